Context: an optimization exercise on an open-source flow, tuned for small area, a short achievable clock period and few clock cycles per item. The choices shown serve that exercise and are no tape-out recipe.
RTL that was checked went through simulation tests only; none was proved equivalent to the original.
Order is by start time. A run may have started before the one above it ended, and the first run may already hold edits.
The series may have gaps, and a smaller design here may also do less where the tests do not look.
The RTL of runs 3 to 8, 13, 15, 16, 19, 21, 22, 26, 29, 30, 33 to 37 and 40 to 44 was laid out without a check of its function.

--- run.sh ---
#!/bin/bash
# synth_recipe.tcl (not shown) runs the flow's synth.tcl, then flattens the netlist and writes it again
# the make line also repeats each setting of config.mk as NAME=value (left out here)
make -C /OpenROAD-flow-scripts/flow DESIGN_CONFIG=/design/flow/config.mk WORK_HOME=/design/flow/orfs CLKGATE_MAP_FILE= SYNTH_SCRIPT=/design/flow/synth_recipe.tcl finish
--- design.v ---
`timescale 1ns/1ns
module divide
   (
	input         clock,		 
	input         reset,		 
	input         start,		 
	input         stop,			 
	input  [31:0] dividend,		 
	input  [31:0] divisor,		 
	output [31:0] quotient,		 
	output [31:0] rest			 
);
reg [31:0] rest_r, quotient_r, rdivisor;
reg [63:0] rdiv;
wire [63:0] muxes_output;
wire [32:0] prest;
assign rest = rest_r;
assign quotient = quotient_r;
always @(posedge clock)
begin
  if ( reset )   
  begin
    rest_r     <= 32'd0;
	quotient_r <= 32'd0;
	rdivisor   <= 32'd0;
	rdiv       <= 64'd0;
  end
  else
  begin
    if ( stop )
    begin
      rest_r     <= rdiv[63:32];
	  quotient_r <= rdiv[31:0];
    end
	if ( start )
	begin
	  rdivisor <= divisor;
	end
	rdiv <= muxes_output;
  end
end
assign prest = rdiv[63:31] - { 1'b0, divisor };
assign muxes_output[30:0] = start ? dividend[30:0] :
                                    { rdiv[29:0], ~prest[32] };
reg [32:0] left_mux_output_r;
always @*
begin
  if ( start )
    left_mux_output_r = { 32'd0, dividend[31] };
  else
  begin
    if ( prest[32] )
	  left_mux_output_r = rdiv[62:30];
	else
	  left_mux_output_r = { prest[31:0], rdiv[30] };
  end
end
assign muxes_output[63:31] = left_mux_output_r;
endmodule
module datapath #(
    parameter RAM_SIZE = 10,
    parameter N = 5,
    parameter NBITS = 32
)(
    input clock,
    input reset,
    output reg [RAM_SIZE-1:0] Addr,
    output [NBITS-1:0] Wdata,
    input [NBITS-1:0] Rdata,
    input [RAM_SIZE-1:0] Ndata,
    input Wdata_control,
    input LoadX_reg,             
    input LoadY_reg,             
    input [2:0] control_Addr,
    input stop_div,
    input start_div,
    output stopvd
);
parameter   resetAddr = 3'd0,
            inc_Addr = 3'd1,
            inc2_Addr = 3'd2,
            dec_Addr = 3'd3,
            hold_Addr = 3'd4;
reg [NBITS-1:0] regX;   
reg [NBITS-1:0] regY;   
wire [NBITS-1:0] rest_w;
wire [NBITS-1:0] quotient_w;
divide u_divide(
    .clock(clock),
    .reset(reset),
    .start(start_div),
    .stop(stop_div),
    .dividend(regX),
    .divisor(regY),
    .quotient(quotient_w),
    .rest(rest_w)
);
assign stopvd = (Addr == (Ndata << 1)) ? 1'b1 : 1'b0;
assign Wdata = Wdata_control ? quotient_w : rest_w;
always @(posedge clock) begin
    case (control_Addr)
        resetAddr:
            Addr <= 'h0;
        inc_Addr:
            Addr <= Addr + 1;
        inc2_Addr:
            Addr <= Addr + 2;
        dec_Addr:
            Addr <= Addr - 1;
        hold_Addr:
            Addr <= Addr;
        default:
            Addr <= Addr;
    endcase
end
always @(posedge clock) begin
    if(reset) begin
        regX <= 0;
        regY <= 0;
    end else begin
        if(LoadX_reg) regX <= Rdata;
        if(LoadY_reg) regY <= Rdata;
    end
end
endmodule
module fsm #(
    parameter RAM_SIZE = 10,
    parameter N = 5,
    parameter NBITS = 32
)(
    input clock,
    input reset,
    output reg Wdata_control,    
    output reg LoadX_reg,        
    output reg LoadY_reg,        
    output reg [2:0] control_Addr,
    output reg stop_div,
    output reg start_div,
    output reg Wenable,
    output reg busyvd,
    input startvd,   
    input stopvd     
);
reg [2:0] state, next_state;
reg [RAM_SIZE-1:0] clock_count;           
parameter   IDLE = 3'd0,
            READ_MEM = 3'd1,              
            DIVISION = 3'd2,              
            WRITE_MEM = 3'd3,             
            STOP = 3'd4;
always @(posedge clock) begin
  if(reset) begin
    state <= IDLE;
    clock_count <= 'd0;
  end else begin
    state <= next_state;
    if(state != IDLE && state != STOP)
      clock_count <= clock_count + 1;
    else
      clock_count <= 'd0;
  end
end
always @(*) begin
  next_state = state;                
  start_div = 0;                     
  stop_div = 0;                      
  Wenable = 0;                       
  busyvd = 1;                        
  LoadX_reg = 0;                     
  LoadY_reg = 0;                     
  Wdata_control = 0;                 
  control_Addr = 3'd4;
  case(state)
    IDLE: begin
      busyvd = 0;
      control_Addr = 'd0;
      if (startvd) begin
        next_state = READ_MEM;       
      end
    end
     READ_MEM: begin                  
      busyvd = 1;                    
      if(clock_count == 0) begin
        LoadX_reg = 1;               
        control_Addr = 3'd1;         
      end
      else if (clock_count == 2)
        LoadY_reg = 1;               
      else if (clock_count == 3) begin
        start_div = 1;               
        next_state = DIVISION;       
      end
    end
    DIVISION: begin                  
      if(clock_count == NBITS + 4)
        stop_div = 1;                
      if(clock_count == NBITS + 5) begin
        Wenable = 1;                 
        control_Addr = 3'd3;         
        next_state = WRITE_MEM;      
      end
    end
    WRITE_MEM: begin                 
        Wenable = 1;                 
        Wdata_control = 1;           
        control_Addr = 3'd2;         
        next_state = STOP;           
    end
    STOP: begin
      if(stopvd) begin
        busyvd = 0;                  
        control_Addr = 3'd0;         
        next_state = IDLE;           
      end else begin
        next_state = READ_MEM;       
      end
    end
  endcase
end
endmodule
module vector_divider #(
    parameter RAM_SIZE = 10,        
    parameter N = 5,
    parameter NBITS = 32            
)(
    input clock,
    input reset,
    output [RAM_SIZE-1:0] Addr,     
    output [NBITS-1:0] Wdata,       
    input [NBITS-1:0] Rdata,        
    input [RAM_SIZE-1:0] Ndata,     
    output Wenable,                 
    input startvd,                  
    output busyvd                   
);
wire LoadX_w;
wire LoadY_w;
wire [2:0] control_Addr_w;
wire stop_div_w;
wire start_div_w;
wire Wdata_control_w;
wire stopvd_w;
fsm #(
    .RAM_SIZE(RAM_SIZE),
    .N(N),
    .NBITS(NBITS)
)   u_fsm(
    .clock(clock),
    .reset(reset),
    .Wdata_control(Wdata_control_w),
    .LoadX_reg(LoadX_w),
    .LoadY_reg(LoadY_w),
    .control_Addr(control_Addr_w),
    .stop_div(stop_div_w),
    .start_div(start_div_w),
    .Wenable(Wenable),
    .busyvd(busyvd),
    .startvd(startvd),
    .stopvd(stopvd_w)
);
datapath #(
    .RAM_SIZE(RAM_SIZE),
    .N(N),
    .NBITS(NBITS)
)   u_datapath(
    .clock(clock),
    .reset(reset),
    .Addr(Addr),
    .Wdata(Wdata),
    .Rdata(Rdata),
    .Ndata(Ndata),
    .Wdata_control(Wdata_control_w),
    .LoadX_reg(LoadX_w),
    .LoadY_reg(LoadY_w),
    .control_Addr(control_Addr_w),
    .stop_div(stop_div_w),
    .start_div(start_div_w),
    .stopvd(stopvd_w)
);
endmodule
--- config.mk ---
export PLATFORM = sky130hd
export DESIGN_NAME = vector_divider
export DESIGN_NICKNAME = vector_divider
export VERILOG_FILES = /design/flow/design.v
export SDC_FILE = /design/flow/constraint.sdc
export NUM_CORES = 4
export LEC_CHECK = 0
export CAP_MARGIN = 20
export CORE_MARGIN = 2
export CORE_UTILIZATION = 40
export SLEW_MARGIN = 20
--- constraint.sdc ---
create_clock -name core_clock -period 4.5 [get_ports {clock}]
set_input_delay 0.9000 -clock core_clock [delete_from_list [all_inputs] [get_ports {clock}]]
set_output_delay 0.9000 -clock core_clock [all_outputs]
set_load 0.01 [all_outputs]
==> results by group, run 1 <==
Critical path
  – Critical R2R Launch: u_datapath.u_divide.rdiv[31]
  – CP Cell Sequence: inv_1, ha_1, fa_1, nand2b_1, a21oi_1, o21ai_2, a2111oi_4, nor4b_2, o21bai_2, a311o_2, mux2i_1, nor2_1
  – Crit path launch: u_datapath.u_divide.rdiv[31]
  – CP arrival: 4.14 ns
  – CP max stage delay: 0.93 ns
  – Critical path capture point type: flip-flop
  – CP Data Required Time: 4.87 ns
  – WS Path Type: flip-flop to flip-flop
  – CP Launch Type: flip-flop
  – Crit Path Max Fanout: 36
  – Slowest CP cell: a311o_2

STA
  – Final hold violation count: 0
  – Worst-margin pin slew: 1.08 ns
  – Final period util: 83.7%
  – Max-slew headroom: 28.3%
  – Fmax: 265 MHz
  – RSZ-0062 raised after global routing: no
  – # setup viols final: 0
  – Fin Setup TNS: 0 ns
  – Skew final: 0.0159 ns
  – Max-slew violations: 0
  – Tmin final: 3.77 ns

Synth
  – Syn Inst Count: 1,279
  – Area contributors post-synth: dfxtp_1 40%, nand2_1 13%, a21oi_1 9.8%
  – Area share of xor/xnor cells in the synthesized design: 5.10%
  – Top-count cell post-synth: nand2_1
  – Mux share of post-synthesis cell area: 6.42%
  – Sequential area share after synthesis: 42.8%
  – Synthesized cell area: 10,300 um2
  – Synth top area share: 39.9%
  – Largest family of logic cells by synthesized area: simple AND/OR/NAND/NOR gates
  – Biggest area consumer among synthesized cells: dfxtp_1
  – Synth Area in Adders: 5.86%
  – Top cells by count, synth: 359 x nand2_1, 205 x dfxtp_1, 201 x a21oi_1
  – Ys Warns: 3
  – Seq cells post-synth: 215
  – Complex-gate fraction of the synthesized area: 15.2%
  – Synth Flop Type: dfxtp_1
  – Async S/R FF share, synth: 0%
  – Simple-gate share of the synthesized area: 19.9%
  – Number of synthesized flops with an enable pin: 10
  – Syn avg cell area: 8.05 um2
  – Yosys cell types: 53

Layout
  – Area Growth Syn to Fin: 18.7%
  – Cell area after layout: 12,200 um2
  – # nets final: 1,427
  – Fraction of layout cells with a size suffix above 1: 7.25%
  – Ant. Diodes: 0
  – Fill cell count: 2,499

Clock network
  – Inserted Clock Buffers: 24
  – TritonCTS clock tree: built
  – CTS root buffer: clkbuf_16
  – TritonCTS Sinks: 215
  – Hold_buf cts: 0
  – Postcts setup bufs: 0
  – Clock Tree Buf Depth: 3
  – Post-CTS sizing: 0
  – H-tree depth: 1
  – Clock slew at the register clock pins of the worst setup and hold paths: 0.06 ns
  – Worst-Skew Late Latency: 0.52 ns

Outcome
  – Status: complete, no violations

Detailed routing
  – Final ANT Viol Nets: 0
  – Vias per Instance: 5.04
  – Routed wire per std cell: 14.4 um
  – Initial DRC count: 408
  – First-pass DRT Iterations: 4
  – Via count: 8,479
  – Residual DRC: 0
  – Final wirelength: 24,200 um

Die
  – Num ports: 89
  – Initial Util: 40.8%
  – Die width: 164 um
  – DIE AREA: 27,000 um2
  – Die Y: 164 um
  – Placeable Area: 25,300 um2
  – Cell row count: 58

Global routing
  – All-Layer GR Usage: 18.3%
  – Antenna violations before repair: 0
  – Largest net degree at the start of global routing: 64
  – Grt total ovfl: 0
  – Global-route wire length before repair: 40,600 um
  – Vias in the first global route: 8,230

Placed design
  – Post-DP Area: 11,400 um2
  – I/O Buffers: 87
  – Final HPWL DP: 16,200 um
  – GP Congestion: 0.818

Hold path
  – Worst hold path type: flip-flop to flip-flop
  – Hold Crit Start: u_datapath.u_divide.quotient_r[4]

Run
  – Max cap viols: 0
cell type report:
class	instances	area (um2)	area share, %
flip-flops and latches	215	4400	36.0
repair buffers	99	958	7.84
multi-input cells	944	5410	44.3
clock inverters	7	90.1	0.737
clock buffers	35	754	6.17
well taps	330	413	3.38
inverters	51	191	1.57
worst paths after layout:
check                                 endpoint  slack, ns  cells past startpoint
max               u_datapath.u_divide.rdiv[43]       0.73                     12
max reg2reg       u_datapath.u_divide.rdiv[43]       0.73                     12
min reg2reg  u_datapath.u_divide.quotient_r[4]       0.45                      2
min          u_datapath.u_divide.quotient_r[4]       0.45                      2
cell usage in the layout, fill, tap and decap left out, types with 9 or more instances in the layout:
master           synthesis  layout
a31oi_1                  9       9
nand2_1                359     359
buf_4                    0      13
mux2_2                  32      32
o21bai_1                10      10
inv_1                   51      51
clkdlybuf4s50_1          0      86
a21o_1                  12      12
nand3_1                 16      15
xor2_1                  28      28
o21ai_0                 17      17
clkbuf_16                0      26
dfxtp_1                205     205
a21oi_1                201     201
mux2i_1                 30      30
ha_1                    45      45
nor2b_1                  9       9
xnor2_1                 32      32
edfxtp_1                10      10
nor2_1                  63      63
sequential cells by signal, indices dropped and copies added (netlist names):
name / flops
u_datapath.regX: 32
u_datapath.Addr: 10
u_datapath.u_divide.rest_r: 32
u_fsm.clock_count: 10
u_datapath.regY: 32
u_datapath.u_divide.quotient_r: 32
u_fsm.state: 3
u_datapath.u_divide.rdiv: 64
worst max-delay path, delay by kind of cell, from the launching register on:
family / cells / cell delay [ns]
adder cells (fa/ha/maj): 2 / 0.61
buffers and inverters: 1 / 0.06
AO/OA/AOI/OAI: 5 / 1.94
multiplexers: 1 / 0.29
flip-flops: 1 / 0.36
AND/OR/NAND/NOR: 3 / 0.36
routing by layer:
| metal | GRT usage (%) | part of all wire [%] | up-vias |
|---|---|---|---|
| met5 | 0 | 0 | - |
| met1 | 25.2 | 49 | 3956 |
| met4 | 3.87 | 1.4 | 0 |
| li1 | - | - | 4361 |
| met3 | 2.54 | 4.0 | 24 |
| met2 | 30.8 | 46 | 138 |
kinds of logic after synthesis:
family | after synthesis
buffers and inverters | 120
xor gates and xnor gates | 60
and+or+nand+nor | 497
muxes | 62
adders and majority gates | 47
AOI/OAI and AO/OA | 278
DFF | 215
metrics by stage:
stage               instances  worst slack (ns)  hold slack, ns  utilization, %
finish                   1681             0.732           0.450            48.4
global route             1681             0.421           0.462            48.4
CTS                      1681             0.682           0.451            48.4
detailed placement       1639             0.718           0.442            45.1
global placement         1639             0.773           0.438            45.1
floorplan                1279              1.37           0.432               -
Testbench counts, summed over its fixed seeds: cycles 28,048, items 700.
Power of run 1 is not shown: the default activity estimate is doubtful for this run.
==> inputs of run 2 (changes only) <==
==> design.v (replaced) <==
module vector_divider #(
    parameter RAM_SIZE = 10,
    parameter N = 5,
    parameter NBITS = 32
)(
    input clock,
    input reset,
    output reg [RAM_SIZE-1:0] Addr,
    output [NBITS-1:0] Wdata,
    input [NBITS-1:0] Rdata,
    input [RAM_SIZE-1:0] Ndata,
    output Wenable,
    input startvd,
    output busyvd
);
localparam RX = 3;            
localparam XW = 32 + RX;      
localparam [3:0] IDLE = 4'd0,
                 C1   = 4'd1,    
                 C2   = 4'd2,    
                 D1   = 4'd3,    
                 P1   = 4'd4,    
                 P2   = 4'd5,    
                 E    = 4'd6,    
                 W1   = 4'd7,    
                 W2   = 4'd8;    
reg [3:0] state;
reg first;
reg [31:0] R, Q;
reg [XW-1:0] X;
reg [5:0] j;
wire [32:0] diff = {1'b0, R} - {1'b0, X[31:0]};
wire ge = ~diff[32] & ~|X[XW-1:32];
wire ph1 = (state == D1) | (state == P1);
wire shl = ge & ~j[5];                  
wire last = (Addr[9:1] == Ndata[8:0]);  
wire done2 = (j == 6'd0);
assign busyvd = (state != IDLE);
assign Wenable = ((state == C2) | (state == D1)) & ~first | (state == W1) | (state == W2);
assign Wdata = ((state == D1) | (state == W2)) ? Q : R;
always @(posedge clock) begin
    if (reset) begin
        state <= IDLE;
        Addr <= 10'd1;
        first <= 1'b0;
    end else begin
        case (state)
            IDLE: if (startvd) begin
                state <= C1;
                Addr <= Addr - 10'd1;
                first <= 1'b1;
            end
            C1: begin
                state <= C2;
                Addr <= Addr - 10'd1;
            end
            C2: begin
                state <= D1;
                Addr <= Addr - 10'd1;
            end
            D1: begin
                state <= shl ? P1 : E;
                Addr <= Addr + 10'd5;
                first <= 1'b0;
            end
            P1: if (!shl) state <= P2;
            P2: if (done2) begin
                state <= last ? W1 : C1;
                Addr <= last ? Addr - 10'd2 : Addr - 10'd1;
            end
            E: begin
                state <= last ? W1 : C1;
                Addr <= last ? Addr - 10'd2 : Addr - 10'd1;
            end
            W1: begin
                state <= W2;
                Addr <= Addr - 10'd1;
            end
            default: begin
                state <= IDLE;
                Addr <= 10'd1;
            end
        endcase
    end
end
always @(posedge clock) begin
    if (state == C1)
        X <= {{RX{1'b0}}, Rdata};
    else if (ph1)
        X <= shl ? {X[XW-1-RX:0], {RX{1'b0}}} : {1'b0, X[XW-1:1]};
    else if (state == P2)
        X <= {1'b0, X[XW-1:1]};
    if (state == C2)
        R <= Rdata;
    else if (state == P2 && ge)
        R <= diff[31:0];
    if (state == D1)
        Q <= 32'd0;
    else if (state == P2)
        Q <= {Q[30:0], ge};
    if (state == C1)
        j <= 6'd0;
    else if (ph1)
        j <= shl ? j + RX : j - 6'd1;
    else if (state == P2)
        j <= j - 6'd1;
end
endmodule
==> run 2 against run 1 <==
  * Clock-buffer cell count fell by 12
  * Setup slack got worse by 0.29 ns
  * Clock skew barely moved
  * Hold slack got worse by 0.00088 ns
  * First-iteration DRC count rose by 16%
  * Largest cell class unchanged
==> results by group, run 2 <==
Outcome
  – Status: complete, no violations

Layout
  – Fraction of layout cells with a size suffix above 1: 9.06%
  – # nets final: 1,154
  – Most frequent cells in the layout: 178 x nand2_1, 106 x a21oi_1, 94 x nor2_1, 87 x clkdlybuf4s50_1, 64 x edfxtp_1
  – Ant. Diodes: 0
  – Biggest regs: X: 35 flops, Q: 32 flops, R: 32 flops
  – Area Growth Syn to Fin: 20.5%
  – Final std cells w/o fill: 1,352
  – Most common cell after layout, fill and taps aside: nand2_1
  – Max reg flops: 35
  – Reg with most FFs: X

Synth
  – Seq cells post-synth: 120
  – Area contributors post-synth: edfxtp_1 23%, dfxtp_1 14%, nand2_1 8.1%
  – Synth Flop Type: edfxtp_1
  – Synthesized cell area: 8250 um2
  – Number of synthesized flops with an enable pin: 64
  – Top cells by count, synth: 179 x nand2_1, 107 x a21oi_1, 95 x nor2_1
  – Biggest area consumer among synthesized cells: edfxtp_1
  – Top-count cell post-synth: nand2_1
  – Syn avg cell area: 8.20 um2
  – Sequential area share after synthesis: 36.9%
  – Synth top area share: 23.3%
  – Ys Warns: 1
  – Syn Inst Count: 1,006
  – Async S/R FF share, synth: 0%
  – Yosys cell types: 74

Detailed routing
  – Residual DRC: 0
  – Via count: 7,470
  – Routed wire per std cell: 17.3 um
  – Final ANT Viol Nets: 0
  – Vias per Instance: 5.53
  – First-pass DRT Iterations: 5
  – Final wirelength: 23,400 um
  – Initial DRC count: 472

Critical path
  – Reg2reg path depth: 11
  – Slowest CP cell: dfxtp_1
  – CP Launch Type: flip-flop
  – CP arrival: 3.16 ns
  – R2R setup slack: 0.93 ns
  – CP Data Required Time: 3.60 ns
  – Critical path capture point type: output pin
  – CP Cell Sequence: or3b_2, a21oi_4, buf_4, nand2_1, o21ai_0, clkdlybuf4s50_1
  – Crit Path Max Fanout: 19
  – Top delay family on crit path: buffers and inverters
  – Critical R2R Capture: R[20]
  – WS Path Type: flip-flop to output pin
  – Critical R2R Launch: X[0]
  – CP max stage delay: 0.67 ns
  – Crit path buf inv count: 2

Die
  – Die width: 148 um
  – Cell row count: 52
  – Num ports: 89
  – Die Y: 148 um
  – DIE AREA: 21,800 um2
  – Initial Util: 40.8%
  – Placeable Area: 20,200 um2

Clock network
  – Postcts setup bufs: 0
  – Hold_buf cts: 0
  – CTS root buffer: clkbuf_16
  – Post-CTS sizing: 0
  – Worst-Skew Late Latency: 0.43 ns
  – Clock slew at the register clock pins of the worst setup and hold paths: 0.06 ns
  – H-tree depth: 4
  – Clock Tree Buf Depth: 2
  – TritonCTS Sinks: 120
  – Inserted Clock Buffers: 17
  – TritonCTS clock tree: built

STA
  – Max-slew headroom: 41.3%
  – Worst-margin pin slew: 0.877 ns
  – Skew final: 0.0164 ns
  – Max-slew violations: 0
  – Final period util: 90.3%
  – # setup viols final: 0
  – Post-route setup slack: 0.437 ns
  – Final hold violation count: 0
  – RSZ-0062 raised after global routing: no
  – Fin Setup TNS: 0 ns
  – Tmin final: 4.06 ns
  – Fmax: 246 MHz

Hold path
  – Hold depth: 2
  – Hold Crit Start: Q[31]
  – WHS Endpoint: Q[31]
  – Worst hold path type: flip-flop to flip-flop

Placed design
  – Final HPWL DP: 16,600 um
  – I/O Buffers: 87
  – GP Congestion: 0.871
  – Pre-CTS setup slack: 0.905 ns
  – DP Cell Count: 1,320

Global routing
  – Antenna violations before repair: 0
  – Global-route wire length before repair: 37,100 um
  – All-Layer GR Usage: 21.5%
  – Grt total ovfl: 0
  – Vias in the first global route: 7,030
  – Largest net degree at the start of global routing: 59

Run
  – Max cap viols: 0
==> run 2: changes by cell type after synthesis, moves of 17 or more <==
cell and change:
nor2_1 +32, mux2i_1 -26, a31oi_1 +30, dfxtp_1 -149, o21ai_1 +18, nand2_1 -180, xor2_1 -18, clkbuf_1 -17
edfxtp_1 +54, a21oi_1 -94
==> run 2: stage by stage <==
step | area, um2 | utilization (%) | hold slack, ns
floorplan | 8250 | - | 0.433
global placement | 9350 | 46.2 | 0.441
detailed placement | 9350 | 46.2 | 0.443
CTS | 9940 | 49.1 | 0.451
global route | 9940 | 49.1 | 0.486
finish | 9940 | 49.1 | 0.449
==> run 2: area by class of cell <==
type,count,area [um2]
clock buffer,23,489
tap,270,338
inverter,47,176
fill,1969,10300
timing repair buffer,102,996
clock inverter,9,96.3
multi-input combinational,781,4800
sequential,120,3040
==> run 2: worst register-to-register path, cell delays in order (launching register included) <==
cell,delay [ns]
edfxtp_1,0.39
ha_1,0.23
fa_1,0.44
nor2b_4,0.16
o31a_4,0.16
a41oi_4,0.18
nor4_4,0.43
o21a_1,0.31
a21o_1,0.14
nand3_1,0.09
nand2_1,0.45
buf_12,0.27
==> run 2: kinds of logic (layout without fill, tap and decap cells) <==
logic type | count (synthesis) | in the layout | share of synthesized area, %
compound gates | 293 | 293 | 22.7
mux | 35 | 35 | 4.72
buf+inv | 105 | 181 | 5.35
simple gates | 378 | 378 | 20.5
xor+xnor | 35 | 35 | 3.72
flops | 120 | 120 | 36.9
fa+ha+maj | 40 | 40 | 6.16
==> run 2: routing by layer <==
layer	GRT usage, %	vias to the layer above	part of all wire (%)
met4	7.45	0	2.2
met1	30.3	3497	48
met3	3.86	35	4.7
met5	0	-	0
met2	33.4	196	45
li1	-	3742	-
==> run 2: how the worst max path moves through the flow <==
stage | start | end | cells past startpoint
after floorplan | X[0] | R[0] | 10
after global placement | state[3] | Wdata[1] | 6
after detailed placement | state[3] | Wdata[1] | 6
after CTS | state[3] | Wdata[1] | 6
after global routing | state[3] | Wdata[1] | 6
final | state[3] | Wdata[1] | 6
Testbench counts for the RTL of run 2, summed over its fixed seeds: cycles 8,089, items 700.
Power of run 2 is not shown: the default activity estimate is doubtful for this run.
==> inputs of run 3 (changes only) <==
==> design.v (replaced) <==
module vector_divider #(
    parameter RAM_SIZE = 10,
    parameter N = 5,
    parameter NBITS = 32
)(
    input clock,
    input reset,
    output reg [RAM_SIZE-1:0] Addr,
    output [NBITS-1:0] Wdata,
    input [NBITS-1:0] Rdata,
    input [RAM_SIZE-1:0] Ndata,
    output reg Wenable,
    input startvd,
    output reg busyvd
);
localparam RX = 3;            
localparam XW = 32 + RX;      
localparam [3:0] IDLE = 4'd0,
                 C1   = 4'd1,    
                 C2   = 4'd2,    
                 D1   = 4'd3,    
                 P1   = 4'd4,    
                 P2   = 4'd5,    
                 E    = 4'd6,    
                 W1   = 4'd7,    
                 W2   = 4'd8;    
reg [3:0] state, nstate;
reg first, wsel;
reg [31:0] R, Q;
reg [XW-1:0] X;
reg [5:0] j;
wire [32:0] diff = {1'b0, R} - {1'b0, X[31:0]};
wire ge = ~diff[32] & ~|X[XW-1:32];
wire ph1 = (state == D1) | (state == P1);
wire shl = ge & ~j[5];                  
wire last = (Addr[9:1] == Ndata[8:0]);  
wire done2 = (j == 6'd0);
assign Wdata = wsel ? Q : R;
always @(*) begin
    nstate = state;
    case (state)
        IDLE: if (startvd) nstate = C1;
        C1:   nstate = C2;
        C2:   nstate = D1;
        D1:   nstate = shl ? P1 : E;
        P1:   if (!shl) nstate = P2;
        P2:   if (done2) nstate = last ? W1 : C1;
        E:    nstate = last ? W1 : C1;
        W1:   nstate = W2;
        default: nstate = IDLE;
    endcase
end
always @(posedge clock) begin
    if (reset) begin
        state <= IDLE;
        Addr <= 10'd1;
        first <= 1'b0;
        busyvd <= 1'b0;
        Wenable <= 1'b0;
        wsel <= 1'b0;
    end else begin
        state <= nstate;
        busyvd <= (nstate != IDLE);
        wsel <= (nstate == D1) | (nstate == W2);
        Wenable <= ((nstate == C2) | (nstate == D1)) & ~first | (nstate == W1) | (nstate == W2);
        case (state)
            IDLE: if (startvd) begin
                Addr <= Addr - 10'd1;
                first <= 1'b1;
            end
            C1: Addr <= Addr - 10'd1;
            C2: Addr <= Addr - 10'd1;
            D1: begin
                Addr <= Addr + 10'd5;
                first <= 1'b0;
            end
            P2: if (done2) Addr <= last ? Addr - 10'd2 : Addr - 10'd1;
            E:  Addr <= last ? Addr - 10'd2 : Addr - 10'd1;
            W1: Addr <= Addr - 10'd1;
            W2: Addr <= 10'd1;
            default: ;
        endcase
    end
end
always @(posedge clock) begin
    if (state == C1)
        X <= {{RX{1'b0}}, Rdata};
    else if (ph1)
        X <= shl ? {X[XW-1-RX:0], {RX{1'b0}}} : {1'b0, X[XW-1:1]};
    else if (state == P2)
        X <= {1'b0, X[XW-1:1]};
    if (state == C2)
        R <= Rdata;
    else if (state == P2 && ge)
        R <= diff[31:0];
    if (state == D1)
        Q <= 32'd0;
    else if (state == P2)
        Q <= {Q[30:0], ge};
    if (state == C1)
        j <= 6'd0;
    else if (ph1)
        j <= shl ? j + RX : j - 6'd1;
    else if (state == P2)
        j <= j - 6'd1;
end
endmodule
==> run 3 against run 2 <==
  * Still clean
  * Utilization shrank 0.19 points
  * Synthesized cell count shrank 3.2%
  * Critical path depth grew 6
  * Final area shrank 1.0%
  * Hold slack gained 0.0063 ns
  * Area after synthesis shrank 1.4%
  * Fmax grew 20%
  * Critical path type is now flip-flop to flip-flop
  * Largest cell class unchanged
==> results by group, run 3 <==
Outcome
  – Status: complete, no violations

Critical path
  – Crit path buf inv count: 1
  – Top delay family on crit path: simple AND/OR/NAND/NOR gates
  – WS Path Type: flip-flop to flip-flop
  – Slowest CP cell: edfxtp_1
  – CP Cell Sequence: ha_1, fa_1, nand2b_1, a21oi_1, nor3b_1, or2_2, a21oi_2, o21ai_2, nor2_4, buf_4, mux2i_1, o21ai_0
  – Critical path capture point type: flip-flop
  – CP Launch Type: flip-flop
  – Reg2reg path depth: 12
  – CP arrival: 3.55 ns
  – CP max stage delay: 0.41 ns
  – Total stage count of the critical path: 12
  – CP Data Required Time: 4.65 ns
  – Crit Path Max Fanout: 25

Clock network
  – Hold_buf cts: 0
  – Worst-Skew Late Latency: 0.43 ns
  – Postcts setup bufs: 0
  – TritonCTS Sinks: 123
  – Clock slew at the register clock pins of the worst setup and hold paths: 0.06 ns
  – CTS root buffer: clkbuf_16
  – Clock Tree Buf Depth: 2
  – TritonCTS clock tree: built
  – Inserted Clock Buffers: 17
  – H-tree depth: 4
  – Post-CTS sizing: 0

Die
  – Placeable Area: 20,100 um2
  – Num ports: 89
  – DIE AREA: 21,500 um2
  – Initial Util: 40.4%
  – Die Y: 147 um
  – Cell row count: 52
  – Die width: 147 um

STA
  – RSZ-0062 raised after global routing: no
  – Fin Setup TNS: 0 ns
  – Max-slew headroom: 34.7%
  – Final period util: 75.5%
  – # setup viols final: 0
  – Max-slew violations: 0
  – Skew final: 0.00595 ns
  – Final hold violation count: 0
  – Worst-margin pin slew: 0.955 ns
  – Fmax: 295 MHz
  – Tmin final: 3.40 ns
  – Post-route setup slack: 1.10 ns

Synth
  – Syn avg cell area: 8.35 um2
  – Syn Inst Count: 974
  – Synth top area share: 23.6%
  – Synth Flop Type: edfxtp_1
  – Complex-gate fraction of the synthesized area: 20.8%
  – Synthesized cell area: 8130 um2
  – Largest family of logic cells by synthesized area: compound AO/OA/AOI/OAI gates
  – Simple-gate share of the synthesized area: 17.8%
  – Top cells by count, synth: 175 x nand2_1, 114 x a21oi_1, 73 x nor2_1
  – Sequential area share after synthesis: 38.2%
  – Async S/R FF share, synth: 0%
  – Seq cells post-synth: 123
  – Biggest area consumer among synthesized cells: edfxtp_1
  – Top-count cell post-synth: nand2_1
  – Yosys cell types: 68
  – Mux share of post-synthesis cell area: 8.22%
  – Synth Area in Adders: 6.09%
  – Area contributors post-synth: edfxtp_1 24%, dfxtp_1 15%, nand2_1 8.1%
  – Ys Warns: 1
  – Area share of xor/xnor cells in the synthesized design: 4.20%
  – Number of synthesized flops with an enable pin: 64

Global routing
  – Vias in the first global route: 6,941
  – Global-route wire length before repair: 36,200 um
  – Grt total ovfl: 0
  – Antenna violations before repair: 0
  – All-Layer GR Usage: 21.1%
  – Largest net degree at the start of global routing: 66

Placed design
  – I/O Buffers: 87
  – Pre-CTS setup slack: 0.972 ns
  – GP Congestion: 0.859
  – Final HPWL DP: 15,400 um
  – Post-DP Area: 9230 um2

Detailed routing
  – Final wirelength: 22,100 um
  – Routed wire per std cell: 16.7 um
  – Vias per Instance: 5.42
  – Residual DRC: 0
  – Final ANT Viol Nets: 0
  – Initial DRC count: 595
  – First-pass DRT Iterations: 5
  – Via count: 7,182

Hold path
  – Hold depth: 1
  – Worst hold path type: flip-flop to flip-flop

Layout
  – Reg with most FFs: X
  – Cell area after layout: 9840 um2
  – Ant. Diodes: 0
  – Most frequent cells in the layout: 175 x nand2_1, 114 x a21oi_1, 87 x clkdlybuf4s50_1, 72 x nor2_1, 71 x o21ai_0
  – Max reg flops: 35
  – Fraction of layout cells with a size suffix above 1: 7.58%
  – Area Growth Syn to Fin: 21.0%
  – Biggest regs: X: 35 flops, Q: 32 flops, R: 32 flops
  – Most common cell after layout, fill and taps aside: nand2_1
  – # nets final: 1,126

Run
  – Max cap viols: 0
run 3: changes by cell type after synthesis, moves of 6 or more:
cell / before / now
xnor2_1: 25 / 12
nor3_1: 20 / 14
o21a_1: 10 / 4
mux2i_1: 4 / 33
o21ai_0: 31 / 71
a21oi_1: 107 / 114
buf_2: 11 / 5
nor2_1: 95 / 73
a31oi_1: 39 / 9
xor2_1: 10 / 27
o21ai_1: 19 / 4
run 3: metal layers:
metal | wire [um] | GRT usage [%] | up-vias
met2 | 10000 | 33.6 | 211
li1 | - | - | 3603
met1 | 10500 | 29.1 | 3342
met3 | 1110 | 3.38 | 26
met4 | 429 | 7.72 | 0
met5 | 0 | 0 | -
run 3: worst register-to-register path, cell delays in order, from the launching register on:
cell,delay (ns)
edfxtp_1,0.41
ha_1,0.23
fa_1,0.40
nand2b_1,0.19
a21oi_1,0.20
nor3b_1,0.10
or2_2,0.34
a21oi_2,0.21
o21ai_2,0.18
nor2_4,0.11
buf_4,0.39
mux2i_1,0.29
o21ai_0,0.09
run 3: layout make-up:
cell class                 instances  area [um2]
sequential                       123        3100
multi-input combinational        756        4660
tap                              270         338
timing repair buffer             101         976
clock inverter                    14         178
fill                            1933       10300
clock buffer                      18         429
inverter                          43         161
run 3: final timing paths:
path                            startpoint    to  slack (ns)
worst max-delay path                  X[0]  X[8]        1.10
worst min register to register        j[0]  j[0]        0.45
worst min-delay path                  j[0]  j[0]        0.45
worst max register to register        X[0]  X[8]        1.10
run 3: kinds of logic after synthesis:
family	count (synthesis)
AO/OA/AOI/OAI	284
XOR/XNOR	39
adder cells (fa/ha/maj)	39
buffers and inverters	95
flip-flops	123
multiplexers	63
AND/OR/NAND/NOR	331
run 3: stage by stage:
step,cells,hold WS [ns],utilization [%]
2_1_floorplan,974,0.429,-
3_3_place_gp,1293,0.441,45.9
3_5_place_dp,1293,0.449,45.9
4_1_cts,1325,0.456,48.9
5_1_grt,1325,0.483,48.9
6_report,1325,0.455,48.9
Power of run 3 is not shown: the default activity estimate is doubtful for this run.
==> inputs of run 4 (changes only) <==
--- a/config.mk
+++ b/config.mk
@@ -6,4 +6,5 @@
 export NUM_CORES = 4
 export LEC_CHECK = 0
+export ABC_CLOCK_PERIOD_IN_PS = 2500
 export CAP_MARGIN = 20
 export CORE_MARGIN = 2
==> run 4 against run 3 <==
  * Synthesized cell count is the same
  * Hold slack is the same
  * Sequential cell count is the same
  * Sequential share of layout area is the same
  * Critical path depth is the same
  * Cell count is the same
  * Via count is the same
  * Critical path type unchanged
  * Critical endpoint unchanged
  * Highest routed layer unchanged
==> results by group, run 4 <==
Synth
  – Synthesized cell area: 8130 um2
  – Syn avg cell area: 8.35 um2
  – Async S/R FF share, synth: 0%
  – Top cells by count, synth: 175 x nand2_1, 114 x a21oi_1, 73 x nor2_1
  – Biggest area consumer among synthesized cells: edfxtp_1
  – Ys Warns: 1
  – Synth top area share: 23.6%
  – Number of synthesized flops with an enable pin: 64
  – Yosys cell types: 68
  – Area contributors post-synth: edfxtp_1 24%, dfxtp_1 15%, nand2_1 8.1%
  – Top-count cell post-synth: nand2_1
  – Synth Flop Type: edfxtp_1
  – Sequential area share after synthesis: 38.2%
  – Syn Inst Count: 974
  – Seq cells post-synth: 123

Clock network
  – Clock slew at the register clock pins of the worst setup and hold paths: 0.06 ns
  – Worst-Skew Late Latency: 0.43 ns
  – TritonCTS clock tree: built
  – CTS root buffer: clkbuf_16
  – TritonCTS Sinks: 123
  – Post-CTS sizing: 0
  – Hold_buf cts: 0
  – H-tree depth: 4
  – Postcts setup bufs: 0
  – Clock Tree Buf Depth: 2
  – Inserted Clock Buffers: 17

Hold path
  – Hold Crit Start: j[0]
  – WHS Endpoint: j[0]
  – Hold depth: 1
  – Worst hold path type: flip-flop to flip-flop

Critical path
  – CP Launch Type: flip-flop
  – Slowest CP cell: edfxtp_1
  – CP max stage delay: 0.41 ns
  – R2R setup slack: 1.10 ns
  – CP Cell Sequence: ha_1, fa_1, nand2b_1, a21oi_1, nor3b_1, or2_2, a21oi_2, o21ai_2, nor2_4, buf_4, mux2i_1, o21ai_0
  – Critical R2R Capture: X[8]
  – Critical path capture point type: flip-flop
  – Critical R2R Launch: X[0]
  – CP Data Required Time: 4.65 ns
  – Crit path launch: X[0]
  – WS Path Type: flip-flop to flip-flop
  – Crit Path Max Fanout: 25
  – CP arrival: 3.55 ns
  – Reg2reg path depth: 12

Layout
  – # nets final: 1,126
  – Fraction of layout cells with a size suffix above 1: 7.58%
  – Fill cell count: 1,933
  – Area Growth Syn to Fin: 21.0%
  – Most frequent cells in the layout: 175 x nand2_1, 114 x a21oi_1, 87 x clkdlybuf4s50_1, 72 x nor2_1, 71 x o21ai_0
  – Most common cell after layout, fill and taps aside: nand2_1
  – Biggest regs: X: 35 flops, Q: 32 flops, R: 32 flops
  – Final std cells w/o fill: 1,325
  – Reg with most FFs: X
  – Ant. Diodes: 0
  – Max reg flops: 35

Placed design
  – Final HPWL DP: 15,400 um
  – I/O Buffers: 87
  – DP Cell Count: 1,293
  – GP Congestion: 0.859

Die
  – Die Y: 147 um
  – Die width: 147 um
  – Num ports: 89
  – Cell row count: 52
  – Placeable Area: 20,100 um2
  – DIE AREA: 21,500 um2
  – Initial Util: 40.4%

Global routing
  – Grt total ovfl: 0
  – All-Layer GR Usage: 21.1%
  – Vias in the first global route: 6,941
  – Global-route wire length before repair: 36,200 um
  – Largest net degree at the start of global routing: 66
  – Antenna violations before repair: 0

STA
  – Max-slew headroom: 34.7%
  – RSZ-0062 raised after global routing: no
  – Tmin final: 3.40 ns
  – Max-slew violations: 0
  – # setup viols final: 0
  – Final period util: 75.5%
  – Fin Setup TNS: 0 ns
  – Fmax: 295 MHz
  – Worst-margin pin slew: 0.955 ns
  – Skew final: 0.00595 ns
  – Final hold violation count: 0

Detailed routing
  – First-pass DRT Iterations: 5
  – Final wirelength: 22,100 um
  – Via count: 7,182
  – Vias per Instance: 5.42
  – Residual DRC: 0
  – Initial DRC count: 595
  – Final ANT Viol Nets: 0
  – Routed wire per std cell: 16.7 um

Run
  – Max cap viols: 0

Outcome
  – Status: complete, no violations
-- run 4: cell counts after synthesis --
Identical to the previous run, type by type.
-- run 4: kinds of logic after synthesis --
| kind of cell | count (synthesis) | share of synthesized area, % |
|---|---|---|
| compound gates | 284 | 20.8 |
| mux | 63 | 8.22 |
| flops | 123 | 38.2 |
| xor+xnor | 39 | 4.20 |
| fa+ha+maj | 39 | 6.09 |
| simple gates | 331 | 17.8 |
| buf+inv | 95 | 4.74 |
-- run 4: worst max-delay path by stage --
stage,slack [ns],depth (start not counted),to
floorplan,1.31,11,R[0]
global placement,0.97,9,Addr[8]
detailed placement,0.97,9,Addr[8]
CTS,1.06,12,X[8]
global route,0.84,12,X[8]
finish,1.10,12,X[8]
-- run 4: stage by stage --
| step | util (%) | hold WS [ns] | cell area [um2] | setup slack, ns |
|---|---|---|---|---|
| 6_report | 48.9 | 0.455 | 9840 | 1.10 |
| 5_1_grt | 48.9 | 0.483 | 9840 | 0.835 |
| 2_1_floorplan | - | 0.429 | 8130 | 1.31 |
| 3_5_place_dp | 45.9 | 0.449 | 9230 | 0.972 |
| 4_1_cts | 48.9 | 0.456 | 9840 | 1.06 |
| 3_3_place_gp | 45.9 | 0.441 | 9230 | 0.973 |
-- run 4: worst max-delay path: cells and delay by family, from the launching register on --
family	cells	cell delay, ns
AND/OR/NAND/NOR	4	0.73
AO/OA/AOI/OAI	4	0.68
adder cells (fa/ha/maj)	2	0.63
flip-flops	1	0.41
buffers and inverters	1	0.39
multiplexers	1	0.27
-- run 4: area by class of cell --
cell class	instances	area [um2]	share of cell area (%)
clock buffers	18	429	4.36
clock inverters	14	178	1.81
inverters	43	161	1.64
multi-input cells	756	4660	47.3
flip-flops and latches	123	3100	31.5
well taps	270	338	3.43
repair buffers	101	976	9.92
-- run 4: per-layer routing --
| metal | global-route usage (%) | routed length, um |
|---|---|---|
| met2 | 33.6 | 10000 |
| met3 | 3.38 | 1110 |
| met4 | 7.72 | 429 |
| met5 | 0 | 0 |
| met1 | 29.1 | 10500 |
Power of run 4 is not shown: the default activity estimate is doubtful for this run.
==> inputs of run 5 (changes only) <==
--- a/design.v
+++ b/design.v
@@ -1,2 +1,123 @@
+module cmpsub #(parameter W=32) (input [W-1:0] a, input [W-1:0] b, output [W-1:0] d, output c);
+wire [W-1:0] p = a ^ ~b;
+wire [W-1:0] g0 = a & ~b;
+wire G_0_0 = g0[0] | p[0];
+wire ng1 = g0[1] | (p[1] & G_0_0);
+wire ng2 = g0[3] | (p[3] & g0[2]);
+wire np2 = p[3] & p[2];
+wire ng3 = g0[5] | (p[5] & g0[4]);
+wire np3 = p[5] & p[4];
+wire ng4 = g0[7] | (p[7] & g0[6]);
+wire np4 = p[7] & p[6];
+wire ng5 = g0[9] | (p[9] & g0[8]);
+wire np5 = p[9] & p[8];
+wire ng6 = g0[11] | (p[11] & g0[10]);
+wire np6 = p[11] & p[10];
+wire ng7 = g0[13] | (p[13] & g0[12]);
+wire np7 = p[13] & p[12];
+wire ng8 = g0[15] | (p[15] & g0[14]);
+wire np8 = p[15] & p[14];
+wire ng9 = g0[17] | (p[17] & g0[16]);
+wire np9 = p[17] & p[16];
+wire ng10 = g0[19] | (p[19] & g0[18]);
+wire np10 = p[19] & p[18];
+wire ng11 = g0[21] | (p[21] & g0[20]);
+wire np11 = p[21] & p[20];
+wire ng12 = g0[23] | (p[23] & g0[22]);
+wire np12 = p[23] & p[22];
+wire ng13 = g0[25] | (p[25] & g0[24]);
+wire np13 = p[25] & p[24];
+wire ng14 = g0[27] | (p[27] & g0[26]);
+wire np14 = p[27] & p[26];
+wire ng15 = g0[29] | (p[29] & g0[28]);
+wire np15 = p[29] & p[28];
+wire ng16 = g0[31] | (p[31] & g0[30]);
+wire np16 = p[31] & p[30];
+wire ng17 = ng2 | (np2 & ng1);
+wire ng18 = ng4 | (np4 & ng3);
+wire np18 = np4 & np3;
+wire ng19 = ng6 | (np6 & ng5);
+wire np19 = np6 & np5;
+wire ng20 = ng8 | (np8 & ng7);
+wire np20 = np8 & np7;
+wire ng21 = ng10 | (np10 & ng9);
+wire np21 = np10 & np9;
+wire ng22 = ng12 | (np12 & ng11);
+wire np22 = np12 & np11;
+wire ng23 = ng14 | (np14 & ng13);
+wire np23 = np14 & np13;
+wire ng24 = ng16 | (np16 & ng15);
+wire np24 = np16 & np15;
+wire ng25 = ng18 | (np18 & ng17);
+wire ng26 = ng20 | (np20 & ng19);
+wire np26 = np20 & np19;
+wire ng27 = ng22 | (np22 & ng21);
+wire np27 = np22 & np21;
+wire ng28 = ng24 | (np24 & ng23);
+wire np28 = np24 & np23;
+wire ng29 = ng26 | (np26 & ng25);
+wire ng30 = ng28 | (np28 & ng27);
+wire np30 = np28 & np27;
+wire ng31 = ng30 | (np30 & ng29);
+wire ng32 = ng27 | (np27 & ng29);
+wire ng33 = ng19 | (np19 & ng25);
+wire ng34 = ng21 | (np21 & ng29);
+wire ng35 = ng23 | (np23 & ng32);
+wire ng36 = ng3 | (np3 & ng17);
+wire ng37 = ng5 | (np5 & ng25);
+wire ng38 = ng7 | (np7 & ng33);
+wire ng39 = ng9 | (np9 & ng29);
+wire ng40 = ng11 | (np11 & ng34);
+wire ng41 = ng13 | (np13 & ng32);
+wire ng42 = ng15 | (np15 & ng35);
+wire ng43 = g0[2] | (p[2] & ng1);
+wire ng44 = g0[4] | (p[4] & ng17);
+wire ng45 = g0[6] | (p[6] & ng36);
+wire ng46 = g0[8] | (p[8] & ng25);
+wire ng47 = g0[10] | (p[10] & ng37);
+wire ng48 = g0[12] | (p[12] & ng33);
+wire ng49 = g0[14] | (p[14] & ng38);
+wire ng50 = g0[16] | (p[16] & ng29);
+wire ng51 = g0[18] | (p[18] & ng39);
+wire ng52 = g0[20] | (p[20] & ng34);
+wire ng53 = g0[22] | (p[22] & ng40);
+wire ng54 = g0[24] | (p[24] & ng32);
+wire ng55 = g0[26] | (p[26] & ng41);
+wire ng56 = g0[28] | (p[28] & ng35);
+wire ng57 = g0[30] | (p[30] & ng42);
+assign d[0] = ~p[0];
+assign d[1] = p[1] ^ G_0_0;
+assign d[2] = p[2] ^ ng1;
+assign d[3] = p[3] ^ ng43;
+assign d[4] = p[4] ^ ng17;
+assign d[5] = p[5] ^ ng44;
+assign d[6] = p[6] ^ ng36;
+assign d[7] = p[7] ^ ng45;
+assign d[8] = p[8] ^ ng25;
+assign d[9] = p[9] ^ ng46;
+assign d[10] = p[10] ^ ng37;
+assign d[11] = p[11] ^ ng47;
+assign d[12] = p[12] ^ ng33;
+assign d[13] = p[13] ^ ng48;
+assign d[14] = p[14] ^ ng38;
+assign d[15] = p[15] ^ ng49;
+assign d[16] = p[16] ^ ng29;
+assign d[17] = p[17] ^ ng50;
+assign d[18] = p[18] ^ ng39;
+assign d[19] = p[19] ^ ng51;
+assign d[20] = p[20] ^ ng34;
+assign d[21] = p[21] ^ ng52;
+assign d[22] = p[22] ^ ng40;
+assign d[23] = p[23] ^ ng53;
+assign d[24] = p[24] ^ ng32;
+assign d[25] = p[25] ^ ng54;
+assign d[26] = p[26] ^ ng41;
+assign d[27] = p[27] ^ ng55;
+assign d[28] = p[28] ^ ng35;
+assign d[29] = p[29] ^ ng56;
+assign d[30] = p[30] ^ ng42;
+assign d[31] = p[31] ^ ng57;
+assign c = ng31;
+endmodule
 module vector_divider #(
     parameter RAM_SIZE = 10,
@@ -30,6 +151,8 @@
 reg [XW-1:0] X;
 reg [5:0] j;
-wire [32:0] diff = {1'b0, R} - {1'b0, X[31:0]};
-wire ge = ~diff[32] & ~|X[XW-1:32];
+wire [31:0] diff;
+wire nb;
+cmpsub #(.W(32)) u_sub (.a(R), .b(X[31:0]), .d(diff), .c(nb));
+wire ge = nb & ~|X[XW-1:32];
 wire ph1 = (state == D1) | (state == P1);
 wire shl = ge & ~j[5];                  
@@ -93,5 +216,5 @@
         R <= Rdata;
     else if (state == P2 && ge)
-        R <= diff[31:0];
+        R <= diff;
     if (state == D1)
         Q <= 32'd0;
--- a/config.mk
+++ b/config.mk
@@ -6,5 +6,4 @@
 export NUM_CORES = 4
 export LEC_CHECK = 0
-export ABC_CLOCK_PERIOD_IN_PS = 2500
 export CAP_MARGIN = 20
 export CORE_MARGIN = 2
==> run 5 against run 4 <==
  * Final area is 3.3% lower
  * Register-to-register slack worse by 0.23 ns
  * Critical path depth stayed put
  * Clock-buffer cell count is 7 higher
  * Clock skew is 0.0043 ns higher
  * Non-clock buffer count is 4 lower
  * Hold slack worse by 0.0032 ns
==> results by group, run 5 <==
STA
  – Final period util: 80.6%
  – # setup viols final: 0
  – RSZ-0062 raised after global routing: no
  – Tmin final: 3.63 ns
  – Final hold violation count: 0
  – Max-slew violations: 0
  – Skew final: 0.0102 ns
  – Max-slew headroom: 33.7%
  – Fmax: 276 MHz
  – Fin Setup TNS: 0 ns
  – Post-route setup slack: 0.871 ns
  – Worst-margin pin slew: 0.989 ns

Outcome
  – Status: complete, no violations

Placed design
  – I/O Buffers: 87
  – GP Congestion: 0.850
  – Final HPWL DP: 14,100 um
  – Pre-CTS setup slack: 0.895 ns

Detailed routing
  – Initial DRC count: 462
  – Final ANT Viol Nets: 0
  – Via count: 6,622
  – Routed wire per std cell: 16.1 um
  – Residual DRC: 0
  – Final wirelength: 20,100 um
  – Vias per Instance: 5.30
  – First-pass DRT Iterations: 5

Global routing
  – Global-route wire length before repair: 33,200 um
  – Vias in the first global route: 6,347
  – Largest net degree at the start of global routing: 62
  – All-Layer GR Usage: 20.5%
  – Grt total ovfl: 0
  – Antenna violations before repair: 0

Layout
  – Fraction of layout cells with a size suffix above 1: 9.44%
  – Ant. Diodes: 0
  – Most common cell after layout, fill and taps aside: nand2_1
  – Biggest regs: X: 35 flops, Q: 32 flops, R: 32 flops
  – # nets final: 1,070
  – Max reg flops: 35
  – Most frequent cells in the layout: 189 x nand2_1, 87 x clkdlybuf4s50_1, 77 x a21oi_1, 68 x nor2_1, 64 x edfxtp_1
  – Reg with most FFs: X
  – Area Growth Syn to Fin: 21.4%

Clock network
  – H-tree depth: 4
  – Clock Tree Buf Depth: 2
  – Post-CTS sizing: 0
  – Postcts setup bufs: 0
  – TritonCTS Sinks: 123
  – Worst-Skew Late Latency: 0.42 ns
  – CTS root buffer: clkbuf_16
  – Clock slew at the register clock pins of the worst setup and hold paths: 0.06 ns
  – TritonCTS clock tree: built
  – Hold_buf cts: 0
  – Inserted Clock Buffers: 17

Hold path
  – Hold Crit Start: Q[31]
  – WHS Endpoint: Q[31]
  – Worst hold path type: flip-flop to flip-flop
  – Hold depth: 2

Critical path
  – Reg2reg path depth: 12
  – CP arrival: 3.80 ns
  – WS Path Type: flip-flop to flip-flop
  – Crit Path Max Fanout: 3
  – Slowest CP cell: fa_1
  – CP Data Required Time: 4.67 ns
  – Top delay family on crit path: compound AO/OA/AOI/OAI gates
  – Critical R2R Launch: X[0]
  – Crit path buf inv count: 1
  – Critical path capture point type: flip-flop
  – CP max stage delay: 0.45 ns
  – CP Cell Sequence: ha_1, fa_1, nand2b_1, a21oi_1, o21ai_1, a21oi_1, a21bo_2, inv_1, o21a_1, o21ai_0, fa_1, mux2_2
  – Critical R2R Capture: R[30]
  – R2R setup slack: 0.87 ns
  – CP Launch Type: flip-flop

Synth
  – Sequential area share after synthesis: 39.6%
  – Yosys cell types: 69
  – Ys Warns: 1
  – Syn avg cell area: 8.63 um2
  – Syn Inst Count: 908
  – Synthesized cell area: 7840 um2
  – Async S/R FF share, synth: 0%
  – Synth top area share: 24.5%
  – Area contributors post-synth: edfxtp_1 25%, dfxtp_1 15%, nand2_1 9.1%
  – Biggest area consumer among synthesized cells: edfxtp_1
  – Seq cells post-synth: 123
  – Top-count cell post-synth: nand2_1
  – Number of synthesized flops with an enable pin: 64
  – Top cells by count, synth: 190 x nand2_1, 77 x a21oi_1, 69 x nor2_1
  – Synth Flop Type: edfxtp_1

Die
  – Die width: 144 um
  – Placeable Area: 19,300 um2
  – Initial Util: 40.5%
  – DIE AREA: 20,700 um2
  – Cell row count: 51
  – Die Y: 144 um
  – Num ports: 89

Run
  – Max cap viols: 0
-- run 5: cell count changes after synthesis, moves of 7 or more --
cell,before,now
mux2_2,30,38
mux2i_1,33,4
a21o_1,18,10
xor2_1,27,13
or3_1,1,8
a31oi_1,9,32
nand3_1,16,9
nand2_1,175,190
o21ai_0,71,51
fa_1,1,16
a21oi_1,114,77
-- run 5: metrics by stage --
step	instance area (um2)	util (%)	hold WS (ns)	cells
after floorplan	7840	-	0.433	908
after global placement	8930	46.2	0.439	1218
after detailed placement	8930	46.2	0.447	1218
after CTS	9510	49.2	0.455	1250
after global routing	9510	49.2	0.480	1250
final	9510	49.2	0.452	1250
-- run 5: worst max-delay path by stage --
stage               start    end  cells past startpoint
global route        X[13]  R[19]                     10
detailed placement   X[0]  R[14]                     10
finish               X[0]  R[30]                     12
global placement     X[0]  R[30]                     12
CTS                  X[0]  R[30]                     12
floorplan            X[0]   R[0]                      9
-- run 5: cell type report --
class | count | area [um2]
Multi-Input combinational cell | 683 | 4360
Timing Repair Buffer | 97 | 958
Sequential cell | 123 | 3100
Tap cell | 265 | 332
Inverter | 50 | 188
Clock buffer | 25 | 485
Fill cell | 1848 | 9820
Clock inverter | 7 | 90.1
-- run 5: cell families (layout without fill, tap and decap cells) --
group | after synthesis | after routing | share of synthesized area [%]
AO/OA/AOI/OAI | 227 | 227 | 17.8
XOR/XNOR | 28 | 28 | 3.13
adder cells (fa/ha/maj) | 53 | 53 | 10.0
buffers and inverters | 102 | 179 | 5.08
flip-flops | 123 | 123 | 39.6
multiplexers | 43 | 43 | 6.16
AND/OR/NAND/NOR | 332 | 332 | 18.2
-- run 5: layer usage --
metal,vias up,wire [um],part of all wire [%],GRT usage (%)
met4,0,144,0.72,5.68
met3,11,1020,5.1,3.47
met2,171,9130,45,31.6
met5,-,0,0,0
met1,3123,9790,49,29.6
li1,3317,-,-,-
-- run 5: worst min-delay path, stage by stage (launching register included) --
cell     delay (ns)
dfxtp_1        0.30
nand2_1        0.05
a21oi_1        0.05
Power of run 5 is not shown: the default activity estimate is doubtful for this run.
==> inputs of run 6 (changes only) <==
--- a/design.v
+++ b/design.v
@@ -135,5 +135,5 @@
     output reg busyvd
 );
-localparam RX = 3;            
+localparam RX = 4;            
 localparam XW = 32 + RX;      
 localparam [3:0] IDLE = 4'd0,
==> run 6 against run 5 <==
  * Area after synthesis decreased by 1.7%
  * Via count shrank 4.2%
  * Register-to-register slack gained 0.20 ns
  * First-iteration DRC count decreased by 18%
  * Clock skew is 0.0027 ns higher
  * Wire length down 3.0%
  * Critical path depth did not move
==> results by group, run 6 <==
Outcome
  – Status: complete, no violations

Run
  – Max cap viols: 0

STA
  – Tmin final: 3.43 ns
  – Max-slew headroom: 31.1%
  – Skew final: 0.0130 ns
  – RSZ-0062 raised after global routing: no
  – Worst hold slack: 0.468 ns
  – # setup viols final: 0
  – Fmax: 292 MHz
  – Final period util: 76.2%
  – Final hold violation count: 0
  – Worst-margin pin slew: 1.03 ns
  – Fin Setup TNS: 0 ns
  – Max-slew violations: 0
  – Post-route setup slack: 1.07 ns

Detailed routing
  – Final wirelength: 19,500 um
  – Via count: 6,346
  – Routed wire per std cell: 16.4 um
  – First-pass DRT Iterations: 5
  – Residual DRC: 0
  – Vias per Instance: 5.33
  – Final ANT Viol Nets: 0
  – Initial DRC count: 380

Critical path
  – Critical R2R Launch: X[0]
  – CP Launch Type: flip-flop
  – Critical R2R Capture: R[22]
  – CP Data Required Time: 4.67 ns
  – R2R setup slack: 1.07 ns
  – CP arrival: 3.60 ns
  – Crit Path Max Fanout: 3
  – Critical path capture point type: flip-flop
  – WS Path Type: flip-flop to flip-flop
  – Crit path capture: R[22]
  – Reg2reg path depth: 12
  – Crit path launch: X[0]

Global routing
  – M3 GR Usage: 4.19%
  – Met2 usage: 32.5%
  – Global-route wire length before repair: 31,900 um
  – All-Layer GR Usage: 20.0%
  – Grt total ovfl: 0
  – GR peak layer: met2
  – Vias in the first global route: 6,092
  – Antenna violations before repair: 0
  – Largest net degree at the start of global routing: 66
  – Grt met1 use: 27.7%

Clock network
  – Clock slew at the register clock pins of the worst setup and hold paths: 0.06 ns
  – Clock Tree Buf Depth: 2
  – Post-CTS sizing: 0
  – Inserted Clock Buffers: 17
  – Hold_buf cts: 0
  – TritonCTS clock tree: built
  – TritonCTS Sinks: 124
  – CTS root buffer: clkbuf_16
  – Worst-Skew Late Latency: 0.42 ns
  – H-tree depth: 4
  – Postcts setup bufs: 0

Die
  – Placeable Area: 18,800 um2
  – Cell row count: 50
  – Num ports: 89
  – Die width: 143 um
  – DIE AREA: 20,400 um2
  – Initial Util: 40.9%
  – Die Y: 143 um

Synth
  – Yosys cell types: 60
  – Syn avg cell area: 9.06 um2
  – Area share of xor/xnor cells in the synthesized design: 3.41%
  – Synth Flop Type: edfxtp_1
  – Syn Inst Count: 850
  – Mux share of post-synthesis cell area: 6.33%
  – Complex-gate fraction of the synthesized area: 18.9%
  – Top-count cell post-synth: nand2_1
  – Sequential area share after synthesis: 40.5%
  – Ys Warns: 1
  – Number of synthesized flops with an enable pin: 64
  – Simple-gate share of the synthesized area: 15.1%
  – Synth top area share: 24.9%
  – Async S/R FF share, synth: 0%
  – Top cells by count, synth: 147 x nand2_1, 76 x a21oi_1, 64 x edfxtp_1, 64 x o21ai_0, 60 x dfxtp_1
  – Area contributors post-synth: edfxtp_1 25%, dfxtp_1 16%, nand2_1 7.2%
  – Seq cells post-synth: 124
  – Biggest area consumer among synthesized cells: edfxtp_1
  – Synth Area in Adders: 10.5%
  – Largest family of logic cells by synthesized area: compound AO/OA/AOI/OAI gates
  – Synthesized cell area: 7700 um2

Layout
  – Ant. Diodes: 0
  – Biggest regs: X: 36 flops, Q: 32 flops, R: 32 flops
  – Max reg flops: 36
  – # nets final: 1,018
  – Reg with most FFs: X
  – Fraction of layout cells with a size suffix above 1: 9.24%
  – Area Growth Syn to Fin: 21.5%
  – Most common cell after layout, fill and taps aside: nand2_1
  – Cell area after layout: 9360 um2
  – Most frequent cells in the layout: 147 x nand2_1, 87 x clkdlybuf4s50_1, 76 x a21oi_1, 64 x edfxtp_1, 64 x o21ai_0

Hold path
  – Hold Crit Start: Q[14]
  – Worst hold path type: flip-flop to flip-flop

Placed design
  – Final HPWL DP: 13,800 um
  – Pre-CTS setup slack: 1.06 ns
  – GP Congestion: 0.852
  – Post-DP Area: 8800 um2
  – I/O Buffers: 87
[run 6: changes by cell type in the layout (fill, tap and decap cells not counted), moves of 4 or more]
cell and delta:
inv_1 +9, nor3_1 +19, nor2_1 -37, nand2_1 -42, a221o_1 +20, o311ai_0 +5, o21ai_0 +13, o21a_1 -4
a31oi_1 -26
[run 6: final cells by class]
| class | instances | area, um2 |
|---|---|---|
| sequential | 124 | 3120 |
| clock buffer | 28 | 539 |
| tap | 260 | 325 |
| inverter | 58 | 218 |
| timing repair buffer | 96 | 938 |
| clock inverter | 4 | 26.3 |
| fill | 1784 | 9470 |
| multi-input combinational | 621 | 4190 |
[run 6: worst max-delay path, stage by stage, from the launching register on]
cell,delay (ns)
edfxtp_1,0.41
ha_1,0.21
fa_1,0.41
nor2b_1,0.16
o2111a_1,0.24
o211ai_1,0.16
nand3_1,0.21
a21o_1,0.14
a21o_1,0.17
a31oi_1,0.10
nor3_1,0.26
fa_1,0.45
mux2_2,0.26
[run 6: worst min path at each step]
stage | to | cells past startpoint | slack, ns
finish | Q[15] | 2 | 0.47
floorplan | Q[31] | 2 | 0.43
global route | Q[19] | 2 | 0.48
detailed placement | Q[23] | 2 | 0.46
global placement | Q[19] | 2 | 0.45
CTS | Q[14] | 2 | 0.47
[run 6: stage by stage]
stage               utilization [%]  cells
global route                   49.7   1191
detailed placement             46.7   1159
global placement               46.7   1159
finish                         49.7   1191
floorplan                         -    850
CTS                            49.7   1191
[run 6: cells by family (layout without fill, tap and decap cells)]
| kind of cell | after synthesis | after routing |
|---|---|---|
| DFF | 124 | 124 |
| and+or+nand+nor | 263 | 263 |
| xor gates and xnor gates | 30 | 30 |
| AOI/OAI and AO/OA | 229 | 229 |
| buffers and inverters | 105 | 186 |
| adders and majority gates | 55 | 55 |
| muxes | 44 | 44 |
[run 6: per-layer routing]
layer	wire length, um	share of wire (%)
met1	9470	49
met2	8990	46
met3	855	4.4
met4	178	0.91
met5	0	0
Power of run 6 is not shown: the default activity estimate is doubtful for this run.
==> inputs of run 7 (changes only) <==
--- a/config.mk
+++ b/config.mk
@@ -8,4 +8,4 @@
 export CAP_MARGIN = 20
 export CORE_MARGIN = 2
-export CORE_UTILIZATION = 40
+export CORE_UTILIZATION = 65
 export SLEW_MARGIN = 20
==> run 7 against run 6 <==
  * Still clean on timing, DRC and antenna
  * Global-route usage is 13 points higher
  * Critical path type unchanged
  * Critical path depth stayed put
  * Largest cell class unchanged
  * Clock-buffer cell count is 10 lower
==> results by group, run 7 <==
Layout
  – Most common cell after layout, fill and taps aside: nand2_1
  – Biggest regs: X: 36 flops, Q: 32 flops, R: 32 flops
  – Ant. Diodes: 0
  – Fraction of layout cells with a size suffix above 1: 9.54%
  – Max reg flops: 36
  – # nets final: 1,020
  – Reg with most FFs: X
  – Area Growth Syn to Fin: 21.0%
  – Most frequent cells in the layout: 147 x nand2_1, 87 x clkdlybuf4s50_1, 76 x a21oi_1, 64 x edfxtp_1, 64 x o21ai_0

Detailed routing
  – Routed wire per std cell: 18.9 um
  – Via count: 6,848
  – Vias per Instance: 6.36
  – Final ANT Viol Nets: 0
  – First-pass DRT Iterations: 17
  – Initial DRC count: 720
  – Final wirelength: 20,300 um
  – Residual DRC: 0

STA
  – Fin Setup TNS: 0 ns
  – RSZ-0062 raised after global routing: no
  – Fmax: 282 MHz
  – # setup viols final: 0
  – Max-slew violations: 0
  – Final period util: 78.9%
  – Tmin final: 3.55 ns
  – Worst-margin pin slew: 1.03 ns
  – Max-slew headroom: 31.3%
  – Skew final: 0.00805 ns
  – Final hold violation count: 0

Critical path
  – Critical R2R Launch: X[0]
  – CP Launch Type: flip-flop
  – Slowest CP cell: fa_1
  – R2R setup slack: 0.95 ns
  – WS Path Type: flip-flop to flip-flop
  – Reg2reg path depth: 12
  – CP Cell Sequence: ha_1, fa_1, nor2b_1, o2111a_1, o211ai_1, nand3_1, a21o_1, a21o_1, a31oi_1, nor3_1, fa_1, mux2_2
  – Crit path launch: X[0]
  – CP arrival: 3.72 ns
  – Crit path buf inv count: 0
  – Crit Path Max Fanout: 3
  – CP Data Required Time: 4.67 ns
  – Critical path capture point type: flip-flop
  – CP max stage delay: 0.46 ns
  – Critical R2R Capture: R[22]
  – Crit path capture: R[22]
  – Total stage count of the critical path: 12
  – Top delay family on crit path: adder cells

Die
  – Num ports: 89
  – Initial Util: 66.9%
  – DIE AREA: 12,700 um2
  – Die Y: 113 um
  – Die width: 113 um
  – Cell row count: 39
  – Placeable Area: 11,500 um2

Synth
  – Async S/R FF share, synth: 0%
  – Top-count cell post-synth: nand2_1
  – Yosys cell types: 60
  – Synth Flop Type: edfxtp_1
  – Ys Warns: 1
  – Biggest area consumer among synthesized cells: edfxtp_1
  – Seq cells post-synth: 124
  – Synth top area share: 24.9%
  – Area contributors post-synth: edfxtp_1 25%, dfxtp_1 16%, nand2_1 7.2%
  – Syn avg cell area: 9.06 um2
  – Sequential area share after synthesis: 40.5%
  – Syn Inst Count: 850
  – Synthesized cell area: 7700 um2
  – Top cells by count, synth: 147 x nand2_1, 76 x a21oi_1, 64 x edfxtp_1, 64 x o21ai_0, 60 x dfxtp_1
  – Number of synthesized flops with an enable pin: 64

Placed design
  – Final HPWL DP: 14,200 um
  – GP Congestion: 0.967
  – I/O Buffers: 87

Global routing
  – Largest net degree at the start of global routing: 55
  – Global-route wire length before repair: 32,700 um
  – Antenna violations before repair: 0
  – All-Layer GR Usage: 32.6%
  – Grt total ovfl: 0
  – Vias in the first global route: 6,664

Hold path
  – Hold Crit Start: Q[4]
  – Worst hold path type: flip-flop to flip-flop

Clock network
  – Postcts setup bufs: 0
  – Clock slew at the register clock pins of the worst setup and hold paths: 0.05 ns
  – Hold_buf cts: 0
  – H-tree depth: 4
  – TritonCTS clock tree: built
  – Post-CTS sizing: 0
  – TritonCTS Sinks: 124
  – Clock Tree Buf Depth: 2
  – Worst-Skew Late Latency: 0.42 ns
  – CTS root buffer: clkbuf_16
  – Inserted Clock Buffers: 17

Run
  – Max cap viols: 0

Outcome
  – Status: complete, no violations
==> run 7: cell counts after synthesis <==
No cell type changed its count.
==> run 7: worst register-to-register path: stages, from the launching register on <==
cell and delay, ns:
edfxtp_1 0.40, ha_1 0.22, fa_1 0.41, nor2b_1 0.18
o2111a_1 0.25, o211ai_1 0.17, nand3_1 0.21, a21o_1 0.14
a21o_1 0.18, a31oi_1 0.12, nor3_1 0.30, fa_1 0.47
mux2_2 0.27
==> run 7: per-layer routing <==
layer	part of all wire, %	up-vias	GRT usage [%]
li1	-	3185	-
met1	39	3275	39.7
met2	50	333	55.7
met3	8.2	55	8.03
met4	2.6	0	13.3
met5	0	-	0
==> run 7: area by class of cell <==
type | instances | area [um2]
inverters | 58 | 218
multi-input cells | 621 | 4200
repair buffers | 98 | 953
clock inverters | 14 | 224
well taps | 143 | 179
clock buffers | 18 | 429
fillers | 736 | 2190
flip-flops and latches | 124 | 3120
==> run 7: worst min-delay path by stage <==
| stage | cells after the start | to | slack (ns) |
|---|---|---|---|
| 6_report | 2 | Q[5] | 0.47 |
| 5_1_grt | 2 | Q[31] | 0.48 |
| 4_1_cts | 2 | Q[30] | 0.47 |
| 3_5_place_dp | 2 | Q[30] | 0.46 |
| 3_3_place_gp | 2 | Q[9] | 0.45 |
| 2_1_floorplan | 2 | Q[31] | 0.43 |
==> run 7: through the flow <==
stage               hold slack, ns  instances  util (%)  area [um2]  setup WS (ns)
finish                       0.466       1076      81.0        9330          0.949
detailed placement           0.461       1044      75.3        8670           1.01
CTS                          0.468       1076      81.0        9330           1.01
global placement             0.448       1044      75.2        8670          0.989
global route                 0.480       1076      81.0        9330          0.806
floorplan                    0.433        850         -        7700           1.48
==> run 7: logic make-up (layout without fill, tap and decap cells) <==
group / Yosys count / in the layout / share of synthesized area [%]
AOI/OAI and AO/OA: 229 / 229 / 18.9
xor gates and xnor gates: 30 / 30 / 3.41
adders and majority gates: 55 / 55 / 10.5
buffers and inverters: 105 / 188 / 5.23
DFF: 124 / 124 / 40.5
muxes: 44 / 44 / 6.33
and+or+nand+nor: 263 / 263 / 15.1
Power of run 7 is not shown: the default activity estimate is doubtful for this run.
==> inputs of run 8 (changes only) <==
--- a/config.mk
+++ b/config.mk
@@ -8,4 +8,4 @@
 export CAP_MARGIN = 20
 export CORE_MARGIN = 2
-export CORE_UTILIZATION = 65
+export CORE_UTILIZATION = 80
 export SLEW_MARGIN = 20
==> run 8 against run 7 <==
  * The flow now stops in clock tree synthesis (4_1_cts)
  * Synthesized cell count did not move
  * Area after synthesis did not move
==> results by group, run 8 <==
Outcome
  – Status: stopped before the end
  – Stopping stage: clock tree synthesis (4_1_cts)
  – First error: [ERROR DPL-0033] detailed placement checks failed during check placement.

Synth
  – Synth Flop Type: edfxtp_1
  – Yosys cell types: 60
  – Number of synthesized flops with an enable pin: 64
  – Seq cells post-synth: 124
  – Biggest area consumer among synthesized cells: edfxtp_1
  – Area contributors post-synth: edfxtp_1 25%, dfxtp_1 16%, nand2_1 7.2%
  – Top-count cell post-synth: nand2_1
  – Synthesized cell area: 7700 um2
  – Synth top area share: 24.9%
  – Ys Warns: 1
  – Async S/R FF share, synth: 0%
  – Syn Inst Count: 850
  – Syn avg cell area: 9.06 um2
  – Top cells by count, synth: 147 x nand2_1, 76 x a21oi_1, 64 x edfxtp_1, 64 x o21ai_0, 60 x dfxtp_1
  – Sequential area share after synthesis: 40.5%

Placed design
  – GP Congestion: 0.961
  – Final HPWL DP: 17,100 um
  – I/O Buffers: 87

Die
  – Cell row count: 35
  – Initial Util: 83.0%
  – Die width: 102 um
  – Num ports: 89
  – Die Y: 102 um

Clock network
  – Postcts setup bufs: 0
  – Clock Tree Buf Depth: 2
  – Hold_buf cts: 0
  – CTS root buffer: clkbuf_8
  – Post-CTS sizing: 0
  – TritonCTS Sinks: 124
  – Inserted Clock Buffers: 17
  – H-tree depth: 4
[run 8: cell counts after synthesis]
No cell type changed its count.
[run 8: how the worst min path moves through the flow]
stage / start / to / depth (start not counted)
floorplan: Q[31] / Q[31] / 2
global placement: Q[29] / Q[30] / 2
detailed placement: Q[6] / Q[6] / 2
[run 8: cells by family after synthesis]
family	count (synthesis)	synth area share, %
AND/OR/NAND/NOR	263	15.1
adder cells (fa/ha/maj)	55	10.5
XOR/XNOR	30	3.41
buffers and inverters	105	5.23
multiplexers	44	6.33
AO/OA/AOI/OAI	229	18.9
flip-flops	124	40.5
[run 8: stage by stage]
step	setup slack (ns)	hold slack (ns)	util, %	instance area [um2]	cells
3_5_place_dp	0.892	0.464	93.2	8660	1031
3_3_place_gp	1.16	0.446	93.2	8650	1030
2_1_floorplan	1.48	0.433	-	7700	850
==> inputs of run 9 (changes only) <==
--- a/design.v
+++ b/design.v
@@ -208,8 +208,8 @@
 always @(posedge clock) begin
     if (state == C1)
-        X <= {{RX{1'b0}}, Rdata};
-    else if (ph1)
-        X <= shl ? {X[XW-1-RX:0], {RX{1'b0}}} : {1'b0, X[XW-1:1]};
-    else if (state == P2)
+        X <= {{RX-1{1'b0}}, Rdata, 1'b0};
+    else if (ph1 && shl)
+        X <= {X[XW-1-RX:0], {RX{1'b0}}};
+    else
         X <= {1'b0, X[XW-1:1]};
     if (state == C2)
@@ -222,8 +222,8 @@
         Q <= {Q[30:0], ge};
     if (state == C1)
-        j <= 6'd0;
-    else if (ph1)
-        j <= shl ? j + RX : j - 6'd1;
-    else if (state == P2)
+        j <= 6'd1;
+    else if (ph1 && shl)
+        j <= j + RX;
+    else
         j <= j - 6'd1;
 end
==> flow/run.sh (new file) <==
#!/bin/bash
cd "$(dirname "$0")/.."
cp standard.sh standard_sh_copy.log
export BUFFER_PORTS_ARGS="-buffer_cell sky130_fd_sc_hd__buf_1"
bash standard.sh > standard_run.log 2>&1
==> standard.sh (new file) <==
#!/bin/bash
# synth_recipe.tcl (not shown) runs the flow's synth.tcl, then flattens the netlist and writes it again
# the make line also repeats each setting of config.mk as NAME=value (left out here)
make -C /OpenROAD-flow-scripts/flow DESIGN_CONFIG=/design/flow/config.mk WORK_HOME=/design/flow/orfs CLKGATE_MAP_FILE= SYNTH_SCRIPT=/design/flow/synth_recipe.tcl "${@:-finish}"
--- a/config.mk
+++ b/config.mk
@@ -8,4 +8,4 @@
 export CAP_MARGIN = 20
 export CORE_MARGIN = 2
-export CORE_UTILIZATION = 80
+export CORE_UTILIZATION = 40
 export SLEW_MARGIN = 20
removed: run.sh
==> run 9 against run 8 <==
  * The run now finishes clean
  * Area after synthesis shrank 3.1%
  * Synthesized cell count is 0.24% lower
==> results by group, run 9 <==
Clock network
  – Inserted Clock Buffers: 17
  – Worst-Skew Late Latency: 0.42 ns
  – TritonCTS clock tree: built
  – Hold_buf cts: 0
  – Clock Tree Buf Depth: 2
  – H-tree depth: 4
  – Clock slew at the register clock pins of the worst setup and hold paths: 0.06 ns
  – TritonCTS Sinks: 124
  – Post-CTS sizing: 0
  – Postcts setup bufs: 0
  – CTS root buffer: clkbuf_16

STA
  – Max-slew violations: 0
  – Worst hold slack: 0.451 ns
  – Fmax: 284 MHz
  – Skew final: 0.00927 ns
  – Fin Setup TNS: 0 ns
  – Worst-margin pin slew: 0.934 ns
  – RSZ-0062 raised after global routing: no
  – Tmin final: 3.53 ns
  – Final hold violation count: 0
  – Post-route setup slack: 0.974 ns
  – Max-slew headroom: 37.7%
  – # setup viols final: 0
  – Final period util: 78.4%

Synth
  – Synthesized cell area: 7470 um2
  – Top-count cell post-synth: nand2_1
  – Seq cells post-synth: 124
  – Syn avg cell area: 8.81 um2
  – Async S/R FF share, synth: 0%
  – Number of synthesized flops with an enable pin: 32
  – Synth Flop Type: dfxtp_1
  – Sequential area share after synthesis: 37.5%
  – Area contributors post-synth: dfxtp_1 25%, edfxtp_1 13%, nand2_1 7.1%
  – Synth top area share: 24.7%
  – Biggest area consumer among synthesized cells: dfxtp_1
  – Ys Warns: 1
  – Top cells by count, synth: 142 x nand2_1, 99 x a21oi_1, 92 x dfxtp_1
  – Syn Inst Count: 848
  – Yosys cell types: 67

Layout
  – Reg with most FFs: X
  – Fill cell count: 1,775
  – Most common cell after layout, fill and taps aside: nand2_1
  – Ant. Diodes: 0
  – Most frequent cells in the layout: 142 x nand2_1, 99 x a21oi_1, 91 x dfxtp_1, 87 x buf_1, 55 x o21ai_0
  – Fraction of layout cells with a size suffix above 1: 10.7%
  – Util after Layout: 47.5%
  – Area Growth Syn to Fin: 15.4%
  – Biggest regs: X: 36 flops, Q: 32 flops, R: 32 flops
  – Max reg flops: 36
  – # nets final: 1,014

Critical path
  – Crit path buf inv count: 2
  – Slowest CP cell: or3_1
  – R2R setup slack: 0.97 ns
  – CP Data Required Time: 4.59 ns
  – CP arrival: 3.61 ns
  – WS Path Type: flip-flop to flip-flop
  – Crit path launch: R[0]
  – CP max stage delay: 0.41 ns
  – Crit Path Max Fanout: 22
  – Total stage count of the critical path: 12
  – CP Cell Sequence: inv_1, ha_1, fa_1, nand2b_1, a21o_1, a21oi_1, o31a_1, or2_1, a31oi_1, or3_1, nand2b_2, buf_4
  – Reg2reg path depth: 12
  – CP Launch Type: flip-flop
  – Critical R2R Launch: R[0]
  – Critical path capture point type: flip-flop
  – Top delay family on crit path: simple AND/OR/NAND/NOR gates
  – Critical R2R Capture: R[3]

Die
  – Die Y: 141 um
  – Die width: 141 um
  – Num ports: 89
  – Placeable Area: 18,100 um2
  – Initial Util: 41.2%
  – Cell row count: 49
  – DIE AREA: 19,800 um2

Detailed routing
  – Vias per Instance: 5.49
  – Residual DRC: 0
  – First-pass DRT Iterations: 5
  – Initial DRC count: 340
  – Final ANT Viol Nets: 0
  – Final wirelength: 19,100 um
  – Via count: 6,349
  – Routed wire per std cell: 16.6 um

Global routing
  – All-Layer GR Usage: 19.7%
  – Antenna violations before repair: 0
  – Grt total ovfl: 0
  – Met2 usage: 30.9%
  – GR peak layer: met2
  – M3 GR Usage: 4.31%
  – Grt met1 use: 27.5%
  – Global-route wire length before repair: 31,100 um
  – Largest net degree at the start of global routing: 39
  – Vias in the first global route: 6,085

Run
  – Max cap viols: 0

Hold path
  – Worst hold path type: flip-flop to flip-flop
  – Hold depth: 2
  – Hold Crit Start: Q[31]
  – WHS Endpoint: Q[31]

Placed design
  – GP Congestion: 0.881
  – Final HPWL DP: 13,400 um
  – I/O Buffers: 87
  – Pre-CTS setup slack: 0.979 ns

Outcome
  – Status: complete, no violations
[run 9: layout make-up]
cell class	instances	area, um2	area share (%)
inverter	53	199	2.31
timing repair buffer	98	409	4.75
multi-input combinational	620	4250	49.3
clock buffer	19	453	5.26
sequential	124	2800	32.5
clock inverter	13	214	2.48
tap	229	287	3.33
[run 9: through the flow]
stage                     area, um2  instances
after floorplan                7470        848
after global placement         7950       1124
after detailed placement       7950       1124
after CTS                      8620       1156
after global routing           8620       1156
final                          8620       1156
[run 9: worst register-to-register path, cell delays in order (launching register included)]
cell      delay, ns
edfxtp_1       0.32
inv_1          0.05
ha_1           0.20
fa_1           0.39
nand2b_1       0.18
a21o_1         0.18
a21oi_1        0.20
o31a_1         0.25
or2_1          0.21
a31oi_1        0.10
or3_1          0.41
nand2b_2       0.28
buf_4          0.39
[run 9: cells by family (layout without fill, tap and decap cells)]
group,count (synthesis),in the layout,share of synthesized area (%)
buf+inv,104,183,5.78
xor+xnor,30,30,3.52
compound gates,249,249,21.4
fa+ha+maj,55,55,10.8
simple gates,246,246,15.0
flops,124,124,37.5
mux,40,40,6.00
[run 9: layer usage]
metal  up-vias  share of wire (%)  routed length, um
met2       183                 45               8610
met3        15                5.7               1080
met5         -                  0                  0
li1       3159                  -                  -
met4         0                1.0                197
met1      2992                 48               9240
[run 9: worst max path at each step]
| stage | end | slack, ns |
|---|---|---|
| 3_5_place_dp | R[9] | 0.98 |
| 5_1_grt | R[7] | 0.79 |
| 6_report | R[3] | 0.97 |
| 4_1_cts | R[7] | 0.94 |
| 3_3_place_gp | R[2] | 0.95 |
| 2_1_floorplan | R[0] | 1.20 |
Testbench counts for the RTL of run 9, summed over its fixed seeds: cycles 7,930, items 700.
Power of run 9 is not shown: the default activity estimate is doubtful for this run.
==> inputs of run 10 (changes only) <==
--- a/config.mk
+++ b/config.mk
@@ -9,3 +9,6 @@
 export CORE_MARGIN = 2
 export CORE_UTILIZATION = 40
+export CTS_BUF_LIST = sky130_fd_sc_hd__clkbuf_4 sky130_fd_sc_hd__clkbuf_8
+export CTS_CLUSTER_DIAMETER = 100
+export CTS_CLUSTER_SIZE = 30
 export SLEW_MARGIN = 20
==> run 10 against run 9 <==
  * Still clean on timing, DRC and antenna
  * Hold slack better by 0.0020 ns
  * Via count down 0.14%
  * First-iteration DRC count up 5.3%
  * Synthesized cell count unchanged
  * Critical endpoint unchanged
==> results by group, run 10 <==
Outcome
  – Status: complete, no violations

Clock network
  – Inserted Clock Buffers: 17
  – Hold_buf cts: 0
  – Post-CTS sizing: 0
  – Clock slew at the register clock pins of the worst setup and hold paths: 0.08 ns
  – H-tree depth: 4
  – Worst-Skew Late Latency: 0.46 ns
  – TritonCTS clock tree: built
  – CTS root buffer: clkbuf_8
  – Clock Tree Buf Depth: 2
  – TritonCTS Sinks: 124
  – Postcts setup bufs: 0

Placed design
  – I/O Buffers: 87
  – Final HPWL DP: 13,400 um
  – GP Congestion: 0.881

Detailed routing
  – Via count: 6,340
  – Residual DRC: 0
  – Initial DRC count: 358
  – Vias per Instance: 5.48
  – Final ANT Viol Nets: 0
  – Routed wire per std cell: 16.5 um
  – Final wirelength: 19,100 um
  – First-pass DRT Iterations: 6

Synth
  – Syn avg cell area: 8.81 um2
  – Syn Inst Count: 848
  – Seq cells post-synth: 124
  – Synthesized cell area: 7470 um2
  – Area contributors post-synth: dfxtp_1 25%, edfxtp_1 13%, nand2_1 7.1%
  – Ys Warns: 1
  – Top-count cell post-synth: nand2_1
  – Async S/R FF share, synth: 0%
  – Yosys cell types: 67
  – Top cells by count, synth: 142 x nand2_1, 99 x a21oi_1, 92 x dfxtp_1
  – Synth Flop Type: dfxtp_1
  – Number of synthesized flops with an enable pin: 32
  – Synth top area share: 24.7%
  – Biggest area consumer among synthesized cells: dfxtp_1
  – Sequential area share after synthesis: 37.5%

STA
  – Final period util: 78.6%
  – RSZ-0062 raised after global routing: no
  – Fmax: 283 MHz
  – Fin Setup TNS: 0 ns
  – Max-slew violations: 0
  – Tmin final: 3.54 ns
  – Worst-margin pin slew: 0.922 ns
  – # setup viols final: 0
  – Skew final: 0.0149 ns
  – Final hold violation count: 0
  – Max-slew headroom: 38.5%

Critical path
  – Crit path launch: R[0]
  – Critical R2R Launch: R[0]
  – CP Data Required Time: 4.62 ns
  – Crit Path Max Fanout: 22
  – WS Path Type: flip-flop to flip-flop
  – Reg2reg path depth: 12
  – R2R setup slack: 0.96 ns
  – Critical path capture point type: flip-flop
  – CP Launch Type: flip-flop
  – Critical R2R Capture: R[3]
  – CP arrival: 3.66 ns

Layout
  – Biggest regs: X: 36 flops, Q: 32 flops, R: 32 flops
  – Fraction of layout cells with a size suffix above 1: 10.7%
  – Area Growth Syn to Fin: 12.8%
  – Sequential cell area: 2800 um2
  – Most frequent cells in the layout: 142 x nand2_1, 99 x a21oi_1, 91 x dfxtp_1, 87 x buf_1, 55 x o21ai_0
  – Reg with most FFs: X
  – Fill cell count: 1,801
  – Ant. Diodes: 0
  – Most common cell after layout, fill and taps aside: nand2_1
  – Max reg flops: 36
  – Footprint of the multi-input gates: 4250 um2
  – # nets final: 1,014

Global routing
  – Global-route wire length before repair: 31,100 um
  – Largest net degree at the start of global routing: 39
  – Vias in the first global route: 6,068
  – Grt total ovfl: 0
  – All-Layer GR Usage: 19.7%
  – Antenna violations before repair: 0

Die
  – Initial Util: 41.2%
  – Die Y: 141 um
  – Die width: 141 um
  – DIE AREA: 19,800 um2
  – Num ports: 89
  – Cell row count: 49
  – Placeable Area: 18,100 um2

Hold path
  – Hold depth: 2
  – Hold Crit Start: Q[31]
  – Worst hold path type: flip-flop to flip-flop
  – WHS Endpoint: Q[31]

Run
  – Max cap viols: 0
[run 10: cell counts after synthesis]
No cell type changed its count.
[run 10: area by class of cell]
cell class,count,share of cell area (%)
clock buffer,19,3.10
clock inverter,13,2.54
inverter,53,2.36
multi-input combinational,620,50.5
sequential,124,33.3
tap,229,3.40
timing repair buffer,98,4.86
[run 10: cell families (layout without fill, tap and decap cells)]
kind of cell | Yosys count | count (layout) | synth area share [%]
buf+inv | 104 | 183 | 5.78
fa+ha+maj | 55 | 55 | 10.8
simple gates | 246 | 246 | 15.0
compound gates | 249 | 249 | 21.4
mux | 40 | 40 | 6.00
xor+xnor | 30 | 30 | 3.52
flops | 124 | 124 | 37.5
[run 10: worst max-delay path by stage]
| stage | endpoint | slack, ns | depth (start not counted) |
|---|---|---|---|
| 3_5_place_dp | R[9] | 0.98 | 12 |
| 3_3_place_gp | R[2] | 0.95 | 12 |
| 5_1_grt | R[7] | 0.78 | 12 |
| 2_1_floorplan | R[0] | 1.20 | 11 |
| 4_1_cts | R[7] | 0.93 | 12 |
| 6_report | R[3] | 0.96 | 12 |
[run 10: layer usage]
layer	global-route usage [%]	wire length (um)	vias to the layer above
li1	-	-	3161
met1	27.5	9320	2998
met2	30.9	8560	162
met3	4.31	940	19
met4	5.63	233	0
met5	0	0	-
[run 10: stage by stage]
stage          cell area [um2]  hold WS (ns)  setup slack (ns)  cells  utilization [%]
5_1_grt                   8420         0.471             0.783   1156             46.4
3_3_place_gp              7950         0.434             0.948   1124             43.8
3_5_place_dp              7950         0.446             0.979   1124             43.8
6_report                  8420         0.453             0.961   1156             46.4
2_1_floorplan             7470         0.425              1.20    848                -
4_1_cts                   8420         0.457             0.932   1156             46.4
[run 10: worst max-delay path, cell delays in order (launching register included)]
cell and delay [ns]:
edfxtp_1 0.33, inv_1 0.05, ha_1 0.20, fa_1 0.39, nand2b_1 0.18, a21o_1 0.18, a21oi_1 0.20, o31a_1 0.25
or2_1 0.21, a31oi_1 0.10, or3_1 0.41, nand2b_2 0.28, buf_4 0.39
Power of run 10 is not shown: the default activity estimate is doubtful for this run.
==> inputs of run 11 (changes only) <==
==> run.sh (new file) <==
#!/bin/bash
# synth_recipe.tcl (not shown) runs the flow's synth.tcl, then flattens the netlist and writes it again
# the make line also repeats each setting of config.mk as NAME=value (left out here)
make -C /OpenROAD-flow-scripts/flow DESIGN_CONFIG=/design/flow/config.mk WORK_HOME=/design/flow/orfs CLKGATE_MAP_FILE= SYNTH_SCRIPT=/design/flow/synth_recipe.tcl finish
--- a/config.mk
+++ b/config.mk
@@ -9,6 +9,3 @@
 export CORE_MARGIN = 2
 export CORE_UTILIZATION = 40
-export CTS_BUF_LIST = sky130_fd_sc_hd__clkbuf_4 sky130_fd_sc_hd__clkbuf_8
-export CTS_CLUSTER_DIAMETER = 100
-export CTS_CLUSTER_SIZE = 30
 export SLEW_MARGIN = 20
removed: flow/run.sh
removed: standard.sh
==> run 11 against run 10 <==
  * Register-to-register slack better by 0.10 ns
  * Clock skew down 0.0051 ns
  * Setup slack better by 0.10 ns
  * Still clean
==> results by group, run 11 <==
Clock network
  – Inserted Clock Buffers: 17
  – Worst-Skew Late Latency: 0.42 ns
  – Postcts setup bufs: 0
  – TritonCTS clock tree: built
  – TritonCTS Sinks: 124
  – Hold_buf cts: 0
  – Post-CTS sizing: 0
  – CTS root buffer: clkbuf_16
  – Clock Tree Buf Depth: 2
  – Clock slew at the register clock pins of the worst setup and hold paths: 0.06 ns
  – H-tree depth: 4

Die
  – Die width: 141 um
  – Die Y: 141 um
  – DIE AREA: 19,800 um2
  – Num ports: 89
  – Placeable Area: 18,100 um2
  – Initial Util: 41.2%
  – Cell row count: 49

Layout
  – Area Growth Syn to Fin: 21.9%
  – Footprint of the multi-input gates: 4250 um2
  – Fill cell count: 1,737
  – Ant. Diodes: 0
  – Max reg flops: 36
  – Reg with most FFs: X
  – Sequential cell area: 2800 um2
  – Fraction of layout cells with a size suffix above 1: 10.2%
  – # nets final: 1,014
  – Biggest regs: X: 36 flops, Q: 32 flops, R: 32 flops
  – Most common cell after layout, fill and taps aside: nand2_1
  – Most frequent cells in the layout: 142 x nand2_1, 99 x a21oi_1, 91 x dfxtp_1, 87 x clkdlybuf4s50_1, 55 x o21ai_0

Synth
  – Synth top area share: 24.7%
  – Synth Flop Type: dfxtp_1
  – Number of synthesized flops with an enable pin: 32
  – Async S/R FF share, synth: 0%
  – Area contributors post-synth: dfxtp_1 25%, edfxtp_1 13%, nand2_1 7.1%
  – Top cells by count, synth: 142 x nand2_1, 99 x a21oi_1, 92 x dfxtp_1
  – Syn avg cell area: 8.81 um2
  – Seq cells post-synth: 124
  – Sequential area share after synthesis: 37.5%
  – Synthesized cell area: 7470 um2
  – Top-count cell post-synth: nand2_1
  – Ys Warns: 1
  – Syn Inst Count: 848
  – Yosys cell types: 67
  – Biggest area consumer among synthesized cells: dfxtp_1

Placed design
  – GP Congestion: 0.852
  – Final HPWL DP: 13,300 um
  – I/O Buffers: 87

Critical path
  – CP Data Required Time: 4.67 ns
  – CP arrival: 3.61 ns
  – WS Path Type: flip-flop to flip-flop
  – Crit Path Max Fanout: 3
  – Critical path capture point type: flip-flop
  – CP Launch Type: flip-flop

Global routing
  – Global-route wire length before repair: 31,400 um
  – Vias in the first global route: 6,118
  – Grt total ovfl: 0
  – Largest net degree at the start of global routing: 48
  – All-Layer GR Usage: 19.8%
  – Antenna violations before repair: 0

Hold path
  – Worst hold path type: flip-flop to flip-flop

Detailed routing
  – Via count: 6,250
  – Vias per Instance: 5.41
  – Final ANT Viol Nets: 0
  – Routed wire per std cell: 16.4 um
  – Initial DRC count: 386
  – First-pass DRT Iterations: 5
  – Residual DRC: 0
  – Final wirelength: 18,900 um

STA
  – Fmax: 291 MHz
  – RSZ-0062 raised after global routing: no
  – Max-slew headroom: 35.4%
  – Skew final: 0.00974 ns
  – Final period util: 76.4%
  – Fin Setup TNS: 0 ns
  – # setup viols final: 0
  – Final hold violation count: 0
  – Worst-margin pin slew: 0.969 ns
  – Tmin final: 3.44 ns
  – Max-slew violations: 0

Run
  – Max cap viols: 0

Outcome
  – Status: complete, no violations
run 11: area by class of cell:
class,count,area share [%]
sequential,124,30.8
inverter,53,2.19
clock inverter,6,0.880
timing repair buffer,98,10.5
multi-input combinational,620,46.7
tap,229,3.15
clock buffer,26,5.83
run 11: routing by layer:
metal | share of wire [%] | routed length [um] | vias to the layer above | GRT usage (%)
li1 | - | - | 3158 | -
met1 | 49 | 9300 | 2934 | 27.6
met2 | 45 | 8440 | 134 | 30.9
met4 | 1.5 | 279 | 0 | 6.00
met3 | 4.7 | 894 | 24 | 4.18
met5 | 0 | 0 | - | 0
run 11: path summary, 6_finish.rpt:
| kind | from | end | slack (ns) | cells after the start |
|---|---|---|---|---|
| worst max-delay path | R[0] | R[22] | 1.06 | 13 |
| worst min-delay path | Q[31] | Q[31] | 0.45 | 2 |
| worst max register to register | R[0] | R[22] | 1.06 | 13 |
| worst min register to register | Q[31] | Q[31] | 0.45 | 2 |
run 11: worst max-delay path: stages (launching register included):
cell and delay [ns]:
edfxtp_1 0.32, inv_1 0.05, ha_1 0.20, fa_1 0.39
nand2b_1 0.18, a21o_1 0.19, a21oi_1 0.20, o31a_1 0.25
or2_1 0.20, a21o_1 0.15, a41oi_1 0.15, a21oi_1 0.23
fa_1 0.44, mux2_2 0.26
run 11: through the flow:
stage | cell area [um2] | hold WS [ns] | setup WS, ns | cells | util [%]
6_report | 9100 | 0.451 | 1.06 | 1156 | 50.2
3_3_place_gp | 8490 | 0.439 | 1.07 | 1124 | 46.8
2_1_floorplan | 7470 | 0.425 | 1.20 | 848 | -
5_1_grt | 9100 | 0.473 | 0.851 | 1156 | 50.2
4_1_cts | 9100 | 0.454 | 1.05 | 1156 | 50.2
3_5_place_dp | 8490 | 0.446 | 1.07 | 1124 | 46.8
run 11: kinds of logic after synthesis:
| logic type | after synthesis | share of synthesized area [%] |
|---|---|---|
| flops | 124 | 37.5 |
| simple gates | 246 | 15.0 |
| buf+inv | 104 | 5.78 |
| compound gates | 249 | 21.4 |
| fa+ha+maj | 55 | 10.8 |
| xor+xnor | 30 | 3.52 |
| mux | 40 | 6.00 |
Power of run 11 is not shown: the default activity estimate is doubtful for this run.
==> inputs of run 12 (changes only) <==
==> flow/run.sh (new file) <==
#!/bin/bash
cd "$(dirname "$0")/.."
cp standard.sh standard_sh_copy.log
export BUFFER_PORTS_ARGS="-buffer_cell sky130_fd_sc_hd__buf_1"
bash standard.sh > standard_run.log 2>&1
==> standard.sh (new file) <==
#!/bin/bash
# synth_recipe.tcl (not shown) runs the flow's synth.tcl, then flattens the netlist and writes it again
# the make line also repeats each setting of config.mk as NAME=value (left out here)
make -C /OpenROAD-flow-scripts/flow DESIGN_CONFIG=/design/flow/config.mk WORK_HOME=/design/flow/orfs CLKGATE_MAP_FILE= SYNTH_SCRIPT=/design/flow/synth_recipe.tcl "${@:-finish}"
--- a/config.mk
+++ b/config.mk
@@ -9,3 +9,5 @@
 export CORE_MARGIN = 2
 export CORE_UTILIZATION = 40
+export CTS_BUF_LIST = sky130_fd_sc_hd__clkbuf_8
+export SETUP_SLACK_MARGIN = 1.3
 export SLEW_MARGIN = 20
removed: run.sh
==> run 12 against run 11 <==
  * Still clean on timing, DRC and antenna
  * Clock-buffer cell count decreased by 6
  * Synthesized cell count unchanged
  * Sequential share of layout area increased by 1.8 points
  * Hold slack improved by 0.0069 ns
  * Final area decreased by 5.5%
  * Utilization decreased by 2.8 points
  * Critical path depth unchanged
  * Clock skew decreased by 0.00091 ns
  * Non-clock buffer count increased by 11
==> results by group, run 12 <==
Global routing
  – Grt total ovfl: 0
  – Global-route wire length before repair: 30,800 um
  – Largest net degree at the start of global routing: 46
  – Antenna violations before repair: 0
  – All-Layer GR Usage: 19.5%
  – Vias in the first global route: 5,939

Critical path
  – CP max stage delay: 0.44 ns
  – Reg2reg path depth: 13
  – Slowest CP cell: fa_2
  – Critical path capture point type: flip-flop
  – Critical R2R Launch: R[0]
  – Crit path buf inv count: 1
  – WS Path Type: flip-flop to flip-flop
  – Critical R2R Capture: R[22]
  – R2R setup slack: 1.25 ns
  – CP Cell Sequence: inv_2, ha_4, fa_2, nand2b_4, a21o_1, a21oi_2, o31a_1, or2_4, a21o_1, a41oi_2, a21oi_2, fa_2, mux2_4
  – Top delay family on crit path: compound AO/OA/AOI/OAI gates
  – CP Data Required Time: 4.71 ns
  – Crit Path Max Fanout: 3
  – CP Launch Type: flip-flop
  – CP arrival: 3.45 ns

Synth
  – Biggest area consumer among synthesized cells: dfxtp_1
  – Sequential area share after synthesis: 37.5%
  – Synth top area share: 24.7%
  – Ys Warns: 1
  – Async S/R FF share, synth: 0%
  – Syn Inst Count: 848
  – Number of synthesized flops with an enable pin: 32
  – Area contributors post-synth: dfxtp_1 25%, edfxtp_1 13%, nand2_1 7.1%
  – Synthesized cell area: 7470 um2
  – Seq cells post-synth: 124
  – Synth Flop Type: dfxtp_1
  – Yosys cell types: 67
  – Top cells by count, synth: 142 x nand2_1, 99 x a21oi_1, 92 x dfxtp_1
  – Syn avg cell area: 8.81 um2
  – Top-count cell post-synth: nand2_1

STA
  – Fin Setup TNS: 0 ns
  – Max-slew violations: 0
  – # setup viols final: 0
  – Final period util: 72.2%
  – Skew final: 0.00883 ns
  – RSZ-0062 raised after global routing: yes
  – Fmax: 308 MHz
  – Max-slew headroom: 29.0%
  – Tmin final: 3.25 ns
  – Worst-margin pin slew: 1.06 ns
  – Final hold violation count: 0

Detailed routing
  – Vias per Instance: 5.45
  – Routed wire per std cell: 16.4 um
  – Final wirelength: 19,100 um
  – Initial DRC count: 368
  – Residual DRC: 0
  – Via count: 6,363
  – First-pass DRT Iterations: 5
  – Final ANT Viol Nets: 0

Clock network
  – TritonCTS Sinks: 124
  – H-tree depth: 4
  – Clock Tree Buf Depth: 2
  – TritonCTS clock tree: built
  – Hold_buf cts: 0
  – Worst-Skew Late Latency: 0.45 ns
  – Clock slew at the register clock pins of the worst setup and hold paths: 0.08 ns
  – CTS root buffer: clkbuf_8
  – Inserted Clock Buffers: 17

Die
  – Initial Util: 41.2%
  – Num ports: 89
  – Die Y: 141 um
  – Die width: 141 um
  – DIE AREA: 19,800 um2
  – Cell row count: 49
  – Placeable Area: 18,100 um2

Placed design
  – I/O Buffers: 87
  – GP Congestion: 0.828
  – DP Cell Count: 1,122
  – Final HPWL DP: 13,200 um

Layout
  – Most frequent cells in the layout: 142 x nand2_1, 94 x a21oi_1, 91 x dfxtp_1, 87 x buf_1
  – Final std cells w/o fill: 1,167
  – Sequential cell area: 2800 um2
  – Fill cell count: 1,786
  – Footprint of the multi-input gates: 4370 um2
  – Most common cell after layout, fill and taps aside: nand2_1
  – Ant. Diodes: 0
  – Fraction of layout cells with a size suffix above 1: 13.9%
  – Reg with most FFs: X
  – Biggest regs: X: 36 flops, Q: 32 flops, R: 32 flops
  – # nets final: 1,025
  – Max reg flops: 36
  – Area Growth Syn to Fin: 15.2%

Hold path
  – Worst hold path type: flip-flop to flip-flop
  – WHS Endpoint: Q[31]
  – Hold depth: 2
  – Hold Crit Start: Q[31]

Outcome
  – Status: complete, no violations

Run
  – Max cap viols: 0
[run 12: cell types whose count changed in the layout (fill, tap and decap cells not counted), sizes merged]
cell           change
buf               +98
bufinv             +2
clkbuf             -6
clkdlybuf4s50     -87
clkinv             +1
clkinvlp           +2
inv                +1
[run 12: worst max path at each step]
stage	start	end	slack, ns	depth (start not counted)
floorplan	R[6]	R[22]	1.40	11
global placement	R[0]	R[2]	0.98	12
detailed placement	R[0]	R[4]	0.98	12
CTS	R[0]	R[22]	1.24	13
global route	R[0]	R[22]	1.14	13
finish	R[0]	R[22]	1.25	13
[run 12: cell type report]
cell class | count | share of cell area [%]
clock buffers | 20 | 3.20
clock inverters | 12 | 1.93
inverters | 53 | 2.31
multi-input cells | 620 | 50.8
flip-flops and latches | 124 | 32.6
well taps | 229 | 3.33
repair buffers | 109 | 5.86
[run 12: cell families after synthesis]
family | Yosys count | synth area share, %
flip-flops | 124 | 37.5
AND/OR/NAND/NOR | 246 | 15.0
buffers and inverters | 104 | 5.78
multiplexers | 40 | 6.00
adder cells (fa/ha/maj) | 55 | 10.8
AO/OA/AOI/OAI | 249 | 21.4
XOR/XNOR | 30 | 3.52
[run 12: routing by layer]
metal  vias to the layer above  global-route usage, %  routed length, um
met5                         -                      0                  0
met4                         0                   6.32                319
met3                        21                   3.43                824
met2                       149                   30.5               8740
met1                      3017                   27.4               9210
li1                       3176                      -                  -
[run 12: timing repair]
item                                   CTS  global route
pin swaps                                7             9
setup buffers                            5             8
setup endpoints to repair               31            62
endpoints found under the hold margin    0             0
gates cloned                             0             0
gates resized for setup                 17            14
[run 12: stage by stage]
step,instance area [um2],hold slack (ns),utilization [%],setup slack (ns)
2_1_floorplan,7470,0.425,-,1.40
3_3_place_gp,7930,0.435,43.7,0.975
3_5_place_dp,7930,0.450,43.7,0.983
4_1_cts,8490,0.461,46.8,1.24
5_1_grt,8600,0.469,47.4,1.14
6_report,8600,0.458,47.4,1.25
[run 12: tightest hold or removal path, cell delays in order (launching register included)]
cell and delay, ns:
dfxtp_1 0.31, nand2_1 0.05, a21oi_1 0.05
Power of run 12 is not shown: the default activity estimate is doubtful for this run.
==> inputs of run 13 (changes only) <==
==> design.v (replaced) <==
module cmpsub #(parameter W=32) (input [W-1:0] a, input [W-1:0] b, output [W-1:0] d, output c);
wire [W-1:0] p = a ^ ~b;
wire [W-1:0] g0 = a & ~b;
wire G_0_0 = g0[0] | p[0];
wire ng1 = g0[31] | (p[31] & g0[30]);
wire np1 = p[31] & p[30];
wire ng2 = g0[30] | (p[30] & g0[29]);
wire np2 = p[30] & p[29];
wire ng3 = g0[29] | (p[29] & g0[28]);
wire np3 = p[29] & p[28];
wire ng4 = g0[28] | (p[28] & g0[27]);
wire np4 = p[28] & p[27];
wire ng5 = g0[27] | (p[27] & g0[26]);
wire np5 = p[27] & p[26];
wire ng6 = g0[26] | (p[26] & g0[25]);
wire np6 = p[26] & p[25];
wire ng7 = g0[25] | (p[25] & g0[24]);
wire np7 = p[25] & p[24];
wire ng8 = g0[24] | (p[24] & g0[23]);
wire np8 = p[24] & p[23];
wire ng9 = g0[23] | (p[23] & g0[22]);
wire np9 = p[23] & p[22];
wire ng10 = g0[22] | (p[22] & g0[21]);
wire np10 = p[22] & p[21];
wire ng11 = g0[21] | (p[21] & g0[20]);
wire np11 = p[21] & p[20];
wire ng12 = g0[20] | (p[20] & g0[19]);
wire np12 = p[20] & p[19];
wire ng13 = g0[19] | (p[19] & g0[18]);
wire np13 = p[19] & p[18];
wire ng14 = g0[18] | (p[18] & g0[17]);
wire np14 = p[18] & p[17];
wire ng15 = g0[17] | (p[17] & g0[16]);
wire np15 = p[17] & p[16];
wire ng16 = g0[16] | (p[16] & g0[15]);
wire np16 = p[16] & p[15];
wire ng17 = g0[15] | (p[15] & g0[14]);
wire np17 = p[15] & p[14];
wire ng18 = g0[14] | (p[14] & g0[13]);
wire np18 = p[14] & p[13];
wire ng19 = g0[13] | (p[13] & g0[12]);
wire np19 = p[13] & p[12];
wire ng20 = g0[12] | (p[12] & g0[11]);
wire np20 = p[12] & p[11];
wire ng21 = g0[11] | (p[11] & g0[10]);
wire np21 = p[11] & p[10];
wire ng22 = g0[10] | (p[10] & g0[9]);
wire np22 = p[10] & p[9];
wire ng23 = g0[9] | (p[9] & g0[8]);
wire np23 = p[9] & p[8];
wire ng24 = g0[8] | (p[8] & g0[7]);
wire np24 = p[8] & p[7];
wire ng25 = g0[7] | (p[7] & g0[6]);
wire np25 = p[7] & p[6];
wire ng26 = g0[6] | (p[6] & g0[5]);
wire np26 = p[6] & p[5];
wire ng27 = g0[5] | (p[5] & g0[4]);
wire np27 = p[5] & p[4];
wire ng28 = g0[4] | (p[4] & g0[3]);
wire np28 = p[4] & p[3];
wire ng29 = g0[3] | (p[3] & g0[2]);
wire np29 = p[3] & p[2];
wire ng30 = g0[2] | (p[2] & g0[1]);
wire np30 = p[2] & p[1];
wire ng31 = g0[1] | (p[1] & G_0_0);
wire ng32 = ng1 | (np1 & ng3);
wire np32 = np1 & np3;
wire ng33 = ng2 | (np2 & ng4);
wire np33 = np2 & np4;
wire ng34 = ng3 | (np3 & ng5);
wire np34 = np3 & np5;
wire ng35 = ng4 | (np4 & ng6);
wire np35 = np4 & np6;
wire ng36 = ng5 | (np5 & ng7);
wire np36 = np5 & np7;
wire ng37 = ng6 | (np6 & ng8);
wire np37 = np6 & np8;
wire ng38 = ng7 | (np7 & ng9);
wire np38 = np7 & np9;
wire ng39 = ng8 | (np8 & ng10);
wire np39 = np8 & np10;
wire ng40 = ng9 | (np9 & ng11);
wire np40 = np9 & np11;
wire ng41 = ng10 | (np10 & ng12);
wire np41 = np10 & np12;
wire ng42 = ng11 | (np11 & ng13);
wire np42 = np11 & np13;
wire ng43 = ng12 | (np12 & ng14);
wire np43 = np12 & np14;
wire ng44 = ng13 | (np13 & ng15);
wire np44 = np13 & np15;
wire ng45 = ng14 | (np14 & ng16);
wire np45 = np14 & np16;
wire ng46 = ng15 | (np15 & ng17);
wire np46 = np15 & np17;
wire ng47 = ng16 | (np16 & ng18);
wire np47 = np16 & np18;
wire ng48 = ng17 | (np17 & ng19);
wire np48 = np17 & np19;
wire ng49 = ng18 | (np18 & ng20);
wire np49 = np18 & np20;
wire ng50 = ng19 | (np19 & ng21);
wire np50 = np19 & np21;
wire ng51 = ng20 | (np20 & ng22);
wire np51 = np20 & np22;
wire ng52 = ng21 | (np21 & ng23);
wire np52 = np21 & np23;
wire ng53 = ng22 | (np22 & ng24);
wire np53 = np22 & np24;
wire ng54 = ng23 | (np23 & ng25);
wire np54 = np23 & np25;
wire ng55 = ng24 | (np24 & ng26);
wire np55 = np24 & np26;
wire ng56 = ng25 | (np25 & ng27);
wire np56 = np25 & np27;
wire ng57 = ng26 | (np26 & ng28);
wire np57 = np26 & np28;
wire ng58 = ng27 | (np27 & ng29);
wire np58 = np27 & np29;
wire ng59 = ng28 | (np28 & ng30);
wire np59 = np28 & np30;
wire ng60 = ng29 | (np29 & ng31);
wire ng61 = ng30 | (np30 & G_0_0);
wire ng62 = ng32 | (np32 & ng36);
wire np62 = np32 & np36;
wire ng63 = ng33 | (np33 & ng37);
wire np63 = np33 & np37;
wire ng64 = ng34 | (np34 & ng38);
wire np64 = np34 & np38;
wire ng65 = ng35 | (np35 & ng39);
wire np65 = np35 & np39;
wire ng66 = ng36 | (np36 & ng40);
wire np66 = np36 & np40;
wire ng67 = ng37 | (np37 & ng41);
wire np67 = np37 & np41;
wire ng68 = ng38 | (np38 & ng42);
wire np68 = np38 & np42;
wire ng69 = ng39 | (np39 & ng43);
wire np69 = np39 & np43;
wire ng70 = ng40 | (np40 & ng44);
wire np70 = np40 & np44;
wire ng71 = ng41 | (np41 & ng45);
wire np71 = np41 & np45;
wire ng72 = ng42 | (np42 & ng46);
wire np72 = np42 & np46;
wire ng73 = ng43 | (np43 & ng47);
wire np73 = np43 & np47;
wire ng74 = ng44 | (np44 & ng48);
wire np74 = np44 & np48;
wire ng75 = ng45 | (np45 & ng49);
wire np75 = np45 & np49;
wire ng76 = ng46 | (np46 & ng50);
wire np76 = np46 & np50;
wire ng77 = ng47 | (np47 & ng51);
wire np77 = np47 & np51;
wire ng78 = ng48 | (np48 & ng52);
wire np78 = np48 & np52;
wire ng79 = ng49 | (np49 & ng53);
wire np79 = np49 & np53;
wire ng80 = ng50 | (np50 & ng54);
wire np80 = np50 & np54;
wire ng81 = ng51 | (np51 & ng55);
wire np81 = np51 & np55;
wire ng82 = ng52 | (np52 & ng56);
wire np82 = np52 & np56;
wire ng83 = ng53 | (np53 & ng57);
wire np83 = np53 & np57;
wire ng84 = ng54 | (np54 & ng58);
wire np84 = np54 & np58;
wire ng85 = ng55 | (np55 & ng59);
wire np85 = np55 & np59;
wire ng86 = ng56 | (np56 & ng60);
wire ng87 = ng57 | (np57 & ng61);
wire ng88 = ng58 | (np58 & ng31);
wire ng89 = ng59 | (np59 & G_0_0);
wire ng90 = ng62 | (np62 & ng70);
wire np90 = np62 & np70;
wire ng91 = ng63 | (np63 & ng71);
wire np91 = np63 & np71;
wire ng92 = ng64 | (np64 & ng72);
wire np92 = np64 & np72;
wire ng93 = ng65 | (np65 & ng73);
wire np93 = np65 & np73;
wire ng94 = ng66 | (np66 & ng74);
wire np94 = np66 & np74;
wire ng95 = ng67 | (np67 & ng75);
wire np95 = np67 & np75;
wire ng96 = ng68 | (np68 & ng76);
wire np96 = np68 & np76;
wire ng97 = ng69 | (np69 & ng77);
wire np97 = np69 & np77;
wire ng98 = ng70 | (np70 & ng78);
wire np98 = np70 & np78;
wire ng99 = ng71 | (np71 & ng79);
wire np99 = np71 & np79;
wire ng100 = ng72 | (np72 & ng80);
wire np100 = np72 & np80;
wire ng101 = ng73 | (np73 & ng81);
wire np101 = np73 & np81;
wire ng102 = ng74 | (np74 & ng82);
wire np102 = np74 & np82;
wire ng103 = ng75 | (np75 & ng83);
wire np103 = np75 & np83;
wire ng104 = ng76 | (np76 & ng84);
wire np104 = np76 & np84;
wire ng105 = ng77 | (np77 & ng85);
wire np105 = np77 & np85;
wire ng106 = ng78 | (np78 & ng86);
wire ng107 = ng79 | (np79 & ng87);
wire ng108 = ng80 | (np80 & ng88);
wire ng109 = ng81 | (np81 & ng89);
wire ng110 = ng82 | (np82 & ng60);
wire ng111 = ng83 | (np83 & ng61);
wire ng112 = ng84 | (np84 & ng31);
wire ng113 = ng85 | (np85 & G_0_0);
wire ng114 = ng90 | (np90 & ng106);
wire ng115 = ng91 | (np91 & ng107);
wire ng116 = ng92 | (np92 & ng108);
wire ng117 = ng93 | (np93 & ng109);
wire ng118 = ng94 | (np94 & ng110);
wire ng119 = ng95 | (np95 & ng111);
wire ng120 = ng96 | (np96 & ng112);
wire ng121 = ng97 | (np97 & ng113);
wire ng122 = ng98 | (np98 & ng86);
wire ng123 = ng99 | (np99 & ng87);
wire ng124 = ng100 | (np100 & ng88);
wire ng125 = ng101 | (np101 & ng89);
wire ng126 = ng102 | (np102 & ng60);
wire ng127 = ng103 | (np103 & ng61);
wire ng128 = ng104 | (np104 & ng31);
wire ng129 = ng105 | (np105 & G_0_0);
assign d[0] = ~p[0];
assign d[1] = p[1] ^ G_0_0;
assign d[2] = p[2] ^ ng31;
assign d[3] = p[3] ^ ng61;
assign d[4] = p[4] ^ ng60;
assign d[5] = p[5] ^ ng89;
assign d[6] = p[6] ^ ng88;
assign d[7] = p[7] ^ ng87;
assign d[8] = p[8] ^ ng86;
assign d[9] = p[9] ^ ng113;
assign d[10] = p[10] ^ ng112;
assign d[11] = p[11] ^ ng111;
assign d[12] = p[12] ^ ng110;
assign d[13] = p[13] ^ ng109;
assign d[14] = p[14] ^ ng108;
assign d[15] = p[15] ^ ng107;
assign d[16] = p[16] ^ ng106;
assign d[17] = p[17] ^ ng129;
assign d[18] = p[18] ^ ng128;
assign d[19] = p[19] ^ ng127;
assign d[20] = p[20] ^ ng126;
assign d[21] = p[21] ^ ng125;
assign d[22] = p[22] ^ ng124;
assign d[23] = p[23] ^ ng123;
assign d[24] = p[24] ^ ng122;
assign d[25] = p[25] ^ ng121;
assign d[26] = p[26] ^ ng120;
assign d[27] = p[27] ^ ng119;
assign d[28] = p[28] ^ ng118;
assign d[29] = p[29] ^ ng117;
assign d[30] = p[30] ^ ng116;
assign d[31] = p[31] ^ ng115;
assign c = ng114;
endmodule
module vector_divider #(
    parameter RAM_SIZE = 10,
    parameter N = 5,
    parameter NBITS = 32
)(
    input clock,
    input reset,
    output reg [RAM_SIZE-1:0] Addr,
    output [NBITS-1:0] Wdata,
    input [NBITS-1:0] Rdata,
    input [RAM_SIZE-1:0] Ndata,
    output reg Wenable,
    input startvd,
    output reg busyvd
);
localparam RX = 4;            
localparam XW = 32 + RX;      
localparam [3:0] IDLE = 4'd0,
                 C1   = 4'd1,    
                 C2   = 4'd2,    
                 D1   = 4'd3,    
                 P1   = 4'd4,    
                 P2   = 4'd5,    
                 E    = 4'd6,    
                 W1   = 4'd7,    
                 W2   = 4'd8;    
reg [3:0] state, nstate;
reg first, wsel;
reg [31:0] R, Q;
reg [XW-1:0] X;
reg [5:0] j;
wire [31:0] diff;
wire nb;
cmpsub #(.W(32)) u_sub (.a(R), .b(X[31:0]), .d(diff), .c(nb));
wire ge = nb & ~|X[XW-1:32];
wire ph1 = (state == D1) | (state == P1);
wire shl = ge & ~j[5];                  
wire last = (Addr[9:1] == Ndata[8:0]);  
wire done2 = (j == 6'd0);
assign Wdata = wsel ? Q : R;
always @(*) begin
    nstate = state;
    case (state)
        IDLE: if (startvd) nstate = C1;
        C1:   nstate = C2;
        C2:   nstate = D1;
        D1:   nstate = shl ? P1 : E;
        P1:   if (!shl) nstate = P2;
        P2:   if (done2) nstate = last ? W1 : C1;
        E:    nstate = last ? W1 : C1;
        W1:   nstate = W2;
        default: nstate = IDLE;
    endcase
end
always @(posedge clock) begin
    if (reset) begin
        state <= IDLE;
        Addr <= 10'd1;
        first <= 1'b0;
        busyvd <= 1'b0;
        Wenable <= 1'b0;
        wsel <= 1'b0;
    end else begin
        state <= nstate;
        busyvd <= (nstate != IDLE);
        wsel <= (nstate == D1) | (nstate == W2);
        Wenable <= ((nstate == C2) | (nstate == D1)) & ~first | (nstate == W1) | (nstate == W2);
        case (state)
            IDLE: if (startvd) begin
                Addr <= Addr - 10'd1;
                first <= 1'b1;
            end
            C1: Addr <= Addr - 10'd1;
            C2: Addr <= Addr - 10'd1;
            D1: begin
                Addr <= Addr + 10'd5;
                first <= 1'b0;
            end
            P2: if (done2) Addr <= last ? Addr - 10'd2 : Addr - 10'd1;
            E:  Addr <= last ? Addr - 10'd2 : Addr - 10'd1;
            W1: Addr <= Addr - 10'd1;
            W2: Addr <= 10'd1;
            default: ;
        endcase
    end
end
always @(posedge clock) begin
    if (state == C1)
        X <= {{RX-1{1'b0}}, Rdata, 1'b0};
    else if (ph1 && shl)
        X <= {X[XW-1-RX:0], {RX{1'b0}}};
    else
        X <= {1'b0, X[XW-1:1]};
    if (state == C2)
        R <= Rdata;
    else if (state == P2 && ge)
        R <= diff;
    if (state == D1)
        Q <= 32'd0;
    else if (state == P2)
        Q <= {Q[30:0], ge};
    if (state == C1)
        j <= 6'd1;
    else if (ph1 && shl)
        j <= j + RX;
    else
        j <= j - 6'd1;
end
endmodule
--- a/config.mk
+++ b/config.mk
@@ -9,5 +9,6 @@
 export CORE_MARGIN = 2
 export CORE_UTILIZATION = 40
-export CTS_BUF_LIST = sky130_fd_sc_hd__clkbuf_8
-export SETUP_SLACK_MARGIN = 1.3
+export CTS_BUF_LIST = sky130_fd_sc_hd__clkbuf_4 sky130_fd_sc_hd__clkbuf_8
+export CTS_CLUSTER_DIAMETER = 100
+export CTS_CLUSTER_SIZE = 30
 export SLEW_MARGIN = 20
==> run 13 against run 12 <==
  * Still clean on timing, DRC and antenna
  * Sequential cell count stayed put
  * Register-to-register slack got worse by 0.32 ns
  * Clock skew about the same
  * Via count rose by 12%
  * Cell count is 11% higher
  * Critical endpoint is now R[30]
==> results by group, run 13 <==
Outcome
  – Status: complete, no violations

Clock network
  – CTS root buffer: clkbuf_8
  – Clock Tree Buf Depth: 2
  – H-tree depth: 4
  – Worst-Skew Late Latency: 0.46 ns
  – Post-CTS sizing: 0
  – TritonCTS clock tree: built
  – Inserted Clock Buffers: 17
  – Postcts setup bufs: 0
  – Hold_buf cts: 0
  – Clock slew at the register clock pins of the worst setup and hold paths: 0.07 ns
  – TritonCTS Sinks: 124

Detailed routing
  – Residual DRC: 0
  – Initial DRC count: 552
  – Via count: 7,142
  – Final ANT Viol Nets: 0
  – First-pass DRT Iterations: 5
  – Routed wire per std cell: 16.4 um
  – Final wirelength: 21,200 um
  – Vias per Instance: 5.53

Die
  – Die width: 144 um
  – Die Y: 144 um
  – Placeable Area: 19,300 um2
  – Initial Util: 40.5%
  – Num ports: 89
  – DIE AREA: 20,600 um2
  – Cell row count: 51

Synth
  – Async S/R FF share, synth: 0%
  – Mux share of post-synthesis cell area: 4.59%
  – Synthesized cell area: 7800 um2
  – Number of synthesized flops with an enable pin: 32
  – Synth Flop Type: dfxtp_1
  – Yosys cell types: 70
  – Top-count cell post-synth: nand2_1
  – Area contributors post-synth: dfxtp_1 24%, edfxtp_1 12%, nand2_1 6.5%
  – Simple-gate share of the synthesized area: 18.0%
  – Complex-gate fraction of the synthesized area: 25.2%
  – Area share of xor/xnor cells in the synthesized design: 3.93%
  – Syn Inst Count: 952
  – Syn avg cell area: 8.19 um2
  – Top cells by count, synth: 134 x nand2_1, 97 x a21oi_1, 92 x dfxtp_1
  – Synth Area in Adders: 6.68%
  – Biggest area consumer among synthesized cells: dfxtp_1
  – Ys Warns: 1
  – Sequential area share after synthesis: 35.9%
  – Seq cells post-synth: 124
  – Synth top area share: 23.6%
  – Largest family of logic cells by synthesized area: compound AO/OA/AOI/OAI gates

Global routing
  – Grt total ovfl: 0
  – All-Layer GR Usage: 21.1%
  – Largest net degree at the start of global routing: 43
  – Global-route wire length before repair: 34,400 um
  – Antenna violations before repair: 0
  – Vias in the first global route: 6,668

STA
  – Fin Setup TNS: 0 ns
  – Max-slew violations: 0
  – Tmin final: 3.57 ns
  – Skew final: 0.00928 ns
  – Fmax: 280 MHz
  – Max-slew headroom: 41.1%
  – RSZ-0062 raised after global routing: no
  – # setup viols final: 0
  – Final period util: 79.4%
  – Final hold violation count: 0
  – Worst-margin pin slew: 0.883 ns

Critical path
  – WS Path Type: flip-flop to flip-flop
  – Crit path launch: R[0]
  – Crit Path Max Fanout: 12
  – Critical path capture point type: flip-flop
  – CP Launch Type: flip-flop
  – CP Cell Sequence: inv_1, ha_1, fa_1, nor2b_1, o31a_1, o21ai_1, a21oi_1, o21ai_2, or3_1, nand2_1, buf_4
  – Slowest CP cell: or3_1
  – CP arrival: 3.72 ns
  – Crit path buf inv count: 2
  – Top delay family on crit path: simple AND/OR/NAND/NOR gates
  – CP Data Required Time: 4.65 ns
  – CP max stage delay: 0.45 ns
  – Critical R2R Launch: R[0]

Placed design
  – GP Congestion: 0.896
  – DP Cell Count: 1,261
  – Final HPWL DP: 15,400 um
  – I/O Buffers: 87

Layout
  – Area Growth Syn to Fin: 12.7%
  – # nets final: 1,101
  – Most frequent cells in the layout: 134 x nand2_1, 97 x a21oi_1, 91 x dfxtp_1, 87 x buf_1, 62 x nor2_1
  – Most common cell after layout, fill and taps aside: nand2_1
  – Final std cells w/o fill: 1,292
  – Biggest regs: X: 36 flops, Q: 32 flops, R: 32 flops
  – Ant. Diodes: 0
  – Reg with most FFs: X
  – Fraction of layout cells with a size suffix above 1: 8.37%
  – Max reg flops: 36

Run
  – Max cap viols: 0

Hold path
  – Worst hold path type: flip-flop to flip-flop
  – Hold Crit Start: Q[31]
## run 13: cell types whose count changed after synthesis, moves of 8 or more
cell,change
buf_2,-9
xnor2_1,+13
nand2_1,-8
mux2_2,-8
nor3_1,+32
xor2_1,-8
nor2_1,+32
clkbuf_1,+13
fa_1,-15
## run 13: tightest hold or removal path: cells and delay by family, from the launching register on
| family | cells | cell delay [ns] |
|---|---|---|
| simple gates | 1 | 0.05 |
| flops | 1 | 0.31 |
| compound gates | 1 | 0.05 |
## run 13: cells by family after synthesis
kind of cell,after synthesis
xor gates and xnor gates,35
and+or+nand+nor,310
adders and majority gates,41
buffers and inverters,113
muxes,32
AOI/OAI and AO/OA,297
DFF,124
## run 13: layer usage
| layer | vias up | part of all wire [%] | global-route usage [%] |
|---|---|---|---|
| met5 | - | 0 | 0 |
| met4 | 0 | 1.4 | 5.88 |
| met1 | 3333 | 48 | 28.8 |
| li1 | 3577 | - | - |
| met3 | 28 | 4.9 | 4.00 |
| met2 | 204 | 46 | 34.1 |
## run 13: path summary, 6_finish.rpt
| path | endpoint | slack [ns] | cells after the start |
|---|---|---|---|
| max | R[30] | 0.93 | 11 |
| min | Q[31] | 0.45 | 2 |
| max reg2reg | R[30] | 0.93 | 11 |
| min reg2reg | Q[31] | 0.45 | 2 |
## run 13: layout make-up
class / count / area, um2
clock inverters: 8 / 139
well taps: 265 / 332
clock buffers: 23 / 304
flip-flops and latches: 124 / 2800
multi-input cells: 715 / 4570
inverters: 56 / 210
fillers: 1997 / 10500
repair buffers: 101 / 432
## run 13: per-stage QoR
step / hold slack [ns] / instance area, um2 / utilization, % / setup slack, ns
after floorplan: 0.433 / 7800 / - / 1.26
after global placement: 0.441 / 8340 / 43.3 / 0.986
after detailed placement: 0.447 / 8340 / 43.3 / 0.918
after CTS: 0.455 / 8790 / 45.6 / 0.896
after global routing: 0.483 / 8790 / 45.6 / 0.696
final: 0.455 / 8790 / 45.6 / 0.928
Power of run 13 is not shown: the default activity estimate is doubtful for this run.
==> inputs of run 14 (changes only) <==
==> design.v: back to that of run 9 <==
--- a/config.mk
+++ b/config.mk
@@ -9,6 +9,5 @@
 export CORE_MARGIN = 2
 export CORE_UTILIZATION = 40
-export CTS_BUF_LIST = sky130_fd_sc_hd__clkbuf_4 sky130_fd_sc_hd__clkbuf_8
-export CTS_CLUSTER_DIAMETER = 100
-export CTS_CLUSTER_SIZE = 30
+export CTS_BUF_LIST = sky130_fd_sc_hd__clkbuf_8
+export SETUP_SLACK_MARGIN = 1.8
 export SLEW_MARGIN = 20
==> run 14 against run 13 <==
  * Fmax up 11%
  * Die area shrank 4.1%
  * Synthesized cell count down 11%
  * Area after synthesis shrank 4.2%
  * Largest cell class unchanged
  * First-iteration DRC count decreased by 24%
  * Global-route usage decreased by 0.86 points
  * Clock-buffer cell count down 5
  * Critical endpoint is now R[26]
  * Highest routed layer unchanged
==> results by group, run 14 <==
Critical path
  – CP arrival: 3.43 ns
  – Most used cell, CP: a21o_1
  – Slowest CP cell: fa_2
  – Top delay family on crit path: compound AO/OA/AOI/OAI gates
  – CP max stage delay: 0.43 ns
  – CP Cell Sequence: ha_1, o21a_1, o21ai_1, a21oi_2, o31a_1, buf_6, o21ai_4, nand2_4, a21o_1, a21o_1, fa_2, mux2_2
  – Crit Path Max Fanout: 3
  – Crit path buf inv count: 1
  – CP Data Required Time: 4.70 ns
  – WS Path Type: flip-flop to flip-flop
  – CP Launch Type: flip-flop
  – Critical path capture point type: flip-flop

Global routing
  – Global-route wire length before repair: 32,000 um
  – Vias in the first global route: 6,201
  – Antenna violations before repair: 0
  – Largest net degree at the start of global routing: 40
  – All-Layer GR Usage: 20.2%
  – Grt total ovfl: 0

Synth
  – Yosys cell types: 67
  – Top cells by count, synth: 142 x nand2_1, 99 x a21oi_1, 92 x dfxtp_1
  – Area contributors post-synth: dfxtp_1 25%, edfxtp_1 13%, nand2_1 7.1%
  – Number of synthesized flops with an enable pin: 32
  – Ys Warns: 1
  – Async S/R FF share, synth: 0%
  – Biggest area consumer among synthesized cells: dfxtp_1
  – Synth top area share: 24.7%
  – Syn avg cell area: 8.81 um2
  – Seq cells post-synth: 124
  – Synth Flop Type: dfxtp_1
  – Top-count cell post-synth: nand2_1
  – Syn Inst Count: 848
  – Sequential area share after synthesis: 37.5%
  – Synthesized cell area: 7470 um2

Layout
  – Reg with most FFs: X
  – Fill cell count: 1,779
  – Cell area after layout: 9140 um2
  – # nets final: 1,046
  – Ant. Diodes: 0
  – Fraction of layout cells with a size suffix above 1: 18.0%
  – Max reg flops: 36
  – Most frequent cells in the layout: 141 x nand2_1, 93 x a21oi_1, 88 x dfxtp_1, 87 x buf_1, 52 x inv_1
  – Area Growth Syn to Fin: 22.3%
  – Most common cell after layout, fill and taps aside: nand2_1
  – Biggest regs: X: 36 flops, Q: 32 flops, R: 32 flops

Die
  – Die width: 141 um
  – Die Y: 141 um
  – Initial Util: 41.2%
  – Placeable Area: 18,100 um2
  – Num ports: 89
  – Cell row count: 49
  – DIE AREA: 19,800 um2

STA
  – Final period util: 71.6%
  – Fmax: 310 MHz
  – Fin Setup TNS: 0 ns
  – Worst-margin pin slew: 0.840 ns
  – Tmin final: 3.22 ns
  – RSZ-0062 raised after global routing: yes
  – # setup viols final: 0
  – Worst hold slack: 0.458 ns
  – Skew final: 0.0128 ns
  – Max-slew headroom: 43.4%
  – Max-slew violations: 0
  – Final hold violation count: 0

Placed design
  – Post-DP Area: 8000 um2
  – Final HPWL DP: 13,500 um
  – GP Congestion: 0.845
  – I/O Buffers: 87

Clock network
  – Clock Tree Buf Depth: 2
  – TritonCTS Sinks: 124
  – CTS root buffer: clkbuf_8
  – Inserted Clock Buffers: 17
  – H-tree depth: 4
  – Clock slew at the register clock pins of the worst setup and hold paths: 0.08 ns
  – TritonCTS clock tree: built
  – Worst-Skew Late Latency: 0.46 ns

Detailed routing
  – Residual DRC: 0
  – Final wirelength: 19,900 um
  – First-pass DRT Iterations: 5
  – Initial DRC count: 419
  – Final ANT Viol Nets: 0
  – Vias per Instance: 5.44
  – Via count: 6,467
  – Routed wire per std cell: 16.8 um

Hold path
  – Worst hold path type: flip-flop to flip-flop

Run
  – Max cap viols: 0

Outcome
  – Status: complete, no violations
==> run 14: cell types whose count changed after synthesis, moves of 7 or more <==
| cell | delta |
|---|---|
| a211oi_1 | -7 |
| buf_2 | +9 |
| clkbuf_1 | -13 |
| fa_1 | +15 |
| mux2_2 | +8 |
| nand2_1 | +8 |
| nor2_1 | -32 |
| nor3_1 | -32 |
| xnor2_1 | -13 |
| xor2_1 | +8 |
==> run 14: logic make-up (layout without fill, tap and decap cells) <==
| logic type | Yosys count | after routing | synth area share, % |
|---|---|---|---|
| AO/OA/AOI/OAI | 249 | 249 | 21.4 |
| XOR/XNOR | 30 | 30 | 3.52 |
| adder cells (fa/ha/maj) | 55 | 55 | 10.8 |
| buffers and inverters | 104 | 214 | 5.78 |
| flip-flops | 124 | 124 | 37.5 |
| multiplexers | 40 | 40 | 6.00 |
| AND/OR/NAND/NOR | 246 | 247 | 15.0 |
==> run 14: worst paths after layout <==
kind                            start  endpoint  slack (ns)  cells after the start
worst min register to register   Q[8]      Q[9]        0.46                      2
worst min-delay path             Q[8]      Q[9]        0.46                      2
worst max register to register   R[6]     R[26]        1.28                     12
worst max-delay path             R[6]     R[26]        1.28                     12
==> run 14: final cells by class <==
type	instances	area, um2	share of cell area [%]
Timing Repair Buffer	129	837	9.16
Inverter	53	199	2.18
Multi-Input combinational cell	621	4510	49.4
Clock inverter	14	241	2.64
Sequential cell	124	2810	30.8
Tap cell	229	287	3.14
Clock buffer	18	248	2.71
==> run 14: routing by layer <==
| metal | track usage (%) | vias to the layer above | share of wire [%] |
|---|---|---|---|
| met5 | 0 | - | 0 |
| met4 | 6.26 | 0 | 1.9 |
| met3 | 4.14 | 23 | 4.7 |
| met2 | 31.4 | 154 | 46 |
| met1 | 28.5 | 3067 | 48 |
| li1 | - | 3223 | - |
==> run 14: per-stage QoR <==
| step | setup WS (ns) | instances | utilization (%) |
|---|---|---|---|
| global placement | 1.18 | 1123 | 44.1 |
| CTS | 1.36 | 1178 | 49.2 |
| finish | 1.28 | 1188 | 50.3 |
| global route | 1.19 | 1188 | 50.3 |
| detailed placement | 1.19 | 1123 | 44.1 |
| floorplan | 1.52 | 848 | - |
==> run 14: worst reg2reg max path, stage by stage (launching register included) <==
cell and delay [ns]:
edfxtp_1 0.42, ha_1 0.33, o21a_1 0.19, o21ai_1 0.16
a21oi_2 0.06, o31a_1 0.33, buf_6 0.14, o21ai_4 0.17
nand2_4 0.09, a21o_1 0.21, a21o_1 0.18, fa_2 0.43
mux2_2 0.26
==> run 14: what timing repair did <==
item                       CTS  global route
cloned                       3             1
pin swaps                   10            13
setup buffers               20             9
hold buffers                 0             0
gates resized for setup     40            30
setup endpoints to repair  115           102
Testbench counts for the RTL of run 14, summed over its fixed seeds: cycles 7,930, items 700.
Power of run 14 is not shown: the default activity estimate is doubtful for this run.
==> inputs of run 15 (changes only) <==
--- a/design.v
+++ b/design.v
@@ -127,5 +127,5 @@
     input clock,
     input reset,
-    output reg [RAM_SIZE-1:0] Addr,
+    output [RAM_SIZE-1:0] Addr,
     output [NBITS-1:0] Wdata,
     input [NBITS-1:0] Rdata,
@@ -147,5 +147,6 @@
                  W2   = 4'd8;    
 reg [3:0] state, nstate;
-reg first, wsel;
+reg first, wsel, ainc, alo;
+reg [8:0] h;
 reg [31:0] R, Q;
 reg [XW-1:0] X;
@@ -157,6 +158,8 @@
 wire ph1 = (state == D1) | (state == P1);
 wire shl = ge & ~j[5];                  
-wire last = (Addr[9:1] == Ndata[8:0]);  
+wire [8:0] h1 = h + 9'd1;
+wire last = (h1 == Ndata[8:0]);         
 wire done2 = (j == 6'd0);
+assign Addr = {ainc ? h1 : h, alo};
 assign Wdata = wsel ? Q : R;
 always @(*) begin
@@ -177,9 +180,11 @@
     if (reset) begin
         state <= IDLE;
-        Addr <= 10'd1;
+        h <= 9'h1ff;
         first <= 1'b0;
         busyvd <= 1'b0;
         Wenable <= 1'b0;
         wsel <= 1'b0;
+        ainc <= 1'b1;
+        alo <= 1'b1;
     end else begin
         state <= nstate;
@@ -187,21 +192,14 @@
         wsel <= (nstate == D1) | (nstate == W2);
         Wenable <= ((nstate == C2) | (nstate == D1)) & ~first | (nstate == W1) | (nstate == W2);
-        case (state)
-            IDLE: if (startvd) begin
-                Addr <= Addr - 10'd1;
-                first <= 1'b1;
-            end
-            C1: Addr <= Addr - 10'd1;
-            C2: Addr <= Addr - 10'd1;
-            D1: begin
-                Addr <= Addr + 10'd5;
-                first <= 1'b0;
-            end
-            P2: if (done2) Addr <= last ? Addr - 10'd2 : Addr - 10'd1;
-            E:  Addr <= last ? Addr - 10'd2 : Addr - 10'd1;
-            W1: Addr <= Addr - 10'd1;
-            W2: Addr <= 10'd1;
-            default: ;
-        endcase
+        ainc <= ~((nstate == C2) | (nstate == D1) | (nstate == W1) | (nstate == W2));
+        alo <= ~((nstate == C1) | (nstate == D1) | (nstate == W2));
+        if (state == IDLE && startvd)
+            first <= 1'b1;
+        if (state == D1) begin
+            h <= h1;
+            first <= 1'b0;
+        end
+        if (state == W2)
+            h <= 9'h1ff;
     end
 end
--- a/config.mk
+++ b/config.mk
@@ -10,4 +10,3 @@
 export CORE_UTILIZATION = 40
 export CTS_BUF_LIST = sky130_fd_sc_hd__clkbuf_8
-export SETUP_SLACK_MARGIN = 1.8
 export SLEW_MARGIN = 20
==> run 15 against run 14 <==
  * Still clean
  * Critical path depth unchanged
  * Register-to-register slack got worse by 0.43 ns
  * Setup slack worse by 0.43 ns
  * Fmax down 12%
  * Clock skew shrank 0.0018 ns
  * Sequential cell count is 1 higher
  * Global-route usage down 0.75 points
  * Hold slack got worse by 0.0051 ns
  * Wire length is 12% lower
  * Critical path type unchanged
==> results by group, run 15 <==
Synth
  – Complex-gate fraction of the synthesized area: 16.7%
  – Async S/R FF share, synth: 0%
  – Top-count cell post-synth: nand2_1
  – Largest family of logic cells by synthesized area: simple AND/OR/NAND/NOR gates
  – Sequential area share after synthesis: 39.8%
  – Syn avg cell area: 8.90 um2
  – Syn Inst Count: 797
  – Area share of xor/xnor cells in the synthesized design: 5.06%
  – Biggest area consumer among synthesized cells: dfxtp_1
  – Number of synthesized flops with an enable pin: 32
  – Ys Warns: 1
  – Seq cells post-synth: 125
  – Simple-gate share of the synthesized area: 17.7%
  – Area contributors post-synth: dfxtp_1 26%, edfxtp_1 14%, nand2_1 8.1%
  – Synth Flop Type: dfxtp_1
  – Top cells by count, synth: 153 x nand2_1, 93 x dfxtp_1, 71 x a21oi_1
  – Synth Area in Adders: 10.7%
  – Synthesized cell area: 7100 um2
  – Yosys cell types: 62
  – Mux share of post-synthesis cell area: 4.43%
  – Synth top area share: 26.2%

Detailed routing
  – Residual DRC: 0
  – Final ANT Viol Nets: 0
  – Final wirelength: 17,500 um
  – Vias per Instance: 5.26
  – Routed wire per std cell: 15.8 um
  – Initial DRC count: 402
  – First-pass DRT Iterations: 4
  – Via count: 5,807

STA
  – Max-slew headroom: 38.4%
  – Final period util: 81.1%
  – # setup viols final: 0
  – Fin Setup TNS: 0 ns
  – Skew final: 0.0110 ns
  – Final hold violation count: 0
  – Fmax: 274 MHz
  – Tmin final: 3.65 ns
  – RSZ-0062 raised after global routing: no
  – Worst-margin pin slew: 0.924 ns
  – Post-route setup slack: 0.851 ns
  – Max-slew violations: 0

Outcome
  – Status: complete, no violations

Die
  – Initial Util: 41.0%
  – Die width: 137 um
  – DIE AREA: 18,800 um2
  – Cell row count: 48
  – Die Y: 137 um
  – Placeable Area: 17,300 um2
  – Num ports: 89

Clock network
  – Clock slew at the register clock pins of the worst setup and hold paths: 0.08 ns
  – Clock Tree Buf Depth: 2
  – Inserted Clock Buffers: 17
  – H-tree depth: 4
  – TritonCTS Sinks: 125
  – CTS root buffer: clkbuf_8
  – Worst-Skew Late Latency: 0.45 ns
  – Hold_buf cts: 0
  – Post-CTS sizing: 0
  – Postcts setup bufs: 0
  – TritonCTS clock tree: built

Critical path
  – Critical path capture point type: flip-flop
  – Crit path launch: R[9]
  – CP Data Required Time: 4.70 ns
  – CP arrival: 3.85 ns
  – Crit Path Max Fanout: 4
  – Critical R2R Launch: R[9]
  – WS Path Type: flip-flop to flip-flop
  – CP Launch Type: flip-flop
  – Reg2reg path depth: 12

Hold path
  – Hold depth: 2
  – Worst hold path type: flip-flop to flip-flop
  – Hold Crit Start: j[1]

Layout
  – Most common cell after layout, fill and taps aside: nand2_1
  – Ant. Diodes: 0
  – Fraction of layout cells with a size suffix above 1: 10.2%
  – Final std cells w/o fill: 1,105
  – Area Growth Syn to Fin: 13.4%
  – Most frequent cells in the layout: 153 x nand2_1, 92 x dfxtp_1, 87 x buf_1, 70 x a21oi_1, 50 x inv_1
  – Max reg flops: 36
  – Reg with most FFs: X
  – # nets final: 963
  – Biggest regs: X: 36 flops, Q: 32 flops, R: 32 flops

Placed design
  – I/O Buffers: 87
  – DP Cell Count: 1,073
  – GP Congestion: 0.813
  – Pre-CTS setup slack: 0.917 ns
  – Final HPWL DP: 12,300 um

Global routing
  – Vias in the first global route: 5,504
  – All-Layer GR Usage: 19.5%
  – Largest net degree at the start of global routing: 71
  – Global-route wire length before repair: 28,300 um
  – Antenna violations before repair: 0
  – Grt total ovfl: 0

Run
  – Max cap viols: 0
==> run 15: metrics by stage <==
step / hold WS (ns) / cell area (um2) / util (%)
detailed placement: 0.440 / 7600 / 43.9
global route: 0.488 / 8050 / 46.5
floorplan: 0.425 / 7100 / -
finish: 0.453 / 8050 / 46.5
CTS: 0.458 / 8050 / 46.5
global placement: 0.435 / 7600 / 43.9
==> run 15: worst paths after layout <==
kind / endpoint / slack (ns)
worst max-delay path: R[31] / 0.85
worst min-delay path: j[1] / 0.45
worst max register to register: R[31] / 0.85
worst min register to register: j[1] / 0.45
==> run 15: per-layer routing <==
layer | routed length (um) | vias to the layer above | track usage (%)
met1 | 8340 | 2733 | 26.6
met4 | 232 | 0 | 6.24
li1 | - | 2929 | -
met2 | 8030 | 127 | 30.8
met3 | 902 | 18 | 4.08
met5 | 0 | - | 0
==> run 15: critical path: stages, from the launching register on <==
cell	delay, ns
edfxtp_1	0.41
ha_1	0.39
a2111oi_2	0.38
nand2_1	0.09
nor3_1	0.35
o41ai_2	0.17
nor2_1	0.23
nor2b_1	0.10
a21boi_0	0.36
o21ai_0	0.21
fa_1	0.41
xnor2_1	0.19
o21ai_0	0.09
==> run 15: area by class of cell <==
cell class                      instances  area, um2
Inverter                               50        188
Clock inverter                         13        188
Tap cell                              225        282
Clock buffer                           19        262
Multi-Input combinational cell        575       3900
Sequential cell                       125       2820
Timing Repair Buffer                   98        409
Fill cell                            1738       9250
==> run 15: cells by family (layout without fill, tap and decap cells) <==
family	Yosys count	after routing
adders and majority gates	51	51
buffers and inverters	97	180
and+or+nand+nor	278	278
AOI/OAI and AO/OA	177	177
xor gates and xnor gates	41	41
muxes	28	28
DFF	125	125
Power of run 15 is not shown: the default activity estimate is doubtful for this run.
==> inputs of run 16 (changes only) <==
--- a/config.mk
+++ b/config.mk
@@ -10,3 +10,4 @@
 export CORE_UTILIZATION = 40
 export CTS_BUF_LIST = sky130_fd_sc_hd__clkbuf_8
+export SETUP_SLACK_MARGIN = 1.3
 export SLEW_MARGIN = 20
==> run 16 against run 15 <==
  * Area after synthesis stayed put
  * Critical path depth is 1 higher
  * Wire length is 4.6% higher
  * Clock skew is 0.0011 ns lower
  * Utilization is 1.9 points higher
  * Die area stayed put
  * Register-to-register slack better by 0.51 ns
==> results by group, run 16 <==
Global routing
  – Antenna violations before repair: 0
  – Global-route wire length before repair: 28,200 um
  – Vias in the first global route: 5,504
  – All-Layer GR Usage: 19.4%
  – Grt total ovfl: 0
  – Largest net degree at the start of global routing: 71

STA
  – RSZ-0062 raised after global routing: yes
  – Final period util: 69.8%
  – Max-slew violations: 0
  – Tmin final: 3.14 ns
  – Max-slew headroom: 33.9%
  – # setup viols final: 0
  – Final hold violation count: 0
  – Fin Setup TNS: 0 ns
  – Skew final: 0.00995 ns
  – Fmax: 318 MHz
  – Worst-margin pin slew: 0.992 ns

Synth
  – Area contributors post-synth: dfxtp_1 26%, edfxtp_1 14%, nand2_1 8.1%
  – Complex-gate fraction of the synthesized area: 16.7%
  – Largest family of logic cells by synthesized area: simple AND/OR/NAND/NOR gates
  – Ys Warns: 1
  – Area share of xor/xnor cells in the synthesized design: 5.06%
  – Syn Inst Count: 797
  – Biggest area consumer among synthesized cells: dfxtp_1
  – Top cells by count, synth: 153 x nand2_1, 93 x dfxtp_1, 71 x a21oi_1
  – Sequential area share after synthesis: 39.8%
  – Synth Area in Adders: 10.7%
  – Async S/R FF share, synth: 0%
  – Top-count cell post-synth: nand2_1
  – Number of synthesized flops with an enable pin: 32
  – Synth top area share: 26.2%
  – Syn avg cell area: 8.90 um2
  – Synthesized cell area: 7100 um2
  – Synth Flop Type: dfxtp_1
  – Simple-gate share of the synthesized area: 17.7%
  – Yosys cell types: 62
  – Seq cells post-synth: 125
  – Mux share of post-synthesis cell area: 4.43%

Placed design
  – I/O Buffers: 87
  – GP Congestion: 0.844
  – Final HPWL DP: 12,300 um

Detailed routing
  – First-pass DRT Iterations: 4
  – Vias per Instance: 5.26
  – Residual DRC: 0
  – Initial DRC count: 354
  – Via count: 5,904
  – Final ANT Viol Nets: 0
  – Routed wire per std cell: 16.3 um
  – Final wirelength: 18,300 um

Layout
  – Fraction of layout cells with a size suffix above 1: 16.0%
  – Most frequent cells in the layout: 150 x nand2_1, 88 x dfxtp_1, 87 x buf_1, 67 x a21oi_1, 49 x inv_1
  – Biggest regs: X: 36 flops, Q: 32 flops, R: 32 flops
  – Reg with most FFs: X
  – Max reg flops: 36
  – Ant. Diodes: 0
  – Util after Layout: 48.4%
  – Area Growth Syn to Fin: 18.0%
  – Most common cell after layout, fill and taps aside: nand2_1
  – # nets final: 981

Clock network
  – TritonCTS clock tree: built
  – TritonCTS Sinks: 125
  – Clock slew at the register clock pins of the worst setup and hold paths: 0.08 ns
  – Hold_buf cts: 0
  – H-tree depth: 4
  – CTS root buffer: clkbuf_8
  – Worst-Skew Late Latency: 0.46 ns
  – Inserted Clock Buffers: 17
  – Clock Tree Buf Depth: 2

Run
  – Max cap viols: 0

Critical path
  – Critical R2R Capture: X[6]
  – Reg2reg path depth: 13
  – Critical R2R Launch: R[0]
  – CP arrival: 3.49 ns
  – CP Launch Type: flip-flop
  – Critical path capture point type: flip-flop
  – CP Data Required Time: 4.85 ns
  – WS Path Type: flip-flop to flip-flop
  – Crit Path Max Fanout: 30
  – R2R setup slack: 1.36 ns

Die
  – DIE AREA: 18,800 um2
  – Cell row count: 48
  – Placeable Area: 17,300 um2
  – Initial Util: 41.0%
  – Die Y: 137 um
  – Num ports: 89
  – Die width: 137 um

Outcome
  – Status: complete, no violations

Hold path
  – Hold depth: 2
  – Worst hold path type: flip-flop to flip-flop
  – WHS Endpoint: X[31]
  – Hold Crit Start: X[32]
-- run 16: changes by cell type in the layout (fill, tap and decap cells not counted), sizes merged --
cell	previous run	this run
inv	52	54
bufinv	4	0
clkinv	4	8
clkbuf	19	20
buf	98	113
-- run 16: layout make-up --
class | instances | area [um2]
timing repair buffer | 116 | 609
multi-input combinational | 575 | 4110
fill | 1654 | 8930
clock buffer | 17 | 234
inverter | 50 | 188
tap | 225 | 282
clock inverter | 15 | 116
sequential | 125 | 2830
-- run 16: cells by family after synthesis --
group	count (synthesis)
AOI/OAI and AO/OA	177
xor gates and xnor gates	41
adders and majority gates	51
buffers and inverters	97
DFF	125
muxes	28
and+or+nand+nor	278
-- run 16: critical path: stages, from the launching register on --
cell	delay [ns]
edfxtp_1	0.35
inv_2	0.06
ha_4	0.15
fa_2	0.38
nand2b_4	0.16
a21oi_4	0.17
nor3_4	0.08
buf_6	0.12
o41ai_4	0.41
o2111ai_2	0.21
a21oi_4	0.20
buf_4	0.34
nor3_1	0.09
a221o_1	0.28
-- run 16: worst max-delay path by stage --
stage                     slack, ns  startpoint  endpoint
after CTS                      1.30        R[9]     R[23]
after detailed placement       0.91        R[9]     R[31]
after floorplan                1.43        R[9]     R[23]
after global placement         0.94        R[9]     R[23]
final                          1.36        R[0]      X[6]
after global routing           1.22        R[0]     R[26]
-- run 16: per-stage QoR --
step | worst slack [ns] | std cells | hold WS, ns | area, um2
2_1_floorplan | 1.43 | 797 | 0.425 | 7100
3_3_place_gp | 0.940 | 1071 | 0.437 | 7600
3_5_place_dp | 0.913 | 1071 | 0.440 | 7600
4_1_cts | 1.30 | 1113 | 0.458 | 8160
5_1_grt | 1.22 | 1123 | 0.495 | 8370
6_report | 1.36 | 1123 | 0.455 | 8370
-- run 16: what timing repair did --
item / in CTS / in global routing
buffers inserted: 10 / 8
resized for setup: 30 / 25
gates cloned: 0 / 2
pin swaps: 11 / 17
endpoints found under the setup margin: 71 / 72
-- run 16: per-layer routing --
layer	up-vias	share of wire [%]	global-route usage (%)
li1	2975	-	-
met4	0	2.0	7.16
met3	27	4.7	4.42
met1	2767	48	27.0
met2	135	45	29.6
met5	-	0	0
Power of run 16 is not shown: the default activity estimate is doubtful for this run.
==> inputs of run 17 (changes only) <==
--- a/design.v
+++ b/design.v
@@ -131,5 +131,5 @@
     input [NBITS-1:0] Rdata,
     input [RAM_SIZE-1:0] Ndata,
-    output reg Wenable,
+    output Wenable,
     input startvd,
     output reg busyvd
@@ -137,15 +137,15 @@
 localparam RX = 4;            
 localparam XW = 32 + RX;      
-localparam [3:0] IDLE = 4'd0,
-                 C1   = 4'd1,    
-                 C2   = 4'd2,    
-                 D1   = 4'd3,    
-                 P1   = 4'd4,    
-                 P2   = 4'd5,    
-                 E    = 4'd6,    
-                 W1   = 4'd7,    
-                 W2   = 4'd8;    
+localparam [3:0] IDLE = 4'b1000,
+                 P1   = 4'b1001,    
+                 P2   = 4'b1010,    
+                 E    = 4'b1011,    
+                 C1   = 4'b0000,    
+                 C2   = 4'b1100,    
+                 W1   = 4'b1101,    
+                 D1   = 4'b0100,    
+                 W2   = 4'b0101;    
 reg [3:0] state, nstate;
-reg first, wsel, ainc, alo;
+reg first;
 reg [8:0] h;
 reg [31:0] R, Q;
@@ -161,6 +161,9 @@
 wire last = (h1 == Ndata[8:0]);         
 wire done2 = (j == 6'd0);
-assign Addr = {ainc ? h1 : h, alo};
-assign Wdata = wsel ? Q : R;
+wire alo = state[3];
+wire we = state[2];
+assign Addr = {we ? h : h1, alo};
+assign Wdata = alo ? R : Q;
+assign Wenable = we & ~first;
 always @(*) begin
     nstate = state;
@@ -174,4 +177,5 @@
         E:    nstate = last ? W1 : C1;
         W1:   nstate = W2;
+        W2:   nstate = IDLE;
         default: nstate = IDLE;
     endcase
@@ -183,15 +187,7 @@
         first <= 1'b0;
         busyvd <= 1'b0;
-        Wenable <= 1'b0;
-        wsel <= 1'b0;
-        ainc <= 1'b1;
-        alo <= 1'b1;
     end else begin
         state <= nstate;
         busyvd <= (nstate != IDLE);
-        wsel <= (nstate == D1) | (nstate == W2);
-        Wenable <= ((nstate == C2) | (nstate == D1)) & ~first | (nstate == W1) | (nstate == W2);
-        ainc <= ~((nstate == C2) | (nstate == D1) | (nstate == W1) | (nstate == W2));
-        alo <= ~((nstate == C1) | (nstate == D1) | (nstate == W2));
         if (state == IDLE && startvd)
             first <= 1'b1;
--- a/config.mk
+++ b/config.mk
@@ -10,4 +10,4 @@
 export CORE_UTILIZATION = 40
 export CTS_BUF_LIST = sky130_fd_sc_hd__clkbuf_8
-export SETUP_SLACK_MARGIN = 1.3
+export SETUP_SLACK_MARGIN = 1.0
 export SLEW_MARGIN = 20
==> run 17 against run 16 <==
  * Final area is 4.8% lower
  * Largest cell class unchanged
  * Critical path type unchanged
  * Global-route usage is 0.18 points lower
  * Non-clock buffer count is 16 lower
  * Highest routed layer unchanged
==> results by group, run 17 <==
STA
  – Worst-margin pin slew: 0.910 ns
  – Post-route setup slack: 1.22 ns
  – Max-slew headroom: 39.3%
  – Skew final: 0.0118 ns
  – # setup viols final: 0
  – Fin Setup TNS: 0 ns
  – RSZ-0062 raised after global routing: yes
  – Max-slew violations: 0
  – Final period util: 72.9%
  – Tmin final: 3.28 ns
  – Fmax: 305 MHz
  – Final hold violation count: 0

Synth
  – Synth Flop Type: dfxtp_1
  – Syn avg cell area: 8.89 um2
  – Synthesized cell area: 7030 um2
  – Yosys cell types: 61
  – Syn Inst Count: 790
  – Area contributors post-synth: dfxtp_1 25%, edfxtp_1 14%, nand2_1 8.0%
  – Ys Warns: 1
  – Top-count cell post-synth: nand2_1
  – Number of synthesized flops with an enable pin: 32
  – Async S/R FF share, synth: 0%
  – Sequential area share after synthesis: 39.0%
  – Synth top area share: 25.4%
  – Top cells by count, synth: 150 x nand2_1, 89 x dfxtp_1, 62 x a21oi_1
  – Seq cells post-synth: 121
  – Biggest area consumer among synthesized cells: dfxtp_1

Critical path
  – R2R setup slack: 1.22 ns
  – CP Launch Type: flip-flop
  – CP arrival: 3.49 ns
  – Critical R2R Capture: R[30]
  – WS Path Type: flip-flop to flip-flop
  – CP Data Required Time: 4.71 ns
  – Critical path capture point type: flip-flop
  – Crit Path Max Fanout: 4
  – Critical R2R Launch: R[0]
  – Reg2reg path depth: 14

Layout
  – Most frequent cells in the layout: 150 x nand2_1, 88 x dfxtp_1, 87 x buf_1, 62 x a21oi_1, 50 x inv_1
  – Max reg flops: 36
  – Most common cell after layout, fill and taps aside: nand2_1
  – # nets final: 955
  – Cell area after layout: 7970 um2
  – Ant. Diodes: 0
  – Reg with most FFs: X
  – Area Growth Syn to Fin: 13.5%
  – Fraction of layout cells with a size suffix above 1: 10.7%
  – Util after Layout: 46.3%
  – Biggest regs: X: 36 flops, Q: 32 flops, R: 32 flops

Clock network
  – Worst-Skew Late Latency: 0.45 ns
  – Inserted Clock Buffers: 17
  – Clock slew at the register clock pins of the worst setup and hold paths: 0.07 ns
  – CTS root buffer: clkbuf_8
  – H-tree depth: 4
  – TritonCTS Sinks: 121
  – TritonCTS clock tree: built
  – Clock Tree Buf Depth: 2
  – Postcts setup bufs: 0

Hold path
  – Hold Crit Start: X[5]
  – Hold depth: 2
  – Worst hold path type: flip-flop to flip-flop
  – WHS Endpoint: X[4]

Run
  – Max cap viols: 0

Die
  – DIE AREA: 18,600 um2
  – Die width: 137 um
  – Die Y: 137 um
  – Num ports: 89
  – Initial Util: 40.8%
  – Cell row count: 48
  – Placeable Area: 17,200 um2

Placed design
  – Post-DP Area: 7510 um2
  – Pre-CTS setup slack: 0.767 ns
  – GP Congestion: 0.815
  – I/O Buffers: 87
  – Final HPWL DP: 12,500 um

Global routing
  – Antenna violations before repair: 0
  – Largest net degree at the start of global routing: 43
  – Grt total ovfl: 0
  – Vias in the first global route: 5,498
  – All-Layer GR Usage: 19.3%
  – Global-route wire length before repair: 27,900 um

Detailed routing
  – Routed wire per std cell: 15.7 um
  – Final ANT Viol Nets: 0
  – First-pass DRT Iterations: 4
  – Vias per Instance: 5.16
  – Residual DRC: 0
  – Final wirelength: 17,200 um
  – Initial DRC count: 270
  – Via count: 5,662

Outcome
  – Status: complete, no violations
-- run 17: cell count changes in the layout (fill, tap and decap cells not counted), sizes merged, moves of 4 or more --
| cell | delta |
|---|---|
| clkinv | -5 |
| buf | -13 |
| nand3 | +4 |
| xnor2 | -7 |
| xor2 | +5 |
| mux2 | +7 |
| dfxtp | -4 |
| a21oi | -7 |
| bufinv | +4 |
| and3 | -7 |
| or3 | +7 |
-- run 17: per-stage QoR --
step                      cells  hold slack (ns)
after floorplan             790            0.422
after global routing       1097            0.470
after global placement     1065            0.428
after CTS                  1097            0.438
final                      1097            0.442
after detailed placement   1065            0.434
-- run 17: what timing repair did --
action / 4_1_cts / 5_1_grt
endpoints found under the setup margin: 5 / 7
pin swaps: 0 / 0
hold endpoints to repair: 0 / 0
hold buffers: 0 / 0
resized for setup: 3 / 4
-- run 17: cell type report --
cell class / count / area [um2]
Fill cell: 1753 / 9260
Tap cell: 225 / 282
Sequential cell: 121 / 2740
Inverter: 47 / 176
Clock buffer: 20 / 275
Timing Repair Buffer: 100 / 424
Clock inverter: 12 / 156
Multi-Input combinational cell: 572 / 3920
-- run 17: kinds of logic (layout without fill, tap and decap cells) --
family,Yosys count,after routing,share of synthesized area [%]
buffers and inverters,97,179,5.91
flip-flops,121,121,39.0
multiplexers,35,35,5.59
AND/OR/NAND/NOR,282,282,18.2
XOR/XNOR,39,39,4.86
adder cells (fa/ha/maj),51,51,10.8
AO/OA/AOI/OAI,165,165,15.6
-- run 17: worst max-delay path by stage --
stage                      from  endpoint  cells after the start
after floorplan            R[0]     R[30]                     14
after global placement     R[0]     R[30]                     14
after detailed placement   R[0]     R[30]                     14
after CTS                  R[9]     R[31]                     12
after global routing      R[19]    busyvd                      9
final                      R[0]     R[30]                     14
-- run 17: critical path, cell delays in order, from the launching register on --
cell and delay [ns]:
edfxtp_1 0.35, inv_1 0.05, ha_1 0.20, fa_1 0.38, nand2b_1 0.17, a21o_1 0.18, a31o_2 0.24, o21ai_4 0.22
nand2_1 0.12, o21ai_2 0.23, a21oi_1 0.14, o21ai_1 0.19, fa_1 0.43, nand2_1 0.06, nand2_1 0.07
-- run 17: layer usage --
layer | track usage [%] | up-vias | routed length (um) | share of wire [%]
li1 | - | 2898 | - | -
met1 | 26.5 | 2643 | 8300 | 48
met2 | 30.7 | 106 | 7970 | 46
met3 | 3.56 | 15 | 727 | 4.2
met4 | 6.31 | 0 | 203 | 1.2
met5 | 0 | - | 0 | 0
Testbench counts for the RTL of run 17, summed over its fixed seeds: cycles 7,930, items 700.
Power of run 17 is not shown: the default activity estimate is doubtful for this run.
==> inputs of run 18 (changes only) <==
--- a/config.mk
+++ b/config.mk
@@ -10,4 +10,4 @@
 export CORE_UTILIZATION = 40
 export CTS_BUF_LIST = sky130_fd_sc_hd__clkbuf_8
-export SETUP_SLACK_MARGIN = 1.0
+export SETUP_SLACK_MARGIN = 1.3
 export SLEW_MARGIN = 20
==> run 18 against run 17 <==
  * Still clean on timing, DRC and antenna
  * First-iteration DRC count is 1.9% lower
  * Clock-buffer cell count stayed put
  * Clock skew hardly changed
  * Non-clock buffer count rose by 8
  * Register-to-register slack improved by 0.16 ns
  * Die area is the same
  * Utilization grew 0.65 points
  * Area after synthesis stayed put
  * Fmax increased by 5.2%
  * Hold slack hardly changed
  * Sequential cell count is the same
  * Critical path type unchanged
==> results by group, run 18 <==
Outcome
  – Status: complete, no violations

Clock network
  – TritonCTS clock tree: built
  – CTS root buffer: clkbuf_8
  – Clock slew at the register clock pins of the worst setup and hold paths: 0.07 ns
  – Hold_buf cts: 0
  – TritonCTS Sinks: 121
  – Clock Tree Buf Depth: 2
  – Inserted Clock Buffers: 17
  – H-tree depth: 4
  – Worst-Skew Late Latency: 0.45 ns

Synth
  – Ys Warns: 1
  – Area contributors post-synth: dfxtp_1 25%, edfxtp_1 14%, nand2_1 8.0%
  – Syn avg cell area: 8.89 um2
  – Syn Inst Count: 790
  – Synth Flop Type: dfxtp_1
  – Async S/R FF share, synth: 0%
  – Top-count cell post-synth: nand2_1
  – Yosys cell types: 61
  – Top cells by count, synth: 150 x nand2_1, 89 x dfxtp_1, 62 x a21oi_1
  – Number of synthesized flops with an enable pin: 32
  – Sequential area share after synthesis: 39.0%
  – Biggest area consumer among synthesized cells: dfxtp_1
  – Seq cells post-synth: 121
  – Synth top area share: 25.4%
  – Synthesized cell area: 7030 um2

Global routing
  – Grt met1 use: 26.6%
  – Antenna violations before repair: 0
  – Met2 usage: 30.9%
  – Largest net degree at the start of global routing: 43
  – Global-route wire length before repair: 28,100 um
  – Grt total ovfl: 0
  – All-Layer GR Usage: 19.4%
  – GR peak layer: met2
  – M3 GR Usage: 3.56%
  – Vias in the first global route: 5,512

Hold path
  – Worst hold path type: flip-flop to flip-flop

STA
  – Tmin final: 3.12 ns
  – RSZ-0062 raised after global routing: yes
  – Final hold violation count: 0
  – Max-slew headroom: 39.2%
  – Final period util: 69.4%
  – # setup viols final: 0
  – Max-slew violations: 0
  – Worst-margin pin slew: 0.910 ns
  – Skew final: 0.0123 ns
  – Fmax: 320 MHz
  – Fin Setup TNS: 0 ns

Layout
  – Biggest regs: X: 36 flops, Q: 32 flops, R: 32 flops
  – # nets final: 963
  – Most common cell after layout, fill and taps aside: nand2_1
  – Fill cell count: 1,742
  – Max reg flops: 36
  – Area Growth Syn to Fin: 15.0%
  – Most frequent cells in the layout: 149 x nand2_1, 87 x dfxtp_1, 87 x buf_1, 62 x a21oi_1, 50 x inv_1
  – Fraction of layout cells with a size suffix above 1: 12.2%
  – Reg with most FFs: X
  – Ant. Diodes: 0

Critical path
  – Critical path capture point type: flip-flop
  – CP Data Required Time: 4.69 ns
  – Crit Path Max Fanout: 3
  – CP arrival: 3.31 ns
  – WS Path Type: flip-flop to flip-flop
  – CP Launch Type: flip-flop

Placed design
  – I/O Buffers: 87
  – Final HPWL DP: 12,500 um
  – GP Congestion: 0.815

Detailed routing
  – Final wirelength: 17,300 um
  – Routed wire per std cell: 15.7 um
  – First-pass DRT Iterations: 4
  – Final ANT Viol Nets: 0
  – Via count: 5,733
  – Residual DRC: 0
  – Vias per Instance: 5.19
  – Initial DRC count: 265

Die
  – Die width: 137 um
  – Initial Util: 40.8%
  – Placeable Area: 17,200 um2
  – Cell row count: 48
  – Die Y: 137 um
  – DIE AREA: 18,600 um2
  – Num ports: 89

Run
  – Max cap viols: 0
[run 18: cell counts after synthesis]
Identical to the previous run, type by type.
[run 18: per-layer routing]
layer / wire length, um / vias to the layer above
met2: 8160 / 108
met5: 0 / -
li1: - / 2913
met4: 180 / 0
met1: 8260 / 2699
met3: 706 / 13
[run 18: what timing repair did]
action	CTS	global route
gates resized for setup	9	7
pin swaps	3	4
endpoints found under the hold margin	0	0
buffers inserted	2	6
endpoints found under the setup margin	22	20
[run 18: final timing paths]
| check | slack (ns) | endpoint | startpoint | cells past startpoint |
|---|---|---|---|---|
| hold / removal | 0.44 | X[4] | X[5] | 2 |
| setup reg to reg | 1.38 | R[22] | R[0] | 14 |
| hold reg to reg | 0.44 | X[4] | X[5] | 2 |
| setup / recovery | 1.38 | R[22] | R[0] | 14 |
[run 18: final cells by class]
class | count | area, um2 | share of cell area (%)
Timing Repair Buffer | 108 | 484 | 5.99
Sequential cell | 121 | 2750 | 34.0
Tap cell | 225 | 282 | 3.48
Inverter | 47 | 176 | 2.18
Multi-Input combinational cell | 572 | 3970 | 49.0
Clock inverter | 12 | 156 | 1.93
Clock buffer | 20 | 275 | 3.41
[run 18: cell families after synthesis]
family                   Yosys count  synth area share, %
AO/OA/AOI/OAI                    165                 15.6
multiplexers                      35                 5.59
AND/OR/NAND/NOR                  282                 18.2
adder cells (fa/ha/maj)           51                 10.8
flip-flops                       121                 39.0
XOR/XNOR                          39                 4.86
buffers and inverters             97                 5.91
[run 18: stage by stage]
step | instance area, um2 | utilization (%) | worst slack [ns] | hold WS, ns | instances
2_1_floorplan | 7030 | - | 1.31 | 0.422 | 790
3_3_place_gp | 7510 | 43.6 | 0.809 | 0.428 | 1065
3_5_place_dp | 7510 | 43.6 | 0.767 | 0.434 | 1065
4_1_cts | 8000 | 46.4 | 1.29 | 0.438 | 1099
5_1_grt | 8080 | 46.9 | 1.22 | 0.470 | 1105
6_report | 8080 | 46.9 | 1.38 | 0.442 | 1105
[run 18: critical path: stages (launching register included)]
cell	delay, ns
edfxtp_1	0.36
inv_1	0.05
ha_2	0.18
fa_2	0.34
nand2b_4	0.15
a21o_1	0.18
a31o_4	0.24
o21ai_4	0.17
a31o_2	0.17
a21o_1	0.15
nand2_1	0.08
a31oi_1	0.22
fa_1	0.44
nand2_1	0.07
nand2_1	0.08
Power of run 18 is not shown: the default activity estimate is doubtful for this run.
==> inputs of run 19 (changes only) <==
--- a/design.v
+++ b/design.v
@@ -1,6 +1,7 @@
 module cmpsub #(parameter W=32) (input [W-1:0] a, input [W-1:0] b, output [W-1:0] d, output c);
-wire [W-1:0] p = a ^ ~b;
+wire [W-1:0] x = a ^ ~b;
 wire [W-1:0] g0 = a & ~b;
-wire G_0_0 = g0[0] | p[0];
+wire [W-1:0] p = x;
+wire G_0_0 = a[0] | ~b[0];
 wire ng1 = g0[1] | (p[1] & G_0_0);
 wire ng2 = g0[3] | (p[3] & g0[2]);
@@ -71,51 +72,81 @@
 wire ng41 = ng13 | (np13 & ng32);
 wire ng42 = ng15 | (np15 & ng35);
-wire ng43 = g0[2] | (p[2] & ng1);
-wire ng44 = g0[4] | (p[4] & ng17);
-wire ng45 = g0[6] | (p[6] & ng36);
-wire ng46 = g0[8] | (p[8] & ng25);
-wire ng47 = g0[10] | (p[10] & ng37);
-wire ng48 = g0[12] | (p[12] & ng33);
-wire ng49 = g0[14] | (p[14] & ng38);
-wire ng50 = g0[16] | (p[16] & ng29);
-wire ng51 = g0[18] | (p[18] & ng39);
-wire ng52 = g0[20] | (p[20] & ng34);
-wire ng53 = g0[22] | (p[22] & ng40);
-wire ng54 = g0[24] | (p[24] & ng32);
-wire ng55 = g0[26] | (p[26] & ng41);
-wire ng56 = g0[28] | (p[28] & ng35);
-wire ng57 = g0[30] | (p[30] & ng42);
-assign d[0] = ~p[0];
-assign d[1] = p[1] ^ G_0_0;
-assign d[2] = p[2] ^ ng1;
-assign d[3] = p[3] ^ ng43;
-assign d[4] = p[4] ^ ng17;
-assign d[5] = p[5] ^ ng44;
-assign d[6] = p[6] ^ ng36;
-assign d[7] = p[7] ^ ng45;
-assign d[8] = p[8] ^ ng25;
-assign d[9] = p[9] ^ ng46;
-assign d[10] = p[10] ^ ng37;
-assign d[11] = p[11] ^ ng47;
-assign d[12] = p[12] ^ ng33;
-assign d[13] = p[13] ^ ng48;
-assign d[14] = p[14] ^ ng38;
-assign d[15] = p[15] ^ ng49;
-assign d[16] = p[16] ^ ng29;
-assign d[17] = p[17] ^ ng50;
-assign d[18] = p[18] ^ ng39;
-assign d[19] = p[19] ^ ng51;
-assign d[20] = p[20] ^ ng34;
-assign d[21] = p[21] ^ ng52;
-assign d[22] = p[22] ^ ng40;
-assign d[23] = p[23] ^ ng53;
-assign d[24] = p[24] ^ ng32;
-assign d[25] = p[25] ^ ng54;
-assign d[26] = p[26] ^ ng41;
-assign d[27] = p[27] ^ ng55;
-assign d[28] = p[28] ^ ng35;
-assign d[29] = p[29] ^ ng56;
-assign d[30] = p[30] ^ ng42;
-assign d[31] = p[31] ^ ng57;
+wire ng43 = g0[2] | (p[2] & g0[1]);
+wire np43 = p[2] & p[1];
+wire ng44 = ng43 | (np43 & G_0_0);
+wire ng45 = g0[4] | (p[4] & g0[3]);
+wire np45 = p[4] & p[3];
+wire ng46 = ng45 | (np45 & ng44);
+wire ng47 = g0[6] | (p[6] & g0[5]);
+wire np47 = p[6] & p[5];
+wire ng48 = ng47 | (np47 & ng46);
+wire ng49 = g0[8] | (p[8] & g0[7]);
+wire np49 = p[8] & p[7];
+wire ng50 = ng49 | (np49 & ng48);
+wire ng51 = g0[10] | (p[10] & g0[9]);
+wire np51 = p[10] & p[9];
+wire ng52 = ng51 | (np51 & ng50);
+wire ng53 = g0[12] | (p[12] & g0[11]);
+wire np53 = p[12] & p[11];
+wire ng54 = ng53 | (np53 & ng52);
+wire ng55 = g0[14] | (p[14] & g0[13]);
+wire np55 = p[14] & p[13];
+wire ng56 = ng55 | (np55 & ng54);
+wire ng57 = g0[16] | (p[16] & g0[15]);
+wire np57 = p[16] & p[15];
+wire ng58 = ng57 | (np57 & ng56);
+wire ng59 = g0[18] | (p[18] & g0[17]);
+wire np59 = p[18] & p[17];
+wire ng60 = ng59 | (np59 & ng58);
+wire ng61 = g0[20] | (p[20] & g0[19]);
+wire np61 = p[20] & p[19];
+wire ng62 = ng61 | (np61 & ng60);
+wire ng63 = g0[22] | (p[22] & g0[21]);
+wire np63 = p[22] & p[21];
+wire ng64 = ng63 | (np63 & ng62);
+wire ng65 = g0[24] | (p[24] & g0[23]);
+wire np65 = p[24] & p[23];
+wire ng66 = ng65 | (np65 & ng64);
+wire ng67 = g0[26] | (p[26] & g0[25]);
+wire np67 = p[26] & p[25];
+wire ng68 = ng67 | (np67 & ng66);
+wire ng69 = g0[28] | (p[28] & g0[27]);
+wire np69 = p[28] & p[27];
+wire ng70 = ng69 | (np69 & ng68);
+wire ng71 = g0[30] | (p[30] & g0[29]);
+wire np71 = p[30] & p[29];
+wire ng72 = ng71 | (np71 & ng70);
+assign d[0] = ~x[0];
+assign d[1] = x[1] ^ G_0_0;
+assign d[2] = x[2] ^ ng1;
+assign d[3] = x[3] ^ ng44;
+assign d[4] = x[4] ^ ng17;
+assign d[5] = x[5] ^ ng46;
+assign d[6] = x[6] ^ ng36;
+assign d[7] = x[7] ^ ng48;
+assign d[8] = x[8] ^ ng25;
+assign d[9] = x[9] ^ ng50;
+assign d[10] = x[10] ^ ng37;
+assign d[11] = x[11] ^ ng52;
+assign d[12] = x[12] ^ ng33;
+assign d[13] = x[13] ^ ng54;
+assign d[14] = x[14] ^ ng38;
+assign d[15] = x[15] ^ ng56;
+assign d[16] = x[16] ^ ng29;
+assign d[17] = x[17] ^ ng58;
+assign d[18] = x[18] ^ ng39;
+assign d[19] = x[19] ^ ng60;
+assign d[20] = x[20] ^ ng34;
+assign d[21] = x[21] ^ ng62;
+assign d[22] = x[22] ^ ng40;
+assign d[23] = x[23] ^ ng64;
+assign d[24] = x[24] ^ ng32;
+assign d[25] = x[25] ^ ng66;
+assign d[26] = x[26] ^ ng41;
+assign d[27] = x[27] ^ ng68;
+assign d[28] = x[28] ^ ng35;
+assign d[29] = x[29] ^ ng70;
+assign d[30] = x[30] ^ ng42;
+assign d[31] = x[31] ^ ng72;
 assign c = ng31;
 endmodule
==> flow/run.sh (replaced) <==
#!/bin/bash
cd "$(dirname "$0")/.."
export BUFFER_PORTS_ARGS="-buffer_cell sky130_fd_sc_hd__buf_1"
export CTS_ARGS="-sink_clustering_enable -repair_clock_nets -buf_list sky130_fd_sc_hd__clkbuf_8 -dont_use_dummy_load"
bash standard.sh > standard_run.log 2>&1
==> run 19 against run 18 <==
  * First-iteration DRC count increased by 63%
  * Sequential share of layout area decreased by 0.070 points
  * Area after synthesis increased by 1.1%
  * Critical endpoint is now X[31]
==> results by group, run 19 <==
Outcome
  – Status: complete, no violations

Die
  – Initial Util: 40.9%
  – DIE AREA: 18,800 um2
  – Cell row count: 48
  – Die width: 137 um
  – Die Y: 137 um
  – Num ports: 89
  – Placeable Area: 17,400 um2

Synth
  – Syn Inst Count: 827
  – Async S/R FF share, synth: 0%
  – Synth Flop Type: dfxtp_1
  – Area share of xor/xnor cells in the synthesized design: 6.29%
  – Yosys cell types: 58
  – Number of synthesized flops with an enable pin: 32
  – Top cells by count, synth: 118 x nand2_1, 89 x dfxtp_1, 79 x a21oi_1
  – Area contributors post-synth: dfxtp_1 25%, edfxtp_1 14%, ha_1 6.3%
  – Complex-gate fraction of the synthesized area: 21.8%
  – Mux share of post-synthesis cell area: 5.51%
  – Seq cells post-synth: 121
  – Ys Warns: 1
  – Largest family of logic cells by synthesized area: compound AO/OA/AOI/OAI gates
  – Synth Area in Adders: 6.62%
  – Simple-gate share of the synthesized area: 16.0%
  – Syn avg cell area: 8.59 um2
  – Top-count cell post-synth: nand2_1
  – Synth top area share: 25.1%
  – Sequential area share after synthesis: 38.6%
  – Synthesized cell area: 7100 um2
  – Biggest area consumer among synthesized cells: dfxtp_1

Layout
  – Reg with most FFs: X
  – Final std cells w/o fill: 1,125
  – Max reg flops: 36
  – Area Growth Syn to Fin: 14.3%
  – Biggest regs: X: 36 flops, Q: 32 flops, R: 32 flops
  – Most common cell after layout, fill and taps aside: nand2_1
  – Most frequent cells in the layout: 116 x nand2_1, 86 x buf_1, 85 x dfxtp_1, 78 x a21oi_1, 46 x inv_1
  – Fraction of layout cells with a size suffix above 1: 11.4%
  – Ant. Diodes: 0
  – # nets final: 984

Critical path
  – WS Path Type: flip-flop to flip-flop
  – Crit path capture: X[31]
  – Critical R2R Capture: X[31]
  – Critical R2R Launch: R[5]
  – CP arrival: 3.42 ns
  – Crit path launch: R[5]
  – CP Data Required Time: 4.82 ns
  – Reg2reg path depth: 11
  – CP max stage delay: 0.44 ns
  – Slowest CP cell: a211oi_4
  – CP Cell Sequence: ha_2, and3_1, a221oi_4, o21a_4, nor4_4, o211a_1, o21ai_4, a211oi_4, buf_12, nor2_2, a21o_1
  – R2R setup slack: 1.40 ns
  – Crit Path Max Fanout: 19
  – Critical path capture point type: flip-flop
  – CP Launch Type: flip-flop

Placed design
  – Final HPWL DP: 12,700 um
  – GP Congestion: 0.798
  – DP Cell Count: 1,099
  – I/O Buffers: 87

Detailed routing
  – Residual DRC: 0
  – Final ANT Viol Nets: 0
  – Routed wire per std cell: 16.3 um
  – Vias per Instance: 5.37
  – First-pass DRT Iterations: 5
  – Initial DRC count: 432
  – Final wirelength: 18,300 um
  – Via count: 6,045

Clock network
  – CTS root buffer: clkbuf_8
  – TritonCTS Sinks: 121
  – Inserted Clock Buffers: 17
  – H-tree depth: 4
  – Clock Tree Buf Depth: 2
  – Worst-Skew Late Latency: 0.46 ns
  – TritonCTS clock tree: built
  – Clock slew at the register clock pins of the worst setup and hold paths: 0.09 ns

Global routing
  – Vias in the first global route: 5,749
  – All-Layer GR Usage: 19.7%
  – Global-route wire length before repair: 29,000 um
  – Grt total ovfl: 0
  – Largest net degree at the start of global routing: 71
  – Antenna violations before repair: 0

STA
  – Final period util: 68.9%
  – RSZ-0062 raised after global routing: yes
  – Skew final: 0.0369 ns
  – Fin Setup TNS: 0 ns
  – Max-slew headroom: 37.2%
  – # setup viols final: 0
  – Final hold violation count: 0
  – Worst-margin pin slew: 0.940 ns
  – Fmax: 323 MHz
  – Max-slew violations: 0
  – Tmin final: 3.10 ns

Hold path
  – Worst hold path type: flip-flop to flip-flop

Run
  – Max cap viols: 0
## run 19: cell families after synthesis
kind of cell	count (synthesis)
XOR/XNOR	51
adder cells (fa/ha/maj)	37
AO/OA/AOI/OAI	241
flip-flops	121
multiplexers	35
AND/OR/NAND/NOR	249
buffers and inverters	93
## run 19: worst min path at each step
stage	cells after the start	to	from	slack, ns
after CTS	1	X[32]	X[33]	0.46
after global placement	1	X[32]	X[33]	0.44
after floorplan	1	X[31]	X[32]	0.43
after global routing	2	Q[4]	Q[3]	0.47
after detailed placement	1	X[32]	X[33]	0.44
final	2	Q[14]	Q[13]	0.46
## run 19: metal layers
layer  vias up  part of all wire, %  GRT usage, %
li1       3076                    -             -
met1      2820                   49          27.5
met2       130                   45          31.0
met3        19                  3.9          3.79
met4         0                  1.5          5.73
met5         -                    0             0
## run 19: through the flow
stage               hold slack, ns  cell area, um2  utilization (%)  setup slack, ns
finish                       0.458            8120             46.8             1.40
detailed placement           0.444            7580             43.7            0.830
global route                 0.471            8120             46.8             1.25
floorplan                    0.426            7110                -             1.43
CTS                          0.457            7900             45.5             1.28
global placement             0.445            7580             43.7            0.862
## run 19: cell type report
class | instances | area, um2
multi-input cells | 615 | 4210
well taps | 225 | 282
fillers | 1721 | 9230
clock buffers | 17 | 234
inverters | 46 | 173
repair buffers | 101 | 475
flip-flops and latches | 121 | 2750
## run 19: what timing repair did
item,CTS,global route
pin swaps,2,5
cloned,1,2
hold buffers,0,0
setup endpoints to repair,69,78
buffers inserted,2,4
gates resized for setup,11,32
## run 19: worst max-delay path, delay by kind of cell, from the launching register on
kind	cells	cell delay (ns)
compound gates	6	1.30
fa+ha+maj	1	0.41
buf+inv	1	0.23
flops	1	0.42
simple gates	3	0.59
Power of run 19 is not shown: the default activity estimate is doubtful for this run.
==> inputs of run 20 (changes only) <==
==> design.v: back to that of run 17 <==
==> run 20 against run 19 <==
  * Register-to-register slack barely moved
  * Synthesized cell count fell by 4.5%
  * Cell count fell by 3.2%
  * Area after synthesis fell by 1.1%
  * Die area fell by 1.1%
  * Setup slack got worse by 0.0016 ns
  * Hold slack got worse by 0.029 ns
  * Fmax barely moved
  * Critical path depth rose by 2
  * Clock-buffer cell count did not move
  * Via count fell by 5.6%
  * Non-clock buffer count rose by 6
  * Critical path type unchanged
==> results by group, run 20 <==
Detailed routing
  – First-pass DRT Iterations: 5
  – Via count: 5,708
  – Routed wire per std cell: 15.8 um
  – Final ANT Viol Nets: 0
  – Final wirelength: 17,200 um
  – Initial DRC count: 261
  – Residual DRC: 0
  – Vias per Instance: 5.24

Clock network
  – CTS root buffer: clkbuf_8
  – Clock Tree Buf Depth: 2
  – TritonCTS Sinks: 121
  – Clock slew at the register clock pins of the worst setup and hold paths: 0.07 ns
  – Worst-Skew Late Latency: 0.45 ns
  – H-tree depth: 4
  – TritonCTS clock tree: built
  – Inserted Clock Buffers: 17
  – Hold_buf cts: 0

Placed design
  – I/O Buffers: 87
  – GP Congestion: 0.815
  – Final HPWL DP: 12,500 um

Global routing
  – Global-route wire length before repair: 27,800 um
  – Vias in the first global route: 5,456
  – Grt total ovfl: 0
  – Antenna violations before repair: 0
  – Largest net degree at the start of global routing: 43
  – All-Layer GR Usage: 19.2%

Synth
  – Ys Warns: 1
  – Synth Flop Type: dfxtp_1
  – Largest family of logic cells by synthesized area: simple AND/OR/NAND/NOR gates
  – Syn avg cell area: 8.89 um2
  – Top-count cell post-synth: nand2_1
  – Complex-gate fraction of the synthesized area: 15.6%
  – Yosys cell types: 61
  – Synth top area share: 25.4%
  – Sequential area share after synthesis: 39.0%
  – Biggest area consumer among synthesized cells: dfxtp_1
  – Area contributors post-synth: dfxtp_1 25%, edfxtp_1 14%, nand2_1 8.0%
  – Top cells by count, synth: 150 x nand2_1, 89 x dfxtp_1, 62 x a21oi_1
  – Seq cells post-synth: 121
  – Synthesized cell area: 7030 um2
  – Syn Inst Count: 790
  – Mux share of post-synthesis cell area: 5.59%
  – Async S/R FF share, synth: 0%
  – Simple-gate share of the synthesized area: 18.2%
  – Area share of xor/xnor cells in the synthesized design: 4.86%
  – Number of synthesized flops with an enable pin: 32
  – Synth Area in Adders: 10.8%

Die
  – Cell row count: 48
  – Initial Util: 40.8%
  – DIE AREA: 18,600 um2
  – Num ports: 89
  – Die Y: 137 um
  – Die width: 137 um
  – Placeable Area: 17,200 um2

Run
  – Max cap viols: 0

Layout
  – # nets final: 962
  – Fraction of layout cells with a size suffix above 1: 11.6%
  – Most common cell after layout, fill and taps aside: nand2_1
  – Most frequent cells in the layout: 149 x nand2_1, 87 x dfxtp_1, 87 x buf_1, 61 x a21oi_1, 46 x inv_1
  – Biggest regs: X: 36 flops, Q: 32 flops, R: 32 flops
  – Ant. Diodes: 0
  – Reg with most FFs: X
  – Area Growth Syn to Fin: 12.4%
  – Fill cell count: 1,760
  – Max reg flops: 36

Critical path
  – Crit Path Max Fanout: 3
  – R2R setup slack: 1.40 ns
  – CP Launch Type: flip-flop
  – CP Data Required Time: 4.66 ns
  – CP arrival: 3.26 ns
  – Critical path capture point type: flip-flop
  – WS Path Type: flip-flop to flip-flop

STA
  – Final hold violation count: 0
  – Final period util: 68.9%
  – # setup viols final: 0
  – Max-slew headroom: 40.3%
  – Fin Setup TNS: 0 ns
  – Worst-margin pin slew: 0.895 ns
  – Max-slew violations: 0
  – Skew final: 0.0250 ns
  – Tmin final: 3.10 ns
  – Fmax: 323 MHz
  – RSZ-0062 raised after global routing: yes

Outcome
  – Status: complete, no violations

Hold path
  – Worst hold path type: flip-flop to flip-flop
## run 20: cell types whose count changed in the layout (fill, tap and decap cells not counted), sizes merged, moves of 10 or more
cell	before	now
a22oi	27	2
nor3	11	41
fa	1	16
a21o	20	10
o21ai	42	32
a221o	1	27
nor2	46	34
nand2	120	150
o31ai	33	6
a21oi	79	65
## run 20: worst paths after layout
kind,depth (start not counted),startpoint,to
worst min-delay path,2,X[6],X[5]
worst max register to register,13,R[0],R[20]
worst min register to register,2,X[6],X[5]
worst max-delay path,13,R[0],R[20]
## run 20: critical path, stage by stage (launching register included)
cell	delay [ns]
edfxtp_1	0.35
inv_1	0.05
ha_2	0.18
fa_2	0.34
nand2b_4	0.15
a21o_1	0.18
a31o_4	0.24
o21ai_4	0.16
a31o_2	0.16
a21o_1	0.16
nand2_2	0.07
and2_4	0.16
fa_2	0.56
a21oi_1	0.06
## run 20: logic make-up after synthesis
| kind of cell | count (synthesis) |
|---|---|
| AOI/OAI and AO/OA | 165 |
| xor gates and xnor gates | 39 |
| adders and majority gates | 51 |
| buffers and inverters | 97 |
| DFF | 121 |
| muxes | 35 |
| and+or+nand+nor | 282 |
## run 20: what timing repair did
action / 4_1_cts / 5_1_grt
gates resized for setup: 11 / 10
endpoints found under the setup margin: 20 / 18
setup buffers: 2 / 5
pin swaps: 3 / 8
## run 20: final cells by class
cell class	count	area (um2)	share of cell area [%]
Clock buffer	17	234	2.96
Inverter	47	176	2.23
Multi-Input combinational cell	572	3980	50.4
Sequential cell	121	2750	34.8
Tap cell	225	282	3.56
Timing Repair Buffer	107	477	6.04
## run 20: layer usage
layer	share of wire, %	wire [um]	global-route usage (%)
met1	48	8270	26.4
met2	47	8020	30.6
met3	4.3	742	3.67
met4	1.1	191	6.13
met5	0	0	0
## run 20: metrics by stage
stage | hold slack, ns | utilization [%] | setup WS, ns | cells | area [um2]
after floorplan | 0.422 | - | 1.31 | 790 | 7030
after global placement | 0.428 | 43.6 | 0.809 | 1065 | 7510
after detailed placement | 0.434 | 43.6 | 0.767 | 1065 | 7510
after CTS | 0.432 | 45.3 | 1.34 | 1084 | 7820
after global routing | 0.469 | 45.8 | 1.27 | 1089 | 7900
final | 0.429 | 45.8 | 1.40 | 1089 | 7900
Testbench counts for the RTL of run 20, summed over its fixed seeds: cycles 7,930, items 700.
Power of run 20 is not shown: the default activity estimate is doubtful for this run.
==> inputs of run 21 (changes only) <==
--- a/design.v
+++ b/design.v
@@ -158,10 +158,10 @@
 wire ph1 = (state == D1) | (state == P1);
 wire shl = ge & ~j[5];                  
-wire [8:0] h1 = h + 9'd1;
-wire last = (h1 == Ndata[8:0]);         
+wire [8:0] hd = h - 9'd1;
+wire last = (h == 9'd0);                
 wire done2 = (j == 6'd0);
 wire alo = state[3];
 wire we = state[2];
-assign Addr = {we ? h : h1, alo};
+assign Addr = {we ? h : hd, alo};
 assign Wdata = alo ? R : Q;
 assign Wenable = we & ~first;
@@ -169,5 +169,5 @@
     nstate = state;
     case (state)
-        IDLE: if (startvd) nstate = C1;
+        IDLE: if (startvd) nstate = E;
         C1:   nstate = C2;
         C2:   nstate = D1;
@@ -184,5 +184,4 @@
     if (reset) begin
         state <= IDLE;
-        h <= 9'h1ff;
         first <= 1'b0;
         busyvd <= 1'b0;
@@ -190,12 +189,12 @@
         state <= nstate;
         busyvd <= (nstate != IDLE);
-        if (state == IDLE && startvd)
+        if (state == IDLE) begin
+            h <= Ndata[8:0];
             first <= 1'b1;
+        end
         if (state == D1) begin
-            h <= h1;
+            h <= hd;
             first <= 1'b0;
         end
-        if (state == W2)
-            h <= 9'h1ff;
     end
 end
==> run 21 against run 20 <==
  * Clock skew decreased by 0.013 ns
  * Still clean
  * Sequential share of layout area increased by 0.96 points
  * Setup slack got worse by 0.074 ns
  * Critical path depth fell by 7
  * Via count fell by 3.3%
==> results by group, run 21 <==
Clock network
  – TritonCTS clock tree: built
  – Inserted Clock Buffers: 17
  – TritonCTS Sinks: 121
  – Clock slew at the register clock pins of the worst setup and hold paths: 0.07 ns
  – Clock Tree Buf Depth: 2
  – CTS root buffer: clkbuf_8
  – Hold_buf cts: 0
  – Worst-Skew Late Latency: 0.44 ns
  – H-tree depth: 4

Global routing
  – Antenna violations before repair: 1
  – Vias in the first global route: 5,288
  – Grt total ovfl: 0
  – All-Layer GR Usage: 18.9%
  – Largest net degree at the start of global routing: 70
  – Global-route wire length before repair: 27,100 um

STA
  – # setup viols final: 0
  – Max-slew headroom: 32.4%
  – RSZ-0062 raised after global routing: yes
  – Fmax: 315 MHz
  – Final hold violation count: 0
  – Final period util: 70.5%
  – Post-route setup slack: 1.33 ns
  – Fin Setup TNS: 0 ns
  – Worst hold slack: 0.452 ns
  – Tmin final: 3.17 ns
  – Worst-margin pin slew: 1.01 ns
  – Max-slew violations: 0
  – Skew final: 0.0122 ns

Synth
  – Synthesized cell area: 6930 um2
  – Synth Flop Type: dfxtp_1
  – Area contributors post-synth: dfxtp_1 23%, edfxtp_1 18%, nand2_1 7.5%
  – Top cells by count, synth: 139 x nand2_1, 80 x dfxtp_1, 60 x a21oi_1
  – Seq cells post-synth: 121
  – Ys Warns: 1
  – Yosys cell types: 53
  – Async S/R FF share, synth: 0%
  – Top-count cell post-synth: nand2_1
  – Number of synthesized flops with an enable pin: 41
  – Sequential area share after synthesis: 40.9%
  – Synth top area share: 23.1%
  – Syn Inst Count: 747
  – Biggest area consumer among synthesized cells: dfxtp_1
  – Syn avg cell area: 9.27 um2

Layout
  – Area Growth Syn to Fin: 14.6%
  – Ant. Diodes: 0
  – Reg with most FFs: X
  – Most common cell after layout, fill and taps aside: nand2_1
  – Fill cell count: 1,699
  – Max reg flops: 36
  – # nets final: 933
  – Biggest regs: X: 36 flops, Q: 32 flops, R: 32 flops
  – Most frequent cells in the layout: 136 x nand2_1, 84 x buf_1, 79 x dfxtp_1, 58 x a21oi_1, 49 x inv_1
  – Fraction of layout cells with a size suffix above 1: 14.0%
  – Final std cells w/o fill: 1,060

Detailed routing
  – Initial DRC count: 299
  – Final ANT Viol Nets: 0
  – Via count: 5,519
  – Final wirelength: 16,900 um
  – First-pass DRT Iterations: 4
  – Residual DRC: 0
  – Vias per Instance: 5.21
  – Routed wire per std cell: 15.9 um

Placed design
  – I/O Buffers: 87
  – Pre-CTS setup slack: 0.916 ns
  – DP Cell Count: 1,025
  – Final HPWL DP: 11,400 um
  – GP Congestion: 0.827

Die
  – DIE AREA: 18,400 um2
  – Num ports: 89
  – Cell row count: 48
  – Die width: 136 um
  – Initial Util: 40.5%
  – Placeable Area: 17,100 um2
  – Die Y: 136 um

Critical path
  – Slowest CP cell: edfxtp_1
  – CP Launch Type: flip-flop
  – CP arrival: 2.27 ns
  – Reg2reg path depth: 13
  – Most used cell, CP: or3_4
  – Critical path capture point type: output pin
  – CP Cell Sequence: buf_4, or3_4, or3_4, nor4_4, xor2_1, buf_2
  – Crit Path Max Fanout: 4
  – CP Data Required Time: 3.60 ns
  – WS Path Type: flip-flop to output pin
  – CP max stage delay: 0.41 ns

Run
  – Max cap viols: 0

Hold path
  – Worst hold path type: flip-flop to flip-flop
  – Hold depth: 2

Outcome
  – Status: complete, no violations
-- run 21: changes by cell type in the layout (fill, tap and decap cells not counted), sizes merged, moves of 5 or more --
cell    before  now
dfxtp       89   80
edfxtp      32   41
nand2      150  141
nand3       12    4
nor3        41   35
and3         6    1
buf        107  112
nor2        34   29
xnor2       23   18
-- run 21: worst max-delay path, delay by kind of cell (launching register included) --
| kind | cells | cell delay [ns] |
|---|---|---|
| and+or+nand+nor | 3 | 0.94 |
| DFF | 1 | 0.41 |
| buffers and inverters | 2 | 0.32 |
| xor gates and xnor gates | 1 | 0.17 |
-- run 21: worst paths after layout --
kind	slack, ns	start	end
setup reg to reg	1.37	R[0]	R[30]
hold reg to reg	0.45	Q[6]	Q[7]
hold / removal	0.45	Q[6]	Q[7]
setup / recovery	1.33	h[0]	Addr[8]
-- run 21: area by class of cell --
class	count	area [um2]	area share [%]
clock buffers	17	234	2.95
well taps	225	282	3.55
inverters	51	191	2.41
multi-input cells	533	3830	48.2
repair buffers	113	567	7.14
flip-flops and latches	121	2830	35.7
-- run 21: cells by family (layout without fill, tap and decap cells) --
kind of cell / Yosys count / after routing / synth area share [%]
xor+xnor: 34 / 34 / 4.30
simple gates: 244 / 246 / 15.6
mux: 33 / 33 / 5.35
buf+inv: 95 / 181 / 6.07
flops: 121 / 121 / 40.9
fa+ha+maj: 51 / 51 / 10.9
compound gates: 169 / 169 / 16.9
-- run 21: metal layers --
layer / wire [um] / global-route usage [%] / vias up
li1: - / - / 2783
met1: 8060 / 26.1 / 2596
met2: 7690 / 29.5 / 115
met3: 878 / 4.71 / 23
met4: 233 / 5.27 / 2
met5: 13 / 0 / -
-- run 21: timing repair --
action | in CTS | in global routing
pin swaps | 3 | 10
gates resized for setup | 17 | 20
endpoints found under the setup margin | 59 | 72
buffers inserted | 8 | 8
endpoints found under the hold margin | 0 | 0
cloned | 2 | 0
-- run 21: per-stage QoR --
stage          area [um2]  util (%)
2_1_floorplan        6930         -
3_3_place_gp         7400      43.2
3_5_place_dp         7400      43.2
4_1_cts              7830      45.8
5_1_grt              7940      46.4
6_report             7940      46.4
Power of run 21 is not shown: the default activity estimate is doubtful for this run.
==> inputs of run 22 (changes only) <==
==> flow/run.sh (replaced) <==
#!/bin/bash
cd "$(dirname "$0")/.."
export BUFFER_PORTS_ARGS="-buffer_cell sky130_fd_sc_hd__buf_1"
export CTS_ARGS="-sink_clustering_enable -repair_clock_nets -root_buf sky130_fd_sc_hd__clkbuf_8 -buf_list sky130_fd_sc_hd__clkbuf_4 -dont_use_dummy_load"
bash standard.sh > standard_run.log 2>&1
==> run 22 against run 21 <==
  * Critical path depth did not move
  * Hold slack lost 0.0058 ns
  * Clock skew up 0.013 ns
  * Die area is the same
  * Setup slack improved by 0.013 ns
  * Cell count is essentially flat
  * Sequential cell count unchanged
  * Sequential share of layout area increased by 0.42 points
  * Still clean
  * Non-clock buffer count increased by 1
  * First-iteration DRC count up 15%
  * Critical path type unchanged
  * Clock-buffer cell count stayed put
==> results by group, run 22 <==
Clock network
  – TritonCTS clock tree: built
  – H-tree depth: 4
  – CTS root buffer: clkbuf_8
  – TritonCTS Sinks: 121
  – Clock Tree Buf Depth: 2
  – Worst-Skew Late Latency: 0.42 ns
  – Clock slew at the register clock pins of the worst setup and hold paths: 0.10 ns
  – Inserted Clock Buffers: 17
  – Hold_buf cts: 0

Placed design
  – GP Congestion: 0.827
  – I/O Buffers: 87
  – Final HPWL DP: 11,400 um

Synth
  – Number of synthesized flops with an enable pin: 41
  – Async S/R FF share, synth: 0%
  – Synth top area share: 23.1%
  – Sequential area share after synthesis: 40.9%
  – Synth Flop Type: dfxtp_1
  – Mux share of post-synthesis cell area: 5.35%
  – Top-count cell post-synth: nand2_1
  – Biggest area consumer among synthesized cells: dfxtp_1
  – Syn avg cell area: 9.27 um2
  – Complex-gate fraction of the synthesized area: 16.9%
  – Ys Warns: 1
  – Synthesized cell area: 6930 um2
  – Seq cells post-synth: 121
  – Syn Inst Count: 747
  – Yosys cell types: 53
  – Synth Area in Adders: 10.9%
  – Largest family of logic cells by synthesized area: compound AO/OA/AOI/OAI gates
  – Simple-gate share of the synthesized area: 15.6%
  – Area contributors post-synth: dfxtp_1 23%, edfxtp_1 18%, nand2_1 7.5%
  – Area share of xor/xnor cells in the synthesized design: 4.30%
  – Top cells by count, synth: 139 x nand2_1, 80 x dfxtp_1, 60 x a21oi_1

STA
  – Final period util: 70.2%
  – Skew final: 0.0253 ns
  – Max-slew violations: 0
  – RSZ-0062 raised after global routing: yes
  – # setup viols final: 0
  – Final hold violation count: 0
  – Fmax: 316 MHz
  – Max-slew headroom: 31.0%
  – Worst-margin pin slew: 1.03 ns
  – Tmin final: 3.16 ns
  – Fin Setup TNS: 0 ns

Hold path
  – Worst hold path type: flip-flop to flip-flop
  – Hold depth: 2

Detailed routing
  – Initial DRC count: 344
  – Routed wire per std cell: 15.7 um
  – Via count: 5,508
  – Final ANT Viol Nets: 0
  – Final wirelength: 16,600 um
  – First-pass DRT Iterations: 5
  – Residual DRC: 0
  – Vias per Instance: 5.19

Layout
  – Most frequent cells in the layout: 136 x nand2_1, 84 x buf_1, 79 x dfxtp_1, 58 x a21oi_1, 49 x inv_1
  – Reg with most FFs: X
  – # nets final: 934
  – Max reg flops: 36
  – Ant. Diodes: 0
  – Most common cell after layout, fill and taps aside: nand2_1
  – Fill cell count: 1,713
  – Biggest regs: X: 36 flops, Q: 32 flops, R: 32 flops
  – Fraction of layout cells with a size suffix above 1: 14.1%
  – Area Growth Syn to Fin: 13.2%

Global routing
  – Global-route wire length before repair: 27,000 um
  – Largest net degree at the start of global routing: 70
  – Grt total ovfl: 0
  – Antenna violations before repair: 1
  – All-Layer GR Usage: 18.8%
  – Vias in the first global route: 5,261

Die
  – Initial Util: 40.5%
  – Num ports: 89
  – DIE AREA: 18,400 um2
  – Die Y: 136 um
  – Die width: 136 um
  – Placeable Area: 17,100 um2
  – Cell row count: 48

Run
  – Max cap viols: 0

Critical path
  – CP Launch Type: flip-flop
  – Reg2reg path depth: 13
  – CP arrival: 2.26 ns
  – WS Path Type: flip-flop to output pin
  – CP Data Required Time: 3.60 ns
  – Crit Path Max Fanout: 4
  – Critical path capture point type: output pin

Outcome
  – Status: complete, no violations
run 22: cell count changes in the layout (fill, tap and decap cells not counted), sizes merged:
| cell | change |
|---|---|
| buf | +1 |
run 22: routing by layer:
metal,track usage [%],routed length (um),share of wire (%)
met5,0,13,0.078
met4,5.56,216,1.3
met3,4.94,930,5.6
met2,28.8,7540,45
met1,26.0,7940,48
run 22: worst paths after layout:
check,slack (ns),startpoint,to
min reg2reg,0.45,Q[6],Q[7]
max,1.34,h[0],Addr[8]
max reg2reg,1.39,R[0],R[30]
min,0.45,Q[6],Q[7]
run 22: what timing repair did:
action / 4_1_cts / 5_1_grt
resized for setup: 17 / 20
buffers inserted: 8 / 9
pin swaps: 3 / 10
cloned: 2 / 0
endpoints found under the setup margin: 58 / 72
run 22: cell type report:
cell class,count,area (um2),area share [%]
multi-input combinational,533,3830,48.8
sequential,121,2830,36.1
timing repair buffer,114,574,7.32
tap,225,282,3.59
inverter,51,191,2.44
clock buffer,17,134,1.71
run 22: metrics by stage:
stage                     area [um2]  hold slack [ns]  cells  utilization (%)  worst slack [ns]
after global placement          7400            0.438   1025             43.2             0.991
final                           7840            0.447   1061             45.8              1.34
after detailed placement        7400            0.448   1025             43.2             0.916
after global routing            7840            0.483   1061             45.8              1.21
after floorplan                 6930            0.426    747                -              1.55
after CTS                       7730            0.448   1052             45.2              1.29
run 22: cell families after synthesis:
logic type / count (synthesis)
simple gates: 244
compound gates: 169
xor+xnor: 34
flops: 121
mux: 33
buf+inv: 95
fa+ha+maj: 51
run 22: worst max-delay path: stages (launching register included):
cell and delay, ns:
edfxtp_1 0.42, buf_4 0.16, or3_4 0.40, or3_4 0.38, nor4_4 0.17, xor2_1 0.17
buf_2 0.15
Power of run 22 is not shown: the default activity estimate is doubtful for this run.
==> inputs of run 23 (changes only) <==
--- a/design.v
+++ b/design.v
@@ -158,10 +158,10 @@
 wire ph1 = (state == D1) | (state == P1);
 wire shl = ge & ~j[5];                  
-wire [8:0] hd = h - 9'd1;
-wire last = (h == 9'd0);                
+wire [8:0] h1 = h + 9'd1;
+wire last = (h1 == Ndata[8:0]);         
 wire done2 = (j == 6'd0);
 wire alo = state[3];
 wire we = state[2];
-assign Addr = {we ? h : hd, alo};
+assign Addr = {we ? h : h1, alo};
 assign Wdata = alo ? R : Q;
 assign Wenable = we & ~first;
@@ -169,5 +169,5 @@
     nstate = state;
     case (state)
-        IDLE: if (startvd) nstate = E;
+        IDLE: if (startvd) nstate = C1;
         C1:   nstate = C2;
         C2:   nstate = D1;
@@ -184,4 +184,5 @@
     if (reset) begin
         state <= IDLE;
+        h <= 9'h1ff;
         first <= 1'b0;
         busyvd <= 1'b0;
@@ -189,12 +190,12 @@
         state <= nstate;
         busyvd <= (nstate != IDLE);
-        if (state == IDLE) begin
-            h <= Ndata[8:0];
+        if (state == IDLE && startvd)
             first <= 1'b1;
-        end
         if (state == D1) begin
-            h <= hd;
+            h <= h1;
             first <= 1'b0;
         end
+        if (state == W2)
+            h <= 9'h1ff;
     end
 end
==> flow/run.sh (replaced) <==
#!/bin/bash
cd "$(dirname "$0")/.."
export BUFFER_PORTS_ARGS="-buffer_cell sky130_fd_sc_hd__buf_1"
export CTS_ARGS="-sink_clustering_enable -repair_clock_nets -buf_list sky130_fd_sc_hd__clkbuf_8 -dont_use_dummy_load"
bash standard.sh > standard_run.log 2>&1
--- a/config.mk
+++ b/config.mk
@@ -9,5 +9,4 @@
 export CORE_MARGIN = 2
 export CORE_UTILIZATION = 40
-export CTS_BUF_LIST = sky130_fd_sc_hd__clkbuf_8
-export SETUP_SLACK_MARGIN = 1.3
+export SETUP_SLACK_MARGIN = 1.5
 export SLEW_MARGIN = 20
==> run 23 against run 22 <==
  * Utilization increased by 0.78 points
  * Wire length increased by 3.4%
  * Global-route usage increased by 0.38 points
  * Sequential share of layout area decreased by 1.9 points
==> results by group, run 23 <==
Critical path
  – Crit path buf inv count: 1
  – CP arrival: 3.24 ns
  – Total stage count of the critical path: 14
  – CP Cell Sequence: inv_1, ha_2, fa_2, nand2b_4, a21o_1, a31o_4, o21ai_4, a31o_2, a21o_1, nand2_2, a31oi_2, fa_1, nand2_1, nand2_1
  – CP max stage delay: 0.43 ns
  – CP Launch Type: flip-flop
  – Critical R2R Launch: R[0]
  – WS Path Type: flip-flop to flip-flop
  – Slowest CP cell: fa_1
  – CP Data Required Time: 4.68 ns
  – Crit path launch: R[0]
  – R2R setup slack: 1.43 ns
  – Reg2reg path depth: 14
  – Critical R2R Capture: R[22]
  – Critical path capture point type: flip-flop
  – Top delay family on crit path: compound AO/OA/AOI/OAI gates
  – Crit Path Max Fanout: 3
  – Crit path capture: R[22]

Die
  – Placeable Area: 17,200 um2
  – Num ports: 89
  – Die Y: 137 um
  – DIE AREA: 18,600 um2
  – Die width: 137 um
  – Cell row count: 48
  – Initial Util: 40.8%

Global routing
  – Antenna violations before repair: 1
  – Global-route wire length before repair: 27,800 um
  – Largest net degree at the start of global routing: 43
  – All-Layer GR Usage: 19.2%
  – Vias in the first global route: 5,462
  – Grt total ovfl: 0

Synth
  – Synth top area share: 25.4%
  – Biggest area consumer among synthesized cells: dfxtp_1
  – Seq cells post-synth: 121
  – Ys Warns: 1
  – Area contributors post-synth: dfxtp_1 25%, edfxtp_1 14%, nand2_1 8.0%
  – Number of synthesized flops with an enable pin: 32
  – Top-count cell post-synth: nand2_1
  – Synth Flop Type: dfxtp_1
  – Syn avg cell area: 8.89 um2
  – Syn Inst Count: 790
  – Synthesized cell area: 7030 um2
  – Top cells by count, synth: 150 x nand2_1, 89 x dfxtp_1, 62 x a21oi_1
  – Async S/R FF share, synth: 0%
  – Sequential area share after synthesis: 39.0%
  – Yosys cell types: 61

Detailed routing
  – Via count: 5,793
  – Routed wire per std cell: 15.7 um
  – First-pass DRT Iterations: 4
  – Vias per Instance: 5.29
  – Final ANT Viol Nets: 0
  – Initial DRC count: 297
  – Final wirelength: 17,200 um
  – Residual DRC: 0

Layout
  – Reg with most FFs: X
  – Ant. Diodes: 0
  – Most frequent cells in the layout: 147 x nand2_1, 87 x dfxtp_1, 87 x buf_1, 59 x a21oi_1, 44 x inv_1
  – # nets final: 969
  – Biggest regs: X: 36 flops, Q: 32 flops, R: 32 flops
  – Fill cell count: 1,709
  – Most common cell after layout, fill and taps aside: nand2_1
  – Area Growth Syn to Fin: 14.3%
  – Max reg flops: 36
  – Fraction of layout cells with a size suffix above 1: 13.7%

STA
  – Final period util: 68.1%
  – Fmax: 326 MHz
  – # setup viols final: 0
  – Max-slew headroom: 36.1%
  – Worst-margin pin slew: 0.959 ns
  – Skew final: 0.0196 ns
  – Tmin final: 3.07 ns
  – Final hold violation count: 0
  – RSZ-0062 raised after global routing: yes
  – Post-route setup slack: 1.43 ns
  – Max-slew violations: 0
  – Fin Setup TNS: 0 ns

Hold path
  – Hold depth: 2
  – Worst hold path type: flip-flop to flip-flop

Clock network
  – Inserted Clock Buffers: 17
  – Worst-Skew Late Latency: 0.44 ns
  – TritonCTS Sinks: 121
  – CTS root buffer: clkbuf_8
  – Clock slew at the register clock pins of the worst setup and hold paths: 0.07 ns
  – TritonCTS clock tree: built
  – H-tree depth: 4
  – Clock Tree Buf Depth: 2

Placed design
  – I/O Buffers: 87
  – GP Congestion: 0.820
  – Pre-CTS setup slack: 1.11 ns
  – Final HPWL DP: 12,200 um

Run
  – Max cap viols: 0

Outcome
  – Status: complete, no violations
## run 23: changes by cell type after synthesis, moves of 6 or more
cell / change
dfxtp_1: +9
edfxtp_1: -9
nand2_1: +11
nand3_1: +7
o21ai_0: -6
## run 23: area by class of cell
| cell class | count | area, um2 | area share [%] |
|---|---|---|---|
| Tap cell | 225 | 282 | 3.51 |
| Multi-Input combinational cell | 572 | 4050 | 50.4 |
| Timing Repair Buffer | 114 | 546 | 6.79 |
| Inverter | 47 | 176 | 2.20 |
| Sequential cell | 121 | 2750 | 34.2 |
| Clock buffer | 17 | 234 | 2.91 |
## run 23: worst min path at each step
stage,from,endpoint,slack [ns]
6_report,X[6],X[5],0.44
5_1_grt,X[6],X[5],0.48
4_1_cts,X[6],X[5],0.44
3_5_place_dp,X[6],X[5],0.43
3_3_place_gp,X[5],X[4],0.43
2_1_floorplan,X[5],X[4],0.42
## run 23: worst register-to-register path: stages, from the launching register on
cell	delay [ns]
edfxtp_1	0.34
inv_1	0.05
ha_2	0.18
fa_2	0.34
nand2b_4	0.15
a21o_1	0.18
a31o_4	0.24
o21ai_4	0.17
a31o_2	0.17
a21o_1	0.15
nand2_2	0.07
a31oi_2	0.22
fa_1	0.43
nand2_1	0.07
nand2_1	0.06
## run 23: metal layers
metal  track usage [%]  part of all wire (%)
met5                 0                 0.093
met4              6.31                   1.4
met3              4.30                   4.8
met2              30.1                    46
met1              26.2                    48
## run 23: logic make-up (layout without fill, tap and decap cells)
kind of cell	Yosys count	count (layout)	synth area share [%]
simple gates	282	282	18.2
compound gates	165	165	15.6
flops	121	121	39.0
buf+inv	97	178	5.91
fa+ha+maj	51	51	10.8
xor+xnor	39	39	4.86
mux	35	35	5.59
## run 23: through the flow
stage | area, um2 | cells | util [%] | hold WS (ns)
finish | 8030 | 1096 | 46.6 | 0.442
global route | 8030 | 1096 | 46.6 | 0.475
CTS | 7910 | 1087 | 45.9 | 0.443
detailed placement | 7530 | 1063 | 43.7 | 0.435
global placement | 7530 | 1063 | 43.7 | 0.430
floorplan | 7040 | 790 | - | 0.422
## run 23: repair_timing
| item | 4_1_cts | 5_1_grt |
|---|---|---|
| hold buffers | 0 | 0 |
| buffers inserted | 7 | 9 |
| pin swaps | 6 | 3 |
| resized for setup | 19 | 12 |
| setup endpoints to repair | 75 | 43 |
Testbench counts for the RTL of run 23, summed over its fixed seeds: cycles 7,930, items 700.
Power of run 23 is not shown: the default activity estimate is doubtful for this run.
==> inputs of run 24 (changes only) <==
--- a/config.mk
+++ b/config.mk
@@ -6,7 +6,7 @@
 export NUM_CORES = 4
 export LEC_CHECK = 0
-export CAP_MARGIN = 20
+export CAP_MARGIN = 0
 export CORE_MARGIN = 2
 export CORE_UTILIZATION = 40
-export SETUP_SLACK_MARGIN = 1.5
-export SLEW_MARGIN = 20
+export SETUP_SLACK_MARGIN = 1.3
+export SLEW_MARGIN = 0
==> run 24 against run 23 <==
  * Hold slack worse by 0.0097 ns
  * Still clean on timing, DRC and antenna
  * Critical path depth is 1 lower
  * Wire length hardly changed
  * Via count decreased by 2.0%
  * First-iteration DRC count shrank 10%
  * Sequential share of layout area is 0.58 points higher
  * Clock skew grew 0.0048 ns
  * Area after synthesis unchanged
  * Die area did not move
  * Setup slack lost 0.036 ns
  * Final area fell by 1.7%
  * Critical path type unchanged
==> results by group, run 24 <==
Synth
  – Sequential area share after synthesis: 39.0%
  – Top-count cell post-synth: nand2_1
  – Synth top area share: 25.4%
  – Ys Warns: 1
  – Simple-gate share of the synthesized area: 18.2%
  – Number of synthesized flops with an enable pin: 32
  – Async S/R FF share, synth: 0%
  – Seq cells post-synth: 121
  – Syn Inst Count: 790
  – Area contributors post-synth: dfxtp_1 25%, edfxtp_1 14%, nand2_1 8.0%
  – Biggest area consumer among synthesized cells: dfxtp_1
  – Area share of xor/xnor cells in the synthesized design: 4.86%
  – Syn avg cell area: 8.89 um2
  – Yosys cell types: 61
  – Synth Flop Type: dfxtp_1
  – Largest family of logic cells by synthesized area: simple AND/OR/NAND/NOR gates
  – Synth Area in Adders: 10.8%
  – Top cells by count, synth: 150 x nand2_1, 89 x dfxtp_1, 62 x a21oi_1
  – Complex-gate fraction of the synthesized area: 15.6%
  – Synthesized cell area: 7030 um2
  – Mux share of post-synthesis cell area: 5.59%

Clock network
  – Inserted Clock Buffers: 17
  – Worst-Skew Late Latency: 0.44 ns
  – TritonCTS Sinks: 121
  – TritonCTS clock tree: built
  – Clock Tree Buf Depth: 2
  – H-tree depth: 4
  – Hold_buf cts: 0
  – Clock slew at the register clock pins of the worst setup and hold paths: 0.06 ns
  – CTS root buffer: clkbuf_8

Layout
  – Max reg flops: 36
  – Fraction of layout cells with a size suffix above 1: 11.6%
  – Cell area after layout: 7890 um2
  – Reg with most FFs: X
  – # nets final: 962
  – Most common cell after layout, fill and taps aside: nand2_1
  – Most frequent cells in the layout: 149 x nand2_1, 87 x dfxtp_1, 87 x buf_1, 61 x a21oi_1, 46 x inv_1
  – Fill cell count: 1,759
  – Ant. Diodes: 0
  – Biggest regs: X: 36 flops, Q: 32 flops, R: 32 flops
  – Area Growth Syn to Fin: 12.3%

Placed design
  – Final HPWL DP: 12,500 um
  – I/O Buffers: 87
  – Post-DP Area: 7510 um2
  – GP Congestion: 0.815

Critical path
  – Critical R2R Launch: R[0]
  – CP Data Required Time: 4.66 ns
  – CP Launch Type: flip-flop
  – Critical path capture point type: flip-flop
  – Reg2reg path depth: 13
  – Crit Path Max Fanout: 3
  – WS Path Type: flip-flop to flip-flop
  – CP arrival: 3.26 ns
  – Crit path launch: R[0]

STA
  – Tmin final: 3.10 ns
  – Fmax: 322 MHz
  – # setup viols final: 0
  – Final period util: 68.9%
  – RSZ-0062 raised after global routing: yes
  – Max-slew violations: 0
  – Max-slew headroom: 22.7%
  – Final hold violation count: 0
  – Worst-margin pin slew: 1.15 ns
  – Skew final: 0.0243 ns
  – Fin Setup TNS: 0 ns

Die
  – DIE AREA: 18,600 um2
  – Initial Util: 40.8%
  – Die width: 137 um
  – Num ports: 89
  – Placeable Area: 17,200 um2
  – Cell row count: 48
  – Die Y: 137 um

Hold path
  – Hold depth: 2
  – Worst hold path type: flip-flop to flip-flop
  – Hold Crit Start: X[6]

Detailed routing
  – Routed wire per std cell: 15.8 um
  – Final wirelength: 17,200 um
  – Residual DRC: 0
  – Via count: 5,676
  – First-pass DRT Iterations: 4
  – Final ANT Viol Nets: 0
  – Initial DRC count: 266
  – Vias per Instance: 5.21

Outcome
  – Status: complete, no violations

Global routing
  – Global-route wire length before repair: 27,800 um
  – Vias in the first global route: 5,456
  – Grt total ovfl: 0
  – All-Layer GR Usage: 19.2%
  – Largest net degree at the start of global routing: 43
  – Antenna violations before repair: 0

Run
  – Max cap viols: 0
-- run 24: layout make-up --
type	instances	area (um2)	area share [%]
clock buffers	17	234	2.96
inverters	47	176	2.24
multi-input cells	572	3980	50.4
flip-flops and latches	121	2750	34.8
well taps	225	282	3.57
repair buffers	107	477	6.04
-- run 24: repair_timing --
| item | in CTS | in global routing |
|---|---|---|
| endpoints found under the setup margin | 20 | 18 |
| cloned | 0 | 0 |
| setup buffers | 2 | 5 |
| gates resized for setup | 11 | 10 |
| pin swaps | 3 | 8 |
-- run 24: path summary, 6_finish.rpt --
| path | to | slack (ns) |
|---|---|---|
| setup / recovery | R[20] | 1.40 |
| hold / removal | X[5] | 0.43 |
| setup reg to reg | R[20] | 1.40 |
| hold reg to reg | X[5] | 0.43 |
-- run 24: metal layers --
layer / track usage [%] / share of wire (%)
met1: 26.4 / 48
met2: 30.6 / 47
met3: 3.67 / 4.3
met4: 6.13 / 0.92
met5: 0 / 0
-- run 24: per-stage QoR --
stage,instances,hold slack (ns),util [%],setup WS (ns)
final,1089,0.432,45.8,1.40
after global routing,1089,0.469,45.8,1.27
after CTS,1084,0.432,45.3,1.34
after detailed placement,1065,0.434,43.6,0.767
after global placement,1065,0.428,43.6,0.809
after floorplan,790,0.422,-,1.31
-- run 24: logic make-up after synthesis --
| family | count (synthesis) |
|---|---|
| AND/OR/NAND/NOR | 282 |
| AO/OA/AOI/OAI | 165 |
| flip-flops | 121 |
| buffers and inverters | 97 |
| adder cells (fa/ha/maj) | 51 |
| XOR/XNOR | 39 |
| multiplexers | 35 |
-- run 24: critical path, cell delays in order (launching register included) --
cell and delay [ns]:
edfxtp_1 0.35, inv_1 0.05, ha_2 0.18, fa_2 0.34, nand2b_4 0.15, a21o_1 0.18, a31o_4 0.24, o21ai_4 0.16
a31o_2 0.16, a21o_1 0.16, nand2_2 0.07, and2_4 0.16, fa_2 0.56, a21oi_1 0.06
Power of run 24 is not shown: the default activity estimate is doubtful for this run.
==> inputs of run 25 (changes only) <==
==> flow/run.sh (replaced) <==
#!/bin/bash
cd "$(dirname "$0")/.."
export BUFFER_PORTS_ARGS="-buffer_cell sky130_fd_sc_hd__buf_1"
export CTS_ARGS="-sink_clustering_enable -repair_clock_nets -root_buf sky130_fd_sc_hd__clkbuf_8 -buf_list sky130_fd_sc_hd__clkbuf_4 -dont_use_dummy_load"
bash standard.sh > standard_run.log 2>&1
--- a/config.mk
+++ b/config.mk
@@ -6,7 +6,8 @@
 export NUM_CORES = 4
 export LEC_CHECK = 0
-export CAP_MARGIN = 0
+export CAP_MARGIN = 20
 export CORE_MARGIN = 2
 export CORE_UTILIZATION = 40
+export CTS_BUF_LIST = sky130_fd_sc_hd__clkbuf_8
 export SETUP_SLACK_MARGIN = 1.3
-export SLEW_MARGIN = 0
+export SLEW_MARGIN = 20
==> run 25 against run 24 <==
  * Final area fell by 1.1%
  * Utilization fell by 0.52 points
  * Setup slack got worse by 0.059 ns
  * Critical path type unchanged
  * Critical path depth did not move
  * Still clean on timing, DRC and antenna
  * Area after synthesis did not move
  * Highest routed layer unchanged
  * First-iteration DRC count fell by 4.5%
  * Fmax fell by 1.9%
  * Via count fell by 0.74%
  * Register-to-register slack got worse by 0.06 ns
  * Non-clock buffer count did not move
==> results by group, run 25 <==
Synth
  – Area contributors post-synth: dfxtp_1 25%, edfxtp_1 14%, nand2_1 8.0%
  – Number of synthesized flops with an enable pin: 32
  – Synth Flop Type: dfxtp_1
  – Synthesized cell area: 7030 um2
  – Ys Warns: 1
  – Top cells by count, synth: 150 x nand2_1, 89 x dfxtp_1, 62 x a21oi_1
  – Biggest area consumer among synthesized cells: dfxtp_1
  – Sequential area share after synthesis: 39.0%
  – Syn Inst Count: 790
  – Async S/R FF share, synth: 0%
  – Synth top area share: 25.4%
  – Syn avg cell area: 8.89 um2
  – Top-count cell post-synth: nand2_1
  – Yosys cell types: 61
  – Seq cells post-synth: 121

STA
  – Post-route setup slack: 1.34 ns
  – Worst-margin pin slew: 0.907 ns
  – Fmax: 316 MHz
  – Tmin final: 3.16 ns
  – Fin Setup TNS: 0 ns
  – Final hold violation count: 0
  – RSZ-0062 raised after global routing: yes
  – Max-slew violations: 0
  – Skew final: 0.0388 ns
  – # setup viols final: 0
  – Max-slew headroom: 39.5%
  – Final period util: 70.2%

Detailed routing
  – Routed wire per std cell: 15.7 um
  – Initial DRC count: 254
  – Final ANT Viol Nets: 0
  – Final wirelength: 17,100 um
  – Vias per Instance: 5.17
  – Residual DRC: 0
  – First-pass DRT Iterations: 4
  – Via count: 5,634

Run
  – Max cap viols: 0

Die
  – Die width: 137 um
  – Cell row count: 48
  – DIE AREA: 18,600 um2
  – Placeable Area: 17,200 um2
  – Num ports: 89
  – Die Y: 137 um
  – Initial Util: 40.8%

Placed design
  – Final HPWL DP: 12,500 um
  – GP Congestion: 0.815
  – I/O Buffers: 87
  – Pre-CTS setup slack: 0.767 ns

Layout
  – Most frequent cells in the layout: 148 x nand2_1, 87 x dfxtp_1, 87 x buf_1, 60 x a21oi_1, 46 x inv_1
  – Most common cell after layout, fill and taps aside: nand2_1
  – Fraction of layout cells with a size suffix above 1: 11.6%
  – # nets final: 962
  – Ant. Diodes: 0
  – Reg with most FFs: X
  – Biggest regs: X: 36 flops, Q: 32 flops, R: 32 flops
  – Area Growth Syn to Fin: 11.0%
  – Max reg flops: 36

Critical path
  – WS Path Type: flip-flop to flip-flop
  – Slowest CP cell: fa_2
  – Critical R2R Launch: R[0]
  – Crit Path Max Fanout: 3
  – Top delay family on crit path: adder cells
  – CP Cell Sequence: inv_1, ha_2, fa_2, nand2b_4, a21o_1, a31o_4, o21ai_4, a31o_2, a21o_1, nand2_2, and2_4, fa_2, a21oi_1
  – Crit path buf inv count: 1
  – Crit path launch: R[0]
  – CP Launch Type: flip-flop
  – R2R setup slack: 1.34 ns
  – CP max stage delay: 0.52 ns
  – Critical path capture point type: flip-flop
  – CP arrival: 3.30 ns
  – CP Data Required Time: 4.64 ns

Global routing
  – M3 GR Usage: 3.81%
  – Grt total ovfl: 0
  – Antenna violations before repair: 0
  – GR peak layer: met2
  – Met2 usage: 30.4%
  – Largest net degree at the start of global routing: 43
  – All-Layer GR Usage: 19.2%
  – Global-route wire length before repair: 27,700 um
  – Grt met1 use: 26.4%
  – Vias in the first global route: 5,439

Clock network
  – TritonCTS Sinks: 121
  – TritonCTS clock tree: built
  – CTS root buffer: clkbuf_8
  – Hold_buf cts: 0
  – Clock slew at the register clock pins of the worst setup and hold paths: 0.10 ns
  – H-tree depth: 4
  – Inserted Clock Buffers: 17
  – Worst-Skew Late Latency: 0.43 ns
  – Clock Tree Buf Depth: 2

Outcome
  – Status: complete, no violations

Hold path
  – Worst hold path type: flip-flop to flip-flop
  – Hold Crit Start: X[6]
[run 25: timing repair]
action / CTS / global route
pin swaps: 2 / 8
gates resized for setup: 11 / 11
buffers inserted: 2 / 5
setup endpoints to repair: 20 / 16
[run 25: kinds of logic after synthesis]
group	synth area share [%]
AOI/OAI and AO/OA	15.6
muxes	5.59
adders and majority gates	10.8
DFF	39.0
buffers and inverters	5.91
xor gates and xnor gates	4.86
and+or+nand+nor	18.2
[run 25: worst paths after layout]
path	endpoint	depth (start not counted)
hold / removal	X[5]	2
setup / recovery	R[20]	13
setup reg to reg	R[20]	13
hold reg to reg	X[5]	2
[run 25: layout make-up]
class	instances	area (um2)
clock buffers	17	134
fillers	1773	9430
inverters	47	176
multi-input cells	572	3990
flip-flops and latches	121	2750
well taps	225	282
repair buffers	107	477
[run 25: stage by stage]
stage          cell area (um2)  std cells  util (%)  hold WS [ns]
2_1_floorplan             7030        790         -         0.422
3_3_place_gp              7510       1065      43.6         0.428
3_5_place_dp              7510       1065      43.6         0.434
4_1_cts                   7710       1084      44.8         0.425
5_1_grt                   7800       1089      45.3         0.462
6_report                  7800       1089      45.3         0.428
[run 25: tightest hold or removal path, delay by kind of cell, from the launching register on]
kind	cells	cell delay [ns]
flip-flops	1	0.32
AND/OR/NAND/NOR	2	0.09
[run 25: routing by layer]
metal / vias up / wire length, um
met5: - / 0
met3: 12 / 768
met1: 2607 / 8190
met4: 0 / 184
met2: 105 / 7980
li1: 2910 / -
Power of run 25 is not shown: the default activity estimate is doubtful for this run.
==> inputs of run 26 (changes only) <==
--- a/design.v
+++ b/design.v
@@ -161,4 +161,7 @@
 wire last = (h1 == Ndata[8:0]);         
 wire done2 = (j == 6'd0);
+wire xld = (state == C1);
+wire xsl = ~xld & ph1 & shl;
+wire xsr = ~xld & ~(ph1 & shl);
 wire alo = state[3];
 wire we = state[2];
@@ -201,10 +204,7 @@
 end
 always @(posedge clock) begin
-    if (state == C1)
-        X <= {{RX-1{1'b0}}, Rdata, 1'b0};
-    else if (ph1 && shl)
-        X <= {X[XW-1-RX:0], {RX{1'b0}}};
-    else
-        X <= {1'b0, X[XW-1:1]};
+    X <= ({XW{xld}} & {{RX-1{1'b0}}, Rdata, 1'b0})
+       | ({XW{xsl}} & {X[XW-1-RX:0], {RX{1'b0}}})
+       | ({XW{xsr}} & {1'b0, X[XW-1:1]});
     if (state == C2)
         R <= Rdata;
==> run 26 against run 25 <==
  * Clock-buffer cell count did not move
  * Largest cell class unchanged
  * Wire length fell by 4.6%
  * Hold slack improved by 0.026 ns
  * Die area fell by 0.66%
  * Sequential cell count did not move
  * Critical path depth fell by 1
  * Still clean on timing, DRC and antenna
  * Clock skew fell by 0.0064 ns
  * Register-to-register slack got worse by 0.04 ns
  * Sequential share of layout area rose by 0.085 points
  * Utilization barely moved
==> results by group, run 26 <==
Clock network
  – H-tree depth: 4
  – Inserted Clock Buffers: 17
  – CTS root buffer: clkbuf_8
  – Hold_buf cts: 0
  – Worst-Skew Late Latency: 0.43 ns
  – Clock Tree Buf Depth: 2
  – TritonCTS clock tree: built
  – Clock slew at the register clock pins of the worst setup and hold paths: 0.11 ns
  – TritonCTS Sinks: 121

Detailed routing
  – Residual DRC: 0
  – First-pass DRT Iterations: 5
  – Routed wire per std cell: 15.4 um
  – Final ANT Viol Nets: 0
  – Final wirelength: 16,300 um
  – Vias per Instance: 5.29
  – Via count: 5,616
  – Initial DRC count: 312

Placed design
  – Final HPWL DP: 11,800 um
  – I/O Buffers: 87
  – GP Congestion: 0.802

Synth
  – Number of synthesized flops with an enable pin: 32
  – Top cells by count, synth: 113 x nand2_1, 89 x dfxtp_1, 53 x a21oi_1
  – Synth Flop Type: dfxtp_1
  – Syn Inst Count: 763
  – Ys Warns: 1
  – Area contributors post-synth: dfxtp_1 26%, edfxtp_1 14%, mux2_2 7.1%
  – Top-count cell post-synth: nand2_1
  – Sequential area share after synthesis: 39.3%
  – Synth top area share: 25.5%
  – Yosys cell types: 57
  – Synthesized cell area: 6980 um2
  – Biggest area consumer among synthesized cells: dfxtp_1
  – Async S/R FF share, synth: 0%
  – Seq cells post-synth: 121
  – Syn avg cell area: 9.15 um2

Critical path
  – WS Path Type: flip-flop to flip-flop
  – CP Data Required Time: 4.67 ns
  – Crit Path Max Fanout: 4
  – Reg2reg path depth: 12
  – Critical R2R Capture: R[26]
  – R2R setup slack: 1.30 ns
  – Critical path capture point type: flip-flop
  – CP Launch Type: flip-flop
  – CP arrival: 3.37 ns
  – Critical R2R Launch: R[0]

Global routing
  – Antenna violations before repair: 0
  – Vias in the first global route: 5,304
  – Global-route wire length before repair: 26,700 um
  – Grt total ovfl: 0
  – Largest net degree at the start of global routing: 68
  – All-Layer GR Usage: 18.5%

Hold path
  – Worst hold path type: flip-flop to flip-flop
  – WHS Endpoint: Q[3]
  – Hold depth: 2
  – Hold Crit Start: Q[2]

Layout
  – Most common cell after layout, fill and taps aside: nand2_1
  – Reg with most FFs: X
  – Ant. Diodes: 0
  – Area Growth Syn to Fin: 11.5%
  – Most frequent cells in the layout: 112 x nand2_1, 87 x dfxtp_1, 87 x buf_1, 51 x inv_1, 51 x a21oi_1
  – Biggest regs: X: 36 flops, Q: 32 flops, R: 32 flops
  – # nets final: 935
  – Max reg flops: 36
  – Fraction of layout cells with a size suffix above 1: 12.3%

STA
  – Max-slew headroom: 42.4%
  – Final period util: 71.1%
  – Max-slew violations: 0
  – Worst-margin pin slew: 0.863 ns
  – Fin Setup TNS: 0 ns
  – Fmax: 312 MHz
  – Final hold violation count: 0
  – Skew final: 0.0324 ns
  – # setup viols final: 0
  – Tmin final: 3.20 ns
  – RSZ-0062 raised after global routing: yes

Die
  – Cell row count: 48
  – Num ports: 89
  – Die width: 136 um
  – Placeable Area: 17,200 um2
  – DIE AREA: 18,500 um2
  – Die Y: 136 um
  – Initial Util: 40.6%

Run
  – Max cap viols: 0

Outcome
  – Status: complete, no violations
==> run 26: changes by cell type after synthesis, sizes merged, moves of 13 or more <==
cell | before | now
o31ai | 6 | 30
nor3 | 41 | 10
nor2 | 34 | 21
a221o | 27 | 0
nand2 | 150 | 113
a22oi | 2 | 27
==> run 26: cell families after synthesis <==
family | share of synthesized area, %
and+or+nand+nor | 14.2
AOI/OAI and AO/OA | 17.5
DFF | 39.3
buffers and inverters | 5.97
adders and majority gates | 10.9
muxes | 7.39
xor gates and xnor gates | 4.77
==> run 26: per-layer routing <==
| layer | part of all wire (%) | vias up | track usage, % | wire length [um] |
|---|---|---|---|---|
| li1 | - | 2825 | - | - |
| met1 | 48 | 2666 | 25.2 | 7870 |
| met2 | 46 | 104 | 29.4 | 7580 |
| met3 | 3.8 | 21 | 3.32 | 624 |
| met4 | 1.6 | 0 | 6.54 | 269 |
| met5 | 0 | - | 0 | 0 |
==> run 26: worst max-delay path by stage <==
stage	from	end	slack, ns	cells after the start
final	R[0]	R[26]	1.30	12
after global routing	R[0]	R[26]	1.17	12
after CTS	R[0]	R[26]	1.29	12
after detailed placement	R[0]	R[26]	1.01	12
after global placement	R[2]	R[26]	1.04	10
after floorplan	R[2]	R[26]	1.40	10
==> run 26: area by class of cell <==
class                           instances  area (um2)
Clock buffer                           17         134
Fill cell                            1759        9390
Inverter                               51         191
Multi-Input combinational cell        543        3960
Sequential cell                       121        2750
Tap cell                              225         282
Timing Repair Buffer                  105         469
==> run 26: what timing repair did <==
item	4_1_cts	5_1_grt
hold endpoints to repair	0	0
cloned	0	0
setup endpoints to repair	8	77
resized for setup	7	22
pin swaps	2	8
setup buffers	2	6
==> run 26: critical path, stage by stage, from the launching register on <==
cell       delay, ns
edfxtp_1        0.39
inv_1           0.07
ha_2            0.20
fa_2            0.25
nor2b_4         0.06
o2111ai_4       0.24
a31oi_4         0.13
or3_4           0.42
a31oi_4         0.20
o21bai_1        0.12
a21bo_1         0.19
fa_2            0.40
mux2_4          0.27
==> run 26: through the flow <==
stage	worst slack, ns	instance area [um2]	utilization (%)	hold slack (ns)	std cells
after global routing	1.17	7780	45.3	0.487	1062
after floorplan	1.40	6980	-	0.426	763
final	1.30	7780	45.3	0.454	1062
after global placement	1.04	7450	43.4	0.435	1037
after CTS	1.29	7640	44.5	0.463	1056
after detailed placement	1.01	7450	43.4	0.446	1037
Power of run 26 is not shown: the default activity estimate is doubtful for this run.
==> inputs of run 27 (changes only) <==
--- a/design.v
+++ b/design.v
@@ -161,7 +161,4 @@
 wire last = (h1 == Ndata[8:0]);         
 wire done2 = (j == 6'd0);
-wire xld = (state == C1);
-wire xsl = ~xld & ph1 & shl;
-wire xsr = ~xld & ~(ph1 & shl);
 wire alo = state[3];
 wire we = state[2];
@@ -204,7 +201,10 @@
 end
 always @(posedge clock) begin
-    X <= ({XW{xld}} & {{RX-1{1'b0}}, Rdata, 1'b0})
-       | ({XW{xsl}} & {X[XW-1-RX:0], {RX{1'b0}}})
-       | ({XW{xsr}} & {1'b0, X[XW-1:1]});
+    if (state == C1)
+        X <= {{RX-1{1'b0}}, Rdata, 1'b0};
+    else if (ph1 && shl)
+        X <= {X[XW-1-RX:0], {RX{1'b0}}};
+    else
+        X <= {1'b0, X[XW-1:1]};
     if (state == C2)
         R <= Rdata;
==> flow/run.sh (replaced) <==
#!/bin/bash
cd "$(dirname "$0")/.."
export BUFFER_PORTS_ARGS="-buffer_cell sky130_fd_sc_hd__buf_1"
export CTS_ARGS="-sink_clustering_enable -repair_clock_nets -buf_list sky130_fd_sc_hd__clkbuf_8 -dont_use_dummy_load"
bash standard.sh > standard_run.log 2>&1
--- a/config.mk
+++ b/config.mk
@@ -9,5 +9,5 @@
 export CORE_MARGIN = 2
 export CORE_UTILIZATION = 40
-export CTS_BUF_LIST = sky130_fd_sc_hd__clkbuf_8
+export PLACE_DENSITY = 0.8
 export SETUP_SLACK_MARGIN = 1.3
 export SLEW_MARGIN = 20
==> run 27 against run 26 <==
  * Still clean
  * Utilization rose by 0.47 points
  * Synthesized cell count rose by 3.5%
  * Via count rose by 4.4%
  * Clock skew fell by 0.0055 ns
  * Cell count rose by 2.3%
  * Clock-buffer cell count did not move
  * Hold slack got worse by 0.0027 ns
  * Non-clock buffer count fell by 1
==> results by group, run 27 <==
Synth
  – Synth Flop Type: dfxtp_1
  – Biggest area consumer among synthesized cells: dfxtp_1
  – Sequential area share after synthesis: 39.0%
  – Yosys cell types: 61
  – Async S/R FF share, synth: 0%
  – Seq cells post-synth: 121
  – Syn Inst Count: 790
  – Synthesized cell area: 7030 um2
  – Top-count cell post-synth: nand2_1
  – Ys Warns: 1
  – Top cells by count, synth: 150 x nand2_1, 89 x dfxtp_1, 62 x a21oi_1
  – Synth top area share: 25.4%
  – Number of synthesized flops with an enable pin: 32
  – Syn avg cell area: 8.89 um2
  – Area contributors post-synth: dfxtp_1 25%, edfxtp_1 14%, nand2_1 8.0%

Die
  – Placeable Area: 17,200 um2
  – Initial Util: 40.8%
  – Cell row count: 48
  – Die width: 137 um
  – DIE AREA: 18,600 um2
  – Num ports: 89
  – Die Y: 137 um

Detailed routing
  – First-pass DRT Iterations: 5
  – Residual DRC: 0
  – Via count: 5,865
  – Vias per Instance: 5.40
  – Initial DRC count: 437
  – Final wirelength: 17,100 um
  – Routed wire per std cell: 15.8 um
  – Final ANT Viol Nets: 0

Placed design
  – GP Congestion: 0.847
  – I/O Buffers: 87
  – Final HPWL DP: 12,200 um

Layout
  – Area Growth Syn to Fin: 12.3%
  – Fill cell count: 1,667
  – Footprint of the multi-input gates: 4000 um2
  – Reg with most FFs: X
  – Biggest regs: X: 36 flops, Q: 32 flops, R: 32 flops
  – Most frequent cells in the layout: 149 x nand2_1, 88 x dfxtp_1, 87 x buf_1, 61 x a21oi_1, 46 x inv_1
  – Fraction of layout cells with a size suffix above 1: 11.3%
  – # nets final: 959
  – Max reg flops: 36
  – Ant. Diodes: 0
  – Most common cell after layout, fill and taps aside: nand2_1
  – Sequential cell area: 2750 um2

Global routing
  – Vias in the first global route: 5,657
  – Grt total ovfl: 0
  – Antenna violations before repair: 0
  – All-Layer GR Usage: 19.2%
  – Largest net degree at the start of global routing: 46
  – Global-route wire length before repair: 28,100 um

Critical path
  – Crit Path Max Fanout: 3
  – Slowest CP cell: fa_2
  – CP max stage delay: 0.36 ns
  – WS Path Type: flip-flop to flip-flop
  – Top delay family on crit path: compound AO/OA/AOI/OAI gates
  – CP Launch Type: flip-flop
  – CP Data Required Time: 4.68 ns
  – Critical path capture point type: flip-flop
  – CP arrival: 3.29 ns
  – CP Cell Sequence: inv_1, ha_2, fa_2, nand2b_4, a21o_1, a31o_4, o21ai_4, a31o_2, a21o_1, nand2_2, and2_1, fa_2, xor2_1, a21oi_1
  – Crit path buf inv count: 1

Clock network
  – Worst-Skew Late Latency: 0.44 ns
  – CTS root buffer: clkbuf_8
  – TritonCTS clock tree: built
  – Clock slew at the register clock pins of the worst setup and hold paths: 0.07 ns
  – Inserted Clock Buffers: 17
  – Clock Tree Buf Depth: 2
  – TritonCTS Sinks: 121
  – Hold_buf cts: 0
  – H-tree depth: 4

Outcome
  – Status: complete, no violations

STA
  – Final period util: 69.1%
  – Worst-margin pin slew: 1.04 ns
  – Fmax: 321 MHz
  – Skew final: 0.0269 ns
  – Tmin final: 3.11 ns
  – RSZ-0062 raised after global routing: yes
  – Max-slew violations: 0
  – Fin Setup TNS: 0 ns
  – Final hold violation count: 0
  – # setup viols final: 0
  – Max-slew headroom: 30.8%

Hold path
  – Worst hold path type: flip-flop to flip-flop

Run
  – Max cap viols: 0
-- run 27: cell count changes in the layout (fill, tap and decap cells not counted), moves of 24 or more --
cell	delta
a221o_1	+27
a22oi_1	-25
nand2_1	+37
nor3_1	+29
o31ai_1	-24
-- run 27: metal layers --
| metal | track usage [%] | vias to the layer above | share of wire (%) |
|---|---|---|---|
| met5 | 0 | - | 0 |
| met4 | 5.32 | 0 | 1.0 |
| met3 | 4.59 | 19 | 6.3 |
| met2 | 30.2 | 178 | 47 |
| met1 | 26.3 | 2767 | 46 |
| li1 | - | 2901 | - |
-- run 27: final timing paths --
path | startpoint | endpoint | slack (ns) | cells after the start
worst max-delay path | R[0] | R[21] | 1.39 | 14
worst min-delay path | Q[24] | Q[25] | 0.45 | 2
worst max register to register | R[0] | R[21] | 1.39 | 14
worst min register to register | Q[24] | Q[25] | 0.45 | 2
-- run 27: kinds of logic after synthesis --
family	share of synthesized area, %
buf+inv	5.91
mux	5.59
compound gates	15.6
xor+xnor	4.86
fa+ha+maj	10.8
simple gates	18.2
flops	39.0
-- run 27: cell type report --
type,count,share of cell area [%]
Tap cell,225,3.57
Sequential cell,121,34.8
Timing Repair Buffer,104,5.75
Inverter,47,2.24
Multi-Input combinational cell,572,50.7
Clock buffer,17,2.96
-- run 27: worst min-delay path, delay by kind of cell (launching register included) --
| family | cells | cell delay (ns) |
|---|---|---|
| AO/OA/AOI/OAI | 1 | 0.05 |
| flip-flops | 1 | 0.32 |
| AND/OR/NAND/NOR | 1 | 0.06 |
-- run 27: per-stage QoR --
stage                     worst slack [ns]  hold slack, ns  util [%]  cells  area [um2]
after floorplan                       1.31           0.422         -    790        7030
after global placement               0.901           0.428      43.5   1063        7500
after detailed placement             0.875           0.450      43.5   1063        7500
after CTS                             1.30           0.457      45.2   1081        7790
after global routing                  1.20           0.471      45.8   1086        7890
final                                 1.39           0.451      45.8   1086        7890
-- run 27: repair_timing --
item	4_1_cts	5_1_grt
cloned	0	0
setup buffers	1	5
gates resized for setup	11	11
setup endpoints to repair	30	29
pin swaps	3	5
Testbench counts for the RTL of run 27, summed over its fixed seeds: cycles 7,930, items 700.
Power of run 27 is not shown: the default activity estimate is doubtful for this run.
==> inputs of run 28 (changes only) <==
--- a/config.mk
+++ b/config.mk
@@ -8,6 +8,5 @@
 export CAP_MARGIN = 20
 export CORE_MARGIN = 2
-export CORE_UTILIZATION = 40
-export PLACE_DENSITY = 0.8
+export CORE_UTILIZATION = 50
 export SETUP_SLACK_MARGIN = 1.3
 export SLEW_MARGIN = 20
==> run 28 against run 27 <==
  * Largest cell class unchanged
  * Via count barely moved
  * Final area about the same
  * Critical path depth is the same
  * Clock-buffer cell count did not move
  * Fmax is 0.10% lower
  * Utilization grew 11 points
  * Area after synthesis unchanged
  * Global-route usage rose by 4.5 points
==> results by group, run 28 <==
Layout
  – # nets final: 963
  – Max reg flops: 36
  – Most common cell after layout, fill and taps aside: nand2_1
  – Area Growth Syn to Fin: 12.2%
  – Most frequent cells in the layout: 148 x nand2_1, 88 x dfxtp_1, 87 x buf_1, 61 x a21oi_1, 46 x inv_1
  – Ant. Diodes: 0
  – Reg with most FFs: X
  – Fill cell count: 1,318
  – Biggest regs: X: 36 flops, Q: 32 flops, R: 32 flops
  – Fraction of layout cells with a size suffix above 1: 11.8%

Die
  – DIE AREA: 15,000 um2
  – Die Y: 123 um
  – Initial Util: 50.8%
  – Placeable Area: 13,800 um2
  – Num ports: 89
  – Cell row count: 43
  – Die width: 123 um

STA
  – Fmax: 321 MHz
  – Final period util: 69.2%
  – Worst-margin pin slew: 1.12 ns
  – Tmin final: 3.11 ns
  – RSZ-0062 raised after global routing: yes
  – Post-route setup slack: 1.39 ns
  – Final hold violation count: 0
  – Max-slew violations: 0
  – # setup viols final: 0
  – Skew final: 0.00995 ns
  – Max-slew headroom: 25.4%
  – Fin Setup TNS: 0 ns

Clock network
  – H-tree depth: 4
  – TritonCTS clock tree: built
  – Inserted Clock Buffers: 17
  – Clock Tree Buf Depth: 2
  – CTS root buffer: clkbuf_8
  – Worst-Skew Late Latency: 0.44 ns
  – TritonCTS Sinks: 121
  – Clock slew at the register clock pins of the worst setup and hold paths: 0.06 ns

Placed design
  – I/O Buffers: 87
  – Final HPWL DP: 12,200 um
  – Pre-CTS setup slack: 0.783 ns
  – GP Congestion: 0.843

Global routing
  – Vias in the first global route: 5,676
  – Global-route wire length before repair: 27,700 um
  – All-Layer GR Usage: 23.7%
  – Antenna violations before repair: 0
  – Largest net degree at the start of global routing: 46
  – Grt total ovfl: 0

Critical path
  – CP Data Required Time: 4.69 ns
  – CP Launch Type: flip-flop
  – CP arrival: 3.31 ns
  – WS Path Type: flip-flop to flip-flop
  – Crit Path Max Fanout: 3
  – Critical path capture point type: flip-flop

Synth
  – Yosys cell types: 61
  – Synth Flop Type: dfxtp_1
  – Synth top area share: 25.4%
  – Area contributors post-synth: dfxtp_1 25%, edfxtp_1 14%, nand2_1 8.0%
  – Seq cells post-synth: 121
  – Async S/R FF share, synth: 0%
  – Sequential area share after synthesis: 39.0%
  – Synthesized cell area: 7030 um2
  – Number of synthesized flops with an enable pin: 32
  – Syn Inst Count: 790
  – Top-count cell post-synth: nand2_1
  – Top cells by count, synth: 150 x nand2_1, 89 x dfxtp_1, 62 x a21oi_1
  – Biggest area consumer among synthesized cells: dfxtp_1
  – Ys Warns: 1
  – Syn avg cell area: 8.89 um2

Detailed routing
  – First-pass DRT Iterations: 5
  – Via count: 5,860
  – Vias per Instance: 5.61
  – Initial DRC count: 288
  – Final wirelength: 17,100 um
  – Residual DRC: 0
  – Final ANT Viol Nets: 0
  – Routed wire per std cell: 16.4 um

Hold path
  – Worst hold path type: flip-flop to flip-flop

Outcome
  – Status: complete, no violations

Run
  – Max cap viols: 0
run 28: cell counts after synthesis:
Identical to the previous run, type by type.
run 28: through the flow:
step           util (%)  instances  cell area (um2)  hold slack [ns]
2_1_floorplan         -        790             7030            0.422
3_3_place_gp       53.9       1018             7450            0.437
3_5_place_dp       53.9       1018             7450            0.445
4_1_cts            56.1       1038             7760            0.451
5_1_grt            57.0       1045             7890            0.476
6_report           57.0       1045             7890            0.450
run 28: worst paths after layout:
| check | start | endpoint | slack, ns | cells past startpoint |
|---|---|---|---|---|
| worst max-delay path | R[0] | R[22] | 1.39 | 14 |
| worst min-delay path | X[5] | X[4] | 0.45 | 2 |
| worst max register to register | R[0] | R[22] | 1.39 | 14 |
| worst min register to register | X[5] | X[4] | 0.45 | 2 |
run 28: what timing repair did:
action                     in CTS  in global routing
setup buffers                   3                  7
setup endpoints to repair      74                 49
pin swaps                       2                  4
gates resized for setup        11                 13
hold buffers                    0                  0
run 28: metal layers:
metal / up-vias / wire [um] / GRT usage, %
met5: - / 0 / 0
li1: 2906 / - / -
met4: 0 / 323 / 9.12
met1: 2772 / 7980 / 31.0
met3: 33 / 744 / 4.93
met2: 149 / 8070 / 38.6
run 28: cell families (layout without fill, tap and decap cells):
group | after synthesis | after routing | synth area share (%)
simple gates | 282 | 282 | 18.2
fa+ha+maj | 51 | 51 | 10.8
xor+xnor | 39 | 39 | 4.86
flops | 121 | 121 | 39.0
mux | 35 | 35 | 5.59
buf+inv | 97 | 172 | 5.91
compound gates | 165 | 165 | 15.6
run 28: area by class of cell:
class / instances / area [um2] / area share [%]
timing repair buffer: 108 / 497 / 6.30
clock buffer: 17 / 234 / 2.97
multi-input combinational: 572 / 4010 / 50.8
tap: 180 / 225 / 2.86
sequential: 121 / 2750 / 34.8
inverter: 47 / 176 / 2.24
run 28: critical path, stage by stage, from the launching register on:
cell and delay [ns]:
edfxtp_1 0.35, inv_1 0.05, ha_1 0.20, fa_2 0.35
nand2b_4 0.15, a21o_1 0.18, a31o_4 0.25, o21ai_4 0.18
a31o_2 0.17, a21o_1 0.15, nand2_2 0.07, a31oi_1 0.22
fa_1 0.44, nand2_1 0.07, nand2_1 0.05
Power of run 28 is not shown: the default activity estimate is doubtful for this run.
==> inputs of run 29 (changes only) <==
--- a/design.v
+++ b/design.v
@@ -158,10 +158,13 @@
 wire ph1 = (state == D1) | (state == P1);
 wire shl = ge & ~j[5];                  
-wire [8:0] h1 = h + 9'd1;
-wire last = (h1 == Ndata[8:0]);         
+wire [8:0] hd = h - 9'd1;
+wire last = (h == 9'd0);                
 wire done2 = (j == 6'd0);
+wire xld = (state == C1);
+wire xsl = ~xld & ph1 & shl;
+wire xsr = ~xld & ~(ph1 & shl);
 wire alo = state[3];
 wire we = state[2];
-assign Addr = {we ? h : h1, alo};
+assign Addr = {we ? h : hd, alo};
 assign Wdata = alo ? R : Q;
 assign Wenable = we & ~first;
@@ -169,5 +172,5 @@
     nstate = state;
     case (state)
-        IDLE: if (startvd) nstate = C1;
+        IDLE: if (startvd) nstate = E;
         C1:   nstate = C2;
         C2:   nstate = D1;
@@ -184,5 +187,4 @@
     if (reset) begin
         state <= IDLE;
-        h <= 9'h1ff;
         first <= 1'b0;
         busyvd <= 1'b0;
@@ -190,21 +192,18 @@
         state <= nstate;
         busyvd <= (nstate != IDLE);
-        if (state == IDLE && startvd)
+        if (state == IDLE) begin
+            h <= Ndata[8:0];
             first <= 1'b1;
+        end
         if (state == D1) begin
-            h <= h1;
+            h <= hd;
             first <= 1'b0;
         end
-        if (state == W2)
-            h <= 9'h1ff;
     end
 end
 always @(posedge clock) begin
-    if (state == C1)
-        X <= {{RX-1{1'b0}}, Rdata, 1'b0};
-    else if (ph1 && shl)
-        X <= {X[XW-1-RX:0], {RX{1'b0}}};
-    else
-        X <= {1'b0, X[XW-1:1]};
+    X <= ({XW{xld}} & {{RX-1{1'b0}}, Rdata, 1'b0})
+       | ({XW{xsl}} & {X[XW-1-RX:0], {RX{1'b0}}})
+       | ({XW{xsr}} & {1'b0, X[XW-1:1]});
     if (state == C2)
         R <= Rdata;
--- a/config.mk
+++ b/config.mk
@@ -8,5 +8,6 @@
 export CAP_MARGIN = 20
 export CORE_MARGIN = 2
-export CORE_UTILIZATION = 50
+export CORE_UTILIZATION = 40
+export CTS_BUF_LIST = sky130_fd_sc_hd__clkbuf_8
 export SETUP_SLACK_MARGIN = 1.3
 export SLEW_MARGIN = 20
==> run 29 against run 28 <==
  * Area after synthesis is 2.0% lower
  * Global-route usage is 4.9 points lower
  * Still clean
  * Synthesized cell count is 7.6% lower
==> results by group, run 29 <==
Synth
  – Ys Warns: 1
  – Sequential area share after synthesis: 41.1%
  – Synth Flop Type: dfxtp_1
  – Top-count cell post-synth: nand2_1
  – Syn Inst Count: 730
  – Syn avg cell area: 9.44 um2
  – Top cells by count, synth: 112 x nand2_1, 80 x dfxtp_1, 55 x inv_1
  – Area contributors post-synth: dfxtp_1 23%, edfxtp_1 18%, mux2_2 7.0%
  – Seq cells post-synth: 121
  – Biggest area consumer among synthesized cells: dfxtp_1
  – Number of synthesized flops with an enable pin: 41
  – Synth top area share: 23.2%
  – Async S/R FF share, synth: 0%
  – Yosys cell types: 51
  – Synthesized cell area: 6890 um2

STA
  – Tmin final: 3.21 ns
  – Fin Setup TNS: 0 ns
  – Worst hold slack: 0.456 ns
  – RSZ-0062 raised after global routing: yes
  – Max-slew headroom: 38.1%
  – Skew final: 0.0197 ns
  – Final hold violation count: 0
  – Final period util: 71.3%
  – Max-slew violations: 0
  – Worst-margin pin slew: 0.927 ns
  – Fmax: 312 MHz
  – Post-route setup slack: 1.29 ns
  – # setup viols final: 0

Clock network
  – Clock slew at the register clock pins of the worst setup and hold paths: 0.07 ns
  – Worst-Skew Late Latency: 0.45 ns
  – TritonCTS Sinks: 121
  – Clock Tree Buf Depth: 2
  – Inserted Clock Buffers: 17
  – TritonCTS clock tree: built
  – H-tree depth: 4
  – CTS root buffer: clkbuf_8

Global routing
  – Vias in the first global route: 5,230
  – All-Layer GR Usage: 18.8%
  – Global-route wire length before repair: 27,000 um
  – Grt total ovfl: 0
  – Largest net degree at the start of global routing: 68
  – Antenna violations before repair: 0

Placed design
  – Final HPWL DP: 11,600 um
  – Pre-CTS setup slack: 0.986 ns
  – I/O Buffers: 87
  – GP Congestion: 0.812

Die
  – Cell row count: 47
  – DIE AREA: 18,300 um2
  – Placeable Area: 16,700 um2
  – Initial Util: 41.2%
  – Die Y: 135 um
  – Num ports: 89
  – Die width: 135 um

Layout
  – Ant. Diodes: 0
  – Biggest regs: X: 36 flops, Q: 32 flops, R: 32 flops
  – Fraction of layout cells with a size suffix above 1: 14.4%
  – Most frequent cells in the layout: 111 x nand2_1, 86 x buf_1, 79 x dfxtp_1, 54 x inv_1, 46 x a21oi_1
  – # nets final: 913
  – Most common cell after layout, fill and taps aside: nand2_1
  – Util after Layout: 47.9%
  – Reg with most FFs: X
  – Area Growth Syn to Fin: 16.1%
  – Max reg flops: 36

Critical path
  – Critical path capture point type: flip-flop
  – Reg2reg path depth: 12
  – Top delay family on crit path: compound AO/OA/AOI/OAI gates
  – CP arrival: 3.42 ns
  – Crit Path Max Fanout: 3
  – CP Data Required Time: 4.71 ns
  – CP Cell Sequence: inv_2, ha_4, fa_2, nor2b_4, o2111ai_4, a21o_1, a2111oi_4, or2_4, a21o_1, a21o_1, fa_1, mux2_4
  – CP max stage delay: 0.40 ns
  – WS Path Type: flip-flop to flip-flop
  – Crit path buf inv count: 1
  – Most used cell, CP: a21o_1
  – Critical R2R Capture: R[30]
  – CP Launch Type: flip-flop
  – Slowest CP cell: fa_1
  – Critical R2R Launch: R[0]
  – R2R setup slack: 1.29 ns

Detailed routing
  – Final ANT Viol Nets: 0
  – Via count: 5,452
  – Final wirelength: 17,000 um
  – Initial DRC count: 325
  – Routed wire per std cell: 16.4 um
  – First-pass DRT Iterations: 5
  – Vias per Instance: 5.27
  – Residual DRC: 0

Run
  – Max cap viols: 0

Hold path
  – WHS Endpoint: Q[28]
  – Hold depth: 2
  – Worst hold path type: flip-flop to flip-flop
  – Hold Crit Start: Q[27]

Outcome
  – Status: complete, no violations
## run 29: changes by cell type after synthesis, sizes merged, moves of 11 or more
cell,before,now
a221o,27,0
o31ai,6,31
nor2,34,23
a22oi,2,28
a21oi,65,52
nand2,150,112
nor3,41,10
## run 29: worst max path at each step
stage / from / end / slack [ns] / depth (start not counted)
final: R[0] / R[30] / 1.29 / 12
after global routing: R[0] / R[30] / 1.20 / 12
after CTS: R[0] / R[30] / 1.23 / 12
after detailed placement: R[0] / R[12] / 0.99 / 12
after global placement: R[0] / R[12] / 0.99 / 12
after floorplan: R[0] / R[0] / 1.41 / 11
## run 29: layout make-up
type                            instances  area, um2
Fill cell                            1621       8700
Tap cell                              220        275
Multi-Input combinational cell        509       3830
Clock buffer                           17        234
Timing Repair Buffer                  113        618
Inverter                               55        206
Sequential cell                       121       2830
## run 29: cell families after synthesis
logic type                 Yosys count  synth area share, %
muxes                               45                 7.32
AOI/OAI and AO/OA                  192                 18.4
DFF                                121                 41.1
buffers and inverters              100                 5.81
xor gates and xnor gates            34                 4.32
adders and majority gates           51                 11.0
and+or+nand+nor                    187                 12.0
## run 29: layer usage
layer | share of wire, % | GRT usage, % | vias to the layer above
met5 | 0 | 0 | -
met4 | 1.5 | 6.37 | 0
met3 | 3.0 | 3.70 | 21
met1 | 49 | 26.0 | 2610
met2 | 47 | 29.4 | 83
li1 | - | - | 2738
## run 29: worst register-to-register path, delay by kind of cell (launching register included)
family                     cells  cell delay, ns
AOI/OAI and AO/OA              5            1.01
DFF                            1            0.36
buffers and inverters          1            0.06
muxes                          1            0.28
and+or+nand+nor                2            0.35
adders and majority gates      3            0.92
## run 29: what timing repair did
action | 4_1_cts | 5_1_grt
hold buffers | 0 | 0
endpoints found under the setup margin | 46 | 89
gates resized for setup | 14 | 23
pin swaps | 4 | 11
buffers inserted | 3 | 11
gates cloned | 1 | 2
## run 29: through the flow
stage                     instance area [um2]  std cells
final                                    8000       1035
after global routing                     8000       1035
after CTS                                7760       1022
after detailed placement                 7400       1001
after global placement                   7400       1001
after floorplan                          6890        730
Power of run 29 is not shown: the default activity estimate is doubtful for this run.
==> inputs of run 30 (changes only) <==
==> flow/run.sh (replaced) <==
#!/bin/bash
cd "$(dirname "$0")/.."
export BUFFER_PORTS_ARGS="-buffer_cell sky130_fd_sc_hd__buf_1"
export CTS_ARGS="-sink_clustering_enable -repair_clock_nets -root_buf sky130_fd_sc_hd__clkbuf_8 -buf_list sky130_fd_sc_hd__clkbuf_4 -dont_use_dummy_load"
bash standard.sh > standard_run.log 2>&1
==> run 30 against run 29 <==
  * Clock skew increased by 0.0078 ns
  * Non-clock buffer count increased by 5
  * Area after synthesis unchanged
  * Cell count increased by 0.48%
  * Critical path depth unchanged
  * Fmax about the same
  * Critical path type unchanged
==> results by group, run 30 <==
Outcome
  – Status: complete, no violations

Detailed routing
  – Final ANT Viol Nets: 0
  – Via count: 5,445
  – Residual DRC: 0
  – Final wirelength: 17,300 um
  – WL met3: 700 um
  – DR top layer: met4
  – Initial DRC count: 357
  – Routed wire per std cell: 16.6 um
  – Met2 routed WL: 7930 um
  – Routed length on met1: 8390 um
  – First-pass DRT Iterations: 4
  – Vias per Instance: 5.24

Global routing
  – Grt total ovfl: 0
  – Global-route wire length before repair: 27,300 um
  – Vias in the first global route: 5,232
  – Largest net degree at the start of global routing: 68
  – Antenna violations before repair: 0
  – All-Layer GR Usage: 19.1%

Layout
  – Fraction of layout cells with a size suffix above 1: 15.0%
  – Most frequent cells in the layout: 111 x nand2_1, 86 x buf_1, 79 x dfxtp_1, 54 x inv_1, 46 x a21oi_1
  – Cell area after layout: 7990 um2
  – Biggest regs: X: 36 flops, Q: 32 flops, R: 32 flops
  – # nets final: 918
  – Max reg flops: 36
  – Fill cell count: 1,619
  – Reg with most FFs: X
  – Most common cell after layout, fill and taps aside: nand2_1
  – Ant. Diodes: 0
  – Area Growth Syn to Fin: 16.0%

Critical path
  – CP max stage delay: 0.40 ns
  – Slowest CP cell: a2111oi_4
  – CP Launch Type: flip-flop
  – CP Cell Sequence: inv_2, ha_4, fa_2, nor2b_4, o2111ai_4, a21o_1, a2111oi_4, or2_4, a21o_1, a21o_1, fa_1, mux2_4
  – Critical R2R Launch: R[0]
  – R2R setup slack: 1.29 ns
  – Most used cell, CP: a21o_1
  – Top delay family on crit path: compound AO/OA/AOI/OAI gates
  – Critical R2R Capture: R[30]
  – Crit path buf inv count: 1
  – Critical path capture point type: flip-flop
  – Reg2reg path depth: 12
  – Crit Path Max Fanout: 3
  – Total stage count of the critical path: 12
  – WS Path Type: flip-flop to flip-flop
  – CP Data Required Time: 4.69 ns
  – CP arrival: 3.40 ns

Synth
  – Area contributors post-synth: dfxtp_1 23%, edfxtp_1 18%, mux2_2 7.0%
  – Synth Flop Type: dfxtp_1
  – Ys Warns: 1
  – Syn Inst Count: 730
  – Syn avg cell area: 9.44 um2
  – Biggest area consumer among synthesized cells: dfxtp_1
  – Top-count cell post-synth: nand2_1
  – Seq cells post-synth: 121
  – Yosys cell types: 51
  – Async S/R FF share, synth: 0%
  – Synthesized cell area: 6890 um2
  – Top cells by count, synth: 112 x nand2_1, 80 x dfxtp_1, 55 x inv_1
  – Number of synthesized flops with an enable pin: 41
  – Synth top area share: 23.2%
  – Sequential area share after synthesis: 41.1%

STA
  – RSZ-0062 raised after global routing: yes
  – Final period util: 71.3%
  – Fin Setup TNS: 0 ns
  – Skew final: 0.0275 ns
  – Max-slew violations: 0
  – Max-slew headroom: 37.9%
  – Final hold violation count: 0
  – Fmax: 312 MHz
  – # setup viols final: 0
  – Tmin final: 3.21 ns
  – Worst-margin pin slew: 0.931 ns

Placed design
  – GP Congestion: 0.812
  – I/O Buffers: 87
  – Post-DP Area: 7400 um2
  – Final HPWL DP: 11,600 um

Clock network
  – Worst-Skew Late Latency: 0.43 ns
  – Clock slew at the register clock pins of the worst setup and hold paths: 0.11 ns
  – CTS root buffer: clkbuf_8
  – Clock Tree Buf Depth: 2
  – TritonCTS clock tree: built
  – H-tree depth: 4
  – Inserted Clock Buffers: 17
  – TritonCTS Sinks: 121
  – Hold_buf cts: 0

Hold path
  – Hold depth: 2
  – WHS Endpoint: Q[28]
  – Hold Crit Start: Q[27]
  – Worst hold path type: flip-flop to flip-flop

Run
  – Max cap viols: 0

Die
  – Initial Util: 41.2%
  – Die Y: 135 um
  – Cell row count: 47
  – Die width: 135 um
  – Placeable Area: 16,700 um2
  – DIE AREA: 18,300 um2
  – Num ports: 89
-- run 30: cell count changes in the layout (fill, tap and decap cells not counted) --
| cell | delta |
|---|---|
| buf_4 | +2 |
| o2111ai_2 | +1 |
| buf_6 | -1 |
| clkbuf_4 | +16 |
| and4_1 | -1 |
| o21ai_0 | +2 |
| clkbuf_16 | +3 |
| o21ai_1 | -2 |
| and4_2 | +1 |
| o2111ai_4 | -1 |
| clkbuf_8 | -16 |
| buf_16 | +1 |
-- run 30: stage by stage --
step	hold slack (ns)	util [%]	instances	setup WS (ns)
after detailed placement	0.427	44.3	1001	0.986
after floorplan	0.418	-	730	1.41
final	0.455	47.9	1040	1.29
after global routing	0.482	47.9	1040	1.18
after CTS	0.459	46.3	1026	1.24
after global placement	0.438	44.3	1001	0.993
-- run 30: tightest hold or removal path, delay by kind of cell, from the launching register on --
kind | cells | cell delay, ns
flip-flops | 1 | 0.33
AND/OR/NAND/NOR | 1 | 0.06
AO/OA/AOI/OAI | 1 | 0.05
-- run 30: cell families (layout without fill, tap and decap cells) --
kind of cell,Yosys count,count (layout),synth area share (%)
AOI/OAI and AO/OA,192,192,18.4
and+or+nand+nor,187,187,12.0
DFF,121,121,41.1
buffers and inverters,100,190,5.81
adders and majority gates,51,51,11.0
muxes,45,45,7.32
xor gates and xnor gates,34,34,4.32
-- run 30: how the worst max path moves through the flow --
stage,from,slack (ns),end
CTS,R[0],1.24,R[30]
finish,R[0],1.29,R[30]
global placement,R[0],0.99,R[12]
global route,R[0],1.18,R[30]
floorplan,R[0],1.41,R[0]
detailed placement,R[0],0.99,R[12]
-- run 30: routing by layer --
layer | up-vias | GRT usage (%)
li1 | 2749 | -
met1 | 2571 | 26.6
met2 | 107 | 29.8
met3 | 18 | 3.59
met4 | 0 | 6.54
met5 | - | 0
-- run 30: layout make-up --
class	instances	area, um2	share of cell area, %
Multi-Input combinational cell	509	3820	47.8
Sequential cell	121	2830	35.5
Timing Repair Buffer	118	724	9.06
Tap cell	220	275	3.44
Inverter	55	206	2.58
Clock buffer	17	134	1.67
-- run 30: what timing repair did --
action,in CTS,in global routing
gates cloned,2,4
setup buffers,6,10
gates resized for setup,15,21
pin swaps,5,9
endpoints found under the setup margin,46,88
Power of run 30 is not shown: the default activity estimate is doubtful for this run.
==> inputs of run 31 (changes only) <==
--- a/design.v
+++ b/design.v
@@ -158,13 +158,10 @@
 wire ph1 = (state == D1) | (state == P1);
 wire shl = ge & ~j[5];                  
-wire [8:0] hd = h - 9'd1;
-wire last = (h == 9'd0);                
+wire [8:0] h1 = h + 9'd1;
+wire last = (h1 == Ndata[8:0]);         
 wire done2 = (j == 6'd0);
-wire xld = (state == C1);
-wire xsl = ~xld & ph1 & shl;
-wire xsr = ~xld & ~(ph1 & shl);
 wire alo = state[3];
 wire we = state[2];
-assign Addr = {we ? h : hd, alo};
+assign Addr = {we ? h : h1, alo};
 assign Wdata = alo ? R : Q;
 assign Wenable = we & ~first;
@@ -172,5 +169,5 @@
     nstate = state;
     case (state)
-        IDLE: if (startvd) nstate = E;
+        IDLE: if (startvd) nstate = C1;
         C1:   nstate = C2;
         C2:   nstate = D1;
@@ -187,4 +184,5 @@
     if (reset) begin
         state <= IDLE;
+        h <= 9'h1ff;
         first <= 1'b0;
         busyvd <= 1'b0;
@@ -192,18 +190,21 @@
         state <= nstate;
         busyvd <= (nstate != IDLE);
-        if (state == IDLE) begin
-            h <= Ndata[8:0];
+        if (state == IDLE && startvd)
             first <= 1'b1;
-        end
         if (state == D1) begin
-            h <= hd;
+            h <= h1;
             first <= 1'b0;
         end
+        if (state == W2)
+            h <= 9'h1ff;
     end
 end
 always @(posedge clock) begin
-    X <= ({XW{xld}} & {{RX-1{1'b0}}, Rdata, 1'b0})
-       | ({XW{xsl}} & {X[XW-1-RX:0], {RX{1'b0}}})
-       | ({XW{xsr}} & {1'b0, X[XW-1:1]});
+    if (state == C1)
+        X <= {{RX-1{1'b0}}, Rdata, 1'b0};
+    else if (ph1 && shl)
+        X <= {X[XW-1-RX:0], {RX{1'b0}}};
+    else
+        X <= {1'b0, X[XW-1:1]};
     if (state == C2)
         R <= Rdata;
==> flow/run.sh (replaced) <==
#!/bin/bash
cd "$(dirname "$0")/.."
export BUFFER_PORTS_ARGS="-buffer_cell sky130_fd_sc_hd__buf_1"
export CTS_ARGS="-sink_clustering_enable -repair_clock_nets -buf_list sky130_fd_sc_hd__clkbuf_8 -dont_use_dummy_load"
export RECOVER_POWER=100
bash standard.sh > standard_run.log 2>&1
==> run 31 against run 30 <==
  * Clock skew is 0.0038 ns lower
  * Area after synthesis increased by 2.0%
  * Sequential cell count unchanged
  * Die area rose by 1.9%
  * Still clean
  * Hold slack lost 0.024 ns
  * Via count grew 4.0%
  * Final area fell by 2.4%
  * Highest routed layer unchanged
  * Register-to-register slack worse by 0.26 ns
==> results by group, run 31 <==
Die
  – Initial Util: 40.8%
  – DIE AREA: 18,600 um2
  – Die width: 137 um
  – Num ports: 89
  – Cell row count: 48
  – Die Y: 137 um
  – Placeable Area: 17,200 um2

Detailed routing
  – Residual DRC: 0
  – Via count: 5,665
  – Final ANT Viol Nets: 0
  – Initial DRC count: 274
  – Vias per Instance: 5.20
  – Final wirelength: 17,200 um
  – Routed wire per std cell: 15.8 um
  – First-pass DRT Iterations: 4

Placed design
  – I/O Buffers: 87
  – Final HPWL DP: 12,500 um
  – GP Congestion: 0.815

Synth
  – Top cells by count, synth: 150 x nand2_1, 89 x dfxtp_1, 62 x a21oi_1
  – Ys Warns: 1
  – Syn Inst Count: 790
  – Biggest area consumer among synthesized cells: dfxtp_1
  – Number of synthesized flops with an enable pin: 32
  – Seq cells post-synth: 121
  – Synthesized cell area: 7030 um2
  – Top-count cell post-synth: nand2_1
  – Synth top area share: 25.4%
  – Async S/R FF share, synth: 0%
  – Sequential area share after synthesis: 39.0%
  – Synth Flop Type: dfxtp_1
  – Syn avg cell area: 8.89 um2
  – Yosys cell types: 61
  – Area contributors post-synth: dfxtp_1 25%, edfxtp_1 14%, nand2_1 8.0%

STA
  – Final hold violation count: 0
  – RSZ-0062 raised after global routing: yes
  – Final period util: 77.1%
  – Fmax: 288 MHz
  – Max-slew violations: 0
  – Fin Setup TNS: 0 ns
  – Max-slew headroom: 16.0%
  – Worst-margin pin slew: 1.26 ns
  – # setup viols final: 0
  – Tmin final: 3.47 ns
  – Skew final: 0.0238 ns

Critical path
  – Total stage count of the critical path: 14
  – Critical R2R Capture: R[30]
  – Most used cell, CP: nand2_1
  – CP max stage delay: 0.45 ns
  – Crit path launch: R[0]
  – Critical path capture point type: flip-flop
  – WS Path Type: flip-flop to flip-flop
  – Critical R2R Launch: R[0]
  – Top delay family on crit path: compound AO/OA/AOI/OAI gates
  – CP arrival: 3.67 ns
  – Slowest CP cell: fa_1
  – CP Data Required Time: 4.70 ns
  – R2R setup slack: 1.03 ns
  – Crit Path Max Fanout: 3
  – CP Cell Sequence: inv_1, ha_1, fa_1, nand2b_1, a21o_1, a31o_1, o21ai_4, nand2_1, o21ai_0, a21oi_1, o21ai_0, fa_1, nand2_1, nand2_1
  – Crit path buf inv count: 1
  – Reg2reg path depth: 14
  – Crit path capture: R[30]
  – CP Launch Type: flip-flop

Layout
  – Most common cell after layout, fill and taps aside: nand2_1
  – Biggest regs: X: 36 flops, Q: 32 flops, R: 32 flops
  – Sequential cell area: 2740 um2
  – Reg with most FFs: X
  – # nets final: 962
  – Most frequent cells in the layout: 149 x nand2_1, 88 x dfxtp_1, 87 x buf_1, 64 x a21oi_1, 46 x inv_1
  – Ant. Diodes: 0
  – Fill cell count: 1,787
  – Max reg flops: 36
  – Footprint of the multi-input gates: 3910 um2
  – Area Growth Syn to Fin: 11.0%
  – Fraction of layout cells with a size suffix above 1: 8.80%

Global routing
  – Largest net degree at the start of global routing: 43
  – Grt total ovfl: 0
  – Vias in the first global route: 5,456
  – Global-route wire length before repair: 27,800 um
  – Grt met1 use: 26.4%
  – Antenna violations before repair: 0
  – All-Layer GR Usage: 19.2%
  – GR peak layer: met2
  – Met2 usage: 30.6%
  – M3 GR Usage: 3.67%

Clock network
  – TritonCTS clock tree: built
  – H-tree depth: 4
  – Clock slew at the register clock pins of the worst setup and hold paths: 0.07 ns
  – TritonCTS Sinks: 121
  – Worst-Skew Late Latency: 0.45 ns
  – Clock Tree Buf Depth: 2
  – Inserted Clock Buffers: 17
  – CTS root buffer: clkbuf_8

Hold path
  – Worst hold path type: flip-flop to flip-flop

Outcome
  – Status: complete, no violations

Run
  – Max cap viols: 0
run 31: worst min-delay path by stage:
stage	start	cells after the start	endpoint
3_3_place_gp	X[6]	2	X[5]
2_1_floorplan	X[5]	2	X[4]
3_5_place_dp	X[6]	2	X[5]
5_1_grt	X[5]	2	X[4]
4_1_cts	X[6]	2	X[5]
6_report	X[6]	2	X[5]
run 31: cells by family after synthesis:
family                     synth area share, %
and+or+nand+nor                           18.2
AOI/OAI and AO/OA                         15.6
DFF                                       39.0
buffers and inverters                     5.91
adders and majority gates                 10.8
xor gates and xnor gates                  4.86
muxes                                     5.59
run 31: worst register-to-register path, delay by kind of cell, from the launching register on:
kind | cells | cell delay, ns
adders and majority gates | 3 | 1.03
buffers and inverters | 1 | 0.05
DFF | 1 | 0.35
AOI/OAI and AO/OA | 6 | 1.41
and+or+nand+nor | 4 | 0.39
run 31: final cells by class:
type | count | area share (%)
flip-flops and latches | 121 | 35.2
repair buffers | 107 | 5.77
multi-input cells | 572 | 50.2
well taps | 225 | 3.61
inverters | 47 | 2.26
clock buffers | 17 | 3.00
run 31: per-layer routing:
layer / vias to the layer above / share of wire (%)
met5: - / 0
met1: 2646 / 48
met4: 0 / 1.3
li1: 2900 / -
met3: 13 / 4.1
met2: 106 / 47
run 31: what timing repair did:
action / in CTS / in global routing
buffers inserted: 2 / 5
hold buffers: 0 / 0
resized for setup: 11 / 10
pin swaps: 3 / 8
setup endpoints to repair: 20 / 18
run 31: metrics by stage:
step	setup slack [ns]	hold slack (ns)	cells	instance area, um2	util, %
4_1_cts	1.34	0.432	1084	7820	45.3
3_5_place_dp	0.767	0.434	1065	7510	43.6
2_1_floorplan	1.31	0.422	790	7030	-
3_3_place_gp	0.809	0.428	1065	7510	43.6
6_report	1.03	0.431	1089	7800	45.3
5_1_grt	0.778	0.469	1089	7800	45.3
Testbench counts for the RTL of run 31, summed over its fixed seeds: cycles 7,930, items 700.
Power of run 31 is not shown: the default activity estimate is doubtful for this run.
==> inputs of run 32 (changes only) <==
==> flow/run.sh (replaced) <==
#!/bin/bash
cd "$(dirname "$0")/.."
export BUFFER_PORTS_ARGS="-buffer_cell sky130_fd_sc_hd__buf_1"
export CTS_ARGS="-sink_clustering_enable -repair_clock_nets -buf_list sky130_fd_sc_hd__clkbuf_8 -dont_use_dummy_load"
export REMOVE_ABC_BUFFERS=1
bash standard.sh > standard_run.log 2>&1
==> run 32 against run 31 <==
  * Still clean on timing, DRC and antenna
  * Wire length up 2.9%
  * Synthesized cell count did not move
  * Non-clock buffer count unchanged
  * First-iteration DRC count rose by 9.1%
==> results by group, run 32 <==
Detailed routing
  – Via count: 5,800
  – Initial DRC count: 299
  – Vias per Instance: 5.33
  – First-pass DRT Iterations: 5
  – Final ANT Viol Nets: 0
  – Final wirelength: 17,700 um
  – Residual DRC: 0
  – Routed wire per std cell: 16.2 um

STA
  – Worst-margin pin slew: 1.04 ns
  – Fmax: 325 MHz
  – Worst hold slack: 0.446 ns
  – Max-slew headroom: 30.2%
  – RSZ-0062 raised after global routing: yes
  – Max-slew violations: 0
  – # setup viols final: 0
  – Tmin final: 3.07 ns
  – Final hold violation count: 0
  – Skew final: 0.0183 ns
  – Final period util: 68.3%

Critical path
  – CP max stage delay: 0.40 ns
  – Crit path launch: R[0]
  – Top delay family on crit path: compound AO/OA/AOI/OAI gates
  – Crit Path Max Fanout: 4
  – Crit path capture: R[26]
  – Total stage count of the critical path: 15
  – Critical R2R Launch: R[0]
  – Crit path buf inv count: 2
  – Slowest CP cell: fa_1
  – Critical path capture point type: flip-flop
  – WS Path Type: flip-flop to flip-flop
  – Most used cell, CP: a21o_1
  – R2R setup slack: 1.43 ns
  – CP Cell Sequence: inv_1, ha_2, fa_2, nand2b_4, a21o_1, a31o_4, o21ai_4, nand2_2, o21ai_2, buf_4, a21o_1, a21o_1, fa_1, nand2_1, nand2_1
  – CP Data Required Time: 4.70 ns
  – Reg2reg path depth: 15
  – Critical R2R Capture: R[26]
  – CP arrival: 3.27 ns
  – CP Launch Type: flip-flop

Synth
  – Sequential area share after synthesis: 39.0%
  – Top-count cell post-synth: nand2_1
  – Complex-gate fraction of the synthesized area: 15.6%
  – Syn avg cell area: 8.89 um2
  – Synth Area in Adders: 10.8%
  – Mux share of post-synthesis cell area: 5.59%
  – Seq cells post-synth: 121
  – Top cells by count, synth: 150 x nand2_1, 89 x dfxtp_1, 62 x a21oi_1
  – Simple-gate share of the synthesized area: 18.2%
  – Synth top area share: 25.4%
  – Synthesized cell area: 7030 um2
  – Biggest area consumer among synthesized cells: dfxtp_1
  – Syn Inst Count: 790
  – Area contributors post-synth: dfxtp_1 25%, edfxtp_1 14%, nand2_1 8.0%
  – Ys Warns: 1
  – Yosys cell types: 61
  – Synth Flop Type: dfxtp_1
  – Area share of xor/xnor cells in the synthesized design: 4.86%
  – Number of synthesized flops with an enable pin: 32
  – Largest family of logic cells by synthesized area: simple AND/OR/NAND/NOR gates
  – Async S/R FF share, synth: 0%

Global routing
  – Antenna violations before repair: 0
  – Global-route wire length before repair: 28,900 um
  – Largest net degree at the start of global routing: 33
  – All-Layer GR Usage: 19.9%
  – Grt total ovfl: 0
  – Vias in the first global route: 5,558

Clock network
  – CTS root buffer: clkbuf_8
  – Clock Tree Buf Depth: 2
  – Inserted Clock Buffers: 17
  – H-tree depth: 4
  – TritonCTS clock tree: built
  – Clock slew at the register clock pins of the worst setup and hold paths: 0.07 ns
  – TritonCTS Sinks: 121
  – Worst-Skew Late Latency: 0.45 ns

Placed design
  – Post-DP Area: 7520 um2
  – I/O Buffers: 87
  – Final HPWL DP: 12,500 um
  – GP Congestion: 0.812

Layout
  – Max reg flops: 36
  – Cell area after layout: 7920 um2
  – Area Growth Syn to Fin: 12.6%
  – # nets final: 962
  – Ant. Diodes: 0
  – Reg with most FFs: X
  – Footprint of the multi-input gates: 3990 um2
  – Sequential cell area: 2750 um2
  – Fill cell count: 1,721
  – Most common cell after layout, fill and taps aside: nand2_1
  – Biggest regs: X: 36 flops, Q: 32 flops, R: 32 flops
  – Fraction of layout cells with a size suffix above 1: 11.8%
  – Most frequent cells in the layout: 148 x nand2_1, 87 x dfxtp_1, 87 x buf_1, 61 x a21oi_1, 46 x inv_1

Die
  – Die width: 137 um
  – Cell row count: 48
  – Die Y: 137 um
  – Num ports: 89
  – Initial Util: 40.8%
  – DIE AREA: 18,600 um2
  – Placeable Area: 17,200 um2

Run
  – Max cap viols: 0

Hold path
  – Worst hold path type: flip-flop to flip-flop

Outcome
  – Status: complete, no violations
run 32: layer usage:
| layer | vias up | global-route usage [%] | wire [um] |
|---|---|---|---|
| met1 | 2741 | 27.7 | 8590 |
| met3 | 19 | 4.11 | 807 |
| met2 | 141 | 31.1 | 8010 |
| li1 | 2899 | - | - |
| met4 | 0 | 6.13 | 237 |
| met5 | - | 0 | 0 |
run 32: worst register-to-register path: stages, from the launching register on:
cell and delay, ns:
edfxtp_1 0.34, inv_1 0.05, ha_2 0.18, fa_2 0.34
nand2b_4 0.15, a21o_1 0.17, a31o_4 0.25, o21ai_4 0.19
nand2_2 0.08, o21ai_2 0.21, buf_4 0.14, a21o_1 0.10
a21o_1 0.12, fa_1 0.40, nand2_1 0.07, nand2_1 0.05
run 32: how the worst min path moves through the flow:
stage,start,endpoint,depth (start not counted)
final,X[5],X[4],2
after global routing,X[5],X[4],2
after CTS,X[5],X[4],2
after detailed placement,X[5],X[4],2
after global placement,X[5],X[4],2
after floorplan,X[5],X[4],2
run 32: per-stage QoR:
stage / setup TNS (ns) / cells / utilization, % / worst slack (ns)
6_report: 0 / 1089 / 45.9 / 1.43
5_1_grt: 0 / 1089 / 45.9 / 1.28
4_1_cts: 0 / 1083 / 45.3 / 1.28
3_5_place_dp: 0 / 1064 / 43.6 / 0.763
3_3_place_gp: 0 / 1064 / 43.6 / 0.787
2_1_floorplan: -1.02 / 740 / - / -0.0318
run 32: kinds of logic after synthesis:
kind of cell	Yosys count
and+or+nand+nor	282
AOI/OAI and AO/OA	165
muxes	35
xor gates and xnor gates	39
adders and majority gates	51
DFF	121
buffers and inverters	97
run 32: final cells by class:
| type | instances | area share [%] |
|---|---|---|
| multi-input cells | 572 | 50.4 |
| inverters | 47 | 2.23 |
| repair buffers | 107 | 6.18 |
| flip-flops and latches | 121 | 34.7 |
| well taps | 225 | 3.56 |
| clock buffers | 17 | 2.96 |
run 32: repair_timing:
item / CTS / global route
pin swaps: 3 / 4
hold buffers: 0 / 0
setup buffers: 2 / 5
resized for setup: 9 / 16
hold endpoints to repair: 0 / 0
setup endpoints to repair: 62 / 72
Power of run 32 is not shown: the default activity estimate is doubtful for this run.
==> inputs of run 33 (changes only) <==
==> design.v (replaced) <==
module cmpsub #(parameter W=32) (input [W-1:0] a, input [W-1:0] b, output [W-1:0] d, output c);
wire [W-1:0] p = a | ~b;
wire [W-1:0] g0 = a & ~b;
wire G_0_0 = p[0];
wire ng1 = g0[31] | (p[31] & g0[30]);
wire np1 = p[31] & p[30];
wire ng2 = g0[30] | (p[30] & g0[29]);
wire np2 = p[30] & p[29];
wire ng3 = g0[29] | (p[29] & g0[28]);
wire np3 = p[29] & p[28];
wire ng4 = g0[28] | (p[28] & g0[27]);
wire np4 = p[28] & p[27];
wire ng5 = g0[27] | (p[27] & g0[26]);
wire np5 = p[27] & p[26];
wire ng6 = g0[26] | (p[26] & g0[25]);
wire np6 = p[26] & p[25];
wire ng7 = g0[25] | (p[25] & g0[24]);
wire np7 = p[25] & p[24];
wire ng8 = g0[24] | (p[24] & g0[23]);
wire np8 = p[24] & p[23];
wire ng9 = g0[23] | (p[23] & g0[22]);
wire np9 = p[23] & p[22];
wire ng10 = g0[22] | (p[22] & g0[21]);
wire np10 = p[22] & p[21];
wire ng11 = g0[21] | (p[21] & g0[20]);
wire np11 = p[21] & p[20];
wire ng12 = g0[20] | (p[20] & g0[19]);
wire np12 = p[20] & p[19];
wire ng13 = g0[19] | (p[19] & g0[18]);
wire np13 = p[19] & p[18];
wire ng14 = g0[18] | (p[18] & g0[17]);
wire np14 = p[18] & p[17];
wire ng15 = g0[17] | (p[17] & g0[16]);
wire np15 = p[17] & p[16];
wire ng16 = g0[16] | (p[16] & g0[15]);
wire np16 = p[16] & p[15];
wire ng17 = g0[15] | (p[15] & g0[14]);
wire np17 = p[15] & p[14];
wire ng18 = g0[14] | (p[14] & g0[13]);
wire np18 = p[14] & p[13];
wire ng19 = g0[13] | (p[13] & g0[12]);
wire np19 = p[13] & p[12];
wire ng20 = g0[12] | (p[12] & g0[11]);
wire np20 = p[12] & p[11];
wire ng21 = g0[11] | (p[11] & g0[10]);
wire np21 = p[11] & p[10];
wire ng22 = g0[10] | (p[10] & g0[9]);
wire np22 = p[10] & p[9];
wire ng23 = g0[9] | (p[9] & g0[8]);
wire np23 = p[9] & p[8];
wire ng24 = g0[8] | (p[8] & g0[7]);
wire np24 = p[8] & p[7];
wire ng25 = g0[7] | (p[7] & g0[6]);
wire np25 = p[7] & p[6];
wire ng26 = g0[6] | (p[6] & g0[5]);
wire np26 = p[6] & p[5];
wire ng27 = g0[5] | (p[5] & g0[4]);
wire np27 = p[5] & p[4];
wire ng28 = g0[4] | (p[4] & g0[3]);
wire np28 = p[4] & p[3];
wire ng29 = g0[3] | (p[3] & g0[2]);
wire np29 = p[3] & p[2];
wire ng30 = g0[2] | (p[2] & g0[1]);
wire np30 = p[2] & p[1];
wire ng31 = g0[1] | (p[1] & G_0_0);
wire ng32 = ng1 | (np1 & ng3);
wire np32 = np1 & np3;
wire ng33 = ng2 | (np2 & ng4);
wire np33 = np2 & np4;
wire ng34 = ng3 | (np3 & ng5);
wire np34 = np3 & np5;
wire ng35 = ng4 | (np4 & ng6);
wire np35 = np4 & np6;
wire ng36 = ng5 | (np5 & ng7);
wire np36 = np5 & np7;
wire ng37 = ng6 | (np6 & ng8);
wire np37 = np6 & np8;
wire ng38 = ng7 | (np7 & ng9);
wire np38 = np7 & np9;
wire ng39 = ng8 | (np8 & ng10);
wire np39 = np8 & np10;
wire ng40 = ng9 | (np9 & ng11);
wire np40 = np9 & np11;
wire ng41 = ng10 | (np10 & ng12);
wire np41 = np10 & np12;
wire ng42 = ng11 | (np11 & ng13);
wire np42 = np11 & np13;
wire ng43 = ng12 | (np12 & ng14);
wire np43 = np12 & np14;
wire ng44 = ng13 | (np13 & ng15);
wire np44 = np13 & np15;
wire ng45 = ng14 | (np14 & ng16);
wire np45 = np14 & np16;
wire ng46 = ng15 | (np15 & ng17);
wire np46 = np15 & np17;
wire ng47 = ng16 | (np16 & ng18);
wire np47 = np16 & np18;
wire ng48 = ng17 | (np17 & ng19);
wire np48 = np17 & np19;
wire ng49 = ng18 | (np18 & ng20);
wire np49 = np18 & np20;
wire ng50 = ng19 | (np19 & ng21);
wire np50 = np19 & np21;
wire ng51 = ng20 | (np20 & ng22);
wire np51 = np20 & np22;
wire ng52 = ng21 | (np21 & ng23);
wire np52 = np21 & np23;
wire ng53 = ng22 | (np22 & ng24);
wire np53 = np22 & np24;
wire ng54 = ng23 | (np23 & ng25);
wire np54 = np23 & np25;
wire ng55 = ng24 | (np24 & ng26);
wire np55 = np24 & np26;
wire ng56 = ng25 | (np25 & ng27);
wire np56 = np25 & np27;
wire ng57 = ng26 | (np26 & ng28);
wire np57 = np26 & np28;
wire ng58 = ng27 | (np27 & ng29);
wire np58 = np27 & np29;
wire ng59 = ng28 | (np28 & ng30);
wire np59 = np28 & np30;
wire ng60 = ng29 | (np29 & ng31);
wire ng61 = ng30 | (np30 & G_0_0);
wire ng62 = ng32 | (np32 & ng36);
wire np62 = np32 & np36;
wire ng63 = ng33 | (np33 & ng37);
wire np63 = np33 & np37;
wire ng64 = ng34 | (np34 & ng38);
wire np64 = np34 & np38;
wire ng65 = ng35 | (np35 & ng39);
wire np65 = np35 & np39;
wire ng66 = ng36 | (np36 & ng40);
wire np66 = np36 & np40;
wire ng67 = ng37 | (np37 & ng41);
wire np67 = np37 & np41;
wire ng68 = ng38 | (np38 & ng42);
wire np68 = np38 & np42;
wire ng69 = ng39 | (np39 & ng43);
wire np69 = np39 & np43;
wire ng70 = ng40 | (np40 & ng44);
wire np70 = np40 & np44;
wire ng71 = ng41 | (np41 & ng45);
wire np71 = np41 & np45;
wire ng72 = ng42 | (np42 & ng46);
wire np72 = np42 & np46;
wire ng73 = ng43 | (np43 & ng47);
wire np73 = np43 & np47;
wire ng74 = ng44 | (np44 & ng48);
wire np74 = np44 & np48;
wire ng75 = ng45 | (np45 & ng49);
wire np75 = np45 & np49;
wire ng76 = ng46 | (np46 & ng50);
wire np76 = np46 & np50;
wire ng77 = ng47 | (np47 & ng51);
wire np77 = np47 & np51;
wire ng78 = ng48 | (np48 & ng52);
wire np78 = np48 & np52;
wire ng79 = ng49 | (np49 & ng53);
wire np79 = np49 & np53;
wire ng80 = ng50 | (np50 & ng54);
wire np80 = np50 & np54;
wire ng81 = ng51 | (np51 & ng55);
wire np81 = np51 & np55;
wire ng82 = ng52 | (np52 & ng56);
wire np82 = np52 & np56;
wire ng83 = ng53 | (np53 & ng57);
wire np83 = np53 & np57;
wire ng84 = ng54 | (np54 & ng58);
wire np84 = np54 & np58;
wire ng85 = ng55 | (np55 & ng59);
wire np85 = np55 & np59;
wire ng86 = ng56 | (np56 & ng60);
wire ng87 = ng57 | (np57 & ng61);
wire ng88 = ng58 | (np58 & ng31);
wire ng89 = ng59 | (np59 & G_0_0);
wire ng90 = ng62 | (np62 & ng70);
wire np90 = np62 & np70;
wire ng91 = ng63 | (np63 & ng71);
wire np91 = np63 & np71;
wire ng92 = ng64 | (np64 & ng72);
wire np92 = np64 & np72;
wire ng93 = ng65 | (np65 & ng73);
wire np93 = np65 & np73;
wire ng94 = ng66 | (np66 & ng74);
wire np94 = np66 & np74;
wire ng95 = ng67 | (np67 & ng75);
wire np95 = np67 & np75;
wire ng96 = ng68 | (np68 & ng76);
wire np96 = np68 & np76;
wire ng97 = ng69 | (np69 & ng77);
wire np97 = np69 & np77;
wire ng98 = ng70 | (np70 & ng78);
wire np98 = np70 & np78;
wire ng99 = ng71 | (np71 & ng79);
wire np99 = np71 & np79;
wire ng100 = ng72 | (np72 & ng80);
wire np100 = np72 & np80;
wire ng101 = ng73 | (np73 & ng81);
wire np101 = np73 & np81;
wire ng102 = ng74 | (np74 & ng82);
wire np102 = np74 & np82;
wire ng103 = ng75 | (np75 & ng83);
wire np103 = np75 & np83;
wire ng104 = ng76 | (np76 & ng84);
wire np104 = np76 & np84;
wire ng105 = ng77 | (np77 & ng85);
wire np105 = np77 & np85;
wire ng106 = ng78 | (np78 & ng86);
wire ng107 = ng79 | (np79 & ng87);
wire ng108 = ng80 | (np80 & ng88);
wire ng109 = ng81 | (np81 & ng89);
wire ng110 = ng82 | (np82 & ng60);
wire ng111 = ng83 | (np83 & ng61);
wire ng112 = ng84 | (np84 & ng31);
wire ng113 = ng85 | (np85 & G_0_0);
wire ng114 = ng90 | (np90 & ng106);
wire ng115 = ng91 | (np91 & ng107);
wire ng116 = ng92 | (np92 & ng108);
wire ng117 = ng93 | (np93 & ng109);
wire ng118 = ng94 | (np94 & ng110);
wire ng119 = ng95 | (np95 & ng111);
wire ng120 = ng96 | (np96 & ng112);
wire ng121 = ng97 | (np97 & ng113);
wire ng122 = ng98 | (np98 & ng86);
wire ng123 = ng99 | (np99 & ng87);
wire ng124 = ng100 | (np100 & ng88);
wire ng125 = ng101 | (np101 & ng89);
wire ng126 = ng102 | (np102 & ng60);
wire ng127 = ng103 | (np103 & ng61);
wire ng128 = ng104 | (np104 & ng31);
wire ng129 = ng105 | (np105 & G_0_0);
assign d[0] = a[0] ^ b[0];
assign d[1] = a[1] ^ (b[1] ^ ~G_0_0);
assign d[2] = a[2] ^ (b[2] ^ ~ng31);
assign d[3] = a[3] ^ (b[3] ^ ~ng61);
assign d[4] = a[4] ^ (b[4] ^ ~ng60);
assign d[5] = a[5] ^ (b[5] ^ ~ng89);
assign d[6] = a[6] ^ (b[6] ^ ~ng88);
assign d[7] = a[7] ^ (b[7] ^ ~ng87);
assign d[8] = a[8] ^ (b[8] ^ ~ng86);
assign d[9] = a[9] ^ (b[9] ^ ~ng113);
assign d[10] = a[10] ^ (b[10] ^ ~ng112);
assign d[11] = a[11] ^ (b[11] ^ ~ng111);
assign d[12] = a[12] ^ (b[12] ^ ~ng110);
assign d[13] = a[13] ^ (b[13] ^ ~ng109);
assign d[14] = a[14] ^ (b[14] ^ ~ng108);
assign d[15] = a[15] ^ (b[15] ^ ~ng107);
assign d[16] = a[16] ^ (b[16] ^ ~ng106);
assign d[17] = a[17] ^ (b[17] ^ ~ng129);
assign d[18] = a[18] ^ (b[18] ^ ~ng128);
assign d[19] = a[19] ^ (b[19] ^ ~ng127);
assign d[20] = a[20] ^ (b[20] ^ ~ng126);
assign d[21] = a[21] ^ (b[21] ^ ~ng125);
assign d[22] = a[22] ^ (b[22] ^ ~ng124);
assign d[23] = a[23] ^ (b[23] ^ ~ng123);
assign d[24] = a[24] ^ (b[24] ^ ~ng122);
assign d[25] = a[25] ^ (b[25] ^ ~ng121);
assign d[26] = a[26] ^ (b[26] ^ ~ng120);
assign d[27] = a[27] ^ (b[27] ^ ~ng119);
assign d[28] = a[28] ^ (b[28] ^ ~ng118);
assign d[29] = a[29] ^ (b[29] ^ ~ng117);
assign d[30] = a[30] ^ (b[30] ^ ~ng116);
assign d[31] = a[31] ^ (b[31] ^ ~ng115);
assign c = ng114;
endmodule
module vector_divider #(
    parameter RAM_SIZE = 10,
    parameter N = 5,
    parameter NBITS = 32
)(
    input clock,
    input reset,
    output [RAM_SIZE-1:0] Addr,
    output [NBITS-1:0] Wdata,
    input [NBITS-1:0] Rdata,
    input [RAM_SIZE-1:0] Ndata,
    output Wenable,
    input startvd,
    output reg busyvd
);
localparam RX = 4;            
localparam XW = 32 + RX;      
localparam [3:0] IDLE = 4'b1000,
                 P1   = 4'b1001,    
                 P2   = 4'b1010,    
                 E    = 4'b1011,    
                 C1   = 4'b0000,    
                 C2   = 4'b1100,    
                 W1   = 4'b1101,    
                 D1   = 4'b0100,    
                 W2   = 4'b0101;    
reg [3:0] state, nstate;
reg first;
reg [8:0] h;
reg [31:0] R, Q;
reg [XW-1:0] X;
reg [5:0] j;
wire [31:0] diff;
wire nb;
cmpsub #(.W(32)) u_sub (.a(R), .b(X[31:0]), .d(diff), .c(nb));
wire ge = nb & ~|X[XW-1:32];
wire ph1 = (state == D1) | (state == P1);
wire shl = ge & ~j[5];                  
wire [8:0] h1 = h + 9'd1;
wire last = (h1 == Ndata[8:0]);         
wire done2 = (j == 6'd0);
wire alo = state[3];
wire we = state[2];
assign Addr = {we ? h : h1, alo};
assign Wdata = alo ? R : Q;
assign Wenable = we & ~first;
always @(*) begin
    nstate = state;
    case (state)
        IDLE: if (startvd) nstate = C1;
        C1:   nstate = C2;
        C2:   nstate = D1;
        D1:   nstate = shl ? P1 : E;
        P1:   if (!shl) nstate = P2;
        P2:   if (done2) nstate = last ? W1 : C1;
        E:    nstate = last ? W1 : C1;
        W1:   nstate = W2;
        W2:   nstate = IDLE;
        default: nstate = IDLE;
    endcase
end
always @(posedge clock) begin
    if (reset) begin
        state <= IDLE;
        h <= 9'h1ff;
        first <= 1'b0;
        busyvd <= 1'b0;
    end else begin
        state <= nstate;
        busyvd <= (nstate != IDLE);
        if (state == IDLE && startvd)
            first <= 1'b1;
        if (state == D1) begin
            h <= h1;
            first <= 1'b0;
        end
        if (state == W2)
            h <= 9'h1ff;
    end
end
always @(posedge clock) begin
    if (state == C1)
        X <= {{RX-1{1'b0}}, Rdata, 1'b0};
    else if (ph1 && shl)
        X <= {X[XW-1-RX:0], {RX{1'b0}}};
    else
        X <= {1'b0, X[XW-1:1]};
    if (state == C2)
        R <= Rdata;
    else if (state == P2 && ge)
        R <= diff;
    if (state == D1)
        Q <= 32'd0;
    else if (state == P2)
        Q <= {Q[30:0], ge};
    if (state == C1)
        j <= 6'd1;
    else if (ph1 && shl)
        j <= j + RX;
    else
        j <= j - 6'd1;
end
endmodule
==> flow/run.sh (replaced) <==
#!/bin/bash
cd "$(dirname "$0")/.."
export BUFFER_PORTS_ARGS="-buffer_cell sky130_fd_sc_hd__buf_1"
export CTS_ARGS="-sink_clustering_enable -repair_clock_nets -buf_list sky130_fd_sc_hd__clkbuf_8 -dont_use_dummy_load"
bash standard.sh > standard_run.log 2>&1
==> run 33 against run 32 <==
  * Clock-buffer cell count is the same
  * Sequential share of layout area decreased by 4.5 points
  * Wire length is 19% higher
  * Fmax fell by 11%
  * Register-to-register slack got worse by 0.38 ns
  * Setup slack got worse by 0.38 ns
  * Still clean
  * Sequential cell count stayed put
  * Area after synthesis up 6.8%
  * Synthesized cell count rose by 18%
  * Clock skew is 0.0039 ns higher
==> results by group, run 33 <==
Die
  – Die Y: 141 um
  – Cell row count: 50
  – Initial Util: 40.4%
  – DIE AREA: 19,900 um2
  – Placeable Area: 18,600 um2
  – Num ports: 89
  – Die width: 141 um

Synth
  – Synth Area in Adders: 4.67%
  – Ys Warns: 1
  – Largest family of logic cells by synthesized area: simple AND/OR/NAND/NOR gates
  – Mux share of post-synthesis cell area: 5.37%
  – Complex-gate fraction of the synthesized area: 17.5%
  – Top-count cell post-synth: nand2_1
  – Synth Flop Type: dfxtp_1
  – Sequential area share after synthesis: 36.5%
  – Area contributors post-synth: dfxtp_1 24%, edfxtp_1 13%, nand2_1 8.6%
  – Biggest area consumer among synthesized cells: dfxtp_1
  – Area share of xor/xnor cells in the synthesized design: 7.35%
  – Top cells by count, synth: 172 x nand2_1, 89 x dfxtp_1, 88 x nor2_1
  – Syn avg cell area: 8.02 um2
  – Synthesized cell area: 7510 um2
  – Number of synthesized flops with an enable pin: 32
  – Async S/R FF share, synth: 0%
  – Synth top area share: 23.7%
  – Syn Inst Count: 936
  – Seq cells post-synth: 121
  – Simple-gate share of the synthesized area: 24.0%
  – Yosys cell types: 65

Critical path
  – Crit Path Max Fanout: 8
  – CP Data Required Time: 4.63 ns
  – Critical R2R Launch: R[0]
  – Reg2reg path depth: 16
  – Critical R2R Capture: R[15]
  – R2R setup slack: 1.05 ns
  – CP arrival: 3.58 ns
  – Crit path launch: R[0]
  – Critical path capture point type: flip-flop
  – WS Path Type: flip-flop to flip-flop
  – CP Launch Type: flip-flop

Global routing
  – Grt total ovfl: 0
  – Antenna violations before repair: 0
  – All-Layer GR Usage: 21.2%
  – Vias in the first global route: 6,488
  – Global-route wire length before repair: 33,600 um
  – Largest net degree at the start of global routing: 55

Layout
  – Fill cell count: 1,841
  – Fraction of layout cells with a size suffix above 1: 17.3%
  – Area Growth Syn to Fin: 21.1%
  – Biggest regs: X: 36 flops, Q: 32 flops, R: 32 flops
  – Most common cell after layout, fill and taps aside: nand2_1
  – Util after Layout: 48.9%
  – Max reg flops: 36
  – Footprint of the multi-input gates: 4840 um2
  – Most frequent cells in the layout: 155 x nand2_1, 87 x dfxtp_1, 87 x buf_1, 81 x nor2_1, 65 x a21oi_1
  – Sequential cell area: 2750 um2
  – # nets final: 1,099
  – Ant. Diodes: 0
  – Reg with most FFs: X

STA
  – Fmax: 290 MHz
  – RSZ-0062 raised after global routing: yes
  – # setup viols final: 0
  – Final hold violation count: 0
  – Worst-margin pin slew: 0.867 ns
  – Fin Setup TNS: 0 ns
  – Max-slew violations: 0
  – Final period util: 76.7%
  – Skew final: 0.0222 ns
  – Tmin final: 3.45 ns
  – Max-slew headroom: 42.2%

Clock network
  – TritonCTS clock tree: built
  – Hold_buf cts: 0
  – CTS root buffer: clkbuf_8
  – H-tree depth: 4
  – Inserted Clock Buffers: 17
  – TritonCTS Sinks: 121
  – Clock Tree Buf Depth: 2
  – Clock slew at the register clock pins of the worst setup and hold paths: 0.07 ns
  – Worst-Skew Late Latency: 0.45 ns

Detailed routing
  – Via count: 6,923
  – Initial DRC count: 467
  – Routed wire per std cell: 16.5 um
  – Final wirelength: 21,100 um
  – Final ANT Viol Nets: 0
  – First-pass DRT Iterations: 5
  – Vias per Instance: 5.41
  – Residual DRC: 0

Hold path
  – Hold depth: 2
  – WHS Endpoint: X[32]
  – Hold Crit Start: X[33]
  – Worst hold path type: flip-flop to flip-flop

Placed design
  – I/O Buffers: 87
  – GP Congestion: 0.882
  – Final HPWL DP: 14,100 um

Run
  – Max cap viols: 0

Outcome
  – Status: complete, no violations
-- run 33: changes by cell type after synthesis, sizes merged, moves of 22 or more --
cell	change
ha	-30
maj3	+26
nand2	+22
nand2b	+22
nor2	+55
nor2b	+30
-- run 33: area by class of cell --
type	instances	area share [%]
Multi-Input combinational cell	733	53.2
Sequential cell	121	30.2
Timing Repair Buffer	134	9.05
Tap cell	234	3.22
Clock buffer	17	2.57
Inverter	41	1.69
-- run 33: cells by family after synthesis --
| group | Yosys count |
|---|---|
| mux | 36 |
| buf+inv | 85 |
| simple gates | 399 |
| fa+ha+maj | 32 |
| flops | 121 |
| xor+xnor | 63 |
| compound gates | 200 |
-- run 33: worst max-delay path, cell delays in order, from the launching register on --
cell	delay, ns
edfxtp_1	0.35
inv_1	0.05
ha_2	0.19
fa_2	0.39
nand2_2	0.11
a41oi_4	0.13
a31oi_4	0.22
a2bb2oi_4	0.18
maj3_4	0.25
o2111ai_4	0.16
a211oi_4	0.34
o21ai_2	0.12
buf_4	0.16
buf_6	0.11
nand2_4	0.08
nand2_8	0.13
nand2_8	0.18
-- run 33: worst max path at each step --
| stage | endpoint | slack, ns | cells after the start |
|---|---|---|---|
| 2_1_floorplan | X[25] | 1.35 | 15 |
| 3_3_place_gp | X[18] | 0.80 | 15 |
| 3_5_place_dp | X[18] | 0.76 | 15 |
| 4_1_cts | X[0] | 1.08 | 17 |
| 5_1_grt | X[28] | 0.93 | 18 |
| 6_report | R[15] | 1.05 | 16 |
-- run 33: through the flow --
| step | std cells | setup slack (ns) | hold WS [ns] | instance area [um2] |
|---|---|---|---|---|
| 6_report | 1280 | 1.05 | 0.452 | 9090 |
| 4_1_cts | 1267 | 1.08 | 0.438 | 8690 |
| 2_1_floorplan | 936 | 1.35 | 0.415 | 7520 |
| 3_3_place_gp | 1222 | 0.799 | 0.430 | 8040 |
| 5_1_grt | 1280 | 0.935 | 0.471 | 9090 |
| 3_5_place_dp | 1222 | 0.764 | 0.432 | 8040 |
-- run 33: repair_timing --
action                                  CTS  global route
resized for setup                        28            61
pin swaps                                23            33
endpoints found under the setup margin   85            94
cloned                                    4             2
setup buffers                            24            11
-- run 33: metal layers --
metal | track usage (%) | vias to the layer above | part of all wire, %
met5 | 0 | - | 0
met4 | 6.63 | 0 | 1.8
met3 | 4.55 | 26 | 4.2
met2 | 34.7 | 154 | 48
met1 | 28.2 | 3283 | 46
li1 | - | 3460 | -
Power of run 33 is not shown: the default activity estimate is doubtful for this run.
==> inputs of run 34 (changes only) <==
==> design.v (replaced) <==
module cmpsub #(parameter W=32) (input [W-1:0] a, input [W-1:0] b, output [W-1:0] d, output c);
wire [W-1:0] p = a | ~b;
wire [W-1:0] g0 = a & ~b;
wire G_0_0 = p[0];
wire ng1 = g0[1] | (p[1] & G_0_0);
wire ng2 = g0[3] | (p[3] & g0[2]);
wire np2 = p[3] & p[2];
wire ng3 = g0[5] | (p[5] & g0[4]);
wire np3 = p[5] & p[4];
wire ng4 = g0[7] | (p[7] & g0[6]);
wire np4 = p[7] & p[6];
wire ng5 = g0[9] | (p[9] & g0[8]);
wire np5 = p[9] & p[8];
wire ng6 = g0[11] | (p[11] & g0[10]);
wire np6 = p[11] & p[10];
wire ng7 = g0[13] | (p[13] & g0[12]);
wire np7 = p[13] & p[12];
wire ng8 = g0[15] | (p[15] & g0[14]);
wire np8 = p[15] & p[14];
wire ng9 = g0[17] | (p[17] & g0[16]);
wire np9 = p[17] & p[16];
wire ng10 = g0[19] | (p[19] & g0[18]);
wire np10 = p[19] & p[18];
wire ng11 = g0[21] | (p[21] & g0[20]);
wire np11 = p[21] & p[20];
wire ng12 = g0[23] | (p[23] & g0[22]);
wire np12 = p[23] & p[22];
wire ng13 = g0[25] | (p[25] & g0[24]);
wire np13 = p[25] & p[24];
wire ng14 = g0[27] | (p[27] & g0[26]);
wire np14 = p[27] & p[26];
wire ng15 = g0[29] | (p[29] & g0[28]);
wire np15 = p[29] & p[28];
wire ng16 = g0[31] | (p[31] & g0[30]);
wire np16 = p[31] & p[30];
wire ng17 = g0[2] | (p[2] & ng1);
wire ng18 = ng2 | (np2 & ng1);
wire ng19 = g0[6] | (p[6] & ng3);
wire np19 = p[6] & np3;
wire ng20 = ng4 | (np4 & ng3);
wire np20 = np4 & np3;
wire ng21 = g0[10] | (p[10] & ng5);
wire np21 = p[10] & np5;
wire ng22 = ng6 | (np6 & ng5);
wire np22 = np6 & np5;
wire ng23 = g0[14] | (p[14] & ng7);
wire np23 = p[14] & np7;
wire ng24 = ng8 | (np8 & ng7);
wire np24 = np8 & np7;
wire ng25 = g0[18] | (p[18] & ng9);
wire np25 = p[18] & np9;
wire ng26 = ng10 | (np10 & ng9);
wire np26 = np10 & np9;
wire ng27 = g0[22] | (p[22] & ng11);
wire np27 = p[22] & np11;
wire ng28 = ng12 | (np12 & ng11);
wire np28 = np12 & np11;
wire ng29 = g0[26] | (p[26] & ng13);
wire np29 = p[26] & np13;
wire ng30 = ng14 | (np14 & ng13);
wire np30 = np14 & np13;
wire ng31 = g0[30] | (p[30] & ng15);
wire np31 = p[30] & np15;
wire ng32 = ng16 | (np16 & ng15);
wire np32 = np16 & np15;
wire ng33 = g0[4] | (p[4] & ng18);
wire ng34 = ng3 | (np3 & ng18);
wire ng35 = ng19 | (np19 & ng18);
wire ng36 = ng20 | (np20 & ng18);
wire ng37 = g0[12] | (p[12] & ng22);
wire np37 = p[12] & np22;
wire ng38 = ng7 | (np7 & ng22);
wire np38 = np7 & np22;
wire ng39 = ng23 | (np23 & ng22);
wire np39 = np23 & np22;
wire ng40 = ng24 | (np24 & ng22);
wire np40 = np24 & np22;
wire ng41 = g0[20] | (p[20] & ng26);
wire np41 = p[20] & np26;
wire ng42 = ng11 | (np11 & ng26);
wire np42 = np11 & np26;
wire ng43 = ng27 | (np27 & ng26);
wire np43 = np27 & np26;
wire ng44 = ng28 | (np28 & ng26);
wire np44 = np28 & np26;
wire ng45 = g0[28] | (p[28] & ng30);
wire np45 = p[28] & np30;
wire ng46 = ng15 | (np15 & ng30);
wire np46 = np15 & np30;
wire ng47 = ng31 | (np31 & ng30);
wire np47 = np31 & np30;
wire ng48 = ng32 | (np32 & ng30);
wire np48 = np32 & np30;
wire ng49 = g0[8] | (p[8] & ng36);
wire ng50 = ng5 | (np5 & ng36);
wire ng51 = ng21 | (np21 & ng36);
wire ng52 = ng22 | (np22 & ng36);
wire ng53 = ng37 | (np37 & ng36);
wire ng54 = ng38 | (np38 & ng36);
wire ng55 = ng39 | (np39 & ng36);
wire ng56 = ng40 | (np40 & ng36);
wire ng57 = g0[24] | (p[24] & ng44);
wire np57 = p[24] & np44;
wire ng58 = ng13 | (np13 & ng44);
wire np58 = np13 & np44;
wire ng59 = ng29 | (np29 & ng44);
wire np59 = np29 & np44;
wire ng60 = ng30 | (np30 & ng44);
wire np60 = np30 & np44;
wire ng61 = ng45 | (np45 & ng44);
wire np61 = np45 & np44;
wire ng62 = ng46 | (np46 & ng44);
wire np62 = np46 & np44;
wire ng63 = ng47 | (np47 & ng44);
wire np63 = np47 & np44;
wire ng64 = ng48 | (np48 & ng44);
wire np64 = np48 & np44;
wire ng65 = g0[16] | (p[16] & ng56);
wire ng66 = ng9 | (np9 & ng56);
wire ng67 = ng25 | (np25 & ng56);
wire ng68 = ng26 | (np26 & ng56);
wire ng69 = ng41 | (np41 & ng56);
wire ng70 = ng42 | (np42 & ng56);
wire ng71 = ng43 | (np43 & ng56);
wire ng72 = ng44 | (np44 & ng56);
wire ng73 = ng57 | (np57 & ng56);
wire ng74 = ng58 | (np58 & ng56);
wire ng75 = ng59 | (np59 & ng56);
wire ng76 = ng60 | (np60 & ng56);
wire ng77 = ng61 | (np61 & ng56);
wire ng78 = ng62 | (np62 & ng56);
wire ng79 = ng63 | (np63 & ng56);
wire ng80 = ng64 | (np64 & ng56);
assign d[0] = a[0] ^ b[0];
assign d[1] = a[1] ^ (b[1] ^ ~G_0_0);
assign d[2] = a[2] ^ (b[2] ^ ~ng1);
assign d[3] = a[3] ^ (b[3] ^ ~ng17);
assign d[4] = a[4] ^ (b[4] ^ ~ng18);
assign d[5] = a[5] ^ (b[5] ^ ~ng33);
assign d[6] = a[6] ^ (b[6] ^ ~ng34);
assign d[7] = a[7] ^ (b[7] ^ ~ng35);
assign d[8] = a[8] ^ (b[8] ^ ~ng36);
assign d[9] = a[9] ^ (b[9] ^ ~ng49);
assign d[10] = a[10] ^ (b[10] ^ ~ng50);
assign d[11] = a[11] ^ (b[11] ^ ~ng51);
assign d[12] = a[12] ^ (b[12] ^ ~ng52);
assign d[13] = a[13] ^ (b[13] ^ ~ng53);
assign d[14] = a[14] ^ (b[14] ^ ~ng54);
assign d[15] = a[15] ^ (b[15] ^ ~ng55);
assign d[16] = a[16] ^ (b[16] ^ ~ng56);
assign d[17] = a[17] ^ (b[17] ^ ~ng65);
assign d[18] = a[18] ^ (b[18] ^ ~ng66);
assign d[19] = a[19] ^ (b[19] ^ ~ng67);
assign d[20] = a[20] ^ (b[20] ^ ~ng68);
assign d[21] = a[21] ^ (b[21] ^ ~ng69);
assign d[22] = a[22] ^ (b[22] ^ ~ng70);
assign d[23] = a[23] ^ (b[23] ^ ~ng71);
assign d[24] = a[24] ^ (b[24] ^ ~ng72);
assign d[25] = a[25] ^ (b[25] ^ ~ng73);
assign d[26] = a[26] ^ (b[26] ^ ~ng74);
assign d[27] = a[27] ^ (b[27] ^ ~ng75);
assign d[28] = a[28] ^ (b[28] ^ ~ng76);
assign d[29] = a[29] ^ (b[29] ^ ~ng77);
assign d[30] = a[30] ^ (b[30] ^ ~ng78);
assign d[31] = a[31] ^ (b[31] ^ ~ng79);
assign c = ng80;
endmodule
module vector_divider #(
    parameter RAM_SIZE = 10,
    parameter N = 5,
    parameter NBITS = 32
)(
    input clock,
    input reset,
    output [RAM_SIZE-1:0] Addr,
    output [NBITS-1:0] Wdata,
    input [NBITS-1:0] Rdata,
    input [RAM_SIZE-1:0] Ndata,
    output Wenable,
    input startvd,
    output reg busyvd
);
localparam RX = 4;            
localparam XW = 32 + RX;      
localparam [3:0] IDLE = 4'b1000,
                 P1   = 4'b1001,    
                 P2   = 4'b1010,    
                 E    = 4'b1011,    
                 C1   = 4'b0000,    
                 C2   = 4'b1100,    
                 W1   = 4'b1101,    
                 D1   = 4'b0100,    
                 W2   = 4'b0101;    
reg [3:0] state, nstate;
reg first;
reg [8:0] h;
reg [31:0] R, Q;
reg [XW-1:0] X;
reg [5:0] j;
wire [31:0] diff;
wire nb;
cmpsub #(.W(32)) u_sub (.a(R), .b(X[31:0]), .d(diff), .c(nb));
wire ge = nb & ~|X[XW-1:32];
wire ph1 = (state == D1) | (state == P1);
wire shl = ge & ~j[5];                  
wire [8:0] h1 = h + 9'd1;
wire last = (h1 == Ndata[8:0]);         
wire done2 = (j == 6'd0);
wire alo = state[3];
wire we = state[2];
assign Addr = {we ? h : h1, alo};
assign Wdata = alo ? R : Q;
assign Wenable = we & ~first;
always @(*) begin
    nstate = state;
    case (state)
        IDLE: if (startvd) nstate = C1;
        C1:   nstate = C2;
        C2:   nstate = D1;
        D1:   nstate = shl ? P1 : E;
        P1:   if (!shl) nstate = P2;
        P2:   if (done2) nstate = last ? W1 : C1;
        E:    nstate = last ? W1 : C1;
        W1:   nstate = W2;
        W2:   nstate = IDLE;
        default: nstate = IDLE;
    endcase
end
always @(posedge clock) begin
    if (reset) begin
        state <= IDLE;
        h <= 9'h1ff;
        first <= 1'b0;
        busyvd <= 1'b0;
    end else begin
        state <= nstate;
        busyvd <= (nstate != IDLE);
        if (state == IDLE && startvd)
            first <= 1'b1;
        if (state == D1) begin
            h <= h1;
            first <= 1'b0;
        end
        if (state == W2)
            h <= 9'h1ff;
    end
end
always @(posedge clock) begin
    if (state == C1)
        X <= {{RX-1{1'b0}}, Rdata, 1'b0};
    else if (ph1 && shl)
        X <= {X[XW-1-RX:0], {RX{1'b0}}};
    else
        X <= {1'b0, X[XW-1:1]};
    if (state == C2)
        R <= Rdata;
    else if (state == P2 && ge)
        R <= diff;
    if (state == D1)
        Q <= 32'd0;
    else if (state == P2)
        Q <= {Q[30:0], ge};
    if (state == C1)
        j <= 6'd1;
    else if (ph1 && shl)
        j <= j + RX;
    else
        j <= j - 6'd1;
end
endmodule
==> run 34 against run 33 <==
  * Still clean
  * Register-to-register slack better by 0.25 ns
  * First-iteration DRC count decreased by 6.2%
  * Hold slack better by 0.00065 ns
  * Fmax grew 7.7%
  * Critical path depth decreased by 3
  * Final area down 6.6%
  * Via count is 7.5% lower
  * Cell count fell by 9.8%
  * Clock skew rose by 0.0044 ns
  * Wire length shrank 6.0%
  * Non-clock buffer count shrank 14
  * Die area fell by 2.7%
  * Largest cell class unchanged
==> results by group, run 34 <==
Layout
  – Most frequent cells in the layout: 115 x nand2_1, 87 x buf_1, 86 x dfxtp_1, 65 x a21oi_1, 39 x nor2_1
  – Most common cell after layout, fill and taps aside: nand2_1
  – Area Growth Syn to Fin: 16.3%
  – Footprint of the multi-input gates: 4420 um2
  – Max reg flops: 36
  – Fraction of layout cells with a size suffix above 1: 14.9%
  – Fill cell count: 1,768
  – Reg with most FFs: X
  – # nets final: 982
  – Ant. Diodes: 0
  – Biggest regs: X: 36 flops, Q: 32 flops, R: 32 flops
  – Sequential cell area: 2750 um2

Synth
  – Synthesized cell area: 7300 um2
  – Number of synthesized flops with an enable pin: 32
  – Yosys cell types: 70
  – Sequential area share after synthesis: 37.6%
  – Area contributors post-synth: dfxtp_1 24%, edfxtp_1 13%, nand2_1 6.0%
  – Syn avg cell area: 8.70 um2
  – Syn Inst Count: 839
  – Top-count cell post-synth: nand2_1
  – Ys Warns: 1
  – Async S/R FF share, synth: 0%
  – Seq cells post-synth: 121
  – Top cells by count, synth: 116 x nand2_1, 89 x dfxtp_1, 67 x a21oi_1
  – Synth top area share: 24.4%
  – Biggest area consumer among synthesized cells: dfxtp_1
  – Synth Flop Type: dfxtp_1

Placed design
  – GP Congestion: 0.844
  – I/O Buffers: 87
  – Final HPWL DP: 13,500 um

Global routing
  – Vias in the first global route: 6,001
  – Largest net degree at the start of global routing: 39
  – All-Layer GR Usage: 20.7%
  – Met2 usage: 32.1%
  – Antenna violations before repair: 0
  – Global-route wire length before repair: 32,300 um
  – Grt total ovfl: 0
  – Grt met1 use: 29.9%
  – GR peak layer: met2
  – M3 GR Usage: 3.52%

Critical path
  – Critical R2R Launch: R[0]
  – WS Path Type: flip-flop to flip-flop
  – Crit path launch: R[0]
  – Crit Path Max Fanout: 4
  – R2R setup slack: 1.30 ns
  – Critical path capture point type: flip-flop
  – CP Data Required Time: 4.69 ns
  – CP arrival: 3.39 ns
  – CP Launch Type: flip-flop
  – Reg2reg path depth: 13
  – Crit path capture: R[15]
  – Critical R2R Capture: R[15]

Detailed routing
  – Residual DRC: 0
  – Initial DRC count: 438
  – Routed wire per std cell: 17.2 um
  – Final ANT Viol Nets: 0
  – Vias per Instance: 5.55
  – Final wirelength: 19,800 um
  – Via count: 6,405
  – First-pass DRT Iterations: 6

Die
  – Placeable Area: 18,000 um2
  – Die width: 139 um
  – Cell row count: 49
  – Num ports: 89
  – DIE AREA: 19,300 um2
  – Die Y: 139 um
  – Initial Util: 40.6%

STA
  – Fmax: 312 MHz
  – Fin Setup TNS: 0 ns
  – Worst-margin pin slew: 1.10 ns
  – Worst hold slack: 0.452 ns
  – Final period util: 71.2%
  – Final hold violation count: 0
  – RSZ-0062 raised after global routing: yes
  – # setup viols final: 0
  – Skew final: 0.0266 ns
  – Tmin final: 3.20 ns
  – Max-slew violations: 0
  – Max-slew headroom: 26.5%

Clock network
  – Hold_buf cts: 0
  – CTS root buffer: clkbuf_8
  – H-tree depth: 4
  – TritonCTS clock tree: built
  – Clock Tree Buf Depth: 2
  – Inserted Clock Buffers: 17
  – TritonCTS Sinks: 121
  – Clock slew at the register clock pins of the worst setup and hold paths: 0.07 ns
  – Worst-Skew Late Latency: 0.45 ns

Outcome
  – Status: complete, no violations

Run
  – Max cap viols: 0

Hold path
  – Worst hold path type: flip-flop to flip-flop
[run 34: cell count changes after synthesis, sizes merged, moves of 11 or more]
cell   previous run  this run
and3              6        37
o21ai            48        37
a22oi            16         1
nor2             89        41
nor3             26         9
a221o            14        30
nand2           172       116
[run 34: worst max-delay path: stages, from the launching register on]
cell and delay [ns]:
edfxtp_1 0.34, inv_1 0.05, ha_2 0.17, fa_2 0.38, nor4bb_2 0.28, a311oi_1 0.09, a41oi_2 0.21, o2bb2ai_4 0.12
buf_6 0.14, maj3_2 0.30, maj3_2 0.31, maj3_2 0.34, xnor2_2 0.14, o21ai_1 0.07
[run 34: layout make-up]
cell class | instances | share of cell area (%)
Inverter | 34 | 1.50
Multi-Input combinational cell | 633 | 52.0
Tap cell | 229 | 3.38
Timing Repair Buffer | 120 | 7.96
Sequential cell | 121 | 32.4
Clock buffer | 17 | 2.76
[run 34: worst min-delay path by stage]
stage          startpoint  endpoint  slack [ns]  cells past startpoint
2_1_floorplan       Q[31]     Q[31]        0.43                      2
3_3_place_gp        Q[31]     Q[31]        0.45                      2
3_5_place_dp        Q[31]     Q[31]        0.46                      2
4_1_cts             Q[28]     Q[29]        0.46                      2
5_1_grt             Q[28]     Q[29]        0.48                      2
6_report            Q[28]     Q[29]        0.45                      2
[run 34: layer usage]
metal,vias up,wire length (um),share of wire (%)
li1,3162,-,-
met1,3061,9640,49
met2,166,9000,45
met3,16,931,4.7
met4,0,232,1.2
met5,-,0,0
[run 34: repair_timing]
| action | 4_1_cts | 5_1_grt |
|---|---|---|
| cloned | 3 | 0 |
| setup endpoints to repair | 77 | 88 |
| gates resized for setup | 25 | 17 |
| setup buffers | 17 | 2 |
| pin swaps | 20 | 16 |
[run 34: cells by family (layout without fill, tap and decap cells)]
kind of cell	count (synthesis)	after routing	share of synthesized area (%)
xor gates and xnor gates	60	60	7.20
buffers and inverters	87	171	4.94
muxes	36	36	5.54
AOI/OAI and AO/OA	187	187	18.0
DFF	121	121	37.6
and+or+nand+nor	315	317	21.3
adders and majority gates	33	33	5.48
[run 34: through the flow]
step | utilization, % | instances | instance area, um2 | setup WS, ns
2_1_floorplan | - | 839 | 7310 | 1.30
3_3_place_gp | 43.5 | 1115 | 7810 | 0.855
3_5_place_dp | 43.5 | 1115 | 7810 | 0.801
4_1_cts | 46.7 | 1152 | 8390 | 1.14
5_1_grt | 47.3 | 1154 | 8490 | 1.17
6_report | 47.3 | 1154 | 8490 | 1.30
Power of run 34 is not shown: the default activity estimate is doubtful for this run.
==> inputs of run 35 (changes only) <==
==> design.v (replaced) <==
module cmpsub #(parameter W=32) (input [W-1:0] a, input [W-1:0] b, output [W-1:0] cv, output c);
wire [W-1:0] g0 = a & ~b;
wire [W-1:0] t = a | ~b;
wire ng1 = g0[1] | (t[1] & t[0]);
wire ng2 = g0[3] | (t[3] & g0[2]);
wire np2 = t[3] & t[2];
wire ng3 = g0[5] | (t[5] & g0[4]);
wire np3 = t[5] & t[4];
wire ng4 = g0[7] | (t[7] & g0[6]);
wire np4 = t[7] & t[6];
wire ng5 = g0[9] | (t[9] & g0[8]);
wire np5 = t[9] & t[8];
wire ng6 = g0[11] | (t[11] & g0[10]);
wire np6 = t[11] & t[10];
wire ng7 = g0[13] | (t[13] & g0[12]);
wire np7 = t[13] & t[12];
wire ng8 = g0[15] | (t[15] & g0[14]);
wire np8 = t[15] & t[14];
wire ng9 = g0[17] | (t[17] & g0[16]);
wire np9 = t[17] & t[16];
wire ng10 = g0[19] | (t[19] & g0[18]);
wire np10 = t[19] & t[18];
wire ng11 = g0[21] | (t[21] & g0[20]);
wire np11 = t[21] & t[20];
wire ng12 = g0[23] | (t[23] & g0[22]);
wire np12 = t[23] & t[22];
wire ng13 = g0[25] | (t[25] & g0[24]);
wire np13 = t[25] & t[24];
wire ng14 = g0[27] | (t[27] & g0[26]);
wire np14 = t[27] & t[26];
wire ng15 = g0[29] | (t[29] & g0[28]);
wire np15 = t[29] & t[28];
wire ng16 = g0[31] | (t[31] & g0[30]);
wire np16 = t[31] & t[30];
wire ng17 = ng2 | (np2 & ng1);
wire ng18 = ng4 | (np4 & ng3);
wire np18 = np4 & np3;
wire ng19 = ng6 | (np6 & ng5);
wire np19 = np6 & np5;
wire ng20 = ng8 | (np8 & ng7);
wire np20 = np8 & np7;
wire ng21 = ng10 | (np10 & ng9);
wire np21 = np10 & np9;
wire ng22 = ng12 | (np12 & ng11);
wire np22 = np12 & np11;
wire ng23 = ng14 | (np14 & ng13);
wire np23 = np14 & np13;
wire ng24 = ng16 | (np16 & ng15);
wire np24 = np16 & np15;
wire ng25 = ng18 | (np18 & ng17);
wire ng26 = ng20 | (np20 & ng19);
wire np26 = np20 & np19;
wire ng27 = ng22 | (np22 & ng21);
wire np27 = np22 & np21;
wire ng28 = ng24 | (np24 & ng23);
wire np28 = np24 & np23;
wire ng29 = ng26 | (np26 & ng25);
wire ng30 = ng28 | (np28 & ng27);
wire np30 = np28 & np27;
wire ng31 = ng30 | (np30 & ng29);
wire ng32 = ng27 | (np27 & ng29);
wire ng33 = ng19 | (np19 & ng25);
wire ng34 = ng21 | (np21 & ng29);
wire ng35 = ng23 | (np23 & ng32);
wire ng36 = ng3 | (np3 & ng17);
wire ng37 = ng5 | (np5 & ng25);
wire ng38 = ng7 | (np7 & ng33);
wire ng39 = ng9 | (np9 & ng29);
wire ng40 = ng11 | (np11 & ng34);
wire ng41 = ng13 | (np13 & ng32);
wire ng42 = ng15 | (np15 & ng35);
wire ng43 = g0[2] | (t[2] & ng1);
wire ng44 = g0[4] | (t[4] & ng17);
wire ng45 = g0[6] | (t[6] & ng36);
wire ng46 = g0[8] | (t[8] & ng25);
wire ng47 = g0[10] | (t[10] & ng37);
wire ng48 = g0[12] | (t[12] & ng33);
wire ng49 = g0[14] | (t[14] & ng38);
wire ng50 = g0[16] | (t[16] & ng29);
wire ng51 = g0[18] | (t[18] & ng39);
wire ng52 = g0[20] | (t[20] & ng34);
wire ng53 = g0[22] | (t[22] & ng40);
wire ng54 = g0[24] | (t[24] & ng32);
wire ng55 = g0[26] | (t[26] & ng41);
wire ng56 = g0[28] | (t[28] & ng35);
wire ng57 = g0[30] | (t[30] & ng42);
assign cv[0] = 1'b1;
assign cv[1] = t[0];
assign cv[2] = ng1;
assign cv[3] = ng43;
assign cv[4] = ng17;
assign cv[5] = ng44;
assign cv[6] = ng36;
assign cv[7] = ng45;
assign cv[8] = ng25;
assign cv[9] = ng46;
assign cv[10] = ng37;
assign cv[11] = ng47;
assign cv[12] = ng33;
assign cv[13] = ng48;
assign cv[14] = ng38;
assign cv[15] = ng49;
assign cv[16] = ng29;
assign cv[17] = ng50;
assign cv[18] = ng39;
assign cv[19] = ng51;
assign cv[20] = ng34;
assign cv[21] = ng52;
assign cv[22] = ng40;
assign cv[23] = ng53;
assign cv[24] = ng32;
assign cv[25] = ng54;
assign cv[26] = ng41;
assign cv[27] = ng55;
assign cv[28] = ng35;
assign cv[29] = ng56;
assign cv[30] = ng42;
assign cv[31] = ng57;
assign c = ng31;
endmodule
module vector_divider #(
    parameter RAM_SIZE = 10,
    parameter N = 5,
    parameter NBITS = 32
)(
    input clock,
    input reset,
    output [RAM_SIZE-1:0] Addr,
    output [NBITS-1:0] Wdata,
    input [NBITS-1:0] Rdata,
    input [RAM_SIZE-1:0] Ndata,
    output Wenable,
    input startvd,
    output reg busyvd
);
localparam RX = 4;            
localparam XW = 32 + RX;      
localparam [3:0] IDLE = 4'b1000,
                 P1   = 4'b1001,    
                 P2   = 4'b1010,    
                 E    = 4'b1011,    
                 C1   = 4'b0000,    
                 C2   = 4'b1100,    
                 W1   = 4'b1101,    
                 D1   = 4'b0100,    
                 W2   = 4'b0101;    
reg [3:0] state, nstate;
reg first;
reg [8:0] h;
reg [31:0] R, Q;
reg [XW-1:0] X;
reg [5:0] j;
wire [31:0] cv;
wire nb;
cmpsub #(.W(32)) u_sub (.a(R), .b(X[31:0]), .cv(cv), .c(nb));
wire ge = nb & ~|X[XW-1:32];
wire ph1 = (state == D1) | (state == P1);
wire shl = ge & ~j[5];                  
wire [8:0] h1 = h + 9'd1;
wire last = (h1 == Ndata[8:0]);         
wire done2 = (j == 6'd0);
wire alo = state[3];
wire we = state[2];
assign Addr = {we ? h : h1, alo};
assign Wdata = alo ? R : Q;
assign Wenable = we & ~first;
always @(*) begin
    nstate = state;
    case (state)
        IDLE: if (startvd) nstate = C1;
        C1:   nstate = C2;
        C2:   nstate = D1;
        D1:   nstate = shl ? P1 : E;
        P1:   if (!shl) nstate = P2;
        P2:   if (done2) nstate = last ? W1 : C1;
        E:    nstate = last ? W1 : C1;
        W1:   nstate = W2;
        W2:   nstate = IDLE;
        default: nstate = IDLE;
    endcase
end
always @(posedge clock) begin
    if (reset) begin
        state <= IDLE;
        h <= 9'h1ff;
        first <= 1'b0;
        busyvd <= 1'b0;
    end else begin
        state <= nstate;
        busyvd <= (nstate != IDLE);
        if (state == IDLE && startvd)
            first <= 1'b1;
        if (state == D1) begin
            h <= h1;
            first <= 1'b0;
        end
        if (state == W2)
            h <= 9'h1ff;
    end
end
always @(posedge clock) begin
    if (state == C1)
        X <= {{RX-1{1'b0}}, Rdata, 1'b0};
    else if (ph1 && shl)
        X <= {X[XW-1-RX:0], {RX{1'b0}}};
    else
        X <= {1'b0, X[XW-1:1]};
    if (state == C2)
        R <= Rdata;
    else
        R <= R ^ ({32{(state == P2) & ge}} & ~(X[31:0] ^ cv));
    if (state == D1)
        Q <= 32'd0;
    else if (state == P2)
        Q <= {Q[30:0], ge};
    if (state == C1)
        j <= 6'd1;
    else if (ph1 && shl)
        j <= j + RX;
    else
        j <= j - 6'd1;
end
endmodule
==> flow/run.sh (replaced) <==
#!/bin/bash
cd "$(dirname "$0")/.."
export BUFFER_PORTS_ARGS="-buffer_cell sky130_fd_sc_hd__buf_1"
export CTS_ARGS="-sink_clustering_enable -repair_clock_nets -buf_list sky130_fd_sc_hd__clkbuf_8 -dont_use_dummy_load"
export REMOVE_ABC_BUFFERS=1
bash standard.sh > standard_run.log 2>&1
==> run 35 against run 34 <==
  * Sequential share of layout area decreased by 1.9 points
  * Wire length is 6.4% lower
  * Fmax is essentially flat
  * Area after synthesis down 7.0%
  * Utilization grew 1.1 points
  * First-iteration DRC count fell by 8.9%
==> results by group, run 35 <==
Global routing
  – Global-route wire length before repair: 28,800 um
  – Largest net degree at the start of global routing: 42
  – Grt total ovfl: 0
  – Antenna violations before repair: 0
  – All-Layer GR Usage: 20.3%
  – Vias in the first global route: 5,452

Synth
  – Top cells by count, synth: 175 x nand2_1, 121 x dfxtp_1, 62 x xnor2_1
  – Async S/R FF share, synth: 0%
  – Sequential area share after synthesis: 35.7%
  – Number of synthesized flops with an enable pin: 0
  – Top-count cell post-synth: nand2_1
  – Ys Warns: 1
  – Area contributors post-synth: dfxtp_1 36%, nand2_1 9.7%, xnor2_1 8.0%
  – Seq cells post-synth: 121
  – Yosys cell types: 61
  – Syn Inst Count: 863
  – Syn avg cell area: 7.86 um2
  – Synth Flop Type: dfxtp_1
  – Synthesized cell area: 6790 um2
  – Biggest area consumer among synthesized cells: dfxtp_1
  – Synth top area share: 35.7%

Clock network
  – Hold_buf cts: 0
  – Clock Tree Buf Depth: 2
  – H-tree depth: 4
  – Worst-Skew Late Latency: 0.44 ns
  – Inserted Clock Buffers: 17
  – TritonCTS clock tree: built
  – TritonCTS Sinks: 121
  – CTS root buffer: clkbuf_8
  – Clock slew at the register clock pins of the worst setup and hold paths: 0.07 ns

Detailed routing
  – Vias per Instance: 5.17
  – Final wirelength: 18,500 um
  – Routed length on met1: 9060 um
  – WL met3: 781 um
  – DR top layer: met4
  – Residual DRC: 0
  – Routed wire per std cell: 15.8 um
  – First-pass DRT Iterations: 5
  – Initial DRC count: 399
  – Via count: 6,067
  – Met2 routed WL: 8540 um
  – Final ANT Viol Nets: 0

Critical path
  – CP max stage delay: 0.40 ns
  – CP arrival: 3.57 ns
  – Crit path launch: X[2]
  – Crit Path Max Fanout: 6
  – Top delay family on crit path: compound AO/OA/AOI/OAI gates
  – CP Launch Type: flip-flop
  – Crit path buf inv count: 1
  – Critical R2R Launch: X[2]
  – CP Cell Sequence: nand2b_4, maj3_2, o41a_1, o31a_1, o21ba_4, o221a_4, o21ai_4, a31oi_4, or2_4, buf_6, or3_1, a31oi_1
  – WS Path Type: flip-flop to flip-flop
  – Slowest CP cell: or2_4
  – Critical path capture point type: flip-flop
  – CP Data Required Time: 4.87 ns

Hold path
  – Worst hold path type: flip-flop to flip-flop
  – Hold Crit Start: Q[31]

Die
  – Num ports: 89
  – Initial Util: 40.9%
  – Cell row count: 47
  – Die width: 134 um
  – Die Y: 134 um
  – Placeable Area: 16,600 um2
  – DIE AREA: 18,000 um2

STA
  – Fin Setup TNS: 0 ns
  – Max-slew violations: 0
  – Tmin final: 3.20 ns
  – Final hold violation count: 0
  – # setup viols final: 0
  – Skew final: 0.0148 ns
  – RSZ-0062 raised after global routing: yes
  – Final period util: 71.2%
  – Worst-margin pin slew: 0.971 ns
  – Max-slew headroom: 35.1%
  – Fmax: 312 MHz

Layout
  – Max reg flops: 36
  – Fill cell count: 1,726
  – Reg with most FFs: X
  – Ant. Diodes: 0
  – Footprint of the multi-input gates: 4190 um2
  – Most common cell after layout, fill and taps aside: nand2_1
  – # nets final: 1,005
  – Fraction of layout cells with a size suffix above 1: 15.3%
  – Biggest regs: X: 36 flops, Q: 32 flops, R: 32 flops
  – Area Growth Syn to Fin: 18.0%
  – Sequential cell area: 2440 um2
  – Most frequent cells in the layout: 175 x nand2_1, 112 x dfxtp_1, 87 x buf_1, 60 x xnor2_1, 57 x a21oi_1
  – Util after Layout: 48.3%

Outcome
  – Status: complete, no violations

Placed design
  – Final HPWL DP: 12,000 um
  – GP Congestion: 0.836
  – I/O Buffers: 87

Run
  – Max cap viols: 0
-- run 35: changes by cell type after synthesis, sizes merged, moves of 9 or more --
cell / before / now
dfxtp: 89 / 121
nand2: 116 / 175
o21ai: 37 / 49
a21oi: 68 / 58
xnor2: 37 / 62
edfxtp: 32 / 0
nand2b: 30 / 16
and3: 37 / 5
a22oi: 1 / 30
nor2: 41 / 70
nand3: 25 / 14
clkbuf: 38 / 29
a221o: 30 / 0
-- run 35: final timing paths --
path / cells after the start / endpoint / slack (ns)
worst max register to register: 12 / R[27] / 1.30
worst min-delay path: 2 / Q[31] / 0.46
worst max-delay path: 12 / R[27] / 1.30
worst min register to register: 2 / Q[31] / 0.46
-- run 35: cells by family (layout without fill, tap and decap cells) --
logic type	after synthesis	count (layout)	synth area share [%]
AO/OA/AOI/OAI	182	182	16.9
XOR/XNOR	84	84	10.8
adder cells (fa/ha/maj)	24	24	3.71
buffers and inverters	87	178	5.46
flip-flops	121	121	35.7
multiplexers	35	35	5.77
AND/OR/NAND/NOR	330	330	21.6
-- run 35: stage by stage --
stage,worst slack (ns),hold WS (ns),instances,instance area (um2)
2_1_floorplan,-3.14,0.422,814,6560
3_3_place_gp,0.781,0.435,1131,7270
3_5_place_dp,0.744,0.435,1131,7270
4_1_cts,1.31,0.456,1164,7700
5_1_grt,1.22,0.475,1174,8010
6_report,1.30,0.457,1174,8010
-- run 35: cell type report --
type / count / share of cell area (%)
Sequential cell: 121 / 30.4
Multi-Input combinational cell: 655 / 52.3
Clock buffer: 17 / 2.92
Tap cell: 220 / 3.44
Timing Repair Buffer: 123 / 9.14
Inverter: 38 / 1.78
-- run 35: worst reg2reg max path, cell delays in order, from the launching register on --
cell      delay [ns]
dfxtp_4         0.36
nand2b_4        0.14
maj3_2          0.29
o41a_1          0.14
o31a_1          0.31
o21ba_4         0.22
o221a_4         0.25
o21ai_4         0.22
a31oi_4         0.15
or2_4           0.40
buf_6           0.16
or3_1           0.33
a31oi_1         0.16
-- run 35: repair_timing --
item / 4_1_cts / 5_1_grt
gates cloned: 1 / 4
endpoints found under the setup margin: 76 / 70
setup buffers: 15 / 6
pin swaps: 8 / 22
gates resized for setup: 17 / 49
-- run 35: routing by layer --
layer / vias to the layer above / track usage [%]
li1: 3090 / -
met1: 2844 / 27.7
met2: 120 / 32.9
met3: 13 / 4.38
met4: 0 / 4.56
met5: - / 0
Power of run 35 is not shown: the default activity estimate is doubtful for this run.
==> inputs of run 36 (changes only) <==
--- a/config.mk
+++ b/config.mk
@@ -9,5 +9,4 @@
 export CORE_MARGIN = 2
 export CORE_UTILIZATION = 40
-export CTS_BUF_LIST = sky130_fd_sc_hd__clkbuf_8
-export SETUP_SLACK_MARGIN = 1.3
+export SETUP_SLACK_MARGIN = 1.0
 export SLEW_MARGIN = 20
==> run 36 against run 35 <==
  * Register-to-register slack worse by 0.15 ns
  * Hold slack worse by 0.0015 ns
  * Final area is 4.3% lower
  * Critical path type unchanged
==> results by group, run 36 <==
Run
  – Max cap viols: 0

Critical path
  – Crit path buf inv count: 1
  – Critical path capture point type: flip-flop
  – CP Data Required Time: 4.86 ns
  – CP max stage delay: 0.36 ns
  – CP Launch Type: flip-flop
  – CP Cell Sequence: nand2b_1, maj3_1, o41a_1, o31a_1, o21ba_2, o221a_4, o21ai_4, a31oi_4, or2_4, buf_4, or3_1, a31oi_1
  – CP arrival: 3.71 ns
  – Crit Path Max Fanout: 6
  – Slowest CP cell: maj3_1
  – WS Path Type: flip-flop to flip-flop
  – Top delay family on crit path: compound AO/OA/AOI/OAI gates

STA
  – Max-slew violations: 0
  – Max-slew headroom: 38.6%
  – Post-route setup slack: 1.15 ns
  – Fmax: 298 MHz
  – # setup viols final: 0
  – Final hold violation count: 0
  – Worst hold slack: 0.455 ns
  – RSZ-0062 raised after global routing: no
  – Skew final: 0.0157 ns
  – Tmin final: 3.35 ns
  – Final period util: 74.5%
  – Worst-margin pin slew: 0.919 ns

Synth
  – Synth Flop Type: dfxtp_1
  – Top cells by count, synth: 175 x nand2_1, 121 x dfxtp_1, 62 x xnor2_1
  – Syn avg cell area: 7.86 um2
  – Top-count cell post-synth: nand2_1
  – Yosys cell types: 61
  – Number of synthesized flops with an enable pin: 0
  – Area contributors post-synth: dfxtp_1 36%, nand2_1 9.7%, xnor2_1 8.0%
  – Biggest area consumer among synthesized cells: dfxtp_1
  – Async S/R FF share, synth: 0%
  – Syn Inst Count: 863
  – Ys Warns: 1
  – Sequential area share after synthesis: 35.7%
  – Synthesized cell area: 6790 um2
  – Synth top area share: 35.7%
  – Seq cells post-synth: 121

Clock network
  – Worst-Skew Late Latency: 0.44 ns
  – TritonCTS Sinks: 121
  – Clock slew at the register clock pins of the worst setup and hold paths: 0.07 ns
  – Clock Tree Buf Depth: 2
  – TritonCTS clock tree: built
  – H-tree depth: 4
  – CTS root buffer: clkbuf_8
  – Inserted Clock Buffers: 17

Outcome
  – Status: complete, no violations

Layout
  – # nets final: 990
  – Reg with most FFs: X
  – Ant. Diodes: 0
  – Max reg flops: 36
  – Util after Layout: 46.2%
  – Fill cell count: 1,736
  – Biggest regs: X: 36 flops, Q: 32 flops, R: 32 flops
  – Fraction of layout cells with a size suffix above 1: 11.1%
  – Area Growth Syn to Fin: 13.0%
  – Most common cell after layout, fill and taps aside: nand2_1
  – Most frequent cells in the layout: 175 x nand2_1, 119 x dfxtp_1, 87 x buf_1, 62 x xnor2_1, 57 x a21oi_1

Placed design
  – Final HPWL DP: 12,000 um
  – I/O Buffers: 87
  – Pre-CTS setup slack: 0.744 ns
  – GP Congestion: 0.836

Detailed routing
  – Routed length on met1: 8580 um
  – Initial DRC count: 419
  – Residual DRC: 0
  – Final ANT Viol Nets: 0
  – WL met3: 880 um
  – Met2 routed WL: 8080 um
  – Routed wire per std cell: 15.3 um
  – First-pass DRT Iterations: 4
  – Via count: 5,927
  – Vias per Instance: 5.11
  – DR top layer: met4
  – Final wirelength: 17,700 um

Global routing
  – Antenna violations before repair: 0
  – Grt total ovfl: 0
  – Global-route wire length before repair: 28,500 um
  – Vias in the first global route: 5,414
  – All-Layer GR Usage: 20.1%
  – Largest net degree at the start of global routing: 42

Die
  – DIE AREA: 18,000 um2
  – Placeable Area: 16,600 um2
  – Cell row count: 47
  – Die Y: 134 um
  – Die width: 134 um
  – Initial Util: 40.9%
  – Num ports: 89

Hold path
  – Worst hold path type: flip-flop to flip-flop
[run 36: cell types whose count changed in the layout (fill, tap and decap cells not counted), moves of 5 or more]
cell	delta
nor2_1	+10
dfxtp_2	-5
buf_4	-9
dfxtp_1	+7
nor2_4	-13
[run 36: per-layer routing]
| metal | up-vias | track usage (%) |
|---|---|---|
| met4 | 0 | 4.80 |
| met3 | 10 | 4.46 |
| met5 | - | 0 |
| met2 | 115 | 32.4 |
| met1 | 2748 | 27.5 |
| li1 | 3054 | - |
[run 36: final timing paths]
kind,from,end,slack (ns),depth (start not counted)
worst max-delay path,X[2],R[27],1.15,12
worst min-delay path,X[32],X[31],0.46,2
worst max register to register,X[2],R[27],1.15,12
worst min register to register,X[32],X[31],0.46,2
[run 36: kinds of logic (layout without fill, tap and decap cells)]
family / count (synthesis) / after routing / synth area share, %
XOR/XNOR: 84 / 84 / 10.8
flip-flops: 121 / 121 / 35.7
AO/OA/AOI/OAI: 182 / 182 / 16.9
buffers and inverters: 87 / 163 / 5.46
adder cells (fa/ha/maj): 24 / 24 / 3.71
multiplexers: 35 / 35 / 5.77
AND/OR/NAND/NOR: 330 / 330 / 21.6
[run 36: timing repair]
item	4_1_cts	5_1_grt
pin swaps	2	7
gates resized for setup	5	9
gates cloned	1	1
hold buffers	0	0
setup buffers	6	3
setup endpoints to repair	57	64
[run 36: through the flow]
stage | area, um2 | cells | TNS (ns)
after floorplan | 6560 | 814 | -112.83
after global placement | 7270 | 1131 | 0
after CTS | 7580 | 1155 | 0
after global routing | 7670 | 1159 | 0
after detailed placement | 7270 | 1131 | 0
final | 7670 | 1159 | 0
[run 36: layout make-up]
cell class                      count  area [um2]  share of cell area [%]
Multi-Input combinational cell    655        4060                    52.9
Sequential cell                   121        2420                    31.6
Timing Repair Buffer              108         534                    6.97
Tap cell                          220         275                    3.59
Clock buffer                       17         234                    3.05
Inverter                           38         143                    1.86
[run 36: worst register-to-register path, stage by stage, from the launching register on]
cell      delay [ns]
dfxtp_1         0.35
nand2b_1        0.17
maj3_1          0.36
o41a_1          0.14
o31a_1          0.33
o21ba_2         0.26
o221a_4         0.26
o21ai_4         0.23
a31oi_4         0.15
or2_4           0.36
buf_4           0.17
or3_1           0.34
a31oi_1         0.15
Power of run 36 is not shown: the default activity estimate is doubtful for this run.
==> inputs of run 37 (changes only) <==
--- a/config.mk
+++ b/config.mk
@@ -9,4 +9,4 @@
 export CORE_MARGIN = 2
 export CORE_UTILIZATION = 40
-export SETUP_SLACK_MARGIN = 1.0
+export SETUP_SLACK_MARGIN = 1.15
 export SLEW_MARGIN = 20
==> run 37 against run 36 <==
  * Via count rose by 1.2%
  * Sequential share of layout area fell by 0.39 points
  * Hold slack got worse by 0.00079 ns
  * Sequential cell count did not move
  * Area after synthesis did not move
  * Cell count rose by 0.86%
  * First-iteration DRC count fell by 1.4%
  * Critical path depth rose by 2
  * Largest cell class unchanged
  * Highest routed layer unchanged
==> results by group, run 37 <==
Outcome
  – Status: complete, no violations

Layout
  – Util after Layout: 47.1%
  – # nets final: 1,000
  – Most common cell after layout, fill and taps aside: nand2_1
  – Reg with most FFs: X
  – Most frequent cells in the layout: 175 x nand2_1, 112 x dfxtp_1, 87 x buf_1, 62 x xnor2_1, 57 x a21oi_1
  – Area Growth Syn to Fin: 15.0%
  – Max reg flops: 36
  – Biggest regs: X: 36 flops, Q: 32 flops, R: 32 flops
  – Ant. Diodes: 0
  – Fraction of layout cells with a size suffix above 1: 13.4%

Die
  – Placeable Area: 16,600 um2
  – Num ports: 89
  – Initial Util: 40.9%
  – Cell row count: 47
  – Die Y: 134 um
  – DIE AREA: 18,000 um2
  – Die width: 134 um

Placed design
  – Final HPWL DP: 12,000 um
  – I/O Buffers: 87
  – GP Congestion: 0.836

Synth
  – Area contributors post-synth: dfxtp_1 36%, nand2_1 9.7%, xnor2_1 8.0%
  – Ys Warns: 1
  – Biggest area consumer among synthesized cells: dfxtp_1
  – Syn avg cell area: 7.86 um2
  – Synthesized cell area: 6790 um2
  – Seq cells post-synth: 121
  – Synth Flop Type: dfxtp_1
  – Async S/R FF share, synth: 0%
  – Syn Inst Count: 863
  – Sequential area share after synthesis: 35.7%
  – Top-count cell post-synth: nand2_1
  – Yosys cell types: 61
  – Synth top area share: 35.7%
  – Top cells by count, synth: 175 x nand2_1, 121 x dfxtp_1, 62 x xnor2_1
  – Number of synthesized flops with an enable pin: 0

Hold path
  – Hold depth: 2
  – Worst hold path type: flip-flop to flip-flop

STA
  – Fmax: 302 MHz
  – Tmin final: 3.31 ns
  – Final period util: 73.5%
  – Max-slew headroom: 36.8%
  – RSZ-0062 raised after global routing: yes
  – Skew final: 0.0175 ns
  – Final hold violation count: 0
  – # setup viols final: 0
  – Max-slew violations: 0
  – Worst-margin pin slew: 0.946 ns

Detailed routing
  – Initial DRC count: 413
  – Vias per Instance: 5.13
  – Residual DRC: 0
  – First-pass DRT Iterations: 5
  – Final ANT Viol Nets: 0
  – Routed wire per std cell: 15.4 um
  – Final wirelength: 18,000 um
  – Via count: 5,997

Clock network
  – Worst-Skew Late Latency: 0.44 ns
  – Inserted Clock Buffers: 17
  – H-tree depth: 4
  – TritonCTS clock tree: built
  – TritonCTS Sinks: 121
  – Hold_buf cts: 0
  – Clock slew at the register clock pins of the worst setup and hold paths: 0.07 ns
  – Clock Tree Buf Depth: 2
  – CTS root buffer: clkbuf_8

Global routing
  – All-Layer GR Usage: 20.2%
  – Vias in the first global route: 5,410
  – Grt total ovfl: 0
  – Largest net degree at the start of global routing: 42
  – Antenna violations before repair: 0
  – Global-route wire length before repair: 28,600 um

Critical path
  – Slowest CP cell: or2_4
  – CP Cell Sequence: nand2b_4, maj3_2, o41a_1, o31a_1, o21ba_4, o221a_4, o21ai_4, a31oi_4, or2_4, buf_12, buf_4, nor2_1, xnor2_1, o21ai_1
  – WS Path Type: flip-flop to flip-flop
  – Top delay family on crit path: compound AO/OA/AOI/OAI gates
  – CP max stage delay: 0.38 ns
  – Total stage count of the critical path: 14
  – CP arrival: 3.63 ns
  – Reg2reg path depth: 14
  – Crit path buf inv count: 2
  – CP Launch Type: flip-flop
  – Crit Path Max Fanout: 6
  – Critical path capture point type: flip-flop
  – CP Data Required Time: 4.82 ns

Run
  – Max cap viols: 0
-- run 37: cell counts after synthesis --
No cell type changed its count.
-- run 37: final cells by class --
cell class / instances / area [um2]
clock buffers: 17 / 234
repair buffers: 118 / 634
well taps: 220 / 275
fillers: 1725 / 8780
flip-flops and latches: 121 / 2440
inverters: 38 / 143
multi-input cells: 655 / 4080
-- run 37: worst reg2reg max path, delay by kind of cell (launching register included) --
kind            cells  cell delay (ns)
compound gates      7             1.46
simple gates        3             0.65
flops               1             0.36
fa+ha+maj           1             0.30
buf+inv             2             0.29
xor+xnor            1             0.13
-- run 37: timing repair --
item | in CTS | in global routing
resized for setup | 9 | 25
pin swaps | 4 | 13
endpoints found under the setup margin | 66 | 64
cloned | 1 | 2
buffers inserted | 7 | 11
-- run 37: final timing paths --
| path | start | to | slack [ns] |
|---|---|---|---|
| worst max-delay path | X[2] | R[2] | 1.19 |
| worst min register to register | X[33] | X[32] | 0.45 |
| worst max register to register | X[2] | R[2] | 1.19 |
| worst min-delay path | X[33] | X[32] | 0.45 |
-- run 37: layer usage --
layer	GRT usage, %	wire length (um)	up-vias
met3	4.38	780	9
met2	32.6	8350	113
met5	0	0	-
li1	-	-	3075
met4	4.56	125	0
met1	27.6	8730	2800
-- run 37: kinds of logic (layout without fill, tap and decap cells) --
kind of cell	after synthesis	count (layout)	synth area share, %
buf+inv	87	173	5.46
mux	35	35	5.77
fa+ha+maj	24	24	3.71
simple gates	330	330	21.6
flops	121	121	35.7
xor+xnor	84	84	10.8
compound gates	182	182	16.9
-- run 37: through the flow --
step                TNS, ns  hold slack, ns  worst slack (ns)  cell area (um2)  instances
floorplan           -112.83           0.422             -3.14             6560        814
global placement          0           0.435             0.781             7270       1131
detailed placement        0           0.435             0.744             7270       1131
CTS                       0           0.456              1.14             7600       1156
global route              0           0.475              1.08             7810       1169
finish                    0           0.455              1.19             7810       1169
Power of run 37 is not shown: the default activity estimate is doubtful for this run.
==> inputs of run 38 (changes only) <==
==> design.v: back to that of run 17 <==
--- a/config.mk
+++ b/config.mk
@@ -9,4 +9,4 @@
 export CORE_MARGIN = 2
 export CORE_UTILIZATION = 40
-export SETUP_SLACK_MARGIN = 1.15
+export SETUP_SLACK_MARGIN = 1.2
 export SLEW_MARGIN = 20
==> run 38 against run 37 <==
  * Synthesized cell count is 8.5% lower
  * Critical path type unchanged
  * Via count shrank 4.3%
  * Final area increased by 0.79%
  * Global-route usage is 0.25 points lower
  * First-iteration DRC count down 18%
  * Utilization fell by 1.4 points
  * Fmax is 3.7% higher
  * Sequential cell count did not move
  * Clock skew increased by 0.0021 ns
==> results by group, run 38 <==
Outcome
  – Status: complete, no violations

Layout
  – Reg with most FFs: X
  – Biggest regs: X: 36 flops, Q: 32 flops, R: 32 flops
  – Footprint of the multi-input gates: 3960 um2
  – # nets final: 960
  – Most common cell after layout, fill and taps aside: nand2_1
  – Max reg flops: 36
  – Area Growth Syn to Fin: 12.0%
  – Fraction of layout cells with a size suffix above 1: 10.7%
  – Sequential cell area: 2750 um2
  – Final std cells w/o fill: 1,087
  – Most frequent cells in the layout: 149 x nand2_1, 87 x dfxtp_1, 87 x buf_1, 61 x a21oi_1, 46 x inv_1
  – Ant. Diodes: 0
  – Fill cell count: 1,726

STA
  – Max-slew headroom: 29.3%
  – Fmax: 313 MHz
  – Max-slew violations: 0
  – Final hold violation count: 0
  – Skew final: 0.0196 ns
  – Final period util: 70.9%
  – Tmin final: 3.19 ns
  – Worst-margin pin slew: 1.05 ns
  – # setup viols final: 0
  – RSZ-0062 raised after global routing: yes

Die
  – Cell row count: 48
  – Initial Util: 40.8%
  – Die Y: 137 um
  – Num ports: 89
  – Placeable Area: 17,200 um2
  – DIE AREA: 18,600 um2
  – Die width: 137 um

Critical path
  – WS Path Type: flip-flop to flip-flop
  – CP max stage delay: 0.46 ns
  – Slowest CP cell: fa_1
  – Total stage count of the critical path: 14
  – Crit path capture: R[22]
  – Crit Path Max Fanout: 4
  – Reg2reg path depth: 14
  – CP Launch Type: flip-flop
  – Critical R2R Launch: R[0]
  – Top delay family on crit path: compound AO/OA/AOI/OAI gates
  – Crit path launch: R[0]
  – Most used cell, CP: nand2_1
  – CP arrival: 3.39 ns
  – R2R setup slack: 1.31 ns
  – Critical path capture point type: flip-flop
  – CP Data Required Time: 4.70 ns
  – Crit path buf inv count: 1
  – CP Cell Sequence: inv_1, ha_1, fa_1, nand2b_1, a21o_1, a31o_2, o21ai_4, a31o_2, a21o_1, nand2_1, a31oi_1, fa_1, nand2_1, nand2_1
  – Critical R2R Capture: R[22]

Detailed routing
  – Residual DRC: 0
  – Routed wire per std cell: 16.2 um
  – Via count: 5,740
  – Initial DRC count: 339
  – Final ANT Viol Nets: 0
  – First-pass DRT Iterations: 4
  – Vias per Instance: 5.28
  – Final wirelength: 17,600 um

Clock network
  – Clock Tree Buf Depth: 2
  – H-tree depth: 4
  – TritonCTS Sinks: 121
  – Inserted Clock Buffers: 17
  – Clock slew at the register clock pins of the worst setup and hold paths: 0.07 ns
  – Hold_buf cts: 0
  – TritonCTS clock tree: built
  – CTS root buffer: clkbuf_8
  – Worst-Skew Late Latency: 0.45 ns

Synth
  – Synthesized cell area: 7030 um2
  – Ys Warns: 1
  – Synth Flop Type: dfxtp_1
  – Area contributors post-synth: dfxtp_1 25%, edfxtp_1 14%, nand2_1 8.0%
  – Syn avg cell area: 8.89 um2
  – Syn Inst Count: 790
  – Yosys cell types: 61
  – Biggest area consumer among synthesized cells: dfxtp_1
  – Synth top area share: 25.4%
  – Seq cells post-synth: 121
  – Top cells by count, synth: 150 x nand2_1, 89 x dfxtp_1, 62 x a21oi_1
  – Number of synthesized flops with an enable pin: 32
  – Top-count cell post-synth: nand2_1
  – Sequential area share after synthesis: 39.0%
  – Async S/R FF share, synth: 0%

Global routing
  – Vias in the first global route: 5,517
  – All-Layer GR Usage: 19.9%
  – Grt total ovfl: 0
  – Largest net degree at the start of global routing: 33
  – Global-route wire length before repair: 28,800 um
  – Antenna violations before repair: 0

Placed design
  – I/O Buffers: 87
  – Final HPWL DP: 12,500 um
  – GP Congestion: 0.812
  – DP Cell Count: 1,064

Hold path
  – Worst hold path type: flip-flop to flip-flop
  – Hold Crit Start: X[5]

Run
  – Max cap viols: 0
-- run 38: stage by stage --
| stage | worst slack, ns | hold WS, ns | setup TNS [ns] | cell area [um2] | util [%] |
|---|---|---|---|---|---|
| after floorplan | -0.0318 | 0.422 | -1.02 | 6790 | - |
| after global placement | 0.787 | 0.430 | 0 | 7520 | 43.6 |
| after detailed placement | 0.763 | 0.435 | 0 | 7520 | 43.6 |
| after CTS | 1.12 | 0.445 | 0 | 7770 | 45.1 |
| after global routing | 1.19 | 0.468 | 0 | 7870 | 45.7 |
| final | 1.31 | 0.445 | 0 | 7870 | 45.7 |
-- run 38: final cells by class --
cell class                 instances  share of cell area, %
sequential                       121                   34.9
multi-input combinational        572                   50.3
timing repair buffer             105                   6.03
tap                              225                   3.58
clock buffer                      17                   2.97
inverter                          47                   2.24
-- run 38: cell families (layout without fill, tap and decap cells) --
family	Yosys count	count (layout)	synth area share [%]
and+or+nand+nor	282	282	18.2
xor gates and xnor gates	39	39	4.86
adders and majority gates	51	51	10.8
buffers and inverters	97	169	5.91
AOI/OAI and AO/OA	165	165	15.6
DFF	121	121	39.0
muxes	35	35	5.59
-- run 38: tightest hold or removal path, cell delays in order (launching register included) --
cell and delay (ns):
dfxtp_1 0.31, nand2_1 0.05, nand2_1 0.04
-- run 38: how the worst min path moves through the flow --
stage / end / slack, ns / depth (start not counted)
final: X[4] / 0.44 / 2
after global routing: X[4] / 0.47 / 2
after CTS: X[4] / 0.44 / 2
after detailed placement: X[4] / 0.43 / 2
after global placement: X[4] / 0.43 / 2
after floorplan: X[4] / 0.42 / 2
-- run 38: metal layers --
layer  global-route usage, %  wire (um)  vias to the layer above
met5                       0          0                        -
met4                    5.79        231                        0
met3                    3.96        794                       19
met2                    31.2       8000                      127
met1                    27.9       8590                     2701
li1                        -          -                     2893
-- run 38: what timing repair did --
item	in CTS	in global routing
pin swaps	0	5
resized for setup	6	10
setup endpoints to repair	57	60
setup buffers	0	5
Testbench counts for the RTL of run 38, summed over its fixed seeds: cycles 7,930, items 700.
Power of run 38 is not shown: the default activity estimate is doubtful for this run.
==> inputs of run 39 (changes only) <==
--- a/config.mk
+++ b/config.mk
@@ -9,4 +9,4 @@
 export CORE_MARGIN = 2
 export CORE_UTILIZATION = 40
-export SETUP_SLACK_MARGIN = 1.2
+export SETUP_SLACK_MARGIN = 1.4
 export SLEW_MARGIN = 20
==> run 39 against run 38 <==
  * Area after synthesis unchanged
  * Synthesized cell count stayed put
  * Critical endpoint unchanged
  * Hold slack better by 0.00077 ns
  * Via count is 1.8% higher
  * Sequential share of layout area is 0.73 points lower
  * Die area stayed put
  * Global-route usage barely moved
  * Critical path depth unchanged
  * First-iteration DRC count decreased by 2.1%
  * Setup slack improved by 0.11 ns
  * Sequential cell count unchanged
==> results by group, run 39 <==
Outcome
  – Status: complete, no violations

Global routing
  – Grt met1 use: 27.8%
  – GR peak layer: met2
  – All-Layer GR Usage: 19.9%
  – Global-route wire length before repair: 28,800 um
  – Grt total ovfl: 0
  – Largest net degree at the start of global routing: 33
  – M3 GR Usage: 4.11%
  – Met2 usage: 31.1%
  – Antenna violations before repair: 0
  – Vias in the first global route: 5,550

Critical path
  – Crit path buf inv count: 1
  – Slowest CP cell: fa_1
  – CP Launch Type: flip-flop
  – Crit Path Max Fanout: 4
  – CP Cell Sequence: inv_1, ha_2, fa_2, nand2b_4, a21o_1, a31o_4, o21ai_4, a31o_2, a21o_1, nand2_2, a31oi_4, fa_1, nand2_1, nand2_1
  – CP arrival: 3.28 ns
  – Critical path capture point type: flip-flop
  – Top delay family on crit path: compound AO/OA/AOI/OAI gates
  – WS Path Type: flip-flop to flip-flop
  – CP Data Required Time: 4.70 ns
  – CP max stage delay: 0.44 ns

Clock network
  – Worst-Skew Late Latency: 0.45 ns
  – Inserted Clock Buffers: 17
  – Hold_buf cts: 0
  – TritonCTS clock tree: built
  – H-tree depth: 4
  – Clock slew at the register clock pins of the worst setup and hold paths: 0.07 ns
  – CTS root buffer: clkbuf_8
  – TritonCTS Sinks: 121
  – Clock Tree Buf Depth: 2

Detailed routing
  – Residual DRC: 0
  – Routed wire per std cell: 16.3 um
  – Vias per Instance: 5.35
  – Via count: 5,845
  – First-pass DRT Iterations: 5
  – Initial DRC count: 332
  – Final wirelength: 17,900 um
  – Final ANT Viol Nets: 0

Hold path
  – Worst hold path type: flip-flop to flip-flop

Run
  – Max cap viols: 0

Synth
  – Synthesized cell area: 7030 um2
  – Number of synthesized flops with an enable pin: 32
  – Top cells by count, synth: 150 x nand2_1, 89 x dfxtp_1, 62 x a21oi_1
  – Synth top area share: 25.4%
  – Biggest area consumer among synthesized cells: dfxtp_1
  – Top-count cell post-synth: nand2_1
  – Syn Inst Count: 790
  – Async S/R FF share, synth: 0%
  – Area contributors post-synth: dfxtp_1 25%, edfxtp_1 14%, nand2_1 8.0%
  – Seq cells post-synth: 121
  – Ys Warns: 1
  – Synth Flop Type: dfxtp_1
  – Sequential area share after synthesis: 39.0%
  – Syn avg cell area: 8.89 um2
  – Yosys cell types: 61

Layout
  – Most common cell after layout, fill and taps aside: nand2_1
  – Ant. Diodes: 0
  – Fraction of layout cells with a size suffix above 1: 14.3%
  – Biggest regs: X: 36 flops, Q: 32 flops, R: 32 flops
  – Most frequent cells in the layout: 147 x nand2_1, 87 x buf_1, 86 x dfxtp_1, 58 x a21oi_1, 42 x inv_1
  – Area Growth Syn to Fin: 14.5%
  – Max reg flops: 36
  – # nets final: 966
  – Reg with most FFs: X

Die
  – Num ports: 89
  – Placeable Area: 17,200 um2
  – DIE AREA: 18,600 um2
  – Initial Util: 40.8%
  – Die Y: 137 um
  – Cell row count: 48
  – Die width: 137 um

STA
  – Max-slew headroom: 30.2%
  – Worst hold slack: 0.446 ns
  – Fmax: 325 MHz
  – RSZ-0062 raised after global routing: yes
  – Worst-margin pin slew: 1.04 ns
  – Max-slew violations: 0
  – Final period util: 68.5%
  – Skew final: 0.0193 ns
  – Tmin final: 3.08 ns
  – # setup viols final: 0
  – Final hold violation count: 0

Placed design
  – GP Congestion: 0.812
  – Final HPWL DP: 12,500 um
  – I/O Buffers: 87
==> run 39: routing by layer <==
| metal | up-vias | wire [um] |
|---|---|---|
| met2 | 145 | 8120 |
| met3 | 21 | 844 |
| li1 | 2911 | - |
| met4 | 0 | 242 |
| met1 | 2768 | 8650 |
| met5 | - | 0 |
==> run 39: kinds of logic (layout without fill, tap and decap cells) <==
| kind of cell | Yosys count | after routing | share of synthesized area, % |
|---|---|---|---|
| AOI/OAI and AO/OA | 165 | 165 | 15.6 |
| muxes | 35 | 35 | 5.59 |
| xor gates and xnor gates | 39 | 39 | 4.86 |
| and+or+nand+nor | 282 | 282 | 18.2 |
| adders and majority gates | 51 | 51 | 10.8 |
| buffers and inverters | 97 | 175 | 5.91 |
| DFF | 121 | 121 | 39.0 |
==> run 39: worst min-delay path, delay by kind of cell, from the launching register on <==
family	cells	cell delay [ns]
flops	1	0.31
simple gates	2	0.09
==> run 39: final timing paths <==
path | from | to | slack (ns) | cells after the start
worst min-delay path | X[5] | X[4] | 0.45 | 2
worst max register to register | R[0] | R[22] | 1.42 | 14
worst min register to register | X[5] | X[4] | 0.45 | 2
worst max-delay path | R[0] | R[22] | 1.42 | 14
==> run 39: area by class of cell <==
type	count	area, um2
Fill cell	1710	9190
Multi-Input combinational cell	572	4090
Sequential cell	121	2750
Timing Repair Buffer	111	523
Tap cell	225	282
Clock buffer	17	234
Inverter	47	176
==> run 39: timing repair <==
action | CTS | global route
pin swaps | 4 | 16
resized for setup | 16 | 33
setup endpoints to repair | 75 | 74
hold endpoints to repair | 0 | 0
buffers inserted | 3 | 8
==> run 39: through the flow <==
stage / cells / cell area, um2 / setup slack, ns / setup TNS, ns / utilization (%)
2_1_floorplan: 740 / 6790 / -0.0318 / -1.02 / -
3_3_place_gp: 1064 / 7520 / 0.787 / 0 / 43.6
3_5_place_dp: 1064 / 7520 / 0.763 / 0 / 43.6
4_1_cts: 1084 / 7850 / 1.37 / 0 / 45.5
5_1_grt: 1093 / 8050 / 1.30 / 0 / 46.7
6_report: 1093 / 8050 / 1.42 / 0 / 46.7
Power of run 39 is not shown: the default activity estimate is doubtful for this run.
==> inputs of run 40 (changes only) <==
--- a/design.v
+++ b/design.v
@@ -149,7 +149,7 @@
 reg first;
 reg [8:0] h;
-reg [31:0] R, Q;
+reg [31:0] R;
+reg [32:0] Q;                           
 reg [XW-1:0] X;
-reg [5:0] j;
 wire [31:0] diff;
 wire nb;
@@ -157,12 +157,12 @@
 wire ge = nb & ~|X[XW-1:32];
 wire ph1 = (state == D1) | (state == P1);
-wire shl = ge & ~j[5];                  
+wire shl = ge & ~((state == P1) & Q[4]);  
 wire [8:0] h1 = h + 9'd1;
 wire last = (h1 == Ndata[8:0]);         
-wire done2 = (j == 6'd0);
+wire done2 = Q[31];
 wire alo = state[3];
 wire we = state[2];
 assign Addr = {we ? h : h1, alo};
-assign Wdata = alo ? R : Q;
+assign Wdata = alo ? R : Q[31:0];
 assign Wenable = we & ~first;
 always @(*) begin
@@ -212,13 +212,9 @@
         R <= diff;
     if (state == D1)
-        Q <= 32'd0;
+        Q <= 33'h100000000;
+    else if (state == P1)
+        Q <= {4'd0, Q[32:4]};
     else if (state == P2)
-        Q <= {Q[30:0], ge};
-    if (state == C1)
-        j <= 6'd1;
-    else if (ph1 && shl)
-        j <= j + RX;
-    else
-        j <= j - 6'd1;
+        Q <= {Q[31:0], ge};
 end
 endmodule
--- a/config.mk
+++ b/config.mk
@@ -9,4 +9,5 @@
 export CORE_MARGIN = 2
 export CORE_UTILIZATION = 40
-export SETUP_SLACK_MARGIN = 1.4
+export CTS_BUF_LIST = sky130_fd_sc_hd__clkbuf_8
+export SETUP_SLACK_MARGIN = 1.3
 export SLEW_MARGIN = 20
==> run 40 against run 39 <==
  * Critical path depth is the same
  * Wire length is 3.2% lower
  * Final area fell by 4.1%
  * Register-to-register slack got worse by 0.17 ns
  * Cell count decreased by 6.7%
  * Via count shrank 2.9%
  * Clock skew is 0.0071 ns lower
  * Global-route usage fell by 0.27 points
  * Die area is 3.5% lower
  * First-iteration DRC count rose by 30%
  * Setup slack lost 0.17 ns
  * Sequential share of layout area increased by 0.12 points
  * Critical path type unchanged
  * Largest cell class unchanged
==> results by group, run 40 <==
Outcome
  – Status: complete, no violations

STA
  – Max-slew headroom: 41.9%
  – Final hold violation count: 0
  – Final period util: 72.3%
  – Max-slew violations: 0
  – # setup viols final: 0
  – Worst-margin pin slew: 0.868 ns
  – Fmax: 308 MHz
  – Tmin final: 3.25 ns
  – RSZ-0062 raised after global routing: yes
  – Skew final: 0.0122 ns

Critical path
  – Crit Path Max Fanout: 3
  – Critical path capture point type: flip-flop
  – CP Launch Type: flip-flop
  – Critical R2R Capture: R[26]
  – Critical R2R Launch: R[0]
  – R2R setup slack: 1.25 ns
  – CP Data Required Time: 4.69 ns
  – Reg2reg path depth: 14
  – CP arrival: 3.44 ns
  – WS Path Type: flip-flop to flip-flop

Placed design
  – I/O Buffers: 87
  – Final HPWL DP: 12,200 um
  – Post-DP Area: 7280 um2
  – GP Congestion: 0.857

Clock network
  – TritonCTS Sinks: 116
  – Hold_buf cts: 0
  – CTS root buffer: clkbuf_8
  – TritonCTS clock tree: built
  – Worst-Skew Late Latency: 0.44 ns
  – H-tree depth: 4
  – Inserted Clock Buffers: 17
  – Clock Tree Buf Depth: 2
  – Clock slew at the register clock pins of the worst setup and hold paths: 0.06 ns

Synth
  – Biggest area consumer among synthesized cells: dfxtp_1
  – Seq cells post-synth: 116
  – Yosys cell types: 50
  – Synth Area in Adders: 10.6%
  – Area share of xor/xnor cells in the synthesized design: 5.04%
  – Syn avg cell area: 9.37 um2
  – Ys Warns: 1
  – Sequential area share after synthesis: 39.0%
  – Synth Flop Type: dfxtp_1
  – Simple-gate share of the synthesized area: 11.9%
  – Synth top area share: 24.8%
  – Mux share of post-synthesis cell area: 7.31%
  – Top cells by count, synth: 84 x dfxtp_1, 80 x nand2_1, 56 x a22oi_1
  – Synthesized cell area: 6780 um2
  – Top-count cell post-synth: dfxtp_1
  – Number of synthesized flops with an enable pin: 32
  – Async S/R FF share, synth: 0%
  – Area contributors post-synth: dfxtp_1 25%, edfxtp_1 14%, mux2_2 7.3%
  – Largest family of logic cells by synthesized area: compound AO/OA/AOI/OAI gates
  – Complex-gate fraction of the synthesized area: 20.9%
  – Syn Inst Count: 723

Layout
  – Reg with most FFs: X
  – Ant. Diodes: 0
  – Area Growth Syn to Fin: 13.9%
  – Cell area after layout: 7720 um2
  – Max reg flops: 36
  – Most common cell after layout, fill and taps aside: buf_1
  – Fraction of layout cells with a size suffix above 1: 14.4%
  – Most frequent cells in the layout: 87 x buf_1, 81 x dfxtp_1, 80 x nand2_1, 56 x a22oi_1, 48 x a21oi_1
  – # nets final: 895
  – Biggest regs: X: 36 flops, Q: 33 flops, R: 32 flops
  – Fill cell count: 1,619

Hold path
  – Hold Crit Start: X[32]
  – Hold depth: 1
  – Worst hold path type: flip-flop to flip-flop
  – WHS Endpoint: X[31]

Die
  – DIE AREA: 18,000 um2
  – Die width: 134 um
  – Die Y: 134 um
  – Cell row count: 47
  – Initial Util: 40.9%
  – Placeable Area: 16,600 um2
  – Num ports: 89

Global routing
  – Grt total ovfl: 0
  – Global-route wire length before repair: 28,100 um
  – Antenna violations before repair: 0
  – Vias in the first global route: 5,585
  – All-Layer GR Usage: 19.7%
  – Largest net degree at the start of global routing: 37

Detailed routing
  – Residual DRC: 0
  – Via count: 5,675
  – Final wirelength: 17,300 um
  – Routed wire per std cell: 16.9 um
  – Vias per Instance: 5.56
  – First-pass DRT Iterations: 5
  – Initial DRC count: 433
  – Final ANT Viol Nets: 0

Run
  – Max cap viols: 0
run 40: worst max-delay path by stage:
| stage | endpoint | slack [ns] | start | cells past startpoint |
|---|---|---|---|---|
| final | R[26] | 1.25 | R[0] | 14 |
| after global routing | R[30] | 1.13 | R[0] | 13 |
| after CTS | R[30] | 1.29 | R[0] | 13 |
| after detailed placement | R[22] | 0.98 | R[10] | 11 |
| after global placement | R[22] | 1.0 | R[10] | 11 |
| after floorplan | X[0] | -1.78 | state[3] | 3 |
run 40: worst max-delay path, cell delays in order (launching register included):
cell      delay (ns)
edfxtp_1        0.34
inv_1           0.05
ha_2            0.18
fa_2            0.34
nand2b_4        0.15
a21o_1          0.20
a21oi_4         0.20
a21oi_4         0.10
o31a_1          0.32
buf_4           0.14
nor2b_1         0.11
o21ai_1         0.06
nand2b_1        0.10
fa_2            0.44
mux2_2          0.27
run 40: cell families after synthesis:
kind of cell,count (synthesis)
fa+ha+maj,48
xor+xnor,39
flops,116
compound gates,216
mux,44
simple gates,170
buf+inv,90
run 40: metrics by stage:
| step | setup slack (ns) | hold WS (ns) | cells | TNS, ns | util [%] |
|---|---|---|---|---|---|
| 2_1_floorplan | -1.78 | 0.418 | 676 | -57.23 | - |
| 3_3_place_gp | 0.996 | 0.429 | 994 | 0 | 43.9 |
| 3_5_place_dp | 0.979 | 0.440 | 994 | 0 | 43.9 |
| 4_1_cts | 1.29 | 0.456 | 1016 | 0 | 46.1 |
| 5_1_grt | 1.13 | 0.483 | 1020 | 0 | 46.6 |
| 6_report | 1.25 | 0.454 | 1020 | 0 | 46.6 |
run 40: repair_timing:
action,in CTS,in global routing
pin swaps,10,11
gates resized for setup,19,13
endpoints found under the setup margin,31,35
buffers inserted,5,4
run 40: area by class of cell:
type	instances	area [um2]	area share, %
Clock buffer	17	234	3.03
Inverter	43	161	2.09
Multi-Input combinational cell	517	3920	50.8
Sequential cell	116	2650	34.3
Tap cell	220	275	3.57
Timing Repair Buffer	107	484	6.27
run 40: routing by layer:
metal / up-vias / global-route usage [%] / wire length [um]
met4: 0 / 6.73 / 299
met1: 2721 / 26.5 / 7960
met5: - / 0 / 0
met3: 26 / 4.54 / 932
li1: 2759 / - / -
met2: 169 / 31.2 / 8080
Power of run 40 is not shown: the default activity estimate is doubtful for this run.
==> inputs of run 41 (changes only) <==
--- a/design.v
+++ b/design.v
@@ -158,10 +158,13 @@
 wire ph1 = (state == D1) | (state == P1);
 wire shl = ge & ~((state == P1) & Q[4]);  
-wire [8:0] h1 = h + 9'd1;
-wire last = (h1 == Ndata[8:0]);         
+wire [8:0] hd = h - 9'd1;
+wire last = (h == 9'd0);                
 wire done2 = Q[31];
+wire xld = (state == C1);
+wire xsl = ~xld & ph1 & shl;
+wire xsr = ~xld & ~(ph1 & shl);
 wire alo = state[3];
 wire we = state[2];
-assign Addr = {we ? h : h1, alo};
+assign Addr = {we ? h : hd, alo};
 assign Wdata = alo ? R : Q[31:0];
 assign Wenable = we & ~first;
@@ -169,5 +172,5 @@
     nstate = state;
     case (state)
-        IDLE: if (startvd) nstate = C1;
+        IDLE: if (startvd) nstate = E;
         C1:   nstate = C2;
         C2:   nstate = D1;
@@ -184,5 +187,4 @@
     if (reset) begin
         state <= IDLE;
-        h <= 9'h1ff;
         first <= 1'b0;
         busyvd <= 1'b0;
@@ -190,21 +192,18 @@
         state <= nstate;
         busyvd <= (nstate != IDLE);
-        if (state == IDLE && startvd)
+        if (state == IDLE) begin
+            h <= Ndata[8:0];
             first <= 1'b1;
+        end
         if (state == D1) begin
-            h <= h1;
+            h <= hd;
             first <= 1'b0;
         end
-        if (state == W2)
-            h <= 9'h1ff;
     end
 end
 always @(posedge clock) begin
-    if (state == C1)
-        X <= {{RX-1{1'b0}}, Rdata, 1'b0};
-    else if (ph1 && shl)
-        X <= {X[XW-1-RX:0], {RX{1'b0}}};
-    else
-        X <= {1'b0, X[XW-1:1]};
+    X <= ({XW{xld}} & {{RX-1{1'b0}}, Rdata, 1'b0})
+       | ({XW{xsl}} & {X[XW-1-RX:0], {RX{1'b0}}})
+       | ({XW{xsr}} & {1'b0, X[XW-1:1]});
     if (state == C2)
         R <= Rdata;
==> run 41 against run 40 <==
  * Clock-buffer cell count did not move
  * Clock skew rose by 0.0026 ns
  * Hold slack got worse by 0.0014 ns
  * Setup slack got worse by 0.068 ns
  * Area after synthesis fell by 1.4%
  * Synthesized cell count fell by 3.2%
  * Utilization rose by 0.84 points
  * Sequential cell count did not move
==> results by group, run 41 <==
Outcome
  – Status: complete, no violations

Critical path
  – CP max stage delay: 0.42 ns
  – Slowest CP cell: fa_1
  – CP Data Required Time: 4.68 ns
  – Crit path buf inv count: 3
  – Critical path capture point type: flip-flop
  – WS Path Type: flip-flop to flip-flop
  – Crit Path Max Fanout: 3
  – Top delay family on crit path: compound AO/OA/AOI/OAI gates
  – CP Cell Sequence: inv_1, ha_2, fa_2, nor2b_2, o2111a_1, o211a_1, o211ai_1, o31a_1, buf_4, buf_6, o21ai_4, fa_1, mux2_4
  – CP arrival: 3.50 ns
  – CP Launch Type: flip-flop

Synth
  – Area contributors post-synth: dfxtp_1 22%, edfxtp_1 18%, mux2_2 7.2%
  – Synth Flop Type: dfxtp_1
  – Ys Warns: 1
  – Syn avg cell area: 9.55 um2
  – Top-count cell post-synth: nand2_1
  – Biggest area consumer among synthesized cells: dfxtp_1
  – Seq cells post-synth: 116
  – Synth top area share: 22.5%
  – Top cells by count, synth: 88 x nand2_1, 75 x dfxtp_1, 56 x a22oi_1
  – Async S/R FF share, synth: 0%
  – Synthesized cell area: 6680 um2
  – Syn Inst Count: 700
  – Number of synthesized flops with an enable pin: 41
  – Sequential area share after synthesis: 40.9%
  – Yosys cell types: 53

Placed design
  – Final HPWL DP: 12,100 um
  – I/O Buffers: 87
  – GP Congestion: 0.853
  – Pre-CTS setup slack: 1.00 ns

STA
  – Tmin final: 3.32 ns
  – Final period util: 73.8%
  – Post-route setup slack: 1.18 ns
  – Fmax: 301 MHz
  – Final hold violation count: 0
  – # setup viols final: 0
  – Max-slew headroom: 29.6%
  – Skew final: 0.0148 ns
  – Max-slew violations: 0
  – RSZ-0062 raised after global routing: yes
  – Worst-margin pin slew: 1.05 ns

Clock network
  – TritonCTS clock tree: built
  – H-tree depth: 4
  – CTS root buffer: clkbuf_8
  – TritonCTS Sinks: 116
  – Clock Tree Buf Depth: 2
  – Clock slew at the register clock pins of the worst setup and hold paths: 0.07 ns
  – Hold_buf cts: 0
  – Worst-Skew Late Latency: 0.44 ns
  – Inserted Clock Buffers: 17

Hold path
  – Worst hold path type: flip-flop to flip-flop

Layout
  – # nets final: 880
  – Most frequent cells in the layout: 88 x nand2_1, 83 x buf_1, 74 x dfxtp_1, 56 x a22oi_1, 50 x a21oi_1
  – Biggest regs: X: 36 flops, Q: 33 flops, R: 32 flops
  – Reg with most FFs: X
  – Ant. Diodes: 0
  – Max reg flops: 36
  – Fraction of layout cells with a size suffix above 1: 16.8%
  – Area Growth Syn to Fin: 16.8%
  – Most common cell after layout, fill and taps aside: nand2_1

Global routing
  – Vias in the first global route: 5,396
  – Grt total ovfl: 0
  – Global-route wire length before repair: 28,100 um
  – Largest net degree at the start of global routing: 64
  – Antenna violations before repair: 0
  – All-Layer GR Usage: 20.0%

Die
  – Die Y: 133 um
  – Cell row count: 47
  – Num ports: 89
  – Placeable Area: 16,500 um2
  – Initial Util: 40.6%
  – DIE AREA: 17,800 um2
  – Die width: 133 um

Detailed routing
  – Routed wire per std cell: 17.6 um
  – Initial DRC count: 409
  – Vias per Instance: 5.55
  – DR top layer: met4
  – Final ANT Viol Nets: 0
  – WL met3: 860 um
  – Final wirelength: 17,700 um
  – Via count: 5,577
  – Met2 routed WL: 8390 um
  – Routed length on met1: 8150 um
  – First-pass DRT Iterations: 5
  – Residual DRC: 0

Run
  – Max cap viols: 0
run 41: layout make-up:
type | count | area, um2
clock buffers | 17 | 234
fillers | 1564 | 8660
well taps | 220 | 275
inverters | 44 | 165
flip-flops and latches | 116 | 2730
multi-input cells | 499 | 3860
repair buffers | 109 | 533
run 41: worst paths after layout:
| check | start | end | slack [ns] | cells past startpoint |
|---|---|---|---|---|
| setup / recovery | R[0] | R[26] | 1.18 | 13 |
| hold / removal | X[31] | X[35] | 0.45 | 1 |
| setup reg to reg | R[0] | R[26] | 1.18 | 13 |
| hold reg to reg | X[31] | X[35] | 0.45 | 1 |
run 41: kinds of logic (layout without fill, tap and decap cells):
family                     Yosys count  in the layout  synth area share (%)
AOI/OAI and AO/OA                  213            214                  20.5
and+or+nand+nor                    162            162                  11.2
DFF                                116            116                  40.9
buffers and inverters               86            170                  5.07
adders and majority gates           48             48                  10.8
muxes                               46             46                  7.69
xor gates and xnor gates            29             29                  3.80
run 41: layer usage:
layer / track usage (%) / vias up
met5: 0 / -
met4: 6.68 / 0
met3: 3.81 / 25
met2: 32.2 / 181
met1: 27.1 / 2660
li1: - / 2711
run 41: stage by stage:
stage	cells	util [%]	hold WS [ns]	setup TNS (ns)	instance area (um2)
finish	1005	47.4	0.452	0	7800
global route	1005	47.4	0.480	0	7800
CTS	1001	46.3	0.453	0	7620
detailed placement	974	44.0	0.449	0	7240
global placement	974	44.0	0.444	0	7240
floorplan	658	-	0.426	-21.89	6510
run 41: timing repair:
action | 4_1_cts | 5_1_grt
cloned | 1 | 0
pin swaps | 11 | 13
buffers inserted | 9 | 4
gates resized for setup | 24 | 38
setup endpoints to repair | 28 | 49
Power of run 41 is not shown: the default activity estimate is doubtful for this run.
==> inputs of run 42 (changes only) <==
--- a/design.v
+++ b/design.v
@@ -158,13 +158,10 @@
 wire ph1 = (state == D1) | (state == P1);
 wire shl = ge & ~((state == P1) & Q[4]);  
-wire [8:0] hd = h - 9'd1;
-wire last = (h == 9'd0);                
+wire [8:0] h1 = h + 9'd1;
+wire last = (h1 == Ndata[8:0]);         
 wire done2 = Q[31];
-wire xld = (state == C1);
-wire xsl = ~xld & ph1 & shl;
-wire xsr = ~xld & ~(ph1 & shl);
 wire alo = state[3];
 wire we = state[2];
-assign Addr = {we ? h : hd, alo};
+assign Addr = {we ? h : h1, alo};
 assign Wdata = alo ? R : Q[31:0];
 assign Wenable = we & ~first;
@@ -172,5 +169,5 @@
     nstate = state;
     case (state)
-        IDLE: if (startvd) nstate = E;
+        IDLE: if (startvd) nstate = C1;
         C1:   nstate = C2;
         C2:   nstate = D1;
@@ -187,4 +184,5 @@
     if (reset) begin
         state <= IDLE;
+        h <= 9'h1ff;
         first <= 1'b0;
         busyvd <= 1'b0;
@@ -192,18 +190,21 @@
         state <= nstate;
         busyvd <= (nstate != IDLE);
-        if (state == IDLE) begin
-            h <= Ndata[8:0];
+        if (state == IDLE && startvd)
             first <= 1'b1;
-        end
         if (state == D1) begin
-            h <= hd;
+            h <= h1;
             first <= 1'b0;
         end
+        if (state == W2)
+            h <= 9'h1ff;
     end
 end
 always @(posedge clock) begin
-    X <= ({XW{xld}} & {{RX-1{1'b0}}, Rdata, 1'b0})
-       | ({XW{xsl}} & {X[XW-1-RX:0], {RX{1'b0}}})
-       | ({XW{xsr}} & {1'b0, X[XW-1:1]});
+    if (state == C1)
+        X <= {{RX-1{1'b0}}, Rdata, 1'b0};
+    else if (ph1 && shl)
+        X <= {X[XW-1-RX:0], {RX{1'b0}}};
+    else
+        X <= {1'b0, X[XW-1:1]};
     if (state == C2)
         R <= Rdata;
--- a/config.mk
+++ b/config.mk
@@ -9,5 +9,4 @@
 export CORE_MARGIN = 2
 export CORE_UTILIZATION = 40
-export CTS_BUF_LIST = sky130_fd_sc_hd__clkbuf_8
-export SETUP_SLACK_MARGIN = 1.3
+export SETUP_SLACK_MARGIN = 1.5
 export SLEW_MARGIN = 20
==> run 42 against run 41 <==
  * Wire length up 0.96%
  * Synthesized cell count up 3.3%
  * Via count up 1.8%
  * First-iteration DRC count up 14%
  * Clock-buffer cell count unchanged
  * Clock skew down 0.0017 ns
  * Area after synthesis up 1.4%
  * Still clean
  * Hold slack better by 0.0025 ns
  * Register-to-register slack better by 0.06 ns
==> results by group, run 42 <==
Critical path
  – Crit path buf inv count: 2
  – Critical R2R Launch: R[0]
  – Slowest CP cell: fa_2
  – Crit Path Max Fanout: 3
  – CP max stage delay: 0.44 ns
  – Critical R2R Capture: R[26]
  – Critical path capture point type: flip-flop
  – CP Cell Sequence: inv_1, ha_2, fa_2, nand2b_4, a21o_1, a21oi_4, a21oi_4, o31a_1, buf_4, nor2b_1, o21ai_1, nand2b_1, fa_2, mux2_2
  – Reg2reg path depth: 14
  – Top delay family on crit path: adder cells
  – WS Path Type: flip-flop to flip-flop
  – CP arrival: 3.44 ns
  – CP Data Required Time: 4.69 ns
  – CP Launch Type: flip-flop
  – R2R setup slack: 1.24 ns

Clock network
  – Clock slew at the register clock pins of the worst setup and hold paths: 0.06 ns
  – H-tree depth: 4
  – CTS root buffer: clkbuf_8
  – TritonCTS clock tree: built
  – Hold_buf cts: 0
  – Clock Tree Buf Depth: 2
  – TritonCTS Sinks: 116
  – Worst-Skew Late Latency: 0.44 ns
  – Inserted Clock Buffers: 17

STA
  – Fmax: 307 MHz
  – Skew final: 0.0131 ns
  – Max-slew violations: 0
  – Tmin final: 3.26 ns
  – # setup viols final: 0
  – Worst-margin pin slew: 0.875 ns
  – Post-route setup slack: 1.24 ns
  – Final period util: 72.4%
  – Max-slew headroom: 41.4%
  – Final hold violation count: 0
  – RSZ-0062 raised after global routing: yes
  – Worst hold slack: 0.455 ns

Hold path
  – Hold depth: 1
  – Hold Crit Start: X[32]
  – Worst hold path type: flip-flop to flip-flop
  – WHS Endpoint: X[31]

Global routing
  – Largest net degree at the start of global routing: 37
  – Vias in the first global route: 5,671
  – Global-route wire length before repair: 28,700 um
  – Antenna violations before repair: 0
  – Grt total ovfl: 0
  – All-Layer GR Usage: 20.1%

Synth
  – Synthesized cell area: 6780 um2
  – Synth top area share: 24.8%
  – Seq cells post-synth: 116
  – Biggest area consumer among synthesized cells: dfxtp_1
  – Ys Warns: 1
  – Synth Flop Type: dfxtp_1
  – Top cells by count, synth: 84 x dfxtp_1, 80 x nand2_1, 56 x a22oi_1
  – Yosys cell types: 50
  – Top-count cell post-synth: dfxtp_1
  – Number of synthesized flops with an enable pin: 32
  – Area contributors post-synth: dfxtp_1 25%, edfxtp_1 14%, mux2_2 7.3%
  – Sequential area share after synthesis: 39.0%
  – Async S/R FF share, synth: 0%
  – Syn avg cell area: 9.37 um2
  – Syn Inst Count: 723

Layout
  – Most common cell after layout, fill and taps aside: buf_1
  – Area Growth Syn to Fin: 18.1%
  – Max reg flops: 36
  – Sequential cell area: 2660 um2
  – Reg with most FFs: X
  – Fraction of layout cells with a size suffix above 1: 16.9%
  – # nets final: 906
  – Most frequent cells in the layout: 87 x buf_1, 80 x nand2_1, 78 x dfxtp_1, 56 x a22oi_1, 47 x a21oi_1
  – Footprint of the multi-input gates: 3990 um2
  – Biggest regs: X: 36 flops, Q: 33 flops, R: 32 flops
  – Fill cell count: 1,591
  – Final std cells w/o fill: 1,031
  – Ant. Diodes: 0

Placed design
  – Pre-CTS setup slack: 0.979 ns
  – I/O Buffers: 87
  – GP Congestion: 0.857
  – Final HPWL DP: 12,200 um
  – DP Cell Count: 994

Outcome
  – Status: complete, no violations

Die
  – Die width: 134 um
  – DIE AREA: 18,000 um2
  – Num ports: 89
  – Initial Util: 40.9%
  – Cell row count: 47
  – Die Y: 134 um
  – Placeable Area: 16,600 um2

Detailed routing
  – Final wirelength: 17,800 um
  – Final ANT Viol Nets: 0
  – Residual DRC: 0
  – Initial DRC count: 466
  – First-pass DRT Iterations: 5
  – Vias per Instance: 5.51
  – Via count: 5,678
  – Routed wire per std cell: 17.3 um

Run
  – Max cap viols: 0
==> run 42: cell count changes after synthesis, moves of 6 or more <==
cell / previous run / this run
nand2_1: 88 / 80
edfxtp_1: 41 / 32
buf_2: 1 / 10
nand2b_1: 1 / 11
dfxtp_1: 75 / 84
xnor2_1: 15 / 26
o21ai_0: 47 / 41
==> run 42: logic make-up (layout without fill, tap and decap cells) <==
| group | after synthesis | after routing | synth area share, % |
|---|---|---|---|
| AO/OA/AOI/OAI | 216 | 216 | 20.9 |
| AND/OR/NAND/NOR | 170 | 170 | 11.9 |
| flip-flops | 116 | 116 | 39.0 |
| buffers and inverters | 90 | 178 | 5.23 |
| adder cells (fa/ha/maj) | 48 | 48 | 10.6 |
| multiplexers | 44 | 44 | 7.31 |
| XOR/XNOR | 39 | 39 | 5.04 |
==> run 42: worst register-to-register path: stages (launching register included) <==
cell	delay (ns)
edfxtp_1	0.35
inv_1	0.05
ha_2	0.18
fa_2	0.34
nand2b_4	0.15
a21o_1	0.20
a21oi_4	0.20
a21oi_4	0.10
o31a_1	0.33
buf_4	0.15
nor2b_1	0.11
o21ai_1	0.07
nand2b_1	0.10
fa_2	0.44
mux2_2	0.27
==> run 42: what timing repair did <==
item	in CTS	in global routing
setup endpoints to repair	84	90
setup buffers	12	6
gates resized for setup	42	21
pin swaps	18	10
gates cloned	1	1
==> run 42: how the worst max path moves through the flow <==
stage                         from    end  slack, ns  cells past startpoint
after global placement       R[10]  R[22]        1.0                     11
after detailed placement     R[10]  R[22]       0.98                     11
final                         R[0]  R[26]       1.24                     14
after floorplan           state[3]   X[0]      -1.78                      3
after global routing          R[0]  R[30]       1.12                     13
after CTS                     R[9]  R[30]       1.31                     11
==> run 42: final cells by class <==
cell class | instances | share of cell area (%)
Sequential cell | 116 | 33.2
Inverter | 43 | 2.02
Tap cell | 220 | 3.44
Clock buffer | 17 | 2.92
Timing Repair Buffer | 118 | 8.60
Multi-Input combinational cell | 517 | 49.8
==> run 42: per-layer routing <==
layer	share of wire (%)	track usage (%)
met1	46	27.1
met2	47	31.8
met3	4.9	4.46
met4	1.6	7.31
met5	0	0
==> run 42: per-stage QoR <==
stage / TNS, ns / util [%] / area (um2)
2_1_floorplan: -57.23 / - / 6580
3_3_place_gp: 0 / 43.9 / 7280
3_5_place_dp: 0 / 43.9 / 7280
4_1_cts: 0 / 47.2 / 7830
5_1_grt: 0 / 48.2 / 8000
6_report: 0 / 48.2 / 8000
Power of run 42 is not shown: the default activity estimate is doubtful for this run.
==> inputs of run 43 (changes only) <==
--- a/design.v
+++ b/design.v
@@ -149,7 +149,7 @@
 reg first;
 reg [8:0] h;
-reg [31:0] R;
-reg [32:0] Q;                           
+reg [31:0] R, Q;
 reg [XW-1:0] X;
+reg [5:0] j;
 wire [31:0] diff;
 wire nb;
@@ -157,12 +157,15 @@
 wire ge = nb & ~|X[XW-1:32];
 wire ph1 = (state == D1) | (state == P1);
-wire shl = ge & ~((state == P1) & Q[4]);  
+wire shl = ge & ~j[5];                  
 wire [8:0] h1 = h + 9'd1;
 wire last = (h1 == Ndata[8:0]);         
-wire done2 = Q[31];
+wire done2 = (j == 6'd0);
+wire xld = (state == C1);
+wire xsl = ~xld & ph1 & shl;
+wire xsr = ~xld & ~(ph1 & shl);
 wire alo = state[3];
 wire we = state[2];
 assign Addr = {we ? h : h1, alo};
-assign Wdata = alo ? R : Q[31:0];
+assign Wdata = alo ? R : Q;
 assign Wenable = we & ~first;
 always @(*) begin
@@ -201,10 +204,7 @@
 end
 always @(posedge clock) begin
-    if (state == C1)
-        X <= {{RX-1{1'b0}}, Rdata, 1'b0};
-    else if (ph1 && shl)
-        X <= {X[XW-1-RX:0], {RX{1'b0}}};
-    else
-        X <= {1'b0, X[XW-1:1]};
+    X <= ({XW{xld}} & {{RX-1{1'b0}}, Rdata, 1'b0})
+       | ({XW{xsl}} & {X[XW-1-RX:0], {RX{1'b0}}})
+       | ({XW{xsr}} & {1'b0, X[XW-1:1]});
     if (state == C2)
         R <= Rdata;
@@ -212,9 +212,13 @@
         R <= diff;
     if (state == D1)
-        Q <= 33'h100000000;
-    else if (state == P1)
-        Q <= {4'd0, Q[32:4]};
+        Q <= 32'd0;
     else if (state == P2)
-        Q <= {Q[31:0], ge};
+        Q <= {Q[30:0], ge};
+    if (state == C1)
+        j <= 6'd1;
+    else if (ph1 && shl)
+        j <= j + RX;
+    else
+        j <= j - 6'd1;
 end
 endmodule
--- a/config.mk
+++ b/config.mk
@@ -9,4 +9,5 @@
 export CORE_MARGIN = 2
 export CORE_UTILIZATION = 40
-export SETUP_SLACK_MARGIN = 1.5
+export CTS_BUF_LIST = sky130_fd_sc_hd__clkbuf_8
+export SETUP_SLACK_MARGIN = 1.3
 export SLEW_MARGIN = 20
==> run 43 against run 42 <==
  * Still clean
  * Hold slack got worse by 0.0037 ns
  * Utilization decreased by 2.8 points
  * Register-to-register slack improved by 0.12 ns
  * First-iteration DRC count decreased by 38%
  * Cell count increased by 2.4%
  * Sequential cell count increased by 5
  * Fmax increased by 3.9%
  * Critical path type unchanged
  * Critical endpoint unchanged
  * Largest cell class unchanged
==> results by group, run 43 <==
Hold path
  – WHS Endpoint: X[34]
  – Hold depth: 2
  – Hold Crit Start: X[35]
  – Worst hold path type: flip-flop to flip-flop

Critical path
  – CP arrival: 3.33 ns
  – Critical R2R Launch: R[0]
  – CP Launch Type: flip-flop
  – Critical path capture point type: flip-flop
  – Crit path buf inv count: 1
  – Reg2reg path depth: 12
  – CP max stage delay: 0.43 ns
  – Most used cell, CP: fa_2
  – CP Cell Sequence: inv_1, ha_2, fa_2, nor2b_2, o2111ai_2, a31oi_2, or3_4, a31oi_4, o21bai_1, a21bo_1, fa_2, mux2_2
  – CP Data Required Time: 4.69 ns
  – Critical R2R Capture: R[26]
  – Top delay family on crit path: compound AO/OA/AOI/OAI gates
  – Slowest CP cell: or3_4
  – Crit Path Max Fanout: 4
  – WS Path Type: flip-flop to flip-flop
  – R2R setup slack: 1.36 ns

Detailed routing
  – Final wirelength: 16,700 um
  – Final ANT Viol Nets: 0
  – Vias per Instance: 5.32
  – Via count: 5,622
  – Routed wire per std cell: 15.8 um
  – First-pass DRT Iterations: 8
  – Initial DRC count: 288
  – Residual DRC: 0

Placed design
  – DP Cell Count: 1,035
  – GP Congestion: 0.803
  – I/O Buffers: 87
  – Pre-CTS setup slack: 0.937 ns
  – Final HPWL DP: 12,000 um

Clock network
  – TritonCTS Sinks: 121
  – Inserted Clock Buffers: 17
  – H-tree depth: 4
  – Clock slew at the register clock pins of the worst setup and hold paths: 0.07 ns
  – Clock Tree Buf Depth: 2
  – Hold_buf cts: 0
  – Worst-Skew Late Latency: 0.44 ns
  – TritonCTS clock tree: built
  – CTS root buffer: clkbuf_8

Synth
  – Ys Warns: 1
  – Seq cells post-synth: 121
  – Area contributors post-synth: dfxtp_1 26%, edfxtp_1 14%, mux2_2 7.1%
  – Number of synthesized flops with an enable pin: 32
  – Syn avg cell area: 9.15 um2
  – Synthesized cell area: 6980 um2
  – Largest family of logic cells by synthesized area: compound AO/OA/AOI/OAI gates
  – Async S/R FF share, synth: 0%
  – Synth Flop Type: dfxtp_1
  – Complex-gate fraction of the synthesized area: 17.5%
  – Syn Inst Count: 763
  – Yosys cell types: 57
  – Synth Area in Adders: 10.9%
  – Biggest area consumer among synthesized cells: dfxtp_1
  – Synth top area share: 25.5%
  – Top cells by count, synth: 113 x nand2_1, 89 x dfxtp_1, 53 x a21oi_1
  – Mux share of post-synthesis cell area: 7.39%
  – Top-count cell post-synth: nand2_1
  – Simple-gate share of the synthesized area: 14.2%
  – Area share of xor/xnor cells in the synthesized design: 4.77%
  – Sequential area share after synthesis: 39.3%

STA
  – Fmax: 319 MHz
  – Final period util: 69.7%
  – Post-route setup slack: 1.36 ns
  – Final hold violation count: 0
  – Max-slew headroom: 41.0%
  – Skew final: 0.0275 ns
  – # setup viols final: 0
  – Max-slew violations: 0
  – Tmin final: 3.14 ns
  – Worst-margin pin slew: 0.883 ns
  – RSZ-0062 raised after global routing: yes

Layout
  – Fraction of layout cells with a size suffix above 1: 11.2%
  – Util after Layout: 45.5%
  – Most common cell after layout, fill and taps aside: nand2_1
  – Biggest regs: X: 36 flops, Q: 32 flops, R: 32 flops
  – Most frequent cells in the layout: 113 x nand2_1, 87 x dfxtp_1, 87 x buf_1, 52 x a21oi_1, 51 x inv_1
  – Reg with most FFs: X
  – Max reg flops: 36
  – Final std cells w/o fill: 1,056
  – # nets final: 929
  – Area Growth Syn to Fin: 11.9%
  – Ant. Diodes: 0

Die
  – Num ports: 89
  – DIE AREA: 18,500 um2
  – Initial Util: 40.6%
  – Placeable Area: 17,200 um2
  – Cell row count: 48
  – Die width: 136 um
  – Die Y: 136 um

Global routing
  – Grt total ovfl: 0
  – Largest net degree at the start of global routing: 68
  – All-Layer GR Usage: 19.0%
  – Vias in the first global route: 5,380
  – Antenna violations before repair: 0
  – Global-route wire length before repair: 27,400 um

Outcome
  – Status: complete, no violations

Run
  – Max cap viols: 0
[run 43: cell count changes after synthesis, moves of 4 or more]
| cell | previous run | this run |
|---|---|---|
| nand2_1 | 80 | 113 |
| a22oi_1 | 56 | 27 |
| inv_1 | 43 | 51 |
| nand3_1 | 11 | 18 |
| nand2b_1 | 11 | 5 |
| nor2b_1 | 6 | 12 |
| buf_2 | 10 | 5 |
| dfxtp_1 | 84 | 89 |
| a22o_1 | 4 | 0 |
| and3_1 | 3 | 7 |
| buf_6 | 0 | 4 |
[run 43: how the worst max path moves through the flow]
stage                         from     to  slack (ns)  cells past startpoint
after global placement        R[2]  R[26]        0.94                     10
after CTS                     R[4]  R[26]        1.28                     10
after floorplan           state[3]   j[4]       -1.84                      4
after detailed placement      R[2]  R[26]        0.94                     10
after global routing          R[0]  R[26]        1.24                     12
final                         R[0]  R[26]        1.36                     12
[run 43: tightest hold or removal path, stage by stage (launching register included)]
cell and delay, ns:
dfxtp_1 0.32, nand2_1 0.04, o21ai_0 0.06
[run 43: cell type report]
cell class	count	area (um2)
Inverter	51	191
Tap cell	225	282
Sequential cell	121	2750
Timing Repair Buffer	99	442
Clock buffer	17	234
Multi-Input combinational cell	543	3920
Fill cell	1748	9370
[run 43: kinds of logic (layout without fill, tap and decap cells)]
group / count (synthesis) / count (layout)
mux: 46 / 46
compound gates: 193 / 193
flops: 121 / 121
simple gates: 215 / 215
fa+ha+maj: 51 / 51
xor+xnor: 38 / 38
buf+inv: 99 / 167
[run 43: repair_timing]
item / CTS / global route
setup buffers: 0 / 4
pin swaps: 0 / 5
resized for setup: 8 / 11
endpoints found under the setup margin: 31 / 51
endpoints found under the hold margin: 0 / 0
[run 43: layer usage]
metal	share of wire (%)	up-vias	global-route usage [%]
li1	-	2817	-
met1	48	2670	25.7
met2	46	122	30.1
met3	5.7	13	5.15
met4	0.87	0	4.63
met5	0	-	0
[run 43: through the flow]
stage | cell area [um2] | TNS, ns | hold WS [ns]
finish | 7810 | 0 | 0.451
global placement | 7460 | 0 | 0.440
floorplan | 6750 | -61.38 | 0.426
CTS | 7740 | 0 | 0.454
global route | 7810 | 0 | 0.479
detailed placement | 7460 | 0 | 0.447
Power of run 43 is not shown: the default activity estimate is doubtful for this run.
==> inputs of run 44 (changes only) <==
--- a/design.v
+++ b/design.v
@@ -149,7 +149,7 @@
 reg first;
 reg [8:0] h;
-reg [31:0] R, Q;
+reg [31:0] R;
+reg [32:0] Q;                           
 reg [XW-1:0] X;
-reg [5:0] j;
 wire [31:0] diff;
 wire nb;
@@ -157,15 +157,12 @@
 wire ge = nb & ~|X[XW-1:32];
 wire ph1 = (state == D1) | (state == P1);
-wire shl = ge & ~j[5];                  
+wire shl = ge & ~((state == P1) & Q[4]);  
 wire [8:0] h1 = h + 9'd1;
 wire last = (h1 == Ndata[8:0]);         
-wire done2 = (j == 6'd0);
-wire xld = (state == C1);
-wire xsl = ~xld & ph1 & shl;
-wire xsr = ~xld & ~(ph1 & shl);
+wire done2 = Q[31];
 wire alo = state[3];
 wire we = state[2];
 assign Addr = {we ? h : h1, alo};
-assign Wdata = alo ? R : Q;
+assign Wdata = alo ? R : Q[31:0];
 assign Wenable = we & ~first;
 always @(*) begin
@@ -204,7 +201,10 @@
 end
 always @(posedge clock) begin
-    X <= ({XW{xld}} & {{RX-1{1'b0}}, Rdata, 1'b0})
-       | ({XW{xsl}} & {X[XW-1-RX:0], {RX{1'b0}}})
-       | ({XW{xsr}} & {1'b0, X[XW-1:1]});
+    if (state == C1)
+        X <= {{RX-1{1'b0}}, Rdata, 1'b0};
+    else if (ph1 && shl)
+        X <= {X[XW-1-RX:0], {RX{1'b0}}};
+    else
+        X <= {1'b0, X[XW-1:1]};
     if (state == C2)
         R <= Rdata;
@@ -212,13 +212,9 @@
         R <= diff;
     if (state == D1)
-        Q <= 32'd0;
+        Q <= 33'h100000000;
+    else if (state == P1)
+        Q <= {4'd0, Q[32:4]};
     else if (state == P2)
-        Q <= {Q[30:0], ge};
-    if (state == C1)
-        j <= 6'd1;
-    else if (ph1 && shl)
-        j <= j + RX;
-    else
-        j <= j - 6'd1;
+        Q <= {Q[31:0], ge};
 end
 endmodule
--- a/config.mk
+++ b/config.mk
@@ -9,5 +9,5 @@
 export CORE_MARGIN = 2
 export CORE_UTILIZATION = 40
-export CTS_BUF_LIST = sky130_fd_sc_hd__clkbuf_8
+export PLACE_DENSITY = 0.7
 export SETUP_SLACK_MARGIN = 1.3
 export SLEW_MARGIN = 20
==> run 44 against run 43 <==
  * Global-route usage rose by 0.85 points
  * Die area down 2.8%
  * Area after synthesis shrank 2.9%
  * Hold slack got worse by 0.0013 ns
  * Setup slack worse by 0.047 ns
  * First-iteration DRC count grew 70%
  * Utilization rose by 1.7 points
  * Final area rose by 0.24%
  * Critical path depth down 1
  * Clock skew decreased by 0.014 ns
  * Sequential share of layout area down 1.3 points
  * Fmax decreased by 1.5%
==> results by group, run 44 <==
Synth
  – Ys Warns: 1
  – Biggest area consumer among synthesized cells: dfxtp_1
  – Syn avg cell area: 9.37 um2
  – Sequential area share after synthesis: 39.0%
  – Syn Inst Count: 723
  – Yosys cell types: 50
  – Async S/R FF share, synth: 0%
  – Top-count cell post-synth: dfxtp_1
  – Synthesized cell area: 6780 um2
  – Area contributors post-synth: dfxtp_1 25%, edfxtp_1 14%, mux2_2 7.3%
  – Seq cells post-synth: 116
  – Number of synthesized flops with an enable pin: 32
  – Top cells by count, synth: 84 x dfxtp_1, 80 x nand2_1, 56 x a22oi_1
  – Synth top area share: 24.8%
  – Synth Flop Type: dfxtp_1

Critical path
  – Reg2reg path depth: 11
  – Crit path launch: R[10]
  – WS Path Type: flip-flop to flip-flop
  – Crit path capture: R[26]
  – Critical R2R Capture: R[26]
  – Critical R2R Launch: R[10]
  – CP Data Required Time: 4.70 ns
  – Crit Path Max Fanout: 3
  – CP Launch Type: flip-flop
  – CP arrival: 3.38 ns
  – Critical path capture point type: flip-flop
  – R2R setup slack: 1.32 ns

Die
  – Initial Util: 40.9%
  – Placeable Area: 16,600 um2
  – Die Y: 134 um
  – Num ports: 89
  – Cell row count: 47
  – Die width: 134 um
  – DIE AREA: 18,000 um2

STA
  – Max-slew violations: 0
  – Final period util: 70.8%
  – Max-slew headroom: 38.8%
  – Post-route setup slack: 1.32 ns
  – Final hold violation count: 0
  – RSZ-0062 raised after global routing: yes
  – Tmin final: 3.18 ns
  – Fmax: 314 MHz
  – Skew final: 0.0135 ns
  – Worst-margin pin slew: 0.913 ns
  – # setup viols final: 0

Placed design
  – Final HPWL DP: 12,300 um
  – I/O Buffers: 87
  – Pre-CTS setup slack: 1.01 ns
  – GP Congestion: 0.840

Run
  – Max cap viols: 0

Clock network
  – Clock Tree Buf Depth: 2
  – Hold_buf cts: 0
  – Worst-Skew Late Latency: 0.45 ns
  – H-tree depth: 4
  – CTS root buffer: clkbuf_8
  – Clock slew at the register clock pins of the worst setup and hold paths: 0.06 ns
  – Inserted Clock Buffers: 17
  – TritonCTS clock tree: built
  – TritonCTS Sinks: 116

Layout
  – Biggest regs: X: 36 flops, Q: 33 flops, R: 32 flops
  – Ant. Diodes: 0
  – Area Growth Syn to Fin: 15.5%
  – Most frequent cells in the layout: 87 x buf_1, 80 x dfxtp_1, 80 x nand2_1, 56 x a22oi_1, 48 x a21oi_1
  – Max reg flops: 36
  – Most common cell after layout, fill and taps aside: buf_1
  – Reg with most FFs: X
  – Fraction of layout cells with a size suffix above 1: 15.2%
  – # nets final: 900
  – Fill cell count: 1,616

Detailed routing
  – Initial DRC count: 491
  – Final ANT Viol Nets: 0
  – Via count: 5,609
  – Final wirelength: 17,700 um
  – First-pass DRT Iterations: 6
  – Residual DRC: 0
  – Routed wire per std cell: 17.3 um
  – Vias per Instance: 5.47

Global routing
  – Grt total ovfl: 0
  – Global-route wire length before repair: 28,000 um
  – Largest net degree at the start of global routing: 45
  – Vias in the first global route: 5,441
  – All-Layer GR Usage: 19.8%
  – Antenna violations before repair: 0

Hold path
  – Hold depth: 1
  – Worst hold path type: flip-flop to flip-flop

Outcome
  – Status: complete, no violations
==> run 44: final cells by class <==
type / instances / area, um2 / share of cell area, %
Sequential cell: 116 / 2650 / 33.9
Inverter: 43 / 161 / 2.06
Timing Repair Buffer: 111 / 564 / 7.21
Tap cell: 220 / 275 / 3.52
Multi-Input combinational cell: 518 / 3940 / 50.4
Clock buffer: 17 / 234 / 2.99
==> run 44: worst min path at each step <==
stage / from / endpoint / slack [ns]
finish: X[32] / X[31] / 0.45
detailed placement: X[33] / X[32] / 0.44
global placement: X[32] / X[31] / 0.44
floorplan: X[32] / X[31] / 0.42
global route: X[32] / X[31] / 0.48
CTS: X[32] / X[31] / 0.46
==> run 44: worst max-delay path, stage by stage (launching register included) <==
cell	delay [ns]
edfxtp_1	0.43
ha_4	0.24
and2_4	0.18
a221oi_4	0.27
or3b_4	0.43
a21oi_4	0.20
o31a_1	0.23
nor2b_1	0.07
o21ai_1	0.12
nand2b_1	0.08
fa_1	0.42
mux2_2	0.27
==> run 44: per-stage QoR <==
step | util (%) | hold WS [ns] | cell area [um2] | setup TNS (ns) | cells
2_1_floorplan | - | 0.418 | 6580 | -57.23 | 676
3_3_place_gp | 44.0 | 0.439 | 7290 | 0 | 993
3_5_place_dp | 44.0 | 0.443 | 7300 | 0 | 994
4_1_cts | 46.3 | 0.458 | 7680 | 0 | 1019
5_1_grt | 47.2 | 0.478 | 7830 | 0 | 1025
6_report | 47.2 | 0.450 | 7830 | 0 | 1025
==> run 44: repair_timing <==
action / 4_1_cts / 5_1_grt
setup endpoints to repair: 72 / 69
gates resized for setup: 18 / 28
buffers inserted: 7 / 4
pin swaps: 9 / 10
gates cloned: 1 / 2
==> run 44: kinds of logic after synthesis <==
group / count (synthesis) / share of synthesized area, %
compound gates: 216 / 20.9
simple gates: 170 / 11.9
flops: 116 / 39.0
buf+inv: 90 / 5.23
fa+ha+maj: 48 / 10.6
mux: 44 / 7.31
xor+xnor: 39 / 5.04
==> run 44: routing by layer <==
layer  part of all wire, %  vias to the layer above  wire, um  GRT usage (%)
li1                      -                     2766         -              -
met1                    47                     2665      8350           26.5
met2                    46                      161      8220           31.8
met3                   5.2                       17       917           5.33
met4                   1.2                        0       213           5.32
met5                     0                        -         0              0
Power of run 44 is not shown: the default activity estimate is doubtful for this run.

## what the ideal ports hide
No port has a modelled driver above. Below, the same layouts with a new extraction and two added sets of constraints.
Step 1 sets driving cells, clkbuf_16 on the clock port and buf_2 on the other inputs (assumed; they add their load-dependent delay and slew).
Step 2 also shifts input and output timing later by t, the mid clock arrival at the registers, as if the neighbouring blocks saw the same clock.
Slacks: ideal / step 1 / step 2; pairs: ideal / step 1.
| run | shift t [ns] | slack for setup (ns) | hold slack, ns | worst setup path after step 2 | latest minus earliest clock arrival (ns) |
|---|---|---|---|---|---|
| run 1 | 0.553 | 0.732 / 0.723 / 0.723 | 0.450 / 0.450 / 0.450 | input to output | 0.016 / 0.016 |
| run 2 | 0.466 | 0.437 / 0.393 / 0.858 | 0.449 / 0.449 / 0.449 | register to output | 0.016 / 0.017 |
| run 3 | 0.470 | 1.105 / 1.105 / 0.932 | 0.455 / 0.455 / 0.455 | input to register | 0.006 / 0.006 |
| run 4 | 0.470 | 1.105 / 1.105 / 0.932 | 0.455 / 0.455 / 0.455 | input to register | 0.006 / 0.006 |
| run 5 | 0.454 | 0.871 / 0.871 / 0.871 | 0.452 / 0.452 / 0.452 | register to register | 0.010 / 0.010 |
| run 6 | 0.461 | 1.072 / 1.072 / 1.010 | 0.468 / 0.468 / 0.468 | input to register | 0.013 / 0.013 |
| run 7 | 0.462 | 0.949 / 0.949 / 0.874 | 0.466 / 0.466 / 0.466 | input to register | 0.009 / 0.008 |
| run 9 | 0.463 | 0.974 / 0.974 / 0.974 | 0.451 / 0.451 / 0.451 | register to register | 0.010 / 0.010 |
| run 10 | 0.493 | 0.961 / 0.961 / 0.961 | 0.453 / 0.453 / 0.453 | register to register | 0.015 / 0.015 |
| run 11 | 0.460 | 1.063 / 1.063 / 1.063 | 0.451 / 0.451 / 0.451 | register to register | 0.010 / 0.009 |
| run 12 | 0.486 | 1.253 / 1.253 / 1.253 | 0.458 / 0.458 / 0.458 | register to register | 0.009 / 0.009 |
| run 13 | 0.489 | 0.928 / 0.928 / 0.928 | 0.455 / 0.455 / 0.455 | register to register | 0.009 / 0.010 |
| run 14 | 0.488 | 1.278 / 1.278 / 1.278 | 0.458 / 0.458 / 0.458 | register to register | 0.013 / 0.013 |
| run 15 | 0.489 | 0.851 / 0.851 / 0.851 | 0.453 / 0.453 / 0.453 | register to register | 0.011 / 0.011 |
| run 16 | 0.492 | 1.359 / 1.359 / 1.359 | 0.455 / 0.455 / 0.455 | register to register | 0.010 / 0.010 |
| run 17 | 0.484 | 1.218 / 1.218 / 1.218 | 0.442 / 0.442 / 0.442 | register to register | 0.012 / 0.012 |
| run 18 | 0.479 | 1.379 / 1.379 / 1.379 | 0.442 / 0.442 / 0.442 | register to register | 0.012 / 0.012 |
| run 19 | 0.481 | 1.401 / 1.401 / 1.401 | 0.458 / 0.458 / 0.458 | register to register | 0.037 / 0.037 |
| run 20 | 0.474 | 1.400 / 1.400 / 1.400 | 0.429 / 0.429 / 0.429 | register to register | 0.025 / 0.025 |
| run 21 | 0.467 | 1.326 / 1.290 / 1.373 | 0.452 / 0.452 / 0.452 | register to register | 0.012 / 0.012 |
| run 22 | 0.442 | 1.339 / 1.305 / 1.392 | 0.447 / 0.447 / 0.447 | register to register | 0.025 / 0.025 |
| run 23 | 0.470 | 1.435 / 1.435 / 1.435 | 0.442 / 0.442 / 0.442 | register to register | 0.020 / 0.020 |
| run 24 | 0.469 | 1.399 / 1.399 / 1.399 | 0.432 / 0.432 / 0.432 | register to register | 0.025 / 0.024 |
| run 25 | 0.447 | 1.340 / 1.340 / 1.340 | 0.428 / 0.428 / 0.428 | register to register | 0.039 / 0.039 |
| run 26 | 0.456 | 1.300 / 1.300 / 1.300 | 0.454 / 0.454 / 0.454 | register to register | 0.033 / 0.032 |
| run 27 | 0.467 | 1.389 / 1.389 / 1.389 | 0.451 / 0.451 / 0.451 | register to register | 0.027 / 0.027 |
| run 28 | 0.471 | 1.386 / 1.386 / 1.386 | 0.450 / 0.450 / 0.450 | register to register | 0.010 / 0.010 |
| run 29 | 0.478 | 1.291 / 1.291 / 1.291 | 0.456 / 0.456 / 0.456 | register to register | 0.020 / 0.019 |
| run 30 | 0.450 | 1.293 / 1.293 / 1.293 | 0.455 / 0.455 / 0.455 | register to register | 0.027 / 0.028 |
| run 31 | 0.478 | 1.029 / 1.029 / 1.029 | 0.431 / 0.431 / 0.431 | register to register | 0.024 / 0.024 |
| run 32 | 0.477 | 1.427 / 1.427 / 1.427 | 0.446 / 0.446 / 0.446 | register to register | 0.018 / 0.019 |
| run 33 | 0.479 | 1.049 / 1.049 / 1.049 | 0.452 / 0.452 / 0.452 | register to register | 0.022 / 0.022 |
| run 34 | 0.478 | 1.296 / 1.296 / 1.296 | 0.452 / 0.452 / 0.452 | register to register | 0.026 / 0.027 |
| run 35 | 0.474 | 1.297 / 1.297 / 1.297 | 0.457 / 0.457 / 0.457 | register to register | 0.015 / 0.015 |
| run 36 | 0.468 | 1.148 / 1.148 / 1.148 | 0.455 / 0.455 / 0.455 | register to register | 0.015 / 0.016 |
| run 37 | 0.474 | 1.191 / 1.191 / 1.191 | 0.455 / 0.455 / 0.455 | register to register | 0.018 / 0.018 |
| run 38 | 0.475 | 1.308 / 1.308 / 1.308 | 0.445 / 0.445 / 0.445 | register to register | 0.020 / 0.020 |
| run 39 | 0.474 | 1.418 / 1.418 / 1.418 | 0.446 / 0.446 / 0.446 | register to register | 0.020 / 0.019 |
| run 40 | 0.467 | 1.248 / 1.248 / 1.248 | 0.454 / 0.454 / 0.454 | register to register | 0.014 / 0.013 |
| run 41 | 0.469 | 1.181 / 1.181 / 1.181 | 0.452 / 0.452 / 0.452 | register to register | 0.015 / 0.016 |
| run 42 | 0.465 | 1.241 / 1.241 / 1.241 | 0.455 / 0.455 / 0.455 | register to register | 0.014 / 0.014 |
| run 43 | 0.461 | 1.362 / 1.362 / 1.362 | 0.451 / 0.451 / 0.451 | register to register | 0.028 / 0.028 |
| run 44 | 0.477 | 1.315 / 1.315 / 1.315 | 0.450 / 0.450 / 0.450 | register to register | 0.015 / 0.016 |
After both steps setup and hold are still met in every run listed.
